What follows belongs to an exercise in optimizing a design on an open flow for a short achievable clock period and few clock cycles; a production flow would make more cautious choices. At most, simulation tests tie the RTL to the original design; equivalence was not proved. Runs are listed by start time; runs that overlapped did not see each other's results, and the first one shown may already differ from the original design. The series may have gaps, and a smaller design here may also do less where the tests do not look. No functional check of the RTL was part of runs 2 and 4.

===== design/flow/run.sh =====
#!/bin/bash
# synth_recipe.tcl (not shown) runs the flow's synth.tcl, then flattens the netlist and writes it again
# the make line also repeats each setting of config.mk as NAME=value (left out here)
make -C /OpenROAD-flow-scripts/flow DESIGN_CONFIG=/design/flow/config.mk WORK_HOME=/design/flow/orfs CLKGATE_MAP_FILE= SYNTH_SCRIPT=/design/flow/synth_recipe.tcl finish

===== design/flow/config.mk =====
export PLATFORM = sky130hd
export DESIGN_NAME = RV32Core
export DESIGN_NICKNAME = RV32Core
export VERILOG_FILES = /design/flow/design.v
export SDC_FILE = /design/flow/constraint.sdc
export NUM_CORES = 8
export LEC_CHECK = 0
export CAP_MARGIN = 20
export CORE_MARGIN = 2
export CORE_UTILIZATION = 45
export PLACE_DENSITY = 0.6
export SLEW_MARGIN = 20

===== design/flow/constraint.sdc =====
create_clock -name core_clock -period 10.0 [get_ports {CPU_CLK}]
set_input_delay 2.0000 -clock core_clock [delete_from_list [all_inputs] [get_ports {CPU_CLK}]]
set_output_delay 2.0000 -clock core_clock [all_outputs]
set_load 0.01 [all_outputs]

===== design/flow/design.v =====
`timescale 1ns / 1ps
`timescale 1ns / 1ps
 `timescale 1ns / 1ps
module ALU(input wire [31:0] Operand1,
           input wire [31:0] Operand2,
           input wire [3:0] AluContrl,
           output reg [31:0] AluOut);
always@(*)
begin
    case (AluContrl)
        4'd0:   AluOut = Operand1 << Operand2[4:0];
        4'd1:   AluOut = Operand1 >> Operand2[4:0];
        4'd2:   AluOut = $signed(Operand1) >>> Operand2[4:0];
        4'd3:   AluOut = Operand1 + Operand2;
        4'd4:   AluOut = Operand1 - Operand2;
        4'd5:   AluOut = Operand1 ^ Operand2;
        4'd6:    AluOut = Operand1 | Operand2;
        4'd7:   AluOut = Operand1 & Operand2;
        4'd8:   AluOut = $signed(Operand1) < $signed(Operand2) ? 32'b1 : 32'b0;
        4'd9:  AluOut = Operand1 < Operand2 ? 32'b1 : 32'b0;
        4'd10:   AluOut = Operand2;
        default:AluOut = 32'b0;
    endcase
end
endmodule
`timescale 1ns / 1ps
 `timescale 1ns / 1ps
module BranchDecisionMaking(
    input wire [2:0] BranchTypeE,
    input wire [31:0] Operand1,Operand2,
    output reg BranchE
    );
always@(*) begin
    case (BranchTypeE)
        3'd0: BranchE <= 1'b0;
        3'd1: BranchE <= ($signed(Operand1) == $signed(Operand2));
        3'd2: BranchE <= ($signed(Operand1) != $signed(Operand2));
        3'd3: BranchE <= ($signed(Operand1) < $signed(Operand2));
        3'd4: BranchE <= (Operand1 < Operand2);
        3'd5: BranchE <= ($signed(Operand1) >= $signed(Operand2));
        3'd6: BranchE <= (Operand1 >= Operand2);
        default: BranchE <= 0;
    endcase
end
endmodule
`timescale 1ns / 1ps
 `timescale 1ns / 1ps
module ControlUnit(
    input wire [6:0] Op,
    input wire [2:0] Fn3,
    input wire [6:0] Fn7,
    output wire JalD,
    output wire JalrD,
    output reg [2:0] RegWriteD,
    output wire MemToRegD,
    output reg [3:0] MemWriteD,
    output wire LoadNpcD,
    output reg [1:0] RegReadD,
    output reg [2:0] BranchTypeD,
    output reg [3:0] AluContrlD,
    output wire [1:0] AluSrc2D,
    output wire AluSrc1D,
    output reg [2:0] ImmType        
    );
assign JalD = (Op == 7'b1101111);
assign JalrD = (Op == 7'b1100111);
assign LoadNpcD = (Op == 7'b1101111 || Op == 7'b1100111);
assign AluSrc1D = (Op == 7'b0010111);    
assign AluSrc2D = (Op == 7'b0010011) && ((Fn3 == 3'b001) || (Fn3 == 3'b101)) ? 2'b01 : ( (Op == 7'b0110011 || Op == 7'b1100011 ) ? 2'b00 : 2'b10 );
assign MemToRegD= (Op == 7'b0000011);
always@(*) begin
    case (Op)
        7'b0110111:begin
            RegWriteD <= 3'd3;
            MemWriteD <= 4'b0000;
            RegReadD <= 2'b00;
            BranchTypeD <= 3'd0;
            AluContrlD <= 4'd10;
            ImmType <= 3'd4;
        end
        7'b0010111: begin
            RegWriteD <= 3'd3;
            MemWriteD <= 4'b0000;
            RegReadD <= 2'b00;
            BranchTypeD <= 3'd0;
            AluContrlD <= 4'd3;
            ImmType <= 3'd4;
        end
        7'b0010011: begin
            case (Fn3)
                3'b000: begin
                    RegWriteD <= 3'd3;
                    MemWriteD <= 4'b0000;
                    RegReadD <= 2'b10;    
                    BranchTypeD <= 3'd0;
                    AluContrlD <= 4'd3;
                    ImmType <= 3'd1;
                end
                3'b010: begin
                    RegWriteD <= 3'd3;
                    MemWriteD <= 4'b0000;
                    RegReadD <= 2'b10;    
                    BranchTypeD <= 3'd0;
                    AluContrlD <= 4'd8;
                    ImmType <= 3'd1;
                end
                3'b011: begin
                    RegWriteD <= 3'd3;
                    MemWriteD <= 4'b0000;
                    RegReadD <= 2'b10;    
                    BranchTypeD <= 3'd0;
                    AluContrlD <= 4'd9;
                    ImmType <= 3'd1;
                end
                3'b100: begin
                    RegWriteD <= 3'd3;
                    MemWriteD <= 4'b0000;
                    RegReadD <= 2'b10;    
                    BranchTypeD <= 3'd0;
                    AluContrlD <= 4'd5;
                    ImmType <= 3'd1;
                end
                3'b110: begin
                    RegWriteD <= 3'd3;
                    MemWriteD <= 4'b0000;
                    RegReadD <= 2'b10;    
                    BranchTypeD <= 3'd0;
                    AluContrlD <= 4'd6;
                    ImmType <= 3'd1;
                end
                3'b111: begin
                    RegWriteD <= 3'd3;
                    MemWriteD <= 4'b0000;
                    RegReadD <= 2'b10;    
                    BranchTypeD <= 3'd0;
                    AluContrlD <= 4'd7;
                    ImmType <= 3'd1;
                end
                3'b001: begin
                    RegWriteD <= 3'd3;
                    MemWriteD <= 4'b0000;
                    RegReadD <= 2'b10;    
                    BranchTypeD <= 3'd0;
                    AluContrlD <= 4'd0;
                    ImmType <= 3'd1;
                end
                3'b101: begin
                    case (Fn7)
                        7'b0000000: begin
                            RegWriteD <= 3'd3;
                            MemWriteD <= 4'b0000;
                            RegReadD <= 2'b10;    
                            BranchTypeD <= 3'd0;
                            AluContrlD <= 4'd1;
                            ImmType <= 3'd1;
                        end
                        7'b0100000: begin
                            RegWriteD <= 3'd3;
                            MemWriteD <= 4'b0000;
                            RegReadD <= 2'b10;    
                            BranchTypeD <= 3'd0;
                            AluContrlD <= 4'd2;
                            ImmType <= 3'd1;    
                        end 
                        default: begin
                            RegWriteD <= 3'b0;
                            MemWriteD <= 4'b0000;
                            RegReadD <= 2'b00;
                            BranchTypeD <= 3'd0;
                            AluContrlD <= 4'b0000;
                            ImmType <= 3'b000;
                        end 
                    endcase
                end     
                default: begin
                    RegWriteD <= 3'b0;
                    MemWriteD <= 4'b0000;
                    RegReadD <= 2'b00;
                    BranchTypeD <= 3'd0;
                    AluContrlD <= 4'b0000;
                    ImmType <= 3'b000;
                end 
            endcase
        end
        7'b0110011: begin
            case (Fn3)
                3'b000: begin
                    case (Fn7)
                        7'b0000000: begin
                            RegWriteD <= 3'd3;     
                            MemWriteD <= 4'b0000;
                            RegReadD <= 2'b11;    
                            BranchTypeD <= 3'd0;
                            AluContrlD <= 4'd3;
                            ImmType <= 3'd0;
                        end 
                        7'b0100000: begin
                            RegWriteD <= 3'd3;
                            MemWriteD <= 4'b0000;
                            RegReadD <= 2'b11;    
                            BranchTypeD <= 3'd0;
                            AluContrlD <= 4'd4;
                            ImmType <= 3'd0;
                        end
                        default: begin
                            RegWriteD <= 3'b0;
                            MemWriteD <= 4'b0000;
                            RegReadD <= 2'b00;
                            BranchTypeD <= 3'd0;
                            AluContrlD <= 4'b0000;
                            ImmType <= 3'b000;
                        end
                    endcase
                end
                3'b001: begin
                    RegWriteD <= 3'd3; 
                    MemWriteD <= 4'b0000;
                    RegReadD <= 2'b11;    
                    BranchTypeD <= 3'd0;
                    AluContrlD <= 4'd0;
                    ImmType <= 3'd0;
                end
                3'b010: begin
                    RegWriteD <= 3'd3;
                    MemWriteD <= 4'b0000;
                    RegReadD <= 2'b11;    
                    BranchTypeD <= 3'd0;
                    AluContrlD <= 4'd8;
                    ImmType <= 3'd0;
                end
                3'b011: begin
                    RegWriteD <= 3'd3;
                    MemWriteD <= 4'b0000;
                    RegReadD <= 2'b11;    
                    BranchTypeD <= 3'd0;
                    AluContrlD <= 4'd9;
                    ImmType <= 3'd0;
                end
                3'b100: begin
                    RegWriteD <= 3'd3;
                    MemWriteD <= 4'b0000;
                    RegReadD <= 2'b11;    
                    BranchTypeD <= 3'd0;
                    AluContrlD <= 4'd5;
                    ImmType <= 3'd0;
                end
                3'b101: begin
                    case (Fn7)
                        7'b0000000: begin
                            RegWriteD <= 3'd3;
                            MemWriteD <= 4'b0000;
                            RegReadD <= 2'b11;    
                            BranchTypeD <= 3'd0;
                            AluContrlD <= 4'd1;
                            ImmType <= 3'd0;
                        end 
                        7'b0100000: begin
                            RegWriteD <= 3'd3;
                            MemWriteD <= 4'b0000;
                            RegReadD <= 2'b11;    
                            BranchTypeD <= 3'd0;
                            AluContrlD <= 4'd2;
                            ImmType <= 3'd0;
                        end
                        default: begin
                            RegWriteD <= 3'b0;
                            MemWriteD <= 4'b0000;
                            RegReadD <= 2'b00;
                            BranchTypeD <= 3'd0;
                            AluContrlD <= 4'b0000;
                            ImmType <= 3'b000;
                        end
                    endcase
                end
                3'b110: begin
                    RegWriteD <= 3'd3;
                    MemWriteD <= 4'b0000;
                    RegReadD <= 2'b11;    
                    BranchTypeD <= 3'd0;
                    AluContrlD <= 4'd6;
                    ImmType <= 3'd0;
                end
                3'b111: begin
                    RegWriteD <= 3'd3;
                    MemWriteD <= 4'b0000;
                    RegReadD <= 2'b11;    
                    BranchTypeD <= 3'd0;
                    AluContrlD <= 4'd7;
                    ImmType <= 3'd0;
                end
                default: begin
                    RegWriteD <= 3'b0;
                    MemWriteD <= 4'b0000;
                    RegReadD <= 2'b00;
                    BranchTypeD <= 3'd0;
                    AluContrlD <= 4'b0000;
                    ImmType <= 3'b000;
                end
            endcase
        end
        7'b1101111: begin
            RegWriteD <= 3'd3;
            MemWriteD <= 4'b0000;
            RegReadD <= 2'b00;    
            BranchTypeD <= 3'd0;
            AluContrlD <= 4'd3;
            ImmType <= 3'd5;
        end
        7'b1100111: begin
            RegWriteD <= 3'd3;
            MemWriteD <= 4'b0000;
            RegReadD <= 2'b10;    
            BranchTypeD <= 3'd0;
            AluContrlD <= 4'd3;
            ImmType <= 3'd1;
        end 
        7'b1100011: begin
            case (Fn3)
                3'b000: begin
                    RegWriteD <= 3'b0;
                    MemWriteD <= 4'b0000;
                    RegReadD <= 2'b11;    
                    BranchTypeD <= 3'd1;
                    AluContrlD <= 4'd3;
                    ImmType <= 3'd3;
                end
                3'b001: begin
                    RegWriteD <= 3'b0;
                    MemWriteD <= 4'b0000;
                    RegReadD <= 2'b11;    
                    BranchTypeD <= 3'd2;
                    AluContrlD <= 4'd3;
                    ImmType <= 3'd3;
                end 
                3'b100: begin
                    RegWriteD <= 3'b0;
                    MemWriteD <= 4'b0000;
                    RegReadD <= 2'b11;    
                    BranchTypeD <= 3'd3;
                    AluContrlD <= 4'd3;
                    ImmType <= 3'd3;
                end
                3'b101: begin
                    RegWriteD <= 3'b0;
                    MemWriteD <= 4'b0000;
                    RegReadD <= 2'b11;    
                    BranchTypeD <= 3'd5;
                    AluContrlD <= 4'd3;
                    ImmType <= 3'd3;
                end
                3'b110: begin
                    RegWriteD <= 3'b0;
                    MemWriteD <= 4'b0000;
                    RegReadD <= 2'b11;    
                    BranchTypeD <= 3'd4;
                    AluContrlD <= 4'd3;
                    ImmType <= 3'd3;
                end
                3'b111: begin
                    RegWriteD <= 3'b0;
                    MemWriteD <= 4'b0000;
                    RegReadD <= 2'b11;    
                    BranchTypeD <= 3'd6;
                    AluContrlD <= 4'd3;
                    ImmType <= 3'd3;
                end
                default: begin
                    RegWriteD <= 3'b0;
                    MemWriteD <= 4'b0000;
                    RegReadD <= 2'b00;
                    BranchTypeD <= 3'd0;
                    AluContrlD <= 4'b0000;
                    ImmType <= 3'b000;
                end
            endcase
        end
        7'b0000011:begin
            case (Fn3)
                3'b000:begin
                    RegWriteD <= 3'd1;
                    MemWriteD <= 4'b0000;
                    RegReadD <= 2'b10;    
                    BranchTypeD <= 3'd0;
                    AluContrlD <= 4'd3;
                    ImmType <= 3'd1;
                end
                3'b001: begin
                    RegWriteD <= 3'd2;
                    MemWriteD <= 4'b0000;
                    RegReadD <= 2'b10;    
                    BranchTypeD <= 3'd0;
                    AluContrlD <= 4'd3;
                    ImmType <= 3'd1;
                end
                3'b010: begin
                    RegWriteD <= 3'd3;
                    MemWriteD <= 4'b0000;
                    RegReadD <= 2'b10;    
                    BranchTypeD <= 3'd0;
                    AluContrlD <= 4'd3;
                    ImmType <= 3'd1;
                end
                3'b100: begin
                    RegWriteD <= 3'd4;
                    MemWriteD <= 4'b0000;
                    RegReadD <= 2'b10;    
                    BranchTypeD <= 3'd0;
                    AluContrlD <= 4'd3;
                    ImmType <= 3'd1;
                end
                3'b101: begin
                    RegWriteD <= 3'd5;
                    MemWriteD <= 4'b0000;
                    RegReadD <= 2'b10;    
                    BranchTypeD <= 3'd0;
                    AluContrlD <= 4'd3;
                    ImmType <= 3'd1;
                end 
                default: begin
                    RegWriteD <= 3'b0;
                    MemWriteD <= 4'b0000;
                    RegReadD <= 2'b00;
                    BranchTypeD <= 3'd0;
                    AluContrlD <= 4'b0000;
                    ImmType <= 3'b000;
                end 
            endcase
        end
        7'b0100011: begin
            case (Fn3)
                3'b000: begin
                    RegWriteD <= 3'b0;
                    MemWriteD <= 4'b0001;
                    RegReadD <= 2'b11;    
                    BranchTypeD <= 3'd0;
                    AluContrlD <= 4'd3;
                    ImmType <= 3'd2;
                end
                3'b001: begin
                    RegWriteD <= 3'b0;
                    MemWriteD <= 4'b0011;
                    RegReadD <= 2'b11;    
                    BranchTypeD <= 3'd0;
                    AluContrlD <= 4'd3;
                    ImmType <= 3'd2;
                end
                3'b010: begin
                    RegWriteD <= 3'b0;
                    MemWriteD <= 4'b1111;
                    RegReadD <= 2'b11;    
                    BranchTypeD <= 3'd0;
                    AluContrlD <= 4'd3;
                    ImmType <= 3'd2;
                end 
                default: begin
                    RegWriteD <= 3'b0;
                    MemWriteD <= 4'b0000;
                    RegReadD <= 2'b00;
                    BranchTypeD <= 3'd0;
                    AluContrlD <= 4'b0000;
                    ImmType <= 3'b000;
                end
            endcase
        end
        default: begin
            RegWriteD <= 3'b0;
            MemWriteD <= 4'b0000;
            RegReadD <= 2'b00;
            BranchTypeD <= 3'd0;
            AluContrlD <= 4'b0000;
            ImmType <= 3'b000;
        end
    endcase
end
endmodule
`timescale 1ns / 1ps
 `timescale 1ns / 1ps
module DataExt(
    input wire [31:0] IN,
    input wire [1:0] LoadedBytesSelect,
    input wire [2:0] RegWriteW,
    output reg [31:0] OUT
    );
    always@(*) begin
        case (RegWriteW)
            3'd1: begin
                case (LoadedBytesSelect)
                    2'b00: OUT <= {{25{IN[7]}}, IN[6:0]};
                    2'b01: OUT <= {{25{IN[15]}}, IN[14:8]};
                    2'b10: OUT <= {{25{IN[23]}}, IN[22:16]};
                    2'b11: OUT <= {{25{IN[31]}}, IN[30:24]};  
                    default: OUT <= 32'b0;
                endcase
            end
            3'd2: begin
                case (LoadedBytesSelect)
                    2'b00: OUT <= {{17{IN[15]}}, IN[14:0]};
                    2'b10: OUT <= {{17{IN[31]}}, IN[30:16]};  
                    default: OUT <= 32'b0;
                endcase
            end
            3'd3: begin
                case (LoadedBytesSelect)
                    2'b00: OUT <= IN;  
                    default: OUT <= 32'b0;
                endcase  
            end
            3'd4: begin
                case (LoadedBytesSelect)
                    2'b00: OUT <= {{24'b0}, IN[7:0]};
                    2'b01: OUT <= {{24'b0}, IN[15:8]};
                    2'b10: OUT <= {{24'b0}, IN[23:16]};
                    2'b11: OUT <= {{24'b0}, IN[31:24]};  
                    default: OUT <= 32'b0;
                endcase
            end
            3'd5: begin
                case (LoadedBytesSelect)
                    2'b00: OUT <= {{16'b0}, IN[15:0]};
                    2'b10: OUT <= {{16'b0}, IN[31:16]};  
                    default: OUT <= 32'b0;
                endcase
            end 
            default: OUT <= 32'b0;
        endcase
    end   
endmodule
`timescale 1ns / 1ps
module EXSegReg(
    input wire clk,
    input wire en,
    input wire clear,
    input wire [31:0] PCD,
    output reg [31:0] PCE, 
    input wire [31:0] JalNPC,
    output reg [31:0] BrNPC, 
    input wire [31:0] ImmD,
    output reg [31:0] ImmE,
    input wire [4:0] RdD,
    output reg [4:0] RdE,
    input wire [4:0] Rs1D,
    output reg [4:0] Rs1E,
    input wire [4:0] Rs2D,
    output reg [4:0] Rs2E,
    input wire [31:0] RegOut1D,
    output reg [31:0] RegOut1E,
    input wire [31:0] RegOut2D,
    output reg [31:0] RegOut2E,
    input wire JalrD,
    output reg JalrE,
    input wire [2:0] RegWriteD,
    output reg [2:0] RegWriteE,
    input wire MemToRegD,
    output reg MemToRegE,
    input wire [3:0] MemWriteD,
    output reg [3:0] MemWriteE,
    input wire LoadNpcD,
    output reg LoadNpcE,
    input wire [1:0] RegReadD,
    output reg [1:0] RegReadE, 
    input wire [2:0] BranchTypeD,
    output reg [2:0] BranchTypeE,
    input wire [3:0] AluContrlD,
    output reg [3:0] AluContrlE,
    input wire AluSrc1D,
    output reg AluSrc1E,
    input wire [1:0] AluSrc2D,
    output reg [1:0] AluSrc2E
    );
    always@(posedge clk) begin
        if(en)
            if(clear)
                begin
                PCE<=32'b0; 
                BrNPC<=32'b0; 
                ImmE<=32'b0;
                RdE<=32'b0;
                Rs1E<=5'b0;
                Rs2E<=5'b0;
                RegOut1E<=32'b0;
                RegOut2E<=32'b0;
                JalrE<=1'b0;
                RegWriteE<=1'b0;
                MemToRegE<=1'b0;
                MemWriteE<=1'b0;
                LoadNpcE<=1'b0;
                RegReadE<=2'b00;
                BranchTypeE <= 3'b0;
                AluContrlE<=5'b0;
                AluSrc1E<=1'b0; 
                AluSrc2E<=2'b0;     
            end else begin
                PCE<=PCD; 
                BrNPC<=JalNPC; 
                ImmE<=ImmD;
                RdE<=RdD;
                Rs1E<=Rs1D;
                Rs2E<=Rs2D;
                RegOut1E<=RegOut1D;
                RegOut2E<=RegOut2D;
                JalrE<=JalrD;
                RegWriteE<=RegWriteD;
                MemToRegE<=MemToRegD;
                MemWriteE<=MemWriteD;
                LoadNpcE<=LoadNpcD;
                RegReadE<=RegReadD;
                BranchTypeE <= BranchTypeD;
                AluContrlE<=AluContrlD;
                AluSrc1E<=AluSrc1D;
                AluSrc2E<=AluSrc2D;         
            end
        end
endmodule
`timescale 1ns / 1ps
module HarzardUnit(
    input wire CpuRst, ICacheMiss, DCacheMiss, 
    input wire BranchE, JalrE, JalD, 
    input wire [4:0] Rs1D, Rs2D, Rs1E, Rs2E, RdE, RdM, RdW,
    input wire [1:0] RegReadE,
    input wire [2:0] RegWriteM, RegWriteW,
    input wire MemToRegE,
    output reg StallF, FlushF, StallD, FlushD, StallE, FlushE, StallM, FlushM, StallW, FlushW,
    output reg [1:0] Forward1E, Forward2E
    );
    always@(*) begin
        if((Rs1D == RdE || Rs2D == RdE) && MemToRegE == 1'b1) begin
            StallF <= 1'b1;
            StallD <= 1'b1;
            StallE <= 1'b0;
            StallM <= 1'b0;
            StallW <= 1'b0;
        end
        else begin
            StallF <= 1'b0;
            StallD <= 1'b0;
            StallE <= 1'b0;
            StallM <= 1'b0;
            StallW <= 1'b0;
        end
    end
    always@(*)begin
        if(CpuRst == 1'b1) begin
            FlushF <= 1'b1;
            FlushD <= 1'b1;
            FlushE <= 1'b1;
            FlushM <= 1'b1;
            FlushW <= 1'b1;
        end
        else if (BranchE || JalrE) begin
            FlushF <= 1'b0;
            FlushD <= 1'b1;
            FlushE <= 1'b1;
            FlushM <= 1'b0;
            FlushW <= 1'b0;
        end
        else if (JalD) begin
            FlushF <= 1'b0;
            FlushD <= 1'b1;
            FlushE <= 1'b0;
            FlushM <= 1'b0;
            FlushW <= 1'b0;
        end
        else if((Rs1D == RdE || Rs2D == RdE) && MemToRegE == 1'b1) begin
            FlushF <= 1'b0;
            FlushD <= 1'b0;
            FlushE <= 1'b1;
            FlushM <= 1'b0;
            FlushW <= 1'b0;
        end
        else begin
            FlushF <= 1'b0;
            FlushD <= 1'b0;
            FlushE <= 1'b0;
            FlushM <= 1'b0;
            FlushW <= 1'b0;
        end
    end
    always@(*) begin
        if(RegReadE[1]==1'b1 && Rs1E == RdM && RegWriteM != 3'b0 && Rs1E != 5'b0) 
            Forward1E <= 2'b10;
        else if(RegReadE[1]==1'b1 && Rs1E == RdW && RegWriteW != 3'b0 && Rs1E != 5'b0) 
            Forward1E <= 2'b01;
        else 
            Forward1E <= 2'b00;
        if(RegReadE[0]==1 && Rs2E == RdM && RegWriteM != 3'b0 && Rs2E != 5'b0) 
            Forward2E <= 2'b10;
        else if(RegReadE[0]==1 && Rs2E == RdW && RegWriteW != 3'b0 && Rs2E != 5'b0) 
            Forward2E <= 2'b01;
        else 
            Forward2E <= 2'b00;
    end    
endmodule
`timescale 1ns / 1ps
module IDSegReg(
    input wire clk,
    input wire clear,
    input wire en,
    input wire [31:0] RD_raw,
    output wire [31:0] RD,
    input wire [31:0] PCF,
    output reg [31:0] PCD 
    );
    always@(posedge clk)
        if(en)
            PCD <= clear ? 0: PCF;
    reg stall_ff;
    reg clear_ff;
    reg [31:0] RD_old;
    always @ (posedge clk)
    begin
        stall_ff<=~en;
        clear_ff<=clear;
        RD_old<=RD_raw;
    end    
    assign RD = stall_ff ? RD_old : (clear_ff ? 32'b0 : RD_raw );
endmodule
`timescale 1ns / 1ps
module IFSegReg(
    input wire clk,
    input wire en, clear,
    input wire [31:0] PC_In,
    output reg [31:0] PCF
    );
    always@(posedge clk)
        if(en) begin
            if(clear)
                PCF <= 0;
            else 
                PCF <= PC_In;
        end
endmodule
`timescale 1ns / 1ps
 `timescale 1ns / 1ps
module ImmOperandUnit(
    input wire [31:7] In,
    input wire [2:0] Type,
    output reg [31:0] Out
    );
    always@(*)
    begin
        case(Type)
            3'd1: Out <= {{21{In[31]}}, In[30:20]};
            3'd0: Out <= 32'b0;
            3'd2: Out <= { {21{In[31]}}, In[30:25], In[11:7] };
            3'd3: Out <= { {20{In[31]}}, In[7], In[30:25], In[11:8], 1'b0 };
            3'd4: Out <= { In[31:12], 12'b0 };
            3'd5: Out <= { {12{In[31]}}, In[19:12], In[20], In[30:21], 1'b0 };
            default:Out<=32'h00000000;
        endcase
    end
endmodule
`timescale 1ns / 1ps
module MEMSegReg(
    input wire clk,
    input wire en,
    input wire clear,
    input wire [31:0] AluOutE,
    output reg [31:0] AluOutM, 
    input wire [31:0] ForwardData2,
    output reg [31:0] StoreDataM, 
    input wire [4:0] RdE,
    output reg [4:0] RdM,
    input wire [31:0] PCE,
    output reg [31:0] PCM,
    input wire [2:0] RegWriteE,
    output reg [2:0] RegWriteM,
    input wire MemToRegE,
    output reg MemToRegM,
    input wire [3:0] MemWriteE,
    output reg [3:0] MemWriteM,
    input wire LoadNpcE,
    output reg LoadNpcM
    );
    always@(posedge clk)
        if(en) begin
            AluOutM    <= clear ?     0 : AluOutE;
            StoreDataM <= clear ?     0 : ForwardData2;
            RdM        <= clear ?  5'h0 : RdE;
            PCM        <= clear ?     0 : PCE;
            RegWriteM  <= clear ?  3'h0 : RegWriteE;
            MemToRegM  <= clear ?  1'b0 : MemToRegE;
            MemWriteM  <= clear ?  4'b0 : MemWriteE;
            LoadNpcM   <= clear ?     0 : LoadNpcE;
        end
endmodule
`timescale 1ns / 1ps
module NPC_Generator(input wire [31:0] PCF,
                     JalrTarget,
                     BranchTarget,
                     JalTarget,
                     input wire BranchE,
                     JalD,
                     JalrE,
                     output reg [31:0] PC_In);
always@(*)
begin
    if (BranchE == 1) begin
        PC_In <= BranchTarget;
    end
    else if (JalrE == 1) begin
        PC_In <= JalrTarget;
    end
    else if (JalD == 1) begin
        PC_In <= JalTarget;
    end
    else begin
        PC_In <= PCF + 4;
    end
end
endmodule
`timescale 1ns / 1ps
module RegisterFile(
    input wire clk,
    input wire rst,
    input wire WE3,
    input wire [4:0] A1,
    input wire [4:0] A2,
    input wire [4:0] A3,
    input wire [31:0] WD3,
    output wire [31:0] RD1,
    output wire [31:0] RD2
    );
    reg [31:0] RegFile[31:1];
    integer i;
    always@(negedge clk or posedge rst) 
    begin 
        if(rst)                                 for(i=1;i<32;i=i+1) RegFile[i][31:0]<=32'b0;
        else if( (WE3==1'b1) && (A3!=5'b0) )    RegFile[A3]<=WD3;   
    end
    assign RD1= (A1==5'b0)?32'b0:RegFile[A1];
    assign RD2= (A2==5'b0)?32'b0:RegFile[A2];
endmodule
`timescale 1ns / 1ps
module WBSegReg(
    input wire clk,
    input wire en,
    input wire clear,
    input wire [31:0] A,
    input wire [31:0] WD,
    input wire [3:0] WE,
    output wire [31:0] RD,
    output reg [1:0] LoadedBytesSelect,
    output wire [3:0] WE3,
    output wire [31:0] WD3,
    input wire [31:0] RD_raw,
    input wire [31:0] ResultM,
    output reg [31:0] ResultW, 
    input wire [4:0] RdM,
    output reg [4:0] RdW,
    input wire [2:0] RegWriteM,
    output reg [2:0] RegWriteW,
    input wire MemToRegM,
    output reg MemToRegW
    );
    always@(posedge clk)
        if(en) begin
            LoadedBytesSelect <= clear ? 2'b00 : A[1:0];
            RegWriteW         <= clear ?  1'b0 : RegWriteM;
            MemToRegW         <= clear ?  1'b0 : MemToRegM;
            ResultW           <= clear ?     0 : ResultM;
            RdW               <= clear ?  5'b0 : RdM;
        end
    assign WE3 = WE == 4'b1111 ? WE : WE << A[1:0];
    assign WD3 = WE == 4'b1111 ? WD : WD << (8*A[1:0]);
    reg stall_ff;
    reg clear_ff;
    reg [31:0] RD_old;
    always @ (posedge clk)
    begin
        stall_ff<=~en;
        clear_ff<=clear;
        RD_old<=RD_raw;
    end    
    assign RD = stall_ff ? RD_old : (clear_ff ? 32'b0 : RD_raw );
endmodule
`timescale 1ns / 1ps
module RV32Core(
    input wire CPU_CLK,
    input wire CPU_RST,
    output wire [31:0] IMEM_A,
    input wire [31:0] IMEM_RD,
    output wire [31:0] DMEM_A,
    output wire [31:0] DMEM_WD,
    output wire [3:0] DMEM_WE,
    input wire [31:0] DMEM_RD
    );
    wire StallF, FlushF, StallD, FlushD, StallE, FlushE, StallM, FlushM, StallW, FlushW;
    wire [31:0] PC_In;
    wire [31:0] PCF;
    wire [31:0] Instr, PCD;
    wire JalD, JalrD, LoadNpcD, MemToRegD, AluSrc1D;
    wire [2:0] RegWriteD;
    wire [3:0] MemWriteD;
    wire [1:0] RegReadD;
    wire [2:0] BranchTypeD;
    wire [3:0] AluContrlD;
    wire [1:0] AluSrc2D;
    wire [2:0] RegWriteW;
    wire [4:0] RdW;
    wire [31:0] RegWriteData;
    wire [31:0] DM_RD_Ext;
    wire [2:0] ImmType;
    wire [31:0] ImmD;
    wire [31:0] JalNPC;
    wire [31:0] BrNPC; 
    wire [31:0] ImmE;
    wire [6:0] OpCodeD, Funct7D;
    wire [2:0] Funct3D;
    wire [4:0] Rs1D, Rs2D, RdD;
    wire [4:0] Rs1E, Rs2E, RdE;
    wire [31:0] RegOut1D;
    wire [31:0] RegOut1E;
    wire [31:0] RegOut2D;
    wire [31:0] RegOut2E;
    wire JalrE;
    wire [2:0] RegWriteE;
    wire MemToRegE;
    wire [3:0] MemWriteE;
    wire LoadNpcE;
    wire [1:0] RegReadE;
    wire [2:0] BranchTypeE;
    wire [3:0] AluContrlE;
    wire AluSrc1E;
    wire [1:0] AluSrc2E;
    wire [31:0] Operand1;
    wire [31:0] Operand2;
    wire BranchE;
    wire [31:0] AluOutE;
    wire [31:0] AluOutM; 
    wire [31:0] ForwardData1;
    wire [31:0] ForwardData2;
    wire [31:0] PCE;
    wire [31:0] StoreDataM; 
    wire [4:0] RdM;
    wire [31:0] PCM;
    wire [2:0] RegWriteM;
    wire MemToRegM;
    wire [3:0] MemWriteM;
    wire LoadNpcM;
    wire [31:0] DM_RD;
    wire [31:0] ResultM;
    wire [31:0] ResultW;
    wire MemToRegW;
    wire [1:0] Forward1E;
    wire [1:0] Forward2E;
    wire [1:0] LoadedBytesSelect;
    assign {Funct7D, Rs2D, Rs1D, Funct3D, RdD, OpCodeD} = Instr;
    assign JalNPC=ImmD+PCD;
    assign ForwardData1 = Forward1E[1]?(AluOutM):( Forward1E[0]?RegWriteData:RegOut1E );
    assign Operand1 = AluSrc1E?PCE:ForwardData1;
    assign ForwardData2 = Forward2E[1]?(AluOutM):( Forward2E[0]?RegWriteData:RegOut2E );
    assign Operand2 = AluSrc2E[1]?(ImmE):( AluSrc2E[0]?Rs2E:ForwardData2 );
    assign ResultM = LoadNpcM ? (PCM+4) : AluOutM;
    assign RegWriteData = ~MemToRegW?ResultW:DM_RD_Ext;
    assign IMEM_A = PCF;
    assign DMEM_A = AluOutM;
    NPC_Generator NPC_Generator1(
        .PCF(PCF),
        .JalrTarget(AluOutE), 
        .BranchTarget(BrNPC), 
        .JalTarget(JalNPC),
        .BranchE(BranchE),
        .JalD(JalD),
        .JalrE(JalrE),
        .PC_In(PC_In)
    );
    IFSegReg IFSegReg1(
        .clk(CPU_CLK),
        .en(~StallF),
        .clear(FlushF), 
        .PC_In(PC_In),
        .PCF(PCF)
    );
    IDSegReg IDSegReg1(
        .clk(CPU_CLK),
        .clear(FlushD),
        .en(~StallD),
        .RD_raw(IMEM_RD),
        .RD(Instr),
        .PCF(PCF),
        .PCD(PCD) 
    );
    ControlUnit ControlUnit1(
        .Op(OpCodeD),
        .Fn3(Funct3D),
        .Fn7(Funct7D),
        .JalD(JalD),
        .JalrD(JalrD),
        .RegWriteD(RegWriteD),
        .MemToRegD(MemToRegD),
        .MemWriteD(MemWriteD),
        .LoadNpcD(LoadNpcD),
        .RegReadD(RegReadD),
        .BranchTypeD(BranchTypeD),
        .AluContrlD(AluContrlD),
        .AluSrc1D(AluSrc1D),
        .AluSrc2D(AluSrc2D),
        .ImmType(ImmType)
    );
    ImmOperandUnit ImmOperandUnit1(
        .In(Instr[31:7]),
        .Type(ImmType),
        .Out(ImmD)
    );
    RegisterFile RegisterFile1(
        .clk(CPU_CLK),
        .rst(CPU_RST),
        .WE3(|RegWriteW),
        .A1(Rs1D),
        .A2(Rs2D),
        .A3(RdW),
        .WD3(RegWriteData),
        .RD1(RegOut1D),
        .RD2(RegOut2D)
    );
    EXSegReg EXSegReg1(
        .clk(CPU_CLK),
        .en(~StallE),
        .clear(FlushE),
        .PCD(PCD),
        .PCE(PCE), 
        .JalNPC(JalNPC),
        .BrNPC(BrNPC), 
        .ImmD(ImmD),
        .ImmE(ImmE),
        .RdD(RdD),
        .RdE(RdE),
        .Rs1D(Rs1D),
        .Rs1E(Rs1E),
        .Rs2D(Rs2D),
        .Rs2E(Rs2E),
        .RegOut1D(RegOut1D),
        .RegOut1E(RegOut1E),
        .RegOut2D(RegOut2D),
        .RegOut2E(RegOut2E),
        .JalrD(JalrD),
        .JalrE(JalrE),
        .RegWriteD(RegWriteD),
        .RegWriteE(RegWriteE),
        .MemToRegD(MemToRegD),
        .MemToRegE(MemToRegE),
        .MemWriteD(MemWriteD),
        .MemWriteE(MemWriteE),
        .LoadNpcD(LoadNpcD),
        .LoadNpcE(LoadNpcE),
        .RegReadD(RegReadD),
        .RegReadE(RegReadE),
        .BranchTypeD(BranchTypeD),
        .BranchTypeE(BranchTypeE),
        .AluContrlD(AluContrlD),
        .AluContrlE(AluContrlE),
        .AluSrc1D(AluSrc1D),
        .AluSrc1E(AluSrc1E),
        .AluSrc2D(AluSrc2D),
        .AluSrc2E(AluSrc2E)
    	); 
    ALU ALU1(
        .Operand1(Operand1),
        .Operand2(Operand2),
        .AluContrl(AluContrlE),
        .AluOut(AluOutE)
    	);
    BranchDecisionMaking BranchDecisionMaking1(
        .BranchTypeE(BranchTypeE),
        .Operand1(Operand1),
        .Operand2(Operand2),
        .BranchE(BranchE)
        );
    MEMSegReg MEMSegReg1(
        .clk(CPU_CLK),
        .en(~StallM),
        .clear(FlushM),
        .AluOutE(AluOutE),
        .AluOutM(AluOutM), 
        .ForwardData2(ForwardData2),
        .StoreDataM(StoreDataM), 
        .RdE(RdE),
        .RdM(RdM),
        .PCE(PCE),
        .PCM(PCM),
        .RegWriteE(RegWriteE),
        .RegWriteM(RegWriteM),
        .MemToRegE(MemToRegE),
        .MemToRegM(MemToRegM),
        .MemWriteE(MemWriteE),
        .MemWriteM(MemWriteM),
        .LoadNpcE(LoadNpcE),
        .LoadNpcM(LoadNpcM)
    );
    WBSegReg WBSegReg1(
        .clk(CPU_CLK),
        .en(~StallW),
        .clear(FlushW),
        .A(AluOutM),
        .WD(StoreDataM),
        .WE(MemWriteM),
        .RD(DM_RD),
        .LoadedBytesSelect(LoadedBytesSelect),
        .WE3(DMEM_WE),
        .WD3(DMEM_WD),
        .RD_raw(DMEM_RD),
        .ResultM(ResultM),
        .ResultW(ResultW), 
        .RdM(RdM),
        .RdW(RdW),
        .RegWriteM(RegWriteM),
        .RegWriteW(RegWriteW),
        .MemToRegM(MemToRegM),
        .MemToRegW(MemToRegW)
    );
    DataExt DataExt1(
        .IN(DM_RD),
        .LoadedBytesSelect(LoadedBytesSelect),
        .RegWriteW(RegWriteW),
        .OUT(DM_RD_Ext)
    );
    HarzardUnit HarzardUnit1(
        .CpuRst(CPU_RST),
        .BranchE(BranchE),
        .JalrE(JalrE),
        .JalD(JalD),
        .Rs1D(Rs1D),
        .Rs2D(Rs2D),
        .Rs1E(Rs1E),
        .Rs2E(Rs2E),
        .RegReadE(RegReadE),
        .MemToRegE(MemToRegE),
        .RdE(RdE),
        .RdM(RdM),
        .RegWriteM(RegWriteM),
        .RdW(RdW),
        .RegWriteW(RegWriteW),
        .ICacheMiss(1'b0),
        .DCacheMiss(1'b0),
        .StallF(StallF),
        .FlushF(FlushF),
        .StallD(StallD),
        .FlushD(FlushD),
        .StallE(StallE),
        .FlushE(FlushE),
        .StallM(StallM),
        .FlushM(FlushM),
        .StallW(StallW),
        .FlushW(FlushW),
        .Forward1E(Forward1E),
        .Forward2E(Forward2E)
    	);    
endmodule

==> results.yml, run 1 <==
run_status:
  status: "complete, no violations"
timing:
  fin_crit_sh: 0.9016
  final.setup_skew_ns: 0.1177
  fin_crit_ns: 9.016
  worstMarginPinSlew_ns: 1.375
  relSlewSlack: 0.08366
  setup_violations: 0
  fmax_mhz: 111.6
  slew_viol_final: 0
  fin_setup_tns_ns: 0
  hold_viol: 0
  rsz0062_at_grt: "no"
critical_path:
  startpoint: "DMEM_RD[23]"
  crit_path_start_kind: "input pin"
  critical_path.max_fanout: 31
  cp_data_required_time_ns: 5.54
  reg2reg_from: "WBSegReg1.RegWriteW[2]$_SDFF_PP0_"
  slowest_delay_ns: 0.62
  crit_family: "buffers and inverters"
  crit_slowest_cell: "mux4_2"
  path_cells: "clkdlybuf4s50_1 > mux4_2 > and4_1 > a21oi_1 > and2_1 > buf_12 > o21ai_0"
  path_buf_inv: 2
  arrival_ns: 4.56
  criticalPathCategory: "input pin to flip-flop"
  cp-end-kind: "flip-flop"
routing:
  wirelength_mm: 450.1
  route.vias.total: 83020
  wl_per_cell_um: 39.59
  vias_per_cell: 7.303
  ant_nets: 0
  drt-initial-drc-count: 15990
  drc: 0
  drtPass1Iterations: 11
floorplanning:
  rows: 151
  die_w_um: 416.8
  die_area_um2: 173700
  start_util: 0.4529
  core-area_um2: 169300
  io-pin-count: 166
  die_y_um: 416.8
synthesis:
  yosysTopAreaCell: "dfrtn_1"
  ys_types: 120
  ys.warnings.count: 14
  ys_ff_latch: 1439
  synth_area_um2: 76670
  synth-async-reset-ratio: 0.6894
  ys_seq_area_frac: 0.4488
  synthCells: 8889
  synth_top_area_share: 0.3238
  ys.flop_type: "dfrtn_1"
  syn_area_per_cell_um2: 8.625
  synth_edf_count: 64
  yosys-top-cells-area: "dfrtn_1 (32%), dfxtp_1 (10%), o21ai_0 (6.5%)"
global_route:
  grt_start_max_net_pins: 94
  track_usage: 0.5042
  overflow: 0
  antenna_found_initial: 38
  grt_pass1_wl_mm: 614.7
  grt_pass1_vias: 75760
placed_design:
  port_buffers: 165
  gp_congestion: 1.086
  placed_cells: 11020
  place.detailed.hpwl_mm: 295.8
min_path:
  hp-class: "flip-flop to flip-flop"
  min_from: "EXSegReg1.RegWriteE[1]$_SDFF_PP0_"
clocking:
  cts_setup_buffers: 0
  worstSkewPairLatency_ns: 0.85
  cts_made_buffers: 157
  ctsHoldBuffers: 0
  cts_max_level: 4
  root_buffer: "clkbuf_16"
  cts_tree: "built"
  clock-sinks: 1439
  cts_resized: 0
  clk_pin_slew_ns: 0.06
  clock_path_buffers: 3
job:
  cap_violations: 0
layout:
  finish.utilization: 0.5271
  area_delta_synth_final_pct: 16.39
  fillers: 15850
  nets: 9157
  drive_gt1_frac: 0.1146
  layout.cells.non_filler: 11370
[kinds of logic (layout without fill, tap and decap cells)]
kind of cell | after synthesis | after routing | share of synthesized area
mux | 75 | 75 | 0.01102
fa+ha+maj | 133 | 133 | 0.02200
xor+xnor | 137 | 137 | 0.01589
other cells | 0 | 60 | 0
compound gates | 3377 | 3377 | 0.2883
flops | 1439 | 1439 | 0.4488
buf+inv | 912 | 1112 | 0.04684
simple gates | 2816 | 2816 | 0.1671
[layout make-up]
| type | count | area [um^2] | area share |
|---|---|---|---|
| Sequential cell | 1439 | 34420 | 0.3857 |
| Antenna cell | 60 | 150.1 | 0.001683 |
| Multi-Input combinational cell | 6538 | 39590 | 0.4436 |
| Clock inverter | 72 | 939.7 | 0.01053 |
| Timing Repair Buffer | 687 | 6374 | 0.07143 |
| Tap cell | 2218 | 2775 | 0.03110 |
| Inverter | 135 | 510.5 | 0.005721 |
| Clock buffer | 218 | 4481 | 0.05021 |
[layer usage]
metal  up-vias  global-route usage  part of all wire  wire length, um
li1      33080                   -                 -                -
met1     40010              0.6502              0.37           167400
met2      7672              0.6615              0.38           171700
met3      2218              0.2497              0.16            72980
met4        38              0.3172             0.083            37450
met5         -             0.01389            0.0011              513
[state kept, by name, summed over array words and instances (netlist names), 4 cells and up]
name                   cells
MEMSegReg1.RdM             5
IFSegReg1.PCF             32
IDSegReg1.RD_old          32
WBSegReg1.RdW              5
RegisterFile1.RegFile    992
EXSegReg1.RdE              5
EXSegReg1.RegOut1E        32
EXSegReg1.ImmE            32
IDSegReg1.PCD             32
EXSegReg1.Rs2E             5
WBSegReg1.ResultW         32
EXSegReg1.AluContrlE       4
MEMSegReg1.StoreDataM     32
MEMSegReg1.PCM            32
EXSegReg1.PCE             32
EXSegReg1.Rs1E             5
EXSegReg1.BrNPC           32
EXSegReg1.RegOut2E        32
MEMSegReg1.AluOutM        32
[cell usage after synthesis (all sizes together) (14+ instances only)]
library cell,n
o21bai,25
a21oi,689
and3,120
o311ai,14
a211oi,89
a21o,53
a311oi,17
nand2b,33
mux2,25
edfxtp,64
o22ai,33
o221ai,23
a22oi,631
xnor2,85
o21ai,1020
ha,130
clkbuf,653
or3,24
nor2b,113
and2,56
xor2,52
a31oi,71
a31o,15
o31ai,23
a222oi,59
o21a,35
nor4,48
nand3,184
o211ai,64
o2111ai,22
dfxtp,383
dfrtn,992
nand2,1068
mux2i,45
nand4,192
nor3,213
a22o,173
a221oi,177
buf,124
inv,133
nor2,722
[cell usage in the layout, fill, tap and decap left out, types with 85 or more instances in the layout]
| cell | n |
|---|---|
| and3_1 | 119 |
| dfxtp_1 | 378 |
| ha_1 | 130 |
| nor2b_1 | 111 |
| nand3_1 | 175 |
| o21ai_0 | 990 |
| a21oi_1 | 685 |
| xnor2_1 | 85 |
| dfrtn_1 | 992 |
| a211oi_1 | 85 |
| buf_4 | 461 |
| nand4_1 | 192 |
| clkbuf_16 | 159 |
| inv_1 | 126 |
| nor2_1 | 641 |
| a22oi_1 | 628 |
| nand2_1 | 1052 |
| nor3_1 | 200 |
| a22o_1 | 171 |
| clkdlybuf4s50_1 | 164 |
| a221oi_1 | 173 |
[metrics by stage]
stage | hold WS [ns] | worst slack [ns] | area (um^2)
6_report | 0.4341 | 0.9839 | 89230
5_1_grt | 0.4425 | 0.9339 | 89090
4_1_cts | 0.4351 | 1.092 | 89030
3_5_place_dp | 0.4233 | 0.3091 | 83610
3_3_place_gp | 0.4269 | 0.3574 | 83410
2_1_floorplan | 0.4138 | -0.2352 | 76700
[worst paths after layout]
path                                                                  end  slack [ns]  depth (start not counted)
min in group asynchronous       RegisterFile1.RegFile[21][14]$_DFFE_NP0P_        6.71                          3
worst max register to register   RegisterFile1.RegFile[28][9]$_DFFE_NP0P_        1.18                          8
worst min-delay path                   MEMSegReg1.RegWriteM[1]$_SDFF_PP0_        0.43                          1
worst max-delay path            RegisterFile1.RegFile[10][12]$_DFFE_NP0P_        0.98                          7
max in group asynchronous       RegisterFile1.RegFile[15][10]$_DFFE_NP0P_        2.43                          4
worst min register to register         MEMSegReg1.RegWriteM[1]$_SDFF_PP0_        0.43                          1
Testbench counts, summed over its fixed seeds: cycles 239,067.
Power of run 1 is not shown: the default activity estimate is doubtful for this run.
==> run 2: changes to the inputs <==
==> design/flow/design.v (replaced) <==
`timescale 1ns / 1ps
`timescale 1ns / 1ps
module RV32Core(
    input wire CPU_CLK,
    input wire CPU_RST,
    output wire [31:0] IMEM_A,
    input wire [31:0] IMEM_RD,
    output wire [31:0] DMEM_A,
    output wire [31:0] DMEM_WD,
    output wire [3:0] DMEM_WE,
    input wire [31:0] DMEM_RD
    );
    wire clk = CPU_CLK;
    wire rst = CPU_RST;
    localparam NBTB = 4;
    reg [31:0] pc_f;           
    reg [31:0] imem_a_q;       
    reg        v_d;            
    reg [31:0] pc_d;
    reg        bh_d;           
    reg        hold_d;         
    reg [31:0] ir_hold;
    reg        v_e;
    reg [31:0] pc_e;
    reg [4:0]  rd_e;
    reg        wr_e;           
    reg        ld_e, st_e, br_e, jalr_e, jal_e;
    reg [2:0]  f3_e;
    reg [31:0] rv1_e, rv2_e, imm_e;
    reg [3:0]  fa_e, fb_e;     
    reg        bimm_e;         
    reg [31:0] pre_e;          
    reg        usepre_e;
    reg [3:0]  aop_e;          
    reg        pt_e;           
    reg [31:0] alt_e;          
    reg [31:0] bt_e;           
    reg        v_m;
    reg [31:0] res_m;
    reg [31:0] dmem_a_q;
    reg [31:0] dmem_wd_q;
    reg [3:0]  dmem_we_q;
    reg [4:0]  rd_m;
    reg        wr_m, ld_m;
    reg [2:0]  f3_m;
    reg [31:0] res_w;
    reg [4:0]  rd_w;
    reg        wr_w, ld_w;
    reg [2:0]  f3_w;
    reg [1:0]  a_w;
    reg [31:0] res_r;
    reg [4:0]  rd_r;
    reg        wr_r;
    reg [31:0] rf [1:31];
    reg [NBTB-1:0] btb_v;
    reg [29:0] btb_tag [0:NBTB-1];
    reg [29:0] btb_tgt [0:NBTB-1];
    reg [1:0]  btb_ptr;
    assign IMEM_A  = imem_a_q;
    assign DMEM_A  = dmem_a_q;
    assign DMEM_WD = dmem_wd_q;
    assign DMEM_WE = dmem_we_q;
    reg        btb_hit;
    reg [29:0] btb_t;
    integer bi;
    always @(*) begin
        btb_hit = 1'b0;
        btb_t = 30'd0;
        for (bi = 0; bi < NBTB; bi = bi + 1)
            if (btb_v[bi] && btb_tag[bi] == pc_f[31:2]) begin
                btb_hit = 1'b1;
                btb_t = btb_t | btb_tgt[bi];
            end
    end
    wire [31:0] pc_f4 = pc_f + 32'd4;
    wire [31:0] ir = hold_d ? ir_hold : IMEM_RD;
    wire [6:0] op = ir[6:0];
    wire [4:0] rd = ir[11:7];
    wire [2:0] f3 = ir[14:12];
    wire [4:0] rs1 = ir[19:15];
    wire [4:0] rs2 = ir[24:20];
    wire       f7b = ir[30];
    wire is_lui   = op == 7'b0110111;
    wire is_auipc = op == 7'b0010111;
    wire is_jal   = op == 7'b1101111;
    wire is_jalr  = op == 7'b1100111;
    wire is_br    = op == 7'b1100011;
    wire is_ld    = op == 7'b0000011;
    wire is_st    = op == 7'b0100011;
    wire is_opi   = op == 7'b0010011;
    wire is_op    = op == 7'b0110011;
    wire use1 = is_jalr | is_br | is_ld | is_st | is_opi | is_op;
    wire use2 = is_br | is_st | is_op;
    wire wr_d = (is_lui | is_auipc | is_jal | is_jalr | is_ld | is_opi | is_op) && rd != 5'd0;
    wire [31:0] imm_i = {{20{ir[31]}}, ir[31:20]};
    wire [31:0] imm_s = {{20{ir[31]}}, ir[31:25], ir[11:7]};
    wire [31:0] imm_b = {{19{ir[31]}}, ir[31], ir[7], ir[30:25], ir[11:8], 1'b0};
    wire [31:0] imm_u = {ir[31:12], 12'd0};
    wire [31:0] imm_j = {{11{ir[31]}}, ir[31], ir[19:12], ir[20], ir[30:21], 1'b0};
    wire [31:0] tgt_b = pc_d + imm_b;
    wire [31:0] tgt_j = pc_d + imm_j;
    wire [31:0] pc_d4 = pc_d + 32'd4;
    wire [31:0] auipc_v = pc_d + imm_u;
    wire [31:0] rv1 = (rs1 == 5'd0) ? 32'd0 : rf[rs1];
    wire [31:0] rv2 = (rs2 == 5'd0) ? 32'd0 : rf[rs2];
    wire m1 = v_e && wr_e && rd_e == rs1;   
    wire w1 = v_m && wr_m && rd_m == rs1;
    wire r1 = wr_w && rd_w == rs1;
    wire m2 = v_e && wr_e && rd_e == rs2;
    wire w2 = v_m && wr_m && rd_m == rs2;
    wire r2 = wr_w && rd_w == rs2;
    wire haz1 = use1 && ((m1 && ld_e) || (!m1 && w1 && ld_m));
    wire haz2 = use2 && ((m2 && ld_e) || (!m2 && w2 && ld_m));
    wire stall = v_d && (haz1 || haz2);
    wire [3:0] fa_d = (rs1 == 5'd0) ? 4'b1000 : m1 ? 4'b0001 : w1 ? 4'b0010 : r1 ? 4'b0100 : 4'b1000;
    wire [3:0] fb_d = (rs2 == 5'd0) ? 4'b1000 : m2 ? 4'b0001 : w2 ? 4'b0010 : r2 ? 4'b0100 : 4'b1000;
    localparam A_ADD = 4'd0, A_SUB = 4'd1, A_SLL = 4'd2, A_SLT = 4'd3, A_SLTU = 4'd4,
               A_XOR = 4'd5, A_SRL = 4'd6, A_SRA = 4'd7, A_OR = 4'd8, A_AND = 4'd9;
    reg [3:0] aop_d;
    always @(*) begin
        case (f3)
            3'd0: aop_d = (is_op && f7b) ? A_SUB : A_ADD;
            3'd1: aop_d = A_SLL;
            3'd2: aop_d = A_SLT;
            3'd3: aop_d = A_SLTU;
            3'd4: aop_d = A_XOR;
            3'd5: aop_d = f7b ? A_SRA : A_SRL;
            3'd6: aop_d = A_OR;
            default: aop_d = A_AND;
        endcase
        if (!(is_op || is_opi)) aop_d = A_ADD;
    end
    wire redir_d = v_d && !bh_d && (is_jal || (is_br && ir[31]));
    wire [31:0] tgt_d = is_jal ? tgt_j : tgt_b;
    wire pt_d = bh_d || is_jal || (is_br && ir[31]);
    wire [31:0] a = ({32{fa_e[0]}} & res_m) | ({32{fa_e[1]}} & res_w) | ({32{fa_e[2]}} & res_r) | ({32{fa_e[3]}} & rv1_e);
    wire [31:0] b = ({32{fb_e[0]}} & res_m) | ({32{fb_e[1]}} & res_w) | ({32{fb_e[2]}} & res_r) | ({32{fb_e[3]}} & rv2_e);
    wire [31:0] o2 = bimm_e ? imm_e : b;
    reg [31:0] alu;
    always @(*) begin
        case (aop_e)
            A_ADD:  alu = a + o2;
            A_SUB:  alu = a - o2;
            A_SLL:  alu = a << o2[4:0];
            A_SLT:  alu = {31'd0, $signed(a) < $signed(o2)};
            A_SLTU: alu = {31'd0, a < o2};
            A_XOR:  alu = a ^ o2;
            A_SRL:  alu = a >> o2[4:0];
            A_SRA:  alu = $signed(a) >>> o2[4:0];
            A_OR:   alu = a | o2;
            default: alu = a & o2;
        endcase
    end
    wire [31:0] res_e = usepre_e ? pre_e : alu;
    wire beq = a == b;
    wire blt = $signed(a) < $signed(b);
    wire bltu = a < b;
    reg taken;
    always @(*) begin
        case (f3_e)
            3'd0: taken = beq;
            3'd1: taken = !beq;
            3'd4: taken = blt;
            3'd5: taken = !blt;
            3'd6: taken = bltu;
            default: taken = !bltu;
        endcase
    end
    wire [31:0] jalr_t = (a + imm_e) & 32'hFFFFFFFE;
    wire misp_br = v_e && br_e && (taken != pt_e);
    wire misp_x = v_e && pt_e && !br_e && !jal_e;
    wire misp = misp_br || misp_x || (v_e && jalr_e);
    wire [31:0] tgt_e = jalr_e ? jalr_t : alt_e;
    wire [31:0] ea = a + imm_e;
    reg [3:0] we_e;
    reg [31:0] wd_e;
    always @(*) begin
        case (f3_e[1:0])
            2'd0: begin we_e = 4'b0001 << ea[1:0]; wd_e = {4{b[7:0]}}; end
            2'd1: begin we_e = ea[1] ? 4'b1100 : 4'b0011; wd_e = {2{b[15:0]}}; end
            default: begin we_e = 4'b1111; wd_e = b; end
        endcase
        if (!(v_e && st_e)) we_e = 4'b0000;
    end
    reg [31:0] ldv;
    always @(*) begin
        case (f3_w)
            3'd0: case (a_w)
                    2'd0: ldv = {{24{DMEM_RD[7]}}, DMEM_RD[7:0]};
                    2'd1: ldv = {{24{DMEM_RD[15]}}, DMEM_RD[15:8]};
                    2'd2: ldv = {{24{DMEM_RD[23]}}, DMEM_RD[23:16]};
                    default: ldv = {{24{DMEM_RD[31]}}, DMEM_RD[31:24]};
                  endcase
            3'd1: ldv = a_w[1] ? {{16{DMEM_RD[31]}}, DMEM_RD[31:16]} : {{16{DMEM_RD[15]}}, DMEM_RD[15:0]};
            3'd4: case (a_w)
                    2'd0: ldv = {24'd0, DMEM_RD[7:0]};
                    2'd1: ldv = {24'd0, DMEM_RD[15:8]};
                    2'd2: ldv = {24'd0, DMEM_RD[23:16]};
                    default: ldv = {24'd0, DMEM_RD[31:24]};
                  endcase
            3'd5: ldv = a_w[1] ? {16'd0, DMEM_RD[31:16]} : {16'd0, DMEM_RD[15:0]};
            default: ldv = DMEM_RD;
        endcase
    end
    wire [31:0] wdata = ld_w ? ldv : res_w;
    integer i;
    always @(posedge clk or posedge rst) begin
        if (rst) begin
            for (i = 1; i < 32; i = i + 1) rf[i] <= 32'd0;
        end else if (wr_w) begin
            rf[rd_w] <= wdata;
        end
    end
    wire adv_d = !stall;    
    always @(posedge clk) begin
        if (rst) begin
            pc_f <= 32'd0;
            imem_a_q <= 32'd0;
            v_d <= 1'b0;
            hold_d <= 1'b0;
            v_e <= 1'b0;
            v_m <= 1'b0;
            wr_w <= 1'b0;
            wr_r <= 1'b0;
            dmem_we_q <= 4'd0;
            btb_v <= {NBTB{1'b0}};
            btb_ptr <= 2'd0;
        end else begin
            begin : nextpc
                reg [31:0] npc;
                if (misp) npc = tgt_e;
                else if (stall) npc = pc_f;
                else if (redir_d) npc = tgt_d;
                else if (btb_hit) npc = {btb_t, 2'b00};
                else npc = pc_f4;
                pc_f <= npc;
                imem_a_q <= npc;
            end
            if (misp) begin
                v_d <= 1'b0;
                hold_d <= 1'b0;
            end else if (stall) begin
                hold_d <= 1'b1;
            end else begin
                v_d <= !redir_d;
                hold_d <= 1'b0;
                pc_d <= pc_f;
                bh_d <= btb_hit;
            end
            ir_hold <= ir;
            v_e <= v_d && !stall && !misp;
            v_m <= v_e;
            dmem_we_q <= we_e;   
            wr_w <= v_m && wr_m;
            wr_r <= wr_w;
            if (v_e && ((br_e && taken) || jal_e)) begin
                begin : upd
                    reg found;
                    integer k;
                    found = 1'b0;
                    for (k = 0; k < NBTB; k = k + 1)
                        if (btb_v[k] && btb_tag[k] == pc_e[31:2]) found = 1'b1;
                    if (!found) begin
                        btb_v[btb_ptr] <= 1'b1;
                        btb_ptr <= btb_ptr + 2'd1;
                    end
                end
            end
        end
    end
    always @(posedge clk) begin
        if (!stall) begin
            pc_e <= pc_d;
            rd_e <= rd;
            wr_e <= wr_d;
            ld_e <= is_ld;
            st_e <= is_st;
            br_e <= is_br;
            jalr_e <= is_jalr;
            jal_e <= is_jal;
            f3_e <= f3;
            rv1_e <= rv1;
            rv2_e <= rv2;
            imm_e <= is_st ? imm_s : imm_i;
            fa_e <= fa_d;
            fb_e <= fb_d;
            bimm_e <= !(is_op || is_br);
            pre_e <= is_lui ? imm_u : is_auipc ? auipc_v : pc_d4;
            usepre_e <= is_lui | is_auipc | is_jal | is_jalr;
            aop_e <= aop_d;
            pt_e <= pt_d;
            alt_e <= pt_d ? pc_d4 : tgt_b;
            bt_e <= is_jal ? tgt_j : tgt_b;
        end
        res_m <= res_e;
        dmem_a_q <= ea;
        dmem_wd_q <= wd_e;
        rd_m <= rd_e;
        wr_m <= wr_e;
        ld_m <= ld_e;
        f3_m <= f3_e;
        res_w <= res_m;
        rd_w <= rd_m;
        ld_w <= ld_m;
        f3_w <= f3_m;
        a_w <= dmem_a_q[1:0];
        res_r <= wdata;
        rd_r <= rd_w;
        if (v_e && ((br_e && taken) || jal_e)) begin
            begin : upd2
                reg found;
                integer k;
                found = 1'b0;
                for (k = 0; k < NBTB; k = k + 1)
                    if (btb_v[k] && btb_tag[k] == pc_e[31:2]) found = 1'b1;
                if (!found) begin
                    btb_tag[btb_ptr] <= pc_e[31:2];
                    btb_tgt[btb_ptr] <= bt_e[31:2];
                end
            end
        end
    end
endmodule
--- a/design/flow/config.mk
+++ b/design/flow/config.mk
@@ -7,2 +7,3 @@
 export LEC_CHECK = 0
+export ABC_CLOCK_PERIOD_IN_PS = 3000
 export CAP_MARGIN = 20
@@ -11,2 +12,3 @@
 export PLACE_DENSITY = 0.6
+export SETUP_SLACK_MARGIN = 5
 export SLEW_MARGIN = 20
==> run 2 against run 1 <==
  * Still clean
  * Maximum frequency grew 75%
  * Critical endpoint is now rv2_e[26]$_SDFFCE_PP0N_
  * Core utilization decreased by 0.56 points
  * Global-route usage fell by 8.6 points
  * Sequential cell count up 315
  * Critical path type unchanged
==> results.yml, run 2 <==
run_status:
  status: "complete, no violations"
timing:
  fin_setup_tns_ns: 0
  worstMarginPinSlew_ns: 1.303
  rsz0062_at_grt: "yes"
  fin_crit_ns: 5.123
  slew_viol_final: 0
  fmax_mhz: 195.2
  hold_viol: 0
  fin_crit_sh: 0.5123
  setup_violations: 0
  final.setup_skew_ns: 0.08119
  relSlewSlack: 0.1316
critical_path:
  arrival_ns: 5.67
  cp_data_required_time_ns: 10.55
  crit_path_start_kind: "input pin"
  path_cells: "clkdlybuf4s50_1 > mux2i_1 > buf_6 > clkinvlp_4 > buf_4 > nand3_1 > nor2_4 > buf_4 > a221oi_1 > nand3_1 > nor3_2 > nor2_1"
  criticalPathCategory: "input pin to flip-flop"
  reg2reg_from: "fb_e[0]$_SDFFCE_PP0N_"
  cp-end-kind: "flip-flop"
  crit_family: "simple AND/OR/NAND/NOR gates"
  crit_slowest_cell: "nor3_2"
  critical_path.max_fanout: 23
  reg2reg_depth: 14
  path_buf_inv: 5
  r2r_slack_ns: 5.02
  reg2reg_to: "res_m[7]$_DFF_P_"
  slowest_delay_ns: 0.65
global_route:
  overflow: 0
  antenna_found_initial: 34
  track_usage: 0.4183
  grt_pass1_vias: 81010
  grt_start_max_net_pins: 172
  grt_pass1_wl_mm: 626.3
placed_design:
  placed_cells: 12090
  place.detailed.hpwl_mm: 283.2
  port_buffers: 165
  gp_congestion: 1.006
  place_area_um2: 97270
job:
  cap_violations: 0
synthesis:
  synth_area_um2: 92280
  synthCells: 9766
  ys.flop_type: "dfrtp_1"
  synth_top_area_share: 0.2690
  synth-async-reset-ratio: 0.5656
  syn_area_per_cell_um2: 9.450
  yosys-top-cells-count: "nand2_1 (1463), o21ai_0 (1242), dfrtp_1 (992)"
  ys_types: 102
  yosysTopAreaCell: "dfrtp_1"
  synth_edf_count: 534
  ys.warnings.count: 2
  ys_ff_latch: 1754
  ys_seq_area_frac: 0.4922
  yosys-top-cells-area: "dfrtp_1 (27%), edfxtp_1 (17%), o21ai_0 (6.7%)"
  yosysMostFrequentCell: "nand2_1"
layout:
  drive_gt1_frac: 0.1128
  layout_commonest_cell: "nand2_1"
  stdcell_area_um2: 106500
  top_regs: "rf (992), btb_tag (120), btb_tgt (120)"
  layout_common_cells: "nand2_1 (1424), o21ai_0 (1206), dfrtp_1 (992)"
  top_register: "rf"
  area_delta_synth_final_pct: 15.38
  largest_reg_flops: 992
  nets: 10010
  layout.cells.non_filler: 12580
clocking:
  cts_tree: "built"
  cts_max_level: 4
  worstSkewPairLatency_ns: 0.88
  root_buffer: "clkbuf_16"
  clock_path_buffers: 3
  cts_made_buffers: 187
  clk_pin_slew_ns: 0.06
  clock-sinks: 1754
min_path:
  min_from: "f3_m[0]$_DFF_P_"
  hold_end: "f3_w[0]$_DFF_P_"
  holdPathStages: 0
  hp-class: "flip-flop to flip-flop"
routing:
  ant_nets: 0
  wl_per_cell_um: 36.00
  drt-initial-drc-count: 16890
  drtPass1Iterations: 13
  route.vias.total: 87700
  vias_per_cell: 6.971
  wirelength_mm: 452.9
  drc: 0
floorplanning:
  die_area_um2: 208700
  core-area_um2: 204200
  rows: 166
  io-pin-count: 166
  die_w_um: 456.9
  die_y_um: 456.9
  start_util: 0.4520
[run 2: cell count changes after synthesis, sizes merged, moves of 98 or more]
cell,delta
a221oi,+108
edfxtp,+470
a22oi,-100
dfxtp,-155
dfrtn,-992
xnor2,+229
mux2i,+98
dfrtp,+992
nor2,-235
o21ai,+241
a21oi,-205
nand2,+396
[run 2: area by class of cell]
class / instances / area (um^2)
timing repair buffer: 557 / 5196
antenna: 15 / 37.54
sequential: 1754 / 45430
fill: 18380 / 97690
clock buffer: 262 / 5324
clock inverter: 85 / 1081
tap: 2688 / 3363
inverter: 231 / 930.9
multi-input combinational: 6988 / 45110
timing repair inverter: 1 / 7.507
[run 2: worst max-delay path by stage]
stage | depth (start not counted) | slack [ns] | startpoint | to
2_1_floorplan | 4 | -10.13 | CPU_RST | bh_d$_DFFE_PP_
3_3_place_gp | 16 | 2.72 | bimm_e$_DFFE_PN_ | res_m[18]$_DFF_P_
3_5_place_dp | 15 | 2.68 | fa_e[1]$_SDFFCE_PP0N_ | pc_d[30]$_DFFE_PP_
4_1_cts | 9 | 4.92 | IMEM_RD[3] | pre_e[11]$_SDFFCE_PP0N_
5_1_grt | 16 | 4.79 | IMEM_RD[31] | imem_a_q[31]$_SDFFE_PP0P_
6_report | 12 | 4.88 | IMEM_RD[24] | rv2_e[26]$_SDFFCE_PP0N_
[run 2: worst register-to-register path, stage by stage (launching register included)]
cell and delay [ns]:
edfxtp_1 0.39, buf_6 0.22, a22o_1 0.31, o31a_2 0.36
buf_12 0.21, inv_2 0.09, buf_4 0.65, mux2_2 0.56
mux2i_1 0.58, mux2i_1 0.21, nand2_1 0.29, a32oi_1 0.15
o211ai_1 0.17, o21ai_0 0.32, o21ai_0 0.37
[run 2: metal layers]
metal | global-route usage | part of all wire | up-vias
li1 | - | - | 35960
met1 | 0.5434 | 0.37 | 42350
met2 | 0.5993 | 0.41 | 7321
met3 | 0.1503 | 0.14 | 2035
met4 | 0.2426 | 0.076 | 31
met5 | 0.004133 | 0.00066 | -
[run 2: metrics by stage]
stage / setup WS, ns / util / hold WS [ns]
detailed placement: 2.676 / 0.4764 / 0.3139
global placement: 2.720 / 0.4763 / 0.3179
floorplan: -10.13 / - / 0.3096
global route: 4.793 / 0.5214 / 0.3463
finish: 4.877 / 0.5215 / 0.3300
CTS: 4.922 / 0.5163 / 0.3303
[run 2: logic make-up after synthesis]
family	count (synthesis)	synth area share
AOI/OAI and AO/OA	3440	0.2443
and+or+nand+nor	2720	0.1288
DFF	1754	0.4922
buffers and inverters	1028	0.04301
xor gates and xnor gates	426	0.04043
adders and majority gates	227	0.03126
muxes	171	0.02000
[run 2: repair_timing]
item	4_1_cts	5_1_grt
gates cloned	6	7
buffers inserted	85	34
endpoints found under the setup margin	674	607
resized for setup	204	130
pin swaps	26	31
hold buffers	0	0
Power of run 2 is not shown: the default activity estimate is doubtful for this run.
==> run 3: changes to the inputs <==
==> design/flow/design.v (replaced) <==
`timescale 1ns / 1ps
`timescale 1ns / 1ps
module RV32Core(
    input wire CPU_CLK,
    input wire CPU_RST,
    output wire [31:0] IMEM_A,
    input wire [31:0] IMEM_RD,
    output wire [31:0] DMEM_A,
    output wire [31:0] DMEM_WD,
    output wire [3:0] DMEM_WE,
    input wire [31:0] DMEM_RD
    );
    wire clk = CPU_CLK;
    wire rst = CPU_RST;
    localparam NBTB = 4;
    reg [31:0] pc_f;           
    reg        v_d;            
    reg [31:0] pc_d;
    reg        bh_d;           
    reg        v_e;
    reg [31:0] pc_e;
    reg [4:0]  rd_e;
    reg        wr_e;           
    reg        ld_e, st_e, br_e, jalr_e, jal_e;
    reg [2:0]  f3_e;
    reg [31:0] imm_e;
    reg [31:0] aA_1, aA_o, oA_1, oA_o;
    reg [31:0] aC_1, aC_o, bC_1, bC_o;
    reg [31:0] a_1, a_o, o_1, o_o;
    reg        s_add, s_sub, s_sll, s_srl, s_sra, s_slt, s_sltu, s_xor, s_or, s_and,
               s_imm, s_pcadd, s_pc4;
    reg        pt_e;           
    reg [31:0] res_m;
    reg [31:0] dmem_a_q;
    reg [31:0] dmem_wd_q;
    reg [3:0]  dmem_we_q;
    reg [4:0]  rd_m;
    reg        v_m, wr_m, ld_m;
    reg [2:0]  f3_m;
    reg [31:0] res_w;
    reg [4:0]  rd_w;
    reg        wr_w, ld_w;
    reg [2:0]  f3_w;
    reg [1:0]  a_w;
    reg [31:0] rf [1:31];
    reg [NBTB-1:0] btb_v;
    reg [29:0] btb_tag [0:NBTB-1];
    reg [29:0] btb_tgt [0:NBTB-1];
    reg [1:0]  btb_ptr;
    assign IMEM_A  = pc_f;
    assign DMEM_A  = dmem_a_q;
    assign DMEM_WD = dmem_wd_q;
    assign DMEM_WE = dmem_we_q;
    reg        btb_hit;
    reg [29:0] btb_t;
    integer bi;
    always @(*) begin
        btb_hit = 1'b0;
        btb_t = 30'd0;
        for (bi = 0; bi < NBTB; bi = bi + 1)
            if (btb_v[bi] && btb_tag[bi] == pc_f[31:2]) begin
                btb_hit = 1'b1;
                btb_t = btb_t | btb_tgt[bi];
            end
    end
    wire [31:0] pc_f4 = pc_f + 32'd4;
    wire [31:0] ir = IMEM_RD;
    wire [6:0] op = ir[6:0];
    wire [4:0] rd = ir[11:7];
    wire [2:0] f3 = ir[14:12];
    wire [4:0] rs1 = ir[19:15];
    wire [4:0] rs2 = ir[24:20];
    wire       f7b = ir[30];
    wire is_lui   = op == 7'b0110111;
    wire is_auipc = op == 7'b0010111;
    wire is_jal   = op == 7'b1101111;
    wire is_jalr  = op == 7'b1100111;
    wire is_br    = op == 7'b1100011;
    wire is_ld    = op == 7'b0000011;
    wire is_st    = op == 7'b0100011;
    wire is_opi   = op == 7'b0010011;
    wire is_op    = op == 7'b0110011;
    wire use1 = is_jalr | is_br | is_ld | is_st | is_opi | is_op;
    wire use2 = is_br | is_st | is_op;
    wire wr_d = (is_lui | is_auipc | is_jal | is_jalr | is_ld | is_opi | is_op) && rd != 5'd0;
    wire [31:0] imm_i = {{20{ir[31]}}, ir[31:20]};
    wire [31:0] imm_s = {{20{ir[31]}}, ir[31:25], ir[11:7]};
    wire [31:0] imm_b = {{19{ir[31]}}, ir[31], ir[7], ir[30:25], ir[11:8], 1'b0};
    wire [31:0] imm_u = {ir[31:12], 12'd0};
    wire [31:0] imm_j = {{11{ir[31]}}, ir[31], ir[19:12], ir[20], ir[30:21], 1'b0};
    wire [31:0] imm_d = is_st ? imm_s : is_br ? imm_b : (is_lui | is_auipc) ? imm_u : is_jal ? imm_j : imm_i;
    wire [12:0] bsum = {1'b0, pc_d[12:1]} + {1'b0, ir[31], ir[7], ir[30:25], ir[11:8]};
    wire [20:0] jsum = {1'b0, pc_d[20:1]} + {1'b0, ir[31], ir[19:12], ir[20], ir[30:21]};
    wire [18:0] bhi = pc_d[31:13];
    wire [18:0] bhi_m = bhi - 19'd1;
    wire [10:0] jhi = pc_d[31:21];
    wire [10:0] jhi_p = jhi + 11'd1;
    wire [10:0] jhi_m = jhi - 11'd1;
    wire [31:0] tgt_bb = {bsum[12] ? bhi : bhi_m, bsum[11:0], 1'b0};    
    wire [31:0] tgt_j  = {ir[31] ? (jsum[20] ? jhi : jhi_m) : (jsum[20] ? jhi_p : jhi), jsum[19:0], 1'b0};
    wire [31:0] tgt_d = is_jal ? tgt_j : tgt_bb;
    wire redir_d = v_d && !bh_d && (is_jal || (is_br && ir[31]));
    reg [31:0] rv1, rv2;
    integer ri;
    always @(*) begin
        rv1 = 32'd0;
        rv2 = 32'd0;
        for (ri = 1; ri < 32; ri = ri + 1) begin
            rv1 = rv1 | ({32{rs1 == ri}} & rf[ri]);
            rv2 = rv2 | ({32{rs2 == ri}} & rf[ri]);
        end
    end
    wire d1a = v_e && wr_e && rd_e == rs1;    
    wire d2a = v_m && wr_m && rd_m == rs1;
    wire d3a = wr_w && rd_w == rs1;
    wire d1b = v_e && wr_e && rd_e == rs2;
    wire d2b = v_m && wr_m && rd_m == rs2;
    wire d3b = wr_w && rd_w == rs2;
    wire haz1 = use1 && ((d1a && ld_e) || (!d1a && d2a && ld_m));
    wire haz2 = use2 && ((d1b && ld_e) || (!d1b && d2b && ld_m));
    wire stall = v_d && (haz1 || haz2);
    wire bimm = !(is_op || is_br);
    wire ga1 = d1a;
    wire ga2 = !d1a && d2a;
    wire ga3 = !d1a && !d2a && d3a;
    wire gar = !d1a && !d2a && !d3a;
    wire gb1 = d1b;
    wire gb2 = !d1b && d2b;
    wire gb3 = !d1b && !d2b && d3b;
    wire gbr = !d1b && !d2b && !d3b;
    wire [31:0] wdata;
    wire useA = is_ld | is_st | is_jalr | ((is_op | is_opi) & f3 == 3'd0);   
    wire useC = is_br;                                                       
    wire useS = is_br | is_st;                                               
    wire useM = (is_op | is_opi) & f3 != 3'd0;                               
    wire [31:0] vaA = ({32{ga2 & useA}} & res_m) | ({32{ga3 & useA}} & wdata) | ({32{gar & useA}} & rv1);
    wire [31:0] vaC = ({32{ga2 & useC}} & res_m) | ({32{ga3 & useC}} & wdata) | ({32{gar & useC}} & rv1);
    wire [31:0] vaM = ({32{ga2 & useM}} & res_m) | ({32{ga3 & useM}} & wdata) | ({32{gar & useM}} & rv1);
    wire [31:0] vbC = ({32{gb2 & useS}} & res_m) | ({32{gb3 & useS}} & wdata) | ({32{gbr & useS}} & rv2);
    wire [31:0] voA = bimm ? (imm_d & {32{useA}}) :
                      ({32{gb2 & useA}} & res_m) | ({32{gb3 & useA}} & wdata) | ({32{gbr & useA}} & rv2);
    wire [31:0] voM = bimm ? (imm_d & {32{useM}}) :
                      ({32{gb2 & useM}} & res_m) | ({32{gb3 & useM}} & wdata) | ({32{gbr & useM}} & rv2);
    wire pt_d = bh_d || redir_d;
    wire [31:0] aA = aA_1 | aA_o;
    wire [31:0] oA = oA_1 | oA_o;
    wire [31:0] aC = aC_1 | aC_o;
    wire [31:0] bC = bC_1 | bC_o;
    wire [31:0] a  = a_1 | a_o;
    wire [31:0] o2 = o_1 | o_o;
    wire [31:0] b  = bC;
    wire [31:0] sum  = aA + oA;
    wire [31:0] diff = aA - oA;
    wire [31:0] shl  = a << o2[4:0];
    wire [31:0] shr  = a >> o2[4:0];
    wire [31:0] sra  = $signed(a) >>> o2[4:0];
    wire        lts  = $signed(a) < $signed(o2);
    wire        ltu  = a < o2;
    wire [31:0] pcadd = pc_e + imm_e;
    wire [31:0] pc4   = pc_e + 32'd4;
    wire [31:0] oth_e = ({32{s_sll}} & shl) |
                        ({32{s_srl}} & shr) | ({32{s_sra}} & sra) | {31'd0, (s_slt & lts) | (s_sltu & ltu)} |
                        ({32{s_xor}} & (a ^ o2)) | ({32{s_or}} & (a | o2)) | ({32{s_and}} & (a & o2)) |
                        ({32{s_imm}} & imm_e) | ({32{s_pcadd}} & pcadd) | ({32{s_pc4}} & pc4);
    wire [31:0] res_e = s_add ? sum : s_sub ? diff : oth_e;
    wire beq = aC == bC;
    wire blt = $signed(aC) < $signed(bC);
    wire bltu = aC < bC;
    reg taken;
    always @(*) begin
        case (f3_e)
            3'd0: taken = beq;
            3'd1: taken = !beq;
            3'd4: taken = blt;
            3'd5: taken = !blt;
            3'd6: taken = bltu;
            default: taken = !bltu;
        endcase
    end
    wire act = br_e ? taken : jal_e;          
    wire misp = v_e && (jalr_e || act != pt_e);
    wire [31:0] tgt_e = jalr_e ? {sum[31:1], 1'b0} : pt_e ? pc4 : pcadd;
    reg [3:0] we_e;
    reg [31:0] wd_e;
    always @(*) begin
        case (f3_e[1:0])
            2'd0: begin we_e = 4'b0001 << sum[1:0]; wd_e = {4{b[7:0]}}; end
            2'd1: begin we_e = sum[1] ? 4'b1100 : 4'b0011; wd_e = {2{b[15:0]}}; end
            default: begin we_e = 4'b1111; wd_e = b; end
        endcase
        if (!(v_e && st_e)) we_e = 4'b0000;
    end
    reg [31:0] ldv;
    always @(*) begin
        case (f3_w)
            3'd0: case (a_w)
                    2'd0: ldv = {{24{DMEM_RD[7]}}, DMEM_RD[7:0]};
                    2'd1: ldv = {{24{DMEM_RD[15]}}, DMEM_RD[15:8]};
                    2'd2: ldv = {{24{DMEM_RD[23]}}, DMEM_RD[23:16]};
                    default: ldv = {{24{DMEM_RD[31]}}, DMEM_RD[31:24]};
                  endcase
            3'd1: ldv = a_w[1] ? {{16{DMEM_RD[31]}}, DMEM_RD[31:16]} : {{16{DMEM_RD[15]}}, DMEM_RD[15:0]};
            3'd4: case (a_w)
                    2'd0: ldv = {24'd0, DMEM_RD[7:0]};
                    2'd1: ldv = {24'd0, DMEM_RD[15:8]};
                    2'd2: ldv = {24'd0, DMEM_RD[23:16]};
                    default: ldv = {24'd0, DMEM_RD[31:24]};
                  endcase
            3'd5: ldv = a_w[1] ? {16'd0, DMEM_RD[31:16]} : {16'd0, DMEM_RD[15:0]};
            default: ldv = DMEM_RD;
        endcase
    end
    assign wdata = ld_w ? ldv : res_w;
    integer i;
    always @(posedge clk or posedge rst) begin
        if (rst) begin
            for (i = 1; i < 32; i = i + 1) rf[i] <= 32'd0;
        end else if (wr_w) begin
            rf[rd_w] <= wdata;
        end
    end
    wire take_d = redir_d && !stall && !misp;
    wire [31:0] npc_o = misp ? tgt_e : stall ? pc_d : btb_hit ? {btb_t, 2'b00} : pc_f4;
    wire btb_upd = v_e && act;
    always @(posedge clk) begin
        if (rst) begin
            pc_f <= 32'd0;
            v_d <= 1'b0;
            v_e <= 1'b0;
            v_m <= 1'b0;
            wr_w <= 1'b0;
            dmem_we_q <= 4'd0;
            btb_v <= {NBTB{1'b0}};
            btb_ptr <= 2'd0;
        end else begin
            pc_f <= take_d ? tgt_d : npc_o;
            v_d <= !(misp || stall || take_d);
            v_e <= v_d && !stall && !misp;
            v_m <= v_e;
            dmem_we_q <= we_e;    
            wr_w <= v_m && wr_m;
            if (btb_upd) begin : upd
                reg found;
                integer k;
                found = 1'b0;
                for (k = 0; k < NBTB; k = k + 1)
                    if (btb_v[k] && btb_tag[k] == pc_e[31:2]) found = 1'b1;
                if (!found) begin
                    btb_v[btb_ptr] <= 1'b1;
                    btb_ptr <= btb_ptr + 2'd1;
                end
            end
        end
    end
    always @(posedge clk) begin
        pc_d <= pc_f;
        bh_d <= btb_hit;
        pc_e <= pc_d;
        rd_e <= rd;
        wr_e <= wr_d;
        ld_e <= is_ld;
        st_e <= is_st;
        br_e <= is_br;
        jalr_e <= is_jalr;
        jal_e <= is_jal;
        f3_e <= f3;
        imm_e <= imm_d;
        aA_1 <= res_e & {32{ga1 & useA}};
        aA_o <= vaA;
        oA_1 <= res_e & {32{gb1 & !bimm & useA}};
        oA_o <= voA;
        aC_1 <= res_e & {32{ga1 & useC}};
        aC_o <= vaC;
        bC_1 <= res_e & {32{gb1 & useS}};
        bC_o <= vbC;
        a_1 <= res_e & {32{ga1 & useM}};
        a_o <= vaM;
        o_1 <= res_e & {32{gb1 & !bimm & useM}};
        o_o <= voM;
        s_add  <= (is_op && f3 == 3'd0 && !f7b) || (is_opi && f3 == 3'd0);
        s_sub  <= is_op && f3 == 3'd0 && f7b;
        s_sll  <= (is_op || is_opi) && f3 == 3'd1;
        s_slt  <= (is_op || is_opi) && f3 == 3'd2;
        s_sltu <= (is_op || is_opi) && f3 == 3'd3;
        s_xor  <= (is_op || is_opi) && f3 == 3'd4;
        s_srl  <= (is_op || is_opi) && f3 == 3'd5 && !f7b;
        s_sra  <= (is_op || is_opi) && f3 == 3'd5 && f7b;
        s_or   <= (is_op || is_opi) && f3 == 3'd6;
        s_and  <= (is_op || is_opi) && f3 == 3'd7;
        s_imm  <= is_lui;
        s_pcadd <= is_auipc;
        s_pc4  <= is_jal || is_jalr;
        pt_e <= pt_d;
        res_m <= res_e;
        dmem_a_q <= sum;
        dmem_wd_q <= wd_e;
        rd_m <= rd_e;
        wr_m <= wr_e;
        ld_m <= ld_e;
        f3_m <= f3_e;
        res_w <= res_m;
        rd_w <= rd_m;
        ld_w <= ld_m;
        f3_w <= f3_m;
        a_w <= dmem_a_q[1:0];
        if (btb_upd && !rst) begin : upd2
            reg found;
            integer k;
            found = 1'b0;
            for (k = 0; k < NBTB; k = k + 1)
                if (btb_v[k] && btb_tag[k] == pc_e[31:2]) found = 1'b1;
            if (!found) begin
                btb_tag[btb_ptr] <= pc_e[31:2];
                btb_tgt[btb_ptr] <= pcadd[31:2];
            end
        end
    end
endmodule
--- a/design/flow/config.mk
+++ b/design/flow/config.mk
@@ -7,3 +7,2 @@
 export LEC_CHECK = 0
-export ABC_CLOCK_PERIOD_IN_PS = 3000
 export CAP_MARGIN = 20
==> run 3 against run 2 <==
  * Sequential share of layout area shrank 0.32 points
  * Cell count grew 5.2%
  * Die area grew 4.3%
  * Sequential cell count grew 182
  * Critical path type unchanged
  * Core utilization shrank 0.83 points
  * Routed wire length grew 8.3%
  * Synthesized cell count grew 6.2%
  * Non-clock buffer count shrank 91
  * Worst setup slack gained 0.088 ns
  * Critical endpoint is now oA_o[28]$_DFF_P_
  * Via count grew 5.5%
==> results.yml, run 3 <==
run_status:
  status: "complete, no violations"
floorplanning:
  die_y_um: 466.5
  start_util: 0.4533
  die_w_um: 466.5
  core-area_um2: 212300
  die_area_um2: 217600
  rows: 169
  io-pin-count: 166
clocking:
  cts_tree: "built"
  root_buffer: "clkbuf_16"
  cts_made_buffers: 203
  cts_max_level: 4
  clock_path_buffers: 3
  clock-sinks: 1936
  clk_pin_slew_ns: 0.06
  ctsHoldBuffers: 0
  worstSkewPairLatency_ns: 0.92
synthesis:
  synth-async-reset-ratio: 0.5124
  synthMuxAreaShare: 0.01885
  syn_area_per_cell_um2: 9.281
  synth_edf_count: 240
  yosysTopAreaCell: "dfrtp_1"
  yosys-top-cells-area: "dfrtp_1 (26%), dfxtp_1 (15%), edfxtp_1 (7.5%)"
  synthCells: 10370
  ys.warnings.count: 2
  synth_area_um2: 96240
  yosys.area_share.xor_xnor: 0.03686
  ys_seq_area_frac: 0.4792
  synth-simple-area-share: 0.1427
  synth_top_area_share: 0.2579
  yosysMostFrequentCell: "nand2_1"
  ys.flop_type: "dfrtp_1"
  synth_top_family_by_area: "compound AO/OA/AOI/OAI gates"
  yosys-top-cells-count: "nand2_1 (1390), o21ai_0 (1327), dfrtp_1 (992)"
  ys_ff_latch: 1936
  synth_adder_area_share: 0.03458
  synth_compound_area_frac: 0.2427
  ys_types: 105
routing:
  vias_per_cell: 6.986
  drt-initial-drc-count: 17150
  ant_nets: 0
  wl_per_cell_um: 37.05
  drtPass1Iterations: 14
  wirelength_mm: 490.5
  drc: 0
  route.vias.total: 92480
timing:
  relSlewSlack: 0.1380
  fin_crit_ns: 5.035
  rsz0062_at_grt: "yes"
  final.setup_skew_ns: 0.06478
  hold_viol: 0
  worstMarginPinSlew_ns: 1.293
  slew_viol_final: 0
  fin_crit_sh: 0.5035
  setup_violations: 0
  fin_setup_tns_ns: 0
  fmax_mhz: 198.6
critical_path:
  critical_path.max_fanout: 23
  slowest_delay_ns: 0.72
  criticalPathCategory: "input pin to flip-flop"
  crit_slowest_cell: "buf_4"
  startpoint: "IMEM_RD[24]"
  crit_path_start_kind: "input pin"
  reg2reg_depth: 15
  reg2reg_from: "o_o[1]$_DFF_P_"
  cp-end-kind: "flip-flop"
  cp_data_required_time_ns: 10.75
  arrival_ns: 5.79
  crit_top_cell: "a222oi_1"
  path_cells: "dlygate4sd2_1 > nand3_1 > nor2_4 > buf_4 > a222oi_1 > nand4_1 > or3_1 > a222oi_1 > o21ai_0"
placed_design:
  place.detailed.hpwl_mm: 313.3
  gp_congestion: 1.011
  port_buffers: 165
layout:
  top_register: "rf"
  nets: 10510
  area_delta_synth_final_pct: 13.21
  largest_reg_flops: 992
  fillers: 19540
  layout_commonest_cell: "nand2_1"
  top_regs: "rf (992), btb_tag (120), btb_tgt (120)"
  drive_gt1_frac: 0.1077
  layout_common_cells: "nand2_1 (1363), o21ai_0 (1324), dfrtp_1 (992)"
job:
  cap_violations: 0
global_route:
  overflow: 0
  track_usage: 0.4390
  grt_start_max_net_pins: 175
  grt_pass1_wl_mm: 678.7
  antenna_found_initial: 54
  grt_pass1_vias: 86310
min_path:
  holdPathStages: 0
  hp-class: "flip-flop to flip-flop"
  min_from: "f3_m[2]$_DFF_P_"
-- run 3: cell types whose count changed after synthesis, moves of 98 or more --
cell	delta
nand3_1	+112
a22oi_1	+215
nor2_1	+108
or2_2	+154
a21oi_1	-192
edfxtp_1	-294
a22o_1	-98
dfxtp_1	+476
-- run 3: cell type report --
class                      count  area (um^2)  share of cell area
antenna                       59        147.6            0.001355
multi-input combinational   7317        46970              0.4311
clock buffer                 290         6051             0.05553
tap                         2821         3530             0.03240
inverter                     261         1013            0.009302
clock inverter                89         1079            0.009899
sequential                  1936        46130              0.4234
timing repair buffer         466         4034             0.03702
-- run 3: path summary, 6_finish.rpt --
| kind | slack [ns] | end |
|---|---|---|
| min | 0.33 | f3_w[2]$_DFF_P_ |
| min reg2reg | 0.33 | f3_w[2]$_DFF_P_ |
| max in group asynchronous | 5.42 | rf[2][14]$_DFFE_PP0P_ |
| min in group asynchronous | 1.51 | rf[7][6]$_DFFE_PP0P_ |
| max | 4.96 | oA_o[28]$_DFF_P_ |
| max reg2reg | 4.99 | bC_1[0]$_DFF_P_ |
-- run 3: kinds of logic (layout without fill, tap and decap cells) --
| logic type | Yosys count | in the layout |
|---|---|---|
| AOI/OAI and AO/OA | 3504 | 3504 |
| and+or+nand+nor | 3017 | 3017 |
| DFF | 1936 | 1936 |
| buffers and inverters | 1117 | 1106 |
| xor gates and xnor gates | 405 | 405 |
| adders and majority gates | 263 | 263 |
| muxes | 128 | 128 |
| other | 0 | 59 |
-- run 3: stage by stage --
| step | util | worst slack (ns) | hold slack, ns | instance area [um^2] | std cells |
|---|---|---|---|---|---|
| 2_1_floorplan | - | 4.568 | 0.3096 | 96300 | 10370 |
| 3_3_place_gp | 0.4771 | 3.267 | 0.3139 | 101300 | 12790 |
| 3_5_place_dp | 0.4772 | 3.386 | 0.3147 | 101300 | 12790 |
| 4_1_cts | 0.5117 | 4.896 | 0.3312 | 108600 | 13180 |
| 5_1_grt | 0.5126 | 4.881 | 0.3410 | 108800 | 13190 |
| 6_report | 0.5132 | 4.965 | 0.3288 | 109000 | 13240 |
-- run 3: per-layer routing --
metal,vias to the layer above,global-route usage,wire (um)
li1,37700,-,-
met1,44410,0.5389,174500
met2,7836,0.6391,205200
met3,2513,0.1491,64390
met4,26,0.3223,46130
met5,-,0.01076,356
-- run 3: repair_timing --
item / in CTS / in global routing
setup buffers: 7 / 1
endpoints found under the setup margin: 463 / 260
pin swaps: 4 / 5
resized for setup: 44 / 36
cloned: 0 / 0
hold endpoints to repair: 0 / 0
-- run 3: critical path: cells and delay by family --
family,cells,cell delay (ns)
AO/OA/AOI/OAI,3,0.77
buffers and inverters,2,1.33
AND/OR/NAND/NOR,4,1.60
Testbench counts for the RTL of run 3, summed over its fixed seeds: cycles 217,002.
Power of run 3 is not shown: the default activity estimate is doubtful for this run.
==> run 4: changes to the inputs <==
==> design/flow/design.v (replaced) <==
`timescale 1ns / 1ps
`timescale 1ns / 1ps
module ALU(
    input wire [31:0] aA, oA, a, o2, imm, pc,
    input wire s_add, s_sub, s_sll, s_srl, s_sra, s_slt, s_sltu, s_xor, s_or, s_and,
               s_imm, s_pcadd, s_pc4,
    output wire [31:0] sum,
    output wire [31:0] pcadd,
    output wire [31:0] pc4,
    output wire [31:0] res
    );
    assign sum = aA + oA;
    wire [31:0] diff = aA - oA;
    wire [31:0] shl  = a << o2[4:0];
    wire [31:0] shr  = a >> o2[4:0];
    wire [31:0] sra  = $signed(a) >>> o2[4:0];
    wire        lts  = $signed(a) < $signed(o2);
    wire        ltu  = a < o2;
    assign pcadd = pc + imm;
    assign pc4   = pc + 32'd4;
    wire [31:0] oth = ({32{s_sll}} & shl) |
                      ({32{s_srl}} & shr) | ({32{s_sra}} & sra) | {31'd0, (s_slt & lts) | (s_sltu & ltu)} |
                      ({32{s_xor}} & (a ^ o2)) | ({32{s_or}} & (a | o2)) | ({32{s_and}} & (a & o2)) |
                      ({32{s_imm}} & imm) | ({32{s_pcadd}} & pcadd) | ({32{s_pc4}} & pc4);
    assign res = s_add ? sum : s_sub ? diff : oth;
endmodule
`timescale 1ns / 1ps
module BranchDecisionMaking(
    input wire [2:0] f3,
    input wire [31:0] a, b,
    output reg taken
    );
    wire beq = a == b;
    wire blt = $signed(a) < $signed(b);
    wire bltu = a < b;
    always @(*) begin
        case (f3)
            3'd0: taken = beq;
            3'd1: taken = !beq;
            3'd4: taken = blt;
            3'd5: taken = !blt;
            3'd6: taken = bltu;
            default: taken = !bltu;
        endcase
    end
endmodule
`timescale 1ns / 1ps
module DataExt(
    input wire [31:0] rd,
    input wire [2:0] f3,
    input wire [1:0] a,
    input wire ld,
    input wire [31:0] res,
    output wire [31:0] wdata
    );
    reg [31:0] ldv;
    always @(*) begin
        case (f3)
            3'd0: case (a)
                    2'd0: ldv = {{24{rd[7]}}, rd[7:0]};
                    2'd1: ldv = {{24{rd[15]}}, rd[15:8]};
                    2'd2: ldv = {{24{rd[23]}}, rd[23:16]};
                    default: ldv = {{24{rd[31]}}, rd[31:24]};
                  endcase
            3'd1: ldv = a[1] ? {{16{rd[31]}}, rd[31:16]} : {{16{rd[15]}}, rd[15:0]};
            3'd4: case (a)
                    2'd0: ldv = {24'd0, rd[7:0]};
                    2'd1: ldv = {24'd0, rd[15:8]};
                    2'd2: ldv = {24'd0, rd[23:16]};
                    default: ldv = {24'd0, rd[31:24]};
                  endcase
            3'd5: ldv = a[1] ? {16'd0, rd[31:16]} : {16'd0, rd[15:0]};
            default: ldv = rd;
        endcase
    end
    assign wdata = ld ? ldv : res;
endmodule
`timescale 1ns / 1ps
module NPC_Generator(
    input wire [31:0] pc,
    input wire [31:0] ir,
    output wire [31:0] tgt
    );
    wire [31:0] imm_j = {{11{ir[31]}}, ir[31], ir[19:12], ir[20], ir[30:21], 1'b0};
    wire [31:0] imm_b = {{19{ir[31]}}, ir[31], ir[7], ir[30:25], ir[11:8], 1'b0};
    assign tgt = pc + (ir[2] ? imm_j : imm_b);
endmodule
`timescale 1ns / 1ps
module RegisterFile(
    input wire [32*31-1:0] rf_flat,
    input wire [31:1] rf_v,
    input wire [31:0] oh1, oh2,
    output reg [31:0] rv1, rv2
    );
    integer ri;
    always @(*) begin
        rv1 = 32'd0;
        rv2 = 32'd0;
        for (ri = 1; ri < 32; ri = ri + 1) begin
            rv1 = rv1 | ({32{oh1[ri] & rf_v[ri]}} & rf_flat[32*(ri-1) +: 32]);
            rv2 = rv2 | ({32{oh2[ri] & rf_v[ri]}} & rf_flat[32*(ri-1) +: 32]);
        end
    end
endmodule
`timescale 1ns / 1ps
module RV32Core(
    input wire CPU_CLK,
    input wire CPU_RST,
    output wire [31:0] IMEM_A,
    input wire [31:0] IMEM_RD,
    output wire [31:0] DMEM_A,
    output wire [31:0] DMEM_WD,
    output wire [3:0] DMEM_WE,
    input wire [31:0] DMEM_RD
    );
    wire clk = CPU_CLK;
    wire rst = CPU_RST;
    localparam NBTB = 2;
    reg [31:0] pc_f;           
    reg        v_i;            
    reg [31:0] pc_i;
    reg        bh_i;           
    reg        skid_v;         
    reg [31:0] skid, skid_pc, skid_tgt;
    reg        skid_bh;
    reg        v_d;
    reg [31:0] pc_d;
    reg        bh_d;
    reg [31:0] oh1, oh2;       
    reg [4:0]  rs1_d, rs2_d, rd_d;
    reg [2:0]  f3_d;
    reg        ld_d, st_d, br_d, jalr_d, jal_d;
    reg        use1_d, use2_d, wr_d, bimm_d, useA_d, useC_d, useS_d, useM_d;
    reg        rdir_d;         
    reg [31:0] imm_d, tgt_d;
    reg        s_add_d, s_sub_d, s_sll_d, s_srl_d, s_sra_d, s_slt_d, s_sltu_d,
               s_xor_d, s_or_d, s_and_d, s_imm_d, s_pcadd_d, s_pc4_d;
    reg        v_e;
    reg [31:0] pc_e;
    reg [4:0]  rd_e;
    reg        wr_e;           
    reg        ld_e, st_e, br_e, jalr_e, jal_e;
    reg [2:0]  f3_e;
    reg [31:0] imm_e;
    reg [31:0] aA_1, aA_o, oA_1, oA_o;
    reg [31:0] aC_1, aC_o, bC_1, bC_o;
    reg [31:0] a_1, a_o, o_1, o_o;
    reg        s_add, s_sub, s_sll, s_srl, s_sra, s_slt, s_sltu, s_xor, s_or, s_and,
               s_imm, s_pcadd, s_pc4;
    reg        pt_e;           
    reg [31:0] res_m;
    reg [31:0] dmem_a_q;
    reg [31:0] dmem_wd_q;
    reg [3:0]  dmem_we_q;
    reg [4:0]  rd_m;
    reg        v_m, wr_m, ld_m;
    reg [2:0]  f3_m;
    reg [31:0] res_w;
    reg [4:0]  rd_w;
    reg        wr_w, ld_w;
    reg [2:0]  f3_w;
    reg [1:0]  a_w;
    reg [31:0] rf [1:31];
    reg [31:1] rf_v;           
    reg [NBTB-1:0] btb_v;
    reg [29:0] btb_tag [0:NBTB-1];
    reg [29:0] btb_tgt [0:NBTB-1];
    reg        btb_ptr;
    assign IMEM_A  = pc_f;
    assign DMEM_A  = dmem_a_q;
    assign DMEM_WD = dmem_wd_q;
    assign DMEM_WE = dmem_we_q;
    reg        btb_hit;
    reg [29:0] btb_t;
    integer bi;
    always @(*) begin
        btb_hit = 1'b0;
        btb_t = 30'd0;
        for (bi = 0; bi < NBTB; bi = bi + 1)
            if (btb_v[bi] && btb_tag[bi] == pc_f[31:2]) begin
                btb_hit = 1'b1;
                btb_t = btb_t | btb_tgt[bi];
            end
    end
    wire [31:0] pc_f4 = pc_f + 32'd4;
    wire [31:0] tgt_i;
    NPC_Generator npc_gen(.pc(pc_i), .ir(IMEM_RD), .tgt(tgt_i));
    wire        src_v   = skid_v | v_i;
    wire [31:0] ir      = skid_v ? skid : IMEM_RD;
    wire [31:0] src_pc  = skid_v ? skid_pc : pc_i;
    wire        src_bh  = skid_v ? skid_bh : bh_i;
    wire [31:0] src_tgt = skid_v ? skid_tgt : tgt_i;
    wire [6:0] op = ir[6:0];
    wire [4:0] rd = ir[11:7];
    wire [2:0] f3 = ir[14:12];
    wire [4:0] rs1 = ir[19:15];
    wire [4:0] rs2 = ir[24:20];
    wire       f7b = ir[30];
    wire is_lui   = op == 7'b0110111;
    wire is_auipc = op == 7'b0010111;
    wire is_jal   = op == 7'b1101111;
    wire is_jalr  = op == 7'b1100111;
    wire is_br    = op == 7'b1100011;
    wire is_ld    = op == 7'b0000011;
    wire is_st    = op == 7'b0100011;
    wire is_opi   = op == 7'b0010011;
    wire is_op    = op == 7'b0110011;
    wire [31:0] imm_i = {{20{ir[31]}}, ir[31:20]};
    wire [31:0] imm_s = {{20{ir[31]}}, ir[31:25], ir[11:7]};
    wire [31:0] imm_b = {{19{ir[31]}}, ir[31], ir[7], ir[30:25], ir[11:8], 1'b0};
    wire [31:0] imm_u = {ir[31:12], 12'd0};
    wire [31:0] imm_j = {{11{ir[31]}}, ir[31], ir[19:12], ir[20], ir[30:21], 1'b0};
    reg  [31:0] src_oh1, src_oh2;
    integer oi;
    always @(*) begin
        for (oi = 0; oi < 32; oi = oi + 1) begin
            src_oh1[oi] = rs1 == oi;
            src_oh2[oi] = rs2 == oi;
        end
    end
    wire [31:0] rv1, rv2;
    wire [32*31-1:0] rf_flat;
    genvar gi;
    generate
        for (gi = 1; gi < 32; gi = gi + 1) begin : rff
            assign rf_flat[32*(gi-1) +: 32] = rf[gi];
        end
    endgenerate
    RegisterFile rf_read(.rf_flat(rf_flat), .rf_v(rf_v), .oh1(oh1), .oh2(oh2), .rv1(rv1), .rv2(rv2));
    wire d1a = v_e && wr_e && rd_e == rs1_d;    
    wire d2a = v_m && wr_m && rd_m == rs1_d;
    wire d3a = wr_w && rd_w == rs1_d;
    wire d1b = v_e && wr_e && rd_e == rs2_d;
    wire d2b = v_m && wr_m && rd_m == rs2_d;
    wire d3b = wr_w && rd_w == rs2_d;
    wire haz1 = use1_d && ((d1a && ld_e) || (!d1a && d2a && ld_m));
    wire haz2 = use2_d && ((d1b && ld_e) || (!d1b && d2b && ld_m));
    wire stall = v_d && (haz1 || haz2);
    wire ga1 = d1a;
    wire ga2 = !d1a && d2a;
    wire ga3 = !d1a && !d2a && d3a;
    wire gar = !d1a && !d2a && !d3a;
    wire gb1 = d1b;
    wire gb2 = !d1b && d2b;
    wire gb3 = !d1b && !d2b && d3b;
    wire gbr = !d1b && !d2b && !d3b;
    wire [31:0] wdata;
    wire [31:0] vaA = ({32{ga2 & useA_d}} & res_m) | ({32{ga3 & useA_d}} & wdata) | ({32{gar & useA_d}} & rv1);
    wire [31:0] vaC = ({32{ga2 & useC_d}} & res_m) | ({32{ga3 & useC_d}} & wdata) | ({32{gar & useC_d}} & rv1);
    wire [31:0] vaM = ({32{ga2 & useM_d}} & res_m) | ({32{ga3 & useM_d}} & wdata) | ({32{gar & useM_d}} & rv1);
    wire [31:0] vbC = ({32{gb2 & useS_d}} & res_m) | ({32{gb3 & useS_d}} & wdata) | ({32{gbr & useS_d}} & rv2);
    wire [31:0] voA = bimm_d ? (imm_d & {32{useA_d}}) :
                      ({32{gb2 & useA_d}} & res_m) | ({32{gb3 & useA_d}} & wdata) | ({32{gbr & useA_d}} & rv2);
    wire [31:0] voM = bimm_d ? (imm_d & {32{useM_d}}) :
                      ({32{gb2 & useM_d}} & res_m) | ({32{gb3 & useM_d}} & wdata) | ({32{gbr & useM_d}} & rv2);
    wire redir_d = v_d && !bh_d && rdir_d;
    wire pt_d = bh_d || redir_d;    
    wire [31:0] aA = aA_1 | aA_o;
    wire [31:0] oA = oA_1 | oA_o;
    wire [31:0] aC = aC_1 | aC_o;
    wire [31:0] bC = bC_1 | bC_o;
    wire [31:0] a  = a_1 | a_o;
    wire [31:0] o2 = o_1 | o_o;
    wire [31:0] b  = bC;
    wire [31:0] sum, pcadd, pc4, res_e;
    ALU alu(.aA(aA), .oA(oA), .a(a), .o2(o2), .imm(imm_e), .pc(pc_e),
            .s_add(s_add), .s_sub(s_sub), .s_sll(s_sll), .s_srl(s_srl), .s_sra(s_sra),
            .s_slt(s_slt), .s_sltu(s_sltu), .s_xor(s_xor), .s_or(s_or), .s_and(s_and),
            .s_imm(s_imm), .s_pcadd(s_pcadd), .s_pc4(s_pc4),
            .sum(sum), .pcadd(pcadd), .pc4(pc4), .res(res_e));
    wire taken;
    BranchDecisionMaking bdm(.f3(f3_e), .a(aC), .b(bC), .taken(taken));
    wire act = br_e ? taken : jal_e;          
    wire misp = v_e && (jalr_e || act != pt_e);
    wire [31:0] tgt_e = jalr_e ? {sum[31:1], 1'b0} : pt_e ? pc4 : pcadd;
    reg [3:0] we_e;
    reg [31:0] wd_e;
    always @(*) begin
        case (f3_e[1:0])
            2'd0: begin we_e = 4'b0001 << sum[1:0]; wd_e = {4{b[7:0]}}; end
            2'd1: begin we_e = sum[1] ? 4'b1100 : 4'b0011; wd_e = {2{b[15:0]}}; end
            default: begin we_e = 4'b1111; wd_e = b; end
        endcase
        if (!(v_e && st_e)) we_e = 4'b0000;
    end
    DataExt dext(.rd(DMEM_RD), .f3(f3_w), .a(a_w), .ld(ld_w), .res(res_w), .wdata(wdata));
    always @(posedge clk) begin
        if (wr_w) rf[rd_w] <= wdata;
    end
    wire take_d = redir_d && !stall && !misp;
    wire btb_upd = v_e && act;
    always @(posedge clk) begin
        if (rst) begin
            pc_f <= 32'd0;
            v_i <= 1'b0;
            skid_v <= 1'b0;
            v_d <= 1'b0;
            v_e <= 1'b0;
            v_m <= 1'b0;
            wr_w <= 1'b0;
            dmem_we_q <= 4'd0;
            btb_v <= {NBTB{1'b0}};
            btb_ptr <= 1'b0;
            rf_v <= 31'd0;
        end else begin
            if (wr_w) rf_v[rd_w] <= 1'b1;
            pc_f <= misp ? tgt_e : take_d ? tgt_d : stall ? pc_f : btb_hit ? {btb_t, 2'b00} : pc_f4;
            v_i <= !(misp || take_d);
            if (misp || take_d) begin
                v_d <= 1'b0;
                skid_v <= 1'b0;
            end else if (stall) begin
                if (v_i) skid_v <= 1'b1;
            end else begin
                v_d <= src_v;
                skid_v <= 1'b0;
            end
            v_e <= v_d && !stall && !misp;
            v_m <= v_e;
            dmem_we_q <= we_e;    
            wr_w <= v_m && wr_m;
            if (btb_upd) begin : upd
                reg found;
                integer k;
                found = 1'b0;
                for (k = 0; k < NBTB; k = k + 1)
                    if (btb_v[k] && btb_tag[k] == pc_e[31:2]) found = 1'b1;
                if (!found) begin
                    btb_v[btb_ptr] <= 1'b1;
                    btb_ptr <= !btb_ptr;
                end
            end
        end
    end
    always @(posedge clk) begin
        pc_i <= pc_f;
        bh_i <= btb_hit;
        if (stall && !skid_v) begin
            skid <= IMEM_RD;
            skid_pc <= pc_i;
            skid_bh <= bh_i;
            skid_tgt <= tgt_i;
        end
        if (!stall) begin
            pc_d <= src_pc;
            bh_d <= src_bh;
            tgt_d <= src_tgt;
            oh1 <= src_oh1;
            oh2 <= src_oh2;
            rs1_d <= rs1;
            rs2_d <= rs2;
            rd_d <= rd;
            f3_d <= f3;
            ld_d <= is_ld;
            st_d <= is_st;
            br_d <= is_br;
            jalr_d <= is_jalr;
            jal_d <= is_jal;
            use1_d <= is_jalr | is_br | is_ld | is_st | is_opi | is_op;
            use2_d <= is_br | is_st | is_op;
            wr_d <= (is_lui | is_auipc | is_jal | is_jalr | is_ld | is_opi | is_op) && rd != 5'd0;
            bimm_d <= !(is_op || is_br);
            useA_d <= is_ld | is_st | is_jalr | ((is_op | is_opi) & f3 == 3'd0);   
            useC_d <= is_br;                                                       
            useS_d <= is_br | is_st;                                               
            useM_d <= (is_op | is_opi) & f3 != 3'd0;                               
            rdir_d <= is_jal || (is_br && ir[31]);
            imm_d <= is_st ? imm_s : is_br ? imm_b : (is_lui | is_auipc) ? imm_u : is_jal ? imm_j : imm_i;
            s_add_d  <= (is_op && f3 == 3'd0 && !f7b) || (is_opi && f3 == 3'd0);
            s_sub_d  <= is_op && f3 == 3'd0 && f7b;
            s_sll_d  <= (is_op || is_opi) && f3 == 3'd1;
            s_slt_d  <= (is_op || is_opi) && f3 == 3'd2;
            s_sltu_d <= (is_op || is_opi) && f3 == 3'd3;
            s_xor_d  <= (is_op || is_opi) && f3 == 3'd4;
            s_srl_d  <= (is_op || is_opi) && f3 == 3'd5 && !f7b;
            s_sra_d  <= (is_op || is_opi) && f3 == 3'd5 && f7b;
            s_or_d   <= (is_op || is_opi) && f3 == 3'd6;
            s_and_d  <= (is_op || is_opi) && f3 == 3'd7;
            s_imm_d  <= is_lui;
            s_pcadd_d <= is_auipc;
            s_pc4_d  <= is_jal || is_jalr;
        end
        pc_e <= pc_d;
        rd_e <= rd_d;
        wr_e <= wr_d;
        ld_e <= ld_d;
        st_e <= st_d;
        br_e <= br_d;
        jalr_e <= jalr_d;
        jal_e <= jal_d;
        f3_e <= f3_d;
        imm_e <= imm_d;
        aA_1 <= res_e & {32{ga1 & useA_d}};
        aA_o <= vaA;
        oA_1 <= res_e & {32{gb1 & !bimm_d & useA_d}};
        oA_o <= voA;
        aC_1 <= res_e & {32{ga1 & useC_d}};
        aC_o <= vaC;
        bC_1 <= res_e & {32{gb1 & useS_d}};
        bC_o <= vbC;
        a_1 <= res_e & {32{ga1 & useM_d}};
        a_o <= vaM;
        o_1 <= res_e & {32{gb1 & !bimm_d & useM_d}};
        o_o <= voM;
        s_add <= s_add_d;
        s_sub <= s_sub_d;
        s_sll <= s_sll_d;
        s_srl <= s_srl_d;
        s_sra <= s_sra_d;
        s_slt <= s_slt_d;
        s_sltu <= s_sltu_d;
        s_xor <= s_xor_d;
        s_or <= s_or_d;
        s_and <= s_and_d;
        s_imm <= s_imm_d;
        s_pcadd <= s_pcadd_d;
        s_pc4 <= s_pc4_d;
        pt_e <= pt_d;
        res_m <= res_e;
        dmem_a_q <= sum;
        dmem_wd_q <= wd_e;
        rd_m <= rd_e;
        wr_m <= wr_e;
        ld_m <= ld_e;
        f3_m <= f3_e;
        res_w <= res_m;
        rd_w <= rd_m;
        ld_w <= ld_m;
        f3_w <= f3_m;
        a_w <= dmem_a_q[1:0];
        if (btb_upd && !rst) begin : upd2
            reg found;
            integer k;
            found = 1'b0;
            for (k = 0; k < NBTB; k = k + 1)
                if (btb_v[k] && btb_tag[k] == pc_e[31:2]) found = 1'b1;
            if (!found) begin
                btb_tag[btb_ptr] <= pc_e[31:2];
                btb_tgt[btb_ptr] <= pcadd[31:2];
            end
        end
    end
endmodule
==> design/flow/flow/run.sh (new file) <==
#!/bin/bash
set -euo pipefail
MARGIN=${MARGIN:-7}
bash standard.sh SETUP_SLACK_MARGIN=$MARGIN finish > standard_flow.log 2>&1
==> design/flow/standard.sh (new file) <==
#!/bin/bash
# synth_recipe.tcl (not shown) runs the flow's synth.tcl, then flattens the netlist and writes it again
# the make line also repeats each setting of config.mk as NAME=value (left out here)
make -C /OpenROAD-flow-scripts/flow DESIGN_CONFIG=/design/flow/config.mk WORK_HOME=/design/flow/orfs CLKGATE_MAP_FILE= SYNTH_SCRIPT=/design/flow/synth_recipe.tcl "${@:-finish}"
--- a/design/flow/config.mk
+++ b/design/flow/config.mk
@@ -9,5 +9,5 @@
 export CORE_MARGIN = 2
-export CORE_UTILIZATION = 45
-export PLACE_DENSITY = 0.6
-export SETUP_SLACK_MARGIN = 5
+export CORE_UTILIZATION = 35
+export PLACE_DENSITY = 0.55
 export SLEW_MARGIN = 20
+export SYNTH_HIERARCHICAL = 1
removed: design/flow/run.sh
==> run 4 against run 3 <==
  * Sequential cell count increased by 210
  * Cell area increased by 22%
  * Global-route usage down 9.2 points
  * Worst hold slack lost 0.057 ns
  * Register-to-register slack better by 0.94 ns
  * Count of clock-buffer cells in the layout is 3 higher
  * Clock skew grew 0.089 ns
  * Highest routed layer unchanged
==> results.yml, run 4 <==
run_status:
  status: "complete, no violations"
critical_path:
  r2r_slack_ns: 5.93
  criticalPathCategory: "flip-flop to flip-flop"
  cp_data_required_time_ns: 10.82
  reg2reg_from: "aC_1[9]$_DFF_P_"
  reg2reg_to: "pc_f[19]$_SDFFE_PP0P_"
  cp-end-kind: "flip-flop"
  critical_path.max_fanout: 22
  arrival_ns: 4.89
  crit_path_start_kind: "flip-flop"
  reg2reg_depth: 18
min_path:
  min_from: "jalr_d$_DFFE_PN_"
  holdPathStages: 0
  hold_end: "jalr_e$_DFF_P_"
  hp-class: "flip-flop to flip-flop"
clocking:
  cts_made_buffers: 231
  worstSkewPairLatency_ns: 1.00
  root_buffer: "clkbuf_16"
  clock_path_buffers: 4
  cts_max_level: 4
  clk_pin_slew_ns: 0.07
  ctsHoldBuffers: 0
  clock-sinks: 2146
  cts_tree: "built"
timing:
  rsz0062_at_grt: "yes"
  fin_setup_tns_ns: 0
  fmax_mhz: 245.5
  holdWs_ns: 0.2719
  fin_crit_ns: 4.073
  hold_viol: 0
  worstMarginPinSlew_ns: 1.405
  relSlewSlack: 0.05692
  setup_violations: 0
  fin_crit_sh: 0.4073
  slew_viol_final: 0
  final.setup_skew_ns: 0.1538
floorplanning:
  die_y_um: 542.7
  die_area_um2: 294500
  core-area_um2: 288400
  rows: 197
  io-pin-count: 166
  start_util: 0.3521
  die_w_um: 542.7
routing:
  drt-initial-drc-count: 17820
  vias_per_cell: 6.696
  route.vias.total: 92850
  drtPass1Iterations: 15
  drc: 0
  wirelength_mm: 541.7
  ant_nets: 0
  wl_per_cell_um: 39.06
global_route:
  grt_pass1_vias: 85590
  grt_pass1_wl_mm: 708.8
  overflow: 0
  antenna_found_initial: 54
  track_usage: 0.3468
  grt_start_max_net_pins: 82
synthesis:
  synth_area_um2: 101600
  syn_area_per_cell_um2: 11.22
  ys.warnings.count: 10
  synthCells: 9051
layout:
  largest_reg_flops: 992
  drive_gt1_frac: 0.3034
  multi_input_area_um2: 46880
  layout_common_cells: "edfxtp_1 (1412), nand3_1 (808), buf_4 (594)"
  area_delta_synth_final_pct: 30.36
  top_register: "rf"
  layout_commonest_cell: "edfxtp_1"
  fillers: 26000
  register_area_um2: 57440
  nets: 10160
  top_regs: "rf (992), btb_tag (60), btb_tgt (60)"
placed_design:
  port_buffers: 165
  gp_congestion: 0.9973
  place.detailed.hpwl_mm: 323.7
job:
  cap_violations: 0
[run 4: critical path: stages (launching register included)]
cell and delay (ns):
dfxtp_1 0.30, or2_4 0.25, ha_4 0.27, nand4_1 0.22, nor4_4 0.32, buf_4 0.18, o21ai_1 0.09, a31oi_2 0.18
o21ai_1 0.09, o311ai_1 0.08, buf_4 0.24, mux2i_4 0.11, xnor2_2 0.19, buf_4 0.18, o21a_4 0.30, a31oi_4 0.36
nand3_1 0.12, a21oi_1 0.22, o221a_2 0.21
[run 4: through the flow]
step | setup slack (ns) | cells | utilization | instance area (um^2)
2_1_floorplan | 5.325 | 9051 | - | 102200
3_3_place_gp | 4.099 | 12610 | 0.3760 | 108400
3_5_place_dp | 4.156 | 12610 | 0.3764 | 108500
4_1_cts | 6.064 | 13530 | 0.4399 | 126900
5_1_grt | 5.887 | 13830 | 0.4587 | 132300
6_report | 5.927 | 13870 | 0.4590 | 132400
[run 4: area by class of cell]
type | count | share of cell area
multi-input combinational | 5877 | 0.3541
tap | 3781 | 0.03574
clock buffer | 293 | 0.04889
clock inverter | 136 | 0.01142
sequential | 2146 | 0.4339
antenna | 69 | 0.001304
timing repair buffer | 1209 | 0.1041
inverter | 356 | 0.01052
[run 4: metal layers]
layer,vias to the layer above,wire [um],global-route usage
li1,36280,-,-
met2,8637,219200,0.4926
met3,2670,79360,0.1384
met1,45230,184500,0.4077
met5,-,1000,0.01069
met4,35,57620,0.2905
[run 4: what timing repair did]
action | 4_1_cts | 5_1_grt
cloned | 54 | 42
pin swaps | 364 | 337
buffers inserted | 433 | 227
resized for setup | 1850 | 650
endpoints found under the setup margin | 2359 | 1526
[run 4: worst max-delay path by stage]
stage | from | endpoint
after floorplan | IMEM_RD[2] | tgt_d[29]$_DFFE_PN_
after global placement | IMEM_RD[2] | tgt_d[31]$_DFFE_PN_
after detailed placement | IMEM_RD[2] | tgt_d[31]$_DFFE_PN_
after CTS | IMEM_RD[2] | tgt_d[25]$_DFFE_PN_
after global routing | aC_o[10]$_DFF_P_ | pc_f[24]$_SDFFE_PP0P_
final | aC_1[9]$_DFF_P_ | pc_f[19]$_SDFFE_PP0P_
Power of run 4 is not shown: the default activity estimate is doubtful for this run.
==> run 5: changes to the inputs <==
--- a/design/flow/design.v
+++ b/design/flow/design.v
@@ -2,13 +2,25 @@
 `timescale 1ns / 1ps
+module Adder32(
+    input wire [31:0] a, b,
+    output wire [31:0] s
+    );
+    assign s = a + b;
+endmodule
+module Sub32(
+    input wire [31:0] a, b,
+    output wire [31:0] d
+    );
+    assign d = a - b;
+endmodule
 module ALU(
-    input wire [31:0] aA, oA, a, o2, imm, pc,
+    input wire [31:0] aA, oA, a, o2,
+    input wire [31:0] pre,        
     input wire s_add, s_sub, s_sll, s_srl, s_sra, s_slt, s_sltu, s_xor, s_or, s_and,
-               s_imm, s_pcadd, s_pc4,
+               s_pre,
     output wire [31:0] sum,
-    output wire [31:0] pcadd,
-    output wire [31:0] pc4,
-    output wire [31:0] res
+    output wire [31:0] rest       
     );
-    assign sum = aA + oA;
-    wire [31:0] diff = aA - oA;
+    wire [31:0] diff;
+    Adder32 add(.a(aA), .b(oA), .s(sum));
+    Sub32 sub(.a(aA), .b(oA), .d(diff));
     wire [31:0] shl  = a << o2[4:0];
@@ -18,4 +30,2 @@
     wire        ltu  = a < o2;
-    assign pcadd = pc + imm;
-    assign pc4   = pc + 32'd4;
     wire [31:0] oth = ({32{s_sll}} & shl) |
@@ -23,4 +33,4 @@
                       ({32{s_xor}} & (a ^ o2)) | ({32{s_or}} & (a | o2)) | ({32{s_and}} & (a & o2)) |
-                      ({32{s_imm}} & imm) | ({32{s_pcadd}} & pcadd) | ({32{s_pc4}} & pc4);
-    assign res = s_add ? sum : s_sub ? diff : oth;
+                      ({32{s_pre}} & pre);
+    assign rest = s_sub ? diff : oth;
 endmodule
@@ -78,6 +88,24 @@
 `timescale 1ns / 1ps
-module NPC_Generator(
-    input wire [31:0] pc,
-    input wire [31:0] ir,
-    output wire [31:0] tgt
+module EXSegReg(
+    input wire [31:0] sum, rest, res_m, wdata, rv, imm,
+    input wire g_sum, g_rest, g_m, g_w, g_rv, g_imm,
+    output wire [31:0] q
+    );
+    assign q = ({32{g_sum}} & sum) | ({32{g_rest}} & rest) | ({32{g_m}} & res_m) |
+               ({32{g_w}} & wdata) | ({32{g_rv}} & rv) | ({32{g_imm}} & imm);
+endmodule
+`timescale 1ns / 1ps
+module IFSegReg(
+    input wire taken,
+    input wire [31:0] npc_t, npc_n,
+    output wire [31:0] npc
+    );
+    assign npc = taken ? npc_t : npc_n;
+endmodule
+`timescale 1ns / 1ps
+module TargetLo(
+    input wire [31:0] pc,           
+    input wire [31:0] ir,           
+    output wire [11:0] lo,          
+    output wire [31:12] imm_hi      
     );
@@ -85,3 +113,13 @@
     wire [31:0] imm_b = {{19{ir[31]}}, ir[31], ir[7], ir[30:25], ir[11:8], 1'b0};
-    assign tgt = pc + (ir[2] ? imm_j : imm_b);
+    wire [31:0] imm = ir[2] ? imm_j : imm_b;
+    assign lo = {1'b0, pc[11:1]} + {1'b0, imm[11:1]};
+    assign imm_hi = imm[31:12];
+endmodule
+module NPC_Generator(
+    input wire [31:12] pc_hi,
+    input wire [31:12] imm_hi,
+    input wire [11:0] lo,
+    output wire [31:0] tgt
+    );
+    assign tgt = {pc_hi + imm_hi + {19'd0, lo[11]}, lo[10:0], 1'b0};
 endmodule
@@ -123,3 +161,5 @@
     reg        skid_v;         
-    reg [31:0] skid, skid_pc, skid_tgt;
+    reg [31:0] skid, skid_pc;
+    reg [11:0] skid_lo;
+    reg [31:12] skid_ihi;
     reg        skid_bh;
@@ -134,3 +174,5 @@
     reg        rdir_d;         
-    reg [31:0] imm_d, tgt_d;
+    reg [31:0] imm_d;
+    reg [11:0] lo_d;           
+    reg [31:12] ihi_d;         
     reg        s_add_d, s_sub_d, s_sll_d, s_srl_d, s_sra_d, s_slt_d, s_sltu_d,
@@ -144,9 +186,10 @@
     reg [31:0] imm_e;
-    reg [31:0] aA_1, aA_o, oA_1, oA_o;
-    reg [31:0] aC_1, aC_o, bC_1, bC_o;
-    reg [31:0] a_1, a_o, o_1, o_o;
+    reg [31:0] aA, oA, aC, bC, a, o2;
     reg        s_add, s_sub, s_sll, s_srl, s_sra, s_slt, s_sltu, s_xor, s_or, s_and,
-               s_imm, s_pcadd, s_pc4;
+               s_pre;
+    reg [31:0] pre_e;          
+    reg [31:0] pc4_e;
     reg        pt_e;           
-    reg [31:0] res_m;
+    reg [31:0] sum_m, rest_m;   
+    reg        sadd_m;
     reg [31:0] dmem_a_q;
@@ -185,4 +228,7 @@
     wire [31:0] pc_f4 = pc_f + 32'd4;
-    wire [31:0] tgt_i;
-    NPC_Generator npc_gen(.pc(pc_i), .ir(IMEM_RD), .tgt(tgt_i));
+    wire [11:0] lo_i;
+    wire [31:12] ihi_i;
+    wire [31:0] tgt_d;
+    TargetLo tgt_lo(.pc(pc_i), .ir(IMEM_RD), .lo(lo_i), .imm_hi(ihi_i));
+    NPC_Generator npc_gen(.pc_hi(pc_d[31:12]), .imm_hi(ihi_d), .lo(lo_d), .tgt(tgt_d));
     wire        src_v   = skid_v | v_i;
@@ -191,3 +237,4 @@
     wire        src_bh  = skid_v ? skid_bh : bh_i;
-    wire [31:0] src_tgt = skid_v ? skid_tgt : tgt_i;
+    wire [11:0] src_lo  = skid_v ? skid_lo : lo_i;
+    wire [31:12] src_ihi = skid_v ? skid_ihi : ihi_i;
     wire [6:0] op = ir[6:0];
@@ -247,25 +294,37 @@
     wire [31:0] wdata;
-    wire [31:0] vaA = ({32{ga2 & useA_d}} & res_m) | ({32{ga3 & useA_d}} & wdata) | ({32{gar & useA_d}} & rv1);
-    wire [31:0] vaC = ({32{ga2 & useC_d}} & res_m) | ({32{ga3 & useC_d}} & wdata) | ({32{gar & useC_d}} & rv1);
-    wire [31:0] vaM = ({32{ga2 & useM_d}} & res_m) | ({32{ga3 & useM_d}} & wdata) | ({32{gar & useM_d}} & rv1);
-    wire [31:0] vbC = ({32{gb2 & useS_d}} & res_m) | ({32{gb3 & useS_d}} & wdata) | ({32{gbr & useS_d}} & rv2);
-    wire [31:0] voA = bimm_d ? (imm_d & {32{useA_d}}) :
-                      ({32{gb2 & useA_d}} & res_m) | ({32{gb3 & useA_d}} & wdata) | ({32{gbr & useA_d}} & rv2);
-    wire [31:0] voM = bimm_d ? (imm_d & {32{useM_d}}) :
-                      ({32{gb2 & useM_d}} & res_m) | ({32{gb3 & useM_d}} & wdata) | ({32{gbr & useM_d}} & rv2);
+    wire [31:0] sum, pcadd, rest_e;    
+    wire [31:0] res_m = sadd_m ? sum_m : rest_m;
+    wire [31:0] aA_n, oA_n, aC_n, bC_n, a_n, o2_n;
+    EXSegReg opAA(.sum(sum), .rest(rest_e), .res_m(res_m), .wdata(wdata), .rv(rv1), .imm(imm_d),
+                  .g_sum(ga1 & useA_d & s_add), .g_rest(ga1 & useA_d & !s_add), .g_m(ga2 & useA_d),
+                  .g_w(ga3 & useA_d), .g_rv(gar & useA_d), .g_imm(1'b0), .q(aA_n));
+    EXSegReg opOA(.sum(sum), .rest(rest_e), .res_m(res_m), .wdata(wdata), .rv(rv2), .imm(imm_d),
+                  .g_sum(gb1 & !bimm_d & useA_d & s_add), .g_rest(gb1 & !bimm_d & useA_d & !s_add),
+                  .g_m(gb2 & !bimm_d & useA_d), .g_w(gb3 & !bimm_d & useA_d), .g_rv(gbr & !bimm_d & useA_d),
+                  .g_imm(bimm_d & useA_d), .q(oA_n));
+    EXSegReg opAC(.sum(sum), .rest(rest_e), .res_m(res_m), .wdata(wdata), .rv(rv1), .imm(imm_d),
+                  .g_sum(ga1 & useC_d & s_add), .g_rest(ga1 & useC_d & !s_add), .g_m(ga2 & useC_d),
+                  .g_w(ga3 & useC_d), .g_rv(gar & useC_d), .g_imm(1'b0), .q(aC_n));
+    EXSegReg opBC(.sum(sum), .rest(rest_e), .res_m(res_m), .wdata(wdata), .rv(rv2), .imm(imm_d),
+                  .g_sum(gb1 & useS_d & s_add), .g_rest(gb1 & useS_d & !s_add), .g_m(gb2 & useS_d),
+                  .g_w(gb3 & useS_d), .g_rv(gbr & useS_d), .g_imm(1'b0), .q(bC_n));
+    EXSegReg opAM(.sum(sum), .rest(rest_e), .res_m(res_m), .wdata(wdata), .rv(rv1), .imm(imm_d),
+                  .g_sum(ga1 & useM_d & s_add), .g_rest(ga1 & useM_d & !s_add), .g_m(ga2 & useM_d),
+                  .g_w(ga3 & useM_d), .g_rv(gar & useM_d), .g_imm(1'b0), .q(a_n));
+    EXSegReg opOM(.sum(sum), .rest(rest_e), .res_m(res_m), .wdata(wdata), .rv(rv2), .imm(imm_d),
+                  .g_sum(gb1 & !bimm_d & useM_d & s_add), .g_rest(gb1 & !bimm_d & useM_d & !s_add),
+                  .g_m(gb2 & !bimm_d & useM_d), .g_w(gb3 & !bimm_d & useM_d), .g_rv(gbr & !bimm_d & useM_d),
+                  .g_imm(bimm_d & useM_d), .q(o2_n));
     wire redir_d = v_d && !bh_d && rdir_d;
+    wire [31:0] auipc_d, pc4_d;
+    Adder32 addau(.a(pc_d), .b(imm_d), .s(auipc_d));
+    assign pc4_d = pc_d + 32'd4;
     wire pt_d = bh_d || redir_d;    
-    wire [31:0] aA = aA_1 | aA_o;
-    wire [31:0] oA = oA_1 | oA_o;
-    wire [31:0] aC = aC_1 | aC_o;
-    wire [31:0] bC = bC_1 | bC_o;
-    wire [31:0] a  = a_1 | a_o;
-    wire [31:0] o2 = o_1 | o_o;
     wire [31:0] b  = bC;
-    wire [31:0] sum, pcadd, pc4, res_e;
-    ALU alu(.aA(aA), .oA(oA), .a(a), .o2(o2), .imm(imm_e), .pc(pc_e),
+    wire [31:0] pc4 = pc4_e;
+    ALU alu(.aA(aA), .oA(oA), .a(a), .o2(o2), .pre(pre_e),
             .s_add(s_add), .s_sub(s_sub), .s_sll(s_sll), .s_srl(s_srl), .s_sra(s_sra),
             .s_slt(s_slt), .s_sltu(s_sltu), .s_xor(s_xor), .s_or(s_or), .s_and(s_and),
-            .s_imm(s_imm), .s_pcadd(s_pcadd), .s_pc4(s_pc4),
-            .sum(sum), .pcadd(pcadd), .pc4(pc4), .res(res_e));
+            .s_pre(s_pre), .sum(sum), .rest(rest_e));
+    Adder32 addpc(.a(pc_e), .b(imm_e), .s(pcadd));    
     wire taken;
@@ -274,3 +333,2 @@
     wire misp = v_e && (jalr_e || act != pt_e);
-    wire [31:0] tgt_e = jalr_e ? {sum[31:1], 1'b0} : pt_e ? pc4 : pcadd;
     reg [3:0] we_e;
@@ -289,4 +347,20 @@
     end
-    wire take_d = redir_d && !stall && !misp;
-    wire btb_upd = v_e && act;
+    wire take_d0 = redir_d && !stall;
+    wire take_d = take_d0 && !misp;
+    wire [31:0] npc_d = take_d0 ? tgt_d : stall ? pc_f : btb_hit ? {btb_t, 2'b00} : pc_f4;
+    wire [31:0] jalr_t = {sum[31:1], 1'b0};
+    wire e_jalr = v_e && jalr_e;
+    wire e_nb = v_e && !br_e;                  
+    wire [31:0] npc_t = e_jalr ? jalr_t :
+                        (v_e && br_e && !pt_e) ? pcadd :
+                        (e_nb && jal_e && !pt_e) ? pcadd :
+                        (e_nb && !jal_e && pt_e) ? pc4 : npc_d;
+    wire [31:0] npc_n = e_jalr ? jalr_t :
+                        (v_e && br_e && pt_e) ? pc4 :
+                        (e_nb && jal_e && !pt_e) ? pcadd :
+                        (e_nb && !jal_e && pt_e) ? pc4 : npc_d;
+    wire [31:0] npc;
+    IFSegReg npc_sel(.taken(taken), .npc_t(npc_t), .npc_n(npc_n), .npc(npc));
+    reg btbu_v;
+    reg [29:0] btbu_pc, btbu_tgt;
     always @(posedge clk) begin
@@ -303,2 +377,3 @@
             btb_ptr <= 1'b0;
+            btbu_v <= 1'b0;
             rf_v <= 31'd0;
@@ -306,3 +381,3 @@
             if (wr_w) rf_v[rd_w] <= 1'b1;
-            pc_f <= misp ? tgt_e : take_d ? tgt_d : stall ? pc_f : btb_hit ? {btb_t, 2'b00} : pc_f4;
+            pc_f <= npc;
             v_i <= !(misp || take_d);
@@ -321,3 +396,4 @@
             wr_w <= v_m && wr_m;
-            if (btb_upd) begin : upd
+            btbu_v <= v_e && act;
+            if (btbu_v) begin : upd
                 reg found;
@@ -326,3 +402,3 @@
                 for (k = 0; k < NBTB; k = k + 1)
-                    if (btb_v[k] && btb_tag[k] == pc_e[31:2]) found = 1'b1;
+                    if (btb_v[k] && btb_tag[k] == btbu_pc) found = 1'b1;
                 if (!found) begin
@@ -341,3 +417,4 @@
             skid_bh <= bh_i;
-            skid_tgt <= tgt_i;
+            skid_lo <= lo_i;
+            skid_ihi <= ihi_i;
         end
@@ -346,3 +423,4 @@
             bh_d <= src_bh;
-            tgt_d <= src_tgt;
+            lo_d <= src_lo;
+            ihi_d <= src_ihi;
             oh1 <= src_oh1;
@@ -392,14 +470,8 @@
         imm_e <= imm_d;
-        aA_1 <= res_e & {32{ga1 & useA_d}};
-        aA_o <= vaA;
-        oA_1 <= res_e & {32{gb1 & !bimm_d & useA_d}};
-        oA_o <= voA;
-        aC_1 <= res_e & {32{ga1 & useC_d}};
-        aC_o <= vaC;
-        bC_1 <= res_e & {32{gb1 & useS_d}};
-        bC_o <= vbC;
-        a_1 <= res_e & {32{ga1 & useM_d}};
-        a_o <= vaM;
-        o_1 <= res_e & {32{gb1 & !bimm_d & useM_d}};
-        o_o <= voM;
+        aA <= aA_n;
+        oA <= oA_n;
+        aC <= aC_n;
+        bC <= bC_n;
+        a  <= a_n;
+        o2 <= o2_n;
         s_add <= s_add_d;
@@ -414,7 +486,9 @@
         s_and <= s_and_d;
-        s_imm <= s_imm_d;
-        s_pcadd <= s_pcadd_d;
-        s_pc4 <= s_pc4_d;
+        s_pre <= s_imm_d | s_pcadd_d | s_pc4_d;
+        pre_e <= s_imm_d ? imm_d : s_pcadd_d ? auipc_d : pc4_d;
+        pc4_e <= pc4_d;
         pt_e <= pt_d;
-        res_m <= res_e;
+        sum_m <= sum;
+        rest_m <= rest_e;
+        sadd_m <= s_add;
         dmem_a_q <= sum;
@@ -430,3 +504,5 @@
         a_w <= dmem_a_q[1:0];
-        if (btb_upd && !rst) begin : upd2
+        btbu_pc <= pc_e[31:2];
+        btbu_tgt <= pcadd[31:2];
+        if (btbu_v && !rst) begin : upd2
             reg found;
@@ -435,6 +511,6 @@
             for (k = 0; k < NBTB; k = k + 1)
-                if (btb_v[k] && btb_tag[k] == pc_e[31:2]) found = 1'b1;
+                if (btb_v[k] && btb_tag[k] == btbu_pc) found = 1'b1;
             if (!found) begin
-                btb_tag[btb_ptr] <= pc_e[31:2];
-                btb_tgt[btb_ptr] <= pcadd[31:2];
+                btb_tag[btb_ptr] <= btbu_pc;
+                btb_tgt[btb_ptr] <= btbu_tgt;
             end
==> run 5 against run 4 <==
  * Still clean
  * Sequential cell count decreased by 70
  * Synthesized cell count increased by 3.0%
  * Clock skew fell by 0.052 ns
  * Non-clock buffer count fell by 157
  * Synthesized area up 2.4%
  * Cell count is 1.9% higher
  * Sequential share of layout area shrank 0.53 points
  * Die area rose by 2.4%
  * Register-to-register slack improved by 0.41 ns
  * Worst hold slack improved by 0.058 ns
  * Global-route usage is 1.5 points higher
  * Largest cell class unchanged
==> results.yml, run 5 <==
clocking:
  clock-sinks: 2076
  worstSkewPairLatency_ns: 0.98
  clk_pin_slew_ns: 0.06
  root_buffer: "clkbuf_16"
  cts_max_level: 4
  cts_made_buffers: 229
  ctsHoldBuffers: 0
  clock_path_buffers: 4
  cts_tree: "built"
critical_path:
  crit_path_start_kind: "flip-flop"
  arrival_ns: 4.50
  critical_path.max_fanout: 3
  crit_slowest_cell: "or4_1"
  path_buf_inv: 3
  criticalPathCategory: "flip-flop to flip-flop"
  cp-end-kind: "flip-flop"
  crit_top_cell: "ha_4"
  slowest_delay_ns: 0.54
  cp_data_required_time_ns: 10.84
  crit_family: "simple AND/OR/NAND/NOR gates"
  path_cells: "buf_8 > clkinvlp_4 > ha_4 > nand2_4 > or4_1 > ha_4 > or4b_4 > nor3_2 > nand4_1 > or3_4 > nor3b_4 > buf_4 > a21oi_1 > nor2_1"
timing:
  setup_violations: 0
  fin_crit_ns: 3.662
  fin_setup_tns_ns: 0
  rsz0062_at_grt: "yes"
  fin_crit_sh: 0.3662
  worstMarginPinSlew_ns: 1.292
  slew_viol_final: 0
  relSlewSlack: 0.1384
  setup_ws_ns: 6.338
  hold_viol: 0
  final.setup_skew_ns: 0.1019
  fmax_mhz: 273.1
global_route:
  overflow: 0
  antenna_found_initial: 52
  grt_pass1_vias: 90190
  track_usage: 0.3617
  grt_start_max_net_pins: 65
  grt_pass1_wl_mm: 754.4
placed_design:
  port_buffers: 165
  place.detailed.hpwl_mm: 343.7
  place_area_um2: 110800
  post-place-ws_ns: 4.858
  gp_congestion: 1.018
floorplanning:
  core-area_um2: 296300
  start_util: 0.3509
  rows: 200
  die_area_um2: 301400
  die_y_um: 549.0
  io-pin-count: 166
  die_w_um: 549.0
layout:
  area_delta_synth_final_pct: 26.27
  layout_common_cells: "edfxtp_1 (1412), nand3_1 (1021), a22oi_1 (812)"
  largest_reg_flops: 992
  layout_commonest_cell: "edfxtp_1"
  top_register: "rf"
  stdcell_area_um2: 131300
  top_regs: "rf (992), btb_tag (60), btb_tgt (60)"
  finish.utilization: 0.4431
  drive_gt1_frac: 0.2763
  nets: 10300
routing:
  wl_met1_mm: 193.6
  vias_per_cell: 6.899
  drc: 0
  ant_nets: 0
  highest-signal-layer: "met5"
  drtPass1Iterations: 14
  drt-initial-drc-count: 17490
  wl_per_cell_um: 40.63
  wirelength_mm: 573.9
  route.met3.wl_mm: 84.48
  wl_met2_mm: 232.0
  route.vias.total: 97450
synthesis:
  syn_area_per_cell_um2: 11.15
  ys.warnings.count: 10
  synth_area_um2: 104000
  synthCells: 9325
run_status:
  status: "complete, no violations"
job:
  cap_violations: 0
min_path:
  hp-class: "flip-flop to flip-flop"
run 5: routing by layer:
layer / up-vias / global-route usage
met5: - / 0.001899
met4: 30 / 0.3109
met3: 2896 / 0.1516
met2: 9479 / 0.5121
met1: 47430 / 0.4204
li1: 37620 / -
run 5: path summary, 6_finish.rpt:
path	endpoint	depth (start not counted)	start	slack (ns)
max	rf_v[15]$_SDFFE_PP0P_	14	rd_w[0]$_DFF_P_	6.34
max reg2reg	rf_v[15]$_SDFFE_PP0P_	14	rd_w[0]$_DFF_P_	6.34
min	f3_w[0]$_DFF_P_	0	f3_m[0]$_DFF_P_	0.33
min reg2reg	f3_w[0]$_DFF_P_	0	f3_m[0]$_DFF_P_	0.33
run 5: area by class of cell:
cell class              instances  area, um^2
inverters                     230       919.6
repair buffers               1052       10860
flip-flops and latches       2076       56260
fillers                     27240      165000
clock inverters               130        1394
diodes                         59       147.6
repair inverters                5       53.80
well taps                    3939        4928
clock buffers                 294        6274
multi-input cells            6341       50440
run 5: through the flow:
step,hold WS [ns],std cells
3_3_place_gp,0.3131,13060
5_1_grt,0.3465,14090
4_1_cts,0.3311,13870
2_1_floorplan,0.3096,9344
3_5_place_dp,0.3161,13070
6_report,0.3297,14130
run 5: repair_timing:
item,in CTS,in global routing
hold endpoints to repair,0,0
setup buffers,347,171
gates resized for setup,1598,670
endpoints found under the setup margin,1909,1377
pin swaps,357,414
cloned,37,23
Testbench counts for the RTL of run 5, summed over its fixed seeds: cycles 228,080.
Power of run 5 is not shown: the default activity estimate is doubtful for this run.
==> run 6: changes to the inputs <==
--- a/design/flow/design.v
+++ b/design/flow/design.v
@@ -128,3 +128,2 @@
     input wire [32*31-1:0] rf_flat,
-    input wire [31:1] rf_v,
     input wire [31:0] oh1, oh2,
@@ -137,4 +136,4 @@
         for (ri = 1; ri < 32; ri = ri + 1) begin
-            rv1 = rv1 | ({32{oh1[ri] & rf_v[ri]}} & rf_flat[32*(ri-1) +: 32]);
-            rv2 = rv2 | ({32{oh2[ri] & rf_v[ri]}} & rf_flat[32*(ri-1) +: 32]);
+            rv1 = rv1 | ({32{oh1[ri]}} & rf_flat[32*(ri-1) +: 32]);
+            rv2 = rv2 | ({32{oh2[ri]}} & rf_flat[32*(ri-1) +: 32]);
         end
@@ -203,2 +202,3 @@
     reg        wr_w, ld_w;
+    reg [31:1] wen_w;          
     reg [2:0]  f3_w;
@@ -206,3 +206,2 @@
     reg [31:0] rf [1:31];
-    reg [31:1] rf_v;           
     reg [NBTB-1:0] btb_v;
@@ -275,3 +274,3 @@
     endgenerate
-    RegisterFile rf_read(.rf_flat(rf_flat), .rf_v(rf_v), .oh1(oh1), .oh2(oh2), .rv1(rv1), .rv2(rv2));
+    RegisterFile rf_read(.rf_flat(rf_flat), .oh1(oh1), .oh2(oh2), .rv1(rv1), .rv2(rv2));
     wire d1a = v_e && wr_e && rd_e == rs1_d;    
@@ -344,4 +343,7 @@
     DataExt dext(.rd(DMEM_RD), .f3(f3_w), .a(a_w), .ld(ld_w), .res(res_w), .wdata(wdata));
+    integer wi;
     always @(posedge clk) begin
-        if (wr_w) rf[rd_w] <= wdata;
+        for (wi = 1; wi < 32; wi = wi + 1)
+            if (rst) rf[wi] <= 32'd0;
+            else if (wen_w[wi]) rf[wi] <= wdata;
     end
@@ -365,2 +367,3 @@
     reg [29:0] btbu_pc, btbu_tgt;
+    integer wj;
     always @(posedge clk) begin
@@ -374,2 +377,3 @@
             wr_w <= 1'b0;
+            wen_w <= 31'd0;
             dmem_we_q <= 4'd0;
@@ -378,5 +382,3 @@
             btbu_v <= 1'b0;
-            rf_v <= 31'd0;
         end else begin
-            if (wr_w) rf_v[rd_w] <= 1'b1;
             pc_f <= npc;
@@ -396,2 +398,4 @@
             wr_w <= v_m && wr_m;
+            for (wj = 1; wj < 32; wj = wj + 1)
+                wen_w[wj] <= v_m && wr_m && rd_m == wj;
             btbu_v <= v_e && act;
==> run 6 against run 5 <==
  * Still clean
  * Global-route usage fell by 5.8 points
  * Cell count grew 7.8%
  * Core utilization shrank 0.56 points
==> results.yml, run 6 <==
critical_path:
  critical_path.max_fanout: 7
  arrival_ns: 4.53
  reg2reg_depth: 12
  cp_data_required_time_ns: 10.88
  slowest_delay_ns: 0.55
  crit_slowest_cell: "or4b_4"
  crit_family: "compound AO/OA/AOI/OAI gates"
  cp-end-kind: "flip-flop"
  path_buf_inv: 2
  criticalPathCategory: "flip-flop to flip-flop"
  crit_cells: 12
  r2r_slack_ns: 6.35
  path_cells: "inv_4 > ha_4 > or4_4 > or4b_4 > a211oi_4 > o41ai_4 > a211oi_2 > o211ai_1 > a32oi_4 > buf_12 > a22oi_2 > nand3_1"
  crit_path_start_kind: "flip-flop"
layout:
  layout_commonest_cell: "dfxtp_1"
  top_regs: "rf (992), btb_tag (60), btb_tgt (60)"
  drive_gt1_frac: 0.2364
  largest_reg_flops: 992
  top_register: "rf"
  layout_common_cells: "dfxtp_1 (1445), nor2_1 (1359), a22oi_1 (1266)"
  area_delta_synth_final_pct: 24.64
  nets: 11430
global_route:
  overflow: 0
  grt_pass1_wl_mm: 673.8
  track_usage: 0.3039
  grt_start_max_net_pins: 117
  antenna_found_initial: 44
  grt_pass1_vias: 89380
routing:
  wirelength_mm: 488.9
  ant_nets: 0
  wl_per_cell_um: 32.10
  vias_per_cell: 6.323
  route.vias.total: 96300
  drtPass1Iterations: 10
  drt-initial-drc-count: 14190
  drc: 0
timing:
  slew_viol_final: 0
  fin_setup_tns_ns: 0
  final.setup_skew_ns: 0.1508
  worstMarginPinSlew_ns: 1.242
  relSlewSlack: 0.1687
  fmax_mhz: 273.7
  rsz0062_at_grt: "yes"
  setup_violations: 0
  fin_crit_ns: 3.654
  fin_crit_sh: 0.3654
  hold_viol: 0
clocking:
  cts_tree: "built"
  root_buffer: "clkbuf_16"
  clock-sinks: 2076
  clock_path_buffers: 4
  cts_made_buffers: 229
  ctsHoldBuffers: 0
  cts_max_level: 4
  worstSkewPairLatency_ns: 0.97
  clk_pin_slew_ns: 0.07
synthesis:
  synth_area_um2: 105000
  synthCells: 10730
  ys.warnings.count: 11
  syn_area_per_cell_um2: 9.784
placed_design:
  port_buffers: 165
  place.detailed.hpwl_mm: 311.3
  gp_congestion: 0.9737
floorplanning:
  die_y_um: 551.6
  die_area_um2: 304300
  io-pin-count: 166
  die_w_um: 551.6
  start_util: 0.3510
  rows: 201
  core-area_um2: 299000
run_status:
  status: "complete, no violations"
min_path:
  hp-class: "flip-flop to flip-flop"
  holdPathStages: 0
job:
  cap_violations: 0
## run 6: timing repair
action                                  in CTS  in global routing
resized for setup                         1454                585
cloned                                      42                 24
endpoints found under the setup margin    1923               1075
pin swaps                                  240                340
setup buffers                              345                151
hold endpoints to repair                     0                  0
## run 6: layer usage
metal	GRT usage	up-vias	wire length [um]
li1	-	40790	-
met5	0	-	172
met3	0.07005	1454	55430
met2	0.4551	6476	206600
met4	0.1807	26	35980
met1	0.3981	47560	190700
## run 6: cell type report
| cell class | count | area [um^2] |
|---|---|---|
| Tap cell | 3958 | 4952 |
| Sequential cell | 2076 | 46270 |
| Multi-Input combinational cell | 7562 | 60110 |
| Fill cell | 27980 | 168200 |
| Timing Repair Buffer | 966 | 10550 |
| Clock inverter | 110 | 1484 |
| Antenna cell | 11 | 27.53 |
| Timing Repair inverter | 4 | 50.05 |
| Clock buffer | 314 | 6465 |
| Inverter | 230 | 920.9 |
## run 6: stage by stage
stage | setup WS, ns | area (um^2) | instances | hold WS (ns) | util
6_report | 6.346 | 130800 | 15230 | 0.3138 | 0.4375
5_1_grt | 6.362 | 130800 | 15220 | 0.3304 | 0.4374
4_1_cts | 6.377 | 126300 | 15050 | 0.3148 | 0.4224
3_5_place_dp | 4.528 | 110500 | 14230 | 0.3138 | 0.3697
3_3_place_gp | 4.499 | 110500 | 14230 | 0.3118 | 0.3695
2_1_floorplan | 5.851 | 105800 | 10750 | 0.3096 | -
## run 6: path summary, 6_finish.rpt
check	startpoint	end
worst min register to register	ld_d$_DFFE_PN_	ld_e$_DFF_P_
worst max-delay path	o2[13]$_DFF_P_	aA[0]$_DFF_P_
worst max register to register	o2[13]$_DFF_P_	aA[0]$_DFF_P_
worst min-delay path	ld_d$_DFFE_PN_	ld_e$_DFF_P_
Testbench counts for the RTL of run 6, summed over its fixed seeds: cycles 228,080.
Power of run 6 is not shown: the default activity estimate is doubtful for this run.
==> run 7: changes to the inputs <==
==> design/flow/flow/run.sh (replaced) <==
#!/bin/bash
set -euo pipefail
MARGIN=${MARGIN:-6.6}
bash standard.sh SETUP_SLACK_MARGIN=$MARGIN finish > standard_flow.log 2>&1
==> run 7 against run 6 <==
  * Still clean
  * Critical path depth is 2 higher
  * Clock skew is 0.020 ns higher
  * Non-clock buffer count is 261 lower
  * Synthesized cell count stayed put
  * Cell area is 4.5% lower
  * Cell count is 1.8% lower
  * Maximum frequency is 0.28% higher
  * Via count is 2.4% lower
  * Sequential cell count stayed put
  * Worst hold slack better by 0.011 ns
  * Critical path type unchanged
==> results.yml, run 7 <==
layout:
  layout_commonest_cell: "dfxtp_1"
  layout.cells.non_filler: 14960
  layout_common_cells: "dfxtp_1 (1455), a22oi_1 (1371), nor2_1 (1369)"
  top_register: "rf"
  top_regs: "rf (992), btb_tag (60), btb_tgt (60)"
  area_delta_synth_final_pct: 19.01
  largest_reg_flops: 992
  drive_gt1_frac: 0.1840
  fillers: 28490
  nets: 11160
floorplanning:
  die_area_um2: 304300
  core-area_um2: 299000
  die_w_um: 551.6
  die_y_um: 551.6
  io-pin-count: 166
  rows: 201
  start_util: 0.3510
clocking:
  root_buffer: "clkbuf_16"
  cts_max_level: 4
  clock-sinks: 2076
  clock_path_buffers: 4
  cts_tree: "built"
  clk_pin_slew_ns: 0.06
  cts_made_buffers: 228
  worstSkewPairLatency_ns: 0.98
placed_design:
  placed_cells: 14220
  port_buffers: 165
  gp_congestion: 0.9762
  place.detailed.hpwl_mm: 308.6
timing:
  rsz0062_at_grt: "yes"
  slew_viol_final: 0
  fin_setup_tns_ns: 0
  setup_violations: 0
  final.setup_skew_ns: 0.1713
  fmax_mhz: 274.4
  fin_crit_ns: 3.644
  hold_viol: 0
  relSlewSlack: 0.1302
  fin_crit_sh: 0.3644
  worstMarginPinSlew_ns: 1.291
global_route:
  grt_pass1_vias: 88600
  grt_start_max_net_pins: 204
  track_usage: 0.2995
  grt_pass1_wl_mm: 663.3
  overflow: 0
  antenna_found_initial: 48
critical_path:
  criticalPathCategory: "flip-flop to flip-flop"
  crit_slowest_cell: "or4_4"
  critical_path.max_fanout: 6
  slowest_delay_ns: 0.52
  path_buf_inv: 4
  crit_top_cell: "a211oi_2"
  arrival_ns: 4.51
  path_cells: "inv_2 > ha_4 > or4_4 > or4b_4 > a211oi_2 > o41ai_2 > buf_4 > a211oi_2 > o211ai_1 > a32oi_1 > buf_6 > buf_12 > a22oi_2 > nand3_1"
  cp_data_required_time_ns: 10.86
  cp-end-kind: "flip-flop"
  crit_path_start_kind: "flip-flop"
  crit_family: "compound AO/OA/AOI/OAI gates"
routing:
  drt-initial-drc-count: 12920
  wl_per_cell_um: 32.19
  ant_nets: 0
  wirelength_mm: 481.5
  drtPass1Iterations: 8
  vias_per_cell: 6.282
  drc: 0
  route.vias.total: 93960
job:
  cap_violations: 0
synthesis:
  synth_area_um2: 105000
  synthCells: 10730
  syn_area_per_cell_um2: 9.784
  ys.warnings.count: 11
min_path:
  hp-class: "flip-flop to flip-flop"
run_status:
  status: "complete, no violations"
run 7: cell types whose count changed in the layout (fill, tap and decap cells not counted), moves of 19 or more:
cell     previous run  this run
buf_12            113        46
o21ai_0           135       154
ha_4               60        36
a21oi_1           225       248
a22oi_2           129        24
ha_1              201       224
mux2i_1          1089      1110
a22oi_1          1266      1371
a21oi_2            64        39
buf_4             546       410
nand3_1           397       422
nand3_2            37        11
buf_6             181       133
run 7: stage by stage:
step / setup WS [ns] / utilization / instance area (um^2) / hold WS, ns
finish: 6.356 / 0.4178 / 124900 / 0.3251
global route: 6.268 / 0.4177 / 124900 / 0.3418
CTS: 6.330 / 0.4067 / 121600 / 0.3388
detailed placement: 4.444 / 0.3693 / 110400 / 0.3178
global placement: 4.493 / 0.3692 / 110400 / 0.3148
floorplan: 5.851 / - / 105700 / 0.3096
run 7: area by class of cell:
type	instances	area, um^2	share of cell area
clock inverters	87	1149	0.009195
clock buffers	333	6679	0.05347
repair buffers	705	7134	0.05711
well taps	3958	4952	0.03964
inverters	230	910.9	0.007292
diodes	8	20.02	0.0001603
repair inverters	5	61.31	0.0004908
flip-flops and latches	2076	46230	0.3700
multi-input cells	7555	57790	0.4626
run 7: repair_timing:
action | in CTS | in global routing
pin swaps | 86 | 175
gates resized for setup | 978 | 424
hold buffers | 0 | 0
setup buffers | 135 | 135
setup endpoints to repair | 1677 | 1018
gates cloned | 20 | 15
run 7: routing by layer:
| metal | share of wire | up-vias | routed length, um | global-route usage |
|---|---|---|---|---|
| met2 | 0.43 | 5994 | 205500 | 0.4503 |
| met4 | 0.071 | 14 | 34300 | 0.1807 |
| met3 | 0.11 | 1419 | 51620 | 0.06563 |
| met5 | 0.00022 | - | 108 | 0 |
| met1 | 0.39 | 46310 | 189900 | 0.3921 |
| li1 | - | 40210 | - | - |
run 7: path summary, 6_finish.rpt:
check | to | cells past startpoint | slack (ns) | startpoint
setup / recovery | bC[0]$_DFF_P_ | 14 | 6.36 | a[13]$_DFF_P_
hold / removal | rd_m[2]$_DFF_P_ | 0 | 0.33 | rd_e[2]$_DFF_P_
setup reg to reg | bC[0]$_DFF_P_ | 14 | 6.36 | a[13]$_DFF_P_
hold reg to reg | rd_m[2]$_DFF_P_ | 0 | 0.33 | rd_e[2]$_DFF_P_
Power of run 7 is not shown: the default activity estimate is doubtful for this run.
==> run 8: changes to the inputs <==
--- a/design/flow/design.v
+++ b/design/flow/design.v
@@ -14,2 +14,28 @@
 endmodule
+module Shifter(
+    input wire [31:0] a,
+    input wire [4:0] sh,
+    input wire s_sll, s_srl, s_sra,
+    output wire [31:0] q
+    );
+    wire [31:0] shl = a << sh;
+    wire [31:0] shr = a >> sh;
+    wire [31:0] sra = $signed(a) >>> sh;
+    assign q = ({32{s_sll}} & shl) | ({32{s_srl}} & shr) | ({32{s_sra}} & sra);
+endmodule
+module SetLess(
+    input wire [31:0] a, b,
+    input wire s_slt, s_sltu,
+    output wire q
+    );
+    assign q = (s_slt & ($signed(a) < $signed(b))) | (s_sltu & (a < b));
+endmodule
+module ResultSel(
+    input wire [31:0] diff, shift, logic_r, pre,
+    input wire slt,
+    input wire s_sub, s_pre,
+    output wire [31:0] rest
+    );
+    assign rest = ({32{s_sub}} & diff) | shift | logic_r | ({32{s_pre}} & pre) | {31'd0, slt};
+endmodule
 module ALU(
@@ -22,15 +48,11 @@
     );
-    wire [31:0] diff;
+    wire [31:0] diff, shift;
+    wire slt;
     Adder32 add(.a(aA), .b(oA), .s(sum));
     Sub32 sub(.a(aA), .b(oA), .d(diff));
-    wire [31:0] shl  = a << o2[4:0];
-    wire [31:0] shr  = a >> o2[4:0];
-    wire [31:0] sra  = $signed(a) >>> o2[4:0];
-    wire        lts  = $signed(a) < $signed(o2);
-    wire        ltu  = a < o2;
-    wire [31:0] oth = ({32{s_sll}} & shl) |
-                      ({32{s_srl}} & shr) | ({32{s_sra}} & sra) | {31'd0, (s_slt & lts) | (s_sltu & ltu)} |
-                      ({32{s_xor}} & (a ^ o2)) | ({32{s_or}} & (a | o2)) | ({32{s_and}} & (a & o2)) |
-                      ({32{s_pre}} & pre);
-    assign rest = s_sub ? diff : oth;
+    Shifter shu(.a(a), .sh(o2[4:0]), .s_sll(s_sll), .s_srl(s_srl), .s_sra(s_sra), .q(shift));
+    SetLess slu(.a(a), .b(o2), .s_slt(s_slt), .s_sltu(s_sltu), .q(slt));
+    wire [31:0] logic_r = ({32{s_xor}} & (a ^ o2)) | ({32{s_or}} & (a | o2)) | ({32{s_and}} & (a & o2));
+    ResultSel rsel(.diff(diff), .shift(shift), .logic_r(logic_r), .pre(pre), .slt(slt),
+                   .s_sub(s_sub), .s_pre(s_pre), .rest(rest));
 endmodule
@@ -156,2 +178,4 @@
     reg [31:0] pc_f;           
+    reg [31:0] pcn_f;          
+    wire [31:0] pcq = ~pcn_f;
     reg        v_i;            
@@ -221,3 +245,3 @@
         for (bi = 0; bi < NBTB; bi = bi + 1)
-            if (btb_v[bi] && btb_tag[bi] == pc_f[31:2]) begin
+            if (btb_v[bi] && btb_tag[bi] == pcq[31:2]) begin
                 btb_hit = 1'b1;
@@ -226,3 +250,3 @@
     end
-    wire [31:0] pc_f4 = pc_f + 32'd4;
+    wire [31:0] pc_f4 = pcq + 32'd4;
     wire [11:0] lo_i;
@@ -351,3 +375,3 @@
     wire take_d = take_d0 && !misp;
-    wire [31:0] npc_d = take_d0 ? tgt_d : stall ? pc_f : btb_hit ? {btb_t, 2'b00} : pc_f4;
+    wire [31:0] npc_d = take_d0 ? tgt_d : stall ? pcq : btb_hit ? {btb_t, 2'b00} : pc_f4;
     wire [31:0] jalr_t = {sum[31:1], 1'b0};
@@ -371,2 +395,3 @@
             pc_f <= 32'd0;
+            pcn_f <= 32'hFFFFFFFF;
             v_i <= 1'b0;
@@ -384,2 +409,3 @@
             pc_f <= npc;
+            pcn_f <= ~npc;
             v_i <= !(misp || take_d);
@@ -415,3 +441,3 @@
     always @(posedge clk) begin
-        pc_i <= pc_f;
+        pc_i <= pcq;
         bh_i <= btb_hit;
==> run 8 against run 7 <==
  * Critical path depth unchanged
  * Worst setup slack gained 0.19 ns
  * Clock skew decreased by 0.021 ns
  * Worst hold slack got worse by 0.0029 ns
  * Cell area is 0.25% higher
  * Synthesized area up 1.1%
  * Via count increased by 1.3%
  * Global-route usage grew 0.25 points
  * First-iteration DRC count grew 9.3%
  * Count of clock-buffer cells in the layout is 8 lower
  * Register-to-register slack improved by 0.19 ns
  * Critical path type unchanged
  * Critical endpoint is now pc_f[27]$_SDFF_PP0_
==> results.yml, run 8 <==
critical_path:
  path_cells: "xor2_1 > or4_4 > or3_4 > and4_4 > and2_4 > buf_12 > nor2_4 > o211ai_1 > buf_4 > a221oi_4 > a211oi_2 > mux2_4 > nand2_4 > inv_2"
  cp-end-kind: "flip-flop"
  critical_path.max_fanout: 13
  cp_data_required_time_ns: 10.74
  crit_family: "simple AND/OR/NAND/NOR gates"
  criticalPathCategory: "flip-flop to flip-flop"
  crit_path_start_kind: "flip-flop"
  arrival_ns: 4.19
  slowest_delay_ns: 0.59
  crit_slowest_cell: "or4_4"
  path_buf_inv: 3
timing:
  rsz0062_at_grt: "yes"
  relSlewSlack: 0.1462
  hold_viol: 0
  fin_setup_tns_ns: 0
  setup_violations: 0
  worstMarginPinSlew_ns: 1.281
  slew_viol_final: 0
  fin_crit_sh: 0.3449
  fmax_mhz: 289.9
  fin_crit_ns: 3.449
  final.setup_skew_ns: 0.1501
  setup_ws_ns: 6.551
clocking:
  cts_made_buffers: 231
  clock_path_buffers: 4
  cts_tree: "built"
  ctsHoldBuffers: 0
  clk_pin_slew_ns: 0.06
  worstSkewPairLatency_ns: 0.99
  cts_max_level: 4
  root_buffer: "clkbuf_16"
  clock-sinks: 2108
routing:
  route.vias.total: 95190
  drc: 0
  wl_per_cell_um: 32.52
  drt-initial-drc-count: 14120
  wirelength_mm: 489.1
  drtPass1Iterations: 10
  ant_nets: 0
  vias_per_cell: 6.329
floorplanning:
  die_area_um2: 307500
  rows: 202
  io-pin-count: 166
  start_util: 0.3510
  die_w_um: 554.6
  core-area_um2: 302300
  die_y_um: 554.6
layout:
  finish.utilization: 0.4143
  largest_reg_flops: 992
  top_regs: "rf (992), btb_tag (60), btb_tgt (60)"
  top_register: "rf"
  layout_commonest_cell: "dfxtp_1"
  area_delta_synth_final_pct: 18.04
  layout_common_cells: "dfxtp_1 (1487), a22oi_1 (1394), nor2_1 (1322)"
  drive_gt1_frac: 0.1836
  nets: 11210
synthesis:
  synth_area_um2: 106100
  ys.warnings.count: 11
  synthCells: 10840
  syn_area_per_cell_um2: 9.792
min_path:
  hp-class: "flip-flop to flip-flop"
placed_design:
  gp_congestion: 0.9941
  place.detailed.hpwl_mm: 314.0
  port_buffers: 165
  post-place-ws_ns: 4.749
global_route:
  track_usage: 0.3020
  antenna_found_initial: 45
  overflow: 0
  grt_pass1_wl_mm: 676.0
  grt_pass1_vias: 88890
  grt_start_max_net_pins: 226
job:
  cap_violations: 0
run_status:
  status: "complete, no violations"
-- run 8: timing repair --
item | CTS | global route
setup buffers | 129 | 99
resized for setup | 967 | 403
endpoints found under the setup margin | 1726 | 1014
pin swaps | 87 | 139
gates cloned | 26 | 9
-- run 8: layout make-up --
class                   count  area, um^2
diodes                     21       52.55
well taps                3978        4977
flip-flops and latches   2108       46880
clock buffers             325        6800
fillers                 28980      177100
clock inverters            98        1114
multi-input cells        7569       57870
inverters                 299        1141
repair buffers            643        6390
-- run 8: metal layers --
metal	track usage	wire, um
met1	0.3893	192700
met2	0.4549	209100
met3	0.07817	53460
met4	0.1749	33830
met5	0	131
-- run 8: stage by stage --
stage | instances | hold WS [ns] | cell area (um^2)
2_1_floorplan | 10850 | 0.3096 | 106900
3_3_place_gp | 14330 | 0.3124 | 111400
3_5_place_dp | 14330 | 0.3168 | 111400
4_1_cts | 14910 | 0.3283 | 122600
5_1_grt | 15020 | 0.3356 | 125200
6_report | 15040 | 0.3222 | 125200
-- run 8: final timing paths --
kind                      startpoint  cells past startpoint             endpoint  slack (ns)
setup / recovery  rs1_d[4]$_DFFE_PN_                     14  pc_f[27]$_SDFF_PP0_        6.55
setup reg to reg  rs1_d[4]$_DFFE_PN_                     14  pc_f[27]$_SDFF_PP0_        6.55
hold / removal     rd_d[1]$_DFFE_PN_                      0      rd_e[1]$_DFF_P_        0.32
hold reg to reg    rd_d[1]$_DFFE_PN_                      0      rd_e[1]$_DFF_P_        0.32
Testbench counts for the RTL of run 8, summed over its fixed seeds: cycles 228,080.
Power of run 8 is not shown: the default activity estimate is doubtful for this run.
==> run 9: changes to the inputs <==
==> design/flow/flow/run.sh (replaced) <==
#!/bin/bash
set -euo pipefail
MARGIN=${MARGIN:-6.4}
bash standard.sh SETUP_SLACK_MARGIN=$MARGIN finish > standard_flow.log 2>&1
==> run 9 against run 8 <==
  * Synthesized area unchanged
  * First-iteration DRC count down 1.2%
  * Cell area down 2.3%
  * Maximum frequency down 5.5%
  * Register-to-register slack worse by 0.18 ns
  * Critical path type is now input pin to flip-flop
  * Critical endpoint is now a[5]$_DFF_P_
  * Sequential share of layout area up 0.69 points
  * Critical path depth down 7
  * Worst hold slack worse by 0.027 ns
  * Cell count down 0.78%
  * Global-route usage down 1.3 points
==> results.yml, run 9 <==
timing:
  fmax_mhz: 273.9
  rsz0062_at_grt: "yes"
  fin_crit_sh: 0.3650
  setup_violations: 0
  fin_crit_ns: 3.650
  hold_viol: 0
  holdWs_ns: 0.2953
  relSlewSlack: 0.1218
  worstMarginPinSlew_ns: 1.281
  slew_viol_final: 0
  final.setup_skew_ns: 0.1176
  fin_setup_tns_ns: 0
critical_path:
  critical_path.max_fanout: 6
  path_cells: "clkdlybuf4s50_1 > mux2_2 > mux2i_1 > and2_1 > o2bb2ai_4 > a22oi_1 > nand3_1"
  criticalPathCategory: "input pin to flip-flop"
  slowest_delay_ns: 0.71
  crit_family: "buffers and inverters"
  cp-end-kind: "flip-flop"
  path_buf_inv: 1
  reg2reg_from: "pc_d[14]$_DFFE_PN_"
  startpoint: "DMEM_RD[29]"
  crit_slowest_cell: "clkdlybuf4s50_1"
  r2r_slack_ns: 6.37
  arrival_ns: 4.33
  crit_path_start_kind: "input pin"
  cp_data_required_time_ns: 10.68
placed_design:
  port_buffers: 165
  gp_congestion: 0.9953
  place.detailed.hpwl_mm: 316.1
clocking:
  ctsHoldBuffers: 0
  clock_path_buffers: 4
  clock-sinks: 2108
  cts_tree: "built"
  worstSkewPairLatency_ns: 0.97
  cts_made_buffers: 231
  clk_pin_slew_ns: 0.06
  cts_max_level: 4
  root_buffer: "clkbuf_16"
routing:
  drtPass1Iterations: 11
  route.vias.total: 93210
  wirelength_mm: 468.7
  drc: 0
  wl_per_cell_um: 31.40
  vias_per_cell: 6.246
  drt-initial-drc-count: 13950
  ant_nets: 0
global_route:
  grt_start_max_net_pins: 183
  antenna_found_initial: 53
  grt_pass1_vias: 87490
  grt_pass1_wl_mm: 653.2
  overflow: 0
  track_usage: 0.2893
job:
  cap_violations: 0
layout:
  layout_common_cells: "dfxtp_1 (1577), a22oi_1 (1402), nor2_1 (1326)"
  multi_input_area_um2: 56380
  nets: 11080
  register_area_um2: 46630
  top_regs: "rf (992), btb_tag (60), btb_tgt (60)"
  top_register: "rf"
  area_delta_synth_final_pct: 15.28
  drive_gt1_frac: 0.1410
  largest_reg_flops: 992
  layout_commonest_cell: "dfxtp_1"
  fillers: 29190
synthesis:
  ys.warnings.count: 11
  syn_area_per_cell_um2: 9.792
  synth_area_um2: 106100
  synthCells: 10840
min_path:
  hp-class: "flip-flop to flip-flop"
  min_from: "pc_e[5]$_DFF_P_"
floorplanning:
  io-pin-count: 166
  start_util: 0.3510
  rows: 202
  die_area_um2: 307500
  core-area_um2: 302300
  die_y_um: 554.6
  die_w_um: 554.6
run_status:
  status: "complete, no violations"
run 9: cell count changes in the layout (fill, tap and decap cells not counted), moves of 49 or more:
cell / previous run / this run
buf_6: 83 / 22
dlygate4sd2_1: 6 / 65
buf_2: 55 / 2
dfxtp_4: 90 / 34
ha_1: 225 / 274
buf_4: 362 / 282
dfxtp_1: 1487 / 1577
run 9: final cells by class:
| cell class | instances | share of cell area |
|---|---|---|
| timing repair buffer | 520 | 0.04099 |
| inverter | 299 | 0.009248 |
| sequential | 2108 | 0.3813 |
| multi-input combinational | 7567 | 0.4610 |
| clock buffer | 324 | 0.05563 |
| antenna | 22 | 0.0004501 |
| tap | 3978 | 0.04070 |
| clock inverter | 106 | 0.01069 |
run 9: routing by layer:
metal	vias to the layer above	GRT usage	routed length, um
li1	40130	-	-
met1	46300	0.3789	188900
met2	5603	0.4458	204000
met3	1162	0.06300	47330
met4	16	0.1499	28300
met5	-	0	137
run 9: timing repair:
item | 4_1_cts | 5_1_grt
pin swaps | 30 | 50
resized for setup | 381 | 172
setup buffers | 53 | 52
setup endpoints to repair | 1510 | 857
gates cloned | 14 | 3
run 9: final timing paths:
path                          to  cells after the start
min           btbu_pc[3]$_DFF_P_                      0
max reg2reg  pc_f[30]$_SDFF_PP0_                     16
max                 a[5]$_DFF_P_                      7
min reg2reg   btbu_pc[3]$_DFF_P_                      0
run 9: stage by stage:
stage	setup slack (ns)	cells	cell area, um^2	util
2_1_floorplan	5.703	10850	106500	-
3_3_place_gp	4.884	14350	111400	0.3685
3_5_place_dp	4.857	14350	111400	0.3685
4_1_cts	6.165	14840	121000	0.4004
5_1_grt	6.285	14900	122300	0.4044
6_report	6.350	14920	122300	0.4046
Power of run 9 is not shown: the default activity estimate is doubtful for this run.
==> run 10: changes to the inputs <==
--- a/design/flow/design.v
+++ b/design/flow/design.v
@@ -119,8 +119,39 @@
 `timescale 1ns / 1ps
+module HarzardUnit(
+    input wire [4:0] rs1, rs2, rd_e, rd_m, rd_w,
+    input wire v_d, v_e, wr_e, ld_e, v_m, wr_m, ld_m, wr_w,
+    input wire use1, use2,
+    output wire stall,
+    output wire ga1, ga2, ga3, gar, gb1, gb2, gb3, gbr
+    );
+    wire d1a = v_e && wr_e && rd_e == rs1;    
+    wire d2a = v_m && wr_m && rd_m == rs1;
+    wire d3a = wr_w && rd_w == rs1;
+    wire d1b = v_e && wr_e && rd_e == rs2;
+    wire d2b = v_m && wr_m && rd_m == rs2;
+    wire d3b = wr_w && rd_w == rs2;
+    wire haz1 = use1 && ((d1a && ld_e) || (!d1a && d2a && ld_m));
+    wire haz2 = use2 && ((d1b && ld_e) || (!d1b && d2b && ld_m));
+    assign stall = v_d && (haz1 || haz2);
+    assign ga1 = d1a;
+    assign ga2 = !d1a && d2a;
+    assign ga3 = !d1a && !d2a && d3a;
+    assign gar = !d1a && !d2a && !d3a;
+    assign gb1 = d1b;
+    assign gb2 = !d1b && d2b;
+    assign gb3 = !d1b && !d2b && d3b;
+    assign gbr = !d1b && !d2b && !d3b;
+endmodule
+`timescale 1ns / 1ps
 module IFSegReg(
     input wire taken,
-    input wire [31:0] npc_t, npc_n,
+    input wire sel_t, sel_n,           
+    input wire [31:0] npc_t, npc_n,    
+    input wire stall,
+    input wire [31:0] pc_hold,         
+    input wire [31:0] npc_ns,          
     output wire [31:0] npc
     );
-    assign npc = taken ? npc_t : npc_n;
+    wire [31:0] npc_d = stall ? pc_hold : npc_ns;
+    assign npc = taken ? (sel_t ? npc_t : npc_d) : (sel_n ? npc_n : npc_d);
 endmodule
@@ -299,19 +330,7 @@
     RegisterFile rf_read(.rf_flat(rf_flat), .oh1(oh1), .oh2(oh2), .rv1(rv1), .rv2(rv2));
-    wire d1a = v_e && wr_e && rd_e == rs1_d;    
-    wire d2a = v_m && wr_m && rd_m == rs1_d;
-    wire d3a = wr_w && rd_w == rs1_d;
-    wire d1b = v_e && wr_e && rd_e == rs2_d;
-    wire d2b = v_m && wr_m && rd_m == rs2_d;
-    wire d3b = wr_w && rd_w == rs2_d;
-    wire haz1 = use1_d && ((d1a && ld_e) || (!d1a && d2a && ld_m));
-    wire haz2 = use2_d && ((d1b && ld_e) || (!d1b && d2b && ld_m));
-    wire stall = v_d && (haz1 || haz2);
-    wire ga1 = d1a;
-    wire ga2 = !d1a && d2a;
-    wire ga3 = !d1a && !d2a && d3a;
-    wire gar = !d1a && !d2a && !d3a;
-    wire gb1 = d1b;
-    wire gb2 = !d1b && d2b;
-    wire gb3 = !d1b && !d2b && d3b;
-    wire gbr = !d1b && !d2b && !d3b;
+    wire stall, ga1, ga2, ga3, gar, gb1, gb2, gb3, gbr;
+    HarzardUnit hz(.rs1(rs1_d), .rs2(rs2_d), .rd_e(rd_e), .rd_m(rd_m), .rd_w(rd_w),
+                   .v_d(v_d), .v_e(v_e), .wr_e(wr_e), .ld_e(ld_e), .v_m(v_m), .wr_m(wr_m),
+                   .ld_m(ld_m), .wr_w(wr_w), .use1(use1_d), .use2(use2_d), .stall(stall),
+                   .ga1(ga1), .ga2(ga2), .ga3(ga3), .gar(gar), .gb1(gb1), .gb2(gb2), .gb3(gb3), .gbr(gbr));
     wire [31:0] wdata;
@@ -375,3 +394,3 @@
     wire take_d = take_d0 && !misp;
-    wire [31:0] npc_d = take_d0 ? tgt_d : stall ? pcq : btb_hit ? {btb_t, 2'b00} : pc_f4;
+    wire [31:0] npc_ns = redir_d ? tgt_d : btb_hit ? {btb_t, 2'b00} : pc_f4;
     wire [31:0] jalr_t = {sum[31:1], 1'b0};
@@ -379,12 +398,11 @@
     wire e_nb = v_e && !br_e;                  
-    wire [31:0] npc_t = e_jalr ? jalr_t :
-                        (v_e && br_e && !pt_e) ? pcadd :
-                        (e_nb && jal_e && !pt_e) ? pcadd :
-                        (e_nb && !jal_e && pt_e) ? pc4 : npc_d;
-    wire [31:0] npc_n = e_jalr ? jalr_t :
-                        (v_e && br_e && pt_e) ? pc4 :
-                        (e_nb && jal_e && !pt_e) ? pcadd :
-                        (e_nb && !jal_e && pt_e) ? pc4 : npc_d;
+    wire e_jn = e_nb && jal_e && !pt_e;        
+    wire e_xp = e_nb && !jal_e && pt_e;        
+    wire sel_t = e_jalr | (v_e && br_e && !pt_e) | e_jn | e_xp;
+    wire sel_n = e_jalr | (v_e && br_e && pt_e) | e_jn | e_xp;
+    wire [31:0] npc_t = e_jalr ? jalr_t : e_xp ? pc4 : pcadd;
+    wire [31:0] npc_n = e_jalr ? jalr_t : e_jn ? pcadd : pc4;
     wire [31:0] npc;
-    IFSegReg npc_sel(.taken(taken), .npc_t(npc_t), .npc_n(npc_n), .npc(npc));
+    IFSegReg npc_sel(.taken(taken), .sel_t(sel_t), .sel_n(sel_n), .npc_t(npc_t), .npc_n(npc_n),
+                     .stall(stall), .pc_hold(pcq), .npc_ns(npc_ns), .npc(npc));
     reg btbu_v;
==> design/flow/flow/run.sh (replaced) <==
#!/bin/bash
set -euo pipefail
MARGIN=${MARGIN:-6.6}
bash standard.sh SETUP_SLACK_MARGIN=$MARGIN finish > standard_flow.log 2>&1
==> run 10 against run 9 <==
  * Largest cell class unchanged
  * Critical path type is now flip-flop to output pin
  * Cell count up 0.26%
  * Highest routed layer unchanged
  * Register-to-register slack gained 0.14 ns
  * Still clean on timing, DRC and antenna
  * Count of clock-buffer cells in the layout is 5 higher
  * Worst hold slack worse by 0.0018 ns
==> results.yml, run 10 <==
run_status:
  status: "complete, no violations"
timing:
  final.setup_skew_ns: 0.1670
  rsz0062_at_grt: "yes"
  setup_violations: 0
  fin_setup_tns_ns: 0
  holdWs_ns: 0.2936
  fmax_mhz: 285.5
  fin_crit_sh: 0.3502
  hold_viol: 0
  relSlewSlack: 0.1583
  slew_viol_final: 0
  fin_crit_ns: 3.502
  worstMarginPinSlew_ns: 1.263
global_route:
  grt_start_max_net_pins: 239
  antenna_found_initial: 48
  grtUsageMet1: 0.3696
  busiest_layer: "met2"
  grt_pass1_vias: 87850
  track_usage: 0.2874
  grtUsageMet2: 0.4404
  use_met3: 0.07467
  overflow: 0
  grt_pass1_wl_mm: 651.0
critical_path:
  cp-end-kind: "output pin"
  path_buf_inv: 1
  criticalPathCategory: "flip-flop to output pin"
  cp_data_required_time_ns: 8.00
  arrival_ns: 1.50
  crit_family: "flip-flops"
  crit_slowest_cell: "dfxtp_4"
  path_cells: "buf_6"
  crit_path_start_kind: "flip-flop"
  slowest_delay_ns: 0.45
  critical_path.max_fanout: 2
synthesis:
  ys.warnings.count: 11
  synthCells: 10900
  synth_area_um2: 106400
  syn_area_per_cell_um2: 9.760
floorplanning:
  die_area_um2: 308400
  rows: 202
  start_util: 0.3516
  core-area_um2: 302500
  die_y_um: 555.3
  io-pin-count: 166
  die_w_um: 555.3
layout:
  top_register: "rf"
  stdcell_area_um2: 123100
  layout_common_cells: "dfxtp_1 (1510), a22oi_1 (1372), nor2_1 (1351)"
  top_regs: "rf (992), btb_tag (60), btb_tgt (60)"
  finish.utilization: 0.4068
  layout_commonest_cell: "dfxtp_1"
  drive_gt1_frac: 0.1607
  largest_reg_flops: 992
  area_delta_synth_final_pct: 15.68
  nets: 11140
clocking:
  cts_tree: "built"
  clock-sinks: 2108
  worstSkewPairLatency_ns: 0.99
  cts_made_buffers: 232
  root_buffer: "clkbuf_16"
  clock_path_buffers: 4
  clk_pin_slew_ns: 0.06
  cts_max_level: 4
routing:
  ant_nets: 0
  wirelength_mm: 465.7
  drtPass1Iterations: 10
  vias_per_cell: 6.224
  drt-initial-drc-count: 12180
  wl_per_cell_um: 31.12
  drc: 0
  route.vias.total: 93120
placed_design:
  place_area_um2: 111400
  gp_congestion: 0.9887
  place.detailed.hpwl_mm: 309.2
  port_buffers: 165
min_path:
  hp-class: "flip-flop to flip-flop"
job:
  cap_violations: 0
[run 10: path summary, 6_finish.rpt]
path / startpoint / end / slack (ns) / depth (start not counted)
setup reg to reg: oA[12]$_DFF_P_ / o2[31]$_DFF_P_ / 6.51 / 14
hold / removal: pc_e[3]$_DFF_P_ / btbu_pc[1]$_DFF_P_ / 0.29 / 0
setup / recovery: dmem_a_q[30]$_DFF_P_ / DMEM_A[30] / 6.50 / 1
hold reg to reg: pc_e[3]$_DFF_P_ / btbu_pc[1]$_DFF_P_ / 0.29 / 0
[run 10: cell type report]
class                           instances  area, um^2
Clock buffer                          329        6693
Clock inverter                         92        1052
Antenna cell                           11       27.53
Sequential cell                      2108       46780
Fill cell                           29050      179500
Timing Repair Buffer                  530        5275
Multi-Input combinational cell       7612       57100
Tap cell                             3978        4977
Inverter                              303        1145
[run 10: what timing repair did]
item                       4_1_cts  5_1_grt
hold buffers                     0        0
pin swaps                       48       60
gates resized for setup        848      262
setup endpoints to repair     1643      700
gates cloned                    15        5
buffers inserted                71       68
[run 10: per-stage QoR]
| stage | instances | setup slack, ns |
|---|---|---|
| after CTS | 14880 | 6.457 |
| after global placement | 14370 | 4.712 |
| final | 14960 | 6.498 |
| after floorplan | 10920 | 0.5144 |
| after detailed placement | 14370 | 4.752 |
| after global routing | 14950 | 6.428 |
[run 10: layer usage]
| layer | part of all wire | up-vias |
|---|---|---|
| met5 | 0.00043 | - |
| li1 | - | 40090 |
| met3 | 0.11 | 1275 |
| met4 | 0.061 | 26 |
| met2 | 0.44 | 5601 |
| met1 | 0.40 | 46130 |
Testbench counts for the RTL of run 10, summed over its fixed seeds: cycles 228,080.
Power of run 10 is not shown: the default activity estimate is doubtful for this run.
==> run 11: changes to the inputs <==
==> design/flow/flow/run.sh (replaced) <==
#!/bin/bash
set -euo pipefail
MARGIN=${MARGIN:-6.8}
bash standard.sh SETUP_SLACK_MARGIN=$MARGIN finish > standard_flow.log 2>&1
==> run 11 against run 10 <==
  * Synthesized cell count is the same
  * Still clean
  * Synthesized area did not move
  * Sequential share of layout area decreased by 1.2 points
  * Via count rose by 1.6%
  * Routed wire length is 3.4% higher
  * Cell count increased by 1.3%
  * Worst hold slack improved by 0.040 ns
  * Clock skew is 0.032 ns lower
  * Count of clock-buffer cells in the layout fell by 18
  * Cell area up 3.5%
  * Worst setup slack improved by 0.026 ns
==> results.yml, run 11 <==
layout:
  area_delta_synth_final_pct: 19.76
  register_area_um2: 46940
  top_regs: "rf (992), btb_tag (60), btb_tgt (60)"
  stdcell_area_um2: 127400
  drive_gt1_frac: 0.2057
  layout_common_cells: "dfxtp_1 (1446), nor2_1 (1337), a22oi_1 (1289)"
  nets: 11310
  top_register: "rf"
  largest_reg_flops: 992
  layout_commonest_cell: "dfxtp_1"
  multi_input_area_um2: 59180
  fillers: 28660
critical_path:
  arrival_ns: 1.48
  cp_data_required_time_ns: 8.00
  slowest_delay_ns: 0.44
  r2r_slack_ns: 6.59
  cp-end-kind: "output pin"
  crit_path_start_kind: "flip-flop"
  critical_path.max_fanout: 2
  path_cells: "buf_6"
  crit_slowest_cell: "dfxtp_4"
  crit_family: "flip-flops"
  criticalPathCategory: "flip-flop to output pin"
  path_buf_inv: 1
run_status:
  status: "complete, no violations"
floorplanning:
  rows: 202
  die_y_um: 555.3
  die_w_um: 555.3
  start_util: 0.3516
  die_area_um2: 308400
  io-pin-count: 166
  core-area_um2: 302500
job:
  cap_violations: 0
placed_design:
  place_area_um2: 111600
  gp_congestion: 0.9839
  port_buffers: 165
  place.detailed.hpwl_mm: 310.9
min_path:
  hp-class: "flip-flop to flip-flop"
timing:
  slew_viol_final: 0
  fin_crit_ns: 3.476
  fmax_mhz: 287.7
  fin_crit_sh: 0.3476
  setup_violations: 0
  hold_viol: 0
  rsz0062_at_grt: "yes"
  relSlewSlack: 0.1263
  fin_setup_tns_ns: 0
  final.setup_skew_ns: 0.1348
  worstMarginPinSlew_ns: 1.311
  holdWs_ns: 0.3331
global_route:
  grt_pass1_wl_mm: 668.7
  grt_start_max_net_pins: 241
  overflow: 0
  antenna_found_initial: 46
  track_usage: 0.2968
  grt_pass1_vias: 89550
synthesis:
  synth_area_um2: 106400
  ys.warnings.count: 11
  synthCells: 10900
  syn_area_per_cell_um2: 9.760
routing:
  route.vias.total: 94580
  drt-initial-drc-count: 13060
  drc: 0
  drtPass1Iterations: 9
  wirelength_mm: 481.6
  vias_per_cell: 6.240
  wl_per_cell_um: 31.78
  ant_nets: 0
clocking:
  clock-sinks: 2108
  clk_pin_slew_ns: 0.06
  ctsHoldBuffers: 0
  cts_made_buffers: 233
  worstSkewPairLatency_ns: 0.98
  root_buffer: "clkbuf_16"
  cts_max_level: 4
  clock_path_buffers: 4
  cts_tree: "built"
## run 11: path summary, 6_finish.rpt
kind | from | to | cells after the start
setup / recovery | dmem_a_q[12]$_DFF_P_ | DMEM_A[12] | 1
hold / removal | f3_m[1]$_DFF_P_ | f3_w[1]$_DFF_P_ | 0
setup reg to reg | aA[12]$_DFF_P_ | pc_f[27]$_SDFF_PP0_ | 18
hold reg to reg | f3_m[1]$_DFF_P_ | f3_w[1]$_DFF_P_ | 0
## run 11: area by class of cell
cell class	instances	area share
Sequential cell	2108	0.3685
Clock buffer	311	0.05156
Multi-Input combinational cell	7615	0.4646
Antenna cell	22	0.0004322
Inverter	303	0.008997
Tap cell	3978	0.03907
Clock inverter	126	0.01119
Timing Repair Buffer	694	0.05574
## run 11: per-layer routing
layer  global-route usage  share of wire  up-vias
met3              0.07428           0.11     1304
met2               0.4504           0.43     5752
met1               0.3822           0.39    47020
li1                     -              -    40480
met4               0.1684          0.067       24
met5             0.003751        0.00044        -
## run 11: timing repair
| action | CTS | global route |
|---|---|---|
| pin swaps | 172 | 226 |
| gates cloned | 25 | 8 |
| setup endpoints to repair | 1752 | 1122 |
| buffers inserted | 170 | 110 |
| gates resized for setup | 1232 | 448 |
## run 11: through the flow
| stage | utilization | instances | setup WS [ns] |
|---|---|---|---|
| floorplan | - | 10920 | 0.5144 |
| global placement | 0.3684 | 14380 | 4.713 |
| detailed placement | 0.3687 | 14380 | 4.768 |
| CTS | 0.4110 | 15020 | 6.522 |
| global route | 0.4209 | 15140 | 6.517 |
| finish | 0.4211 | 15160 | 6.524 |
Power of run 11 is not shown: the default activity estimate is doubtful for this run.
==> run 12: changes to the inputs <==
--- a/design/flow/config.mk
+++ b/design/flow/config.mk
@@ -9,4 +9,4 @@
 export CORE_MARGIN = 2
-export CORE_UTILIZATION = 35
-export PLACE_DENSITY = 0.55
+export CORE_UTILIZATION = 50
+export PLACE_DENSITY = 0.65
 export SLEW_MARGIN = 20
==> run 12 against run 11 <==
  * Synthesized cell count stayed put
  * Worst hold slack worse by 0.0062 ns
  * Core utilization is 17 points higher
  * Sequential cell count stayed put
  * Non-clock buffer count is 35 lower
  * Worst setup slack better by 0.081 ns
  * Clock skew is 0.066 ns lower
  * Critical path type unchanged
  * Critical endpoint is now DMEM_A[3]
==> results.yml, run 12 <==
global_route:
  antenna_found_initial: 40
  grt_start_max_net_pins: 200
  overflow: 0
  track_usage: 0.4008
  grt_pass1_wl_mm: 639.0
  grt_pass1_vias: 89490
layout:
  finish.utilization: 0.5879
  drive_gt1_frac: 0.1943
  layout_commonest_cell: "dfxtp_1"
  layout_common_cells: "dfxtp_1 (1467), nor2_1 (1336), a22oi_1 (1334)"
  area_delta_synth_final_pct: 17.10
  nets: 11260
  largest_reg_flops: 992
  stdcell_area_um2: 124600
  top_regs: "rf (992), btb_tag (60), btb_tgt (60)"
  top_register: "rf"
placed_design:
  port_buffers: 165
  place.detailed.hpwl_mm: 295.5
  post-place-ws_ns: 4.859
  gp_congestion: 1.009
  place_area_um2: 109900
timing:
  fin_setup_tns_ns: 0
  fin_crit_ns: 3.395
  setup_ws_ns: 6.605
  slew_viol_final: 0
  rsz0062_at_grt: "yes"
  hold_viol: 0
  final.setup_skew_ns: 0.06862
  worstMarginPinSlew_ns: 1.154
  relSlewSlack: 0.2084
  fin_crit_sh: 0.3395
  fmax_mhz: 294.5
  setup_violations: 0
min_path:
  hp-class: "flip-flop to flip-flop"
  holdPathStages: 0
clocking:
  clk_pin_slew_ns: 0.06
  ctsHoldBuffers: 0
  root_buffer: "clkbuf_16"
  clock_path_buffers: 3
  cts_made_buffers: 220
  cts_max_level: 4
  worstSkewPairLatency_ns: 0.90
  clock-sinks: 2108
  cts_tree: "built"
floorplanning:
  core-area_um2: 211900
  io-pin-count: 166
  die_y_um: 465.2
  die_w_um: 465.2
  rows: 169
  start_util: 0.5021
  die_area_um2: 216500
routing:
  route.vias.total: 95220
  ant_nets: 0
  vias_per_cell: 6.834
  drc: 0
  drtPass1Iterations: 10
  wl_per_cell_um: 32.72
  drt-initial-drc-count: 14220
  wirelength_mm: 455.9
critical_path:
  critical_path.max_fanout: 2
  path_cells: "buf_6"
  crit_path_start_kind: "flip-flop"
  crit_slowest_cell: "dfxtp_4"
  cp_data_required_time_ns: 8.00
  arrival_ns: 1.40
  path_buf_inv: 1
  crit_cells: 1
  cp-end-kind: "output pin"
  criticalPathCategory: "flip-flop to output pin"
  crit_family: "flip-flops"
  slowest_delay_ns: 0.42
  reg2reg_depth: 14
run_status:
  status: "complete, no violations"
synthesis:
  syn_area_per_cell_um2: 9.760
  synth_area_um2: 106400
  synthCells: 10900
  ys.warnings.count: 11
job:
  cap_violations: 0
## run 12: path summary, 6_finish.rpt
check                            from              endpoint  slack, ns
setup / recovery  dmem_a_q[3]$_DFF_P_             DMEM_A[3]       6.60
hold / removal      f3_d[2]$_DFFE_PN_       f3_e[2]$_DFF_P_       0.33
setup reg to reg        oA[0]$_DFF_P_  pcn_f[18]$_SDFF_PP1_       6.66
hold reg to reg     f3_d[2]$_DFFE_PN_       f3_e[2]$_DFF_P_       0.33
## run 12: metal layers
metal	up-vias	share of wire	track usage
met3	1656	0.12	0.1146
met4	34	0.077	0.2533
met5	-	0.00091	0.005709
li1	40390	-	-
met2	6496	0.43	0.6018
met1	46650	0.37	0.5057
## run 12: stage by stage
stage,hold slack [ns],std cells
after floorplan,0.3096,10920
after CTS,0.3180,13810
after global routing,0.3344,13920
final,0.3269,13930
after global placement,0.3170,13210
after detailed placement,0.3168,13210
## run 12: timing repair
action,in CTS,in global routing
pin swaps,139,211
cloned,23,7
resized for setup,1128,397
setup buffers,160,106
endpoints found under the setup margin,1791,1067
## run 12: final cells by class
type,instances,area (um^2)
Multi-Input combinational cell,7615,58670
Fill cell,17880,87310
Timing Repair inverter,1,5.005
Antenna cell,12,30.03
Timing Repair Buffer,659,6719
Sequential cell,2108,46870
Inverter,303,1154
Clock inverter,99,1116
Clock buffer,315,6472
Tap cell,2821,3530
Power of run 12 is not shown: the default activity estimate is doubtful for this run.
==> run 13: changes to the inputs <==
--- a/design/flow/config.mk
+++ b/design/flow/config.mk
@@ -9,4 +9,4 @@
 export CORE_MARGIN = 2
-export CORE_UTILIZATION = 50
-export PLACE_DENSITY = 0.65
+export CORE_UTILIZATION = 42
+export PLACE_DENSITY = 0.6
 export SLEW_MARGIN = 20
==> run 13 against run 12 <==
  * Count of clock-buffer cells in the layout grew 12
  * Sequential share of layout area is 0.48 points lower
  * Critical path type is now flip-flop to flip-flop
  * First-iteration DRC count up 2.6%
  * Synthesized cell count unchanged
  * Critical path depth is 17 higher
  * Via count is 0.19% lower
  * Cell area rose by 1.4%
  * Register-to-register slack lost 0.17 ns
  * Worst setup slack lost 0.12 ns
  * Worst hold slack better by 0.0045 ns
==> results.yml, run 13 <==
layout:
  area_delta_synth_final_pct: 18.68
  layout_common_cells: "dfxtp_1 (1456), nor2_1 (1332), a22oi_1 (1291)"
  layout_commonest_cell: "dfxtp_1"
  top_regs: "rf (992), btb_tag (60), btb_tgt (60)"
  stdcell_area_um2: 126200
  top_register: "rf"
  nets: 11300
  drive_gt1_frac: 0.2020
  largest_reg_flops: 992
timing:
  setup_violations: 0
  final.setup_skew_ns: 0.09706
  fin_crit_sh: 0.3513
  setup_ws_ns: 6.487
  relSlewSlack: 0.2010
  holdWs_ns: 0.3314
  fin_setup_tns_ns: 0
  slew_viol_final: 0
  hold_viol: 0
  fmax_mhz: 284.7
  rsz0062_at_grt: "yes"
  worstMarginPinSlew_ns: 1.175
  fin_crit_ns: 3.513
critical_path:
  slowest_delay_ns: 0.42
  crit_family: "simple AND/OR/NAND/NOR gates"
  critical_path.max_fanout: 7
  arrival_ns: 4.34
  path_cells: "inv_2 > ha_4 > fa_2 > nor2b_4 > o2111ai_4 > a211oi_2 > buf_4 > o211ai_1 > buf_4 > nand4_1 > buf_4 > nand3_2 > a31oi_1 > xor2_1 > nand2_1 > nand2_4 > a22oi_2 > nand3_2"
  crit_slowest_cell: "fa_2"
  path_buf_inv: 4
  cp-end-kind: "flip-flop"
  criticalPathCategory: "flip-flop to flip-flop"
  crit_top_cell: "buf_4"
  cp_data_required_time_ns: 10.83
  crit_path_start_kind: "flip-flop"
synthesis:
  synthCells: 10900
  synth_area_um2: 106400
  syn_area_per_cell_um2: 9.760
  ys.warnings.count: 11
floorplanning:
  die_y_um: 507.3
  start_util: 0.4227
  rows: 184
  core-area_um2: 251600
  die_w_um: 507.3
  io-pin-count: 166
  die_area_um2: 257300
global_route:
  overflow: 0
  grt_pass1_wl_mm: 646.7
  grt_start_max_net_pins: 212
  grt_pass1_vias: 88510
  track_usage: 0.3415
  antenna_found_initial: 35
routing:
  drc: 0
  wl_per_cell_um: 32.24
  route.vias.total: 95040
  drt-initial-drc-count: 14580
  vias_per_cell: 6.559
  ant_nets: 0
  drtPass1Iterations: 9
  wirelength_mm: 467.2
clocking:
  cts_tree: "built"
  cts_made_buffers: 225
  root_buffer: "clkbuf_16"
  clk_pin_slew_ns: 0.06
  clock-sinks: 2108
  cts_max_level: 4
  worstSkewPairLatency_ns: 0.94
  clock_path_buffers: 3
placed_design:
  place.detailed.hpwl_mm: 296.7
  place_area_um2: 110500
  port_buffers: 165
  gp_congestion: 0.9897
  post-place-ws_ns: 4.779
job:
  cap_violations: 0
min_path:
  hp-class: "flip-flop to flip-flop"
run_status:
  status: "complete, no violations"
## run 13: per-stage QoR
| step | instances | util |
|---|---|---|
| finish | 14490 | 0.5017 |
| global route | 14480 | 0.5016 |
| CTS | 14310 | 0.4852 |
| detailed placement | 13730 | 0.4391 |
| global placement | 13730 | 0.4390 |
| floorplan | 10920 | - |
## run 13: path summary, 6_finish.rpt
path / cells after the start / start / slack (ns) / to
worst max-delay path: 18 / aA[0]$_DFF_P_ / 6.49 / a[28]$_DFF_P_
worst min-delay path: 0 / f3_m[1]$_DFF_P_ / 0.33 / f3_w[1]$_DFF_P_
worst max register to register: 18 / aA[0]$_DFF_P_ / 6.49 / a[28]$_DFF_P_
worst min register to register: 0 / f3_m[1]$_DFF_P_ / 0.33 / f3_w[1]$_DFF_P_
## run 13: timing repair
action | CTS | global route
resized for setup | 1055 | 597
setup endpoints to repair | 1817 | 1364
hold buffers | 0 | 0
setup buffers | 143 | 147
cloned | 24 | 21
pin swaps | 96 | 277
## run 13: cell type report
| cell class | count | area (um^2) |
|---|---|---|
| repair buffers | 681 | 7013 |
| well taps | 3348 | 4189 |
| clock inverters | 91 | 1147 |
| diodes | 11 | 27.53 |
| clock buffers | 327 | 6688 |
| multi-input cells | 7621 | 59130 |
| inverters | 303 | 1151 |
| fillers | 22580 | 125400 |
| flip-flops and latches | 2108 | 46910 |
## run 13: routing by layer
metal	wire length, um	up-vias	global-route usage
met5	89	-	0
met3	55240	1565	0.09276
met2	196100	6425	0.5047
li1	-	40480	-
met4	34600	14	0.2107
met1	181200	46550	0.4422
Power of run 13 is not shown: the default activity estimate is doubtful for this run.
==> run 14: changes to the inputs <==
--- a/design/flow/design.v
+++ b/design/flow/design.v
@@ -161,4 +161,4 @@
     input wire [31:0] ir,           
-    output wire [11:0] lo,          
-    output wire [31:12] imm_hi      
+    output wire [6:0] lo,           
+    output wire [31:7] imm_hi       
     );
@@ -167,12 +167,12 @@
     wire [31:0] imm = ir[2] ? imm_j : imm_b;
-    assign lo = {1'b0, pc[11:1]} + {1'b0, imm[11:1]};
-    assign imm_hi = imm[31:12];
+    assign lo = {1'b0, pc[6:1]} + {1'b0, imm[6:1]};
+    assign imm_hi = imm[31:7];
 endmodule
 module NPC_Generator(
-    input wire [31:12] pc_hi,
-    input wire [31:12] imm_hi,
-    input wire [11:0] lo,
+    input wire [31:7] pc_hi,
+    input wire [31:7] imm_hi,
+    input wire [6:0] lo,
     output wire [31:0] tgt
     );
-    assign tgt = {pc_hi + imm_hi + {19'd0, lo[11]}, lo[10:0], 1'b0};
+    assign tgt = {pc_hi + imm_hi + {24'd0, lo[6]}, lo[5:0], 1'b0};
 endmodule
@@ -216,4 +216,4 @@
     reg [31:0] skid, skid_pc;
-    reg [11:0] skid_lo;
-    reg [31:12] skid_ihi;
+    reg [6:0]  skid_lo;
+    reg [31:7] skid_ihi;
     reg        skid_bh;
@@ -229,4 +229,4 @@
     reg [31:0] imm_d;
-    reg [11:0] lo_d;           
-    reg [31:12] ihi_d;         
+    reg [6:0]  lo_d;            
+    reg [31:7] ihi_d;          
     reg        s_add_d, s_sub_d, s_sll_d, s_srl_d, s_sra_d, s_slt_d, s_sltu_d,
@@ -282,7 +282,7 @@
     wire [31:0] pc_f4 = pcq + 32'd4;
-    wire [11:0] lo_i;
-    wire [31:12] ihi_i;
+    wire [6:0] lo_i;
+    wire [31:7] ihi_i;
     wire [31:0] tgt_d;
     TargetLo tgt_lo(.pc(pc_i), .ir(IMEM_RD), .lo(lo_i), .imm_hi(ihi_i));
-    NPC_Generator npc_gen(.pc_hi(pc_d[31:12]), .imm_hi(ihi_d), .lo(lo_d), .tgt(tgt_d));
+    NPC_Generator npc_gen(.pc_hi(pc_d[31:7]), .imm_hi(ihi_d), .lo(lo_d), .tgt(tgt_d));
     wire        src_v   = skid_v | v_i;
@@ -291,4 +291,4 @@
     wire        src_bh  = skid_v ? skid_bh : bh_i;
-    wire [11:0] src_lo  = skid_v ? skid_lo : lo_i;
-    wire [31:12] src_ihi = skid_v ? skid_ihi : ihi_i;
+    wire [6:0] src_lo  = skid_v ? skid_lo : lo_i;
+    wire [31:7] src_ihi = skid_v ? skid_ihi : ihi_i;
     wire [6:0] op = ir[6:0];
--- a/design/flow/config.mk
+++ b/design/flow/config.mk
@@ -9,4 +9,4 @@
 export CORE_MARGIN = 2
-export CORE_UTILIZATION = 42
-export PLACE_DENSITY = 0.6
+export CORE_UTILIZATION = 50
+export PLACE_DENSITY = 0.65
 export SLEW_MARGIN = 20
==> run 14 against run 13 <==
  * Critical path type unchanged
  * Routed wire length decreased by 0.40%
  * Worst hold slack lost 0.0088 ns
  * Still clean on timing, DRC and antenna
  * Worst setup slack got worse by 0.18 ns
  * Highest routed layer unchanged
==> results.yml, run 14 <==
floorplanning:
  die_y_um: 465.2
  core-area_um2: 211700
  rows: 169
  die_area_um2: 216400
  io-pin-count: 166
  die_w_um: 465.2
  start_util: 0.5025
timing:
  fin_crit_ns: 3.688
  hold_viol: 0
  fin_setup_tns_ns: 0
  relSlewSlack: 0.1419
  holdWs_ns: 0.3226
  rsz0062_at_grt: "yes"
  setup_violations: 0
  fin_crit_sh: 0.3688
  fmax_mhz: 271.1
  final.setup_skew_ns: 0.09063
  setup_ws_ns: 6.312
  slew_viol_final: 0
  worstMarginPinSlew_ns: 1.287
clocking:
  clock-sinks: 2108
  cts_max_level: 4
  clk_pin_slew_ns: 0.06
  worstSkewPairLatency_ns: 0.91
  cts_tree: "built"
  cts_made_buffers: 219
  clock_path_buffers: 3
  root_buffer: "clkbuf_16"
  ctsHoldBuffers: 0
routing:
  route.vias.total: 95740
  ant_nets: 0
  vias_per_cell: 6.898
  wirelength_mm: 465.3
  drc: 0
  wl_per_cell_um: 33.52
  drtPass1Iterations: 12
  drt-initial-drc-count: 14340
global_route:
  grt_pass1_wl_mm: 646.4
  antenna_found_initial: 33
  track_usage: 0.4073
  grt_start_max_net_pins: 108
  grt_pass1_vias: 89620
  overflow: 0
job:
  cap_violations: 0
critical_path:
  cp_data_required_time_ns: 10.78
  critical_path.max_fanout: 3
  cp-end-kind: "flip-flop"
  arrival_ns: 4.47
  criticalPathCategory: "flip-flop to flip-flop"
  crit_path_start_kind: "flip-flop"
synthesis:
  synthCells: 10890
  syn_area_per_cell_um2: 9.769
  synth_area_um2: 106400
  ys.warnings.count: 11
placed_design:
  gp_congestion: 1.006
  post-place-ws_ns: 5.050
  place.detailed.hpwl_mm: 296.3
  placed_cells: 13200
  port_buffers: 165
layout:
  layout_commonest_cell: "dfxtp_1"
  layout.cells.non_filler: 13880
  largest_reg_flops: 992
  drive_gt1_frac: 0.1817
  layout_common_cells: "dfxtp_1 (1491), nor2_1 (1343), a22oi_1 (1317)"
  top_register: "rf"
  area_delta_synth_final_pct: 16.23
  fillers: 17960
  nets: 11200
  top_regs: "rf (992), btb_tag (60), btb_tgt (60)"
min_path:
  hp-class: "flip-flop to flip-flop"
run_status:
  status: "complete, no violations"
run 14: final cells by class:
cell class              instances  area, um^2  area share
repair buffers                612        6266     0.05069
multi-input cells            7610       58090      0.4699
clock inverters               122        1516     0.01227
flip-flops and latches       2108       46840      0.3789
diodes                         16       40.04   0.0003239
well taps                    2821        3530     0.02855
inverters                     297        1127    0.009119
clock buffers                 294        6208     0.05022
run 14: worst max-delay path, stage by stage (launching register included):
cell,delay [ns]
edfxtp_1,0.43
fa_2,0.44
fa_2,0.39
a211oi_4,0.25
o211ai_2,0.14
a41oi_2,0.30
o21ai_2,0.11
a21boi_2,0.25
o31a_1,0.19
xnor2_1,0.06
nor2_1,0.16
a21oi_1,0.07
mux2_4,0.31
mux2i_1,0.16
o22ai_2,0.14
nand2b_1,0.14
inv_2,0.05
run 14: what timing repair did:
item / 4_1_cts / 5_1_grt
gates resized for setup: 979 / 375
endpoints found under the setup margin: 1857 / 1241
pin swaps: 110 / 167
setup buffers: 114 / 97
gates cloned: 20 / 18
run 14: metrics by stage:
stage	utilization	area, um^2
after floorplan	-	107200
after global placement	0.5190	109900
after detailed placement	0.5192	109900
after CTS	0.5710	120900
after global routing	0.5839	123600
final	0.5840	123600
run 14: final timing paths:
path / slack (ns) / cells after the start / to / from
setup / recovery: 6.31 / 16 / pc_f[29]$_SDFF_PP0_ / pc_d[7]$_DFFE_PN_
hold / removal: 0.32 / 0 / s_slt$_DFF_P_ / s_slt_d$_DFFE_PN_
setup reg to reg: 6.31 / 16 / pc_f[29]$_SDFF_PP0_ / pc_d[7]$_DFFE_PN_
hold reg to reg: 0.32 / 0 / s_slt$_DFF_P_ / s_slt_d$_DFFE_PN_
run 14: per-layer routing:
metal / vias to the layer above / wire [um] / track usage
li1: 40300 / - / -
met1: 46720 / 171400 / 0.5001
met2: 6801 / 195800 / 0.6041
met3: 1892 / 59200 / 0.1333
met4: 28 / 38470 / 0.2816
met5: - / 415 / 0.006588
Testbench counts for the RTL of run 14, summed over its fixed seeds: cycles 228,080.
Power of run 14 is not shown: the default activity estimate is doubtful for this run.
==> run 15: changes to the inputs <==
--- a/design/flow/config.mk
+++ b/design/flow/config.mk
@@ -9,4 +9,4 @@
 export CORE_MARGIN = 2
-export CORE_UTILIZATION = 50
-export PLACE_DENSITY = 0.65
+export CORE_UTILIZATION = 58
+export PLACE_DENSITY = 0.7
 export SLEW_MARGIN = 20
==> run 15 against run 14 <==
  * Still clean on timing, DRC and antenna
  * Sequential cell count did not move
  * Via count rose by 0.73%
  * Routed wire length fell by 1.1%
  * Maximum frequency rose by 2.7%
  * Synthesized area did not move
  * Non-clock buffer count rose by 12
  * Worst hold slack improved by 0.0015 ns
  * Critical path depth did not move
  * Sequential share of layout area rose by 0.27 points
  * First-iteration DRC count rose by 4.9%
  * Critical path type unchanged
==> results.yml, run 15 <==
run_status:
  status: "complete, no violations"
global_route:
  grt_start_max_net_pins: 215
  antenna_found_initial: 34
  track_usage: 0.4715
  grt_pass1_wl_mm: 642.0
  grt_pass1_vias: 90710
  overflow: 0
placed_design:
  port_buffers: 165
  place.detailed.hpwl_mm: 293.8
  post-place-ws_ns: 4.585
  gp_congestion: 1.063
layout:
  finish.utilization: 0.6724
  fillers: 14140
  top_register: "rf"
  largest_reg_flops: 992
  nets: 11210
  area_delta_synth_final_pct: 15.49
  layout_commonest_cell: "dfxtp_1"
  multi_input_area_um2: 57910
  drive_gt1_frac: 0.1819
  register_area_um2: 46870
  layout_common_cells: "dfxtp_1 (1482), nor2_1 (1340), a22oi_1 (1334)"
  top_regs: "rf (992), btb_tag (60), btb_tgt (60)"
clocking:
  worstSkewPairLatency_ns: 0.90
  clk_pin_slew_ns: 0.06
  clock_path_buffers: 3
  root_buffer: "clkbuf_16"
  cts_max_level: 4
  clock-sinks: 2108
  cts_tree: "built"
  cts_made_buffers: 215
critical_path:
  reg2reg_depth: 16
  slowest_delay_ns: 0.43
  cp_data_required_time_ns: 10.77
  path_buf_inv: 1
  arrival_ns: 4.37
  r2r_slack_ns: 6.41
  reg2reg_to: "pc_f[25]$_SDFF_PP0_"
  crit_family: "compound AO/OA/AOI/OAI gates"
  critical_path.max_fanout: 3
  path_cells: "fa_2 > fa_2 > a211oi_4 > o211ai_2 > a41oi_2 > o21ai_2 > a21boi_2 > o21ai_1 > xor2_1 > nor2_2 > a21oi_2 > mux2_4 > mux2i_1 > o22ai_1 > nand2b_1 > inv_1"
  cp-end-kind: "flip-flop"
  crit_slowest_cell: "fa_2"
  crit_path_start_kind: "flip-flop"
  reg2reg_from: "lo_d[6]$_DFFE_PN_"
  crit_top_cell: "fa_2"
  startpoint: "lo_d[6]$_DFFE_PN_"
  criticalPathCategory: "flip-flop to flip-flop"
min_path:
  hp-class: "flip-flop to flip-flop"
  hold_end: "f3_w[1]$_DFF_P_"
  holdPathStages: 0
  min_from: "f3_m[1]$_DFF_P_"
timing:
  fmax_mhz: 278.4
  hold_viol: 0
  final.setup_skew_ns: 0.05236
  fin_crit_ns: 3.592
  relSlewSlack: 0.2218
  slew_viol_final: 0
  setup_ws_ns: 6.408
  fin_setup_tns_ns: 0
  setup_violations: 0
  fin_crit_sh: 0.3592
  rsz0062_at_grt: "yes"
  worstMarginPinSlew_ns: 1.167
  holdWs_ns: 0.3241
routing:
  wirelength_mm: 460.4
  ant_nets: 0
  drc: 0
  route.vias.total: 96440
  drtPass1Iterations: 13
  vias_per_cell: 7.173
  drt-initial-drc-count: 15040
  wl_per_cell_um: 34.24
floorplanning:
  rows: 157
  die_y_um: 432.2
  die_area_um2: 186800
  die_w_um: 432.2
  io-pin-count: 166
  core-area_um2: 182700
  start_util: 0.5822
job:
  cap_violations: 0
synthesis:
  synth_area_um2: 106400
  ys.warnings.count: 11
  syn_area_per_cell_um2: 9.769
  synthCells: 10890
-- run 15: final cells by class --
type	instances	area share
antenna	20	0.0004074
tap	2385	0.02429
inverter	297	0.009198
timing repair inverter	1	0.00004074
sequential	2108	0.3816
clock buffer	306	0.05140
timing repair buffer	624	0.05228
multi-input combinational	7608	0.4715
clock inverter	96	0.009341
-- run 15: routing by layer --
metal | GRT usage | wire length (um) | vias to the layer above
li1 | - | - | 40280
met1 | 0.5586 | 158400 | 46390
met3 | 0.1549 | 61780 | 2323
met5 | 0 | 97 | -
met2 | 0.6896 | 190800 | 7435
met4 | 0.4012 | 49370 | 14
-- run 15: what timing repair did --
item,4_1_cts,5_1_grt
gates resized for setup,1010,359
endpoints found under the setup margin,1852,1205
pin swaps,84,165
buffers inserted,125,98
endpoints found under the hold margin,0,0
hold buffers,0,0
gates cloned,27,9
-- run 15: through the flow --
| step | std cells | area, um^2 |
|---|---|---|
| floorplan | 10910 | 107200 |
| global placement | 12760 | 109400 |
| detailed placement | 12760 | 109400 |
| CTS | 13320 | 120400 |
| global route | 13430 | 122800 |
| finish | 13450 | 122800 |
-- run 15: worst max-delay path by stage --
stage                                 to  slack [ns]  cells after the start
global placement    skid_lo[1]$_DFFE_PP_        4.63                     10
finish               pc_f[25]$_SDFF_PP0_        6.41                     16
floorplan              skid[0]$_DFFE_PP_        0.51                      6
CTS                  pc_f[29]$_SDFF_PP0_        6.46                     16
detailed placement  skid_pc[2]$_DFFE_PP_        4.58                     10
global route         pc_f[29]$_SDFF_PP0_        6.26                     16
Power of run 15 is not shown: the default activity estimate is doubtful for this run.
==> run 16: changes to the inputs <==
--- a/design/flow/design.v
+++ b/design/flow/design.v
@@ -176,3 +176,4 @@
     );
-    assign tgt = {pc_hi + imm_hi + {24'd0, lo[6]}, lo[5:0], 1'b0};
+    wire [25:0] hs = {pc_hi, lo[6]} + {imm_hi, lo[6]};
+    assign tgt = {hs[25:1], lo[5:0], 1'b0};
 endmodule
@@ -238,2 +239,3 @@
     reg        ld_e, st_e, br_e, jalr_e, jal_e;
+    reg        auipc_e;        
     reg [2:0]  f3_e;
@@ -363,3 +365,7 @@
     assign pc4_d = pc_d + 32'd4;
-    wire pt_d = bh_d || redir_d;    
+    wire redirj_d = v_d && jalr_d && ga1 && auipc_e;
+    wire [31:0] tgtj_s;
+    Adder32 addj(.a(pre_e), .b(imm_d), .s(tgtj_s));
+    wire [31:0] tgtj_d = {tgtj_s[31:1], 1'b0};
+    wire pt_d = bh_d || redir_d || redirj_d;    
     wire [31:0] b  = bC;
@@ -374,3 +380,3 @@
     wire act = br_e ? taken : jal_e;          
-    wire misp = v_e && (jalr_e || act != pt_e);
+    wire misp = v_e && (jalr_e ? !pt_e : act != pt_e);
     reg [3:0] we_e;
@@ -392,10 +398,10 @@
     end
-    wire take_d0 = redir_d && !stall;
+    wire take_d0 = (redir_d || redirj_d) && !stall;
     wire take_d = take_d0 && !misp;
-    wire [31:0] npc_ns = redir_d ? tgt_d : btb_hit ? {btb_t, 2'b00} : pc_f4;
+    wire [31:0] npc_ns = redirj_d ? tgtj_d : redir_d ? tgt_d : btb_hit ? {btb_t, 2'b00} : pc_f4;
     wire [31:0] jalr_t = {sum[31:1], 1'b0};
-    wire e_jalr = v_e && jalr_e;
+    wire e_jalr = v_e && jalr_e && !pt_e;
     wire e_nb = v_e && !br_e;                  
     wire e_jn = e_nb && jal_e && !pt_e;        
-    wire e_xp = e_nb && !jal_e && pt_e;        
+    wire e_xp = e_nb && !jal_e && !jalr_e && pt_e;        
     wire sel_t = e_jalr | (v_e && br_e && !pt_e) | e_jn | e_xp;
@@ -515,2 +521,3 @@
         jalr_e <= jalr_d;
+        auipc_e <= s_pcadd_d;
         jal_e <= jal_d;
--- a/design/flow/config.mk
+++ b/design/flow/config.mk
@@ -9,4 +9,4 @@
 export CORE_MARGIN = 2
-export CORE_UTILIZATION = 58
-export PLACE_DENSITY = 0.7
+export CORE_UTILIZATION = 50
+export PLACE_DENSITY = 0.65
 export SLEW_MARGIN = 20
==> run 16 against run 15 <==
  * Still clean on timing, DRC and antenna
  * Count of clock-buffer cells in the layout increased by 19
  * Synthesized area up 2.1%
  * Cell count is 5.8% higher
  * Largest cell class unchanged
==> results.yml, run 16 <==
synthesis:
  synthCells: 11140
  syn_area_per_cell_um2: 9.744
  synth_area_um2: 108500
  ys.warnings.count: 11
timing:
  final.setup_skew_ns: 0.03976
  relSlewSlack: 0.1090
  fin_crit_ns: 3.682
  hold_viol: 0
  rsz0062_at_grt: "yes"
  fin_setup_tns_ns: 0
  fmax_mhz: 271.6
  slew_viol_final: 0
  worstMarginPinSlew_ns: 1.337
  fin_crit_sh: 0.3682
  holdWs_ns: 0.3281
  setup_violations: 0
layout:
  largest_reg_flops: 992
  nets: 11540
  drive_gt1_frac: 0.2002
  top_register: "rf"
  area_delta_synth_final_pct: 17.69
  layout_common_cells: "dfxtp_1 (1471), nor2_1 (1351), a22oi_1 (1315)"
  fillers: 18300
  layout_commonest_cell: "dfxtp_1"
  finish.utilization: 0.5900
  top_regs: "rf (992), btb_tag (60), btb_tgt (60)"
critical_path:
  reg2reg_from: "imm_d[13]$_DFFE_PN_"
  reg2reg_to: "pc_f[31]$_SDFF_PP0_"
  crit_path_start_kind: "flip-flop"
  arrival_ns: 4.50
  cp_data_required_time_ns: 10.81
  criticalPathCategory: "flip-flop to flip-flop"
  cp-end-kind: "flip-flop"
  reg2reg_depth: 14
  critical_path.max_fanout: 5
  r2r_slack_ns: 6.32
floorplanning:
  rows: 171
  die_w_um: 469.9
  core-area_um2: 216500
  die_area_um2: 220800
  start_util: 0.5013
  io-pin-count: 166
  die_y_um: 469.9
placed_design:
  place.detailed.hpwl_mm: 303.1
  gp_congestion: 0.9827
  port_buffers: 165
clocking:
  worstSkewPairLatency_ns: 0.92
  cts_max_level: 4
  ctsHoldBuffers: 0
  clock_path_buffers: 3
  clk_pin_slew_ns: 0.06
  cts_tree: "built"
  cts_made_buffers: 222
  clock-sinks: 2109
  root_buffer: "clkbuf_16"
global_route:
  grt_pass1_vias: 91930
  track_usage: 0.4042
  grt_pass1_wl_mm: 657.6
  antenna_found_initial: 31
  grt_start_max_net_pins: 213
  overflow: 0
routing:
  drtPass1Iterations: 8
  ant_nets: 0
  wirelength_mm: 473.7
  route.vias.total: 97660
  drc: 0
  wl_per_cell_um: 33.31
  drt-initial-drc-count: 14270
  vias_per_cell: 6.867
run_status:
  status: "complete, no violations"
min_path:
  hp-class: "flip-flop to flip-flop"
  hold_end: "f3_w[0]$_DFF_P_"
  holdPathStages: 0
  min_from: "f3_m[0]$_DFF_P_"
job:
  cap_violations: 0
## run 16: final cells by class
| type | instances | area, um^2 | share of cell area |
|---|---|---|---|
| Antenna cell | 21 | 52.55 | 0.0004114 |
| Sequential cell | 2109 | 46890 | 0.3670 |
| Inverter | 307 | 1161 | 0.009089 |
| Timing Repair Buffer | 669 | 7129 | 0.05581 |
| Tap cell | 2854 | 3571 | 0.02795 |
| Multi-Input combinational cell | 7842 | 61200 | 0.4791 |
| Clock buffer | 325 | 6444 | 0.05044 |
| Clock inverter | 93 | 1291 | 0.01011 |
| Timing Repair inverter | 1 | 7.507 | 0.00005877 |
## run 16: stage by stage
stage	cell area [um^2]	cells	setup slack, ns
floorplan	109300	11160	0.4471
global placement	112100	13490	4.717
detailed placement	112100	13490	4.625
CTS	124500	14090	6.310
global route	127700	14200	6.267
finish	127700	14220	6.318
## run 16: layer usage
metal / wire (um) / up-vias / global-route usage / share of wire
li1: - / 41440 / - / -
met4: 40420 / 16 / 0.2855 / 0.085
met3: 55560 / 1789 / 0.1177 / 0.12
met5: 133 / - / 0 / 0.00028
met2: 203000 / 6668 / 0.6111 / 0.43
met1: 174700 / 47750 / 0.4941 / 0.37
## run 16: worst max-delay path: stages (launching register included)
cell      delay (ns)
edfxtp_1        0.52
ha_1            0.48
nand2_1         0.18
a21o_1          0.22
a22oi_4         0.21
a311oi_4        0.18
o311a_1         0.32
or3_4           0.43
o22ai_2         0.17
a21oi_2         0.05
mux2_4          0.30
mux2i_1         0.16
o22ai_2         0.17
nand2b_1        0.14
inv_1           0.04
## run 16: worst max path at each step
| stage | startpoint | to | slack, ns |
|---|---|---|---|
| global route | imm_d[13]$_DFFE_PN_ | pc_f[31]$_SDFF_PP0_ | 6.27 |
| floorplan | rs1_d[1]$_DFFE_PN_ | skid[0]$_DFFE_PP_ | 0.45 |
| detailed placement | rs2_d[3]$_DFFE_PN_ | skid_ihi[25]$_DFFE_PP_ | 4.63 |
| CTS | imm_d[24]$_DFFE_PN_ | pc_f[31]$_SDFF_PP0_ | 6.31 |
| global placement | rs2_d[3]$_DFFE_PN_ | skid_ihi[27]$_DFFE_PP_ | 4.72 |
| finish | imm_d[13]$_DFFE_PN_ | pc_f[31]$_SDFF_PP0_ | 6.32 |
## run 16: what timing repair did
item,CTS,global route
cloned,28,14
resized for setup,1136,469
setup buffers,154,96
pin swaps,161,181
setup endpoints to repair,1806,1225
Testbench counts for the RTL of run 16, summed over its fixed seeds: cycles 227,030.
Power of run 16 is not shown: the default activity estimate is doubtful for this run.
==> run 17: changes to the inputs <==
--- a/design/flow/design.v
+++ b/design/flow/design.v
@@ -239,3 +239,2 @@
     reg        ld_e, st_e, br_e, jalr_e, jal_e;
-    reg        auipc_e;        
     reg [2:0]  f3_e;
@@ -365,7 +364,3 @@
     assign pc4_d = pc_d + 32'd4;
-    wire redirj_d = v_d && jalr_d && ga1 && auipc_e;
-    wire [31:0] tgtj_s;
-    Adder32 addj(.a(pre_e), .b(imm_d), .s(tgtj_s));
-    wire [31:0] tgtj_d = {tgtj_s[31:1], 1'b0};
-    wire pt_d = bh_d || redir_d || redirj_d;    
+    wire pt_d = bh_d || redir_d;    
     wire [31:0] b  = bC;
@@ -380,3 +375,3 @@
     wire act = br_e ? taken : jal_e;          
-    wire misp = v_e && (jalr_e ? !pt_e : act != pt_e);
+    wire misp = v_e && (jalr_e || act != pt_e);
     reg [3:0] we_e;
@@ -398,10 +393,10 @@
     end
-    wire take_d0 = (redir_d || redirj_d) && !stall;
+    wire take_d0 = redir_d && !stall;
     wire take_d = take_d0 && !misp;
-    wire [31:0] npc_ns = redirj_d ? tgtj_d : redir_d ? tgt_d : btb_hit ? {btb_t, 2'b00} : pc_f4;
+    wire [31:0] npc_ns = redir_d ? tgt_d : btb_hit ? {btb_t, 2'b00} : pc_f4;
     wire [31:0] jalr_t = {sum[31:1], 1'b0};
-    wire e_jalr = v_e && jalr_e && !pt_e;
+    wire e_jalr = v_e && jalr_e;
     wire e_nb = v_e && !br_e;                  
     wire e_jn = e_nb && jal_e && !pt_e;        
-    wire e_xp = e_nb && !jal_e && !jalr_e && pt_e;        
+    wire e_xp = e_nb && !jal_e && pt_e;        
     wire sel_t = e_jalr | (v_e && br_e && !pt_e) | e_jn | e_xp;
@@ -521,3 +516,2 @@
         jalr_e <= jalr_d;
-        auipc_e <= s_pcadd_d;
         jal_e <= jal_d;
==> run 17 against run 16 <==
  * Register-to-register slack improved by 0.15 ns
  * Synthesized cell count decreased by 2.1%
  * Core utilization decreased by 0.17 points
  * First-iteration DRC count decreased by 4.8%
  * Sequential share of layout area increased by 0.92 points
  * Largest cell class unchanged
  * Global-route usage decreased by 0.17 points
  * Maximum frequency increased by 4.2%
  * Highest routed layer unchanged
  * Synthesized area decreased by 2.0%
  * Still clean on timing, DRC and antenna
  * Sequential cell count decreased by 1
==> results.yml, run 17 <==
timing:
  slew_viol_final: 0
  hold_viol: 0
  setup_violations: 0
  fmax_mhz: 283.0
  fin_crit_sh: 0.3534
  fin_setup_tns_ns: 0
  relSlewSlack: 0.1971
  fin_crit_ns: 3.534
  final.setup_skew_ns: 0.07165
  rsz0062_at_grt: "yes"
  worstMarginPinSlew_ns: 1.200
floorplanning:
  die_y_um: 465.3
  io-pin-count: 166
  core-area_um2: 211900
  die_w_um: 465.3
  start_util: 0.5022
  rows: 169
  die_area_um2: 216500
clocking:
  worstSkewPairLatency_ns: 0.92
  ctsHoldBuffers: 0
  root_buffer: "clkbuf_16"
  cts_made_buffers: 222
  cts_tree: "built"
  clk_pin_slew_ns: 0.06
  clock_path_buffers: 3
  clock-sinks: 2108
  cts_max_level: 4
critical_path:
  critical_path.max_fanout: 5
  crit_top_cell: "a31o_4"
  arrival_ns: 4.34
  cp_data_required_time_ns: 10.81
  path_cells: "ha_1 > a21o_1 > a221o_1 > a31o_4 > a31o_4 > a21oi_4 > o31a_1 > o311ai_2 > nor2_1 > a21oi_1 > mux2_4 > mux2i_2 > o22ai_2 > nand2b_1 > inv_1"
  criticalPathCategory: "flip-flop to flip-flop"
  crit_slowest_cell: "edfxtp_1"
  cp-end-kind: "flip-flop"
  startpoint: "pc_d[10]$_DFFE_PN_"
  crit_path_start_kind: "flip-flop"
  reg2reg_from: "pc_d[10]$_DFFE_PN_"
  slowest_delay_ns: 0.41
routing:
  drt-initial-drc-count: 13580
  route.vias.total: 95500
  ant_nets: 0
  wirelength_mm: 458.1
  drtPass1Iterations: 13
  vias_per_cell: 6.865
  drc: 0
  wl_per_cell_um: 32.93
layout:
  area_delta_synth_final_pct: 17.15
  layout.cells.non_filler: 13910
  layout_commonest_cell: "dfxtp_1"
  top_regs: "rf (992), btb_tag (60), btb_tgt (60)"
  drive_gt1_frac: 0.1941
  largest_reg_flops: 992
  layout_common_cells: "dfxtp_1 (1459), nor2_1 (1343), a22oi_1 (1312)"
  top_register: "rf"
  nets: 11230
  finish.utilization: 0.5883
placed_design:
  placed_cells: 13200
  place.detailed.hpwl_mm: 294.2
  port_buffers: 165
  gp_congestion: 0.9958
global_route:
  grt_start_max_net_pins: 220
  track_usage: 0.4026
  antenna_found_initial: 33
  grt_pass1_wl_mm: 639.9
  overflow: 0
  grt_pass1_vias: 89620
synthesis:
  synthCells: 10910
  synth_area_um2: 106400
  ys.warnings.count: 11
  syn_area_per_cell_um2: 9.755
min_path:
  hp-class: "flip-flop to flip-flop"
  min_from: "f3_m[1]$_DFF_P_"
job:
  cap_violations: 0
run_status:
  status: "complete, no violations"
run 17: through the flow:
stage	hold WS (ns)	cell area, um^2	setup slack (ns)
floorplan	0.3096	107200	0.5144
global placement	0.3164	109800	4.519
detailed placement	0.3121	109800	4.437
CTS	0.3363	121800	6.489
global route	0.3462	124600	6.357
finish	0.3341	124700	6.466
run 17: what timing repair did:
action	in CTS	in global routing
setup endpoints to repair	1825	1134
pin swaps	133	255
buffers inserted	144	103
gates cloned	19	7
gates resized for setup	1150	424
run 17: worst max-delay path: cells and delay by family, from the launching register on:
kind	cells	cell delay, ns
and+or+nand+nor	2	0.31
DFF	1	0.41
buffers and inverters	1	0.04
muxes	2	0.49
AOI/OAI and AO/OA	9	1.76
adders and majority gates	1	0.40
run 17: routing by layer:
metal  global-route usage  up-vias  wire length, um
li1                     -    40400                -
met1               0.4961    46750           167800
met2               0.5950     6590           193100
met3               0.1231     1747            56910
met4               0.2937       18            40070
met5                    0        -              230
run 17: path summary, 6_finish.rpt:
kind	slack (ns)	cells past startpoint	end
max	6.47	15	pc_f[28]$_SDFF_PP0_
min	0.33	0	f3_w[1]$_DFF_P_
max reg2reg	6.47	15	pc_f[28]$_SDFF_PP0_
min reg2reg	0.33	0	f3_w[1]$_DFF_P_
run 17: area by class of cell:
class,count,area [um^2]
diodes,21,52.55
clock buffers,301,6315
clock inverters,113,1461
fillers,17950,87220
inverters,298,1132
multi-input cells,7628,59100
flip-flops and latches,2108,46900
well taps,2821,3530
repair buffers,619,6145
repair inverters,2,12.51
Testbench counts for the RTL of run 17, summed over its fixed seeds: cycles 228,080.
Power of run 17 is not shown: the default activity estimate is doubtful for this run.
==> run 18: changes to the inputs <==
--- a/design/flow/config.mk
+++ b/design/flow/config.mk
@@ -10,2 +10,4 @@
 export CORE_UTILIZATION = 50
+export CTS_CLUSTER_DIAMETER = 100
+export CTS_CLUSTER_SIZE = 20
 export PLACE_DENSITY = 0.65
==> run 18 against run 17 <==
  * Sequential share of layout area rose by 1.3 points
  * Non-clock buffer count rose by 15
  * Worst hold slack got worse by 0.018 ns
  * Cell area fell by 3.3%
  * Die area did not move
  * Clock skew fell by 0.016 ns
  * Register-to-register slack got worse by 0.07 ns
  * Core utilization fell by 1.9 points
  * Synthesized area did not move
  * Worst setup slack got worse by 0.073 ns
  * Via count fell by 1.0%
  * Maximum frequency fell by 2.0%
  * Largest cell class unchanged
==> results.yml, run 18 <==
run_status:
  status: "complete, no violations"
critical_path:
  slowest_delay_ns: 0.65
  cp-end-kind: "flip-flop"
  path_buf_inv: 0
  crit_family: "compound AO/OA/AOI/OAI gates"
  arrival_ns: 4.29
  crit_path_start_kind: "flip-flop"
  criticalPathCategory: "flip-flop to flip-flop"
  critical_path.max_fanout: 8
  reg2reg_from: "aA[7]$_DFF_P_"
  crit_slowest_cell: "xnor2_2"
  cp_data_required_time_ns: 10.69
  crit_top_cell: "a21oi_4"
  path_cells: "ha_1 > a21oi_1 > o32ai_2 > a21oi_2 > a21oi_4 > a21oi_4 > xnor2_2 > nor2_1 > a31oi_1 > mux2i_1 > o22ai_1 > nand2b_1"
  reg2reg_to: "pcn_f[24]$_SDFF_PP1_"
  reg2reg_depth: 12
  r2r_slack_ns: 6.39
layout:
  layout_common_cells: "dfxtp_1 (1452), nor2_1 (1343), a22oi_1 (1319)"
  fillers: 18380
  nets: 11150
  layout_commonest_cell: "dfxtp_1"
  top_register: "rf"
  top_regs: "rf (992), btb_tag (60), btb_tgt (60)"
  drive_gt1_frac: 0.1784
  largest_reg_flops: 992
  area_delta_synth_final_pct: 13.27
global_route:
  grt_pass1_vias: 88170
  antenna_found_initial: 30
  grt_start_max_net_pins: 200
  track_usage: 0.4003
  overflow: 0
  grt_pass1_wl_mm: 636.0
clocking:
  root_buffer: "clkbuf_16"
  clock-sinks: 2108
  clock_path_buffers: 3
  cts_max_level: 3
  worstSkewPairLatency_ns: 0.86
  cts_made_buffers: 119
  clk_pin_slew_ns: 0.10
  cts_tree: "built"
timing:
  fin_crit_sh: 0.3607
  slew_viol_final: 0
  worstMarginPinSlew_ns: 1.069
  fmax_mhz: 277.2
  rsz0062_at_grt: "yes"
  setup_violations: 0
  fin_crit_ns: 3.607
  hold_viol: 0
  final.setup_skew_ns: 0.05526
  fin_setup_tns_ns: 0
  relSlewSlack: 0.2873
job:
  cap_violations: 0
routing:
  route.vias.total: 94510
  ant_nets: 0
  vias_per_cell: 6.906
  drtPass1Iterations: 11
  wl_per_cell_um: 33.48
  drc: 0
  drt-initial-drc-count: 13880
  wirelength_mm: 458.1
floorplanning:
  io-pin-count: 166
  die_y_um: 465.3
  die_area_um2: 216500
  rows: 169
  core-area_um2: 211900
  start_util: 0.5022
  die_w_um: 465.3
min_path:
  hold_end: "jalr_e$_DFF_P_"
  min_from: "jalr_d$_DFFE_PN_"
  holdPathStages: 0
  hp-class: "flip-flop to flip-flop"
synthesis:
  synthCells: 10910
  ys.warnings.count: 11
  synth_area_um2: 106400
  syn_area_per_cell_um2: 9.755
placed_design:
  gp_congestion: 0.9958
  place.detailed.hpwl_mm: 294.2
  port_buffers: 165
==> run 18: metrics by stage <==
step | std cells | instance area, um^2 | worst slack [ns] | utilization | hold WS, ns
6_report | 13680 | 120500 | 6.393 | 0.5688 | 0.3161
3_5_place_dp | 13200 | 109800 | 4.437 | 0.5184 | 0.3121
5_1_grt | 13670 | 120500 | 6.317 | 0.5687 | 0.3100
3_3_place_gp | 13200 | 109800 | 4.519 | 0.5184 | 0.3164
2_1_floorplan | 10930 | 107200 | 0.5144 | - | 0.3096
4_1_cts | 13550 | 117400 | 6.439 | 0.5542 | 0.3078
==> run 18: per-layer routing <==
layer  global-route usage  wire length (um)
met1               0.4966            168800
met3               0.1120             56220
met5                    0                81
met4               0.2822             39330
met2               0.6001            193700
==> run 18: cell type report <==
class	count	area (um^2)	share of cell area
Antenna cell	15	37.54	0.0003114
Clock buffer	161	3198	0.02653
Clock inverter	17	296.5	0.002460
Inverter	298	1127	0.009354
Multi-Input combinational cell	7628	58970	0.4893
Sequential cell	2108	46930	0.3894
Tap cell	2821	3530	0.02929
Timing Repair Buffer	634	6420	0.05327
Timing Repair inverter	2	12.51	0.0001038
==> run 18: worst register-to-register path, stage by stage, from the launching register on <==
cell	delay (ns)
dfxtp_1	0.37
ha_1	0.53
a21oi_1	0.18
o32ai_2	0.27
a21oi_2	0.16
a21oi_4	0.28
a21oi_4	0.12
xnor2_2	0.65
nor2_1	0.19
a31oi_1	0.18
mux2i_1	0.09
o22ai_1	0.24
nand2b_1	0.19
==> run 18: what timing repair did <==
item                                   in CTS  in global routing
setup endpoints to repair                1835               1373
cloned                                     20                 15
setup buffers                             151                102
hold buffers                                0                  0
endpoints found under the hold margin       0                  0
resized for setup                        1128                451
pin swaps                                 133                201
==> run 18: worst max-delay path by stage <==
stage,from,cells after the start,endpoint,slack [ns]
floorplan,rs1_d[1]$_DFFE_PN_,6,skid[0]$_DFFE_PP_,0.51
global placement,rs1_d[2]$_DFFE_PN_,9,skid[22]$_DFFE_PP_,4.52
detailed placement,rs1_d[3]$_DFFE_PN_,9,skid[4]$_DFFE_PP_,4.44
CTS,ihi_d[7]$_DFFE_PN_,15,pc_f[28]$_SDFF_PP0_,6.44
global route,lo_d[6]$_DFFE_PN_,15,pc_f[24]$_SDFF_PP0_,6.32
finish,aA[7]$_DFF_P_,12,pcn_f[24]$_SDFF_PP1_,6.39
Power of run 18 is not shown: the default activity estimate is doubtful for this run.
==> run 19: changes to the inputs <==
--- a/design/flow/design.v
+++ b/design/flow/design.v
@@ -79,2 +79,65 @@
 `timescale 1ns / 1ps
+module ControlUnit(
+    input wire [31:0] ir,
+    output reg [31:0] oh1, oh2,       
+    output wire [4:0] rs1, rs2, rd,
+    output wire [2:0] f3,
+    output wire is_ld, is_st, is_br, is_jalr, is_jal,
+    output wire use1, use2, wr, bimm, useA, useC, useS, useM, rdir,
+    output wire [31:0] imm,
+    output wire s_add, s_sub, s_sll, s_slt, s_sltu, s_xor, s_srl, s_sra, s_or, s_and,
+                s_imm, s_pcadd, s_pc4
+    );
+    wire [6:0] op = ir[6:0];
+    assign rd = ir[11:7];
+    assign f3 = ir[14:12];
+    assign rs1 = ir[19:15];
+    assign rs2 = ir[24:20];
+    wire f7b = ir[30];
+    wire is_lui   = op == 7'b0110111;
+    wire is_auipc = op == 7'b0010111;
+    assign is_jal = op == 7'b1101111;
+    assign is_jalr = op == 7'b1100111;
+    assign is_br  = op == 7'b1100011;
+    assign is_ld  = op == 7'b0000011;
+    assign is_st  = op == 7'b0100011;
+    wire is_opi   = op == 7'b0010011;
+    wire is_op    = op == 7'b0110011;
+    wire [31:0] imm_i = {{20{ir[31]}}, ir[31:20]};
+    wire [31:0] imm_s = {{20{ir[31]}}, ir[31:25], ir[11:7]};
+    wire [31:0] imm_b = {{19{ir[31]}}, ir[31], ir[7], ir[30:25], ir[11:8], 1'b0};
+    wire [31:0] imm_u = {ir[31:12], 12'd0};
+    wire [31:0] imm_j = {{11{ir[31]}}, ir[31], ir[19:12], ir[20], ir[30:21], 1'b0};
+    integer oi;
+    always @(*) begin
+        for (oi = 0; oi < 32; oi = oi + 1) begin
+            oh1[oi] = rs1 == oi;
+            oh2[oi] = rs2 == oi;
+        end
+    end
+    assign use1 = is_jalr | is_br | is_ld | is_st | is_opi | is_op;
+    assign use2 = is_br | is_st | is_op;
+    assign wr = (is_lui | is_auipc | is_jal | is_jalr | is_ld | is_opi | is_op) && rd != 5'd0;
+    assign bimm = !(is_op || is_br);
+    assign useA = is_ld | is_st | is_jalr | ((is_op | is_opi) & f3 == 3'd0);   
+    assign useC = is_br;                                                       
+    assign useS = is_br | is_st;                                               
+    assign useM = (is_op | is_opi) & f3 != 3'd0;                               
+    assign rdir = is_jal || (is_br && ir[31]);
+    assign imm = is_st ? imm_s : is_br ? imm_b : (is_lui | is_auipc) ? imm_u : is_jal ? imm_j : imm_i;
+    assign s_add  = (is_op && f3 == 3'd0 && !f7b) || (is_opi && f3 == 3'd0);
+    assign s_sub  = is_op && f3 == 3'd0 && f7b;
+    assign s_sll  = (is_op || is_opi) && f3 == 3'd1;
+    assign s_slt  = (is_op || is_opi) && f3 == 3'd2;
+    assign s_sltu = (is_op || is_opi) && f3 == 3'd3;
+    assign s_xor  = (is_op || is_opi) && f3 == 3'd4;
+    assign s_srl  = (is_op || is_opi) && f3 == 3'd5 && !f7b;
+    assign s_sra  = (is_op || is_opi) && f3 == 3'd5 && f7b;
+    assign s_or   = (is_op || is_opi) && f3 == 3'd6;
+    assign s_and  = (is_op || is_opi) && f3 == 3'd7;
+    assign s_imm  = is_lui;
+    assign s_pcadd = is_auipc;
+    assign s_pc4  = is_jal || is_jalr;
+endmodule
+`timescale 1ns / 1ps
 module DataExt(
@@ -294,30 +357,42 @@
     wire [31:7] src_ihi = skid_v ? skid_ihi : ihi_i;
-    wire [6:0] op = ir[6:0];
-    wire [4:0] rd = ir[11:7];
-    wire [2:0] f3 = ir[14:12];
-    wire [4:0] rs1 = ir[19:15];
-    wire [4:0] rs2 = ir[24:20];
-    wire       f7b = ir[30];
-    wire is_lui   = op == 7'b0110111;
-    wire is_auipc = op == 7'b0010111;
-    wire is_jal   = op == 7'b1101111;
-    wire is_jalr  = op == 7'b1100111;
-    wire is_br    = op == 7'b1100011;
-    wire is_ld    = op == 7'b0000011;
-    wire is_st    = op == 7'b0100011;
-    wire is_opi   = op == 7'b0010011;
-    wire is_op    = op == 7'b0110011;
-    wire [31:0] imm_i = {{20{ir[31]}}, ir[31:20]};
-    wire [31:0] imm_s = {{20{ir[31]}}, ir[31:25], ir[11:7]};
-    wire [31:0] imm_b = {{19{ir[31]}}, ir[31], ir[7], ir[30:25], ir[11:8], 1'b0};
-    wire [31:0] imm_u = {ir[31:12], 12'd0};
-    wire [31:0] imm_j = {{11{ir[31]}}, ir[31], ir[19:12], ir[20], ir[30:21], 1'b0};
-    reg  [31:0] src_oh1, src_oh2;
-    integer oi;
-    always @(*) begin
-        for (oi = 0; oi < 32; oi = oi + 1) begin
-            src_oh1[oi] = rs1 == oi;
-            src_oh2[oi] = rs2 == oi;
-        end
-    end
+    reg [31:0] xd_ir, xd_pc;
+    reg        xd_bh;
+    reg [6:0]  xd_lo;
+    reg [31:7] xd_ihi;
+    wire [31:0] oh1_n, oh1_x;
+    wire [31:0] oh2_n, oh2_x;
+    wire [4:0] rs1_n, rs1_x;
+    wire [4:0] rs2_n, rs2_x;
+    wire [4:0] rd_n, rd_x;
+    wire [2:0] f3_n, f3_x;
+    wire ld_n, ld_x;
+    wire st_n, st_x;
+    wire br_n, br_x;
+    wire jalr_n, jalr_x;
+    wire jal_n, jal_x;
+    wire use1_n, use1_x;
+    wire use2_n, use2_x;
+    wire wr_n, wr_x;
+    wire bimm_n, bimm_x;
+    wire useA_n, useA_x;
+    wire useC_n, useC_x;
+    wire useS_n, useS_x;
+    wire useM_n, useM_x;
+    wire rdir_n, rdir_x;
+    wire [31:0] imm_n, imm_x;
+    wire s_add_n, s_add_x;
+    wire s_sub_n, s_sub_x;
+    wire s_sll_n, s_sll_x;
+    wire s_slt_n, s_slt_x;
+    wire s_sltu_n, s_sltu_x;
+    wire s_xor_n, s_xor_x;
+    wire s_srl_n, s_srl_x;
+    wire s_sra_n, s_sra_x;
+    wire s_or_n, s_or_x;
+    wire s_and_n, s_and_x;
+    wire s_imm_n, s_imm_x;
+    wire s_pcadd_n, s_pcadd_x;
+    wire s_pc4_n, s_pc4_x;
+    ControlUnit dec_n(.ir(ir), .oh1(oh1_n), .oh2(oh2_n), .rs1(rs1_n), .rs2(rs2_n), .rd(rd_n), .f3(f3_n), .is_ld(ld_n), .is_st(st_n), .is_br(br_n), .is_jalr(jalr_n), .is_jal(jal_n), .use1(use1_n), .use2(use2_n), .wr(wr_n), .bimm(bimm_n), .useA(useA_n), .useC(useC_n), .useS(useS_n), .useM(useM_n), .rdir(rdir_n), .imm(imm_n), .s_add(s_add_n), .s_sub(s_sub_n), .s_sll(s_sll_n), .s_slt(s_slt_n), .s_sltu(s_sltu_n), .s_xor(s_xor_n), .s_srl(s_srl_n), .s_sra(s_sra_n), .s_or(s_or_n), .s_and(s_and_n), .s_imm(s_imm_n), .s_pcadd(s_pcadd_n), .s_pc4(s_pc4_n));
+    ControlUnit dec_x(.ir(xd_ir), .oh1(oh1_x), .oh2(oh2_x), .rs1(rs1_x), .rs2(rs2_x), .rd(rd_x), .f3(f3_x), .is_ld(ld_x), .is_st(st_x), .is_br(br_x), .is_jalr(jalr_x), .is_jal(jal_x), .use1(use1_x), .use2(use2_x), .wr(wr_x), .bimm(bimm_x), .useA(useA_x), .useC(useC_x), .useS(useS_x), .useM(useM_x), .rdir(rdir_x), .imm(imm_x), .s_add(s_add_x), .s_sub(s_sub_x), .s_sll(s_sll_x), .s_slt(s_slt_x), .s_sltu(s_sltu_x), .s_xor(s_xor_x), .s_srl(s_srl_x), .s_sra(s_sra_x), .s_or(s_or_x), .s_and(s_and_x), .s_imm(s_imm_x), .s_pcadd(s_pcadd_x), .s_pc4(s_pc4_x));
     wire [31:0] rv1, rv2;
@@ -470,41 +545,46 @@
         if (!stall) begin
-            pc_d <= src_pc;
-            bh_d <= src_bh;
-            lo_d <= src_lo;
-            ihi_d <= src_ihi;
-            oh1 <= src_oh1;
-            oh2 <= src_oh2;
-            rs1_d <= rs1;
-            rs2_d <= rs2;
-            rd_d <= rd;
-            f3_d <= f3;
-            ld_d <= is_ld;
-            st_d <= is_st;
-            br_d <= is_br;
-            jalr_d <= is_jalr;
-            jal_d <= is_jal;
-            use1_d <= is_jalr | is_br | is_ld | is_st | is_opi | is_op;
-            use2_d <= is_br | is_st | is_op;
-            wr_d <= (is_lui | is_auipc | is_jal | is_jalr | is_ld | is_opi | is_op) && rd != 5'd0;
-            bimm_d <= !(is_op || is_br);
-            useA_d <= is_ld | is_st | is_jalr | ((is_op | is_opi) & f3 == 3'd0);   
-            useC_d <= is_br;                                                       
-            useS_d <= is_br | is_st;                                               
-            useM_d <= (is_op | is_opi) & f3 != 3'd0;                               
-            rdir_d <= is_jal || (is_br && ir[31]);
-            imm_d <= is_st ? imm_s : is_br ? imm_b : (is_lui | is_auipc) ? imm_u : is_jal ? imm_j : imm_i;
-            s_add_d  <= (is_op && f3 == 3'd0 && !f7b) || (is_opi && f3 == 3'd0);
-            s_sub_d  <= is_op && f3 == 3'd0 && f7b;
-            s_sll_d  <= (is_op || is_opi) && f3 == 3'd1;
-            s_slt_d  <= (is_op || is_opi) && f3 == 3'd2;
-            s_sltu_d <= (is_op || is_opi) && f3 == 3'd3;
-            s_xor_d  <= (is_op || is_opi) && f3 == 3'd4;
-            s_srl_d  <= (is_op || is_opi) && f3 == 3'd5 && !f7b;
-            s_sra_d  <= (is_op || is_opi) && f3 == 3'd5 && f7b;
-            s_or_d   <= (is_op || is_opi) && f3 == 3'd6;
-            s_and_d  <= (is_op || is_opi) && f3 == 3'd7;
-            s_imm_d  <= is_lui;
-            s_pcadd_d <= is_auipc;
-            s_pc4_d  <= is_jal || is_jalr;
+            xd_ir <= ir;
+            xd_pc <= src_pc;
+            xd_bh <= src_bh;
+            xd_lo <= src_lo;
+            xd_ihi <= src_ihi;
         end
+        pc_d <= stall ? xd_pc : src_pc;
+        bh_d <= stall ? xd_bh : src_bh;
+        lo_d <= stall ? xd_lo : src_lo;
+        ihi_d <= stall ? xd_ihi : src_ihi;
+        oh1 <= stall ? oh1_x : oh1_n;
+        oh2 <= stall ? oh2_x : oh2_n;
+        rs1_d <= stall ? rs1_x : rs1_n;
+        rs2_d <= stall ? rs2_x : rs2_n;
+        rd_d <= stall ? rd_x : rd_n;
+        f3_d <= stall ? f3_x : f3_n;
+        ld_d <= stall ? ld_x : ld_n;
+        st_d <= stall ? st_x : st_n;
+        br_d <= stall ? br_x : br_n;
+        jalr_d <= stall ? jalr_x : jalr_n;
+        jal_d <= stall ? jal_x : jal_n;
+        use1_d <= stall ? use1_x : use1_n;
+        use2_d <= stall ? use2_x : use2_n;
+        wr_d <= stall ? wr_x : wr_n;
+        bimm_d <= stall ? bimm_x : bimm_n;
+        useA_d <= stall ? useA_x : useA_n;
+        useC_d <= stall ? useC_x : useC_n;
+        useS_d <= stall ? useS_x : useS_n;
+        useM_d <= stall ? useM_x : useM_n;
+        rdir_d <= stall ? rdir_x : rdir_n;
+        imm_d <= stall ? imm_x : imm_n;
+        s_add_d <= stall ? s_add_x : s_add_n;
+        s_sub_d <= stall ? s_sub_x : s_sub_n;
+        s_sll_d <= stall ? s_sll_x : s_sll_n;
+        s_slt_d <= stall ? s_slt_x : s_slt_n;
+        s_sltu_d <= stall ? s_sltu_x : s_sltu_n;
+        s_xor_d <= stall ? s_xor_x : s_xor_n;
+        s_srl_d <= stall ? s_srl_x : s_srl_n;
+        s_sra_d <= stall ? s_sra_x : s_sra_n;
+        s_or_d <= stall ? s_or_x : s_or_n;
+        s_and_d <= stall ? s_and_x : s_and_n;
+        s_imm_d <= stall ? s_imm_x : s_imm_n;
+        s_pcadd_d <= stall ? s_pcadd_x : s_pcadd_n;
+        s_pc4_d <= stall ? s_pc4_x : s_pc4_n;
         pc_e <= pc_d;
--- a/design/flow/config.mk
+++ b/design/flow/config.mk
@@ -10,4 +10,2 @@
 export CORE_UTILIZATION = 50
-export CTS_CLUSTER_DIAMETER = 100
-export CTS_CLUSTER_SIZE = 20
 export PLACE_DENSITY = 0.65
==> run 19 against run 18 <==
  * Register-to-register slack worse by 0.07 ns
  * First-iteration DRC count rose by 15%
  * Worst setup slack got worse by 0.067 ns
  * Synthesized area grew 3.5%
  * Cell count rose by 5.7%
  * Clock skew is 0.037 ns higher
  * Largest cell class unchanged
==> results.yml, run 19 <==
critical_path:
  reg2reg_to: "pc_f[24]$_SDFF_PP0_"
  crit_slowest_cell: "edfxtp_1"
  path_buf_inv: 1
  r2r_slack_ns: 6.33
  criticalPathCategory: "flip-flop to flip-flop"
  critical_path.max_fanout: 4
  crit_cells: 15
  cp-end-kind: "flip-flop"
  reg2reg_depth: 15
  cp_data_required_time_ns: 10.78
  reg2reg_from: "lo_d[6]$_DFFE_PN_"
  arrival_ns: 4.46
  path_cells: "fa_2 > a21o_1 > a221o_1 > a31o_4 > a21o_1 > a211o_1 > a21oi_2 > xnor2_2 > nor2_1 > o22ai_1 > mux2_4 > mux2i_1 > o22ai_1 > nand2b_1 > inv_1"
  slowest_delay_ns: 0.54
  crit_path_start_kind: "flip-flop"
  crit_family: "compound AO/OA/AOI/OAI gates"
synthesis:
  synth_area_um2: 110100
  synthCells: 11430
  syn_area_per_cell_um2: 9.639
  ys.warnings.count: 12
timing:
  rsz0062_at_grt: "yes"
  fin_crit_sh: 0.3674
  fmax_mhz: 272.2
  relSlewSlack: 0.05238
  fin_crit_ns: 3.674
  fin_setup_tns_ns: 0
  final.setup_skew_ns: 0.09183
  setup_ws_ns: 6.326
  worstMarginPinSlew_ns: 1.421
  slew_viol_final: 0
  hold_viol: 0
  setup_violations: 0
clocking:
  clock_path_buffers: 3
  cts_tree: "built"
  clock-sinks: 2141
  ctsHoldBuffers: 0
  worstSkewPairLatency_ns: 0.93
  cts_max_level: 4
  root_buffer: "clkbuf_16"
  cts_made_buffers: 222
  clk_pin_slew_ns: 0.06
layout:
  largest_reg_flops: 992
  area_delta_synth_final_pct: 16.26
  nets: 11750
  layout_common_cells: "dfxtp_1 (1599), nor2_1 (1431), a22oi_1 (1284)"
  layout_commonest_cell: "dfxtp_1"
  top_regs: "rf (992), btb_tag (60), btb_tgt (60)"
  drive_gt1_frac: 0.2035
  finish.utilization: 0.5839
  top_register: "rf"
  layout.cells.non_filler: 14470
placed_design:
  placed_cells: 13740
  gp_congestion: 1.029
  post-place-ws_ns: 4.892
  place.detailed.hpwl_mm: 320.8
  port_buffers: 165
global_route:
  overflow: 0
  grt_start_max_net_pins: 113
  grt_pass1_vias: 95090
  antenna_found_initial: 58
  grt_pass1_wl_mm: 691.8
  track_usage: 0.4232
routing:
  drt-initial-drc-count: 15950
  route.vias.total: 101600
  ant_nets: 0
  wl_per_cell_um: 34.62
  vias_per_cell: 7.022
  drc: 0
  drtPass1Iterations: 10
  wirelength_mm: 500.8
min_path:
  hp-class: "flip-flop to flip-flop"
  holdPathStages: 0
  hold_end: "rd_e[4]$_DFF_P_"
  min_from: "rd_d[4]$_DFF_P_"
floorplanning:
  start_util: 0.5022
  rows: 172
  die_w_um: 473.3
  die_area_um2: 224000
  io-pin-count: 166
  core-area_um2: 219300
  die_y_um: 473.3
job:
  cap_violations: 0
run_status:
  status: "complete, no violations"
-- run 19: layout make-up --
class	instances	area, um^2
inverter	300	1139
antenna	26	65.06
multi-input combinational	8036	62180
clock inverter	87	1106
sequential	2141	46420
fill	18560	91250
tap	2871	3592
clock buffer	310	6355
timing repair buffer	694	7184
-- run 19: stage by stage --
step / hold WS (ns) / cell area [um^2]
final: 0.3243 / 128000
after global routing: 0.3244 / 128000
after CTS: 0.3267 / 124200
after detailed placement: 0.3127 / 113500
after global placement: 0.3122 / 113400
after floorplan: 0.3095 / 111600
-- run 19: routing by layer --
layer | vias up | share of wire | track usage
li1 | 42210 | - | -
met1 | 49320 | 0.37 | 0.5224
met2 | 7664 | 0.41 | 0.6152
met3 | 2336 | 0.13 | 0.1394
met4 | 42 | 0.089 | 0.3080
met5 | - | 0.0014 | 0.006057
-- run 19: how the worst max path moves through the flow --
stage / from / end
floorplan: rs1_d[1]$_DFF_P_ / skid[0]$_DFFE_PP_
global placement: CPU_RST / rf[5][19]$_SDFFE_PP0P_
detailed placement: CPU_RST / rf[19][10]$_SDFFE_PP0P_
CTS: lo_d[6]$_DFFE_PN_ / pc_f[28]$_SDFF_PP0_
global route: aA[7]$_DFF_P_ / pc_f[18]$_SDFF_PP0_
finish: lo_d[6]$_DFFE_PN_ / pc_f[24]$_SDFF_PP0_
-- run 19: repair_timing --
item / 4_1_cts / 5_1_grt
gates cloned: 22 / 19
pin swaps: 109 / 251
endpoints found under the setup margin: 1693 / 1349
resized for setup: 998 / 518
buffers inserted: 120 / 144
Testbench counts for the RTL of run 19, summed over its fixed seeds: cycles 228,080.
Power of run 19 is not shown: the default activity estimate is doubtful for this run.
==> run 20: changes to the inputs <==
--- a/design/flow/design.v
+++ b/design/flow/design.v
@@ -450,3 +450,6 @@
     wire act = br_e ? taken : jal_e;          
-    wire misp = v_e && (jalr_e || act != pt_e);
+    reg        jp_v;
+    reg [31:0] jp_t;
+    wire ve = v_e && !jp_v;                   
+    wire misp = jp_v || (ve && (jalr_e || act != pt_e));
     reg [3:0] we_e;
@@ -459,3 +462,3 @@
         endcase
-        if (!(v_e && st_e)) we_e = 4'b0000;
+        if (!(ve && st_e)) we_e = 4'b0000;
     end
@@ -472,10 +475,10 @@
     wire [31:0] jalr_t = {sum[31:1], 1'b0};
-    wire e_jalr = v_e && jalr_e;
-    wire e_nb = v_e && !br_e;                  
+    wire e_jalr = jp_v;
+    wire e_nb = ve && !br_e && !jalr_e;                  
     wire e_jn = e_nb && jal_e && !pt_e;        
     wire e_xp = e_nb && !jal_e && pt_e;        
-    wire sel_t = e_jalr | (v_e && br_e && !pt_e) | e_jn | e_xp;
-    wire sel_n = e_jalr | (v_e && br_e && pt_e) | e_jn | e_xp;
-    wire [31:0] npc_t = e_jalr ? jalr_t : e_xp ? pc4 : pcadd;
-    wire [31:0] npc_n = e_jalr ? jalr_t : e_jn ? pcadd : pc4;
+    wire sel_t = e_jalr | (ve && br_e && !pt_e) | e_jn | e_xp;
+    wire sel_n = e_jalr | (ve && br_e && pt_e) | e_jn | e_xp;
+    wire [31:0] npc_t = e_jalr ? jp_t : e_xp ? pc4 : pcadd;
+    wire [31:0] npc_n = e_jalr ? jp_t : e_jn ? pcadd : pc4;
     wire [31:0] npc;
@@ -501,2 +504,3 @@
             btbu_v <= 1'b0;
+            jp_v <= 1'b0;
         end else begin
@@ -515,3 +519,4 @@
             v_e <= v_d && !stall && !misp;
-            v_m <= v_e;
+            v_m <= ve;
+            jp_v <= ve && jalr_e;
             dmem_we_q <= we_e;    
@@ -520,3 +525,3 @@
                 wen_w[wj] <= v_m && wr_m && rd_m == wj;
-            btbu_v <= v_e && act;
+            btbu_v <= ve && act;
             if (btbu_v) begin : upd
@@ -633,2 +638,3 @@
         a_w <= dmem_a_q[1:0];
+        jp_t <= jalr_t;
         btbu_pc <= pc_e[31:2];
==> run 20 against run 19 <==
  * Global-route usage grew 0.64 points
  * Critical path depth is the same
  * Synthesized area is essentially flat
  * Count of clock-buffer cells in the layout grew 5
  * Clock skew shrank 0.015 ns
  * Sequential share of layout area grew 0.27 points
  * Sequential cell count grew 1
  * Routed wire length grew 0.99%
  * Die area is essentially flat
  * Critical path type unchanged
==> results.yml, run 20 <==
critical_path:
  crit_path_start_kind: "flip-flop"
  criticalPathCategory: "flip-flop to flip-flop"
  cp-end-kind: "flip-flop"
  arrival_ns: 4.41
  cp_data_required_time_ns: 10.78
  critical_path.max_fanout: 3
layout:
  fillers: 18590
  nets: 11710
  largest_reg_flops: 992
  area_delta_synth_final_pct: 15.84
  top_regs: "rf (992), btb_tag (60), btb_tgt (60)"
  top_register: "rf"
  stdcell_area_um2: 127600
  layout_common_cells: "dfxtp_1 (1577), nor2_1 (1440), a22oi_1 (1331)"
  layout_commonest_cell: "dfxtp_1"
  drive_gt1_frac: 0.2006
routing:
  vias_per_cell: 6.971
  wl_per_cell_um: 34.99
  wirelength_mm: 505.8
  drc: 0
  drtPass1Iterations: 14
  route.vias.total: 100800
  drt-initial-drc-count: 14930
  ant_nets: 0
floorplanning:
  start_util: 0.5023
  core-area_um2: 219300
  die_area_um2: 224100
  die_w_um: 473.4
  io-pin-count: 166
  die_y_um: 473.4
  rows: 172
global_route:
  antenna_found_initial: 39
  overflow: 0
  track_usage: 0.4296
  grt_pass1_wl_mm: 698.9
  grt_start_max_net_pins: 117
  grt_pass1_vias: 95610
job:
  cap_violations: 0
synthesis:
  ys.warnings.count: 12
  synth_area_um2: 110200
  syn_area_per_cell_um2: 9.644
  synthCells: 11420
clocking:
  cts_made_buffers: 221
  clk_pin_slew_ns: 0.07
  root_buffer: "clkbuf_16"
  clock-sinks: 2142
  cts_tree: "built"
  clock_path_buffers: 3
  worstSkewPairLatency_ns: 0.90
  cts_max_level: 4
timing:
  relSlewSlack: 0.08644
  fin_setup_tns_ns: 0
  worstMarginPinSlew_ns: 1.361
  hold_viol: 0
  fin_crit_sh: 0.3640
  setup_violations: 0
  rsz0062_at_grt: "yes"
  fmax_mhz: 274.8
  fin_crit_ns: 3.640
  slew_viol_final: 0
  final.setup_skew_ns: 0.07710
placed_design:
  gp_congestion: 1.032
  place_area_um2: 113400
  place.detailed.hpwl_mm: 323.6
  port_buffers: 165
run_status:
  status: "complete, no violations"
min_path:
  hp-class: "flip-flop to flip-flop"
-- run 20: path summary, 6_finish.rpt --
kind                           start                   to  slack [ns]  cells past startpoint
setup / recovery  ihi_d[7]$_DFFE_PN_  pc_f[24]$_SDFF_PP0_        6.36                     15
hold / removal       f3_m[1]$_DFF_P_      f3_w[1]$_DFF_P_        0.33                      0
setup reg to reg  ihi_d[7]$_DFFE_PN_  pc_f[24]$_SDFF_PP0_        6.36                     15
hold reg to reg      f3_m[1]$_DFF_P_      f3_w[1]$_DFF_P_        0.33                      0
-- run 20: timing repair --
action / CTS / global route
hold buffers: 0 / 0
pin swaps: 142 / 194
resized for setup: 1112 / 349
hold endpoints to repair: 0 / 0
setup endpoints to repair: 1705 / 890
gates cloned: 18 / 14
setup buffers: 171 / 77
-- run 20: final cells by class --
class                   count  area, um^2  area share
multi-input cells        8031       61920      0.4852
flip-flops and latches   2142       46600      0.3652
repair buffers            660        6774     0.05308
clock buffers             315        6432     0.05041
well taps                2871        3592     0.02815
inverters                 302        1154    0.009040
clock inverters           100        1049    0.008217
diodes                     34       85.08   0.0006667
-- run 20: stage by stage --
step	setup WS (ns)	instances	util	hold slack (ns)
global placement	4.979	13720	0.5170	0.3112
finish	6.360	14460	0.5819	0.3274
CTS	6.410	14330	0.5700	0.3226
detailed placement	4.945	13730	0.5171	0.3138
global route	6.301	14430	0.5816	0.3296
floorplan	2.134	11440	-	0.3095
-- run 20: critical path: stages (launching register included) --
cell	delay, ns
edfxtp_1	0.46
fa_2	0.41
a21o_1	0.21
a221o_1	0.40
a31o_4	0.27
a21o_1	0.22
a211o_1	0.29
a21oi_2	0.14
xnor2_1	0.08
nor2_1	0.11
o22ai_1	0.10
mux2_4	0.33
mux2i_1	0.15
o22ai_1	0.10
nand2b_1	0.18
inv_1	0.06
-- run 20: layer usage --
layer,global-route usage,share of wire,vias to the layer above
met5,0,0.00049,-
met4,0.3902,0.11,28
met3,0.1344,0.12,2469
met2,0.6362,0.42,7565
met1,0.4958,0.35,48600
li1,-,-,42100
Testbench counts for the RTL of run 20, summed over its fixed seeds: cycles 229,130.
Power of run 20 is not shown: the default activity estimate is doubtful for this run.
==> run 21: changes to the inputs <==
--- a/design/flow/design.v
+++ b/design/flow/design.v
@@ -45,3 +45,4 @@
                s_pre,
-    output wire [31:0] sum,
+    output wire [31:0] sum,       
+    output wire [31:0] sum2,      
     output wire [31:0] rest       
@@ -51,2 +52,3 @@
     Adder32 add(.a(aA), .b(oA), .s(sum));
+    Adder32 add2(.a(aA), .b(oA), .s(sum2));
     Sub32 sub(.a(aA), .b(oA), .d(diff));
@@ -79,65 +81,2 @@
 `timescale 1ns / 1ps
-module ControlUnit(
-    input wire [31:0] ir,
-    output reg [31:0] oh1, oh2,       
-    output wire [4:0] rs1, rs2, rd,
-    output wire [2:0] f3,
-    output wire is_ld, is_st, is_br, is_jalr, is_jal,
-    output wire use1, use2, wr, bimm, useA, useC, useS, useM, rdir,
-    output wire [31:0] imm,
-    output wire s_add, s_sub, s_sll, s_slt, s_sltu, s_xor, s_srl, s_sra, s_or, s_and,
-                s_imm, s_pcadd, s_pc4
-    );
-    wire [6:0] op = ir[6:0];
-    assign rd = ir[11:7];
-    assign f3 = ir[14:12];
-    assign rs1 = ir[19:15];
-    assign rs2 = ir[24:20];
-    wire f7b = ir[30];
-    wire is_lui   = op == 7'b0110111;
-    wire is_auipc = op == 7'b0010111;
-    assign is_jal = op == 7'b1101111;
-    assign is_jalr = op == 7'b1100111;
-    assign is_br  = op == 7'b1100011;
-    assign is_ld  = op == 7'b0000011;
-    assign is_st  = op == 7'b0100011;
-    wire is_opi   = op == 7'b0010011;
-    wire is_op    = op == 7'b0110011;
-    wire [31:0] imm_i = {{20{ir[31]}}, ir[31:20]};
-    wire [31:0] imm_s = {{20{ir[31]}}, ir[31:25], ir[11:7]};
-    wire [31:0] imm_b = {{19{ir[31]}}, ir[31], ir[7], ir[30:25], ir[11:8], 1'b0};
-    wire [31:0] imm_u = {ir[31:12], 12'd0};
-    wire [31:0] imm_j = {{11{ir[31]}}, ir[31], ir[19:12], ir[20], ir[30:21], 1'b0};
-    integer oi;
-    always @(*) begin
-        for (oi = 0; oi < 32; oi = oi + 1) begin
-            oh1[oi] = rs1 == oi;
-            oh2[oi] = rs2 == oi;
-        end
-    end
-    assign use1 = is_jalr | is_br | is_ld | is_st | is_opi | is_op;
-    assign use2 = is_br | is_st | is_op;
-    assign wr = (is_lui | is_auipc | is_jal | is_jalr | is_ld | is_opi | is_op) && rd != 5'd0;
-    assign bimm = !(is_op || is_br);
-    assign useA = is_ld | is_st | is_jalr | ((is_op | is_opi) & f3 == 3'd0);   
-    assign useC = is_br;                                                       
-    assign useS = is_br | is_st;                                               
-    assign useM = (is_op | is_opi) & f3 != 3'd0;                               
-    assign rdir = is_jal || (is_br && ir[31]);
-    assign imm = is_st ? imm_s : is_br ? imm_b : (is_lui | is_auipc) ? imm_u : is_jal ? imm_j : imm_i;
-    assign s_add  = (is_op && f3 == 3'd0 && !f7b) || (is_opi && f3 == 3'd0);
-    assign s_sub  = is_op && f3 == 3'd0 && f7b;
-    assign s_sll  = (is_op || is_opi) && f3 == 3'd1;
-    assign s_slt  = (is_op || is_opi) && f3 == 3'd2;
-    assign s_sltu = (is_op || is_opi) && f3 == 3'd3;
-    assign s_xor  = (is_op || is_opi) && f3 == 3'd4;
-    assign s_srl  = (is_op || is_opi) && f3 == 3'd5 && !f7b;
-    assign s_sra  = (is_op || is_opi) && f3 == 3'd5 && f7b;
-    assign s_or   = (is_op || is_opi) && f3 == 3'd6;
-    assign s_and  = (is_op || is_opi) && f3 == 3'd7;
-    assign s_imm  = is_lui;
-    assign s_pcadd = is_auipc;
-    assign s_pc4  = is_jal || is_jalr;
-endmodule
-`timescale 1ns / 1ps
 module DataExt(
@@ -224,4 +163,4 @@
     input wire [31:0] ir,           
-    output wire [6:0] lo,           
-    output wire [31:7] imm_hi       
+    output wire [11:0] lo,          
+    output wire [31:12] imm_hi      
     );
@@ -230,13 +169,13 @@
     wire [31:0] imm = ir[2] ? imm_j : imm_b;
-    assign lo = {1'b0, pc[6:1]} + {1'b0, imm[6:1]};
-    assign imm_hi = imm[31:7];
+    assign lo = {1'b0, pc[11:1]} + {1'b0, imm[11:1]};
+    assign imm_hi = imm[31:12];
 endmodule
 module NPC_Generator(
-    input wire [31:7] pc_hi,
-    input wire [31:7] imm_hi,
-    input wire [6:0] lo,
+    input wire [31:12] pc_hi,
+    input wire [31:12] imm_hi,
+    input wire [11:0] lo,
     output wire [31:0] tgt
     );
-    wire [25:0] hs = {pc_hi, lo[6]} + {imm_hi, lo[6]};
-    assign tgt = {hs[25:1], lo[5:0], 1'b0};
+    wire [20:0] hs = {pc_hi, lo[11]} + {imm_hi, lo[11]};
+    assign tgt = {hs[20:1], lo[10:0], 1'b0};
 endmodule
@@ -280,4 +219,4 @@
     reg [31:0] skid, skid_pc;
-    reg [6:0]  skid_lo;
-    reg [31:7] skid_ihi;
+    reg [11:0] skid_lo;
+    reg [31:12] skid_ihi;
     reg        skid_bh;
@@ -293,4 +232,4 @@
     reg [31:0] imm_d;
-    reg [6:0]  lo_d;            
-    reg [31:7] ihi_d;          
+    reg [11:0] lo_d;           
+    reg [31:12] ihi_d;         
     reg        s_add_d, s_sub_d, s_sll_d, s_srl_d, s_sra_d, s_slt_d, s_sltu_d,
@@ -346,7 +285,7 @@
     wire [31:0] pc_f4 = pcq + 32'd4;
-    wire [6:0] lo_i;
-    wire [31:7] ihi_i;
+    wire [11:0] lo_i;
+    wire [31:12] ihi_i;
     wire [31:0] tgt_d;
     TargetLo tgt_lo(.pc(pc_i), .ir(IMEM_RD), .lo(lo_i), .imm_hi(ihi_i));
-    NPC_Generator npc_gen(.pc_hi(pc_d[31:7]), .imm_hi(ihi_d), .lo(lo_d), .tgt(tgt_d));
+    NPC_Generator npc_gen(.pc_hi(pc_d[31:12]), .imm_hi(ihi_d), .lo(lo_d), .tgt(tgt_d));
     wire        src_v   = skid_v | v_i;
@@ -355,44 +294,32 @@
     wire        src_bh  = skid_v ? skid_bh : bh_i;
-    wire [6:0] src_lo  = skid_v ? skid_lo : lo_i;
-    wire [31:7] src_ihi = skid_v ? skid_ihi : ihi_i;
-    reg [31:0] xd_ir, xd_pc;
-    reg        xd_bh;
-    reg [6:0]  xd_lo;
-    reg [31:7] xd_ihi;
-    wire [31:0] oh1_n, oh1_x;
-    wire [31:0] oh2_n, oh2_x;
-    wire [4:0] rs1_n, rs1_x;
-    wire [4:0] rs2_n, rs2_x;
-    wire [4:0] rd_n, rd_x;
-    wire [2:0] f3_n, f3_x;
-    wire ld_n, ld_x;
-    wire st_n, st_x;
-    wire br_n, br_x;
-    wire jalr_n, jalr_x;
-    wire jal_n, jal_x;
-    wire use1_n, use1_x;
-    wire use2_n, use2_x;
-    wire wr_n, wr_x;
-    wire bimm_n, bimm_x;
-    wire useA_n, useA_x;
-    wire useC_n, useC_x;
-    wire useS_n, useS_x;
-    wire useM_n, useM_x;
-    wire rdir_n, rdir_x;
-    wire [31:0] imm_n, imm_x;
-    wire s_add_n, s_add_x;
-    wire s_sub_n, s_sub_x;
-    wire s_sll_n, s_sll_x;
-    wire s_slt_n, s_slt_x;
-    wire s_sltu_n, s_sltu_x;
-    wire s_xor_n, s_xor_x;
-    wire s_srl_n, s_srl_x;
-    wire s_sra_n, s_sra_x;
-    wire s_or_n, s_or_x;
-    wire s_and_n, s_and_x;
-    wire s_imm_n, s_imm_x;
-    wire s_pcadd_n, s_pcadd_x;
-    wire s_pc4_n, s_pc4_x;
-    ControlUnit dec_n(.ir(ir), .oh1(oh1_n), .oh2(oh2_n), .rs1(rs1_n), .rs2(rs2_n), .rd(rd_n), .f3(f3_n), .is_ld(ld_n), .is_st(st_n), .is_br(br_n), .is_jalr(jalr_n), .is_jal(jal_n), .use1(use1_n), .use2(use2_n), .wr(wr_n), .bimm(bimm_n), .useA(useA_n), .useC(useC_n), .useS(useS_n), .useM(useM_n), .rdir(rdir_n), .imm(imm_n), .s_add(s_add_n), .s_sub(s_sub_n), .s_sll(s_sll_n), .s_slt(s_slt_n), .s_sltu(s_sltu_n), .s_xor(s_xor_n), .s_srl(s_srl_n), .s_sra(s_sra_n), .s_or(s_or_n), .s_and(s_and_n), .s_imm(s_imm_n), .s_pcadd(s_pcadd_n), .s_pc4(s_pc4_n));
-    ControlUnit dec_x(.ir(xd_ir), .oh1(oh1_x), .oh2(oh2_x), .rs1(rs1_x), .rs2(rs2_x), .rd(rd_x), .f3(f3_x), .is_ld(ld_x), .is_st(st_x), .is_br(br_x), .is_jalr(jalr_x), .is_jal(jal_x), .use1(use1_x), .use2(use2_x), .wr(wr_x), .bimm(bimm_x), .useA(useA_x), .useC(useC_x), .useS(useS_x), .useM(useM_x), .rdir(rdir_x), .imm(imm_x), .s_add(s_add_x), .s_sub(s_sub_x), .s_sll(s_sll_x), .s_slt(s_slt_x), .s_sltu(s_sltu_x), .s_xor(s_xor_x), .s_srl(s_srl_x), .s_sra(s_sra_x), .s_or(s_or_x), .s_and(s_and_x), .s_imm(s_imm_x), .s_pcadd(s_pcadd_x), .s_pc4(s_pc4_x));
+    wire [11:0] src_lo  = skid_v ? skid_lo : lo_i;
+    wire [31:12] src_ihi = skid_v ? skid_ihi : ihi_i;
+    wire [6:0] op = ir[6:0];
+    wire [4:0] rd = ir[11:7];
+    wire [2:0] f3 = ir[14:12];
+    wire [4:0] rs1 = ir[19:15];
+    wire [4:0] rs2 = ir[24:20];
+    wire       f7b = ir[30];
+    wire is_lui   = op == 7'b0110111;
+    wire is_auipc = op == 7'b0010111;
+    wire is_jal   = op == 7'b1101111;
+    wire is_jalr  = op == 7'b1100111;
+    wire is_br    = op == 7'b1100011;
+    wire is_ld    = op == 7'b0000011;
+    wire is_st    = op == 7'b0100011;
+    wire is_opi   = op == 7'b0010011;
+    wire is_op    = op == 7'b0110011;
+    wire [31:0] imm_i = {{20{ir[31]}}, ir[31:20]};
+    wire [31:0] imm_s = {{20{ir[31]}}, ir[31:25], ir[11:7]};
+    wire [31:0] imm_b = {{19{ir[31]}}, ir[31], ir[7], ir[30:25], ir[11:8], 1'b0};
+    wire [31:0] imm_u = {ir[31:12], 12'd0};
+    wire [31:0] imm_j = {{11{ir[31]}}, ir[31], ir[19:12], ir[20], ir[30:21], 1'b0};
+    reg  [31:0] src_oh1, src_oh2;
+    integer oi;
+    always @(*) begin
+        for (oi = 0; oi < 32; oi = oi + 1) begin
+            src_oh1[oi] = rs1 == oi;
+            src_oh2[oi] = rs2 == oi;
+        end
+    end
     wire [31:0] rv1, rv2;
@@ -412,3 +339,3 @@
     wire [31:0] wdata;
-    wire [31:0] sum, pcadd, rest_e;    
+    wire [31:0] sum, sum2, pcadd, rest_e;    
     wire [31:0] res_m = sadd_m ? sum_m : rest_m;
@@ -445,3 +372,3 @@
             .s_slt(s_slt), .s_sltu(s_sltu), .s_xor(s_xor), .s_or(s_or), .s_and(s_and),
-            .s_pre(s_pre), .sum(sum), .rest(rest_e));
+            .s_pre(s_pre), .sum(sum), .sum2(sum2), .rest(rest_e));
     Adder32 addpc(.a(pc_e), .b(imm_e), .s(pcadd));    
@@ -458,4 +385,4 @@
         case (f3_e[1:0])
-            2'd0: begin we_e = 4'b0001 << sum[1:0]; wd_e = {4{b[7:0]}}; end
-            2'd1: begin we_e = sum[1] ? 4'b1100 : 4'b0011; wd_e = {2{b[15:0]}}; end
+            2'd0: begin we_e = 4'b0001 << sum2[1:0]; wd_e = {4{b[7:0]}}; end
+            2'd1: begin we_e = sum2[1] ? 4'b1100 : 4'b0011; wd_e = {2{b[15:0]}}; end
             default: begin we_e = 4'b1111; wd_e = b; end
@@ -474,3 +401,3 @@
     wire [31:0] npc_ns = redir_d ? tgt_d : btb_hit ? {btb_t, 2'b00} : pc_f4;
-    wire [31:0] jalr_t = {sum[31:1], 1'b0};
+    wire [31:0] jalr_t = {sum2[31:1], 1'b0};
     wire e_jalr = jp_v;
@@ -550,46 +477,41 @@
         if (!stall) begin
-            xd_ir <= ir;
-            xd_pc <= src_pc;
-            xd_bh <= src_bh;
-            xd_lo <= src_lo;
-            xd_ihi <= src_ihi;
+            pc_d <= src_pc;
+            bh_d <= src_bh;
+            lo_d <= src_lo;
+            ihi_d <= src_ihi;
+            oh1 <= src_oh1;
+            oh2 <= src_oh2;
+            rs1_d <= rs1;
+            rs2_d <= rs2;
+            rd_d <= rd;
+            f3_d <= f3;
+            ld_d <= is_ld;
+            st_d <= is_st;
+            br_d <= is_br;
+            jalr_d <= is_jalr;
+            jal_d <= is_jal;
+            use1_d <= is_jalr | is_br | is_ld | is_st | is_opi | is_op;
+            use2_d <= is_br | is_st | is_op;
+            wr_d <= (is_lui | is_auipc | is_jal | is_jalr | is_ld | is_opi | is_op) && rd != 5'd0;
+            bimm_d <= !(is_op || is_br);
+            useA_d <= is_ld | is_st | is_jalr | ((is_op | is_opi) & f3 == 3'd0);   
+            useC_d <= is_br;                                                       
+            useS_d <= is_br | is_st;                                               
+            useM_d <= (is_op | is_opi) & f3 != 3'd0;                               
+            rdir_d <= is_jal || (is_br && ir[31]);
+            imm_d <= is_st ? imm_s : is_br ? imm_b : (is_lui | is_auipc) ? imm_u : is_jal ? imm_j : imm_i;
+            s_add_d  <= (is_op && f3 == 3'd0 && !f7b) || (is_opi && f3 == 3'd0);
+            s_sub_d  <= is_op && f3 == 3'd0 && f7b;
+            s_sll_d  <= (is_op || is_opi) && f3 == 3'd1;
+            s_slt_d  <= (is_op || is_opi) && f3 == 3'd2;
+            s_sltu_d <= (is_op || is_opi) && f3 == 3'd3;
+            s_xor_d  <= (is_op || is_opi) && f3 == 3'd4;
+            s_srl_d  <= (is_op || is_opi) && f3 == 3'd5 && !f7b;
+            s_sra_d  <= (is_op || is_opi) && f3 == 3'd5 && f7b;
+            s_or_d   <= (is_op || is_opi) && f3 == 3'd6;
+            s_and_d  <= (is_op || is_opi) && f3 == 3'd7;
+            s_imm_d  <= is_lui;
+            s_pcadd_d <= is_auipc;
+            s_pc4_d  <= is_jal || is_jalr;
         end
-        pc_d <= stall ? xd_pc : src_pc;
-        bh_d <= stall ? xd_bh : src_bh;
-        lo_d <= stall ? xd_lo : src_lo;
-        ihi_d <= stall ? xd_ihi : src_ihi;
-        oh1 <= stall ? oh1_x : oh1_n;
-        oh2 <= stall ? oh2_x : oh2_n;
-        rs1_d <= stall ? rs1_x : rs1_n;
-        rs2_d <= stall ? rs2_x : rs2_n;
-        rd_d <= stall ? rd_x : rd_n;
-        f3_d <= stall ? f3_x : f3_n;
-        ld_d <= stall ? ld_x : ld_n;
-        st_d <= stall ? st_x : st_n;
-        br_d <= stall ? br_x : br_n;
-        jalr_d <= stall ? jalr_x : jalr_n;
-        jal_d <= stall ? jal_x : jal_n;
-        use1_d <= stall ? use1_x : use1_n;
-        use2_d <= stall ? use2_x : use2_n;
-        wr_d <= stall ? wr_x : wr_n;
-        bimm_d <= stall ? bimm_x : bimm_n;
-        useA_d <= stall ? useA_x : useA_n;
-        useC_d <= stall ? useC_x : useC_n;
-        useS_d <= stall ? useS_x : useS_n;
-        useM_d <= stall ? useM_x : useM_n;
-        rdir_d <= stall ? rdir_x : rdir_n;
-        imm_d <= stall ? imm_x : imm_n;
-        s_add_d <= stall ? s_add_x : s_add_n;
-        s_sub_d <= stall ? s_sub_x : s_sub_n;
-        s_sll_d <= stall ? s_sll_x : s_sll_n;
-        s_slt_d <= stall ? s_slt_x : s_slt_n;
-        s_sltu_d <= stall ? s_sltu_x : s_sltu_n;
-        s_xor_d <= stall ? s_xor_x : s_xor_n;
-        s_srl_d <= stall ? s_srl_x : s_srl_n;
-        s_sra_d <= stall ? s_sra_x : s_sra_n;
-        s_or_d <= stall ? s_or_x : s_or_n;
-        s_and_d <= stall ? s_and_x : s_and_n;
-        s_imm_d <= stall ? s_imm_x : s_imm_n;
-        s_pcadd_d <= stall ? s_pcadd_x : s_pcadd_n;
-        s_pc4_d <= stall ? s_pc4_x : s_pc4_n;
         pc_e <= pc_d;
@@ -624,6 +546,6 @@
         pt_e <= pt_d;
-        sum_m <= sum;
+        sum_m <= sum2;
         rest_m <= rest_e;
         sadd_m <= s_add;
-        dmem_a_q <= sum;
+        dmem_a_q <= sum2;
         dmem_wd_q <= wd_e;
==> run 21 against run 20 <==
  * Cell count is 1.9% lower
  * Non-clock buffer count is 11 higher
  * Count of clock-buffer cells in the layout is 4 lower
  * First-iteration DRC count is 0.98% lower
  * Largest cell class unchanged
  * Highest routed layer unchanged
==> results.yml, run 21 <==
timing:
  slew_viol_final: 0
  fin_crit_sh: 0.3477
  relSlewSlack: 0.2751
  worstMarginPinSlew_ns: 1.080
  rsz0062_at_grt: "yes"
  fin_crit_ns: 3.477
  fmax_mhz: 287.6
  setup_violations: 0
  hold_viol: 0
  fin_setup_tns_ns: 0
  final.setup_skew_ns: 0.08439
critical_path:
  cp_data_required_time_ns: 8.00
  path_cells: "buf_8 > buf_6"
  crit_family: "flip-flops"
  slowest_delay_ns: 0.33
  arrival_ns: 1.48
  r2r_slack_ns: 6.67
  path_buf_inv: 2
  reg2reg_from: "bC[20]$_DFF_P_"
  crit_slowest_cell: "dfxtp_2"
  reg2reg_depth: 17
  reg2reg_to: "pcn_f[25]$_SDFF_PP1_"
  crit_path_start_kind: "flip-flop"
  criticalPathCategory: "flip-flop to output pin"
  critical_path.max_fanout: 2
  cp-end-kind: "output pin"
clocking:
  root_buffer: "clkbuf_16"
  clock_path_buffers: 3
  clk_pin_slew_ns: 0.07
  cts_max_level: 4
  cts_tree: "built"
  worstSkewPairLatency_ns: 0.91
  clock-sinks: 2109
  cts_made_buffers: 222
global_route:
  grt_start_max_net_pins: 202
  antenna_found_initial: 34
  track_usage: 0.3988
  overflow: 0
  grt_pass1_wl_mm: 644.6
  grt_pass1_vias: 90380
floorplanning:
  io-pin-count: 166
  die_w_um: 468.6
  start_util: 0.5030
  rows: 170
  die_area_um2: 219600
  die_y_um: 468.6
  core-area_um2: 214600
routing:
  drtPass1Iterations: 12
  wl_per_cell_um: 32.47
  drt-initial-drc-count: 14790
  drc: 0
  route.vias.total: 96910
  ant_nets: 0
  vias_per_cell: 6.836
  wirelength_mm: 460.3
min_path:
  holdPathStages: 0
  hp-class: "flip-flop to flip-flop"
  min_from: "f3_m[1]$_DFF_P_"
  hold_end: "f3_w[1]$_DFF_P_"
synthesis:
  ys.warnings.count: 11
  syn_area_per_cell_um2: 9.726
  synth_area_um2: 107900
  synthCells: 11100
layout:
  layout_commonest_cell: "dfxtp_1"
  nets: 11520
  top_regs: "rf (992), btb_tag (60), btb_tgt (60)"
  layout_common_cells: "dfxtp_1 (1454), nor2_1 (1360), a22oi_1 (1340)"
  largest_reg_flops: 992
  drive_gt1_frac: 0.1915
  top_register: "rf"
  fillers: 17960
  area_delta_synth_final_pct: 17.18
placed_design:
  port_buffers: 165
  gp_congestion: 1.007
  place.detailed.hpwl_mm: 298.3
run_status:
  status: "complete, no violations"
job:
  cap_violations: 0
[run 21: how the worst max path moves through the flow]
stage | startpoint | end | slack, ns | cells after the start
2_1_floorplan | rs1_d[1]$_DFFE_PN_ | skid[0]$_DFFE_PP_ | 0.51 | 6
3_3_place_gp | IMEM_RD[2] | lo_d[8]$_DFFE_PN_ | 4.91 | 11
3_5_place_dp | IMEM_RD[2] | imm_d[16]$_DFFE_PN_ | 4.87 | 7
4_1_cts | dmem_a_q[13]$_DFF_P_ | DMEM_A[13] | 6.48 | 2
5_1_grt | dmem_a_q[18]$_DFF_P_ | DMEM_A[18] | 6.50 | 2
6_report | dmem_a_q[18]$_DFF_P_ | DMEM_A[18] | 6.52 | 2
[run 21: layout make-up]
| type | instances | area (um^2) | area share |
|---|---|---|---|
| Sequential cell | 2109 | 46910 | 0.3708 |
| Clock buffer | 311 | 6571 | 0.05195 |
| Multi-Input combinational cell | 7823 | 60000 | 0.4744 |
| Tap cell | 2838 | 3551 | 0.02807 |
| Timing Repair Buffer | 671 | 6823 | 0.05394 |
| Inverter | 303 | 1144 | 0.009041 |
| Clock inverter | 110 | 1459 | 0.01153 |
| Antenna cell | 12 | 30.03 | 0.0002374 |
[run 21: timing repair]
action / 4_1_cts / 5_1_grt
hold buffers: 0 / 0
setup buffers: 179 / 109
pin swaps: 97 / 192
endpoints found under the setup margin: 1826 / 1329
resized for setup: 992 / 469
gates cloned: 31 / 8
[run 21: metrics by stage]
step / util / cells / setup WS [ns] / instance area [um^2] / hold slack [ns]
floorplan: - / 11120 / 0.5113 / 108700 / 0.3096
global placement: 0.5192 / 13420 / 4.911 / 111400 / 0.3131
detailed placement: 0.5193 / 13420 / 4.865 / 111500 / 0.3150
CTS: 0.5751 / 14050 / 6.483 / 123400 / 0.3271
global route: 0.5892 / 14170 / 6.499 / 126500 / 0.3381
finish: 0.5893 / 14180 / 6.523 / 126500 / 0.3227
[run 21: worst reg2reg max path: cells and delay by family (launching register included)]
kind | cells | cell delay [ns]
buffers and inverters | 8 | 1.12
and+or+nand+nor | 5 | 0.82
DFF | 1 | 0.42
AOI/OAI and AO/OA | 2 | 0.36
adders and majority gates | 1 | 0.27
xor gates and xnor gates | 1 | 0.20
[run 21: per-layer routing]
metal	global-route usage	up-vias	share of wire
li1	-	41300	-
met1	0.5003	47180	0.37
met2	0.5947	6745	0.42
met3	0.1093	1672	0.12
met4	0.2766	20	0.084
met5	0.0006494	-	0.00028
Testbench counts for the RTL of run 21, summed over its fixed seeds: cycles 229,130.
Power of run 21 is not shown: the default activity estimate is doubtful for this run.
==> run 22: changes to the inputs <==
--- a/design/flow/config.mk
+++ b/design/flow/config.mk
@@ -9,4 +9,4 @@
 export CORE_MARGIN = 2
-export CORE_UTILIZATION = 50
-export PLACE_DENSITY = 0.65
+export CORE_UTILIZATION = 35
+export PLACE_DENSITY = 0.55
 export SLEW_MARGIN = 20
==> run 22 against run 21 <==
  * Cell count grew 9.1%
  * Routed wire length grew 7.9%
  * Largest cell class unchanged
  * Count of clock-buffer cells in the layout shrank 9
  * Critical path type unchanged
  * Sequential cell count is the same
  * Critical endpoint is now DMEM_A[12]
==> results.yml, run 22 <==
placed_design:
  place_area_um2: 113200
  port_buffers: 165
  place.detailed.hpwl_mm: 320.1
  post-place-ws_ns: 4.238
  gp_congestion: 0.9732
timing:
  worstMarginPinSlew_ns: 1.355
  fin_crit_sh: 0.3542
  holdWs_ns: 0.3120
  slew_viol_final: 0
  hold_viol: 0
  fin_crit_ns: 3.542
  rsz0062_at_grt: "yes"
  relSlewSlack: 0.09657
  fin_setup_tns_ns: 0
  fmax_mhz: 282.3
  final.setup_skew_ns: 0.1440
  setup_ws_ns: 6.458
  setup_violations: 0
floorplanning:
  die_y_um: 559.3
  die_w_um: 559.3
  core-area_um2: 306300
  rows: 203
  io-pin-count: 166
  start_util: 0.3524
  die_area_um2: 312900
clocking:
  clock-sinks: 2109
  worstSkewPairLatency_ns: 0.98
  cts_tree: "built"
  cts_made_buffers: 230
  clock_path_buffers: 4
  cts_max_level: 4
  clk_pin_slew_ns: 0.07
  root_buffer: "clkbuf_16"
  ctsHoldBuffers: 0
synthesis:
  synth_area_um2: 107900
  ys.warnings.count: 11
  syn_area_per_cell_um2: 9.726
  synthCells: 11100
global_route:
  track_usage: 0.2990
  grt_start_max_net_pins: 98
  antenna_found_initial: 51
  grt_pass1_vias: 91680
  overflow: 0
  grt_pass1_wl_mm: 685.6
layout:
  layout_common_cells: "dfxtp_1 (1438), nor2_1 (1363), a22oi_1 (1267)"
  nets: 11540
  largest_reg_flops: 992
  drive_gt1_frac: 0.2037
  top_regs: "rf (992), btb_tag (60), btb_tgt (60)"
  area_delta_synth_final_pct: 19.78
  layout_commonest_cell: "dfxtp_1"
  top_register: "rf"
  stdcell_area_um2: 129300
routing:
  drt-initial-drc-count: 13060
  wirelength_mm: 496.6
  route.vias.total: 96970
  highest-signal-layer: "met5"
  ant_nets: 0
  wl_met1_mm: 191.2
  drtPass1Iterations: 12
  wl_met2_mm: 212.8
  drc: 0
  vias_per_cell: 6.267
  wl_per_cell_um: 32.09
  route.met3.wl_mm: 52.28
job:
  cap_violations: 0
critical_path:
  cp-end-kind: "output pin"
  critical_path.max_fanout: 2
  path_cells: "buf_12 > buf_6"
  slowest_delay_ns: 0.33
  cp_data_required_time_ns: 8.00
  crit_slowest_cell: "dfxtp_2"
  crit_family: "flip-flops"
  crit_path_start_kind: "flip-flop"
  arrival_ns: 1.54
  criticalPathCategory: "flip-flop to output pin"
  path_buf_inv: 2
min_path:
  hp-class: "flip-flop to flip-flop"
run_status:
  status: "complete, no violations"
[run 22: repair_timing]
action,4_1_cts,5_1_grt
gates resized for setup,1239,461
pin swaps,213,255
setup buffers,180,96
endpoints found under the setup margin,1859,1197
gates cloned,29,16
[run 22: worst reg2reg max path: stages, from the launching register on]
cell	delay, ns
dfxtp_4	0.37
buf_12	0.12
buf_12	0.13
buf_6	0.10
buf_12	0.13
mux4_2	0.56
mux4_2	0.49
o21a_1	0.21
a21oi_2	0.15
a31oi_4	0.08
a211oi_4	0.43
nand2_4	0.20
a22oi_2	0.19
nand3_2	0.12
[run 22: final timing paths]
kind	slack, ns	from	endpoint	depth (start not counted)
max reg2reg	6.63	o2[0]$_DFF_P_	o2[6]$_DFF_P_	13
min	0.31	s_xor_d$_DFFE_PN_	s_xor$_DFF_P_	0
max	6.46	dmem_a_q[12]$_DFF_P_	DMEM_A[12]	2
min reg2reg	0.31	s_xor_d$_DFFE_PN_	s_xor$_DFF_P_	0
[run 22: layer usage]
layer  vias to the layer above  GRT usage
met1                     47870     0.3722
met3                      1598    0.07777
met4                        18     0.2063
met2                      6187     0.4511
li1                      41300          -
met5                         -          0
[run 22: final cells by class]
type                       count  area [um^2]
antenna                       27        67.56
clock buffer                 302         6485
clock inverter               123         1595
fill                       29470       177000
inverter                     303         1150
multi-input combinational   7815        60590
sequential                  2109        46970
tap                         4100         5130
timing repair buffer         692         7291
timing repair inverter         2        15.01
[run 22: through the flow]
step	util	instances
after floorplan	-	11120
final	0.4221	15470
after global routing	0.4220	15460
after CTS	0.4115	15330
after detailed placement	0.3694	14700
after global placement	0.3693	14700
Power of run 22 is not shown: the default activity estimate is doubtful for this run.
==> run 23: changes to the inputs <==
--- a/design/flow/design.v
+++ b/design/flow/design.v
@@ -163,4 +163,4 @@
     input wire [31:0] ir,           
-    output wire [11:0] lo,          
-    output wire [31:12] imm_hi      
+    output wire [9:0] lo,           
+    output wire [31:10] imm_hi      
     );
@@ -169,13 +169,13 @@
     wire [31:0] imm = ir[2] ? imm_j : imm_b;
-    assign lo = {1'b0, pc[11:1]} + {1'b0, imm[11:1]};
-    assign imm_hi = imm[31:12];
+    assign lo = {1'b0, pc[9:1]} + {1'b0, imm[9:1]};
+    assign imm_hi = imm[31:10];
 endmodule
 module NPC_Generator(
-    input wire [31:12] pc_hi,
-    input wire [31:12] imm_hi,
-    input wire [11:0] lo,
+    input wire [31:10] pc_hi,
+    input wire [31:10] imm_hi,
+    input wire [9:0] lo,
     output wire [31:0] tgt
     );
-    wire [20:0] hs = {pc_hi, lo[11]} + {imm_hi, lo[11]};
-    assign tgt = {hs[20:1], lo[10:0], 1'b0};
+    wire [22:0] hs = {pc_hi, lo[9]} + {imm_hi, lo[9]};
+    assign tgt = {hs[22:1], lo[8:0], 1'b0};
 endmodule
@@ -219,4 +219,4 @@
     reg [31:0] skid, skid_pc;
-    reg [11:0] skid_lo;
-    reg [31:12] skid_ihi;
+    reg [9:0] skid_lo;
+    reg [31:10] skid_ihi;
     reg        skid_bh;
@@ -232,4 +232,4 @@
     reg [31:0] imm_d;
-    reg [11:0] lo_d;           
-    reg [31:12] ihi_d;         
+    reg [9:0] lo_d;           
+    reg [31:10] ihi_d;         
     reg        s_add_d, s_sub_d, s_sll_d, s_srl_d, s_sra_d, s_slt_d, s_sltu_d,
@@ -285,7 +285,7 @@
     wire [31:0] pc_f4 = pcq + 32'd4;
-    wire [11:0] lo_i;
-    wire [31:12] ihi_i;
+    wire [9:0] lo_i;
+    wire [31:10] ihi_i;
     wire [31:0] tgt_d;
     TargetLo tgt_lo(.pc(pc_i), .ir(IMEM_RD), .lo(lo_i), .imm_hi(ihi_i));
-    NPC_Generator npc_gen(.pc_hi(pc_d[31:12]), .imm_hi(ihi_d), .lo(lo_d), .tgt(tgt_d));
+    NPC_Generator npc_gen(.pc_hi(pc_d[31:10]), .imm_hi(ihi_d), .lo(lo_d), .tgt(tgt_d));
     wire        src_v   = skid_v | v_i;
@@ -294,4 +294,4 @@
     wire        src_bh  = skid_v ? skid_bh : bh_i;
-    wire [11:0] src_lo  = skid_v ? skid_lo : lo_i;
-    wire [31:12] src_ihi = skid_v ? skid_ihi : ihi_i;
+    wire [9:0] src_lo  = skid_v ? skid_lo : lo_i;
+    wire [31:10] src_ihi = skid_v ? skid_ihi : ihi_i;
     wire [6:0] op = ir[6:0];
--- a/design/flow/config.mk
+++ b/design/flow/config.mk
@@ -9,4 +9,4 @@
 export CORE_MARGIN = 2
-export CORE_UTILIZATION = 35
-export PLACE_DENSITY = 0.55
+export CORE_UTILIZATION = 50
+export PLACE_DENSITY = 0.65
 export SLEW_MARGIN = 20
==> run 23 against run 22 <==
  * Synthesized cell count hardly changed
  * Via count is 0.18% lower
  * Critical path depth is 1 lower
  * Sequential cell count stayed put
  * Non-clock buffer count is 29 lower
  * Core utilization is 16 points higher
==> results.yml, run 23 <==
routing:
  wirelength_mm: 457.9
  vias_per_cell: 6.838
  ant_nets: 0
  wl_per_cell_um: 32.34
  drtPass1Iterations: 11
  drc: 0
  route.vias.total: 96800
  drt-initial-drc-count: 15050
floorplanning:
  die_area_um2: 219600
  die_y_um: 468.7
  start_util: 0.5030
  core-area_um2: 214600
  rows: 170
  io-pin-count: 166
  die_w_um: 468.7
layout:
  layout_common_cells: "dfxtp_1 (1455), nor2_1 (1363), a22oi_1 (1354)"
  multi_input_area_um2: 59650
  largest_reg_flops: 992
  register_area_um2: 46950
  nets: 11510
  layout_commonest_cell: "dfxtp_1"
  top_regs: "rf (992), btb_tag (60), btb_tgt (60)"
  area_delta_synth_final_pct: 16.30
  fillers: 17990
  top_register: "rf"
  drive_gt1_frac: 0.1846
global_route:
  grt_start_max_net_pins: 186
  track_usage: 0.3940
  antenna_found_initial: 36
  overflow: 0
  grt_pass1_vias: 90100
  grt_pass1_wl_mm: 636.7
timing:
  fin_crit_ns: 3.476
  fin_crit_sh: 0.3476
  final.setup_skew_ns: 0.04442
  worstMarginPinSlew_ns: 1.125
  setup_violations: 0
  relSlewSlack: 0.2502
  fin_setup_tns_ns: 0
  fmax_mhz: 287.7
  hold_viol: 0
  slew_viol_final: 0
  rsz0062_at_grt: "yes"
critical_path:
  cp_data_required_time_ns: 8.00
  crit_family: "flip-flops"
  path_buf_inv: 1
  slowest_delay_ns: 0.43
  criticalPathCategory: "flip-flop to output pin"
  arrival_ns: 1.48
  cp-end-kind: "output pin"
  crit_cells: 1
  crit_path_start_kind: "flip-flop"
  reg2reg_depth: 17
  path_cells: "buf_6"
  critical_path.max_fanout: 2
  crit_slowest_cell: "dfxtp_4"
job:
  cap_violations: 0
clocking:
  clk_pin_slew_ns: 0.06
  cts_tree: "built"
  cts_made_buffers: 221
  clock-sinks: 2109
  root_buffer: "clkbuf_16"
  worstSkewPairLatency_ns: 0.94
  cts_max_level: 4
  clock_path_buffers: 3
synthesis:
  synthCells: 11110
  ys.warnings.count: 11
  synth_area_um2: 108000
  syn_area_per_cell_um2: 9.721
run_status:
  status: "complete, no violations"
placed_design:
  port_buffers: 165
  place.detailed.hpwl_mm: 293.5
  gp_congestion: 0.9991
min_path:
  holdPathStages: 0
  hp-class: "flip-flop to flip-flop"
run 23: cell type report:
cell class,instances,share of cell area
Tap cell,2838,0.02828
Antenna cell,9,0.0001794
Inverter,305,0.009328
Clock buffer,313,0.05034
Sequential cell,2109,0.3739
Timing Repair Buffer,663,0.05388
Clock inverter,98,0.008910
Timing Repair inverter,1,0.00005980
Multi-Input combinational cell,7821,0.4751
run 23: metrics by stage:
step                      setup slack [ns]  hold slack, ns  cells  area, um^2    util
after global placement               4.961          0.3111  13400      111200  0.5182
after global routing                 6.497          0.3289  14150      125500  0.5849
after detailed placement             4.983          0.3121  13400      111300  0.5184
after floorplan                     0.5113          0.3096  11120      108700       -
after CTS                            6.502          0.3256  13980      122000  0.5684
final                                6.524          0.3280  14160      125500  0.5850
run 23: final timing paths:
kind	from	endpoint	slack, ns
max	dmem_a_q[10]$_DFF_P_	DMEM_A[10]	6.52
min	pc_e[14]$_DFF_P_	btbu_pc[12]$_DFF_P_	0.33
min reg2reg	pc_e[14]$_DFF_P_	btbu_pc[12]$_DFF_P_	0.33
max reg2reg	aA[0]$_DFF_P_	o2[28]$_DFF_P_	6.57
run 23: repair_timing:
| action | in CTS | in global routing |
|---|---|---|
| hold buffers | 0 | 0 |
| endpoints found under the setup margin | 1780 | 1211 |
| buffers inserted | 139 | 145 |
| cloned | 24 | 25 |
| pin swaps | 95 | 170 |
| gates resized for setup | 933 | 498 |
run 23: metal layers:
layer  wire length (um)  GRT usage  share of wire  up-vias
met4              36850     0.2616          0.080       22
met3              56930     0.1079           0.12     1717
met2             193900     0.5883           0.42     6779
met1             170000     0.4979           0.37    47050
met5                154          0        0.00034        -
li1                   -          -              -    41240
Testbench counts for the RTL of run 23, summed over its fixed seeds: cycles 229,130.
Power of run 23 is not shown: the default activity estimate is doubtful for this run.
==> run 24: changes to the inputs <==
--- a/design/flow/design.v
+++ b/design/flow/design.v
@@ -163,4 +163,4 @@
     input wire [31:0] ir,           
-    output wire [9:0] lo,           
-    output wire [31:10] imm_hi      
+    output wire [11:0] lo,          
+    output wire [31:12] imm_hi      
     );
@@ -169,13 +169,13 @@
     wire [31:0] imm = ir[2] ? imm_j : imm_b;
-    assign lo = {1'b0, pc[9:1]} + {1'b0, imm[9:1]};
-    assign imm_hi = imm[31:10];
+    assign lo = {1'b0, pc[11:1]} + {1'b0, imm[11:1]};
+    assign imm_hi = imm[31:12];
 endmodule
 module NPC_Generator(
-    input wire [31:10] pc_hi,
-    input wire [31:10] imm_hi,
-    input wire [9:0] lo,
+    input wire [31:12] pc_hi,
+    input wire [31:12] imm_hi,
+    input wire [11:0] lo,
     output wire [31:0] tgt
     );
-    wire [22:0] hs = {pc_hi, lo[9]} + {imm_hi, lo[9]};
-    assign tgt = {hs[22:1], lo[8:0], 1'b0};
+    wire [20:0] hs = {pc_hi, lo[11]} + {imm_hi, lo[11]};
+    assign tgt = {hs[20:1], lo[10:0], 1'b0};
 endmodule
@@ -219,4 +219,4 @@
     reg [31:0] skid, skid_pc;
-    reg [9:0] skid_lo;
-    reg [31:10] skid_ihi;
+    reg [11:0] skid_lo;
+    reg [31:12] skid_ihi;
     reg        skid_bh;
@@ -232,4 +232,4 @@
     reg [31:0] imm_d;
-    reg [9:0] lo_d;           
-    reg [31:10] ihi_d;         
+    reg [11:0] lo_d;           
+    reg [31:12] ihi_d;         
     reg        s_add_d, s_sub_d, s_sll_d, s_srl_d, s_sra_d, s_slt_d, s_sltu_d,
@@ -285,7 +285,7 @@
     wire [31:0] pc_f4 = pcq + 32'd4;
-    wire [9:0] lo_i;
-    wire [31:10] ihi_i;
+    wire [11:0] lo_i;
+    wire [31:12] ihi_i;
     wire [31:0] tgt_d;
     TargetLo tgt_lo(.pc(pc_i), .ir(IMEM_RD), .lo(lo_i), .imm_hi(ihi_i));
-    NPC_Generator npc_gen(.pc_hi(pc_d[31:10]), .imm_hi(ihi_d), .lo(lo_d), .tgt(tgt_d));
+    NPC_Generator npc_gen(.pc_hi(pc_d[31:12]), .imm_hi(ihi_d), .lo(lo_d), .tgt(tgt_d));
     wire        src_v   = skid_v | v_i;
@@ -294,4 +294,4 @@
     wire        src_bh  = skid_v ? skid_bh : bh_i;
-    wire [9:0] src_lo  = skid_v ? skid_lo : lo_i;
-    wire [31:10] src_ihi = skid_v ? skid_ihi : ihi_i;
+    wire [11:0] src_lo  = skid_v ? skid_lo : lo_i;
+    wire [31:12] src_ihi = skid_v ? skid_ihi : ihi_i;
     wire [6:0] op = ir[6:0];
==> design/flow/flow/run.sh (replaced) <==
#!/bin/bash
set -euo pipefail
MARGIN=${MARGIN:-7.0}
bash standard.sh SETUP_SLACK_MARGIN=$MARGIN finish > standard_flow.log 2>&1
==> run 24 against run 23 <==
  * Critical path depth unchanged
  * Count of clock-buffer cells in the layout down 2
  * Still clean on timing, DRC and antenna
  * Global-route usage up 1.1 points
  * Worst hold slack worse by 0.0049 ns
  * Non-clock buffer count up 182
  * Cell count up 1.4%
  * Worst setup slack worse by 0.016 ns
  * Die area about the same
  * Sequential cell count unchanged
  * Register-to-register slack better by 0.07 ns
==> results.yml, run 24 <==
critical_path:
  cp_data_required_time_ns: 8.00
  slowest_delay_ns: 0.46
  path_buf_inv: 1
  reg2reg_depth: 15
  arrival_ns: 1.49
  reg2reg_to: "pc_f[27]$_SDFF_PP0_"
  criticalPathCategory: "flip-flop to output pin"
  cp-end-kind: "output pin"
  crit_slowest_cell: "dfxtp_4"
  reg2reg_from: "pc_d[21]$_DFFE_PN_"
  critical_path.max_fanout: 2
  r2r_slack_ns: 6.64
  path_cells: "buf_6"
  crit_path_start_kind: "flip-flop"
  crit_family: "flip-flops"
clocking:
  clock_path_buffers: 3
  cts_max_level: 4
  clock-sinks: 2109
  cts_made_buffers: 222
  root_buffer: "clkbuf_16"
  cts_tree: "built"
  clk_pin_slew_ns: 0.08
  worstSkewPairLatency_ns: 0.91
placed_design:
  port_buffers: 165
  place.detailed.hpwl_mm: 298.3
  gp_congestion: 1.007
layout:
  area_delta_synth_final_pct: 21.84
  register_area_um2: 46990
  layout_commonest_cell: "dfxtp_1"
  top_regs: "rf (992), btb_tag (60), btb_tgt (60)"
  multi_input_area_um2: 62790
  nets: 11690
  top_register: "rf"
  largest_reg_flops: 992
  fillers: 17310
  layout_common_cells: "dfxtp_1 (1434), nor2_1 (1348), a22oi_1 (1211)"
  drive_gt1_frac: 0.2394
global_route:
  antenna_found_initial: 37
  track_usage: 0.4048
  grt_pass1_vias: 91910
  overflow: 0
  grt_start_max_net_pins: 120
  grt_pass1_wl_mm: 654.3
routing:
  vias_per_cell: 6.877
  drtPass1Iterations: 11
  route.vias.total: 98700
  drt-initial-drc-count: 15390
  wl_per_cell_um: 32.87
  ant_nets: 0
  drc: 0
  wirelength_mm: 471.7
floorplanning:
  io-pin-count: 166
  start_util: 0.5030
  rows: 170
  die_w_um: 468.6
  die_area_um2: 219600
  core-area_um2: 214600
  die_y_um: 468.6
timing:
  rsz0062_at_grt: "yes"
  fin_crit_ns: 3.491
  hold_viol: 0
  relSlewSlack: 0.1950
  fin_setup_tns_ns: 0
  fin_crit_sh: 0.3491
  fmax_mhz: 286.4
  setup_violations: 0
  slew_viol_final: 0
  final.setup_skew_ns: 0.08201
  worstMarginPinSlew_ns: 1.199
synthesis:
  syn_area_per_cell_um2: 9.726
  ys.warnings.count: 11
  synth_area_um2: 107900
  synthCells: 11100
min_path:
  holdPathStages: 0
  hold_end: "f3_w[1]$_DFF_P_"
  min_from: "f3_m[1]$_DFF_P_"
  hp-class: "flip-flop to flip-flop"
job:
  cap_violations: 0
run_status:
  status: "complete, no violations"
-- run 24: cell types whose count changed in the layout (fill, tap and decap cells not counted), sizes merged, moves of 6 or more --
cell,delta
buf,+185
bufinv,+15
clkdlybuf4s50,-15
a211oi,+8
clkinv,-7
dlygate4sd2,+7
o21a,-6
-- run 24: how the worst max path moves through the flow --
stage | start | to | slack (ns) | depth (start not counted)
detailed placement | IMEM_RD[2] | imm_d[16]$_DFFE_PN_ | 4.87 | 7
global route | dmem_a_q[28]$_DFF_P_ | DMEM_A[28] | 6.50 | 1
finish | dmem_a_q[28]$_DFF_P_ | DMEM_A[28] | 6.51 | 1
global placement | IMEM_RD[2] | lo_d[8]$_DFFE_PN_ | 4.91 | 11
CTS | dmem_a_q[13]$_DFF_P_ | DMEM_A[13] | 6.48 | 2
floorplan | rs1_d[1]$_DFFE_PN_ | skid[0]$_DFFE_PP_ | 0.51 | 6
-- run 24: repair_timing --
action,CTS,global route
setup endpoints to repair,1932,1446
pin swaps,336,358
gates resized for setup,1488,698
cloned,38,21
setup buffers,312,131
hold buffers,0,0
-- run 24: layout make-up --
| type | instances | share of cell area |
|---|---|---|
| Multi-Input combinational cell | 7824 | 0.4774 |
| Sequential cell | 2109 | 0.3573 |
| Timing Repair Buffer | 845 | 0.06826 |
| Clock buffer | 311 | 0.04997 |
| Tap cell | 2838 | 0.02700 |
| Clock inverter | 110 | 0.01109 |
| Inverter | 303 | 0.008791 |
| Antenna cell | 11 | 0.0002093 |
-- run 24: per-layer routing --
metal	track usage	vias up	part of all wire
met5	0.0008658	-	0.00037
met1	0.5065	48180	0.37
met2	0.6005	7032	0.42
met3	0.1096	1820	0.12
met4	0.2924	24	0.087
li1	-	41640	-
-- run 24: per-stage QoR --
| step | setup WS (ns) | instance area, um^2 | util | cells | hold slack (ns) |
|---|---|---|---|---|---|
| 6_report | 6.509 | 131500 | 0.6128 | 14350 | 0.3231 |
| 5_1_grt | 6.495 | 131500 | 0.6127 | 14340 | 0.3392 |
| 4_1_cts | 6.483 | 126900 | 0.5912 | 14190 | 0.3271 |
| 3_5_place_dp | 4.865 | 111500 | 0.5193 | 13420 | 0.3150 |
| 3_3_place_gp | 4.911 | 111400 | 0.5192 | 13420 | 0.3131 |
| 2_1_floorplan | 0.5113 | 108700 | - | 11120 | 0.3096 |
Testbench counts for the RTL of run 24, summed over its fixed seeds: cycles 229,130.
Power of run 24 is not shown: the default activity estimate is doubtful for this run.
==> run 25: changes to the inputs <==
--- a/design/flow/design.v
+++ b/design/flow/design.v
@@ -234,2 +234,4 @@
     reg [31:12] ihi_d;         
+    reg [31:12] pchi_d;        
+    reg        held_d;         
     reg        s_add_d, s_sub_d, s_sll_d, s_srl_d, s_sra_d, s_slt_d, s_sltu_d,
@@ -289,3 +291,3 @@
     TargetLo tgt_lo(.pc(pc_i), .ir(IMEM_RD), .lo(lo_i), .imm_hi(ihi_i));
-    NPC_Generator npc_gen(.pc_hi(pc_d[31:12]), .imm_hi(ihi_d), .lo(lo_d), .tgt(tgt_d));
+    NPC_Generator npc_gen(.pc_hi(pchi_d), .imm_hi(ihi_d), .lo(lo_d), .tgt(tgt_d));
     wire        src_v   = skid_v | v_i;
@@ -362,3 +364,3 @@
                   .g_imm(bimm_d & useM_d), .q(o2_n));
-    wire redir_d = v_d && !bh_d && rdir_d;
+    wire redir_d = v_d && !bh_d && rdir_d && !held_d;
     wire [31:0] auipc_d, pc4_d;
@@ -476,2 +478,6 @@
         end
+        lo_d <= src_lo;
+        ihi_d <= src_ihi;
+        pchi_d <= src_pc[31:12];
+        held_d <= stall;
         if (!stall) begin
@@ -479,4 +485,2 @@
             bh_d <= src_bh;
-            lo_d <= src_lo;
-            ihi_d <= src_ihi;
             oh1 <= src_oh1;
==> design/flow/flow/run.sh (replaced) <==
#!/bin/bash
set -euo pipefail
MARGIN=${MARGIN:-6.8}
bash standard.sh SETUP_SLACK_MARGIN=$MARGIN finish > standard_flow.log 2>&1
==> run 25 against run 24 <==
  * Synthesized cell count up 0.14%
  * Register-to-register slack worse by 0.13 ns
  * Non-clock buffer count down 213
  * First-iteration DRC count down 6.7%
  * Die area up 0.17%
  * Worst setup slack worse by 0.0035 ns
  * Count of clock-buffer cells in the layout up 3
  * Core utilization down 2.7 points
  * Clock skew up 0.0081 ns
  * Still clean
  * Maximum frequency down 0.10%
  * Synthesized area up 0.17%
  * Global-route usage down 0.44 points
==> results.yml, run 25 <==
timing:
  fmax_mhz: 286.2
  hold_viol: 0
  fin_crit_sh: 0.3495
  worstMarginPinSlew_ns: 1.105
  slew_viol_final: 0
  setup_violations: 0
  fin_crit_ns: 3.495
  rsz0062_at_grt: "yes"
  fin_setup_tns_ns: 0
  setup_ws_ns: 6.505
  final.setup_skew_ns: 0.09008
  holdWs_ns: 0.3213
  relSlewSlack: 0.2423
routing:
  drt-initial-drc-count: 14360
  route.vias.total: 96430
  ant_nets: 0
  wl_per_cell_um: 32.71
  drc: 0
  wirelength_mm: 462.6
  vias_per_cell: 6.818
  drtPass1Iterations: 11
placed_design:
  gp_congestion: 1.002
  place_area_um2: 111600
  port_buffers: 165
  post-place-ws_ns: 4.755
  place.detailed.hpwl_mm: 297.8
critical_path:
  criticalPathCategory: "flip-flop to flip-flop"
  cp-end-kind: "flip-flop"
  arrival_ns: 4.27
  critical_path.max_fanout: 7
  crit_path_start_kind: "flip-flop"
  reg2reg_depth: 13
  cp_data_required_time_ns: 10.78
floorplanning:
  die_area_um2: 220000
  rows: 170
  die_y_um: 469.0
  core-area_um2: 214800
  start_util: 0.5033
  die_w_um: 469.0
  io-pin-count: 166
layout:
  layout_common_cells: "dfxtp_1 (1501), nor2_1 (1359), a22oi_1 (1312)"
  area_delta_synth_final_pct: 16.44
  fillers: 18180
  largest_reg_flops: 992
  multi_input_area_um2: 59750
  layout_commonest_cell: "dfxtp_1"
  stdcell_area_um2: 125900
  top_regs: "rf (992), btb_tag (60), btb_tgt (60)"
  drive_gt1_frac: 0.1854
  register_area_um2: 47050
  nets: 11490
  top_register: "rf"
clocking:
  cts_made_buffers: 221
  clock_path_buffers: 3
  ctsHoldBuffers: 0
  cts_tree: "built"
  worstSkewPairLatency_ns: 0.89
  clk_pin_slew_ns: 0.06
  root_buffer: "clkbuf_16"
  cts_max_level: 4
  clock-sinks: 2130
min_path:
  hp-class: "flip-flop to flip-flop"
  holdPathStages: 0
run_status:
  status: "complete, no violations"
global_route:
  track_usage: 0.4004
  overflow: 0
  grt_pass1_wl_mm: 645.7
  grt_start_max_net_pins: 121
  antenna_found_initial: 36
  grt_pass1_vias: 90540
synthesis:
  synth_area_um2: 108100
  ys.warnings.count: 11
  synthCells: 11110
  syn_area_per_cell_um2: 9.729
job:
  cap_violations: 0
run 25: cell types whose count changed in the layout (fill, tap and decap cells not counted), moves of 32 or more:
cell and delta:
buf_4 -140, a22oi_2 -103, a22oi_1 +101, dfxtp_1 +67
ha_1 +48, buf_12 -39, edfxtp_1 -32
run 25: path summary, 6_finish.rpt:
| path | from | to | slack [ns] |
|---|---|---|---|
| max reg2reg | oA[27]$_DFF_P_ | a[30]$_DFF_P_ | 6.51 |
| min reg2reg | s_or_d$_DFFE_PN_ | s_or$_DFF_P_ | 0.32 |
| min | s_or_d$_DFFE_PN_ | s_or$_DFF_P_ | 0.32 |
| max | oA[27]$_DFF_P_ | a[30]$_DFF_P_ | 6.51 |
run 25: layer usage:
metal	wire (um)	up-vias	global-route usage
met3	52700	1653	0.1082
li1	-	41180	-
met1	173400	47230	0.4972
met5	131	-	0
met2	197100	6351	0.6046
met4	39190	18	0.2774
run 25: metrics by stage:
stage               cells    util
floorplan           11130       -
global placement    13430  0.5193
detailed placement  13430  0.5194
CTS                 14030  0.5724
global route        14130  0.5860
finish              14140  0.5861
run 25: what timing repair did:
item	in CTS	in global routing
setup endpoints to repair	1794	1246
buffers inserted	158	83
pin swaps	100	211
gates resized for setup	1035	453
gates cloned	30	15
run 25: cell type report:
class / count / area share
Timing Repair inverter: 2 / 0.0001193
Tap cell: 2838 / 0.02820
Timing Repair Buffer: 632 / 0.05344
Multi-Input combinational cell: 7805 / 0.4746
Clock buffer: 314 / 0.05031
Clock inverter: 101 / 0.01013
Inverter: 307 / 0.009302
Antenna cell: 13 / 0.0002584
Sequential cell: 2130 / 0.3737
run 25: critical path: stages, from the launching register on:
cell	delay, ns
dfxtp_1	0.53
inv_1	0.08
ha_1	0.37
nand4_1	0.26
nor2_4	0.29
nand3_1	0.12
o21ai_2	0.32
o21bai_2	0.29
nor2_1	0.14
a211oi_4	0.46
nand2_2	0.16
nand2_8	0.17
a22oi_2	0.06
nand3_1	0.15
Testbench counts for the RTL of run 25, summed over its fixed seeds: cycles 229,130.
Power of run 25 is not shown: the default activity estimate is doubtful for this run.
==> run 26: changes to the inputs <==
==> design/flow/flow/run.sh (replaced) <==
#!/bin/bash
set -euo pipefail
MARGIN=${MARGIN:-7.0}
bash standard.sh SETUP_SLACK_MARGIN=$MARGIN finish > standard_flow.log 2>&1
==> run 26 against run 25 <==
  * Non-clock buffer count grew 297
  * Die area is the same
  * Worst hold slack lost 0.0019 ns
  * Clock skew grew 0.0064 ns
  * Still clean on timing, DRC and antenna
  * Critical endpoint is now DMEM_A[16]
==> results.yml, run 26 <==
timing:
  final.setup_skew_ns: 0.09653
  setup_violations: 0
  slew_viol_final: 0
  hold_viol: 0
  relSlewSlack: 0.1966
  rsz0062_at_grt: "yes"
  fin_setup_tns_ns: 0
  fmax_mhz: 284.7
  fin_crit_ns: 3.513
  worstMarginPinSlew_ns: 1.205
  fin_crit_sh: 0.3513
critical_path:
  cp_data_required_time_ns: 8.00
  slowest_delay_ns: 0.33
  crit_family: "flip-flops"
  arrival_ns: 1.51
  critical_path.max_fanout: 2
  crit_path_start_kind: "flip-flop"
  crit_slowest_cell: "dfxtp_2"
  criticalPathCategory: "flip-flop to output pin"
  cp-end-kind: "output pin"
  path_buf_inv: 2
  path_cells: "buf_8 > buf_6"
global_route:
  grt_pass1_vias: 92470
  grt_pass1_wl_mm: 662.3
  overflow: 0
  antenna_found_initial: 35
  grt_start_max_net_pins: 121
  track_usage: 0.4115
routing:
  ant_nets: 0
  wl_per_cell_um: 33.90
  drt-initial-drc-count: 16120
  vias_per_cell: 6.926
  drc: 0
  wirelength_mm: 489.8
  drtPass1Iterations: 12
  route.vias.total: 100100
floorplanning:
  die_area_um2: 220000
  die_y_um: 469.0
  start_util: 0.5033
  die_w_um: 469.0
  io-pin-count: 166
  core-area_um2: 214800
  rows: 170
clocking:
  cts_tree: "built"
  cts_made_buffers: 221
  clock-sinks: 2130
  clock_path_buffers: 3
  root_buffer: "clkbuf_16"
  ctsHoldBuffers: 0
  worstSkewPairLatency_ns: 0.91
  cts_max_level: 4
  clk_pin_slew_ns: 0.06
layout:
  stdcell_area_um2: 133500
  layout_commonest_cell: "dfxtp_1"
  area_delta_synth_final_pct: 23.44
  finish.utilization: 0.6213
  drive_gt1_frac: 0.2399
  top_regs: "rf (992), btb_tag (60), btb_tgt (60)"
  top_register: "rf"
  layout_common_cells: "dfxtp_1 (1484), nor2_1 (1353), a22oi_1 (1197)"
  largest_reg_flops: 992
  nets: 11780
synthesis:
  synth_area_um2: 108100
  ys.warnings.count: 11
  synthCells: 11110
  syn_area_per_cell_um2: 9.729
placed_design:
  place.detailed.hpwl_mm: 297.8
  gp_congestion: 1.002
  place_area_um2: 111600
  port_buffers: 165
job:
  cap_violations: 0
run_status:
  status: "complete, no violations"
min_path:
  hp-class: "flip-flop to flip-flop"
[run 26: through the flow]
stage / cells / hold slack, ns / setup slack, ns
after floorplan: 11130 / 0.3096 / 1.032
after global routing: 14440 / 0.3350 / 6.472
after global placement: 13430 / 0.3144 / 4.910
after detailed placement: 13430 / 0.3144 / 4.755
final: 14450 / 0.3193 / 6.488
after CTS: 14200 / 0.3150 / 6.459
[run 26: layout make-up]
| cell class | instances | area, um^2 |
|---|---|---|
| sequential | 2130 | 47120 |
| clock buffer | 314 | 6334 |
| inverter | 307 | 1180 |
| timing repair inverter | 2 | 15.01 |
| clock inverter | 101 | 1275 |
| multi-input combinational | 7805 | 62260 |
| antenna | 22 | 55.05 |
| tap | 2838 | 3551 |
| fill | 17300 | 81370 |
| timing repair buffer | 929 | 11670 |
[run 26: final timing paths]
| path | from | slack [ns] | endpoint | depth (start not counted) |
|---|---|---|---|---|
| max | dmem_a_q[16]$_DFF_P_ | 6.49 | DMEM_A[16] | 2 |
| min | s_or_d$_DFFE_PN_ | 0.32 | s_or$_DFF_P_ | 0 |
| max reg2reg | oA[25]$_DFF_P_ | 6.60 | a[30]$_DFF_P_ | 13 |
| min reg2reg | s_or_d$_DFFE_PN_ | 0.32 | s_or$_DFF_P_ | 0 |
[run 26: what timing repair did]
| item | CTS | global route |
|---|---|---|
| endpoints found under the hold margin | 0 | 0 |
| buffers inserted | 287 | 157 |
| resized for setup | 1560 | 660 |
| pin swaps | 345 | 474 |
| setup endpoints to repair | 1824 | 1473 |
| gates cloned | 68 | 70 |
[run 26: worst reg2reg max path: stages (launching register included)]
cell and delay, ns:
dfxtp_1 0.48, inv_1 0.08, ha_1 0.41, nand4_1 0.23
nor2_4 0.29, nand3_1 0.16, o21ai_4 0.27, o21bai_2 0.27
nor2_1 0.14, a211oi_4 0.43, nand2_2 0.16, nand2_8 0.17
a22oi_2 0.07, nand3_1 0.14
[run 26: routing by layer]
metal | part of all wire | GRT usage
met5 | 0.00032 | 0
met4 | 0.088 | 0.2998
met1 | 0.37 | 0.5102
met2 | 0.42 | 0.6104
met3 | 0.13 | 0.1185
Power of run 26 is not shown: the default activity estimate is doubtful for this run.
==> run 27: changes to the inputs <==
==> design/flow/flow/run.sh (replaced) <==
#!/bin/bash
set -euo pipefail
MARGIN=${MARGIN:-6.8}
bash standard.sh SETUP_SLACK_MARGIN=$MARGIN finish > standard_flow.log 2>&1
--- a/design/flow/config.mk
+++ b/design/flow/config.mk
@@ -10,3 +10,3 @@
 export CORE_UTILIZATION = 50
-export PLACE_DENSITY = 0.65
+export PLACE_DENSITY = 0.75
 export SLEW_MARGIN = 20
==> run 27 against run 26 <==
  * Still clean on timing, DRC and antenna
  * Non-clock buffer count decreased by 294
  * Via count decreased by 1.4%
  * Routed wire length decreased by 4.6%
  * Critical path depth unchanged
  * Maximum frequency about the same
  * First-iteration DRC count increased by 1.8%
  * Sequential share of layout area increased by 2.0 points
  * Register-to-register slack got worse by 0.07 ns
  * Synthesized area unchanged
  * Core utilization decreased by 3.4 points
  * Worst hold slack improved by 0.0051 ns
  * Largest cell class unchanged
  * Highest routed layer unchanged
==> results.yml, run 27 <==
floorplanning:
  core-area_um2: 214800
  die_w_um: 469.0
  die_area_um2: 220000
  io-pin-count: 166
  start_util: 0.5033
  rows: 170
  die_y_um: 469.0
global_route:
  antenna_found_initial: 44
  grt_pass1_vias: 93190
  track_usage: 0.4026
  grt_start_max_net_pins: 239
  grt_pass1_wl_mm: 651.5
  overflow: 0
routing:
  drc: 0
  wl_per_cell_um: 33.03
  drt-initial-drc-count: 16400
  vias_per_cell: 6.974
  ant_nets: 0
  route.vias.total: 98680
  wirelength_mm: 467.3
  drtPass1Iterations: 12
placed_design:
  port_buffers: 165
  gp_congestion: 0.9956
  place.detailed.hpwl_mm: 296.7
critical_path:
  criticalPathCategory: "flip-flop to output pin"
  crit_path_start_kind: "flip-flop"
  path_cells: "buf_12 > buf_6"
  arrival_ns: 1.51
  cp-end-kind: "output pin"
  critical_path.max_fanout: 2
  slowest_delay_ns: 0.33
  cp_data_required_time_ns: 8.00
  crit_slowest_cell: "dfxtp_2"
synthesis:
  synth_area_um2: 108100
  synthCells: 11110
  syn_area_per_cell_um2: 9.729
  ys.warnings.count: 11
clocking:
  cts_max_level: 4
  clock_path_buffers: 3
  clk_pin_slew_ns: 0.07
  clock-sinks: 2130
  cts_made_buffers: 219
  worstSkewPairLatency_ns: 0.92
  cts_tree: "built"
  root_buffer: "clkbuf_16"
  ctsHoldBuffers: 0
timing:
  setup_violations: 0
  worstMarginPinSlew_ns: 1.231
  slew_viol_final: 0
  fin_setup_tns_ns: 0
  final.setup_skew_ns: 0.07295
  rsz0062_at_grt: "yes"
  fin_crit_ns: 3.512
  fin_crit_sh: 0.3512
  hold_viol: 0
  relSlewSlack: 0.1792
  fmax_mhz: 284.7
job:
  cap_violations: 0
run_status:
  status: "complete, no violations"
layout:
  layout_commonest_cell: "dfxtp_1"
  top_regs: "rf (992), btb_tag (60), btb_tgt (60)"
  top_register: "rf"
  fillers: 17650
  nets: 11490
  layout_common_cells: "dfxtp_1 (1512), nor2_1 (1365), a22oi_1 (1301)"
  area_delta_synth_final_pct: 16.61
  drive_gt1_frac: 0.1887
  largest_reg_flops: 992
  finish.utilization: 0.5869
min_path:
  hp-class: "flip-flop to flip-flop"
[run 27: final cells by class]
type                            instances  area, um^2  area share
Multi-Input combinational cell       7805       60160      0.4771
Tap cell                             2838        3551     0.02816
Inverter                              307        1172    0.009299
Timing Repair Buffer                  635        6504     0.05158
Antenna cell                           22       55.05   0.0004366
Clock buffer                          323        6565     0.05207
Clock inverter                         89        1090    0.008644
Sequential cell                      2130       46980      0.3726
Timing Repair inverter                  1       7.507  0.00005954
[run 27: worst max-delay path, delay by kind of cell (launching register included)]
kind / cells / cell delay [ns]
flip-flops: 1 / 0.33
buffers and inverters: 2 / 0.26
[run 27: through the flow]
| stage | instances | hold slack [ns] | cell area, um^2 | setup slack [ns] |
|---|---|---|---|---|
| CTS | 14010 | 0.3212 | 123000 | 6.467 |
| finish | 14150 | 0.3245 | 126100 | 6.488 |
| floorplan | 11130 | 0.3096 | 109000 | 1.032 |
| global route | 14130 | 0.3331 | 126000 | 6.449 |
| detailed placement | 13440 | 0.3132 | 111600 | 4.328 |
| global placement | 13440 | 0.3138 | 111600 | 4.358 |
[run 27: per-layer routing]
| layer | global-route usage | vias up | wire length [um] |
|---|---|---|---|
| met3 | 0.1340 | 2242 | 62520 |
| met4 | 0.3272 | 28 | 45280 |
| met1 | 0.4876 | 47610 | 166400 |
| met5 | 0.0008658 | - | 182 |
| li1 | - | 41190 | - |
| met2 | 0.5814 | 7601 | 192900 |
[run 27: final timing paths]
check                            start              end  slack, ns  cells after the start
setup / recovery  dmem_a_q[10]$_DFF_P_       DMEM_A[10]       6.49                      2
hold / removal         f3_m[1]$_DFF_P_  f3_w[1]$_DFF_P_       0.32                      0
setup reg to reg         aA[0]$_DFF_P_   aC[24]$_DFF_P_       6.53                     17
hold reg to reg        f3_m[1]$_DFF_P_  f3_w[1]$_DFF_P_       0.32                      0
[run 27: what timing repair did]
action	CTS	global route
gates cloned	20	13
endpoints found under the setup margin	1785	1365
gates resized for setup	1049	455
buffers inserted	142	101
pin swaps	134	220
endpoints found under the hold margin	0	0
Power of run 27 is not shown: the default activity estimate is doubtful for this run.
==> run 28: changes to the inputs <==
--- a/design/flow/config.mk
+++ b/design/flow/config.mk
@@ -10,4 +10,5 @@
 export CORE_UTILIZATION = 50
-export PLACE_DENSITY = 0.75
+export PLACE_DENSITY = 0.65
 export SLEW_MARGIN = 20
 export SYNTH_HIERARCHICAL = 1
+export TNS_END_PERCENT = 20
==> run 28 against run 27 <==
  * Sequential cell count did not move
  * Non-clock buffer count is 69 lower
  * Still clean on timing, DRC and antenna
  * Clock skew down 0.034 ns
  * Largest cell class unchanged
  * Sequential share of layout area is 0.37 points higher
==> results.yml, run 28 <==
placed_design:
  gp_congestion: 1.009
  place_area_um2: 111400
  post-place-ws_ns: 4.696
  port_buffers: 165
  place.detailed.hpwl_mm: 289.7
critical_path:
  slowest_delay_ns: 0.68
  startpoint: "DMEM_RD[28]"
  cp_data_required_time_ns: 10.66
  crit_slowest_cell: "clkdlybuf4s50_1"
  path_cells: "clkdlybuf4s50_1 > mux2_2 > mux2i_1 > and2_2 > o2bb2ai_4 > a22oi_1 > nand3_1"
  criticalPathCategory: "input pin to flip-flop"
  r2r_slack_ns: 6.62
  endpoint: "o2[4]$_DFF_P_"
  crit_path_start_kind: "input pin"
  reg2reg_from: "o2[22]$_DFF_P_"
  cp-end-kind: "flip-flop"
  arrival_ns: 4.17
  reg2reg_depth: 12
  critical_path.max_fanout: 6
  reg2reg_to: "o2[0]$_DFF_P_"
routing:
  vias_per_cell: 6.826
  ant_nets: 0
  wl_per_cell_um: 31.86
  route.vias.total: 96150
  wirelength_mm: 448.7
  drtPass1Iterations: 9
  drc: 0
  drt-initial-drc-count: 13880
clocking:
  ctsHoldBuffers: 0
  cts_max_level: 4
  root_buffer: "clkbuf_16"
  cts_tree: "built"
  clk_pin_slew_ns: 0.07
  worstSkewPairLatency_ns: 0.89
  clock-sinks: 2130
  cts_made_buffers: 222
  clock_path_buffers: 3
layout:
  layout_commonest_cell: "dfxtp_1"
  layout_common_cells: "dfxtp_1 (1515), nor2_1 (1364), a22oi_1 (1331)"
  top_register: "rf"
  stdcell_area_um2: 124900
  largest_reg_flops: 992
  drive_gt1_frac: 0.1732
  nets: 11420
  top_regs: "rf (992), btb_tag (60), btb_tgt (60)"
  area_delta_synth_final_pct: 15.48
timing:
  setup_violations: 0
  fin_setup_tns_ns: 0
  worstMarginPinSlew_ns: 1.279
  fin_crit_sh: 0.3509
  fin_crit_ns: 3.509
  setup_ws_ns: 6.491
  slew_viol_final: 0
  fmax_mhz: 285.0
  hold_viol: 0
  relSlewSlack: 0.1471
  final.setup_skew_ns: 0.03915
  rsz0062_at_grt: "yes"
global_route:
  grt_start_max_net_pins: 238
  antenna_found_initial: 26
  track_usage: 0.3886
  overflow: 0
  grt_pass1_wl_mm: 631.2
  grt_pass1_vias: 90480
synthesis:
  synth_area_um2: 108100
  synthCells: 11110
  syn_area_per_cell_um2: 9.729
  ys.warnings.count: 11
floorplanning:
  rows: 170
  io-pin-count: 166
  die_w_um: 469.0
  die_y_um: 469.0
  start_util: 0.5033
  die_area_um2: 220000
  core-area_um2: 214800
min_path:
  hp-class: "flip-flop to flip-flop"
job:
  cap_violations: 0
run_status:
  status: "complete, no violations"
==> run 28: changes by cell type in the layout (fill, tap and decap cells not counted), moves of 16 or more <==
cell     previous run  this run
buf_2              40        24
buf_4             343       295
nand2_1           456       476
a22oi_1          1301      1331
nand2_4            26        10
a22oi_2            84        54
==> run 28: what timing repair did <==
action,in CTS,in global routing
gates cloned,27,12
gates resized for setup,685,631
setup endpoints to repair,1764,1394
buffers inserted,108,86
pin swaps,69,169
==> run 28: worst min path at each step <==
stage	startpoint	endpoint	slack, ns	cells after the start
global route	f3_m[1]$_DFF_P_	f3_w[1]$_DFF_P_	0.33	0
global placement	f3_m[1]$_DFF_P_	f3_w[1]$_DFF_P_	0.31	0
CTS	f3_m[1]$_DFF_P_	f3_w[1]$_DFF_P_	0.33	0
finish	f3_m[1]$_DFF_P_	f3_w[1]$_DFF_P_	0.33	0
detailed placement	f3_m[1]$_DFF_P_	f3_w[1]$_DFF_P_	0.31	0
floorplan	f3_m[0]$_DFF_P_	f3_w[0]$_DFF_P_	0.31	0
==> run 28: stage by stage <==
stage,util,hold WS [ns],instances
3_3_place_gp,0.5186,0.3149,13420
3_5_place_dp,0.5187,0.3139,13420
2_1_floorplan,-,0.3096,11130
5_1_grt,0.5811,0.3280,14070
4_1_cts,0.5693,0.3295,13970
6_report,0.5812,0.3327,14090
==> run 28: layout make-up <==
cell class                      count  area [um^2]
Sequential cell                  2130        46990
Clock buffer                      324         6561
Timing Repair inverter              2        12.51
Fill cell                       18160        89970
Tap cell                         2838         3551
Antenna cell                       15        37.54
Inverter                          307         1167
Multi-Input combinational cell   7808        59310
Timing Repair Buffer              566         6016
Clock inverter                     96         1220
==> run 28: critical path, delay by kind of cell <==
kind                   cells  cell delay, ns
buffers and inverters      1            0.68
and+or+nand+nor            2            0.56
muxes                      2            0.52
AOI/OAI and AO/OA          2            0.40
==> run 28: routing by layer <==
layer  share of wire  global-route usage  up-vias  wire length, um
met5         0.00031           0.0004329        -              138
met4           0.087              0.2814       20            39080
met3            0.12              0.1043     1805            52710
met2            0.42              0.5816     6610           190400
met1            0.37              0.4828    46640           166400
li1                -                   -    41070                -
Power of run 28 is not shown: the default activity estimate is doubtful for this run.

## separate check: timing with driven ports
Ports are ideal in the flow. The routed layouts listed here were re-timed in OpenROAD.
Step 1 (the two cells are an assumption about what drives the block):
set clk [get_ports {CPU_CLK}]
set_driving_cell -lib_cell sky130_fd_sc_hd__clkbuf_16 $clk
set_driving_cell -lib_cell sky130_fd_sc_hd__buf_2 [delete_from_list [all_inputs] $clk]
Step 2 also shifts input and output timing later by t, the mid clock arrival at the registers, as if the neighbouring blocks saw the same clock.
Three values: ideal ports, drivers, drivers and shift; two values: the first two.
| run | t, ns | setup WS [ns] | worst hold slack (ns) | worst data-port slew with drivers (ns) |
|---|---|---|---|---|
| run 2 | 0.940 | 4.877 / 4.944 / 4.004 | 0.330 / 0.330 / 0.330 | 0.06 |
| run 3 | 0.987 | 4.965 / 4.991 / 4.010 | 0.329 / 0.329 / 0.329 | 0.12 |
| run 4 | 1.022 | 5.927 / 5.927 / 5.010 | 0.272 / 0.272 / 0.272 | 0.12 |
| run 5 | 1.038 | 6.338 / 6.338 / 5.776 | 0.330 / 0.330 / 0.330 | 0.10 |
| run 6 | 0.992 | 6.346 / 6.336 / 5.644 | 0.314 / 0.314 / 0.314 | 0.14 |
| run 7 | 0.993 | 6.356 / 6.307 / 5.646 | 0.325 / 0.325 / 0.325 | 0.10 |
| run 8 | 1.002 | 6.551 / 6.466 / 5.629 | 0.322 / 0.322 / 0.322 | 0.12 |
| run 9 | 1.008 | 6.350 / 6.318 / 5.415 | 0.295 / 0.295 / 0.295 | 0.10 |
| run 10 | 1.002 | 6.498 / 6.400 / 5.602 | 0.294 / 0.294 / 0.294 | 0.15 |
| run 11 | 1.024 | 6.524 / 6.410 / 5.659 | 0.333 / 0.333 / 0.333 | 0.10 |
| run 12 | 0.956 | 6.605 / 6.513 / 5.709 | 0.327 / 0.327 / 0.327 | 0.06 |
| run 13 | 0.986 | 6.487 / 6.438 / 5.750 | 0.331 / 0.331 / 0.331 | 0.11 |
| run 14 | 0.965 | 6.312 / 6.312 / 5.805 | 0.323 / 0.323 / 0.323 | 0.07 |
| run 15 | 0.975 | 6.408 / 6.408 / 5.793 | 0.324 / 0.324 / 0.324 | 0.10 |
| run 16 | 1.000 | 6.318 / 6.318 / 5.803 | 0.328 / 0.328 / 0.328 | 0.06 |
| run 17 | 0.979 | 6.466 / 6.466 / 5.772 | 0.334 / 0.334 / 0.334 | 0.10 |
| run 18 | 0.938 | 6.393 / 6.393 / 5.776 | 0.316 / 0.316 / 0.316 | 0.21 |
| run 19 | 0.983 | 6.326 / 6.326 / 5.833 | 0.324 / 0.324 / 0.324 | 0.16 |
| run 20 | 0.959 | 6.360 / 6.354 / 5.826 | 0.327 / 0.327 / 0.327 | 0.06 |
| run 21 | 0.974 | 6.523 / 6.421 / 5.706 | 0.323 / 0.323 / 0.323 | 0.06 |
| run 22 | 1.004 | 6.458 / 6.357 / 5.707 | 0.312 / 0.312 / 0.312 | 0.12 |
| run 23 | 1.004 | 6.524 / 6.442 / 5.725 | 0.328 / 0.328 / 0.328 | 0.13 |
| run 24 | 0.961 | 6.509 / 6.416 / 5.681 | 0.323 / 0.323 / 0.323 | 0.06 |
| run 25 | 0.942 | 6.505 / 6.416 / 5.766 | 0.321 / 0.321 / 0.321 | 0.13 |
| run 26 | 0.966 | 6.487 / 6.387 / 5.708 | 0.319 / 0.319 / 0.319 | 0.11 |
| run 27 | 0.974 | 6.488 / 6.397 / 5.804 | 0.324 / 0.324 / 0.324 | 0.06 |
| run 28 | 0.974 | 6.491 / 6.429 / 5.594 | 0.333 / 0.333 / 0.333 | 0.06 |
After both steps setup and hold are still met in every run listed. The setup slack of run 3, which loses most, moves by +0.026 ns with the drivers and by -0.955 ns with both steps.
